Context: an optimization exercise on an open-source flow, tuned for small area. The choices shown serve that exercise and are no tape-out recipe. Where RTL was checked, it was by simulation tests only, not by an equivalence proof against the original. Order is by start time. A run may have started before the one above it ended, and the first run may already hold edits. Not every run is shown, and edits may drop behaviour that the tests do not exercise. Function not checked in runs 2 to 6, 28, 31, 32 and 39: the RTL went through the layout flow alone.

--- flow/run.sh ---
#!/bin/bash
# synth_recipe.tcl (not shown) runs the flow's synth.tcl, then flattens the netlist and writes it again
# the make line also repeats each setting of config.mk as NAME=value (left out here)
make -C /OpenROAD-flow-scripts/flow DESIGN_CONFIG=/design/flow/config.mk WORK_HOME=/design/flow/orfs CLKGATE_MAP_FILE= SYNTH_SCRIPT=/design/flow/synth_recipe.tcl finish
--- flow/config.mk ---
export PLATFORM = sky130hd
export DESIGN_NAME = atm
export DESIGN_NICKNAME = atm
export VERILOG_FILES = /design/flow/design.v
export SDC_FILE = /design/flow/constraint.sdc
export NUM_CORES = 4
export LEC_CHECK = 0
export CAP_MARGIN = 20
export CORE_MARGIN = 2
export CORE_UTILIZATION = 40
export SLEW_MARGIN = 20
--- flow/constraint.sdc ---
create_clock -name core_clock -period 6.0 [get_ports {CLK}]
set_input_delay 1.2000 -clock core_clock [delete_from_list [all_inputs] [get_ports {CLK}]]
set_output_delay 1.2000 -clock core_clock [all_outputs]
set_load 0.01 [all_outputs]
--- flow/design.v ---
module atm
	    (
	    CLK,
	    RESET,
	    TARJETA_RECIBIDA,
	    TIPO_DE_TARJETA,
	    PIN,
	    DIGITO,
	    DIGITO_STB,
	    TIPO_TRANS,
	    MONTO,
	    MONTO_STB,
	    BALANCE_ACTUALIZADO,
	    ENTREGAR_DINERO,
	    FONDOS_INSUFICIENTES,
	    PIN_INCORRECTO,
	    ADVERTENCIA,
	    BLOQUEO
	    );
input
	CLK,
	RESET,			 
	TARJETA_RECIBIDA,
	TIPO_DE_TARJETA,	 
	DIGITO_STB,		 
	TIPO_TRANS,		 
	MONTO_STB;		 
input [15:0] PIN;		 
input [3:0] DIGITO;
input [31:0] MONTO;
output reg
	BALANCE_ACTUALIZADO,
	ENTREGAR_DINERO,
	FONDOS_INSUFICIENTES,
	PIN_INCORRECTO,
	ADVERTENCIA,
	BLOQUEO;
reg [63:0] BALANCE;
reg [1:0] Intentos_PIN;
reg [2:0] Contador_PIN;
reg [15:0] PIN_usuario;
reg [5:0] estado_actual;
reg [63:0] BALANCE_n;
reg [1:0] Intentos_PIN_n;
reg [2:0] Contador_PIN_n;
reg [15:0] PIN_usuario_n;
reg [5:0] prox_estado;
reg BA_n, ED_n, FI_n, PI_n, ADV_n, BLQ_n;
always @(posedge CLK) begin
	if (~RESET) begin
		estado_actual		<= 6'b000001;
		BALANCE			<= 64'd0;
		Intentos_PIN		<= 2'd0;
		Contador_PIN		<= 3'd0;
		PIN_usuario		<= 16'd0;
		BALANCE_ACTUALIZADO	<= 1'b0;
		ENTREGAR_DINERO		<= 1'b0;
		FONDOS_INSUFICIENTES	<= 1'b0;
		PIN_INCORRECTO		<= 1'b0;
		ADVERTENCIA		<= 1'b0;
		BLOQUEO			<= 1'b0;
	end else begin
		estado_actual		<= prox_estado;
		BALANCE			<= BALANCE_n;
		Intentos_PIN		<= Intentos_PIN_n;
		Contador_PIN		<= Contador_PIN_n;
		PIN_usuario		<= PIN_usuario_n;
		BALANCE_ACTUALIZADO	<= BA_n;
		ENTREGAR_DINERO		<= ED_n;
		FONDOS_INSUFICIENTES	<= FI_n;
		PIN_INCORRECTO		<= PI_n;
		ADVERTENCIA		<= ADV_n;
		BLOQUEO			<= BLQ_n;
	end
end
always @(*) begin
	prox_estado	= estado_actual;
	BALANCE_n	= BALANCE;
	Intentos_PIN_n	= Intentos_PIN;
	Contador_PIN_n	= Contador_PIN;
	PIN_usuario_n	= PIN_usuario;
	BA_n		= BALANCE_ACTUALIZADO;
	ED_n		= ENTREGAR_DINERO;
	FI_n		= FONDOS_INSUFICIENTES;
	PI_n		= PIN_INCORRECTO;
	ADV_n		= ADVERTENCIA;
	BLQ_n		= BLOQUEO;
	case (estado_actual)
		6'b000001:
		begin
			if (TARJETA_RECIBIDA == 1 && TIPO_DE_TARJETA == 0) begin
				BA_n		= 0;
				ED_n		= 0;
				FI_n		= 0;
				PI_n		= 0;
				ADV_n		= 0;
				BLQ_n		= 0;
				PIN_usuario_n	= 0;
				Contador_PIN_n	= 3'b0;
				Intentos_PIN_n	= 2'b00;
				prox_estado	= 6'b000010;
			end else if (TARJETA_RECIBIDA == 1 && TIPO_DE_TARJETA == 1) begin
				ED_n		= 0;
				FI_n		= 0;
				PI_n		= 0;
				ADV_n		= 0;
				BLQ_n		= 0;
				PIN_usuario_n	= 0;
				Contador_PIN_n	= 3'b0;
				Intentos_PIN_n	= 2'b00;
				BALANCE_n	= BALANCE_n - 2;
				BA_n		= 1;
				prox_estado	= 6'b000010;
			end else begin
				prox_estado	= 6'b000001;
				BALANCE_n	= 0;
				BA_n		= 0;
			end
		end
		6'b000010:
		begin
			PI_n	= 0;
			ADV_n	= 0;
			BA_n	= 0;
			if (DIGITO_STB) begin
				PIN_usuario_n	= {PIN_usuario_n, DIGITO};
				Contador_PIN_n	= Contador_PIN_n + 1;
				prox_estado	= 6'b000010;
			end else begin
				if (Intentos_PIN_n == 3) begin
					prox_estado = 6'b000100;
				end else prox_estado = 6'b000010;
			end
			if (Contador_PIN_n == 4) begin
				if (PIN_usuario_n == PIN) begin
					PIN_usuario_n	= 0;
					Contador_PIN_n	= 0;
					prox_estado	= 6'b001000;
				end else begin
					Contador_PIN_n	= 0;
					Intentos_PIN_n	= Intentos_PIN_n + 1;
					PI_n		= 1;
					if (Intentos_PIN_n < 2) begin
						prox_estado = 6'b000010;
					end
					if (Intentos_PIN_n == 2) begin
						ADV_n		= 1;
						prox_estado	= 6'b000010;
					end else if (Intentos_PIN_n == 3) begin
						prox_estado	= 6'b000100;
					end
				end
			end
		end
		6'b000100:
		begin
			BLQ_n		= 1;
			prox_estado	= 6'b000100;
		end
		6'b001000:
		begin
			BA_n = 0;
			if (TIPO_TRANS) begin
				prox_estado = 6'b010000;
			end else begin
				prox_estado = 6'b100000;
			end
		end
		6'b010000:
		begin
			BA_n = 0;
			if (MONTO_STB) begin
				if (BALANCE_n > MONTO) begin
					BALANCE_n	= BALANCE_n + -MONTO;
					BA_n		= 1;
					ED_n		= 1;
					prox_estado	= 6'b000001;
				end else begin
					FI_n		= 1;
					prox_estado	= 6'b000001;
				end
			end
		end
		6'b100000:
		begin
			BA_n = 0;
			if (MONTO_STB) begin
				BALANCE_n	= BALANCE_n + MONTO;
				BA_n		= 1;
				prox_estado	= 6'b000001;
			end
		end
		default:
		begin
			prox_estado = 6'b000001;
		end
	endcase
end
endmodule
==> results of run 1 <==
[placed cells by master, fill, tap and decap left out, types with 18 or more instances in the layout]
| master | netlist | layout |
|---|---|---|
| nand2b_1 | 18 | 18 |
| and3_1 | 23 | 21 |
| nand2_1 | 138 | 138 |
| a22oi_1 | 23 | 23 |
| ha_1 | 70 | 70 |
| a21o_1 | 18 | 18 |
| o211ai_1 | 22 | 22 |
| nor3_1 | 68 | 67 |
| o22ai_1 | 19 | 19 |
| inv_1 | 81 | 80 |
| a21oi_1 | 158 | 158 |
| nor4_1 | 44 | 44 |
| dfxtp_1 | 97 | 97 |
| nand3_1 | 52 | 50 |
| a31oi_1 | 44 | 44 |
| clkdlybuf4s50_1 | 0 | 64 |
| or4_1 | 23 | 23 |
| nor2b_1 | 21 | 21 |
| nand4_1 | 24 | 24 |
| o21ai_0 | 109 | 109 |
| a211oi_1 | 30 | 30 |
| xnor2_1 | 31 | 31 |
| nor2_1 | 171 | 171 |
| buf_4 | 1 | 26 |
[registers in the layout, summed over array words and instances (netlist names)]
name / count
BLOQUEO: 1
BALANCE_ACTUALIZADO: 1
BALANCE: 64
ENTREGAR_DINERO: 1
ADVERTENCIA: 1
Contador_PIN: 3
PIN_INCORRECTO: 1
FONDOS_INSUFICIENTES: 1
estado_actual: 6
Intentos_PIN: 2
PIN_usuario: 16
[cell families (layout without fill, tap and decap cells)]
| kind of cell | count (synthesis) | in the layout |
|---|---|---|
| DFF | 97 | 97 |
| and+or+nand+nor | 650 | 650 |
| muxes | 19 | 19 |
| xor gates and xnor gates | 44 | 44 |
| AOI/OAI and AO/OA | 628 | 628 |
| buffers and inverters | 217 | 191 |
| adders and majority gates | 72 | 72 |
[synthesized netlist by cell type, drive strengths merged (18+ instances only)]
master,n,area [µm²]
a211oi,31,238
a21o,18,135
a21oi,158,791
a22oi,23,173
a31oi,44,275
and3,23,144
buf,23,138
clkbuf,111,417
dfxtp,97,1940
ha,70,876
inv,81,304
nand2,138,518
nand2b,19,126
nand3,53,270
nand4,24,150
nor2,172,648
nor2b,21,131
nor3,68,340
nor4,48,334
o211ai,22,165
o21ai,111,556
o22ai,19,119
or4,24,184
xnor2,31,272
[routing by layer]
layer / up-vias / part of all wire (%)
met5: - / 0
met4: 0 / 3.4
met3: 128 / 9.3
met2: 750 / 43
met1: 6684 / 44
li1: 6452 / -
[path summary, 6_finish.rpt]
path                            cells after the start  slack, ns              to           start
worst max register to register                      9       1.93     BALANCE[43]      BALANCE[4]
worst max-delay path                               13       1.09     BALANCE[36]        MONTO[1]
worst min register to register                      2       0.47  PIN_INCORRECTO  PIN_INCORRECTO
worst min-delay path                                2       0.47  PIN_INCORRECTO  PIN_INCORRECTO
[worst register-to-register path, cell delays in order, from the launching register on]
cell	delay, ns
dfxtp_1	0.56
ha_1	0.43
nor2_1	0.18
o211ai_1	0.17
a2111oi_2	0.68
o211ai_1	0.28
a211oi_2	0.64
o21ai_1	0.22
or4_1	0.57
a221oi_2	0.25
[area by class of cell]
cell class	instances	area, µm²	share of cell area [%]
clock buffer	9	225	1.73
inverter	83	312	2.39
tap	390	488	3.75
sequential	97	1940	14.9
timing repair buffer	92	876	6.73
clock inverter	7	96.3	0.740
multi-input combinational	1413	9070	69.7
[per-stage QoR]
| stage | setup WS [ns] | utilization [%] | hold slack [ns] | instances | instance area (µm²) |
|---|---|---|---|---|---|
| finish | 1.09 | 44.3 | 0.473 | 2091 | 13000 |
| floorplan | 1.90 | - | 0.465 | 1727 | 11900 |
| global placement | 0.852 | 43.1 | 0.461 | 2075 | 12700 |
| detailed placement | 0.767 | 43.2 | 0.466 | 2075 | 12700 |
| global route | 0.829 | 44.3 | 0.517 | 2091 | 13000 |
| CTS | 1.14 | 44.2 | 0.483 | 2091 | 13000 |
==> results_tabular.tex, run 1 <==
\begin{tabular}{lr}
\hline
Metric & Value \\
\hline
\multicolumn{2}{l}{\textbf{Final layout}} \\
\quad Fraction of final layout cells with drive strength greater than 1 & approximately 5.5\% \\
\quad Number of nets in the finished design & 1827 \\
\quad Filler cells & between 3000 and 4000 \\
\quad Area delta synth->final & 9.80\% \\
\quad Antenna Diode Count & 0 \\
\multicolumn{2}{l}{\textbf{Clocking}} \\
\quad TritonCTS Buffers & 9 \\
\quad Bufs on Longest Clock Path & 2 \\
\quad Source-to-sink clock delay at the later pin of the worst-skew pair & approximately 0.38 ns \\
\quad Number of clock sinks & 97 \\
\quad Number of H-tree levels & 3 \\
\quad Post-CTS setup-driven buffer insertion count & 0 \\
\quad Clock-pin slew of the registers on the worst-case setup and hold paths & roughly 0.090 ns \\
\quad Number of buffers inserted for hold repair after clock tree synthesis & 0 \\
\quad CTS tree & built \\
\quad Clk Tree Root Cell & clkbuf\_16 \\
\quad Resized cells post-CTS & 0 \\
\multicolumn{2}{l}{\textbf{Synthesis}} \\
\quad Post-synthesis share of cell area spent on full adders, half adders and majority gates & 7.73\% \\
\quad Post-Syn Instances & 1727 \\
\quad Synth Cell Area & about 12000 µm² \\
\quad Portion of netlist area occupied by mux cells & around 1.7\% \\
\quad Syn\_nets & about 1900 \\
\quad Synth Area in Simple Gates & between 20\% and 30\% \\
\quad Number of synthesis warnings & 1 \\
\quad Xor and xnor area share after synthesis & 3.25\% \\
\quad Most instantiated flip-flop cell in the synthesis netlist & dfxtp\_1 \\
\quad Complex-gate fraction of the synthesized area & 36.2\% \\
\quad Netlist cell types & 94 \\
\quad Sequential share of the synthesized area & around 16\% \\
\quad Number of synthesized register bits & 97 \\
\quad Synthesized area per cell & 6.86 µm² \\
\quad Largest family of logic cells by synthesized area & compound AO/OA/AOI/OAI gates \\
\quad Post-synth EDFFs & 0 \\
\quad Share of flip-flops with an asynchronous set or reset & 0\% \\
\multicolumn{2}{l}{\textbf{Floorplanning}} \\
\quad Floorplan die width & roughly 180 µm \\
\quad \# rows & 63 \\
\quad Number of I/O pins & between 60 and 70 \\
\quad Starting Density & 40.3\% \\
\quad Core area & $\sim$29000 µm² \\
\quad Vertical die dimension & 176 µm \\
\quad Die Area & slightly above 30000 µm² \\
\multicolumn{2}{l}{\textbf{GRT}} \\
\quad Via count of the first global-routing pass & 12914 \\
\quad Remaining Overflow, GRT & 0 \\
\quad GR Util met2 & between 40 and 50\% \\
\quad Met1 usage in global routing & between 40\% and 50\% \\
\quad Antenna violations before repair & 0 \\
\quad Most Crowded Layer GR & met2 \\
\quad Global Route met3 Usage & 4.95\% \\
\quad GRT Util Overall & 29.5\% \\
\quad Global-route wire length before repair & about 73000 µm \\
\quad Maximum number of pins on one net before global-route repair & between 50 and 60 \\
\multicolumn{2}{l}{\textbf{Placed design}} \\
\quad Number of port buffers & 64 \\
\quad Routability-driven placement congestion ratio & between 0.9 and 1 \\
\quad HPWL after detailed placement & 33900 µm \\
\multicolumn{2}{l}{\textbf{Worst setup path}} \\
\quad Kind of end point of the critical path & flop \\
\quad Buffer and inverter count on the worst path & 3 \\
\quad Delay of the slowest critical-path stage & 0.55 ns \\
\quad Crit path max fanout & 8 \\
\quad CP Data Arrival Time & between 5 and 6 ns \\
\quad Endpoint required time on the critical path & 6.30 ns \\
\quad Crit-path cells & clkdlybuf4s50\_1 -> inv\_1 -> fa\_1 -> o21ba\_2 -> or4\_1 -> a21o\_1 -> a211o\_1 -> a21oi\_1 -> o22ai\_1 -> buf\_4 -> or4\_1 -> a211o\_1 -> a31oi\_1 \\
\quad Critical path's slowest cell & clkdlybuf4s50\_1 \\
\quad Delay-heaviest family, CP & compound AO/OA/AOI/OAI gates \\
\quad Crit Path Class & in2reg \\
\quad Critical path launch point type & primary input \\
\multicolumn{2}{l}{\textbf{STA}} \\
\quad Setup repair after global routing missed its margin & false \\
\quad Max Clock Freq & approximately 200 MHz \\
\quad Max-slew headroom at the worst pin & 31.2\% \\
\quad Min cycle time layout & between 4 and 5 ns \\
\quad Total setup violations reported at the end of the flow & 0 \\
\quad Crit share post-route & between 80\% and 90\% \\
\quad Setup tns final & 0 ns \\
\quad Hold Vio Cnt, Final & 0 \\
\quad Slew @ Worst Pin & between 1 and 1.5 ns \\
\quad Max-slew violation count & 0 \\
\quad Skew final & about 0.012 ns \\
\multicolumn{2}{l}{\textbf{Routing}} \\
\quad DRT Pass-1 Iters & 7 \\
\quad Routed via count & about 14000 \\
\quad Detailed-route vias per instance & about 6.7 \\
\quad Post-route antenna net violation count & 0 \\
\quad Total routed wirelength & 47000 µm \\
\quad Post-detailed-route wirelength per cell & 22.5 µm \\
\quad Total DRC errors in the routed layout & 0 \\
\quad Initial DRC count & about 1600 \\
\multicolumn{2}{l}{\textbf{Min path}} \\
\quad Path type of the worst min-delay path & reg2reg \\
\multicolumn{2}{l}{\textbf{Status}} \\
\quad Run status & finished clean \\
\multicolumn{2}{l}{\textbf{Flow run}} \\
\quad Number of maximum-capacitance violations & 0 \\
\hline
\end{tabular}
Power of run 1 is not shown: the default activity estimate is doubtful for this run.
==> run 2, diff against run 1 <==
==> flow/design.v (replaced) <==
module atm
	    (
	    CLK,
	    RESET,
	    TARJETA_RECIBIDA,
	    TIPO_DE_TARJETA,
	    PIN,
	    DIGITO,
	    DIGITO_STB,
	    TIPO_TRANS,
	    MONTO,
	    MONTO_STB,
	    BALANCE_ACTUALIZADO,
	    ENTREGAR_DINERO,
	    FONDOS_INSUFICIENTES,
	    PIN_INCORRECTO,
	    ADVERTENCIA,
	    BLOQUEO
	    );
input
	CLK,
	RESET,			 
	TARJETA_RECIBIDA,
	TIPO_DE_TARJETA,	 
	DIGITO_STB,		 
	TIPO_TRANS,		 
	MONTO_STB;		 
input [15:0] PIN;		 
input [3:0] DIGITO;
input [31:0] MONTO;
output reg
	BALANCE_ACTUALIZADO,
	ENTREGAR_DINERO,
	FONDOS_INSUFICIENTES,
	PIN_INCORRECTO,
	ADVERTENCIA,
	BLOQUEO;
localparam [2:0]
	S_IDLE	= 3'd0,
	S_PIN0	= 3'd1,
	S_PIN1	= 3'd2,
	S_PIN2	= 3'd3,
	S_ID	= 3'd4,
	S_WD	= 3'd5,
	S_DEP	= 3'd6,
	S_BLK	= 3'd7;
reg [2:0] estado;
reg [31:0] BAL_lo;		 
reg [31:0] BAL_hi;		 
reg pendiente;			 
reg [1:0] Contador_PIN;		 
reg [11:0] PIN_usuario;		 
wire in_idle	= (estado == S_IDLE);
wire in_pin	= (estado == S_PIN0) | (estado == S_PIN1) | (estado == S_PIN2);
wire in_blk	= (estado == S_BLK);
wire in_wd	= (estado == S_WD);
wire in_dep	= (estado == S_DEP);
wire cuarto	= in_pin & DIGITO_STB & (Contador_PIN == 2'd3);
wire igual	= ({PIN_usuario, DIGITO} == PIN);
wire correcto	= cuarto & igual;
wire erroneo	= cuarto & ~igual;
wire [31:0] op	= in_wd ? ~MONTO : in_dep ? MONTO : {{31{in_idle}}, 1'b0};
wire [31:0] suma;
wire acarreo;
add32 u_suma (.a(BAL_lo), .b(op), .ci(pendiente), .s(suma), .co(acarreo));
wire resta	= in_wd | in_idle;	 
wire hi_m	= |BAL_hi[30:1];
wire hi_nz	= hi_m | BAL_hi[0] | BAL_hi[31];
wire fb_up	= BAL_hi[0] ^ BAL_hi[1] ^ BAL_hi[2] ^ BAL_hi[22] ^ ~(hi_m | BAL_hi[31]);
wire fb_dn	= BAL_hi[31] ^ BAL_hi[0] ^ BAL_hi[1] ^ BAL_hi[21] ^ ~(hi_m | BAL_hi[0]);
wire mayor	= hi_nz | acarreo;	 
wire cobra	= in_idle & TARJETA_RECIBIDA & TIPO_DE_TARJETA;
wire retira	= in_wd & MONTO_STB & mayor;
wire deposita	= in_dep & MONTO_STB;
wire limpia	= in_idle & ~TARJETA_RECIBIDA;
wire actualiza	= cobra | retira | deposita | in_pin;
wire sube	= actualiza & ~resta & acarreo;
wire baja	= actualiza & resta & ~acarreo;
reg [2:0] prox;
always @(*) begin
	prox = estado;
	case (estado)
		S_IDLE:	if (TARJETA_RECIBIDA) prox = S_PIN0;
		S_PIN0:	if (correcto) prox = S_ID; else if (erroneo) prox = S_PIN1;
		S_PIN1:	if (correcto) prox = S_ID; else if (erroneo) prox = S_PIN2;
		S_PIN2:	if (correcto) prox = S_ID; else if (erroneo) prox = S_BLK;
		S_ID:	prox = TIPO_TRANS ? S_WD : S_DEP;
		S_WD:	if (MONTO_STB) prox = S_IDLE;
		S_DEP:	if (MONTO_STB) prox = S_IDLE;
		default: prox = S_BLK;
	endcase
end
always @(posedge CLK) begin
	if (DIGITO_STB)
		PIN_usuario <= {PIN_usuario[7:0], DIGITO};
	if (~RESET | limpia) begin
		BAL_lo		<= 32'd0;
		BAL_hi		<= 32'd0;
		pendiente	<= 1'b0;
	end else begin
		if (actualiza) begin
			BAL_lo		<= suma[31:0];
			pendiente	<= retira;
		end
		if (sube)
			BAL_hi <= {fb_up, BAL_hi[31:1]};
		else if (baja)
			BAL_hi <= {BAL_hi[30:0], fb_dn};
	end
	if (~RESET) begin
		estado			<= S_IDLE;
		Contador_PIN		<= 2'd0;
		BALANCE_ACTUALIZADO	<= 1'b0;
		ENTREGAR_DINERO		<= 1'b0;
		FONDOS_INSUFICIENTES	<= 1'b0;
		PIN_INCORRECTO		<= 1'b0;
		ADVERTENCIA		<= 1'b0;
		BLOQUEO			<= 1'b0;
	end else begin
		estado <= prox;
		if (in_pin & DIGITO_STB)
			Contador_PIN <= Contador_PIN + 2'd1;
		BALANCE_ACTUALIZADO	<= cobra | retira | deposita;
		if (in_idle & TARJETA_RECIBIDA) begin
			ENTREGAR_DINERO		<= 1'b0;
			FONDOS_INSUFICIENTES	<= 1'b0;
		end
		if (retira)
			ENTREGAR_DINERO <= 1'b1;
		if (in_wd & MONTO_STB & ~mayor)
			FONDOS_INSUFICIENTES <= 1'b1;
		PIN_INCORRECTO	<= erroneo | in_blk;
		ADVERTENCIA	<= erroneo & (estado == S_PIN1);
		BLOQUEO		<= in_blk;
	end
end
endmodule
module add32(input [31:0] a, input [31:0] b, input ci, output [31:0] s, output co);
wire [31:0] p0 = a ^ b;
wire [31:0] g0 = a & b;
wire gz = g0[0] | (p0[0] & ci);
wire G1 = g0[1] | (p0[1] & gz);
wire P1 = p0[1] & p0[0];
wire G2 = g0[3] | (p0[3] & g0[2]);
wire P2 = p0[3] & p0[2];
wire G3 = g0[5] | (p0[5] & g0[4]);
wire P3 = p0[5] & p0[4];
wire G4 = g0[7] | (p0[7] & g0[6]);
wire P4 = p0[7] & p0[6];
wire G5 = g0[9] | (p0[9] & g0[8]);
wire P5 = p0[9] & p0[8];
wire G6 = g0[11] | (p0[11] & g0[10]);
wire P6 = p0[11] & p0[10];
wire G7 = g0[13] | (p0[13] & g0[12]);
wire P7 = p0[13] & p0[12];
wire G8 = g0[15] | (p0[15] & g0[14]);
wire P8 = p0[15] & p0[14];
wire G9 = g0[17] | (p0[17] & g0[16]);
wire P9 = p0[17] & p0[16];
wire G10 = g0[19] | (p0[19] & g0[18]);
wire P10 = p0[19] & p0[18];
wire G11 = g0[21] | (p0[21] & g0[20]);
wire P11 = p0[21] & p0[20];
wire G12 = g0[23] | (p0[23] & g0[22]);
wire P12 = p0[23] & p0[22];
wire G13 = g0[25] | (p0[25] & g0[24]);
wire P13 = p0[25] & p0[24];
wire G14 = g0[27] | (p0[27] & g0[26]);
wire P14 = p0[27] & p0[26];
wire G15 = g0[29] | (p0[29] & g0[28]);
wire P15 = p0[29] & p0[28];
wire G16 = g0[31] | (p0[31] & g0[30]);
wire P16 = p0[31] & p0[30];
wire G17 = g0[2] | (p0[2] & G1);
wire P17 = p0[2] & P1;
wire G18 = G2 | (P2 & G1);
wire P18 = P2 & P1;
wire G19 = g0[6] | (p0[6] & G3);
wire P19 = p0[6] & P3;
wire G20 = G4 | (P4 & G3);
wire P20 = P4 & P3;
wire G21 = g0[10] | (p0[10] & G5);
wire P21 = p0[10] & P5;
wire G22 = G6 | (P6 & G5);
wire P22 = P6 & P5;
wire G23 = g0[14] | (p0[14] & G7);
wire P23 = p0[14] & P7;
wire G24 = G8 | (P8 & G7);
wire P24 = P8 & P7;
wire G25 = g0[18] | (p0[18] & G9);
wire P25 = p0[18] & P9;
wire G26 = G10 | (P10 & G9);
wire P26 = P10 & P9;
wire G27 = g0[22] | (p0[22] & G11);
wire P27 = p0[22] & P11;
wire G28 = G12 | (P12 & G11);
wire P28 = P12 & P11;
wire G29 = g0[26] | (p0[26] & G13);
wire P29 = p0[26] & P13;
wire G30 = G14 | (P14 & G13);
wire P30 = P14 & P13;
wire G31 = g0[30] | (p0[30] & G15);
wire P31 = p0[30] & P15;
wire G32 = G16 | (P16 & G15);
wire P32 = P16 & P15;
wire G33 = g0[4] | (p0[4] & G18);
wire P33 = p0[4] & P18;
wire G34 = G3 | (P3 & G18);
wire P34 = P3 & P18;
wire G35 = G19 | (P19 & G18);
wire P35 = P19 & P18;
wire G36 = G20 | (P20 & G18);
wire P36 = P20 & P18;
wire G37 = g0[12] | (p0[12] & G22);
wire P37 = p0[12] & P22;
wire G38 = G7 | (P7 & G22);
wire P38 = P7 & P22;
wire G39 = G23 | (P23 & G22);
wire P39 = P23 & P22;
wire G40 = G24 | (P24 & G22);
wire P40 = P24 & P22;
wire G41 = g0[20] | (p0[20] & G26);
wire P41 = p0[20] & P26;
wire G42 = G11 | (P11 & G26);
wire P42 = P11 & P26;
wire G43 = G27 | (P27 & G26);
wire P43 = P27 & P26;
wire G44 = G28 | (P28 & G26);
wire P44 = P28 & P26;
wire G45 = g0[28] | (p0[28] & G30);
wire P45 = p0[28] & P30;
wire G46 = G15 | (P15 & G30);
wire P46 = P15 & P30;
wire G47 = G31 | (P31 & G30);
wire P47 = P31 & P30;
wire G48 = G32 | (P32 & G30);
wire P48 = P32 & P30;
wire G49 = g0[8] | (p0[8] & G36);
wire P49 = p0[8] & P36;
wire G50 = G5 | (P5 & G36);
wire P50 = P5 & P36;
wire G51 = G21 | (P21 & G36);
wire P51 = P21 & P36;
wire G52 = G22 | (P22 & G36);
wire P52 = P22 & P36;
wire G53 = G37 | (P37 & G36);
wire P53 = P37 & P36;
wire G54 = G38 | (P38 & G36);
wire P54 = P38 & P36;
wire G55 = G39 | (P39 & G36);
wire P55 = P39 & P36;
wire G56 = G40 | (P40 & G36);
wire P56 = P40 & P36;
wire G57 = g0[24] | (p0[24] & G44);
wire P57 = p0[24] & P44;
wire G58 = G13 | (P13 & G44);
wire P58 = P13 & P44;
wire G59 = G29 | (P29 & G44);
wire P59 = P29 & P44;
wire G60 = G30 | (P30 & G44);
wire P60 = P30 & P44;
wire G61 = G45 | (P45 & G44);
wire P61 = P45 & P44;
wire G62 = G46 | (P46 & G44);
wire P62 = P46 & P44;
wire G63 = G47 | (P47 & G44);
wire P63 = P47 & P44;
wire G64 = G48 | (P48 & G44);
wire P64 = P48 & P44;
wire G65 = g0[16] | (p0[16] & G56);
wire P65 = p0[16] & P56;
wire G66 = G9 | (P9 & G56);
wire P66 = P9 & P56;
wire G67 = G25 | (P25 & G56);
wire P67 = P25 & P56;
wire G68 = G26 | (P26 & G56);
wire P68 = P26 & P56;
wire G69 = G41 | (P41 & G56);
wire P69 = P41 & P56;
wire G70 = G42 | (P42 & G56);
wire P70 = P42 & P56;
wire G71 = G43 | (P43 & G56);
wire P71 = P43 & P56;
wire G72 = G44 | (P44 & G56);
wire P72 = P44 & P56;
wire G73 = G57 | (P57 & G56);
wire P73 = P57 & P56;
wire G74 = G58 | (P58 & G56);
wire P74 = P58 & P56;
wire G75 = G59 | (P59 & G56);
wire P75 = P59 & P56;
wire G76 = G60 | (P60 & G56);
wire P76 = P60 & P56;
wire G77 = G61 | (P61 & G56);
wire P77 = P61 & P56;
wire G78 = G62 | (P62 & G56);
wire P78 = P62 & P56;
wire G79 = G63 | (P63 & G56);
wire P79 = P63 & P56;
wire G80 = G64 | (P64 & G56);
wire P80 = P64 & P56;
wire [32:0] c;
assign c[0] = ci;
assign c[1] = gz;
assign c[2] = G1;
assign c[3] = G17;
assign c[4] = G18;
assign c[5] = G33;
assign c[6] = G34;
assign c[7] = G35;
assign c[8] = G36;
assign c[9] = G49;
assign c[10] = G50;
assign c[11] = G51;
assign c[12] = G52;
assign c[13] = G53;
assign c[14] = G54;
assign c[15] = G55;
assign c[16] = G56;
assign c[17] = G65;
assign c[18] = G66;
assign c[19] = G67;
assign c[20] = G68;
assign c[21] = G69;
assign c[22] = G70;
assign c[23] = G71;
assign c[24] = G72;
assign c[25] = G73;
assign c[26] = G74;
assign c[27] = G75;
assign c[28] = G76;
assign c[29] = G77;
assign c[30] = G78;
assign c[31] = G79;
assign c[32] = G80;
assign s = p0 ^ c[31:0];
assign co = c[32];
endmodule
==> run 2 against run 1 <==
Worst setup slack got worse by 0.10 ns; clock skew fell by 0.0057 ns; first-iteration DRC count fell by 76%; register-to-register slack got worse by 0.74 ns; via count fell by 62%; core utilization rose by 4.2 points; synthesized cell count fell by 57%; sequential share of layout area rose by 13 points; die area fell by 51%; critical path type unchanged; count of clock-buffer cells in the layout did not move.
==> results_tabular.tex, run 2 <==
\begin{tabular}{lr}
\hline
Metric & Value \\
\hline
\multicolumn{2}{l}{\textbf{Status}} \\
\quad Run status & finished clean \\
\multicolumn{2}{l}{\textbf{Worst setup path}} \\
\quad Endpoint required time on the critical path & 6.22 ns (-0.08 ns) \\
\quad CP Capture Point & BAL\_hi[28] \\
\quad Worst Setup SP & MONTO[0] \\
\quad Crit Path Class & in2reg \\
\quad Worst reg2reg endpoint & BAL\_hi[28] \\
\quad Kind of end point of the critical path & flop \\
\quad Critical path launch point type & primary input \\
\quad Worst reg-to-reg path cell count & 13 (+4) \\
\quad R2R Path Start & estado[0] \\
\quad Crit path max fanout & 34 (+26) \\
\quad CP Data Arrival Time & 5.22 ns (about the same) \\
\quad Worst reg2reg setup slack & 1.19 ns (-0.74 ns) \\
\multicolumn{2}{l}{\textbf{Synthesis}} \\
\quad Number of synthesized register bits & 88 (-9.3\%) \\
\quad Syn\_nets & 845 (-55\%) \\
\quad Sequential share of the synthesized area & 33.0\% (+17 points) \\
\quad Post-Syn Instances & 749 (-57\%) \\
\quad Netlist cell types & 51 (-46\%) \\
\quad Post-synth EDFFs & 12 (+12) \\
\quad Area share of the largest cell type after synthesis & 26.6\% (+10 points) \\
\quad Most instantiated flip-flop cell in the synthesis netlist & dfxtp\_1 \\
\quad Number of synthesis warnings & 1 (unchanged) \\
\quad Biggest area contributors in the synthesized netlist & dfxtp\_1, nand2\_1, ha\_1, edfxtp\_1, a21oi\_1 \\
\quad Leading cell type by number of instances after synthesis & nand2\_1 \\
\quad Share of flip-flops with an asynchronous set or reset & 0\% (unchanged) \\
\quad Synth Cell Area & 5710 µm² (-52\%) \\
\quad List of most frequent post-synthesis cells & nand2\_1, dfxtp\_1, a21oi\_1, o21ai\_0, ha\_1 \\
\quad Largest area contributor in the synthesized netlist & dfxtp\_1 \\
\quad Synthesized area per cell & 7.62 µm² (+11\%) \\
\multicolumn{2}{l}{\textbf{Final layout}} \\
\quad Filler cells & 1330 (-56\%) \\
\quad Area delta synth->final & 18.1\% \\
\quad Number of nets in the finished design & 887 (-51\%) \\
\quad Top library cells by usage in the layout, fill and taps aside & nand2\_1, dfxtp\_1, clkdlybuf4s50\_1 \\
\quad Area of all placed cells without fillers & 6750 µm² (-48\%) \\
\quad Most frequent standard cell in the layout excluding fill and tap cells & nand2\_1 \\
\quad Fraction of final layout cells with drive strength greater than 1 & 4.27\% (-1.3 points) \\
\quad Antenna Diode Count & 0 (unchanged) \\
\quad FF/Latch Area & 1880 µm² (-3.1\%) \\
\quad Multi-input combinational cell area & 3580 µm² (-60\%) \\
\quad Largest regs & BAL\_hi (32), BAL\_lo (32), PIN\_usuario (12) \\
\multicolumn{2}{l}{\textbf{Routing}} \\
\quad Post-route antenna net violation count & 0 (unchanged) \\
\quad Post-detailed-route wirelength per cell & 14.7 µm (-35\%) \\
\quad Initial DRC count & 380 (-76\%) \\
\quad Total DRC errors in the routed layout & 0 (unchanged) \\
\quad Total routed wirelength & 14300 µm (-70\%) \\
\quad Detailed-route vias per instance & 5.50 (-18\%) \\
\quad Routed via count & 5364 (-62\%) \\
\quad DRT Pass-1 Iters & 6 (-1) \\
\multicolumn{2}{l}{\textbf{STA}} \\
\quad Hold Vio Cnt, Final & 0 (unchanged) \\
\quad Total setup violations reported at the end of the flow & 0 (unchanged) \\
\quad Setup repair after global routing missed its margin & false \\
\quad Skew final & 0.00592 ns (-0.00568 ns) \\
\quad Setup tns final & 0 ns (unchanged) \\
\quad Max-slew violation count & 0 (unchanged) \\
\quad Worst hold slack after final layout & 0.459 ns (-0.0148 ns) \\
\quad Max Clock Freq & 200 MHz (-2.0\%) \\
\quad Min cycle time layout & 5.01 ns (+0.101 ns) \\
\quad Max-slew headroom at the worst pin & 41.8\% (+11 points) \\
\quad Slew @ Worst Pin & 0.873 ns (-0.150 ns) \\
\quad Crit share post-route & 83.5\% (+1.7 points) \\
\multicolumn{2}{l}{\textbf{Floorplanning}} \\
\quad Floorplan die width & 123 µm (-30\%) \\
\quad Number of I/O pins & 65 (unchanged) \\
\quad Core area & 13900 µm² (-53\%) \\
\quad \# rows & 43 (-32\%) \\
\quad Die Area & 15200 µm² (-51\%) \\
\quad Vertical die dimension & 123 µm (-30\%) \\
\quad Starting Density & 41.0\% (+0.68 points) \\
\multicolumn{2}{l}{\textbf{Clocking}} \\
\quad Number of H-tree levels & 3 (unchanged) \\
\quad Post-CTS setup-driven buffer insertion count & 0 (unchanged) \\
\quad Number of buffers inserted for hold repair after clock tree synthesis & 0 (unchanged) \\
\quad Resized cells post-CTS & 0 (unchanged) \\
\quad TritonCTS Buffers & 9 (unchanged) \\
\quad Clock-pin slew of the registers on the worst-case setup and hold paths & 0.06 ns (-0.03 ns) \\
\quad Clk Tree Root Cell & clkbuf\_16 \\
\quad Number of clock sinks & 88 (-9.3\%) \\
\quad Source-to-sink clock delay at the later pin of the worst-skew pair & 0.35 ns (-0.03 ns) \\
\quad Bufs on Longest Clock Path & 2 (unchanged) \\
\quad CTS tree & built \\
\multicolumn{2}{l}{\textbf{GRT}} \\
\quad Remaining Overflow, GRT & 0 (unchanged) \\
\quad Maximum number of pins on one net before global-route repair & 50 (-14\%) \\
\quad Antenna violations before repair & 0 (unchanged) \\
\quad Met1 usage in global routing & 25.9\% (-15 points) \\
\quad Most Crowded Layer GR & met2 \\
\quad Via count of the first global-routing pass & 4963 (-62\%) \\
\quad Global Route met3 Usage & 3.87\% (-1.1 points) \\
\quad GRT Util Overall & 19.4\% (-10 points) \\
\quad GR Util met2 & 31.4\% (-14 points) \\
\quad Global-route wire length before repair & 23600 µm (-68\%) \\
\multicolumn{2}{l}{\textbf{Placed design}} \\
\quad Number of port buffers & 64 (unchanged) \\
\quad HPWL after detailed placement & 10100 µm (-70\%) \\
\quad Routability-driven placement congestion ratio & 0.864 (-13\%) \\
\quad Placed cell area & 6480 µm² (-49\%) \\
\multicolumn{2}{l}{\textbf{Min path}} \\
\quad Path type of the worst min-delay path & reg2reg \\
\multicolumn{2}{l}{\textbf{Flow run}} \\
\quad Number of maximum-capacitance violations & 0 (unchanged) \\
\hline
\end{tabular}
==> run 2: routing by layer <==
| metal | vias to the layer above | part of all wire, % | wire (µm) |
|---|---|---|---|
| li1 | 2734 | - | - |
| met1 | 2493 | 47 | 6790 |
| met2 | 122 | 47 | 6650 |
| met3 | 15 | 4.7 | 668 |
| met4 | 0 | 1.3 | 191 |
| met5 | - | 0 | 0 |
==> run 2: kinds of logic after synthesis <==
group	count (synthesis)	share of synthesized area, %
buf+inv	62	4.40
flops	88	33.0
mux	1	0.175
xor+xnor	42	6.44
fa+ha+maj	37	8.90
compound gates	217	24.0
simple gates	302	23.1
==> run 2: metrics by stage <==
| step | cells | worst slack (ns) | util, % |
|---|---|---|---|
| 2_1_floorplan | 749 | 1.84 | - |
| 4_1_cts | 976 | 0.989 | 48.4 |
| 3_3_place_gp | 960 | 0.782 | 46.5 |
| 6_report | 976 | 0.993 | 48.4 |
| 5_1_grt | 976 | 0.650 | 48.4 |
| 3_5_place_dp | 960 | 0.643 | 46.5 |
==> run 2: worst min path at each step <==
stage                          start    endpoint  cells past startpoint
after CTS                 BAL_lo[12]  BAL_lo[12]                      2
after floorplan           BAL_lo[13]  BAL_lo[13]                      2
after detailed placement  BAL_lo[12]  BAL_lo[12]                      2
after global routing      BAL_lo[12]  BAL_lo[12]                      2
final                     BAL_lo[12]  BAL_lo[12]                      2
after global placement    BAL_lo[12]  BAL_lo[12]                      2
==> run 2: critical path, stage by stage <==
cell and delay, ns:
clkdlybuf4s50_1 0.47, nand2_1 0.04, o21ai_0 0.06, and2_1 0.16, fa_1 0.16, inv_1 0.05, fa_1 0.39, nand2b_1 0.21
a211oi_2 0.28, o2111ai_1 0.23, a2111oi_4 0.63, o211ai_4 0.17, a221o_1 0.59, buf_4 0.35, o21ai_1 0.17, a31oi_1 0.05
==> run 2: cell type report <==
type | instances | area share, %
multi-input combinational | 599 | 53.1
sequential | 88 | 27.9
timing repair buffer | 75 | 10.7
clock buffer | 9 | 3.34
tap | 180 | 3.34
inverter | 18 | 1.00
clock inverter | 7 | 0.575
Power of run 2 is not shown: the default activity estimate is doubtful for this run.
==> run 3, diff against run 2 <==
==> flow/design.v (replaced) <==
module atm
	    (
	    CLK,
	    RESET,
	    TARJETA_RECIBIDA,
	    TIPO_DE_TARJETA,
	    PIN,
	    DIGITO,
	    DIGITO_STB,
	    TIPO_TRANS,
	    MONTO,
	    MONTO_STB,
	    BALANCE_ACTUALIZADO,
	    ENTREGAR_DINERO,
	    FONDOS_INSUFICIENTES,
	    PIN_INCORRECTO,
	    ADVERTENCIA,
	    BLOQUEO
	    );
input
	CLK,
	RESET,			 
	TARJETA_RECIBIDA,
	TIPO_DE_TARJETA,	 
	DIGITO_STB,		 
	TIPO_TRANS,		 
	MONTO_STB;		 
input [15:0] PIN;		 
input [3:0] DIGITO;
input [31:0] MONTO;
output reg
	BALANCE_ACTUALIZADO,
	ENTREGAR_DINERO,
	FONDOS_INSUFICIENTES,
	PIN_INCORRECTO,
	ADVERTENCIA,
	BLOQUEO;
localparam [2:0]
	S_IDLE	= 3'b000,
	S_PIN0	= 3'b001,
	S_PIN1	= 3'b011,
	S_PIN2	= 3'b010,
	S_ID	= 3'b100,
	S_WD	= 3'b101,
	S_DEP	= 3'b110,
	S_BLK	= 3'b111;
reg [2:0] estado;
reg [31:0] BAL_lo;		 
reg [31:0] BAL_hi;		 
reg pendiente;			 
reg [1:0] Contador_PIN;		 
reg [11:0] PIN_usuario;		 
wire in_idle	= (estado == S_IDLE);
wire in_pin	= ~estado[2] & (estado[1] | estado[0]);
wire in_blk	= (estado == S_BLK);
wire in_wd	= (estado == S_WD);
wire in_dep	= (estado == S_DEP);
wire cuarto	= in_pin & DIGITO_STB & (Contador_PIN == 2'd3);
wire igual	= ({PIN_usuario, DIGITO} == PIN);
wire correcto	= cuarto & igual;
wire erroneo	= cuarto & ~igual;
wire usa_monto	= (in_wd | in_dep) & MONTO_STB;
wire resta	= (in_wd & MONTO_STB) | in_idle;	 
wire [31:0] op	= ({32{usa_monto}} & MONTO) ^ {{31{resta}}, in_wd & MONTO_STB};
wire [31:0] suma;
wire acarreo;
add32 u_suma (.a(BAL_lo), .b(op), .ci(pendiente), .s(suma), .co(acarreo));
wire hi_m	= |BAL_hi[30:1];
wire hi_nz	= hi_m | BAL_hi[0] | BAL_hi[31];
wire fb_up	= BAL_hi[0] ^ BAL_hi[1] ^ BAL_hi[2] ^ BAL_hi[22] ^ ~(hi_m | BAL_hi[31]);
wire fb_dn	= BAL_hi[31] ^ BAL_hi[0] ^ BAL_hi[1] ^ BAL_hi[21] ^ ~(hi_m | BAL_hi[0]);
wire mayor	= hi_nz | acarreo;	 
wire cobra	= in_idle & TARJETA_RECIBIDA & TIPO_DE_TARJETA;
wire retira	= in_wd & MONTO_STB & mayor;
wire rechaza	= in_wd & MONTO_STB & ~mayor;
wire deposita	= in_dep & MONTO_STB;
wire limpia	= ~RESET | (in_idle & ~TARJETA_RECIBIDA);
wire guarda	= rechaza | (in_idle & ~TIPO_DE_TARJETA);
wire sube	= ~guarda & ~resta & acarreo;
wire baja	= ~guarda & resta & ~acarreo;
reg [2:0] prox;
always @(*) begin
	prox = estado;
	case (estado)
		S_IDLE:	if (TARJETA_RECIBIDA) prox = S_PIN0;
		S_PIN0:	if (correcto) prox = S_ID; else if (erroneo) prox = S_PIN1;
		S_PIN1:	if (correcto) prox = S_ID; else if (erroneo) prox = S_PIN2;
		S_PIN2:	if (correcto) prox = S_ID; else if (erroneo) prox = S_BLK;
		S_ID:	prox = TIPO_TRANS ? S_WD : S_DEP;
		S_WD:	if (MONTO_STB) prox = S_IDLE;
		S_DEP:	if (MONTO_STB) prox = S_IDLE;
		default: prox = S_BLK;
	endcase
end
always @(posedge CLK) begin
	if (DIGITO_STB)
		PIN_usuario <= {PIN_usuario[7:0], DIGITO};
	if (limpia) begin
		BAL_lo		<= 32'd0;
		BAL_hi		<= 32'd0;
		pendiente	<= 1'b0;
	end else begin
		if (~guarda) begin
			BAL_lo		<= suma;
			pendiente	<= retira;
		end
		if (sube)
			BAL_hi <= {fb_up, BAL_hi[31:1]};
		else if (baja)
			BAL_hi <= {BAL_hi[30:0], fb_dn};
	end
	if (~RESET) begin
		estado			<= S_IDLE;
		Contador_PIN		<= 2'd0;
		BALANCE_ACTUALIZADO	<= 1'b0;
		ENTREGAR_DINERO		<= 1'b0;
		FONDOS_INSUFICIENTES	<= 1'b0;
		PIN_INCORRECTO		<= 1'b0;
		ADVERTENCIA		<= 1'b0;
		BLOQUEO			<= 1'b0;
	end else begin
		estado <= prox;
		if (in_pin & DIGITO_STB)
			Contador_PIN <= Contador_PIN + 2'd1;
		BALANCE_ACTUALIZADO	<= cobra | retira | deposita;
		if (in_idle & TARJETA_RECIBIDA) begin
			ENTREGAR_DINERO		<= 1'b0;
			FONDOS_INSUFICIENTES	<= 1'b0;
		end
		if (retira)
			ENTREGAR_DINERO <= 1'b1;
		if (rechaza)
			FONDOS_INSUFICIENTES <= 1'b1;
		PIN_INCORRECTO	<= erroneo | in_blk;
		ADVERTENCIA	<= erroneo & (estado == S_PIN1);
		BLOQUEO		<= in_blk;
	end
end
endmodule
module add32(input [31:0] a, input [31:0] b, input ci, output [31:0] s, output co);
wire [31:0] p0 = a ^ b;
wire [31:0] g0 = a & b;
wire gz = g0[0] | (p0[0] & ci);
wire G1 = g0[1] | (p0[1] & gz);
wire P1 = p0[1] & p0[0];
wire G2 = g0[3] | (p0[3] & g0[2]);
wire P2 = p0[3] & p0[2];
wire G3 = g0[5] | (p0[5] & g0[4]);
wire P3 = p0[5] & p0[4];
wire G4 = g0[7] | (p0[7] & g0[6]);
wire P4 = p0[7] & p0[6];
wire G5 = g0[9] | (p0[9] & g0[8]);
wire P5 = p0[9] & p0[8];
wire G6 = g0[11] | (p0[11] & g0[10]);
wire P6 = p0[11] & p0[10];
wire G7 = g0[13] | (p0[13] & g0[12]);
wire P7 = p0[13] & p0[12];
wire G8 = g0[15] | (p0[15] & g0[14]);
wire P8 = p0[15] & p0[14];
wire G9 = g0[17] | (p0[17] & g0[16]);
wire P9 = p0[17] & p0[16];
wire G10 = g0[19] | (p0[19] & g0[18]);
wire P10 = p0[19] & p0[18];
wire G11 = g0[21] | (p0[21] & g0[20]);
wire P11 = p0[21] & p0[20];
wire G12 = g0[23] | (p0[23] & g0[22]);
wire P12 = p0[23] & p0[22];
wire G13 = g0[25] | (p0[25] & g0[24]);
wire P13 = p0[25] & p0[24];
wire G14 = g0[27] | (p0[27] & g0[26]);
wire P14 = p0[27] & p0[26];
wire G15 = g0[29] | (p0[29] & g0[28]);
wire P15 = p0[29] & p0[28];
wire G16 = g0[31] | (p0[31] & g0[30]);
wire P16 = p0[31] & p0[30];
wire G17 = G2 | (P2 & G1);
wire P17 = P2 & P1;
wire G18 = G4 | (P4 & G3);
wire P18 = P4 & P3;
wire G19 = G6 | (P6 & G5);
wire P19 = P6 & P5;
wire G20 = G8 | (P8 & G7);
wire P20 = P8 & P7;
wire G21 = G10 | (P10 & G9);
wire P21 = P10 & P9;
wire G22 = G12 | (P12 & G11);
wire P22 = P12 & P11;
wire G23 = G14 | (P14 & G13);
wire P23 = P14 & P13;
wire G24 = G16 | (P16 & G15);
wire P24 = P16 & P15;
wire G25 = G18 | (P18 & G17);
wire P25 = P18 & P17;
wire G26 = G20 | (P20 & G19);
wire P26 = P20 & P19;
wire G27 = G22 | (P22 & G21);
wire P27 = P22 & P21;
wire G28 = G24 | (P24 & G23);
wire P28 = P24 & P23;
wire G29 = G26 | (P26 & G25);
wire P29 = P26 & P25;
wire G30 = G28 | (P28 & G27);
wire P30 = P28 & P27;
wire G31 = G30 | (P30 & G29);
wire P31 = P30 & P29;
wire G32 = G27 | (P27 & G29);
wire P32 = P27 & P29;
wire G33 = G19 | (P19 & G25);
wire P33 = P19 & P25;
wire G34 = G21 | (P21 & G29);
wire P34 = P21 & P29;
wire G35 = G23 | (P23 & G32);
wire P35 = P23 & P32;
wire G36 = G3 | (P3 & G17);
wire P36 = P3 & P17;
wire G37 = G5 | (P5 & G25);
wire P37 = P5 & P25;
wire G38 = G7 | (P7 & G33);
wire P38 = P7 & P33;
wire G39 = G9 | (P9 & G29);
wire P39 = P9 & P29;
wire G40 = G11 | (P11 & G34);
wire P40 = P11 & P34;
wire G41 = G13 | (P13 & G32);
wire P41 = P13 & P32;
wire G42 = G15 | (P15 & G35);
wire P42 = P15 & P35;
wire G43 = g0[2] | (p0[2] & G1);
wire P43 = p0[2] & P1;
wire G44 = g0[4] | (p0[4] & G17);
wire P44 = p0[4] & P17;
wire G45 = g0[6] | (p0[6] & G36);
wire P45 = p0[6] & P36;
wire G46 = g0[8] | (p0[8] & G25);
wire P46 = p0[8] & P25;
wire G47 = g0[10] | (p0[10] & G37);
wire P47 = p0[10] & P37;
wire G48 = g0[12] | (p0[12] & G33);
wire P48 = p0[12] & P33;
wire G49 = g0[14] | (p0[14] & G38);
wire P49 = p0[14] & P38;
wire G50 = g0[16] | (p0[16] & G29);
wire P50 = p0[16] & P29;
wire G51 = g0[18] | (p0[18] & G39);
wire P51 = p0[18] & P39;
wire G52 = g0[20] | (p0[20] & G34);
wire P52 = p0[20] & P34;
wire G53 = g0[22] | (p0[22] & G40);
wire P53 = p0[22] & P40;
wire G54 = g0[24] | (p0[24] & G32);
wire P54 = p0[24] & P32;
wire G55 = g0[26] | (p0[26] & G41);
wire P55 = p0[26] & P41;
wire G56 = g0[28] | (p0[28] & G35);
wire P56 = p0[28] & P35;
wire G57 = g0[30] | (p0[30] & G42);
wire P57 = p0[30] & P42;
wire [32:0] c;
assign c[0] = ci;
assign c[1] = gz;
assign c[2] = G1;
assign c[3] = G43;
assign c[4] = G17;
assign c[5] = G44;
assign c[6] = G36;
assign c[7] = G45;
assign c[8] = G25;
assign c[9] = G46;
assign c[10] = G37;
assign c[11] = G47;
assign c[12] = G33;
assign c[13] = G48;
assign c[14] = G38;
assign c[15] = G49;
assign c[16] = G29;
assign c[17] = G50;
assign c[18] = G39;
assign c[19] = G51;
assign c[20] = G34;
assign c[21] = G52;
assign c[22] = G40;
assign c[23] = G53;
assign c[24] = G32;
assign c[25] = G54;
assign c[26] = G41;
assign c[27] = G55;
assign c[28] = G35;
assign c[29] = G56;
assign c[30] = G42;
assign c[31] = G57;
assign c[32] = G31;
assign s = p0 ^ c[31:0];
assign co = c[32];
endmodule
==> flow/flow/run.sh (new file) <==
#!/bin/bash
# Standard layout, with smaller port buffers, no dummy clock loads and
# the standard CTS arguments otherwise.
set -euo pipefail
export BUFFER_PORTS_ARGS="-buffer_cell sky130_fd_sc_hd__buf_1"
export CTS_ARGS="-sink_clustering_enable -repair_clock_nets -dont_use_dummy_load"
bash standard.sh finish > standard_flow.log 2>&1
==> flow/standard.sh (new file) <==
#!/bin/bash
# synth_recipe.tcl (not shown) runs the flow's synth.tcl, then flattens the netlist and writes it again
# the make line also repeats each setting of config.mk as NAME=value (left out here)
make -C /OpenROAD-flow-scripts/flow DESIGN_CONFIG=/design/flow/config.mk WORK_HOME=/design/flow/orfs CLKGATE_MAP_FILE= SYNTH_SCRIPT=/design/flow/synth_recipe.tcl "${@:-finish}"
removed: flow/run.sh
==> run 3 against run 2 <==
Critical path type unchanged; routed wire length shrank 15%; non-clock buffer count increased by 1; final cell count is 10% lower.
==> results_tabular.tex, run 3 <==
\begin{tabular}{lr}
\hline
Metric & Value \\
\hline
\multicolumn{2}{l}{\textbf{STA}} \\
\quad Total setup violations reported at the end of the flow & 0 (unchanged) \\
\quad Setup repair after global routing missed its margin & false \\
\quad Max-slew headroom at the worst pin & 47.4\% (+5.6 points) \\
\quad Hold Vio Cnt, Final & 0 (unchanged) \\
\quad Max-slew violation count & 0 (unchanged) \\
\quad Min cycle time layout & 4.91 ns (-0.101 ns) \\
\quad Max Clock Freq & 204 MHz (+2.1\%) \\
\quad Setup tns final & 0 ns (unchanged) \\
\quad Crit share post-route & 81.8\% (-1.7 points) \\
\quad Skew final & 0.0154 ns (+0.00950 ns) \\
\quad Slew @ Worst Pin & 0.789 ns (-0.0839 ns) \\
\multicolumn{2}{l}{\textbf{Clocking}} \\
\quad Number of buffers inserted for hold repair after clock tree synthesis & 0 (unchanged) \\
\quad Clock-pin slew of the registers on the worst-case setup and hold paths & 0.07 ns (about the same) \\
\quad CTS tree & built \\
\quad Number of clock sinks & 88 (unchanged) \\
\quad Resized cells post-CTS & 0 (unchanged) \\
\quad Number of H-tree levels & 3 (unchanged) \\
\quad Bufs on Longest Clock Path & 2 (unchanged) \\
\quad Source-to-sink clock delay at the later pin of the worst-skew pair & 0.34 ns (about the same) \\
\quad Post-CTS setup-driven buffer insertion count & 0 (unchanged) \\
\quad TritonCTS Buffers & 9 (unchanged) \\
\quad Clk Tree Root Cell & clkbuf\_16 \\
\multicolumn{2}{l}{\textbf{Worst setup path}} \\
\quad Delay of the slowest critical-path stage & 0.57 ns (-0.06 ns) \\
\quad Critical path launch point type & primary input \\
\quad Kind of end point of the critical path & flop \\
\quad Worst Setup SP & MONTO\_STB \\
\quad Most prevalent standard cell on the critical path & buf\_4 \\
\quad Worst reg2reg endpoint & BAL\_lo[23] \\
\quad Crit Path Class & in2reg \\
\quad Endpoint required time on the critical path & 6.27 ns (+0.05 ns) \\
\quad Critical path's slowest cell & nor2\_4 \\
\quad CP Data Arrival Time & 5.17 ns (-0.05 ns) \\
\quad Worst reg-to-reg path cell count & 18 (+5) \\
\quad Delay-heaviest family, CP & compound AO/OA/AOI/OAI gates \\
\quad R2R Path Start & estado[0] \\
\quad Crit-path cells & buf\_1 -> nand2\_1 -> nor2\_1 -> buf\_4 -> nor2\_4 -> buf\_4 -> xor2\_1 -> ha\_1 -> nand2\_1 -> o21ai\_0 -> a221oi\_1 -> o22ai\_1 -> o21ai\_1 -> a211o\_1 -> buf\_4 -> o22ai\_1 -> nor3\_1 \\
\quad Crit path max fanout & 32 (-5.9\%) \\
\quad Worst reg2reg setup slack & 1.38 ns (+0.19 ns) \\
\quad Buffer and inverter count on the worst path & 4 (+1) \\
\multicolumn{2}{l}{\textbf{Min path}} \\
\quad Hold depth & 0 (-2) \\
\quad Worst Min Path Start & PIN\_usuario[4] \\
\quad Path type of the worst min-delay path & reg2reg \\
\quad Destination of the worst hold path & PIN\_usuario[8] \\
\multicolumn{2}{l}{\textbf{Routing}} \\
\quad Initial DRC count & 322 (-15\%) \\
\quad Post-detailed-route wirelength per cell & 13.8 µm (-5.6\%) \\
\quad DRT Pass-1 Iters & 4 (-2) \\
\quad Post-route antenna net violation count & 0 (unchanged) \\
\quad Total DRC errors in the routed layout & 0 (unchanged) \\
\quad Detailed-routed wire length on met3 & 429 µm (-36\%) \\
\quad Met2 routed WL & 5480 µm (-18\%) \\
\quad Total routed wirelength & 12100 µm (-15\%) \\
\quad Sum of routed wire segments on met1 & 5980 µm (-12\%) \\
\quad Uppermost routed layer & met4 \\
\quad Detailed-route vias per instance & 5.26 (-4.4\%) \\
\quad Routed via count & 4593 (-14\%) \\
\multicolumn{2}{l}{\textbf{Final layout}} \\
\quad Fraction of final layout cells with drive strength greater than 1 & 5.33\% (+1.1 points) \\
\quad Number of nets in the finished design & 803 (-9.5\%) \\
\quad Largest regs & BAL\_hi (32), BAL\_lo (32), PIN\_usuario (12) \\
\quad Antenna Diode Count & 0 (unchanged) \\
\quad Area delta synth->final & 11.9\% \\
\quad Most frequent standard cell in the layout excluding fill and tap cells & dfxtp\_1 \\
\quad Filler cells & 1349 (+1.4\%) \\
\quad Top library cells by usage in the layout, fill and taps aside & dfxtp\_1, nand2\_1, a21oi\_1 \\
\multicolumn{2}{l}{\textbf{Synthesis}} \\
\quad Number of synthesized register bits & 88 (unchanged) \\
\quad Leading cell type by number of instances after synthesis & dfxtp\_1 \\
\quad Post-synth EDFFs & 12 (unchanged) \\
\quad Most instantiated flip-flop cell in the synthesis netlist & dfxtp\_1 \\
\quad Largest area contributor in the synthesized netlist & dfxtp\_1 \\
\quad Number of synthesis warnings & 1 (unchanged) \\
\quad Syn\_nets & 751 (-11\%) \\
\quad Sequential share of the synthesized area & 33.8\% (+0.81 points) \\
\quad Share of flip-flops with an asynchronous set or reset & 0\% (unchanged) \\
\quad Synth Cell Area & 5570 µm² (-2.4\%) \\
\quad List of most frequent post-synthesis cells & dfxtp\_1, nand2\_1, a21oi\_1, nor2\_1, xor2\_1 \\
\quad Biggest area contributors in the synthesized netlist & dfxtp\_1, xor2\_1, ha\_1, edfxtp\_1, a21oi\_1 \\
\quad Synthesized area per cell & 8.65 µm² (+14\%) \\
\quad Area share of the largest cell type after synthesis & 27.3\% (+0.66 points) \\
\quad Netlist cell types & 52 (+2.0\%) \\
\quad Post-Syn Instances & 644 (-14\%) \\
\multicolumn{2}{l}{\textbf{Flow run}} \\
\quad Number of maximum-capacitance violations & 0 (unchanged) \\
\multicolumn{2}{l}{\textbf{GRT}} \\
\quad Remaining Overflow, GRT & 0 (unchanged) \\
\quad Antenna violations before repair & 0 (unchanged) \\
\quad Global-route wire length before repair & 20900 µm (-11\%) \\
\quad GRT Util Overall & 17.3\% (-2.1 points) \\
\quad Maximum number of pins on one net before global-route repair & 50 (unchanged) \\
\quad Via count of the first global-routing pass & 4560 (-8.1\%) \\
\multicolumn{2}{l}{\textbf{Placed design}} \\
\quad Number of port buffers & 64 (unchanged) \\
\quad HPWL after detailed placement & 8650 µm (-14\%) \\
\quad Routability-driven placement congestion ratio & 0.798 (-7.6\%) \\
\multicolumn{2}{l}{\textbf{Status}} \\
\quad Run status & finished clean \\
\multicolumn{2}{l}{\textbf{Floorplanning}} \\
\quad Floorplan die width & 122 µm (-1.2\%) \\
\quad Starting Density & 40.6\% (-0.36 points) \\
\quad Die Area & 14900 µm² (-2.3\%) \\
\quad \# rows & 43 (unchanged) \\
\quad Core area & 13700 µm² (-1.5\%) \\
\quad Number of I/O pins & 65 (unchanged) \\
\quad Vertical die dimension & 122 µm (-1.2\%) \\
\hline
\end{tabular}
run 3: changes by cell type in the layout (fill, tap and decap cells not counted), sizes merged, moves of 11 or more:
cell           before  now
fa                  6   17
nor2               22   51
xor2               23   48
buf                11   76
o21ai              71   32
a21oi              54   68
clkdlybuf4s50      64    0
a31oi              23    2
mux2i               1   16
nand2             192   73
run 3: logic make-up (layout without fill, tap and decap cells):
group | Yosys count | after routing | share of synthesized area (%)
xor gates and xnor gates | 69 | 69 | 10.8
buffers and inverters | 61 | 111 | 4.83
muxes | 16 | 16 | 2.87
AOI/OAI and AO/OA | 165 | 165 | 18.4
adders and majority gates | 48 | 48 | 13.1
and+or+nand+nor | 197 | 197 | 16.3
DFF | 88 | 88 | 33.8
run 3: how the worst max path moves through the flow:
| stage | endpoint | cells past startpoint |
|---|---|---|
| floorplan | BAL_lo[23] | 18 |
| global placement | BAL_hi[23] | 17 |
| detailed placement | BAL_hi[3] | 17 |
| CTS | BAL_lo[23] | 18 |
| global route | BAL_lo[23] | 18 |
| finish | BAL_hi[3] | 17 |
run 3: stage by stage:
step	instances	setup slack [ns]	cell area (µm²)	utilization, %	hold slack, ns
after floorplan	644	1.30	5570	-	0.447
after global placement	865	0.868	6010	43.8	0.448
final	874	1.09	6230	45.4	0.474
after detailed placement	865	0.743	6010	43.8	0.457
after CTS	874	1.11	6230	45.4	0.473
after global routing	874	0.588	6230	45.4	0.488
run 3: per-layer routing:
layer	up-vias	global-route usage [%]
li1	2339	-
met1	2155	23.5
met2	83	27.7
met3	16	2.43
met4	0	6.75
met5	-	0
run 3: area by class of cell:
class | instances | area, µm² | share of cell area (%)
multi-input cells | 495 | 3460 | 55.5
flip-flops and latches | 88 | 1880 | 30.2
repair buffers | 76 | 343 | 5.50
clock buffers | 9 | 225 | 3.61
well taps | 180 | 225 | 3.61
inverters | 26 | 97.6 | 1.57
Power of run 3 is not shown: the default activity estimate is doubtful for this run.
==> run 4, diff against run 3 <==
==> flow/flow/run.sh (replaced) <==
#!/bin/bash
# Standard layout, with smaller port buffers, no dummy clock loads and
# the standard CTS arguments otherwise.
set -euo pipefail
export BUFFER_PORTS_ARGS="-buffer_cell sky130_fd_sc_hd__buf_1"
export CTS_ARGS="-sink_clustering_enable -repair_clock_nets -dont_use_dummy_load -buf_list sky130_fd_sc_hd__clkbuf_8 -root_buf sky130_fd_sc_hd__clkbuf_8"
bash standard.sh finish > standard_flow.log 2>&1
==> run 4 against run 3 <==
Via count decreased by 0.30%; core utilization decreased by 0.74 points; maximum frequency increased by 0.52%; critical endpoint is now BAL_lo[23]; synthesized cell count unchanged; critical path type unchanged; cell area decreased by 1.6%.
==> results_tabular.tex, run 4 <==
\begin{tabular}{lr}
\hline
Metric & Value \\
\hline
\multicolumn{2}{l}{\textbf{Synthesis}} \\
\quad Post-Syn Instances & 644 (unchanged) \\
\quad Number of synthesized register bits & 88 (unchanged) \\
\quad Xor and xnor area share after synthesis & 10.8\% (unchanged) \\
\quad Netlist cell types & 52 (unchanged) \\
\quad Synthesized area per cell & 8.65 µm² (unchanged) \\
\quad Sequential share of the synthesized area & 33.8\% (unchanged) \\
\quad Portion of netlist area occupied by mux cells & 2.87\% (unchanged) \\
\quad Synth Area in Simple Gates & 16.3\% (unchanged) \\
\quad Share of flip-flops with an asynchronous set or reset & 0\% (unchanged) \\
\quad Synth Cell Area & 5570 µm² (unchanged) \\
\quad Biggest area contributors in the synthesized netlist & dfxtp\_1, xor2\_1, ha\_1, edfxtp\_1, a21oi\_1 \\
\quad Post-synthesis share of cell area spent on full adders, half adders and majority gates & 13.1\% (unchanged) \\
\quad Area share of the largest cell type after synthesis & 27.3\% (unchanged) \\
\quad Largest area contributor in the synthesized netlist & dfxtp\_1 \\
\quad Largest family of logic cells by synthesized area & compound AO/OA/AOI/OAI gates \\
\quad Most instantiated flip-flop cell in the synthesis netlist & dfxtp\_1 \\
\quad Syn\_nets & 751 (unchanged) \\
\quad Number of synthesis warnings & 1 (unchanged) \\
\quad Complex-gate fraction of the synthesized area & 18.4\% (unchanged) \\
\quad List of most frequent post-synthesis cells & dfxtp\_1, nand2\_1, a21oi\_1, nor2\_1, xor2\_1 \\
\quad Leading cell type by number of instances after synthesis & dfxtp\_1 \\
\quad Post-synth EDFFs & 12 (unchanged) \\
\multicolumn{2}{l}{\textbf{STA}} \\
\quad Total setup violations reported at the end of the flow & 0 (unchanged) \\
\quad Max-slew headroom at the worst pin & 46.4\% (-1.0 points) \\
\quad Hold Vio Cnt, Final & 0 (unchanged) \\
\quad Setup tns final & 0 ns (unchanged) \\
\quad Max-slew violation count & 0 (unchanged) \\
\quad Max Clock Freq & 205 MHz (+0.52\%) \\
\quad Crit share post-route & 81.4\% (-0.43 points) \\
\quad Setup repair after global routing missed its margin & false \\
\quad Skew final & 0.0203 ns (+0.00487 ns) \\
\quad Min cycle time layout & 4.88 ns (-0.0256 ns) \\
\quad Slew @ Worst Pin & 0.804 ns (+0.0152 ns) \\
\quad Post-route setup slack & 1.12 ns (+0.0256 ns) \\
\multicolumn{2}{l}{\textbf{Floorplanning}} \\
\quad \# rows & 43 (unchanged) \\
\quad Starting Density & 40.6\% (unchanged) \\
\quad Vertical die dimension & 122 µm (unchanged) \\
\quad Die Area & 14900 µm² (unchanged) \\
\quad Core area & 13700 µm² (unchanged) \\
\quad Number of I/O pins & 65 (unchanged) \\
\quad Floorplan die width & 122 µm (unchanged) \\
\multicolumn{2}{l}{\textbf{Worst setup path}} \\
\quad Crit path max fanout & 17 (-47\%) \\
\quad CP Data Arrival Time & 5.11 ns (-0.06 ns) \\
\quad Kind of end point of the critical path & flop \\
\quad Crit Path Class & in2reg \\
\quad Endpoint required time on the critical path & 6.23 ns (-0.04 ns) \\
\quad Critical path launch point type & primary input \\
\multicolumn{2}{l}{\textbf{Status}} \\
\quad Run status & finished clean \\
\multicolumn{2}{l}{\textbf{Clocking}} \\
\quad Source-to-sink clock delay at the later pin of the worst-skew pair & 0.37 ns (+0.03 ns) \\
\quad Clk Tree Root Cell & clkbuf\_8 \\
\quad Post-CTS setup-driven buffer insertion count & 0 (unchanged) \\
\quad Resized cells post-CTS & 0 (unchanged) \\
\quad Bufs on Longest Clock Path & 2 (unchanged) \\
\quad Number of clock sinks & 88 (unchanged) \\
\quad TritonCTS Buffers & 9 (unchanged) \\
\quad Clock-pin slew of the registers on the worst-case setup and hold paths & 0.09 ns (+0.02 ns) \\
\quad Number of buffers inserted for hold repair after clock tree synthesis & 0 (unchanged) \\
\quad Number of H-tree levels & 3 (unchanged) \\
\quad CTS tree & built \\
\multicolumn{2}{l}{\textbf{Routing}} \\
\quad Initial DRC count & 350 (+8.7\%) \\
\quad Post-route antenna net violation count & 0 (unchanged) \\
\quad Total DRC errors in the routed layout & 0 (unchanged) \\
\quad Total routed wirelength & 12100 µm (about the same) \\
\quad Detailed-route vias per instance & 5.24 (-0.30\%) \\
\quad Post-detailed-route wirelength per cell & 13.8 µm (about the same) \\
\quad DRT Pass-1 Iters & 5 (+1) \\
\quad Routed via count & 4579 (-0.30\%) \\
\multicolumn{2}{l}{\textbf{Final layout}} \\
\quad Most frequent standard cell in the layout excluding fill and tap cells & dfxtp\_1 \\
\quad Filler cells & 1365 (+1.2\%) \\
\quad Fraction of final layout cells with drive strength greater than 1 & 5.33\% (unchanged) \\
\quad Multi-input combinational cell area & 3460 µm² (unchanged) \\
\quad Top library cells by usage in the layout, fill and taps aside & dfxtp\_1, nand2\_1, a21oi\_1 \\
\quad Area delta synth->final & 10.1\% \\
\quad Largest regs & BAL\_hi (32), BAL\_lo (32), PIN\_usuario (12) \\
\quad Number of nets in the finished design & 803 (unchanged) \\
\quad Antenna Diode Count & 0 (unchanged) \\
\quad FF/Latch Area & 1880 µm² (unchanged) \\
\multicolumn{2}{l}{\textbf{Placed design}} \\
\quad Routability-driven placement congestion ratio & 0.798 (unchanged) \\
\quad Number of port buffers & 64 (unchanged) \\
\quad HPWL after detailed placement & 8650 µm (unchanged) \\
\quad Worst slack after detailed placement & 0.743 ns (unchanged) \\
\multicolumn{2}{l}{\textbf{Flow run}} \\
\quad Number of maximum-capacitance violations & 0 (unchanged) \\
\multicolumn{2}{l}{\textbf{GRT}} \\
\quad GRT Util Overall & 17.3\% (+0.043 points) \\
\quad Via count of the first global-routing pass & 4567 (+0.15\%) \\
\quad Remaining Overflow, GRT & 0 (unchanged) \\
\quad Antenna violations before repair & 0 (unchanged) \\
\quad Global-route wire length before repair & 21000 µm (+0.17\%) \\
\quad Maximum number of pins on one net before global-route repair & 50 (unchanged) \\
\multicolumn{2}{l}{\textbf{Min path}} \\
\quad Path type of the worst min-delay path & reg2reg \\
\hline
\end{tabular}
## run 4: critical path, stage by stage
cell       delay, ns
buf_1           0.16
nand2_1         0.12
nor2_2          0.62
nand2_1         0.17
xor2_1          0.19
ha_1            0.38
o21ai_1         0.10
a2111oi_0       0.41
o21ai_1         0.17
nand2_1         0.15
a21o_1          0.13
nand2_1         0.06
a211o_1         0.30
o21a_1          0.20
fa_1            0.41
xnor2_1         0.13
mux2i_1         0.13
nor2_1          0.05
## run 4: metal layers
| metal | global-route usage, % | vias to the layer above | wire [µm] |
|---|---|---|---|
| met5 | 0 | - | 0 |
| met4 | 6.75 | 0 | 170 |
| met3 | 2.57 | 13 | 393 |
| met2 | 27.6 | 78 | 5480 |
| met1 | 23.7 | 2152 | 6030 |
| li1 | - | 2336 | - |
## run 4: cell type report
type | count | area share [%]
Clock buffer | 9 | 2.02
Inverter | 26 | 1.59
Multi-Input combinational cell | 495 | 56.4
Tap cell | 180 | 3.67
Sequential cell | 88 | 30.7
Timing Repair Buffer | 76 | 5.59
## run 4: kinds of logic after synthesis
kind of cell | Yosys count
flip-flops | 88
XOR/XNOR | 69
AO/OA/AOI/OAI | 165
adder cells (fa/ha/maj) | 48
multiplexers | 16
AND/OR/NAND/NOR | 197
buffers and inverters | 61
## run 4: metrics by stage
| step | cell area, µm² | util [%] | cells | hold WS (ns) |
|---|---|---|---|---|
| CTS | 6130 | 44.7 | 874 | 0.480 |
| finish | 6130 | 44.7 | 874 | 0.479 |
| detailed placement | 6010 | 43.8 | 865 | 0.457 |
| floorplan | 5570 | - | 644 | 0.447 |
| global route | 6130 | 44.7 | 874 | 0.495 |
| global placement | 6010 | 43.8 | 865 | 0.448 |
## run 4: worst paths after layout
| check | slack (ns) | cells past startpoint | to | start |
|---|---|---|---|---|
| worst min-delay path | 0.48 | 2 | Contador_PIN[1] | Contador_PIN[1] |
| worst max register to register | 1.34 | 18 | BAL_lo[23] | estado[0] |
| worst max-delay path | 1.12 | 18 | BAL_lo[23] | MONTO_STB |
| worst min register to register | 0.48 | 2 | Contador_PIN[1] | Contador_PIN[1] |
Power of run 4 is not shown: the default activity estimate is doubtful for this run.
==> run 5, diff against run 4 <==
==> flow/flow/run.sh (replaced) <==
#!/bin/bash
# Standard layout, with smaller port buffers, no dummy clock loads and
# the standard CTS arguments otherwise.
set -euo pipefail
export BUFFER_PORTS_ARGS="-buffer_cell sky130_fd_sc_hd__buf_1"
export CTS_ARGS="-sink_clustering_enable -repair_clock_nets -dont_use_dummy_load -buf_list sky130_fd_sc_hd__clkbuf_4 -root_buf sky130_fd_sc_hd__clkbuf_8"
bash standard.sh finish > standard_flow.log 2>&1
--- a/flow/config.mk
+++ b/flow/config.mk
@@ -9,3 +9,3 @@
 export CORE_MARGIN = 2
-export CORE_UTILIZATION = 40
+export CORE_UTILIZATION = 65
 export SLEW_MARGIN = 20
==> run 5 against run 4 <==
Highest routed layer unchanged; largest cell class unchanged; final cell count is 8.9% lower; die area shrank 37%; area after synthesis unchanged; critical path depth is 1 higher; still clean; count of clock-buffer cells in the layout did not move.
==> results_tabular.tex, run 5 <==
\begin{tabular}{lr}
\hline
Metric & Value \\
\hline
\multicolumn{2}{l}{\textbf{Synthesis}} \\
\quad Most instantiated flip-flop cell in the synthesis netlist & dfxtp\_1 \\
\quad Share of flip-flops with an asynchronous set or reset & 0\% (unchanged) \\
\quad Synthesized area per cell & 8.65 µm² (unchanged) \\
\quad Area share of the largest cell type after synthesis & 27.3\% (unchanged) \\
\quad Number of synthesis warnings & 1 (unchanged) \\
\quad Synth Cell Area & 5570 µm² (unchanged) \\
\quad Leading cell type by number of instances after synthesis & dfxtp\_1 \\
\quad Post-synth EDFFs & 12 (unchanged) \\
\quad Post-Syn Instances & 644 (unchanged) \\
\quad Netlist cell types & 52 (unchanged) \\
\quad Largest area contributor in the synthesized netlist & dfxtp\_1 \\
\quad Syn\_nets & 751 (unchanged) \\
\quad Biggest area contributors in the synthesized netlist & dfxtp\_1, xor2\_1, ha\_1, edfxtp\_1, a21oi\_1 \\
\quad List of most frequent post-synthesis cells & dfxtp\_1, nand2\_1, a21oi\_1, nor2\_1, xor2\_1 \\
\quad Number of synthesized register bits & 88 (unchanged) \\
\quad Sequential share of the synthesized area & 33.8\% (unchanged) \\
\multicolumn{2}{l}{\textbf{STA}} \\
\quad Hold Vio Cnt, Final & 0 (unchanged) \\
\quad Skew final & 0.0279 ns (+0.00757 ns) \\
\quad Max-slew headroom at the worst pin & 49.0\% (+2.6 points) \\
\quad Setup tns final & 0 ns (unchanged) \\
\quad Min cycle time layout & 4.86 ns (-0.0173 ns) \\
\quad Crit share post-route & 81.1\% (-0.29 points) \\
\quad Max-slew violation count & 0 (unchanged) \\
\quad Total setup violations reported at the end of the flow & 0 (unchanged) \\
\quad Max Clock Freq & 206 MHz (+0.36\%) \\
\quad Setup repair after global routing missed its margin & false \\
\quad Slew @ Worst Pin & 0.765 ns (-0.0387 ns) \\
\multicolumn{2}{l}{\textbf{Placed design}} \\
\quad Count of placed standard cells including taps & 787 (-9.0\%) \\
\quad HPWL after detailed placement & 8190 µm (-5.3\%) \\
\quad Routability-driven placement congestion ratio & 0.870 (+9.0\%) \\
\quad Number of port buffers & 64 (unchanged) \\
\multicolumn{2}{l}{\textbf{Routing}} \\
\quad Sum of routed wire segments on met1 & 5230 µm (-13\%) \\
\quad Post-route antenna net violation count & 0 (unchanged) \\
\quad DRT Pass-1 Iters & 5 (unchanged) \\
\quad Uppermost routed layer & met4 \\
\quad Initial DRC count & 143 (-59\%) \\
\quad Met2 routed WL & 5460 µm (-0.33\%) \\
\quad Detailed-routed wire length on met3 & 527 µm (+34\%) \\
\quad Post-detailed-route wirelength per cell & 14.3 µm (+3.6\%) \\
\quad Detailed-route vias per instance & 5.76 (+9.9\%) \\
\quad Total routed wirelength & 11400 µm (-5.7\%) \\
\quad Routed via count & 4583 (+0.087\%) \\
\quad Total DRC errors in the routed layout & 0 (unchanged) \\
\multicolumn{2}{l}{\textbf{Clocking}} \\
\quad Resized cells post-CTS & 0 (unchanged) \\
\quad Number of clock sinks & 88 (unchanged) \\
\quad Post-CTS setup-driven buffer insertion count & 0 (unchanged) \\
\quad Number of buffers inserted for hold repair after clock tree synthesis & 0 (unchanged) \\
\quad Number of H-tree levels & 3 (unchanged) \\
\quad Clock-pin slew of the registers on the worst-case setup and hold paths & 0.09 ns (about the same) \\
\quad TritonCTS Buffers & 9 (unchanged) \\
\quad Bufs on Longest Clock Path & 2 (unchanged) \\
\quad Clk Tree Root Cell & clkbuf\_8 \\
\quad Source-to-sink clock delay at the later pin of the worst-skew pair & 0.36 ns (about the same) \\
\quad CTS tree & built \\
\multicolumn{2}{l}{\textbf{Worst setup path}} \\
\quad Crit path max fanout & 13 (-4) \\
\quad R2R Path Start & estado[2] \\
\quad Kind of end point of the critical path & flop \\
\quad Worst Setup SP & MONTO\_STB \\
\quad CP Data Arrival Time & 5.09 ns (-0.02 ns) \\
\quad Critical path launch point type & primary input \\
\quad Endpoint required time on the critical path & 6.22 ns (about the same) \\
\quad Crit Path Class & in2reg \\
\multicolumn{2}{l}{\textbf{Min path}} \\
\quad Worst Min Path Start & PIN\_usuario[1] \\
\quad Path type of the worst min-delay path & reg2reg \\
\multicolumn{2}{l}{\textbf{Floorplanning}} \\
\quad Die Area & 9330 µm² (-37\%) \\
\quad Number of I/O pins & 65 (unchanged) \\
\quad \# rows & 33 (-23\%) \\
\quad Vertical die dimension & 96.6 µm (-21\%) \\
\quad Floorplan die width & 96.6 µm (-21\%) \\
\quad Core area & 8260 µm² (-40\%) \\
\quad Starting Density & 67.5\% (+27 points) \\
\multicolumn{2}{l}{\textbf{Final layout}} \\
\quad Final standard cell count with taps included and fillers excluded & 796 (-8.9\%) \\
\quad Largest regs & BAL\_hi (32), BAL\_lo (32), PIN\_usuario (12) \\
\quad Area delta synth->final & 7.97\% \\
\quad Filler cells & 652 (-52\%) \\
\quad Fraction of final layout cells with drive strength greater than 1 & 4.92\% (-0.41 points) \\
\quad Number of nets in the finished design & 800 (-0.37\%) \\
\quad Antenna Diode Count & 0 (unchanged) \\
\quad Top library cells by usage in the layout, fill and taps aside & dfxtp\_1, nand2\_1, a21oi\_1 \\
\quad Most frequent standard cell in the layout excluding fill and tap cells & dfxtp\_1 \\
\multicolumn{2}{l}{\textbf{GRT}} \\
\quad Remaining Overflow, GRT & 0 (unchanged) \\
\quad Antenna violations before repair & 0 (unchanged) \\
\quad GRT Util Overall & 26.1\% (+8.8 points) \\
\quad Maximum number of pins on one net before global-route repair & 50 (unchanged) \\
\quad Via count of the first global-routing pass & 4411 (-3.4\%) \\
\quad Global-route wire length before repair & 19200 µm (-8.5\%) \\
\multicolumn{2}{l}{\textbf{Flow run}} \\
\quad Number of maximum-capacitance violations & 0 (unchanged) \\
\multicolumn{2}{l}{\textbf{Status}} \\
\quad Run status & finished clean \\
\hline
\end{tabular}
-- run 5: changes by cell type in the layout (fill, tap and decap cells not counted), sizes merged --
cell / before / now
buf: 76 / 73
-- run 5: path summary, 6_finish.rpt --
check,end,slack [ns],depth (start not counted)
worst max-delay path,BAL_lo[23],1.14,19
worst min-delay path,PIN_usuario[5],0.46,0
worst max register to register,BAL_lo[23],1.49,18
worst min register to register,PIN_usuario[5],0.46,0
-- run 5: worst max-delay path: stages --
cell and delay (ns):
buf_1 0.17, nand2_1 0.13, nor2_1 0.47, nor2_4 0.21, buf_4 0.24, xor2_1 0.18
ha_1 0.35, nand4_1 0.14, a2111oi_0 0.28, o21ai_1 0.18, nand2_1 0.15, a21o_1 0.13
nand2_1 0.06, a211o_1 0.29, o21a_1 0.20, fa_1 0.40, xnor2_1 0.13, mux2i_1 0.13
nor2_1 0.05
-- run 5: layout make-up --
| cell class | instances | area [µm²] | share of cell area, % |
|---|---|---|---|
| multi-input combinational | 495 | 3460 | 57.5 |
| sequential | 88 | 1880 | 31.3 |
| timing repair buffer | 73 | 320 | 5.32 |
| tap | 105 | 131 | 2.18 |
| clock buffer | 9 | 124 | 2.06 |
| inverter | 26 | 97.6 | 1.62 |
-- run 5: kinds of logic (layout without fill, tap and decap cells) --
kind of cell    after synthesis  count (layout)  synth area share, %
simple gates                197             197                 16.3
fa+ha+maj                    48              48                 13.1
compound gates              165             165                 18.4
flops                        88              88                 33.8
buf+inv                      61             108                 4.83
mux                          16              16                 2.87
xor+xnor                     69              69                 10.8
-- run 5: per-layer routing --
metal  GRT usage [%]  up-vias
met3            5.82       15
met2            43.7      100
met1            33.2     2141
met5               0        -
met4            9.15        0
li1                -     2327
-- run 5: stage by stage --
stage                     cell area [µm²]  util [%]  setup WS [ns]  hold WS [ns]
final                                6020      72.9           1.14         0.465
after global routing                 6020      72.9          0.802         0.483
after CTS                            6020      72.9           1.13         0.472
after detailed placement             5890      71.4          0.742         0.461
after global placement               5890      71.4          0.850         0.450
after floorplan                      5570         -           1.30         0.447
Power of run 5 is not shown: the default activity estimate is doubtful for this run.
==> run 6, diff against run 5 <==
--- a/flow/design.v
+++ b/flow/design.v
@@ -80,2 +80,8 @@
 wire baja	= ~guarda & resta & ~acarreo;
+wire h_up	= ~limpia & sube;
+wire h_dn	= ~limpia & baja;
+wire h_keep	= ~limpia & ~sube & ~baja;
+wire [31:0] hi_prox = ({32{h_up}} & {fb_up, BAL_hi[31:1]}) |
+		      ({32{h_dn}} & {BAL_hi[30:0], fb_dn}) |
+		      ({32{h_keep}} & BAL_hi);
 reg [2:0] prox;
@@ -97,5 +103,5 @@
 		PIN_usuario <= {PIN_usuario[7:0], DIGITO};
+	BAL_hi <= hi_prox;
 	if (limpia) begin
 		BAL_lo		<= 32'd0;
-		BAL_hi		<= 32'd0;
 		pendiente	<= 1'b0;
@@ -106,6 +112,2 @@
 		end
-		if (sube)
-			BAL_hi <= {fb_up, BAL_hi[31:1]};
-		else if (baja)
-			BAL_hi <= {BAL_hi[30:0], fb_dn};
 	end
==> run 6 against run 5 <==
Die area fell by 0.93%; final cell count fell by 6.5%; core utilization shrank 0.091 points; first-iteration DRC count rose by 9.8%; register-to-register slack worse by 0.10 ns; worst hold slack lost 0.0088 ns; cell area fell by 0.62%; clock skew up 0.00072 ns; critical path depth down 3; routed wire length down 1.9%; highest routed layer unchanged.
==> results_tabular.tex, run 6 <==
\begin{tabular}{lr}
\hline
Metric & Value \\
\hline
\multicolumn{2}{l}{\textbf{Status}} \\
\quad Run status & finished clean \\
\multicolumn{2}{l}{\textbf{Final layout}} \\
\quad Largest regs & BAL\_hi (32), BAL\_lo (32), PIN\_usuario (12) \\
\quad Area delta synth->final & 8.34\% \\
\quad Most frequent standard cell in the layout excluding fill and tap cells & dfxtp\_1 \\
\quad Antenna Diode Count & 0 (unchanged) \\
\quad Fraction of final layout cells with drive strength greater than 1 & 5.79\% (+0.87 points) \\
\quad Number of nets in the finished design & 748 (-6.5\%) \\
\quad Top library cells by usage in the layout, fill and taps aside & dfxtp\_1, xnor2\_1, buf\_1 \\
\multicolumn{2}{l}{\textbf{Routing}} \\
\quad Total routed wirelength & 11200 µm (-1.9\%) \\
\quad Detailed-route vias per instance & 5.79 (+0.55\%) \\
\quad Post-route antenna net violation count & 0 (unchanged) \\
\quad Total DRC errors in the routed layout & 0 (unchanged) \\
\quad Initial DRC count & 157 (+9.8\%) \\
\quad Routed via count & 4307 (-6.0\%) \\
\quad DRT Pass-1 Iters & 4 (-1) \\
\quad Post-detailed-route wirelength per cell & 15.0 µm (+5.0\%) \\
\multicolumn{2}{l}{\textbf{STA}} \\
\quad Max-slew violation count & 0 (unchanged) \\
\quad Max-slew headroom at the worst pin & 29.9\% (-19 points) \\
\quad Skew final & 0.0286 ns (+0.000718 ns) \\
\quad Setup tns final & 0 ns (unchanged) \\
\quad Min cycle time layout & 4.70 ns (-0.164 ns) \\
\quad Total setup violations reported at the end of the flow & 0 (unchanged) \\
\quad Slew @ Worst Pin & 1.05 ns (+0.287 ns) \\
\quad Setup repair after global routing missed its margin & false \\
\quad Crit share post-route & 78.3\% (-2.7 points) \\
\quad Max Clock Freq & 213 MHz (+3.5\%) \\
\quad Hold Vio Cnt, Final & 0 (unchanged) \\
\multicolumn{2}{l}{\textbf{Floorplanning}} \\
\quad Core area & 8220 µm² (-0.50\%) \\
\quad Vertical die dimension & 96.1 µm (-0.47\%) \\
\quad Die Area & 9240 µm² (-0.93\%) \\
\quad Starting Density & 67.2\% (-0.32 points) \\
\quad Number of I/O pins & 65 (unchanged) \\
\quad Floorplan die width & 96.1 µm (-0.47\%) \\
\quad \# rows & 33 (unchanged) \\
\multicolumn{2}{l}{\textbf{Worst setup path}} \\
\quad Worst reg-to-reg path cell count & 19 (+1) \\
\quad Delay of the slowest critical-path stage & 0.47 ns (about the same) \\
\quad Number of cells on the critical path & 16 (-3) \\
\quad Crit-path cells & buf\_1 -> nand3\_1 -> o21a\_1 -> nor2\_4 -> buf\_4 -> xnor2\_1 -> ha\_1 -> nand4\_1 -> nor3\_1 -> o211ai\_1 -> a21oi\_2 -> o211ai\_4 -> a31oi\_4 -> buf\_12 -> mux2i\_1 -> nor2\_1 \\
\quad Endpoint required time on the critical path & 6.19 ns (-0.03 ns) \\
\quad Critical path launch point type & primary input \\
\quad Buffer and inverter count on the worst path & 3 (+1) \\
\quad Crit path max fanout & 37 (+24) \\
\quad Crit Path Class & in2reg \\
\quad CP Data Arrival Time & 4.89 ns (-0.20 ns) \\
\quad Critical path's slowest cell & a31oi\_4 \\
\quad Delay-heaviest family, CP & compound AO/OA/AOI/OAI gates \\
\quad Kind of end point of the critical path & flop \\
\multicolumn{2}{l}{\textbf{Clocking}} \\
\quad CTS tree & built \\
\quad Number of clock sinks & 88 (unchanged) \\
\quad Number of buffers inserted for hold repair after clock tree synthesis & 0 (unchanged) \\
\quad Clk Tree Root Cell & clkbuf\_8 \\
\quad Resized cells post-CTS & 0 (unchanged) \\
\quad Source-to-sink clock delay at the later pin of the worst-skew pair & 0.36 ns (about the same) \\
\quad TritonCTS Buffers & 9 (unchanged) \\
\quad Clock-pin slew of the registers on the worst-case setup and hold paths & 0.07 ns (-0.02 ns) \\
\quad Post-CTS setup-driven buffer insertion count & 0 (unchanged) \\
\quad Number of H-tree levels & 3 (unchanged) \\
\quad Bufs on Longest Clock Path & 2 (unchanged) \\
\multicolumn{2}{l}{\textbf{Synthesis}} \\
\quad Syn\_nets & 694 (-7.6\%) \\
\quad Biggest area contributors in the synthesized netlist & dfxtp\_1, xnor2\_1, ha\_1, edfxtp\_1, fa\_1 \\
\quad List of most frequent post-synthesis cells & dfxtp\_1, xnor2\_1, nand2\_1, nor2\_1, and2\_1 \\
\quad Netlist cell types & 54 (+3.8\%) \\
\quad Synth Cell Area & 5520 µm² (-0.97\%) \\
\quad Post-synth EDFFs & 12 (unchanged) \\
\quad Number of synthesis warnings & 1 (unchanged) \\
\quad Most instantiated flip-flop cell in the synthesis netlist & dfxtp\_1 \\
\quad Largest area contributor in the synthesized netlist & dfxtp\_1 \\
\quad Sequential share of the synthesized area & 34.1\% (+0.33 points) \\
\quad Area share of the largest cell type after synthesis & 27.6\% (+0.27 points) \\
\quad Post-Syn Instances & 587 (-8.9\%) \\
\quad Synthesized area per cell & 9.40 µm² (+8.7\%) \\
\quad Number of synthesized register bits & 88 (unchanged) \\
\quad Leading cell type by number of instances after synthesis & dfxtp\_1 \\
\quad Share of flip-flops with an asynchronous set or reset & 0\% (unchanged) \\
\multicolumn{2}{l}{\textbf{Placed design}} \\
\quad Number of port buffers & 64 (unchanged) \\
\quad HPWL after detailed placement & 8180 µm (-0.19\%) \\
\quad Routability-driven placement congestion ratio & 0.847 (-2.6\%) \\
\multicolumn{2}{l}{\textbf{GRT}} \\
\quad Maximum number of pins on one net before global-route repair & 38 (-24\%) \\
\quad Via count of the first global-routing pass & 4039 (-8.4\%) \\
\quad Global-route wire length before repair & 18300 µm (-4.6\%) \\
\quad GRT Util Overall & 24.9\% (-1.1 points) \\
\quad Antenna violations before repair & 0 (unchanged) \\
\quad Remaining Overflow, GRT & 0 (unchanged) \\
\multicolumn{2}{l}{\textbf{Flow run}} \\
\quad Number of maximum-capacitance violations & 0 (unchanged) \\
\multicolumn{2}{l}{\textbf{Min path}} \\
\quad Hold depth & 2 (+2) \\
\quad Path type of the worst min-delay path & reg2reg \\
\hline
\end{tabular}
## run 6: cell types whose count changed in the layout (fill, tap and decap cells not counted), sizes merged, moves of 17 or more
| cell | delta |
|---|---|
| a221o | +31 |
| xnor2 | +46 |
| xor2 | -46 |
| nand2 | -17 |
| o21ai | -19 |
| a21oi | -43 |
| and2 | +28 |
## run 6: worst reg2reg max path, cell delays in order, from the launching register on
cell	delay (ns)
dfxtp_1	0.66
nand2b_1	0.19
and2_1	0.22
nor2_2	0.12
buf_4	0.33
nand2_1	0.13
xor2_1	0.17
fa_1	0.39
nand2b_1	0.17
a21oi_1	0.27
nor2_1	0.09
o31ai_1	0.41
a21o_1	0.18
a21o_1	0.15
nand3_1	0.08
and2_1	0.18
fa_1	0.41
xnor2_1	0.14
mux2i_1	0.15
nor2_1	0.06
## run 6: worst paths after layout
path / start / slack [ns] / endpoint
max reg2reg: estado[1] / 1.39 / BAL_lo[15]
min reg2reg: ENTREGAR_DINERO / 0.46 / ENTREGAR_DINERO
max: MONTO_STB / 1.30 / BAL_lo[12]
min: ENTREGAR_DINERO / 0.46 / ENTREGAR_DINERO
## run 6: area by class of cell
class | count | area [µm²]
sequential | 88 | 1880
tap | 105 | 131
fill | 652 | 2240
multi-input combinational | 450 | 3450
inverter | 19 | 71.3
timing repair buffer | 73 | 320
clock buffer | 9 | 124
## run 6: kinds of logic (layout without fill, tap and decap cells)
kind of cell / count (synthesis) / count (layout) / share of synthesized area (%)
simple gates: 195 / 195 / 17.6
flops: 88 / 88 / 34.1
xor+xnor: 69 / 69 / 10.9
compound gates: 119 / 119 / 16.7
buf+inv: 49 / 101 / 4.06
mux: 19 / 19 / 3.45
fa+ha+maj: 48 / 48 / 13.2
## run 6: layer usage
layer,global-route usage (%),routed length (µm),vias to the layer above
li1,-,-,2184
met1,34.5,5350,2033
met2,39.5,5200,75
met3,3.37,442,15
met4,9.52,182,0
met5,0,0,-
## run 6: stage by stage
stage / cells / setup slack [ns] / hold slack [ns] / area (µm²) / utilization (%)
CTS: 744 / 1.30 / 0.460 / 5980 / 72.8
global placement: 735 / 1.08 / 0.447 / 5860 / 71.3
detailed placement: 735 / 0.963 / 0.450 / 5860 / 71.3
finish: 744 / 1.30 / 0.456 / 5980 / 72.8
floorplan: 587 / 1.24 / 0.440 / 5520 / -
global route: 744 / 0.960 / 0.479 / 5980 / 72.8
Power of run 6 is not shown: the default activity estimate is doubtful for this run.
==> run 7, diff against run 6 <==
--- a/flow/design.v
+++ b/flow/design.v
@@ -177,84 +177,130 @@
 wire P16 = p0[31] & p0[30];
-wire G17 = G2 | (P2 & G1);
-wire P17 = P2 & P1;
-wire G18 = G4 | (P4 & G3);
-wire P18 = P4 & P3;
-wire G19 = G6 | (P6 & G5);
-wire P19 = P6 & P5;
-wire G20 = G8 | (P8 & G7);
-wire P20 = P8 & P7;
-wire G21 = G10 | (P10 & G9);
-wire P21 = P10 & P9;
-wire G22 = G12 | (P12 & G11);
-wire P22 = P12 & P11;
-wire G23 = G14 | (P14 & G13);
-wire P23 = P14 & P13;
-wire G24 = G16 | (P16 & G15);
-wire P24 = P16 & P15;
-wire G25 = G18 | (P18 & G17);
-wire P25 = P18 & P17;
-wire G26 = G20 | (P20 & G19);
-wire P26 = P20 & P19;
-wire G27 = G22 | (P22 & G21);
-wire P27 = P22 & P21;
-wire G28 = G24 | (P24 & G23);
-wire P28 = P24 & P23;
-wire G29 = G26 | (P26 & G25);
-wire P29 = P26 & P25;
-wire G30 = G28 | (P28 & G27);
-wire P30 = P28 & P27;
-wire G31 = G30 | (P30 & G29);
-wire P31 = P30 & P29;
-wire G32 = G27 | (P27 & G29);
-wire P32 = P27 & P29;
-wire G33 = G19 | (P19 & G25);
-wire P33 = P19 & P25;
-wire G34 = G21 | (P21 & G29);
-wire P34 = P21 & P29;
-wire G35 = G23 | (P23 & G32);
-wire P35 = P23 & P32;
-wire G36 = G3 | (P3 & G17);
-wire P36 = P3 & P17;
-wire G37 = G5 | (P5 & G25);
-wire P37 = P5 & P25;
-wire G38 = G7 | (P7 & G33);
-wire P38 = P7 & P33;
-wire G39 = G9 | (P9 & G29);
-wire P39 = P9 & P29;
-wire G40 = G11 | (P11 & G34);
-wire P40 = P11 & P34;
-wire G41 = G13 | (P13 & G32);
-wire P41 = P13 & P32;
-wire G42 = G15 | (P15 & G35);
-wire P42 = P15 & P35;
-wire G43 = g0[2] | (p0[2] & G1);
-wire P43 = p0[2] & P1;
-wire G44 = g0[4] | (p0[4] & G17);
-wire P44 = p0[4] & P17;
-wire G45 = g0[6] | (p0[6] & G36);
-wire P45 = p0[6] & P36;
-wire G46 = g0[8] | (p0[8] & G25);
-wire P46 = p0[8] & P25;
-wire G47 = g0[10] | (p0[10] & G37);
-wire P47 = p0[10] & P37;
-wire G48 = g0[12] | (p0[12] & G33);
-wire P48 = p0[12] & P33;
-wire G49 = g0[14] | (p0[14] & G38);
-wire P49 = p0[14] & P38;
-wire G50 = g0[16] | (p0[16] & G29);
-wire P50 = p0[16] & P29;
-wire G51 = g0[18] | (p0[18] & G39);
-wire P51 = p0[18] & P39;
-wire G52 = g0[20] | (p0[20] & G34);
-wire P52 = p0[20] & P34;
-wire G53 = g0[22] | (p0[22] & G40);
-wire P53 = p0[22] & P40;
-wire G54 = g0[24] | (p0[24] & G32);
-wire P54 = p0[24] & P32;
-wire G55 = g0[26] | (p0[26] & G41);
-wire P55 = p0[26] & P41;
-wire G56 = g0[28] | (p0[28] & G35);
-wire P56 = p0[28] & P35;
-wire G57 = g0[30] | (p0[30] & G42);
-wire P57 = p0[30] & P42;
+wire G17 = g0[2] | (p0[2] & G1);
+wire P17 = p0[2] & P1;
+wire G18 = G2 | (P2 & G1);
+wire P18 = P2 & P1;
+wire G19 = g0[6] | (p0[6] & G3);
+wire P19 = p0[6] & P3;
+wire G20 = G4 | (P4 & G3);
+wire P20 = P4 & P3;
+wire G21 = g0[10] | (p0[10] & G5);
+wire P21 = p0[10] & P5;
+wire G22 = G6 | (P6 & G5);
+wire P22 = P6 & P5;
+wire G23 = g0[14] | (p0[14] & G7);
+wire P23 = p0[14] & P7;
+wire G24 = G8 | (P8 & G7);
+wire P24 = P8 & P7;
+wire G25 = g0[18] | (p0[18] & G9);
+wire P25 = p0[18] & P9;
+wire G26 = G10 | (P10 & G9);
+wire P26 = P10 & P9;
+wire G27 = g0[22] | (p0[22] & G11);
+wire P27 = p0[22] & P11;
+wire G28 = G12 | (P12 & G11);
+wire P28 = P12 & P11;
+wire G29 = g0[26] | (p0[26] & G13);
+wire P29 = p0[26] & P13;
+wire G30 = G14 | (P14 & G13);
+wire P30 = P14 & P13;
+wire G31 = g0[30] | (p0[30] & G15);
+wire P31 = p0[30] & P15;
+wire G32 = G16 | (P16 & G15);
+wire P32 = P16 & P15;
+wire G33 = g0[4] | (p0[4] & G18);
+wire P33 = p0[4] & P18;
+wire G34 = G3 | (P3 & G18);
+wire P34 = P3 & P18;
+wire G35 = G19 | (P19 & G18);
+wire P35 = P19 & P18;
+wire G36 = G20 | (P20 & G18);
+wire P36 = P20 & P18;
+wire G37 = g0[12] | (p0[12] & G22);
+wire P37 = p0[12] & P22;
+wire G38 = G7 | (P7 & G22);
+wire P38 = P7 & P22;
+wire G39 = G23 | (P23 & G22);
+wire P39 = P23 & P22;
+wire G40 = G24 | (P24 & G22);
+wire P40 = P24 & P22;
+wire G41 = g0[20] | (p0[20] & G26);
+wire P41 = p0[20] & P26;
+wire G42 = G11 | (P11 & G26);
+wire P42 = P11 & P26;
+wire G43 = G27 | (P27 & G26);
+wire P43 = P27 & P26;
+wire G44 = G28 | (P28 & G26);
+wire P44 = P28 & P26;
+wire G45 = g0[28] | (p0[28] & G30);
+wire P45 = p0[28] & P30;
+wire G46 = G15 | (P15 & G30);
+wire P46 = P15 & P30;
+wire G47 = G31 | (P31 & G30);
+wire P47 = P31 & P30;
+wire G48 = G32 | (P32 & G30);
+wire P48 = P32 & P30;
+wire G49 = g0[8] | (p0[8] & G36);
+wire P49 = p0[8] & P36;
+wire G50 = G5 | (P5 & G36);
+wire P50 = P5 & P36;
+wire G51 = G21 | (P21 & G36);
+wire P51 = P21 & P36;
+wire G52 = G22 | (P22 & G36);
+wire P52 = P22 & P36;
+wire G53 = G37 | (P37 & G36);
+wire P53 = P37 & P36;
+wire G54 = G38 | (P38 & G36);
+wire P54 = P38 & P36;
+wire G55 = G39 | (P39 & G36);
+wire P55 = P39 & P36;
+wire G56 = G40 | (P40 & G36);
+wire P56 = P40 & P36;
+wire G57 = g0[24] | (p0[24] & G44);
+wire P57 = p0[24] & P44;
+wire G58 = G13 | (P13 & G44);
+wire P58 = P13 & P44;
+wire G59 = G29 | (P29 & G44);
+wire P59 = P29 & P44;
+wire G60 = G30 | (P30 & G44);
+wire P60 = P30 & P44;
+wire G61 = G45 | (P45 & G44);
+wire P61 = P45 & P44;
+wire G62 = G46 | (P46 & G44);
+wire P62 = P46 & P44;
+wire G63 = G47 | (P47 & G44);
+wire P63 = P47 & P44;
+wire G64 = G48 | (P48 & G44);
+wire P64 = P48 & P44;
+wire G65 = g0[16] | (p0[16] & G56);
+wire P65 = p0[16] & P56;
+wire G66 = G9 | (P9 & G56);
+wire P66 = P9 & P56;
+wire G67 = G25 | (P25 & G56);
+wire P67 = P25 & P56;
+wire G68 = G26 | (P26 & G56);
+wire P68 = P26 & P56;
+wire G69 = G41 | (P41 & G56);
+wire P69 = P41 & P56;
+wire G70 = G42 | (P42 & G56);
+wire P70 = P42 & P56;
+wire G71 = G43 | (P43 & G56);
+wire P71 = P43 & P56;
+wire G72 = G44 | (P44 & G56);
+wire P72 = P44 & P56;
+wire G73 = G57 | (P57 & G56);
+wire P73 = P57 & P56;
+wire G74 = G58 | (P58 & G56);
+wire P74 = P58 & P56;
+wire G75 = G59 | (P59 & G56);
+wire P75 = P59 & P56;
+wire G76 = G60 | (P60 & G56);
+wire P76 = P60 & P56;
+wire G77 = G61 | (P61 & G56);
+wire P77 = P61 & P56;
+wire G78 = G62 | (P62 & G56);
+wire P78 = P62 & P56;
+wire G79 = G63 | (P63 & G56);
+wire P79 = P63 & P56;
+wire G80 = G64 | (P64 & G56);
+wire P80 = P64 & P56;
 wire [32:0] c;
@@ -263,32 +309,32 @@
 assign c[2] = G1;
-assign c[3] = G43;
-assign c[4] = G17;
-assign c[5] = G44;
-assign c[6] = G36;
-assign c[7] = G45;
-assign c[8] = G25;
-assign c[9] = G46;
-assign c[10] = G37;
-assign c[11] = G47;
-assign c[12] = G33;
-assign c[13] = G48;
-assign c[14] = G38;
-assign c[15] = G49;
-assign c[16] = G29;
-assign c[17] = G50;
-assign c[18] = G39;
-assign c[19] = G51;
-assign c[20] = G34;
-assign c[21] = G52;
-assign c[22] = G40;
-assign c[23] = G53;
-assign c[24] = G32;
-assign c[25] = G54;
-assign c[26] = G41;
-assign c[27] = G55;
-assign c[28] = G35;
-assign c[29] = G56;
-assign c[30] = G42;
-assign c[31] = G57;
-assign c[32] = G31;
+assign c[3] = G17;
+assign c[4] = G18;
+assign c[5] = G33;
+assign c[6] = G34;
+assign c[7] = G35;
+assign c[8] = G36;
+assign c[9] = G49;
+assign c[10] = G50;
+assign c[11] = G51;
+assign c[12] = G52;
+assign c[13] = G53;
+assign c[14] = G54;
+assign c[15] = G55;
+assign c[16] = G56;
+assign c[17] = G65;
+assign c[18] = G66;
+assign c[19] = G67;
+assign c[20] = G68;
+assign c[21] = G69;
+assign c[22] = G70;
+assign c[23] = G71;
+assign c[24] = G72;
+assign c[25] = G73;
+assign c[26] = G74;
+assign c[27] = G75;
+assign c[28] = G76;
+assign c[29] = G77;
+assign c[30] = G78;
+assign c[31] = G79;
+assign c[32] = G80;
 assign s = p0 ^ c[31:0];
==> run 7 against run 6 <==
Worst hold slack gained 0.010 ns; core utilization is 0.38 points lower; synthesized cell count increased by 3.7%; critical path depth up 1; cell area shrank 1.0%; routed wire length grew 3.2%; maximum frequency shrank 6.8%; register-to-register slack lost 0.14 ns; die area shrank 0.67%; first-iteration DRC count fell by 5.7%; area after synthesis shrank 0.70%.
==> results_tabular.tex, run 7 <==
\begin{tabular}{lr}
\hline
Metric & Value \\
\hline
\multicolumn{2}{l}{\textbf{GRT}} \\
\quad Most Crowded Layer GR & met2 \\
\quad GRT Util Overall & 26.6\% (+1.7 points) \\
\quad Via count of the first global-routing pass & 4415 (+9.3\%) \\
\quad Met1 usage in global routing & 34.6\% (+0.15 points) \\
\quad Global-route wire length before repair & 19500 µm (+6.3\%) \\
\quad Maximum number of pins on one net before global-route repair & 33 (-13\%) \\
\quad Antenna violations before repair & 0 (unchanged) \\
\quad GR Util met2 & 43.9\% (+4.4 points) \\
\quad Global Route met3 Usage & 5.17\% (+1.8 points) \\
\quad Remaining Overflow, GRT & 0 (unchanged) \\
\multicolumn{2}{l}{\textbf{Clocking}} \\
\quad Number of buffers inserted for hold repair after clock tree synthesis & 0 (unchanged) \\
\quad Source-to-sink clock delay at the later pin of the worst-skew pair & 0.36 ns (about the same) \\
\quad Post-CTS setup-driven buffer insertion count & 0 (unchanged) \\
\quad Clock-pin slew of the registers on the worst-case setup and hold paths & 0.10 ns (+0.03 ns) \\
\quad TritonCTS Buffers & 9 (unchanged) \\
\quad Number of H-tree levels & 3 (unchanged) \\
\quad Clk Tree Root Cell & clkbuf\_8 \\
\quad Resized cells post-CTS & 0 (unchanged) \\
\quad Bufs on Longest Clock Path & 2 (unchanged) \\
\quad CTS tree & built \\
\quad Number of clock sinks & 88 (unchanged) \\
\multicolumn{2}{l}{\textbf{Routing}} \\
\quad Total routed wirelength & 11500 µm (+3.2\%) \\
\quad DRT Pass-1 Iters & 4 (unchanged) \\
\quad Initial DRC count & 148 (-5.7\%) \\
\quad Routed via count & 4511 (+4.7\%) \\
\quad Detailed-route vias per instance & 5.88 (+1.6\%) \\
\quad Total DRC errors in the routed layout & 0 (unchanged) \\
\quad Post-detailed-route wirelength per cell & 15.0 µm (about the same) \\
\quad Post-route antenna net violation count & 0 (unchanged) \\
\multicolumn{2}{l}{\textbf{Min path}} \\
\quad Hold depth & 0 (-2) \\
\quad Worst Min Path Start & PIN\_usuario[4] \\
\quad Path type of the worst min-delay path & reg2reg \\
\quad Destination of the worst hold path & PIN\_usuario[8] \\
\multicolumn{2}{l}{\textbf{Synthesis}} \\
\quad Largest area contributor in the synthesized netlist & dfxtp\_1 \\
\quad Area share of the largest cell type after synthesis & 27.8\% (+0.20 points) \\
\quad Post-Syn Instances & 609 (+3.7\%) \\
\quad Share of flip-flops with an asynchronous set or reset & 0\% (unchanged) \\
\quad Most instantiated flip-flop cell in the synthesis netlist & dfxtp\_1 \\
\quad Leading cell type by number of instances after synthesis & dfxtp\_1 \\
\quad Synth Cell Area & 5480 µm² (-0.70\%) \\
\quad Synthesized area per cell & 9.00 µm² (-4.3\%) \\
\quad Netlist cell types & 52 (-3.7\%) \\
\quad Biggest area contributors in the synthesized netlist & dfxtp\_1, xnor2\_1, ha\_1, edfxtp\_1, a221o\_1 \\
\quad Number of synthesis warnings & 1 (unchanged) \\
\quad Syn\_nets & 705 (+1.6\%) \\
\quad Number of synthesized register bits & 88 (unchanged) \\
\quad List of most frequent post-synthesis cells & dfxtp\_1, nand2\_1, nor2\_1, xnor2\_1, and2\_1 \\
\quad Post-synth EDFFs & 12 (unchanged) \\
\quad Sequential share of the synthesized area & 34.3\% (+0.24 points) \\
\multicolumn{2}{l}{\textbf{Floorplanning}} \\
\quad Vertical die dimension & 95.8 µm (-0.34\%) \\
\quad Number of I/O pins & 65 (unchanged) \\
\quad Core area & 8180 µm² (-0.50\%) \\
\quad \# rows & 33 (unchanged) \\
\quad Floorplan die width & 95.8 µm (-0.34\%) \\
\quad Starting Density & 67.0\% (-0.14 points) \\
\quad Die Area & 9180 µm² (-0.67\%) \\
\multicolumn{2}{l}{\textbf{Placed design}} \\
\quad Placed cell area & 5790 µm² (-1.0\%) \\
\quad HPWL after detailed placement & 8350 µm (+2.1\%) \\
\quad Routability-driven placement congestion ratio & 0.900 (+6.3\%) \\
\quad Number of port buffers & 64 (unchanged) \\
\multicolumn{2}{l}{\textbf{STA}} \\
\quad Setup repair after global routing missed its margin & false \\
\quad Min cycle time layout & 5.04 ns (+0.344 ns) \\
\quad Max Clock Freq & 198 MHz (-6.8\%) \\
\quad Skew final & 0.0241 ns (-0.00451 ns) \\
\quad Max-slew violation count & 0 (unchanged) \\
\quad Max-slew headroom at the worst pin & 47.9\% (+18 points) \\
\quad Crit share post-route & 84.1\% (+5.7 points) \\
\quad Setup tns final & 0 ns (unchanged) \\
\quad Hold Vio Cnt, Final & 0 (unchanged) \\
\quad Total setup violations reported at the end of the flow & 0 (unchanged) \\
\quad Slew @ Worst Pin & 0.781 ns (-0.271 ns) \\
\multicolumn{2}{l}{\textbf{Worst setup path}} \\
\quad Critical path launch point type & primary input \\
\quad Worst reg-to-reg path cell count & 16 (-3) \\
\quad Worst reg2reg setup slack & 1.25 ns (-0.14 ns) \\
\quad CP Data Arrival Time & 5.28 ns (+0.39 ns) \\
\quad Crit Path Class & in2reg \\
\quad Worst reg2reg endpoint & BAL\_hi[27] \\
\quad Kind of end point of the critical path & flop \\
\quad Endpoint required time on the critical path & 6.24 ns (+0.05 ns) \\
\quad Critical path's slowest cell & nor2\_2 \\
\quad R2R Path Start & estado[1] \\
\quad Crit path max fanout & 32 (-14\%) \\
\quad Crit-path cells & buf\_1 -> nand2\_1 -> nor2\_2 -> buf\_4 -> nand2\_1 -> xnor2\_1 -> ha\_1 -> a21oi\_1 -> nand2\_1 -> a221oi\_1 -> a21oi\_1 -> or2\_2 -> a21oi\_1 -> and2\_1 -> a211oi\_2 -> buf\_4 -> a221o\_1 \\
\quad Delay of the slowest critical-path stage & 0.53 ns (+0.06 ns) \\
\multicolumn{2}{l}{\textbf{Final layout}} \\
\quad Filler cells & 705 (+8.1\%) \\
\quad Fraction of final layout cells with drive strength greater than 1 & 5.14\% (-0.65 points) \\
\quad Number of nets in the finished design & 760 (+1.6\%) \\
\quad Area delta synth->final & 7.99\% \\
\quad FF/Latch Area & 1880 µm² (unchanged) \\
\quad Top library cells by usage in the layout, fill and taps aside & dfxtp\_1, nand2\_1, buf\_1 \\
\quad Multi-input combinational cell area & 3420 µm² (-0.76\%) \\
\quad Area of all placed cells without fillers & 5920 µm² (-1.0\%) \\
\quad Antenna Diode Count & 0 (unchanged) \\
\quad Largest regs & BAL\_hi (32), BAL\_lo (32), PIN\_usuario (12) \\
\quad Most frequent standard cell in the layout excluding fill and tap cells & dfxtp\_1 \\
\multicolumn{2}{l}{\textbf{Flow run}} \\
\quad Number of maximum-capacitance violations & 0 (unchanged) \\
\multicolumn{2}{l}{\textbf{Status}} \\
\quad Run status & finished clean \\
\hline
\end{tabular}
run 7: cell types whose count changed in the layout (fill, tap and decap cells not counted), moves of 5 or more:
cell,before,now
a211oi_1,19,2
a21boi_0,1,6
a21oi_1,22,32
fa_1,17,6
inv_1,19,11
nand2_1,56,65
o21a_1,1,6
o21ai_0,12,23
xnor2_1,67,46
xor2_1,2,29
run 7: metrics by stage:
stage | worst slack (ns) | hold WS (ns) | util [%] | instances
2_1_floorplan | 1.12 | 0.447 | - | 609
3_3_place_gp | 0.795 | 0.454 | 70.9 | 758
3_5_place_dp | 0.583 | 0.466 | 70.9 | 758
4_1_cts | 0.939 | 0.476 | 72.4 | 767
5_1_grt | 0.591 | 0.486 | 72.4 | 767
6_report | 0.955 | 0.466 | 72.4 | 767
run 7: worst max-delay path, delay by kind of cell:
kind / cells / cell delay [ns]
fa+ha+maj: 1 / 0.36
xor+xnor: 1 / 0.13
compound gates: 6 / 1.50
simple gates: 6 / 1.40
buf+inv: 3 / 0.67
run 7: how the worst max path moves through the flow:
stage | end | slack, ns | startpoint | depth (start not counted)
global route | BAL_hi[1] | 0.59 | MONTO_STB | 16
CTS | BAL_hi[3] | 0.94 | MONTO_STB | 17
detailed placement | BAL_hi[6] | 0.58 | MONTO_STB | 17
floorplan | BAL_hi[10] | 1.12 | MONTO_STB | 17
global placement | BAL_hi[8] | 0.79 | MONTO_STB | 17
finish | BAL_hi[27] | 0.96 | MONTO_STB | 17
run 7: cell type report:
type | instances | share of cell area [%]
inverter | 11 | 0.698
sequential | 88 | 31.8
multi-input combinational | 480 | 57.9
clock buffer | 9 | 2.09
tap | 105 | 2.22
timing repair buffer | 74 | 5.33
run 7: routing by layer:
layer / up-vias / routed length (µm)
met1: 2071 / 5130
li1: 2276 / -
met3: 19 / 791
met4: 0 / 188
met2: 145 / 5420
met5: - / 0
run 7: logic make-up (layout without fill, tap and decap cells):
group | Yosys count | in the layout | synth area share, %
simple gates | 217 | 217 | 19.9
compound gates | 135 | 135 | 18.1
flops | 88 | 88 | 34.3
xor+xnor | 75 | 75 | 12.0
buf+inv | 41 | 94 | 3.52
fa+ha+maj | 37 | 37 | 9.27
mux | 16 | 16 | 2.92
Power of run 7 is not shown: the default activity estimate is doubtful for this run.
==> run 8, diff against run 7 <==
==> flow/flow/run.sh (replaced) <==
#!/bin/bash
# Standard layout with three changes:
#  * synthesis is the standard flow's own script, but ABC maps with an area-oriented
#    script (flow/abc_map.script: no delay-optimal mapping, no buffering or
#    sizing inside ABC; the layout's repair steps size for timing instead);
#  * the port buffers are the smallest buffer;
#  * the clock tree uses small clock buffers and no dummy loads.
set -euo pipefail
W=$(pwd)
cat > "$W/flow_synth.tcl" <<EOT
proc abc {args} {
  set i [lsearch -exact \$args -script]
  if {\$i >= 0} { lset args [expr {\$i + 1}] $W/flow/abc_map.script }
  yosys abc {*}\$args
}
source $W/synth_recipe.tcl
EOT
sed "s#SYNTH_SCRIPT=[^ ]*#SYNTH_SCRIPT=$W/flow_synth.tcl#" standard.sh > flow_standard.sh
grep -q "SYNTH_SCRIPT=$W/flow_synth.tcl" flow_standard.sh
export BUFFER_PORTS_ARGS="-buffer_cell sky130_fd_sc_hd__buf_1"
export CTS_ARGS="-sink_clustering_enable -repair_clock_nets -dont_use_dummy_load -buf_list sky130_fd_sc_hd__clkbuf_4 -root_buf sky130_fd_sc_hd__clkbuf_8"
bash flow_standard.sh finish > standard_flow.log 2>&1
==> flow/flow/abc_map.script (new file) <==
&get -n
&st
&dch
&nf -R 1000
&st
&syn2
&if -g -K 6
&synch2
&nf -R 1000
&st
&syn2
&if -g -K 6
&synch2
&nf -R 1000
&st
&syn2
&if -g -K 6
&synch2
&nf -R 1000
&st
&syn2
&if -g -K 6
&synch2
&nf -R 1000
&st
&syn2
&if -g -K 6
&synch2
&nf -R 1000
&put
topo
stime -c
==> run 8 against run 7 <==
Still clean; via count shrank 4.4%; area after synthesis fell by 9.2%; global-route usage shrank 0.11 points; clock skew grew 0.0043 ns; critical path depth grew 11; sequential cell count is the same; die area shrank 8.8%; synthesized cell count shrank 7.2%; first-iteration DRC count rose by 98%; largest cell class unchanged.
==> results_tabular.tex, run 8 <==
\begin{tabular}{lr}
\hline
Metric & Value \\
\hline
\multicolumn{2}{l}{\textbf{Synthesis}} \\
\quad Area share of the largest cell type after synthesis & 30.6\% (+2.8 points) \\
\quad Share of flip-flops with an asynchronous set or reset & 0\% (unchanged) \\
\quad Largest area contributor in the synthesized netlist & dfxtp\_1 \\
\quad Sequential share of the synthesized area & 37.8\% (+3.5 points) \\
\quad Biggest area contributors in the synthesized netlist & dfxtp\_1, xnor2\_1, ha\_1, nand2\_1, edfxtp\_1 \\
\quad Most instantiated flip-flop cell in the synthesis netlist & dfxtp\_1 \\
\quad Synth Cell Area & 4980 µm² (-9.2\%) \\
\quad Number of synthesis warnings & 1 (unchanged) \\
\quad Number of synthesized register bits & 88 (unchanged) \\
\quad Syn\_nets & 661 (-6.2\%) \\
\quad List of most frequent post-synthesis cells & nand2\_1, dfxtp\_1, xnor2\_1, a21oi\_1, clkinv\_1 \\
\quad Netlist cell types & 35 (-33\%) \\
\quad Post-synth EDFFs & 12 (unchanged) \\
\quad Post-Syn Instances & 565 (-7.2\%) \\
\quad Leading cell type by number of instances after synthesis & nand2\_1 \\
\quad Synthesized area per cell & 8.81 µm² (-2.1\%) \\
\multicolumn{2}{l}{\textbf{Worst setup path}} \\
\quad Endpoint required time on the critical path & 6.23 ns (about the same) \\
\quad Crit path max fanout & 32 (unchanged) \\
\quad Crit Path Class & in2reg \\
\quad CP Data Arrival Time & 5.75 ns (+0.47 ns) \\
\quad Critical path launch point type & primary input \\
\quad Kind of end point of the critical path & flop \\
\multicolumn{2}{l}{\textbf{GRT}} \\
\quad Most Crowded Layer GR & met2 \\
\quad Global Route met3 Usage & 5.31\% (+0.14 points) \\
\quad Global-route wire length before repair & 18300 µm (-5.7\%) \\
\quad Maximum number of pins on one net before global-route repair & 33 (unchanged) \\
\quad Via count of the first global-routing pass & 4167 (-5.6\%) \\
\quad Antenna violations before repair & 0 (unchanged) \\
\quad GR Util met2 & 43.8\% (-0.19 points) \\
\quad Met1 usage in global routing & 35.3\% (+0.62 points) \\
\quad GRT Util Overall & 26.5\% (-0.11 points) \\
\quad Remaining Overflow, GRT & 0 (unchanged) \\
\multicolumn{2}{l}{\textbf{Placed design}} \\
\quad Worst slack after detailed placement & -0.0114 ns (-0.595 ns) \\
\quad HPWL after detailed placement & 7560 µm (-9.4\%) \\
\quad Number of port buffers & 64 (unchanged) \\
\quad Routability-driven placement congestion ratio & 0.853 (-5.3\%) \\
\multicolumn{2}{l}{\textbf{Floorplanning}} \\
\quad Core area & 7330 µm² (-10\%) \\
\quad Vertical die dimension & 91.5 µm (-4.5\%) \\
\quad Die Area & 8370 µm² (-8.8\%) \\
\quad Floorplan die width & 91.5 µm (-4.5\%) \\
\quad Number of I/O pins & 65 (unchanged) \\
\quad Starting Density & 67.9\% (+0.86 points) \\
\quad \# rows & 31 (-6.1\%) \\
\multicolumn{2}{l}{\textbf{STA}} \\
\quad Max-slew headroom at the worst pin & 44.9\% (-3.0 points) \\
\quad Slew @ Worst Pin & 0.826 ns (+0.0450 ns) \\
\quad Hold Vio Cnt, Final & 0 (unchanged) \\
\quad Post-route setup slack & 0.478 ns (-0.477 ns) \\
\quad Skew final & 0.0284 ns (+0.00429 ns) \\
\quad Max Clock Freq & 181 MHz (-8.6\%) \\
\quad Crit share post-route & 92.0\% (+8.0 points) \\
\quad Setup repair after global routing missed its margin & false \\
\quad Total setup violations reported at the end of the flow & 0 (unchanged) \\
\quad Min cycle time layout & 5.52 ns (+0.477 ns) \\
\quad Max-slew violation count & 0 (unchanged) \\
\multicolumn{2}{l}{\textbf{Routing}} \\
\quad Detailed-route vias per instance & 5.77 (-1.9\%) \\
\quad Total DRC errors in the routed layout & 0 (unchanged) \\
\quad Initial DRC count & 293 (+98\%) \\
\quad Total routed wirelength & 10500 µm (-8.5\%) \\
\quad DRT Pass-1 Iters & 10 (+6) \\
\quad Routed via count & 4311 (-4.4\%) \\
\quad Post-detailed-route wirelength per cell & 14.1 µm (-6.1\%) \\
\quad Post-route antenna net violation count & 0 (unchanged) \\
\multicolumn{2}{l}{\textbf{Final layout}} \\
\quad Number of nets in the finished design & 746 (-1.8\%) \\
\quad Antenna Diode Count & 0 (unchanged) \\
\quad Multi-input combinational cell area & 3040 µm² (-11\%) \\
\quad Area delta synth->final & 13.4\% \\
\quad Filler cells & 563 (-20\%) \\
\quad FF/Latch Area & 1880 µm² (unchanged) \\
\quad Top library cells by usage in the layout, fill and taps aside & nand2\_1, dfxtp\_1, buf\_1 \\
\quad Largest regs & BAL\_hi (32), BAL\_lo (32), PIN\_usuario (12) \\
\quad Fraction of final layout cells with drive strength greater than 1 & 5.71\% (+0.57 points) \\
\quad Most frequent standard cell in the layout excluding fill and tap cells & nand2\_1 \\
\multicolumn{2}{l}{\textbf{Clocking}} \\
\quad Clock-pin slew of the registers on the worst-case setup and hold paths & 0.09 ns (about the same) \\
\quad Number of clock sinks & 88 (unchanged) \\
\quad Number of buffers inserted for hold repair after clock tree synthesis & 0 (unchanged) \\
\quad Clk Tree Root Cell & clkbuf\_8 \\
\quad TritonCTS Buffers & 9 (unchanged) \\
\quad Post-CTS setup-driven buffer insertion count & 0 (unchanged) \\
\quad Resized cells post-CTS & 0 (unchanged) \\
\quad Bufs on Longest Clock Path & 2 (unchanged) \\
\quad Number of H-tree levels & 3 (unchanged) \\
\quad Source-to-sink clock delay at the later pin of the worst-skew pair & 0.36 ns (about the same) \\
\quad CTS tree & built \\
\multicolumn{2}{l}{\textbf{Flow run}} \\
\quad Number of maximum-capacitance violations & 0 (unchanged) \\
\multicolumn{2}{l}{\textbf{Min path}} \\
\quad Path type of the worst min-delay path & reg2reg \\
\multicolumn{2}{l}{\textbf{Status}} \\
\quad Run status & finished clean \\
\hline
\end{tabular}
## run 8: cell types whose count changed in the layout (fill, tap and decap cells not counted), moves of 11 or more
cell      delta
clkinv_1    +43
and2_1      -36
nand2_1     +33
a221o_1     -32
a222oi_1    +32
nor2_1      -20
mux2i_1     -16
inv_1       -11
## run 8: path summary, 6_finish.rpt
path	endpoint	cells after the start	from	slack (ns)
worst max register to register	BAL_hi[27]	28	estado[1]	0.72
worst max-delay path	BAL_hi[27]	28	MONTO_STB	0.48
worst min-delay path	PIN_usuario[10]	0	PIN_usuario[6]	0.45
worst min register to register	PIN_usuario[10]	0	PIN_usuario[6]	0.45
## run 8: cell type report
cell class	count	area share (%)
clock buffers	9	2.19
inverters	43	2.86
multi-input cells	434	53.8
flip-flops and latches	88	33.3
well taps	99	2.19
repair buffers	74	5.59
## run 8: metrics by stage
| stage | hold WS [ns] | TNS [ns] | std cells | util (%) | cell area (µm²) |
|---|---|---|---|---|---|
| after global routing | 0.470 | 0 | 747 | 77.0 | 5640 |
| after detailed placement | 0.450 | -0.0167 | 738 | 75.3 | 5520 |
| final | 0.452 | 0 | 747 | 77.0 | 5640 |
| after floorplan | 0.436 | -28.94 | 565 | - | 5070 |
| after global placement | 0.441 | 0 | 738 | 75.3 | 5520 |
| after CTS | 0.454 | 0 | 747 | 77.0 | 5640 |
## run 8: logic make-up after synthesis
group / count (synthesis) / share of synthesized area [%]
flip-flops: 88 / 37.8
XOR/XNOR: 77 / 13.5
AO/OA/AOI/OAI: 131 / 18.4
buffers and inverters: 43 / 3.24
adder cells (fa/ha/maj): 37 / 10.2
AND/OR/NAND/NOR: 189 / 16.8
## run 8: metal layers
| layer | up-vias | wire [µm] | part of all wire (%) |
|---|---|---|---|
| li1 | 2187 | - | - |
| met1 | 1996 | 4910 | 47 |
| met2 | 112 | 4900 | 46 |
| met3 | 16 | 561 | 5.3 |
| met4 | 0 | 177 | 1.7 |
| met5 | - | 0 | 0 |
## run 8: critical path: stages
cell       delay, ns
buf_1           0.21
nand2_1         0.18
nor2_4          0.14
buf_4           0.18
nand2_1         0.08
xor2_1          0.15
fa_1            0.44
nor2b_4         0.14
nor3_2          0.05
o21ai_1         0.25
nor3_1          0.08
nor2_1          0.23
a2111oi_2       0.14
nor2b_1         0.16
nand4_1         0.09
nand2_1         0.08
and2_4          0.15
nand3_2         0.08
nand2_2         0.08
a21o_1          0.14
nand2_2         0.08
nor2_4          0.15
a41oi_2         0.20
nor2_1          0.18
a211oi_2        0.05
buf_4           0.27
a222oi_1        0.41
clkinv_1        0.13
Power of run 8 is not shown: the default activity estimate is doubtful for this run.
==> run 9, diff against run 8 <==
==> flow/flow/abc_map.script (replaced) <==
&get -n
&st
&deepsyn -T 60
&dch -f
&nf -R 1000
&st
&syn3
&dch -f
&nf -R 1000
&put
==> run 9 against run 8 <==
The run now fails in clock tree synthesis (4_1_cts); area after synthesis down 11%; synthesized cell count down 16%.
==> results_tabular.tex, run 9 <==
\begin{tabular}{lr}
\hline
Metric & Value \\
\hline
\multicolumn{2}{l}{\textbf{Status}} \\
\quad Run status & did not finish \\
\quad Stage at which the flow ended & clock tree synthesis (4\_1\_cts) \\
\quad Error that halted the flow & [ERROR DPL-0038] Utilization greater than 100\%, impossible to legalize \\
\multicolumn{2}{l}{\textbf{Floorplanning}} \\
\quad Number of I/O pins & 65 (unchanged) \\
\quad Vertical die dimension & 86.7 µm (-5.2\%) \\
\quad \# rows & 30 (-3.2\%) \\
\quad Starting Density & 66.2\% (-1.7 points) \\
\quad Floorplan die width & 86.7 µm (-5.2\%) \\
\multicolumn{2}{l}{\textbf{Synthesis}} \\
\quad Number of synthesized register bits & 88 (unchanged) \\
\quad Synthesized area per cell & 9.35 µm² (+6.1\%) \\
\quad Most instantiated flip-flop cell in the synthesis netlist & dfxtp\_1 \\
\quad Largest area contributor in the synthesized netlist & dfxtp\_1 \\
\quad Post-Syn Instances & 476 (-16\%) \\
\quad Sequential share of the synthesized area & 42.3\% (+4.5 points) \\
\quad Share of flip-flops with an asynchronous set or reset & 0\% (unchanged) \\
\quad Syn\_nets & 572 (-13\%) \\
\quad Netlist cell types & 35 (unchanged) \\
\quad Leading cell type by number of instances after synthesis & dfxtp\_1 \\
\quad Biggest area contributors in the synthesized netlist & dfxtp\_1, ha\_1, edfxtp\_1, a222oi\_1, o21ai\_0 \\
\quad Synth Cell Area & 4450 µm² (-11\%) \\
\quad Area share of the largest cell type after synthesis & 34.2\% (+3.6 points) \\
\quad Number of synthesis warnings & 1 (unchanged) \\
\quad List of most frequent post-synthesis cells & dfxtp\_1, nand2\_1, o21ai\_0, clkinv\_1, a222oi\_1 \\
\quad Post-synth EDFFs & 12 (unchanged) \\
\multicolumn{2}{l}{\textbf{Clocking}} \\
\quad Number of H-tree levels & 3 (unchanged) \\
\quad Number of clock sinks & 88 (unchanged) \\
\quad Resized cells post-CTS & 36 (+36) \\
\quad Bufs on Longest Clock Path & 2 (unchanged) \\
\quad TritonCTS Buffers & 9 (unchanged) \\
\quad Clk Tree Root Cell & clkbuf\_8 \\
\quad Post-CTS setup-driven buffer insertion count & 175 (+175) \\
\quad Number of buffers inserted for hold repair after clock tree synthesis & 0 (unchanged) \\
\multicolumn{2}{l}{\textbf{Placed design}} \\
\quad Number of port buffers & 64 (unchanged) \\
\quad Routability-driven placement congestion ratio & 0.825 (-3.3\%) \\
\quad Placed cell area & 5320 µm² (-3.6\%) \\
\quad HPWL after detailed placement & 7240 µm (-4.2\%) \\
\hline
\end{tabular}
run 9: cell count changes after synthesis, sizes merged, moves of 6 or more:
cell,before,now
nand3,17,2
nor2,27,15
a21o,14,2
o31ai,0,17
o21a,4,16
xnor2,47,14
a211oi,7,0
o21ai,18,50
a21boi,6,0
xor2,30,9
nor3,7,22
a21oi,43,8
nand2,100,63
run 9: worst max path at each step:
| stage | startpoint | to |
|---|---|---|
| global placement | MONTO_STB | BAL_hi[14] |
| detailed placement | MONTO_STB | BAL_hi[5] |
| floorplan | MONTO_STB | BAL_hi[30] |
run 9: kinds of logic after synthesis:
logic type	share of synthesized area [%]
xor gates and xnor gates	4.53
AOI/OAI and AO/OA	23.0
buffers and inverters	3.88
and+or+nand+nor	14.5
adders and majority gates	11.4
DFF	42.3
muxes	0.450
run 9: stage by stage:
stage,instances,setup slack [ns]
floorplan,476,-3.50
global placement,672,-2.85
detailed placement,672,-3.22
==> run 10, diff against run 9 <==
==> flow/flow/abc_map.script (replaced) <==
&get -n
&st
&syn3
&dch -f
&nf -R 1000
&st
&syn3
&dch -f
&nf -R 1000
&st
&syn2
&dch -f
&nf -R 1000
&put
==> run 10 against run 9 <==
The flow stops in global routing (5_1_grt); area after synthesis rose by 5.2%; synthesized cell count rose by 8.2%.
==> results_tabular.tex, run 10 <==
\begin{tabular}{lr}
\hline
Metric & Value \\
\hline
\multicolumn{2}{l}{\textbf{Status}} \\
\quad Run status & did not finish \\
\quad Stage at which the flow ended & global routing (5\_1\_grt) \\
\quad Error that halted the flow & [ERROR DPL-0038] Utilization greater than 100\%, impossible to legalize \\
\multicolumn{2}{l}{\textbf{Synthesis}} \\
\quad Number of synthesis warnings & 1 (unchanged) \\
\quad Share of flip-flops with an asynchronous set or reset & 0\% (unchanged) \\
\quad Sequential share of the synthesized area & 40.2\% (-2.1 points) \\
\quad Complex-gate fraction of the synthesized area & 24.7\% (+1.7 points) \\
\quad Leading cell type by number of instances after synthesis & a21oi\_1 \\
\quad Synth Cell Area & 4680 µm² (+5.2\%) \\
\quad Post-synthesis share of cell area spent on full adders, half adders and majority gates & 10.9\% (-0.56 points) \\
\quad Xor and xnor area share after synthesis & 7.11\% (+2.6 points) \\
\quad Portion of netlist area occupied by mux cells & 0.856\% (+0.41 points) \\
\quad Synth Area in Simple Gates & 12.6\% (-1.8 points) \\
\quad Biggest area contributors in the synthesized netlist & dfxtp\_1, a21oi\_1, ha\_1, edfxtp\_1, a222oi\_1 \\
\quad Syn\_nets & 611 (+6.8\%) \\
\quad Post-synth EDFFs & 12 (unchanged) \\
\quad Number of synthesized register bits & 88 (unchanged) \\
\quad Largest family of logic cells by synthesized area & compound AO/OA/AOI/OAI gates \\
\quad Most instantiated flip-flop cell in the synthesis netlist & dfxtp\_1 \\
\quad Largest area contributor in the synthesized netlist & dfxtp\_1 \\
\quad List of most frequent post-synthesis cells & a21oi\_1, dfxtp\_1, clkinv\_1, nor2\_1 \\
\quad Area share of the largest cell type after synthesis & 32.5\% (-1.7 points) \\
\quad Netlist cell types & 34 (-2.9\%) \\
\quad Synthesized area per cell & 9.09 µm² (-2.8\%) \\
\quad Post-Syn Instances & 515 (+8.2\%) \\
\multicolumn{2}{l}{\textbf{Clocking}} \\
\quad Number of H-tree levels & 3 (unchanged) \\
\quad TritonCTS Buffers & 9 (unchanged) \\
\quad Clk Tree Root Cell & clkbuf\_8 \\
\quad Number of buffers inserted for hold repair after clock tree synthesis & 0 (unchanged) \\
\quad Number of clock sinks & 88 (unchanged) \\
\quad Bufs on Longest Clock Path & 2 (unchanged) \\
\multicolumn{2}{l}{\textbf{STA}} \\
\quad Endpoint with the least setup slack after the last repair & BAL\_hi[28]\$\_DFF\_P\_/D \\
\quad Worst ep type & sequential cell input \\
\multicolumn{2}{l}{\textbf{Floorplanning}} \\
\quad Number of I/O pins & 65 (unchanged) \\
\quad \# rows & 30 (unchanged) \\
\quad Starting Density & 68.1\% (+1.9 points) \\
\quad Floorplan die width & 88.9 µm (+2.4\%) \\
\quad Vertical die dimension & 88.9 µm (+2.4\%) \\
\multicolumn{2}{l}{\textbf{Placed design}} \\
\quad HPWL after detailed placement & 7690 µm (+6.2\%) \\
\quad Placed cell area & 5590 µm² (+5.1\%) \\
\quad Routability-driven placement congestion ratio & 0.843 (+2.2\%) \\
\quad Number of port buffers & 64 (unchanged) \\
\quad Worst slack after detailed placement & -2.49 ns (+0.727 ns) \\
\multicolumn{2}{l}{\textbf{GRT}} \\
\quad Maximum number of pins on one net before global-route repair & 33 \\
\hline
\end{tabular}
## run 10: logic make-up after synthesis
logic type,count (synthesis)
xor+xnor,38
compound gates,182
buf+inv,45
fa+ha+maj,37
simple gates,121
mux,4
flops,88
## run 10: repair_timing
action	CTS
endpoints found under the setup margin	68
cloned	3
pin swaps	36
gates resized for setup	50
setup buffers	49
## run 10: worst max-delay path by stage
stage | startpoint | to | cells past startpoint
4_1_cts | MONTO[0] | BAL_hi[31] | 44
3_5_place_dp | MONTO_STB | BAL_hi[31] | 43
3_3_place_gp | MONTO_STB | BAL_hi[26] | 44
2_1_floorplan | MONTO_STB | BAL_hi[30] | 40
## run 10: through the flow
stage / cells / hold slack [ns] / setup TNS, ns / util, %
after global placement: 726 / 0.440 / -138.83 / 81.4
after floorplan: 515 / 0.435 / -162.73 / -
after CTS: 786 / 0.457 / -103.69 / 92.6
after detailed placement: 726 / 0.446 / -155.74 / 81.4
==> run 11, diff against run 10 <==
==> flow/flow/abc_map.script (replaced) <==
&get -n
&st
&deepsyn -T 60
&dch -f
&nf
&put
--- a/flow/config.mk
+++ b/flow/config.mk
@@ -9,3 +9,3 @@
 export CORE_MARGIN = 2
-export CORE_UTILIZATION = 65
+export CORE_UTILIZATION = 55
 export SLEW_MARGIN = 20
==> run 11 against run 10 <==
Now fails the layout checks on negative setup slack; area after synthesis is 2.4% lower; synthesized cell count fell by 6.4%.
==> results_tabular.tex, run 11 <==
\begin{tabular}{lr}
\hline
Metric & Value \\
\hline
\multicolumn{2}{l}{\textbf{Clocking}} \\
\quad TritonCTS Buffers & 9 (unchanged) \\
\quad Clock-pin slew of the registers on the worst-case setup and hold paths & around 0.06 ns \\
\quad Clk Tree Root Cell & clkbuf\_8 \\
\quad CTS tree & built \\
\quad Bufs on Longest Clock Path & 2 (unchanged) \\
\quad Number of H-tree levels & 3 (unchanged) \\
\quad Number of clock sinks & 88 (unchanged) \\
\quad Number of buffers inserted for hold repair after clock tree synthesis & 0 (unchanged) \\
\quad Source-to-sink clock delay at the later pin of the worst-skew pair & about 0.36 ns \\
\multicolumn{2}{l}{\textbf{Worst setup path}} \\
\quad Critical path's slowest cell & nor4b\_4 \\
\quad Worst reg2reg endpoint & BAL\_hi[31] \\
\quad Most prevalent standard cell on the critical path & o21a\_1 \\
\quad Worst reg2reg setup slack & -1.69 ns \\
\quad Endpoint required time on the critical path & slightly above 6 ns \\
\quad Worst reg-to-reg path cell count & 42 \\
\quad Crit Path Class & in2reg \\
\quad Crit path max fanout & 16 \\
\quad Kind of end point of the critical path & flop \\
\quad Delay of the slowest critical-path stage & around 0.37 ns \\
\quad R2R Path Start & estado[2] \\
\quad Critical path launch point type & primary input \\
\quad CP Data Arrival Time & about 8.4 ns \\
\multicolumn{2}{l}{\textbf{Final layout}} \\
\quad Antenna Diode Count & 0 \\
\quad Number of nets in the finished design & a little over 700 \\
\quad Most frequent standard cell in the layout excluding fill and tap cells & dfxtp\_1 \\
\quad Area delta synth->final & 27.3\% \\
\quad Largest regs & BAL\_hi (32), BAL\_lo (32), PIN\_usuario (12) \\
\quad Top library cells by usage in the layout, fill and taps aside & dfxtp\_1, nand2\_1, buf\_1 \\
\quad Fraction of final layout cells with drive strength greater than 1 & roughly 16\% \\
\quad Filler cells & approximately 660 \\
\quad Area of all placed cells without fillers & about 5800 µm² \\
\multicolumn{2}{l}{\textbf{Routing}} \\
\quad Post-route antenna net violation count & 0 \\
\quad Total DRC errors in the routed layout & 0 \\
\quad Routed via count & $\sim$4100 \\
\quad Total routed wirelength & around 10000 µm \\
\quad Detailed-route vias per instance & about 5.7 \\
\quad Initial DRC count & between 100 and 150 \\
\quad Post-detailed-route wirelength per cell & roughly 14 µm \\
\quad DRT Pass-1 Iters & 4 \\
\multicolumn{2}{l}{\textbf{GRT}} \\
\quad Global-route wire length before repair & around 17000 µm \\
\quad Antenna violations before repair & 0 \\
\quad Maximum number of pins on one net before global-route repair & 33 \\
\quad GRT Util Overall & a little under a quarter \\
\quad Remaining Overflow, GRT & 0 \\
\quad Via count of the first global-routing pass & 3764 \\
\multicolumn{2}{l}{\textbf{Synthesis}} \\
\quad Share of flip-flops with an asynchronous set or reset & 0\% (unchanged) \\
\quad Number of synthesized register bits & 88 (unchanged) \\
\quad Biggest area contributors in the synthesized netlist & dfxtp\_1, ha\_1, edfxtp\_1, a22o\_1, a21o\_1 \\
\quad Leading cell type by number of instances after synthesis & dfxtp\_1 \\
\quad Most instantiated flip-flop cell in the synthesis netlist & dfxtp\_1 \\
\quad Netlist cell types & 41 (+21\%) \\
\quad Number of synthesis warnings & 1 (unchanged) \\
\quad Synthesized area per cell & 9.47 µm² (+4.3\%) \\
\quad Post-synth EDFFs & 12 (unchanged) \\
\quad Synth Cell Area & 4570 µm² (-2.4\%) \\
\quad List of most frequent post-synthesis cells & dfxtp\_1, nand2\_1, o21ai\_0, a22o\_1, a21o\_1 \\
\quad Area share of the largest cell type after synthesis & 33.3\% (+0.80 points) \\
\quad Sequential share of the synthesized area & 41.2\% (+0.99 points) \\
\quad Syn\_nets & 578 (-5.4\%) \\
\quad Post-Syn Instances & 482 (-6.4\%) \\
\quad Largest area contributor in the synthesized netlist & dfxtp\_1 \\
\multicolumn{2}{l}{\textbf{Floorplanning}} \\
\quad Starting Density & 56.1\% (-12 points) \\
\quad Core area & 8130 µm² \\
\quad \# rows & 33 (+10\%) \\
\quad Floorplan die width & 95.1 µm (+7.1\%) \\
\quad Vertical die dimension & 95.1 µm (+7.1\%) \\
\quad Die Area & $\sim$9000 µm² \\
\quad Number of I/O pins & 65 (unchanged) \\
\multicolumn{2}{l}{\textbf{Min path}} \\
\quad Destination of the worst hold path & BAL\_lo[27] \\
\quad Worst Min Path Start & BAL\_lo[27] \\
\quad Hold depth & 2 \\
\quad Path type of the worst min-delay path & reg2reg \\
\multicolumn{2}{l}{\textbf{STA}} \\
\quad Setup tns final & -141.08 ns \\
\quad Slew @ Worst Pin & slightly above 1 ns \\
\quad Crit share post-route & 136\% \\
\quad Skew final & about 0.026 ns \\
\quad Max Clock Freq & $\sim$120 MHz \\
\quad Max-slew violation count & 0 \\
\quad Max-slew headroom at the worst pin & between 30\% and 40\% \\
\quad Worst hold slack after final layout & 0.460 ns \\
\quad Min cycle time layout & 8.14 ns \\
\quad Hold Vio Cnt, Final & 0 \\
\quad Post-route setup slack & -2.14 ns \\
\quad Total setup violations reported at the end of the flow & a little under 70 \\
\quad Setup repair after global routing missed its margin & true \\
\multicolumn{2}{l}{\textbf{Placed design}} \\
\quad Placed cell area & 5370 µm² (-4.0\%) \\
\quad Number of port buffers & 64 (unchanged) \\
\quad HPWL after detailed placement & 6970 µm (-9.4\%) \\
\quad Routability-driven placement congestion ratio & 0.856 (+1.5\%) \\
\quad Worst slack after detailed placement & -2.81 ns (-0.325 ns) \\
\multicolumn{2}{l}{\textbf{Flow run}} \\
\quad Number of maximum-capacitance violations & 0 \\
\multicolumn{2}{l}{\textbf{Status}} \\
\quad Run status & complete, but fails checks \\
\quad Layout violations & negative setup slack \\
\hline
\end{tabular}
-- run 11: changes by cell type after synthesis, moves of 28 or more --
cell,delta
nand2_1,+46
a22o_1,+36
a21o_1,+32
a21oi_1,-79
nor2_1,-28
a222oi_1,-28
-- run 11: logic make-up after synthesis --
family | Yosys count | share of synthesized area (%)
AO/OA/AOI/OAI | 190 | 30.0
XOR/XNOR | 14 | 2.68
adder cells (fa/ha/maj) | 37 | 11.1
buffers and inverters | 24 | 1.97
flip-flops | 88 | 41.2
AND/OR/NAND/NOR | 129 | 13.0
-- run 11: what timing repair did --
item	CTS	global route
resized for setup	9	25
pin swaps	3	31
endpoints found under the setup margin	68	68
setup buffers	6	12
cloned	3	3
-- run 11: layer usage --
layer / up-vias / GRT usage, % / share of wire (%)
met5: - / 0 / 0
li1: 2113 / - / -
met2: 71 / 37.3 / 47
met1: 1919 / 31.0 / 48
met4: 0 / 8.94 / 1.5
met3: 12 / 3.72 / 3.7
-- run 11: area by class of cell --
type	instances	area [µm²]	share of cell area (%)
multi-input cells	371	2720	46.8
flip-flops and latches	88	1880	32.4
repair buffers	129	865	14.9
well taps	105	131	2.26
clock buffers	9	124	2.13
inverters	24	90.1	1.55
-- run 11: worst max-delay path by stage --
stage,endpoint,startpoint
final,BAL_hi[31],MONTO_STB
after global routing,BAL_hi[1],MONTO_STB
after detailed placement,BAL_hi[11],MONTO_STB
after floorplan,BAL_hi[0],MONTO_STB
after global placement,BAL_hi[17],MONTO_STB
after CTS,BAL_hi[10],MONTO_STB
-- run 11: critical path: cells and delay by family --
family | cells | cell delay [ns]
compound gates | 30 | 5.35
buf+inv | 4 | 0.57
simple gates | 6 | 0.98
fa+ha+maj | 1 | 0.27
-- run 11: metrics by stage --
step | instances | util, %
finish | 726 | 71.5
global route | 726 | 71.5
CTS | 713 | 69.3
detailed placement | 696 | 66.1
global placement | 696 | 66.1
floorplan | 482 | -
Power of run 11 is not shown: the default activity estimate is doubtful for this run.
==> run 12, diff against run 11 <==
==> flow/flow/abc_map.script (replaced) <==
&get -n
&st
&syn3
&dch -f
&nf -R 1000
&st
&syn3
&dch -f
&nf -R 1000
&st
&syn2
&dch -f
&nf -R 1000
&put
==> run 12 against run 11 <==
Still fails the layout checks on negative setup slack; worst setup slack lost 0.32 ns; sequential cell count is the same; highest routed layer unchanged; non-clock buffer count grew 97; final cell count grew 18%; maximum frequency shrank 3.8%; critical path depth grew 2; worst hold slack lost 0.020 ns; die area grew 2.4%; synthesized cell count grew 6.8%.
==> results_tabular.tex, run 12 <==
\begin{tabular}{lr}
\hline
Metric & Value \\
\hline
\multicolumn{2}{l}{\textbf{Worst setup path}} \\
\quad CP Data Arrival Time & 8.69 ns (+0.31 ns) \\
\quad Critical path launch point type & primary input \\
\quad Most prevalent standard cell on the critical path & o21a\_1 \\
\quad Critical path's slowest cell & a222oi\_1 \\
\quad Worst reg-to-reg path cell count & 43 (+2.4\%) \\
\quad Crit Path Class & in2reg \\
\quad Endpoint required time on the critical path & 6.23 ns (about the same) \\
\quad Crit path max fanout & 8 (-8) \\
\quad Delay of the slowest critical-path stage & 0.43 ns (+0.06 ns) \\
\quad Kind of end point of the critical path & flop \\
\multicolumn{2}{l}{\textbf{Clocking}} \\
\quad Clock-pin slew of the registers on the worst-case setup and hold paths & 0.10 ns (+0.04 ns) \\
\quad Number of clock sinks & 88 (unchanged) \\
\quad Clk Tree Root Cell & clkbuf\_8 \\
\quad Bufs on Longest Clock Path & 2 (unchanged) \\
\quad Source-to-sink clock delay at the later pin of the worst-skew pair & 0.37 ns (about the same) \\
\quad Number of H-tree levels & 3 (unchanged) \\
\quad CTS tree & built \\
\quad TritonCTS Buffers & 9 (unchanged) \\
\quad Number of buffers inserted for hold repair after clock tree synthesis & 0 (unchanged) \\
\multicolumn{2}{l}{\textbf{Placed design}} \\
\quad Number of port buffers & 64 (unchanged) \\
\quad Routability-driven placement congestion ratio & 0.773 (-9.7\%) \\
\quad HPWL after detailed placement & 7500 µm (+7.6\%) \\
\multicolumn{2}{l}{\textbf{Routing}} \\
\quad Total DRC errors in the routed layout & 0 (unchanged) \\
\quad DRT Pass-1 Iters & 10 (+6) \\
\quad Initial DRC count & 481 (+230\%) \\
\quad Routed via count & 5433 (+32\%) \\
\quad Detailed-route vias per instance & 6.35 (+12\%) \\
\quad Post-route antenna net violation count & 0 (unchanged) \\
\quad Post-detailed-route wirelength per cell & 21.0 µm (+46\%) \\
\quad Total routed wirelength & 18000 µm (+72\%) \\
\multicolumn{2}{l}{\textbf{STA}} \\
\quad Max-slew violation count & 0 (unchanged) \\
\quad Setup repair after global routing missed its margin & true \\
\quad Hold Vio Cnt, Final & 0 (unchanged) \\
\quad Min cycle time layout & 8.46 ns (+0.318 ns) \\
\quad Post-route setup slack & -2.46 ns (-0.318 ns) \\
\quad Setup tns final & -150.91 ns (-9.83 ns) \\
\quad Skew final & 0.0242 ns (-0.00179 ns) \\
\quad Max-slew headroom at the worst pin & 28.9\% (-1.3 points) \\
\quad Crit share post-route & 141\% (+5.3 points) \\
\quad Max Clock Freq & 118 MHz (-3.8\%) \\
\quad Slew @ Worst Pin & 1.07 ns (+0.0273 ns) \\
\quad Total setup violations reported at the end of the flow & 68 (unchanged) \\
\multicolumn{2}{l}{\textbf{GRT}} \\
\quad GRT Util Overall & 32.8\% (+9.7 points) \\
\quad Maximum number of pins on one net before global-route repair & 36 (+9.1\%) \\
\quad Antenna violations before repair & 0 (unchanged) \\
\quad Global-route wire length before repair & 23100 µm (+40\%) \\
\quad Via count of the first global-routing pass & 4821 (+28\%) \\
\quad Remaining Overflow, GRT & 0 (unchanged) \\
\multicolumn{2}{l}{\textbf{Status}} \\
\quad Layout violations & negative setup slack \\
\quad Run status & complete, but fails checks \\
\multicolumn{2}{l}{\textbf{Synthesis}} \\
\quad Sequential share of the synthesized area & 40.2\% (-0.99 points) \\
\quad Number of synthesized register bits & 88 (unchanged) \\
\quad Largest area contributor in the synthesized netlist & dfxtp\_1 \\
\quad Largest family of logic cells by synthesized area & compound AO/OA/AOI/OAI gates \\
\quad Synth Area in Simple Gates & 12.6\% (-0.34 points) \\
\quad Post-synthesis share of cell area spent on full adders, half adders and majority gates & 10.9\% (-0.27 points) \\
\quad List of most frequent post-synthesis cells & a21oi\_1, dfxtp\_1, clkinv\_1, nor2\_1 \\
\quad Syn\_nets & 611 (+5.7\%) \\
\quad Xor and xnor area share after synthesis & 7.11\% (+4.4 points) \\
\quad Post-synth EDFFs & 12 (unchanged) \\
\quad Number of synthesis warnings & 1 (unchanged) \\
\quad Leading cell type by number of instances after synthesis & a21oi\_1 \\
\quad Post-Syn Instances & 515 (+6.8\%) \\
\quad Share of flip-flops with an asynchronous set or reset & 0\% (unchanged) \\
\quad Netlist cell types & 34 (-17\%) \\
\quad Synth Cell Area & 4680 µm² (+2.5\%) \\
\quad Complex-gate fraction of the synthesized area & 24.7\% (-5.3 points) \\
\quad Portion of netlist area occupied by mux cells & 0.856\% (+0.86 points) \\
\quad Synthesized area per cell & 9.09 µm² (-4.1\%) \\
\quad Biggest area contributors in the synthesized netlist & dfxtp\_1, a21oi\_1, ha\_1, edfxtp\_1, a222oi\_1 \\
\quad Area share of the largest cell type after synthesis & 32.5\% (-0.80 points) \\
\quad Most instantiated flip-flop cell in the synthesis netlist & dfxtp\_1 \\
\multicolumn{2}{l}{\textbf{Final layout}} \\
\quad Fraction of final layout cells with drive strength greater than 1 & 31.9\% (+16 points) \\
\quad Antenna Diode Count & 0 (unchanged) \\
\quad Largest regs & BAL\_hi (32), BAL\_lo (32), PIN\_usuario (12) \\
\quad Most frequent standard cell in the layout excluding fill and tap cells & buf\_4 \\
\quad Number of nets in the finished design & 848 (+18\%) \\
\quad Area delta synth->final & 49.7\% \\
\quad Top library cells by usage in the layout, fill and taps aside & buf\_4, dfxtp\_1, a21oi\_1 \\
\multicolumn{2}{l}{\textbf{Floorplanning}} \\
\quad Starting Density & 57.0\% (+0.81 points) \\
\quad Core area & 8220 µm² (+1.0\%) \\
\quad \# rows & 33 (unchanged) \\
\quad Number of I/O pins & 65 (unchanged) \\
\quad Floorplan die width & 96.2 µm (+1.2\%) \\
\quad Die Area & 9260 µm² (+2.4\%) \\
\quad Vertical die dimension & 96.2 µm (+1.2\%) \\
\multicolumn{2}{l}{\textbf{Min path}} \\
\quad Path type of the worst min-delay path & reg2reg \\
\quad Hold depth & 0 (-2) \\
\multicolumn{2}{l}{\textbf{Flow run}} \\
\quad Number of maximum-capacitance violations & 0 (unchanged) \\
\hline
\end{tabular}
run 12: cell count changes after synthesis, sizes merged, moves of 11 or more:
| cell | change |
|---|---|
| a21oi | +79 |
| nand2 | -46 |
| a22o | -36 |
| a21o | -32 |
| a222oi | +28 |
| nor2 | +28 |
| clkinv | +21 |
| o31ai | -21 |
| xnor2 | +18 |
| o21ai | -17 |
| a211oi | +14 |
| o21a | -13 |
| nor3 | -11 |
| or2 | +11 |
run 12: metal layers:
metal / up-vias / GRT usage [%] / part of all wire [%]
li1: 2397 / - / -
met1: 2519 / 37.1 / 36
met2: 384 / 57.3 / 48
met3: 133 / 6.66 / 7.9
met4: 0 / 18.2 / 8.2
met5: - / 0 / 0
run 12: final cells by class:
class	instances	area, µm²
fill	456	1210
sequential	88	1880
tap	105	131
clock buffer	9	124
multi-input combinational	382	3020
inverter	45	171
timing repair buffer	226	1670
run 12: worst paths after layout:
| path | slack (ns) | endpoint | startpoint |
|---|---|---|---|
| worst max-delay path | -2.46 | BAL_hi[7] | MONTO_STB |
| worst min-delay path | 0.44 | PIN_usuario[11] | PIN_usuario[7] |
| worst max register to register | -2.17 | BAL_hi[7] | estado[1] |
| worst min register to register | 0.44 | PIN_usuario[11] | PIN_usuario[7] |
run 12: through the flow:
stage / setup WS [ns] / std cells / hold WS (ns) / cell area, µm² / util, %
floorplan: -2.96 / 515 / 0.435 / 4790 / -
global placement: -2.24 / 738 / 0.441 / 5620 / 68.3
detailed placement: -2.39 / 738 / 0.443 / 5620 / 68.4
CTS: -1.70 / 840 / 0.442 / 6670 / 81.2
global route: -2.70 / 855 / 0.446 / 7000 / 85.2
finish: -2.46 / 855 / 0.440 / 7000 / 85.2
run 12: critical path: cells and delay by family:
family | cells | cell delay, ns
AOI/OAI and AO/OA | 25 | 4.72
adders and majority gates | 1 | 0.30
buffers and inverters | 5 | 0.76
and+or+nand+nor | 11 | 1.55
xor gates and xnor gates | 1 | 0.13
run 12: kinds of logic (layout without fill, tap and decap cells):
family,Yosys count,in the layout
AOI/OAI and AO/OA,182,182
xor gates and xnor gates,38,38
adders and majority gates,37,37
buffers and inverters,45,280
DFF,88,88
muxes,4,4
and+or+nand+nor,121,121
run 12: repair_timing:
action                     in CTS  in global routing
setup endpoints to repair      68                 68
pin swaps                      31                 46
resized for setup              48                 41
setup buffers                  90                 20
gates cloned                    3                  4
Power of run 12 is not shown: the default activity estimate is doubtful for this run.
==> run 13, diff against run 12 <==
--- a/flow/design.v
+++ b/flow/design.v
@@ -61,5 +61,5 @@
 wire erroneo	= cuarto & ~igual;
-wire usa_monto	= (in_wd | in_dep) & MONTO_STB;
-wire resta	= (in_wd & MONTO_STB) | in_idle;	 
-wire [31:0] op	= ({32{usa_monto}} & MONTO) ^ {{31{resta}}, in_wd & MONTO_STB};
+wire usa_monto	= in_wd | in_dep;
+wire resta	= in_wd | in_idle;	 
+wire [31:0] op	= ({32{usa_monto}} & MONTO) ^ {{31{resta}}, in_wd};
 wire [31:0] suma;
@@ -77,8 +77,7 @@
 wire limpia	= ~RESET | (in_idle & ~TARJETA_RECIBIDA);
-wire guarda	= rechaza | (in_idle & ~TIPO_DE_TARJETA);
-wire sube	= ~guarda & ~resta & acarreo;
-wire baja	= ~guarda & resta & ~acarreo;
-wire h_up	= ~limpia & sube;
-wire h_dn	= ~limpia & baja;
-wire h_keep	= ~limpia & ~sube & ~baja;
+wire guarda	= (in_wd & ~retira) | (in_dep & ~MONTO_STB) | (in_idle & ~TIPO_DE_TARJETA);
+reg paso_sube, paso_baja;
+wire h_up	= ~limpia & paso_sube;
+wire h_dn	= ~limpia & paso_baja;
+wire h_keep	= ~limpia & ~paso_sube & ~paso_baja;
 wire [31:0] hi_prox = ({32{h_up}} & {fb_up, BAL_hi[31:1]}) |
@@ -107,2 +106,4 @@
 		pendiente	<= 1'b0;
+		paso_sube	<= 1'b0;
+		paso_baja	<= 1'b0;
 	end else begin
@@ -112,2 +113,4 @@
 		end
+		paso_sube	<= ~guarda & ~resta & acarreo;
+		paso_baja	<= ~guarda & resta & ~acarreo;
 	end
==> flow/flow/abc_map.script (replaced) <==
&get -n
&st
&syn2
&dch -f
&nf -R 1000
&st
&syn2
&dch -f
&nf -R 1000
&st
&syn2
&dch -f
&nf -R 1000
&put
==> run 13 against run 12 <==
The run now finishes clean; via count fell by 17%; cell area fell by 18%; sequential share of layout area rose by 6.5 points; worst hold slack improved by 0.024 ns; area after synthesis rose by 6.6%; first-iteration DRC count fell by 75%; critical path depth fell by 13; synthesized cell count rose by 14%; clock skew rose by 0.0052 ns; global-route usage fell by 9.9 points; critical path type unchanged; maximum frequency rose by 51%.
==> results_tabular.tex, run 13 <==
\begin{tabular}{lr}
\hline
Metric & Value \\
\hline
\multicolumn{2}{l}{\textbf{Routing}} \\
\quad DRT Pass-1 Iters & 4 (-6) \\
\quad Sum of routed wire segments on met1 & 5070 µm (-22\%) \\
\quad Detailed-routed wire length on met3 & 367 µm (-74\%) \\
\quad Met2 routed WL & 5370 µm (-37\%) \\
\quad Uppermost routed layer & met4 \\
\quad Post-route antenna net violation count & 0 (unchanged) \\
\quad Total routed wirelength & 11000 µm (-39\%) \\
\quad Routed via count & 4483 (-17\%) \\
\quad Total DRC errors in the routed layout & 0 (unchanged) \\
\quad Post-detailed-route wirelength per cell & 13.8 µm (-34\%) \\
\quad Initial DRC count & 120 (-75\%) \\
\quad Detailed-route vias per instance & 5.63 (-11\%) \\
\multicolumn{2}{l}{\textbf{Worst setup path}} \\
\quad Crit path max fanout & 15 (+7) \\
\quad CP Data Arrival Time & 5.82 ns (-2.87 ns) \\
\quad Delay of the slowest critical-path stage & 0.36 ns (-0.07 ns) \\
\quad R2R Path Start & estado[0] \\
\quad Critical path launch point type & primary input \\
\quad Worst reg-to-reg path cell count & 30 (-30\%) \\
\quad Crit Path Class & in2reg \\
\quad Endpoint required time on the critical path & 6.23 ns (about the same) \\
\quad Number of cells on the critical path & 30 (-30\%) \\
\quad Delay-heaviest family, CP & simple AND/OR/NAND/NOR gates \\
\quad Critical path's slowest cell & nor4\_1 \\
\quad Worst reg2reg setup slack & 0.64 ns (+2.81 ns) \\
\quad Worst Setup SP & MONTO[0] \\
\quad Worst reg2reg endpoint & BAL\_lo[29] \\
\quad CP Capture Point & BAL\_lo[11] \\
\quad Kind of end point of the critical path & flop \\
\quad Buffer and inverter count on the worst path & 4 (-1) \\
\multicolumn{2}{l}{\textbf{Synthesis}} \\
\quad Synth Area in Simple Gates & 19.1\% (+6.5 points) \\
\quad Number of synthesized register bits & 90 (+2.3\%) \\
\quad List of most frequent post-synthesis cells & nand2\_1, dfxtp\_1, a21oi\_1, o21ai\_0, a22oi\_1 \\
\quad Syn\_nets & 683 (+12\%) \\
\quad Largest family of logic cells by synthesized area & compound AO/OA/AOI/OAI gates \\
\quad Area share of the largest cell type after synthesis & 31.3\% (-1.2 points) \\
\quad Xor and xnor area share after synthesis & 7.20\% (+0.088 points) \\
\quad Number of synthesis warnings & 1 (unchanged) \\
\quad Post-synth EDFFs & 12 (unchanged) \\
\quad Sequential share of the synthesized area & 38.5\% (-1.7 points) \\
\quad Synthesized area per cell & 8.50 µm² (-6.5\%) \\
\quad Share of flip-flops with an asynchronous set or reset & 0\% (unchanged) \\
\quad Biggest area contributors in the synthesized netlist & dfxtp\_1, nand2\_1, ha\_1, edfxtp\_1, a21oi\_1 \\
\quad Portion of netlist area occupied by mux cells & 0.401\% (-0.45 points) \\
\quad Post-Syn Instances & 587 (+14\%) \\
\quad Largest area contributor in the synthesized netlist & dfxtp\_1 \\
\quad Most instantiated flip-flop cell in the synthesis netlist & dfxtp\_1 \\
\quad Post-synthesis share of cell area spent on full adders, half adders and majority gates & 10.2\% (-0.67 points) \\
\quad Complex-gate fraction of the synthesized area & 23.3\% (-1.4 points) \\
\quad Netlist cell types & 40 (+18\%) \\
\quad Synth Cell Area & 4990 µm² (+6.6\%) \\
\quad Leading cell type by number of instances after synthesis & nand2\_1 \\
\multicolumn{2}{l}{\textbf{STA}} \\
\quad Post-route setup slack & 0.413 ns (+2.88 ns) \\
\quad Max Clock Freq & 179 MHz (+51\%) \\
\quad Max-slew violation count & 0 (unchanged) \\
\quad Total setup violations reported at the end of the flow & 0 (-100\%) \\
\quad Skew final & 0.0295 ns (+0.00523 ns) \\
\quad Max-slew headroom at the worst pin & 51.7\% (+23 points) \\
\quad Slew @ Worst Pin & 0.722 ns (-0.344 ns) \\
\quad Min cycle time layout & 5.59 ns (-2.88 ns) \\
\quad Hold Vio Cnt, Final & 0 (unchanged) \\
\quad Crit share post-route & 93.1\% (-48 points) \\
\multicolumn{2}{l}{\textbf{Clocking}} \\
\quad Source-to-sink clock delay at the later pin of the worst-skew pair & 0.36 ns (about the same) \\
\quad Clock-pin slew of the registers on the worst-case setup and hold paths & 0.08 ns (-0.02 ns) \\
\quad Clk Tree Root Cell & clkbuf\_8 \\
\quad Number of clock sinks & 90 (+2.3\%) \\
\quad TritonCTS Buffers & 9 (unchanged) \\
\quad CTS tree & built \\
\quad Bufs on Longest Clock Path & 2 (unchanged) \\
\quad Post-CTS setup-driven buffer insertion count & 0 (-100\%) \\
\quad Number of H-tree levels & 3 (unchanged) \\
\quad Number of buffers inserted for hold repair after clock tree synthesis & 0 (unchanged) \\
\multicolumn{2}{l}{\textbf{GRT}} \\
\quad Antenna violations before repair & 0 (unchanged) \\
\quad Via count of the first global-routing pass & 4218 (-13\%) \\
\quad GRT Util Overall & 22.9\% (-9.9 points) \\
\quad Global-route wire length before repair & 18700 µm (-19\%) \\
\quad Maximum number of pins on one net before global-route repair & 38 (+5.6\%) \\
\quad Remaining Overflow, GRT & 0 (unchanged) \\
\multicolumn{2}{l}{\textbf{Final layout}} \\
\quad Most frequent standard cell in the layout excluding fill and tap cells & nand2\_1 \\
\quad Multi-input combinational cell area & 3070 µm² (+1.7\%) \\
\quad Filler cells & 814 (+79\%) \\
\quad Number of nets in the finished design & 786 (-7.3\%) \\
\quad Antenna Diode Count & 0 (unchanged) \\
\quad Area delta synth->final & 15.6\% \\
\quad Top library cells by usage in the layout, fill and taps aside & nand2\_1, dfxtp\_1, buf\_1 \\
\quad FF/Latch Area & 1920 µm² (+2.2\%) \\
\quad Fraction of final layout cells with drive strength greater than 1 & 7.85\% (-24 points) \\
\quad Largest regs & BAL\_hi (32), BAL\_lo (32), PIN\_usuario (12) \\
\multicolumn{2}{l}{\textbf{Floorplanning}} \\
\quad Core area & 8760 µm² (+6.7\%) \\
\quad Floorplan die width & 99.2 µm (+3.1\%) \\
\quad \# rows & 34 (+3.0\%) \\
\quad Vertical die dimension & 99.2 µm (+3.1\%) \\
\quad Starting Density & 56.9\% (about the same) \\
\quad Number of I/O pins & 65 (unchanged) \\
\quad Die Area & 9850 µm² (+6.3\%) \\
\multicolumn{2}{l}{\textbf{Flow run}} \\
\quad Number of maximum-capacitance violations & 0 (unchanged) \\
\multicolumn{2}{l}{\textbf{Placed design}} \\
\quad HPWL after detailed placement & 8060 µm (+7.5\%) \\
\quad Number of port buffers & 64 (unchanged) \\
\quad Worst slack after detailed placement & -0.0868 ns (+2.30 ns) \\
\quad Routability-driven placement congestion ratio & 0.802 (+3.7\%) \\
\multicolumn{2}{l}{\textbf{Min path}} \\
\quad Hold depth & 2 (+2) \\
\quad Path type of the worst min-delay path & reg2reg \\
\multicolumn{2}{l}{\textbf{Status}} \\
\quad Run status & finished clean \\
\hline
\end{tabular}
-- run 13: repair_timing --
action                     in CTS  in global routing
setup endpoints to repair       0                 35
hold endpoints to repair        0                  0
resized for setup               0                  3
-- run 13: worst min-delay path by stage --
stage,startpoint,endpoint,slack [ns]
3_3_place_gp,BAL_lo[19],BAL_lo[19],0.45
6_report,BAL_lo[24],BAL_lo[24],0.46
3_5_place_dp,BAL_lo[28],BAL_lo[28],0.45
4_1_cts,BAL_hi[19],BAL_hi[20],0.47
5_1_grt,BAL_hi[19],BAL_hi[20],0.48
2_1_floorplan,BAL_lo[21],BAL_lo[21],0.43
-- run 13: per-layer routing --
metal	global-route usage [%]	vias up
met5	0	-
met4	8.11	0
met3	3.16	17
met2	39.4	83
met1	29.6	2038
li1	-	2345
-- run 13: kinds of logic after synthesis --
group / Yosys count
simple gates: 219
compound gates: 182
flops: 90
xor+xnor: 41
fa+ha+maj: 37
buf+inv: 16
mux: 2
-- run 13: cell type report --
cell class | instances | area share [%]
Clock buffer | 9 | 2.15
Inverter | 16 | 1.08
Multi-Input combinational cell | 481 | 53.3
Sequential cell | 90 | 33.3
Tap cell | 108 | 2.34
Timing Repair Buffer | 92 | 7.81
-- run 13: worst reg2reg max path: cells and delay by family, from the launching register on --
| kind | cells | cell delay, ns |
|---|---|---|
| buffers and inverters | 3 | 0.31 |
| flip-flops | 1 | 0.35 |
| adder cells (fa/ha/maj) | 2 | 0.55 |
| AND/OR/NAND/NOR | 15 | 2.17 |
| AO/OA/AOI/OAI | 10 | 1.89 |
-- run 13: stage by stage --
stage	instance area (µm²)	utilization, %	hold WS, ns	instances	TNS (ns)
floorplan	5040	-	0.435	587	-13.60
global route	5770	65.8	0.476	796	-0.262
CTS	5750	65.6	0.465	796	0
global placement	5630	64.2	0.446	787	0
detailed placement	5630	64.2	0.453	787	-1.64
finish	5770	65.8	0.465	796	0
Power of run 13 is not shown: the default activity estimate is doubtful for this run.
==> run 14, diff against run 13 <==
--- a/flow/design.v
+++ b/flow/design.v
@@ -61,5 +61,5 @@
 wire erroneo	= cuarto & ~igual;
-wire usa_monto	= in_wd | in_dep;
-wire resta	= in_wd | in_idle;	 
-wire [31:0] op	= ({32{usa_monto}} & MONTO) ^ {{31{resta}}, in_wd};
+wire usa_monto	= (in_wd | in_dep) & MONTO_STB;
+wire resta	= (in_wd & MONTO_STB) | in_idle;	 
+wire [31:0] op	= ({32{usa_monto}} & MONTO) ^ {{31{resta}}, in_wd & MONTO_STB};
 wire [31:0] suma;
@@ -77,7 +77,8 @@
 wire limpia	= ~RESET | (in_idle & ~TARJETA_RECIBIDA);
-wire guarda	= (in_wd & ~retira) | (in_dep & ~MONTO_STB) | (in_idle & ~TIPO_DE_TARJETA);
-reg paso_sube, paso_baja;
-wire h_up	= ~limpia & paso_sube;
-wire h_dn	= ~limpia & paso_baja;
-wire h_keep	= ~limpia & ~paso_sube & ~paso_baja;
+wire guarda	= rechaza | (in_idle & ~TIPO_DE_TARJETA);
+wire sube	= ~guarda & ~resta & acarreo;
+wire baja	= ~guarda & resta & ~acarreo;
+wire h_up	= ~limpia & sube;
+wire h_dn	= ~limpia & baja;
+wire h_keep	= ~limpia & ~sube & ~baja;
 wire [31:0] hi_prox = ({32{h_up}} & {fb_up, BAL_hi[31:1]}) |
@@ -106,4 +107,2 @@
 		pendiente	<= 1'b0;
-		paso_sube	<= 1'b0;
-		paso_baja	<= 1'b0;
 	end else begin
@@ -113,4 +112,2 @@
 		end
-		paso_sube	<= ~guarda & ~resta & acarreo;
-		paso_baja	<= ~guarda & resta & ~acarreo;
 	end
--- a/flow/config.mk
+++ b/flow/config.mk
@@ -9,3 +9,3 @@
 export CORE_MARGIN = 2
-export CORE_UTILIZATION = 55
+export CORE_UTILIZATION = 65
 export SLEW_MARGIN = 20
==> run 14 against run 13 <==
Clock skew decreased by 0.0040 ns; non-clock buffer count is 17 lower; global-route usage grew 2.1 points; die area shrank 17%; maximum frequency decreased by 0.53%; worst setup slack lost 0.030 ns; still clean; register-to-register slack improved by 0.02 ns; worst hold slack improved by 0.0035 ns; synthesized cell count decreased by 9.5%; core utilization up 12 points.
==> results_tabular.tex, run 14 <==
\begin{tabular}{lr}
\hline
Metric & Value \\
\hline
\multicolumn{2}{l}{\textbf{STA}} \\
\quad Setup repair after global routing missed its margin & false \\
\quad Skew final & 0.0255 ns (-0.00398 ns) \\
\quad Max-slew violation count & 0 (unchanged) \\
\quad Min cycle time layout & 5.62 ns (+0.0297 ns) \\
\quad Total setup violations reported at the end of the flow & 0 (unchanged) \\
\quad Slew @ Worst Pin & 0.697 ns (-0.0255 ns) \\
\quad Hold Vio Cnt, Final & 0 (unchanged) \\
\quad Crit share post-route & 93.6\% (+0.50 points) \\
\quad Max-slew headroom at the worst pin & 53.6\% (+1.9 points) \\
\quad Max Clock Freq & 178 MHz (-0.53\%) \\
\multicolumn{2}{l}{\textbf{Floorplanning}} \\
\quad Core area & 7250 µm² (-17\%) \\
\quad Starting Density & 66.9\% (+10 points) \\
\quad Die Area & 8170 µm² (-17\%) \\
\quad Vertical die dimension & 90.4 µm (-8.9\%) \\
\quad Floorplan die width & 90.4 µm (-8.9\%) \\
\quad Number of I/O pins & 65 (unchanged) \\
\quad \# rows & 31 (-8.8\%) \\
\multicolumn{2}{l}{\textbf{Clocking}} \\
\quad TritonCTS Buffers & 9 (unchanged) \\
\quad CTS tree & built \\
\quad Bufs on Longest Clock Path & 2 (unchanged) \\
\quad Number of clock sinks & 88 (-2.2\%) \\
\quad Number of H-tree levels & 3 (unchanged) \\
\quad Clk Tree Root Cell & clkbuf\_8 \\
\quad Source-to-sink clock delay at the later pin of the worst-skew pair & 0.36 ns (about the same) \\
\quad Clock-pin slew of the registers on the worst-case setup and hold paths & 0.09 ns (about the same) \\
\quad Post-CTS setup-driven buffer insertion count & 0 (unchanged) \\
\multicolumn{2}{l}{\textbf{Final layout}} \\
\quad Filler cells & 541 (-34\%) \\
\quad Fraction of final layout cells with drive strength greater than 1 & 6.49\% (-1.4 points) \\
\quad Area delta synth->final & 15.7\% (about the same) \\
\quad Multi-input combinational cell area & 2970 µm² (-3.4\%) \\
\quad End-of-flow core utilization & 77.4\% (+12 points) \\
\quad Number of nets in the finished design & 714 (-9.2\%) \\
\quad Largest regs & BAL\_hi (32), BAL\_lo (32), PIN\_usuario (12) \\
\quad Most frequent standard cell in the layout excluding fill and tap cells & dfxtp\_1 \\
\quad FF/Latch Area & 1880 µm² (-2.1\%) \\
\quad Top library cells by usage in the layout, fill and taps aside & dfxtp\_1, buf\_1, xnor2\_1 \\
\quad Antenna Diode Count & 0 (unchanged) \\
\multicolumn{2}{l}{\textbf{Worst setup path}} \\
\quad Worst Setup SP & MONTO\_STB \\
\quad Critical path launch point type & primary input \\
\quad Worst reg2reg setup slack & 0.66 ns (+0.02 ns) \\
\quad Kind of end point of the critical path & flop \\
\quad Critical path's slowest cell & a222oi\_1 \\
\quad Endpoint required time on the critical path & 6.22 ns (about the same) \\
\quad Crit Path Class & in2reg \\
\quad Crit path max fanout & 32 (+17) \\
\quad Worst reg2reg endpoint & BAL\_hi[10] \\
\quad Buffer and inverter count on the worst path & 6 (+2) \\
\quad Delay of the slowest critical-path stage & 0.38 ns (+0.02 ns) \\
\quad R2R Path Start & estado[0] \\
\quad CP Data Arrival Time & 5.84 ns (+0.02 ns) \\
\quad Delay-heaviest family, CP & simple AND/OR/NAND/NOR gates \\
\quad Worst reg-to-reg path cell count & 29 (-3.3\%) \\
\multicolumn{2}{l}{\textbf{Routing}} \\
\quad DRT Pass-1 Iters & 7 (+3) \\
\quad Detailed-route vias per instance & 5.74 (+1.9\%) \\
\quad Routed via count & 4105 (-8.4\%) \\
\quad Post-detailed-route wirelength per cell & 14.2 µm (+2.5\%) \\
\quad Total routed wirelength & 10100 µm (-7.9\%) \\
\quad Initial DRC count & 299 (+150\%) \\
\quad Total DRC errors in the routed layout & 0 (unchanged) \\
\quad Post-route antenna net violation count & 0 (unchanged) \\
\multicolumn{2}{l}{\textbf{Synthesis}} \\
\quad Number of synthesized register bits & 88 (-2.2\%) \\
\quad Post-synth EDFFs & 12 (unchanged) \\
\quad Share of flip-flops with an asynchronous set or reset & 0\% (unchanged) \\
\quad Synth Cell Area & 4850 µm² (-2.7\%) \\
\quad Most instantiated flip-flop cell in the synthesis netlist & dfxtp\_1 \\
\quad Leading cell type by number of instances after synthesis & dfxtp\_1 \\
\quad Largest area contributor in the synthesized netlist & dfxtp\_1 \\
\quad Synthesized area per cell & 9.14 µm² (+7.5\%) \\
\quad Area share of the largest cell type after synthesis & 31.4\% (+0.055 points) \\
\quad Biggest area contributors in the synthesized netlist & dfxtp\_1, xnor2\_1, ha\_1, edfxtp\_1, a222oi\_1 \\
\quad Syn\_nets & 627 (-8.2\%) \\
\quad List of most frequent post-synthesis cells & dfxtp\_1, nand2\_1, xnor2\_1, clkinv\_1, a21oi\_1 \\
\quad Number of synthesis warnings & 1 (unchanged) \\
\quad Sequential share of the synthesized area & 38.8\% (+0.26 points) \\
\quad Netlist cell types & 34 (-15\%) \\
\quad Post-Syn Instances & 531 (-9.5\%) \\
\multicolumn{2}{l}{\textbf{Placed design}} \\
\quad Number of port buffers & 64 (unchanged) \\
\quad Routability-driven placement congestion ratio & 0.826 (+3.0\%) \\
\quad HPWL after detailed placement & 7140 µm (-11\%) \\
\multicolumn{2}{l}{\textbf{GRT}} \\
\quad Met1 usage in global routing & 33.4\% (+3.8 points) \\
\quad Remaining Overflow, GRT & 0 (unchanged) \\
\quad Global Route met3 Usage & 4.26\% (+1.1 points) \\
\quad Most Crowded Layer GR & met2 \\
\quad GR Util met2 & 41.8\% (+2.4 points) \\
\quad Antenna violations before repair & 0 (unchanged) \\
\quad Global-route wire length before repair & 17000 µm (-9.1\%) \\
\quad Maximum number of pins on one net before global-route repair & 61 (+61\%) \\
\quad Via count of the first global-routing pass & 3859 (-8.5\%) \\
\quad GRT Util Overall & 25.0\% (+2.1 points) \\
\multicolumn{2}{l}{\textbf{Status}} \\
\quad Run status & finished clean \\
\multicolumn{2}{l}{\textbf{Flow run}} \\
\quad Number of maximum-capacitance violations & 0 (unchanged) \\
\multicolumn{2}{l}{\textbf{Min path}} \\
\quad Path type of the worst min-delay path & reg2reg \\
\quad Hold depth & 2 (unchanged) \\
\quad Worst Min Path Start & ENTREGAR\_DINERO \\
\quad Destination of the worst hold path & ENTREGAR\_DINERO \\
\hline
\end{tabular}
-- run 14: cell count changes after synthesis, moves of 22 or more --
cell      change
xnor2_1      +39
clkinv_1     +28
o211ai_1     -31
nand2_1      -84
a22oi_1      -32
nor2_1       +22
a222oi_1     +31
-- run 14: stage by stage --
step / TNS [ns] / instance area, µm² / instances / setup WS (ns) / hold slack (ns)
2_1_floorplan: -8.48 / 4990 / 531 / -0.306 / 0.435
3_3_place_gp: 0 / 5460 / 705 / 0.119 / 0.446
3_5_place_dp: -2.74 / 5460 / 705 / -0.133 / 0.459
4_1_cts: 0 / 5590 / 714 / 0.223 / 0.476
5_1_grt: 0 / 5610 / 715 / 0.0170 / 0.494
6_report: 0 / 5610 / 715 / 0.383 / 0.468
-- run 14: logic make-up (layout without fill, tap and decap cells) --
| family | Yosys count | in the layout | share of synthesized area (%) |
|---|---|---|---|
| compound gates | 128 | 128 | 18.1 |
| xor+xnor | 77 | 77 | 13.9 |
| fa+ha+maj | 37 | 37 | 10.5 |
| buf+inv | 44 | 128 | 3.40 |
| flops | 88 | 88 | 38.8 |
| mux | 6 | 6 | 1.24 |
| simple gates | 151 | 152 | 14.1 |
-- run 14: layout make-up --
cell class | count | share of cell area [%]
multi-input cells | 400 | 52.8
flip-flops and latches | 88 | 33.5
repair buffers | 75 | 6.26
inverters | 44 | 2.96
clock buffers | 9 | 2.21
well taps | 99 | 2.21
-- run 14: metal layers --
metal	vias to the layer above	part of all wire, %
li1	2090	-
met1	1907	47
met2	98	48
met3	10	4.5
met4	0	1.2
met5	-	0
-- run 14: how the worst max path moves through the flow --
stage	depth (start not counted)	slack [ns]	end
3_3_place_gp	29	0.12	BAL_hi[30]
2_1_floorplan	28	-0.31	BAL_hi[30]
4_1_cts	29	0.22	BAL_hi[10]
6_report	30	0.38	BAL_hi[10]
3_5_place_dp	29	-0.13	BAL_hi[27]
5_1_grt	30	0.02	BAL_hi[27]
-- run 14: worst register-to-register path, delay by kind of cell, from the launching register on --
| kind | cells | cell delay, ns |
|---|---|---|
| simple gates | 17 | 2.32 |
| xor+xnor | 1 | 0.22 |
| buf+inv | 2 | 0.26 |
| fa+ha+maj | 1 | 0.28 |
| compound gates | 8 | 1.58 |
| flops | 1 | 0.52 |
-- run 14: timing repair --
| action | CTS | global route |
|---|---|---|
| gates resized for setup | 0 | 4 |
| setup endpoints to repair | 0 | 64 |
| hold buffers | 0 | 0 |
Power of run 14 is not shown: the default activity estimate is doubtful for this run.
==> run 15, diff against run 14 <==
==> flow/flow/run.sh (replaced) <==
#!/bin/bash
set -euo pipefail
W=$(pwd)
cat > "$W/flow_synth.tcl" <<EOT
proc abc {args} {
  set i [lsearch -exact \$args -script]
  set a1 \$args
  set a2 \$args
  lset a1 [expr {\$i + 1}] $W/flow/abc_adder.script
  lset a2 [expr {\$i + 1}] $W/flow/abc_map.script
  yosys abc {*}\$a1 add32
  yosys abc {*}\$a2 atm
}
source $W/synth_recipe.tcl
EOT
sed "s#SYNTH_SCRIPT=[^ ]*#SYNTH_SCRIPT=$W/flow_synth.tcl#" standard.sh > flow_standard.sh
grep -q "SYNTH_SCRIPT=$W/flow_synth.tcl" flow_standard.sh
export BUFFER_PORTS_ARGS="-buffer_cell sky130_fd_sc_hd__buf_1"
export CTS_ARGS="-sink_clustering_enable -repair_clock_nets -dont_use_dummy_load -buf_list sky130_fd_sc_hd__clkbuf_4 -root_buf sky130_fd_sc_hd__clkbuf_8"
bash flow_standard.sh finish > standard_flow.log 2>&1
==> flow/flow/abc_adder.script (new file) <==
&get -n
&st
&dch
&nf
&st
&syn2
&if -g -K 6
&synch2
&nf
&st
&syn2
&if -g -K 6
&synch2
&nf
&st
&syn2
&if -g -K 6
&synch2
&nf
&st
&syn2
&if -g -K 6
&synch2
&nf
&st
&syn2
&if -g -K 6
&synch2
&nf
&put
==> flow/flow/abc_map.script (replaced) <==
&get -n
&st
&deepsyn -T 60
&dch -f
&nf -R 1000
&st
&syn3
&dch -f
&nf -R 1000
&put
--- a/flow/config.mk
+++ b/flow/config.mk
@@ -9,3 +9,4 @@
 export CORE_MARGIN = 2
-export CORE_UTILIZATION = 65
+export CORE_UTILIZATION = 55
 export SLEW_MARGIN = 20
+export SYNTH_HIERARCHICAL = 1
==> run 15 against run 14 <==
Final cell count grew 9.0%; routed wire length grew 11%; die area grew 19%; maximum frequency grew 1.0%; clock skew is essentially flat; area after synthesis grew 1.6%; via count grew 11%; count of clock-buffer cells in the layout is the same; critical endpoint is now BAL_hi[0]; highest routed layer unchanged.
==> results_tabular.tex, run 15 <==
\begin{tabular}{lr}
\hline
Metric & Value \\
\hline
\multicolumn{2}{l}{\textbf{STA}} \\
\quad Hold Vio Cnt, Final & 0 (unchanged) \\
\quad Skew final & 0.0257 ns (+0.000170 ns) \\
\quad Max Clock Freq & 180 MHz (+1.0\%) \\
\quad Min cycle time layout & 5.56 ns (-0.0576 ns) \\
\quad Total setup violations reported at the end of the flow & 0 (unchanged) \\
\quad Max-slew violation count & 0 (unchanged) \\
\quad Crit share post-route & 92.7\% (-0.96 points) \\
\quad Setup repair after global routing missed its margin & false \\
\quad Slew @ Worst Pin & 0.751 ns (+0.0543 ns) \\
\quad Max-slew headroom at the worst pin & 49.9\% (-3.6 points) \\
\quad Post-route setup slack & 0.441 ns (+0.0576 ns) \\
\quad Worst hold slack after final layout & 0.457 ns (-0.0107 ns) \\
\multicolumn{2}{l}{\textbf{GRT}} \\
\quad Maximum number of pins on one net before global-route repair & 36 (-41\%) \\
\quad Global-route wire length before repair & 19700 µm (+15\%) \\
\quad Antenna violations before repair & 0 (unchanged) \\
\quad GRT Util Overall & 24.2\% (-0.88 points) \\
\quad Via count of the first global-routing pass & 4389 (+14\%) \\
\quad Remaining Overflow, GRT & 0 (unchanged) \\
\multicolumn{2}{l}{\textbf{Synthesis}} \\
\quad Area share of the largest cell type after synthesis & 30.9\% (-0.49 points) \\
\quad Share of flip-flops with an asynchronous set or reset & 0\% (unchanged) \\
\quad Post-Syn Instances & 587 (+11\%) \\
\quad Biggest area contributors in the synthesized netlist & dfxtp\_1, ha\_1, a21oi\_1, edfxtp\_1, a222oi\_1 \\
\quad Synth Cell Area & 4930 µm² (+1.6\%) \\
\quad Number of synthesis warnings & 7 (+6) \\
\quad Portion of netlist area occupied by mux cells & 0.203\% (-1.0 points) \\
\quad Post-synth EDFFs & 12 (unchanged) \\
\quad Netlist cell types & 45 (+32\%) \\
\quad Synth Area in Simple Gates & 17.9\% (+3.8 points) \\
\quad Number of synthesized register bits & 88 (unchanged) \\
\quad Synthesized area per cell & 8.39 µm² (-8.1\%) \\
\quad Complex-gate fraction of the synthesized area & 23.0\% (+5.0 points) \\
\quad Sequential share of the synthesized area & 38.2\% (-0.60 points) \\
\quad Syn\_nets & 683 (+8.9\%) \\
\quad Largest family of logic cells by synthesized area & compound AO/OA/AOI/OAI gates \\
\quad Xor and xnor area share after synthesis & 5.87\% (-8.0 points) \\
\quad Largest area contributor in the synthesized netlist & dfxtp\_1 \\
\quad Post-synthesis share of cell area spent on full adders, half adders and majority gates & 10.3\% (-0.16 points) \\
\quad Most instantiated flip-flop cell in the synthesis netlist & dfxtp\_1 \\
\quad Leading cell type by number of instances after synthesis & nand2\_1 \\
\quad List of most frequent post-synthesis cells & nand2\_1, a21oi\_1, dfxtp\_1, clkinv\_1, nor2\_1 \\
\multicolumn{2}{l}{\textbf{Placed design}} \\
\quad HPWL after detailed placement & 7980 µm (+12\%) \\
\quad Number of port buffers & 64 (unchanged) \\
\quad Worst slack after detailed placement & 0.0990 ns (+0.232 ns) \\
\quad Routability-driven placement congestion ratio & 0.920 (+11\%) \\
\multicolumn{2}{l}{\textbf{Clocking}} \\
\quad Number of H-tree levels & 3 (unchanged) \\
\quad Number of buffers inserted for hold repair after clock tree synthesis & 0 (unchanged) \\
\quad Bufs on Longest Clock Path & 2 (unchanged) \\
\quad TritonCTS Buffers & 9 (unchanged) \\
\quad Post-CTS setup-driven buffer insertion count & 0 (unchanged) \\
\quad Number of clock sinks & 88 (unchanged) \\
\quad Clock-pin slew of the registers on the worst-case setup and hold paths & 0.09 ns (about the same) \\
\quad Source-to-sink clock delay at the later pin of the worst-skew pair & 0.36 ns (about the same) \\
\quad CTS tree & built \\
\quad Resized cells post-CTS & 0 (unchanged) \\
\quad Clk Tree Root Cell & clkbuf\_8 \\
\multicolumn{2}{l}{\textbf{Final layout}} \\
\quad Area delta synth->final & 14.0\% \\
\quad Most frequent standard cell in the layout excluding fill and tap cells & nand2\_1 \\
\quad Top library cells by usage in the layout, fill and taps aside & nand2\_1, a21oi\_1, dfxtp\_1 \\
\quad Number of nets in the finished design & 769 (+7.7\%) \\
\quad Antenna Diode Count & 0 (unchanged) \\
\quad Fraction of final layout cells with drive strength greater than 1 & 5.37\% (-1.1 points) \\
\quad Largest regs & BAL\_hi (32), BAL\_lo (32), PIN\_usuario (12) \\
\multicolumn{2}{l}{\textbf{Routing}} \\
\quad Detailed-route vias per instance & 5.83 (+1.6\%) \\
\quad Total DRC errors in the routed layout & 0 (unchanged) \\
\quad Initial DRC count & 297 (-0.67\%) \\
\quad Post-route antenna net violation count & 0 (unchanged) \\
\quad Routed via count & 4542 (+11\%) \\
\quad DRT Pass-1 Iters & 7 (unchanged) \\
\quad Total routed wirelength & 11200 µm (+11\%) \\
\quad Post-detailed-route wirelength per cell & 14.4 µm (+1.7\%) \\
\multicolumn{2}{l}{\textbf{Floorplanning}} \\
\quad Core area & 8720 µm² (+20\%) \\
\quad \# rows & 34 (+9.7\%) \\
\quad Number of I/O pins & 65 (unchanged) \\
\quad Starting Density & 56.5\% (-10 points) \\
\quad Floorplan die width & 98.7 µm (+9.1\%) \\
\quad Vertical die dimension & 98.7 µm (+9.1\%) \\
\quad Die Area & 9730 µm² (+19\%) \\
\multicolumn{2}{l}{\textbf{Worst setup path}} \\
\quad Crit path max fanout & 16 (-50\%) \\
\quad Kind of end point of the critical path & flop \\
\quad Crit Path Class & in2reg \\
\quad Critical path launch point type & primary input \\
\quad Endpoint required time on the critical path & 6.22 ns (about the same) \\
\quad CP Data Arrival Time & 5.78 ns (-0.06 ns) \\
\multicolumn{2}{l}{\textbf{Flow run}} \\
\quad Number of maximum-capacitance violations & 0 (unchanged) \\
\multicolumn{2}{l}{\textbf{Min path}} \\
\quad Path type of the worst min-delay path & reg2reg \\
\multicolumn{2}{l}{\textbf{Status}} \\
\quad Run status & finished clean \\
\hline
\end{tabular}
run 15: logic make-up (layout without fill, tap and decap cells):
| logic type | Yosys count | in the layout |
|---|---|---|
| AOI/OAI and AO/OA | 169 | 169 |
| xor gates and xnor gates | 33 | 33 |
| adders and majority gates | 37 | 37 |
| buffers and inverters | 59 | 143 |
| DFF | 88 | 88 |
| muxes | 1 | 1 |
| and+or+nand+nor | 200 | 200 |
run 15: path summary, 6_finish.rpt:
kind	from	to	slack (ns)	cells after the start
worst min-delay path	PIN_usuario[0]	PIN_usuario[4]	0.46	0
worst max-delay path	MONTO_STB	BAL_hi[0]	0.44	24
worst max register to register	estado[2]	BAL_hi[0]	0.74	21
worst min register to register	PIN_usuario[0]	PIN_usuario[4]	0.46	0
run 15: critical path, cell delays in order:
cell and delay (ns):
buf_1 0.22, nand2_8 0.08, nor3b_4 0.30, nand2_1 0.09, o21ai_1 0.09, clkinv_1 0.10
fa_2 0.34, clkinv_2 0.06, fa_2 0.21, nand2_2 0.07, a211oi_2 0.30, o2111ai_2 0.21
a211oi_2 0.39, nor3_1 0.11, o31ai_1 0.37, a21o_1 0.23, nor3b_2 0.07, nand2_1 0.15
o21ai_4 0.08, nor4_2 0.38, nor3_2 0.09, buf_4 0.21, a222oi_1 0.32, clkinv_1 0.10
run 15: cell type report:
type	instances	area [µm²]
fill	812	3110
multi-input combinational	440	2920
sequential	88	1880
timing repair buffer	75	335
inverter	59	223
tap	108	135
clock buffer	9	124
run 15: per-stage QoR:
stage,util [%],cells,area (µm²),setup TNS (ns)
floorplan,-,587,5010,-76.92
global placement,63.0,770,5490,0
detailed placement,63.0,770,5490,0
CTS,64.4,779,5620,0
global route,64.4,779,5620,0
finish,64.4,779,5620,0
run 15: per-module statistics from Yosys, one instance, submodules excluded:
module | flops+latches | copies in the design | cells | area (µm²)
atm | 88 | 1 | 421 | 3650
add32 | 0 | 1 | 166 | 1270
run 15: routing by layer:
| metal | wire length [µm] | vias to the layer above | global-route usage [%] |
|---|---|---|---|
| li1 | - | 2303 | - |
| met1 | 5420 | 2121 | 32.4 |
| met2 | 5240 | 111 | 40.5 |
| met3 | 492 | 7 | 4.04 |
| met4 | 74 | 0 | 6.85 |
| met5 | 0 | - | 0 |
Power of run 15 is not shown: the default activity estimate is doubtful for this run.
==> run 16, diff against run 15 <==
==> flow/flow/abc_adder.script (replaced) <==
&get -n
&st
&syn2
&dch -f
&nf -R 1000
&st
&syn2
&dch -f
&nf -R 1000
&st
&syn2
&dch -f
&nf -R 1000
&st
&syn2
&dch -f
&nf -R 1000
&st
&syn2
&dch -f
&nf -R 1000
&put
==> run 16 against run 15 <==
The layout now fails its checks (negative setup slack); register-to-register slack got worse by 0.75 ns; area after synthesis is 3.7% lower; global-route usage increased by 0.17 points; cell area rose by 8.8%; routed wire length increased by 8.2%; non-clock buffer count up 60; worst setup slack got worse by 0.82 ns; die area fell by 3.6%; first-iteration DRC count shrank 22%; clock skew is 0.0027 ns higher.
==> results_tabular.tex, run 16 <==
\begin{tabular}{lr}
\hline
Metric & Value \\
\hline
\multicolumn{2}{l}{\textbf{Routing}} \\
\quad Routed via count & 4620 (+1.7\%) \\
\quad Post-detailed-route wirelength per cell & 14.9 µm (+3.6\%) \\
\quad Detailed-route vias per instance & 5.68 (-2.7\%) \\
\quad DRT Pass-1 Iters & 8 (+1) \\
\quad Initial DRC count & 231 (-22\%) \\
\quad Total routed wirelength & 12100 µm (+8.2\%) \\
\quad Total DRC errors in the routed layout & 0 (unchanged) \\
\quad Post-route antenna net violation count & 0 (unchanged) \\
\multicolumn{2}{l}{\textbf{GRT}} \\
\quad Remaining Overflow, GRT & 0 (unchanged) \\
\quad Global-route wire length before repair & 19300 µm (-1.8\%) \\
\quad Via count of the first global-routing pass & 4396 (+0.16\%) \\
\quad Maximum number of pins on one net before global-route repair & 36 (unchanged) \\
\quad GRT Util Overall & 24.3\% (+0.17 points) \\
\quad Antenna violations before repair & 0 (unchanged) \\
\multicolumn{2}{l}{\textbf{Worst setup path}} \\
\quad Most prevalent standard cell on the critical path & buf\_4 \\
\quad Critical path launch point type & primary input \\
\quad Number of cells on the critical path & 39 (+63\%) \\
\quad Crit Path Class & in2reg \\
\quad Worst reg-to-reg path cell count & 38 (+81\%) \\
\quad CP Data Arrival Time & 6.61 ns (+0.83 ns) \\
\quad Buffer and inverter count on the worst path & 11 (+6) \\
\quad Delay-heaviest family, CP & compound AO/OA/AOI/OAI gates \\
\quad Endpoint required time on the critical path & 6.23 ns (about the same) \\
\quad Delay of the slowest critical-path stage & 0.31 ns (-0.08 ns) \\
\quad Crit path max fanout & 5 (-11) \\
\quad Kind of end point of the critical path & flop \\
\quad Critical path's slowest cell & o31a\_1 \\
\multicolumn{2}{l}{\textbf{Final layout}} \\
\quad FF/Latch Area & 1880 µm² (unchanged) \\
\quad Area delta synth->final & 28.7\% \\
\quad Area of all placed cells without fillers & 6110 µm² (+8.8\%) \\
\quad Number of nets in the finished design & 807 (+4.9\%) \\
\quad Top library cells by usage in the layout, fill and taps aside & dfxtp\_1, a21oi\_1, buf\_1 \\
\quad Multi-input combinational cell area & 2890 µm² (-0.94\%) \\
\quad Antenna Diode Count & 0 (unchanged) \\
\quad Filler cells & 675 (-17\%) \\
\quad Final standard cell count with taps included and fillers excluded & 814 (+4.5\%) \\
\quad Most frequent standard cell in the layout excluding fill and tap cells & dfxtp\_1 \\
\quad Fraction of final layout cells with drive strength greater than 1 & 18.3\% (+13 points) \\
\quad Largest regs & BAL\_hi (32), BAL\_lo (32), PIN\_usuario (12) \\
\multicolumn{2}{l}{\textbf{Synthesis}} \\
\quad Synth Cell Area & 4740 µm² (-3.7\%) \\
\quad Area share of the largest cell type after synthesis & 32.1\% (+1.2 points) \\
\quad Number of synthesis warnings & 7 (unchanged) \\
\quad Sequential share of the synthesized area & 39.7\% (+1.5 points) \\
\quad Leading cell type by number of instances after synthesis & nand2\_1 \\
\quad Most instantiated flip-flop cell in the synthesis netlist & dfxtp\_1 \\
\quad Share of flip-flops with an asynchronous set or reset & 0\% (unchanged) \\
\quad Biggest area contributors in the synthesized netlist & dfxtp\_1, ha\_1, a21oi\_1, edfxtp\_1, a222oi\_1 \\
\quad Number of synthesized register bits & 88 (unchanged) \\
\quad Largest family of logic cells by synthesized area & compound AO/OA/AOI/OAI gates \\
\quad Post-Syn Instances & 562 (-4.3\%) \\
\quad Portion of netlist area occupied by mux cells & 0.211\% (+0.0078 points) \\
\quad List of most frequent post-synthesis cells & nand2\_1, dfxtp\_1, a21oi\_1, nor2\_1, clkinv\_1 \\
\quad Synth Area in Simple Gates & 18.5\% (+0.58 points) \\
\quad Post-synth EDFFs & 12 (unchanged) \\
\quad Syn\_nets & 658 (-3.7\%) \\
\quad Post-synthesis share of cell area spent on full adders, half adders and majority gates & 10.7\% (+0.40 points) \\
\quad Synthesized area per cell & 8.44 µm² (+0.58\%) \\
\quad Complex-gate fraction of the synthesized area & 21.3\% (-1.8 points) \\
\quad Largest area contributor in the synthesized netlist & dfxtp\_1 \\
\quad Xor and xnor area share after synthesis & 5.17\% (-0.70 points) \\
\quad Netlist cell types & 39 (-13\%) \\
\multicolumn{2}{l}{\textbf{STA}} \\
\quad Post-route setup slack & -0.379 ns (-0.819 ns) \\
\quad Hold Vio Cnt, Final & 0 (unchanged) \\
\quad Max-slew violation count & 0 (unchanged) \\
\quad Setup repair after global routing missed its margin & true \\
\quad Skew final & 0.0284 ns (+0.00273 ns) \\
\quad Slew @ Worst Pin & 0.751 ns (+0.00000727 ns) \\
\quad Max-slew headroom at the worst pin & 49.9\% (about the same) \\
\quad Crit share post-route & 106\% (+14 points) \\
\quad Total setup violations reported at the end of the flow & 48 (+48) \\
\quad Max Clock Freq & 157 MHz (-13\%) \\
\quad Setup tns final & -9.66 ns (-9.66 ns) \\
\quad Min cycle time layout & 6.38 ns (+0.819 ns) \\
\multicolumn{2}{l}{\textbf{Floorplanning}} \\
\quad Number of I/O pins & 65 (unchanged) \\
\quad Starting Density & 57.2\% (+0.67 points) \\
\quad Core area & 8300 µm² (-4.8\%) \\
\quad Vertical die dimension & 96.9 µm (-1.8\%) \\
\quad \# rows & 33 (-2.9\%) \\
\quad Die Area & 9390 µm² (-3.6\%) \\
\quad Floorplan die width & 96.9 µm (-1.8\%) \\
\multicolumn{2}{l}{\textbf{Clocking}} \\
\quad CTS tree & built \\
\quad Clock-pin slew of the registers on the worst-case setup and hold paths & 0.07 ns (-0.02 ns) \\
\quad Number of clock sinks & 88 (unchanged) \\
\quad Bufs on Longest Clock Path & 2 (unchanged) \\
\quad Source-to-sink clock delay at the later pin of the worst-skew pair & 0.37 ns (about the same) \\
\quad TritonCTS Buffers & 9 (unchanged) \\
\quad Number of H-tree levels & 3 (unchanged) \\
\quad Clk Tree Root Cell & clkbuf\_8 \\
\multicolumn{2}{l}{\textbf{Min path}} \\
\quad Path type of the worst min-delay path & reg2reg \\
\quad Hold depth & 1 (+1) \\
\multicolumn{2}{l}{\textbf{Placed design}} \\
\quad Placed cell area & 5540 µm² (+0.80\%) \\
\quad Number of port buffers & 64 (unchanged) \\
\quad Routability-driven placement congestion ratio & 0.828 (-9.9\%) \\
\quad Count of placed standard cells including taps & 773 (+0.39\%) \\
\quad HPWL after detailed placement & 7520 µm (-5.7\%) \\
\multicolumn{2}{l}{\textbf{Flow run}} \\
\quad Number of maximum-capacitance violations & 0 (unchanged) \\
\multicolumn{2}{l}{\textbf{Status}} \\
\quad Layout violations & negative setup slack \\
\quad Run status & complete, but fails checks \\
\hline
\end{tabular}
run 16: path summary, 6_finish.rpt:
path / end / from / slack, ns
worst min register to register: Contador_PIN[0] / Contador_PIN[0] / 0.46
worst min-delay path: Contador_PIN[0] / Contador_PIN[0] / 0.46
worst max-delay path: BALANCE_ACTUALIZADO / MONTO_STB / -0.38
worst max register to register: BALANCE_ACTUALIZADO / estado[0] / -0.01
run 16: modules after synthesis (local to each module, per instance):
module  copies in the design  area, µm²  flops+latches  cells
atm                        1       3650             88    421
add32                      1       1090              0    141
run 16: cell families (layout without fill, tap and decap cells):
family	after synthesis	in the layout
fa+ha+maj	37	37
flops	88	88
buf+inv	57	201
mux	1	1
xor+xnor	28	28
simple gates	200	200
compound gates	151	154
run 16: layout make-up:
cell class / instances / area share [%]
clock buffer: 9 / 2.03
multi-input combinational: 420 / 47.3
sequential: 88 / 30.8
inverter: 57 / 3.52
timing repair buffer: 135 / 14.2
tap: 105 / 2.15
run 16: metal layers:
layer  up-vias  wire length (µm)  part of all wire, %  track usage, %
met5         -                 0                    0               0
met4         0               293                  2.4            8.56
met3        24               451                  3.7            4.34
met2       103              6290                   52            43.3
met1      2175              5110                   42            29.5
li1       2318                 -                    -               -
run 16: what timing repair did:
| action | CTS | global route |
|---|---|---|
| gates cloned | 3 | 6 |
| resized for setup | 13 | 38 |
| pin swaps | 47 | 62 |
| hold buffers | 0 | 0 |
| setup endpoints to repair | 65 | 68 |
| buffers inserted | 11 | 12 |
run 16: through the flow:
| step | util [%] | hold WS (ns) | worst slack, ns |
|---|---|---|---|
| 5_1_grt | 73.6 | 0.471 | -0.711 |
| 2_1_floorplan | - | 0.428 | -3.70 |
| 3_3_place_gp | 66.7 | 0.442 | -0.717 |
| 3_5_place_dp | 66.7 | 0.449 | -0.898 |
| 6_report | 73.6 | 0.460 | -0.379 |
| 4_1_cts | 70.0 | 0.459 | -0.277 |
Power of run 16 is not shown: the default activity estimate is doubtful for this run.
==> run 17, diff against run 16 <==
--- a/flow/design.v
+++ b/flow/design.v
@@ -61,5 +61,5 @@
 wire erroneo	= cuarto & ~igual;
-wire usa_monto	= (in_wd | in_dep) & MONTO_STB;
-wire resta	= (in_wd & MONTO_STB) | in_idle;	 
-wire [31:0] op	= ({32{usa_monto}} & MONTO) ^ {{31{resta}}, in_wd & MONTO_STB};
+wire usa_monto	= in_wd | in_dep;
+wire resta	= in_wd | in_idle;	 
+wire [31:0] op	= ({32{usa_monto}} & MONTO) ^ {{31{resta}}, in_wd};
 wire [31:0] suma;
@@ -77,8 +77,7 @@
 wire limpia	= ~RESET | (in_idle & ~TARJETA_RECIBIDA);
-wire guarda	= rechaza | (in_idle & ~TIPO_DE_TARJETA);
-wire sube	= ~guarda & ~resta & acarreo;
-wire baja	= ~guarda & resta & ~acarreo;
-wire h_up	= ~limpia & sube;
-wire h_dn	= ~limpia & baja;
-wire h_keep	= ~limpia & ~sube & ~baja;
+wire guarda	= (in_wd & ~retira) | (in_dep & ~MONTO_STB) | (in_idle & ~TIPO_DE_TARJETA);
+reg paso_sube, paso_baja;
+wire h_up	= ~limpia & paso_sube;
+wire h_dn	= ~limpia & paso_baja;
+wire h_keep	= ~limpia & ~paso_sube & ~paso_baja;
 wire [31:0] hi_prox = ({32{h_up}} & {fb_up, BAL_hi[31:1]}) |
@@ -107,2 +106,4 @@
 		pendiente	<= 1'b0;
+		paso_sube	<= 1'b0;
+		paso_baja	<= 1'b0;
 	end else begin
@@ -112,2 +113,4 @@
 		end
+		paso_sube	<= ~guarda & ~resta & acarreo;
+		paso_baja	<= ~guarda & resta & ~acarreo;
 	end
--- a/flow/flow/run.sh
+++ b/flow/flow/run.sh
@@ -15,3 +15,3 @@
 EOT
-sed "s#SYNTH_SCRIPT=[^ ]*#SYNTH_SCRIPT=$W/flow_synth.tcl#" standard.sh > flow_standard.sh
+sed -e "s#SYNTH_SCRIPT=[^ ]*#SYNTH_SCRIPT=$W/flow_synth.tcl ADDER_MAP_FILE=#" standard.sh > flow_standard.sh
 grep -q "SYNTH_SCRIPT=$W/flow_synth.tcl" flow_standard.sh
==> flow/flow/abc_adder.script (replaced) <==
&get -n
&st
&dch
&nf
&st
&syn2
&if -g -K 6
&synch2
&nf
&st
&syn2
&if -g -K 6
&synch2
&nf
&st
&syn2
&if -g -K 6
&synch2
&nf
&st
&syn2
&if -g -K 6
&synch2
&nf
&st
&syn2
&if -g -K 6
&synch2
&nf
&put
==> run 17 against run 16 <==
Via count shrank 3.3%; highest routed layer unchanged; critical path type is now reg2reg; now clean on timing, DRC and antenna; maximum frequency increased by 17%; count of clock-buffer cells in the layout stayed put; critical endpoint is now pendiente.
==> results_tabular.tex, run 17 <==
\begin{tabular}{lr}
\hline
Metric & Value \\
\hline
\multicolumn{2}{l}{\textbf{Synthesis}} \\
\quad Synthesized area per cell & 9.28 µm² (+9.9\%) \\
\quad Largest area contributor in the synthesized netlist & dfxtp\_1 \\
\quad Syn\_nets & 586 (-11\%) \\
\quad Number of synthesis warnings & 7 (unchanged) \\
\quad Post-Syn Instances & 527 (-6.2\%) \\
\quad Biggest area contributors in the synthesized netlist & dfxtp\_1, xnor2\_1, edfxtp\_1, a222oi\_1, a22o\_1 \\
\quad Most instantiated flip-flop cell in the synthesis netlist & dfxtp\_1 \\
\quad Post-synth EDFFs & 12 (unchanged) \\
\quad Netlist cell types & 41 (+5.1\%) \\
\quad Area share of the largest cell type after synthesis & 31.9\% (-0.13 points) \\
\quad List of most frequent post-synthesis cells & dfxtp\_1, xnor2\_1, clkinv\_1, a21oi\_1, o22ai\_1 \\
\quad Leading cell type by number of instances after synthesis & dfxtp\_1 \\
\quad Sequential share of the synthesized area & 39.3\% (-0.36 points) \\
\quad Share of flip-flops with an asynchronous set or reset & 0\% (unchanged) \\
\quad Number of synthesized register bits & 90 (+2.3\%) \\
\quad Synth Cell Area & 4890 µm² (+3.1\%) \\
\multicolumn{2}{l}{\textbf{Final layout}} \\
\quad Filler cells & 793 (+17\%) \\
\quad Number of nets in the finished design & 676 (-16\%) \\
\quad Fraction of final layout cells with drive strength greater than 1 & 4.55\% (-14 points) \\
\quad Multi-input combinational cell area & 2820 µm² (-2.3\%) \\
\quad Antenna Diode Count & 0 (unchanged) \\
\quad Largest regs & BAL\_hi (32), BAL\_lo (32), PIN\_usuario (12) \\
\quad Area delta synth->final & 12.9\% \\
\quad Most frequent standard cell in the layout excluding fill and tap cells & dfxtp\_1 \\
\quad Top library cells by usage in the layout, fill and taps aside & dfxtp\_1, xnor2\_1, buf\_1 \\
\quad FF/Latch Area & 1920 µm² (+2.1\%) \\
\multicolumn{2}{l}{\textbf{Floorplanning}} \\
\quad Starting Density & 56.3\% (-0.82 points) \\
\quad Die Area & 9660 µm² (+2.9\%) \\
\quad \# rows & 34 (+3.0\%) \\
\quad Floorplan die width & 98.3 µm (+1.5\%) \\
\quad Core area & 8680 µm² (+4.6\%) \\
\quad Vertical die dimension & 98.3 µm (+1.5\%) \\
\quad Number of I/O pins & 65 (unchanged) \\
\multicolumn{2}{l}{\textbf{Clocking}} \\
\quad TritonCTS Buffers & 9 (unchanged) \\
\quad Clock-pin slew of the registers on the worst-case setup and hold paths & 0.09 ns (+0.02 ns) \\
\quad Number of clock sinks & 90 (+2.3\%) \\
\quad Bufs on Longest Clock Path & 2 (unchanged) \\
\quad Resized cells post-CTS & 0 (-13) \\
\quad Number of H-tree levels & 3 (unchanged) \\
\quad CTS tree & built \\
\quad Clk Tree Root Cell & clkbuf\_8 \\
\quad Number of buffers inserted for hold repair after clock tree synthesis & 0 (unchanged) \\
\quad Post-CTS setup-driven buffer insertion count & 0 (-11) \\
\quad Source-to-sink clock delay at the later pin of the worst-skew pair & 0.35 ns (-0.02 ns) \\
\multicolumn{2}{l}{\textbf{Worst setup path}} \\
\quad CP Data Arrival Time & 5.69 ns (-0.92 ns) \\
\quad Kind of end point of the critical path & flop \\
\quad Critical path launch point type & flop \\
\quad Crit path max fanout & 20 (+15) \\
\quad Worst reg2reg setup slack & 0.54 ns (+0.55 ns) \\
\quad Delay of the slowest critical-path stage & 0.87 ns (+0.56 ns) \\
\quad Endpoint required time on the critical path & 6.22 ns (about the same) \\
\quad Crit-path cells & and2\_0 -> a21oi\_1 -> o22ai\_1 -> xnor2\_1 -> nor3\_1 -> and3\_1 -> nand3\_1 -> a31oi\_1 -> o22ai\_1 -> a31oi\_1 -> maj3\_1 -> maj3\_1 -> maj3\_1 -> nor4b\_1 -> buf\_4 -> nor2\_1 -> nor2\_2 -> buf\_4 -> nor2\_1 -> a22o\_1 \\
\quad Worst reg-to-reg path cell count & 20 (-47\%) \\
\quad CP Capture Point & pendiente \\
\quad Crit Path Class & reg2reg \\
\quad Worst Setup SP & estado[1] \\
\quad Most prevalent standard cell on the critical path & maj3\_1 \\
\quad Critical path's slowest cell & and2\_0 \\
\quad R2R Path Start & estado[1] \\
\quad Worst reg2reg endpoint & pendiente \\
\multicolumn{2}{l}{\textbf{STA}} \\
\quad Hold Vio Cnt, Final & 0 (unchanged) \\
\quad Setup tns final & 0 ns (+9.66 ns) \\
\quad Max-slew violation count & 0 (unchanged) \\
\quad Slew @ Worst Pin & 1.05 ns (+0.303 ns) \\
\quad Max Clock Freq & 183 MHz (+17\%) \\
\quad Max-slew headroom at the worst pin & 29.7\% (-20 points) \\
\quad Crit share post-route & 91.1\% (-15 points) \\
\quad Min cycle time layout & 5.46 ns (-0.915 ns) \\
\quad Setup repair after global routing missed its margin & false \\
\quad Skew final & 0.0268 ns (-0.00160 ns) \\
\quad Total setup violations reported at the end of the flow & 0 (-100\%) \\
\multicolumn{2}{l}{\textbf{Routing}} \\
\quad Post-detailed-route wirelength per cell & 15.5 µm (+3.9\%) \\
\quad Routed via count & 4466 (-3.3\%) \\
\quad Total routed wirelength & 11200 µm (-7.7\%) \\
\quad Detailed-route vias per instance & 6.18 (+8.8\%) \\
\quad Initial DRC count & 274 (+19\%) \\
\quad DRT Pass-1 Iters & 8 (unchanged) \\
\quad Post-route antenna net violation count & 0 (unchanged) \\
\quad Total DRC errors in the routed layout & 0 (unchanged) \\
\multicolumn{2}{l}{\textbf{GRT}} \\
\quad Via count of the first global-routing pass & 4113 (-6.4\%) \\
\quad Maximum number of pins on one net before global-route repair & 38 (+5.6\%) \\
\quad Antenna violations before repair & 0 (unchanged) \\
\quad GRT Util Overall & 23.3\% (-0.98 points) \\
\quad Global-route wire length before repair & 18800 µm (-2.3\%) \\
\quad Remaining Overflow, GRT & 0 (unchanged) \\
\multicolumn{2}{l}{\textbf{Placed design}} \\
\quad HPWL after detailed placement & 7900 µm (+5.0\%) \\
\quad Number of port buffers & 64 (unchanged) \\
\quad Routability-driven placement congestion ratio & 0.916 (+11\%) \\
\multicolumn{2}{l}{\textbf{Min path}} \\
\quad Worst Min Path Start & PIN\_usuario[3] \\
\quad Path type of the worst min-delay path & reg2reg \\
\multicolumn{2}{l}{\textbf{Status}} \\
\quad Run status & finished clean \\
\multicolumn{2}{l}{\textbf{Flow run}} \\
\quad Number of maximum-capacitance violations & 0 (unchanged) \\
\hline
\end{tabular}
-- run 17: cell families (layout without fill, tap and decap cells) --
group / Yosys count / in the layout / share of synthesized area, %
AOI/OAI and AO/OA: 205 / 205 / 30.1
adders and majority gates: 21 / 21 / 4.30
and+or+nand+nor: 90 / 90 / 9.14
xor gates and xnor gates: 77 / 77 / 13.8
DFF: 90 / 90 / 39.3
buffers and inverters: 44 / 132 / 3.38
-- run 17: per-module statistics from Yosys, one instance, submodules excluded --
module	cell area [µm²]	flip-flops and latches	cells inside	times used
atm	3640	90	363	1
add32	1250	0	164	1
-- run 17: layout make-up --
| cell class | count | share of cell area (%) |
|---|---|---|
| Tap cell | 108 | 2.45 |
| Multi-Input combinational cell | 393 | 51.1 |
| Timing Repair Buffer | 79 | 6.39 |
| Sequential cell | 90 | 34.8 |
| Clock buffer | 9 | 2.24 |
| Inverter | 44 | 2.99 |
-- run 17: through the flow --
step / setup slack (ns) / instances / util [%] / instance area (µm²) / hold WS, ns
floorplan: 0.103 / 527 / - / 4900 / 0.435
global placement: 0.716 / 714 / 62.2 / 5400 / 0.441
detailed placement: 0.641 / 714 / 62.2 / 5400 / 0.459
CTS: 0.560 / 723 / 63.6 / 5520 / 0.475
global route: 0.0738 / 723 / 63.6 / 5520 / 0.486
finish: 0.536 / 723 / 63.6 / 5520 / 0.468
-- run 17: routing by layer --
layer	global-route usage, %	vias up	part of all wire, %
met5	0	-	0
met4	8.96	0	1.9
met3	3.29	20	4.1
met2	39.1	102	47
met1	30.6	2112	47
li1	-	2232	-
-- run 17: critical path, delay by kind of cell (launching register included) --
family | cells | cell delay, ns
compound gates | 6 | 1.19
simple gates | 8 | 1.83
buf+inv | 2 | 0.38
xor+xnor | 1 | 0.21
flops | 1 | 0.50
fa+ha+maj | 3 | 1.22
-- run 17: worst min path at each step --
stage / endpoint / slack [ns] / cells after the start
2_1_floorplan: PIN_usuario[4] / 0.43 / 0
3_3_place_gp: PIN_usuario[8] / 0.44 / 0
3_5_place_dp: PIN_usuario[9] / 0.46 / 0
4_1_cts: PIN_usuario[7] / 0.47 / 0
5_1_grt: PIN_usuario[7] / 0.49 / 0
6_report: PIN_usuario[7] / 0.47 / 0
Power of run 17 is not shown: the default activity estimate is doubtful for this run.
==> run 18, diff against run 17 <==
==> flow/flow/abc_adder.script (replaced) <==
&get -n
&st
&syn2
&dch -f
&nf -R 1000
&st
&syn2
&dch -f
&nf -R 1000
&st
&syn2
&dch -f
&nf -R 1000
&put
==> run 18 against run 17 <==
Register-to-register slack lost 0.05 ns; routed wire length shrank 0.86%; first-iteration DRC count grew 9.9%; via count is essentially flat; still clean on timing, DRC and antenna.
==> results_tabular.tex, run 18 <==
\begin{tabular}{lr}
\hline
Metric & Value \\
\hline
\multicolumn{2}{l}{\textbf{Status}} \\
\quad Run status & finished clean \\
\multicolumn{2}{l}{\textbf{Floorplanning}} \\
\quad Die Area & 9430 µm² (-2.4\%) \\
\quad \# rows & 33 (-2.9\%) \\
\quad Core area & 8300 µm² (-4.4\%) \\
\quad Number of I/O pins & 65 (unchanged) \\
\quad Vertical die dimension & 97.1 µm (-1.2\%) \\
\quad Floorplan die width & 97.1 µm (-1.2\%) \\
\quad Starting Density & 57.4\% (+1.1 points) \\
\multicolumn{2}{l}{\textbf{Clocking}} \\
\quad Source-to-sink clock delay at the later pin of the worst-skew pair & 0.35 ns (about the same) \\
\quad TritonCTS Buffers & 9 (unchanged) \\
\quad Clock-pin slew of the registers on the worst-case setup and hold paths & 0.07 ns (-0.02 ns) \\
\quad Number of clock sinks & 90 (unchanged) \\
\quad Number of buffers inserted for hold repair after clock tree synthesis & 0 (unchanged) \\
\quad Bufs on Longest Clock Path & 2 (unchanged) \\
\quad CTS tree & built \\
\quad Number of H-tree levels & 3 (unchanged) \\
\quad Clk Tree Root Cell & clkbuf\_8 \\
\multicolumn{2}{l}{\textbf{Routing}} \\
\quad Total DRC errors in the routed layout & 0 (unchanged) \\
\quad Detailed-route vias per instance & 6.01 (-2.7\%) \\
\quad Post-route antenna net violation count & 0 (unchanged) \\
\quad Total routed wirelength & 11100 µm (-0.86\%) \\
\quad DRT Pass-1 Iters & 6 (-2) \\
\quad Initial DRC count & 301 (+9.9\%) \\
\quad Post-detailed-route wirelength per cell & 14.9 µm (-3.7\%) \\
\quad Routed via count & 4470 (+0.090\%) \\
\multicolumn{2}{l}{\textbf{GRT}} \\
\quad GRT Util Overall & 23.9\% (+0.60 points) \\
\quad Maximum number of pins on one net before global-route repair & 33 (-13\%) \\
\quad Global-route wire length before repair & 19100 µm (+1.4\%) \\
\quad Antenna violations before repair & 0 (unchanged) \\
\quad Remaining Overflow, GRT & 0 (unchanged) \\
\quad Via count of the first global-routing pass & 4278 (+4.0\%) \\
\multicolumn{2}{l}{\textbf{Synthesis}} \\
\quad Biggest area contributors in the synthesized netlist & dfxtp\_1, edfxtp\_1, xnor2\_1, a222oi\_1, a22o\_1 \\
\quad Syn\_nets & 602 (+2.7\%) \\
\quad List of most frequent post-synthesis cells & dfxtp\_1, a21oi\_1, nor2\_1, clkinv\_1 \\
\quad Netlist cell types & 36 (-12\%) \\
\quad Sequential share of the synthesized area & 40.3\% (+1.0 points) \\
\quad Synth Cell Area & 4770 µm² (-2.5\%) \\
\quad Largest area contributor in the synthesized netlist & dfxtp\_1 \\
\quad Most instantiated flip-flop cell in the synthesis netlist & dfxtp\_1 \\
\quad Area share of the largest cell type after synthesis & 32.8\% (+0.83 points) \\
\quad Post-synth EDFFs & 12 (unchanged) \\
\quad Share of flip-flops with an asynchronous set or reset & 0\% (unchanged) \\
\quad Post-Syn Instances & 543 (+3.0\%) \\
\quad Synthesized area per cell & 8.78 µm² (-5.4\%) \\
\quad Number of synthesis warnings & 7 (unchanged) \\
\quad Number of synthesized register bits & 90 (unchanged) \\
\quad Leading cell type by number of instances after synthesis & dfxtp\_1 \\
\multicolumn{2}{l}{\textbf{Final layout}} \\
\quad Final standard cell count with taps included and fillers excluded & 744 (+2.9\%) \\
\quad Most frequent standard cell in the layout excluding fill and tap cells & dfxtp\_1 \\
\quad Largest regs & BAL\_hi (32), BAL\_lo (32), PIN\_usuario (12) \\
\quad Top library cells by usage in the layout, fill and taps aside & dfxtp\_1, buf\_1, a21oi\_1 \\
\quad Antenna Diode Count & 0 (unchanged) \\
\quad Number of nets in the finished design & 700 (+3.6\%) \\
\quad Area delta synth->final & 17.2\% \\
\quad Fraction of final layout cells with drive strength greater than 1 & 8.29\% (+3.7 points) \\
\multicolumn{2}{l}{\textbf{STA}} \\
\quad Max Clock Freq & 178 MHz (-2.8\%) \\
\quad Setup repair after global routing missed its margin & false \\
\quad Worst hold slack after final layout & 0.461 ns (-0.00643 ns) \\
\quad Max-slew violation count & 0 (unchanged) \\
\quad Total setup violations reported at the end of the flow & 0 (unchanged) \\
\quad Skew final & 0.0288 ns (+0.00201 ns) \\
\quad Crit share post-route & 93.7\% (+2.7 points) \\
\quad Min cycle time layout & 5.62 ns (+0.159 ns) \\
\quad Slew @ Worst Pin & 0.963 ns (-0.0902 ns) \\
\quad Hold Vio Cnt, Final & 0 (unchanged) \\
\quad Max-slew headroom at the worst pin & 35.1\% (+5.4 points) \\
\multicolumn{2}{l}{\textbf{Worst setup path}} \\
\quad Endpoint required time on the critical path & 6.22 ns (about the same) \\
\quad Crit path max fanout & 22 (+10\%) \\
\quad Crit Path Class & in2reg \\
\quad Delay of the slowest critical-path stage & 0.41 ns (-0.46 ns) \\
\quad CP Capture Point & BAL\_lo[29] \\
\quad Most prevalent standard cell on the critical path & maj3\_1 \\
\quad Critical path's slowest cell & maj3\_1 \\
\quad Critical path launch point type & primary input \\
\quad Worst reg-to-reg path cell count & 25 (+25\%) \\
\quad CP Data Arrival Time & 5.84 ns (+0.15 ns) \\
\quad Kind of end point of the critical path & flop \\
\quad R2R Path Start & estado[1] \\
\quad Worst Setup SP & MONTO[4] \\
\quad Worst reg2reg endpoint & BAL\_lo[29] \\
\quad Worst reg2reg setup slack & 0.49 ns (-0.05 ns) \\
\multicolumn{2}{l}{\textbf{Placed design}} \\
\quad Routability-driven placement congestion ratio & 0.825 (-9.9\%) \\
\quad Count of placed standard cells including taps & 731 (+2.4\%) \\
\quad HPWL after detailed placement & 8010 µm (+1.4\%) \\
\quad Number of port buffers & 64 (unchanged) \\
\multicolumn{2}{l}{\textbf{Min path}} \\
\quad Path type of the worst min-delay path & reg2reg \\
\multicolumn{2}{l}{\textbf{Flow run}} \\
\quad Number of maximum-capacitance violations & 0 (unchanged) \\
\hline
\end{tabular}
[run 18: cell types whose count changed after synthesis, moves of 5 or more]
cell,delta
nor2_1,+23
a31oi_1,+5
a21oi_1,+8
xor2_1,+13
nand2_1,+16
maj3_1,-11
xnor2_1,-26
[run 18: worst min path at each step]
stage                           endpoint  cells past startpoint           start
after detailed placement  PIN_usuario[8]                      0  PIN_usuario[4]
after CTS                 PIN_usuario[8]                      0  PIN_usuario[4]
after floorplan           PIN_usuario[4]                      0  PIN_usuario[0]
final                     PIN_usuario[8]                      0  PIN_usuario[4]
after global placement    PIN_usuario[8]                      0  PIN_usuario[4]
after global routing      PIN_usuario[8]                      0  PIN_usuario[4]
[run 18: through the flow]
step / area (µm²) / TNS, ns / util (%) / setup WS (ns)
global placement: 5430 / 0 / 65.4 / 0.114
detailed placement: 5430 / -0.00263 / 65.4 / -0.00174
finish: 5590 / 0 / 67.3 / 0.377
global route: 5590 / 0 / 67.3 / 0.00125
CTS: 5550 / 0 / 66.9 / 0.316
floorplan: 4880 / 0 / - / 0.00741
[run 18: per-module statistics from Yosys, one instance, submodules excluded]
module,copies in the design,cells
atm,1,363
add32,1,180
[run 18: final cells by class]
| class | instances | area [µm²] |
|---|---|---|
| Multi-Input combinational cell | 406 | 2790 |
| Fill cell | 719 | 2710 |
| Sequential cell | 90 | 1920 |
| Timing Repair Buffer | 87 | 438 |
| Inverter | 47 | 176 |
| Tap cell | 105 | 131 |
| Clock buffer | 9 | 124 |
[run 18: metal layers]
metal / up-vias / global-route usage, % / share of wire (%)
met5: - / 0 / 0
met4: 0 / 9.10 / 1.8
met3: 15 / 3.38 / 3.9
met2: 98 / 40.6 / 49
met1: 2105 / 31.0 / 45
li1: 2252 / - / -
[run 18: kinds of logic after synthesis]
family	count (synthesis)	synth area share, %
AOI/OAI and AO/OA	200	29.2
xor gates and xnor gates	64	11.8
adders and majority gates	10	2.10
buffers and inverters	47	3.70
DFF	90	40.3
and+or+nand+nor	132	12.9
[run 18: worst max-delay path: cells and delay by family]
kind                       cells  cell delay, ns
AOI/OAI and AO/OA             10            1.64
buffers and inverters          4            0.54
adders and majority gates      4            1.43
and+or+nand+nor                7            1.03
[run 18: repair_timing]
item,CTS,global route
endpoints found under the setup margin,0,36
gates resized for setup,0,1
buffers inserted,0,4
Power of run 18 is not shown: the default activity estimate is doubtful for this run.
==> run 19, diff against run 18 <==
--- a/flow/flow/run.sh
+++ b/flow/flow/run.sh
@@ -15,3 +15,3 @@
 EOT
-sed -e "s#SYNTH_SCRIPT=[^ ]*#SYNTH_SCRIPT=$W/flow_synth.tcl ADDER_MAP_FILE=#" standard.sh > flow_standard.sh
+sed "s#SYNTH_SCRIPT=[^ ]*#SYNTH_SCRIPT=$W/flow_synth.tcl#" standard.sh > flow_standard.sh
 grep -q "SYNTH_SCRIPT=$W/flow_synth.tcl" flow_standard.sh
==> flow/flow/abc_adder.script (replaced) <==
&get -n
&st
&dch
&nf
&st
&syn2
&if -g -K 6
&synch2
&nf
&st
&syn2
&if -g -K 6
&synch2
&nf
&st
&syn2
&if -g -K 6
&synch2
&nf
&st
&syn2
&if -g -K 6
&synch2
&nf
&st
&syn2
&if -g -K 6
&synch2
&nf
&put
==> run 19 against run 18 <==
Critical path depth shrank 6; via count shrank 4.9%; final cell count shrank 4.2%; largest cell class unchanged; still clean; non-clock buffer count shrank 14; area after synthesis grew 2.7%.
==> results_tabular.tex, run 19 <==
\begin{tabular}{lr}
\hline
Metric & Value \\
\hline
\multicolumn{2}{l}{\textbf{Status}} \\
\quad Run status & finished clean \\
\multicolumn{2}{l}{\textbf{Clocking}} \\
\quad Source-to-sink clock delay at the later pin of the worst-skew pair & 0.36 ns (about the same) \\
\quad Number of buffers inserted for hold repair after clock tree synthesis & 0 (unchanged) \\
\quad Bufs on Longest Clock Path & 2 (unchanged) \\
\quad CTS tree & built \\
\quad TritonCTS Buffers & 9 (unchanged) \\
\quad Number of H-tree levels & 3 (unchanged) \\
\quad Clk Tree Root Cell & clkbuf\_8 \\
\quad Post-CTS setup-driven buffer insertion count & 0 (unchanged) \\
\quad Resized cells post-CTS & 0 (unchanged) \\
\quad Number of clock sinks & 90 (unchanged) \\
\quad Clock-pin slew of the registers on the worst-case setup and hold paths & 0.08 ns (about the same) \\
\multicolumn{2}{l}{\textbf{Synthesis}} \\
\quad Synthesized area per cell & 9.36 µm² (+6.6\%) \\
\quad Most instantiated flip-flop cell in the synthesis netlist & dfxtp\_1 \\
\quad Biggest area contributors in the synthesized netlist & dfxtp\_1, ha\_1, o21ai\_0, edfxtp\_1, a222oi\_1 \\
\quad List of most frequent post-synthesis cells & dfxtp\_1, o21ai\_0, clkinv\_1, a222oi\_1, a22o\_1 \\
\quad Syn\_nets & 619 (+2.8\%) \\
\quad Sequential share of the synthesized area & 39.3\% (-1.1 points) \\
\quad Netlist cell types & 44 (+22\%) \\
\quad Post-synth EDFFs & 12 (unchanged) \\
\quad Number of synthesis warnings & 7 (unchanged) \\
\quad Share of flip-flops with an asynchronous set or reset & 0\% (unchanged) \\
\quad Post-Syn Instances & 523 (-3.7\%) \\
\quad Largest area contributor in the synthesized netlist & dfxtp\_1 \\
\quad Area share of the largest cell type after synthesis & 31.9\% (-0.85 points) \\
\quad Leading cell type by number of instances after synthesis & dfxtp\_1 \\
\quad Number of synthesized register bits & 90 (unchanged) \\
\quad Synth Cell Area & 4890 µm² (+2.7\%) \\
\multicolumn{2}{l}{\textbf{Floorplanning}} \\
\quad Starting Density & 56.4\% (-1.0 points) \\
\quad Number of I/O pins & 65 (unchanged) \\
\quad Core area & 8680 µm² (+4.6\%) \\
\quad Floorplan die width & 98.3 µm (+1.3\%) \\
\quad Die Area & 9670 µm² (+2.6\%) \\
\quad Vertical die dimension & 98.3 µm (+1.3\%) \\
\quad \# rows & 34 (+3.0\%) \\
\multicolumn{2}{l}{\textbf{Placed design}} \\
\quad Routability-driven placement congestion ratio & 0.885 (+7.2\%) \\
\quad Number of port buffers & 64 (unchanged) \\
\quad HPWL after detailed placement & 7320 µm (-8.7\%) \\
\multicolumn{2}{l}{\textbf{Worst setup path}} \\
\quad CP Data Arrival Time & 5.52 ns (-0.32 ns) \\
\quad Endpoint required time on the critical path & 6.27 ns (+0.05 ns) \\
\quad Critical path launch point type & primary input \\
\quad Kind of end point of the critical path & flop \\
\quad Crit path max fanout & 24 (+9.1\%) \\
\quad Crit Path Class & in2reg \\
\multicolumn{2}{l}{\textbf{Final layout}} \\
\quad Area delta synth->final & 11.7\% \\
\quad Fraction of final layout cells with drive strength greater than 1 & 3.31\% (-5.0 points) \\
\quad Filler cells & 790 (+9.9\%) \\
\quad Largest regs & BAL\_hi (32), BAL\_lo (32), PIN\_usuario (12) \\
\quad Antenna Diode Count & 0 (unchanged) \\
\quad Number of nets in the finished design & 703 (+0.43\%) \\
\quad Top library cells by usage in the layout, fill and taps aside & dfxtp\_1, o21ai\_0, buf\_1 \\
\quad Most frequent standard cell in the layout excluding fill and tap cells & dfxtp\_1 \\
\multicolumn{2}{l}{\textbf{Routing}} \\
\quad Total DRC errors in the routed layout & 0 (unchanged) \\
\quad DRT Pass-1 Iters & 7 (+1) \\
\quad Initial DRC count & 305 (+1.3\%) \\
\quad Routed via count & 4249 (-4.9\%) \\
\quad Total routed wirelength & 10300 µm (-7.7\%) \\
\quad Post-route antenna net violation count & 0 (unchanged) \\
\quad Detailed-route vias per instance & 5.96 (-0.81\%) \\
\quad Post-detailed-route wirelength per cell & 14.4 µm (-3.7\%) \\
\multicolumn{2}{l}{\textbf{STA}} \\
\quad Setup tns final & 0 ns (unchanged) \\
\quad Crit share post-route & 87.6\% (-6.2 points) \\
\quad Setup repair after global routing missed its margin & false \\
\quad Max Clock Freq & 190 MHz (+7.0\%) \\
\quad Skew final & 0.0388 ns (+0.00999 ns) \\
\quad Max-slew headroom at the worst pin & 53.1\% (+18 points) \\
\quad Hold Vio Cnt, Final & 0 (unchanged) \\
\quad Slew @ Worst Pin & 0.696 ns (-0.267 ns) \\
\quad Max-slew violation count & 0 (unchanged) \\
\quad Min cycle time layout & 5.25 ns (-0.370 ns) \\
\quad Total setup violations reported at the end of the flow & 0 (unchanged) \\
\multicolumn{2}{l}{\textbf{GRT}} \\
\quad Met1 usage in global routing & 28.0\% (-3.0 points) \\
\quad Remaining Overflow, GRT & 0 (unchanged) \\
\quad Global Route met3 Usage & 3.22\% (-0.16 points) \\
\quad Via count of the first global-routing pass & 3990 (-6.7\%) \\
\quad Global-route wire length before repair & 17600 µm (-7.8\%) \\
\quad GRT Util Overall & 21.7\% (-2.2 points) \\
\quad Most Crowded Layer GR & met2 \\
\quad GR Util met2 & 37.7\% (-2.9 points) \\
\quad Maximum number of pins on one net before global-route repair & 34 (+3.0\%) \\
\quad Antenna violations before repair & 0 (unchanged) \\
\multicolumn{2}{l}{\textbf{Min path}} \\
\quad Path type of the worst min-delay path & reg2reg \\
\multicolumn{2}{l}{\textbf{Flow run}} \\
\quad Number of maximum-capacitance violations & 0 (unchanged) \\
\hline
\end{tabular}
run 19: changes by cell type in the layout (fill, tap and decap cells not counted), sizes merged, moves of 11 or more:
cell	previous run	this run
a21oi	51	13
ha	0	31
xnor2	39	22
o21ai	20	75
o22ai	39	3
buf	87	73
nor2	48	29
nand2	31	19
xor2	25	14
run 19: stage by stage:
step | hold slack (ns) | setup WS, ns | std cells | cell area [µm²] | utilization [%]
floorplan | 0.427 | 0.248 | 523 | 4890 | -
global placement | 0.436 | 0.550 | 704 | 5340 | 61.6
detailed placement | 0.448 | 0.428 | 704 | 5340 | 61.6
CTS | 0.459 | 0.751 | 713 | 5470 | 63.0
global route | 0.474 | 0.308 | 713 | 5470 | 63.0
finish | 0.452 | 0.746 | 713 | 5470 | 63.0
run 19: cell type report:
class	instances	area, µm²	share of cell area, %
flip-flops and latches	90	1920	35.1
multi-input cells	376	2770	50.6
clock buffers	9	124	2.27
repair buffers	73	308	5.63
inverters	57	214	3.91
well taps	108	135	2.47
run 19: cell families after synthesis:
kind of cell	Yosys count	synth area share, %
AND/OR/NAND/NOR	101	10.1
buffers and inverters	57	4.37
flip-flops	90	39.3
adder cells (fa/ha/maj)	37	10.4
XOR/XNOR	36	6.44
multiplexers	1	0.205
AO/OA/AOI/OAI	201	29.2
run 19: worst max-delay path, cell delays in order:
cell	delay, ns
buf_1	0.09
a221oi_1	0.32
clkinv_1	0.15
fa_1	0.41
clkinv_1	0.06
fa_1	0.18
nand2_1	0.08
a211oi_1	0.39
o2111ai_1	0.31
a211oi_1	0.48
nor3_1	0.14
o31ai_1	0.37
a21o_1	0.21
nor3b_1	0.07
nand2b_1	0.15
a21oi_1	0.25
and2_1	0.19
buf_4	0.28
a22o_1	0.19
run 19: worst paths after layout:
check	from	endpoint	slack (ns)	cells past startpoint
worst max-delay path	MONTO[0]	BAL_lo[13]	0.75	19
worst min register to register	pendiente	pendiente	0.45	2
worst max register to register	estado[1]	BAL_lo[13]	0.90	19
worst min-delay path	pendiente	pendiente	0.45	2
run 19: routing by layer:
layer | wire length [µm] | part of all wire, %
met1 | 4780 | 47
met2 | 4970 | 48
met3 | 336 | 3.3
met4 | 171 | 1.7
met5 | 0 | 0
run 19: Yosys stat by module (local to each module, per instance):
module	flip-flops and latches	copies in the design
atm	90	1
add32	0	1
Power of run 19 is not shown: the default activity estimate is doubtful for this run.
==> run 20, diff against run 19 <==
--- a/flow/flow/run.sh
+++ b/flow/flow/run.sh
@@ -18,3 +18,3 @@
 export BUFFER_PORTS_ARGS="-buffer_cell sky130_fd_sc_hd__buf_1"
-export CTS_ARGS="-sink_clustering_enable -repair_clock_nets -dont_use_dummy_load -buf_list sky130_fd_sc_hd__clkbuf_4 -root_buf sky130_fd_sc_hd__clkbuf_8"
+export CTS_ARGS="-sink_clustering_enable -repair_clock_nets -dont_use_dummy_load -buf_list sky130_fd_sc_hd__clkbuf_4 -root_buf sky130_fd_sc_hd__clkbuf_8 -sink_clustering_size 10 -sink_clustering_max_diameter 60"
 bash flow_standard.sh finish > standard_flow.log 2>&1
==> run 20 against run 19 <==
Synthesized cell count stayed put; maximum frequency stayed put; non-clock buffer count stayed put; first-iteration DRC count stayed put; sequential cell count stayed put; via count stayed put; global-route usage stayed put; worst hold slack stayed put; clock skew stayed put; die area stayed put; critical path depth stayed put.
==> results_tabular.tex, run 20 <==
\begin{tabular}{lr}
\hline
Metric & Value \\
\hline
\multicolumn{2}{l}{\textbf{Status}} \\
\quad Run status & finished clean \\
\multicolumn{2}{l}{\textbf{Final layout}} \\
\quad Number of nets in the finished design & 703 (unchanged) \\
\quad Largest regs & BAL\_hi (32), BAL\_lo (32), PIN\_usuario (12) \\
\quad Most frequent standard cell in the layout excluding fill and tap cells & dfxtp\_1 \\
\quad Antenna Diode Count & 0 (unchanged) \\
\quad FF/Latch Area & 1920 µm² (unchanged) \\
\quad Filler cells & 790 (unchanged) \\
\quad Area delta synth->final & 11.7\% (unchanged) \\
\quad Top library cells by usage in the layout, fill and taps aside & dfxtp\_1, o21ai\_0, buf\_1 \\
\quad Fraction of final layout cells with drive strength greater than 1 & 3.31\% (unchanged) \\
\quad Multi-input combinational cell area & 2770 µm² (unchanged) \\
\quad Final standard cell count with taps included and fillers excluded & 713 (unchanged) \\
\multicolumn{2}{l}{\textbf{Routing}} \\
\quad Routed via count & 4249 (unchanged) \\
\quad Initial DRC count & 305 (unchanged) \\
\quad Total DRC errors in the routed layout & 0 (unchanged) \\
\quad Post-route antenna net violation count & 0 (unchanged) \\
\quad Detailed-route vias per instance & 5.96 (unchanged) \\
\quad DRT Pass-1 Iters & 7 (unchanged) \\
\quad Total routed wirelength & 10300 µm (unchanged) \\
\quad Post-detailed-route wirelength per cell & 14.4 µm (unchanged) \\
\multicolumn{2}{l}{\textbf{Clocking}} \\
\quad Resized cells post-CTS & 0 (unchanged) \\
\quad Bufs on Longest Clock Path & 2 (unchanged) \\
\quad CTS tree & built \\
\quad Number of clock sinks & 90 (unchanged) \\
\quad Clock-pin slew of the registers on the worst-case setup and hold paths & 0.08 ns (about the same) \\
\quad Source-to-sink clock delay at the later pin of the worst-skew pair & 0.36 ns (about the same) \\
\quad Clk Tree Root Cell & clkbuf\_8 \\
\quad Post-CTS setup-driven buffer insertion count & 0 (unchanged) \\
\quad Number of H-tree levels & 3 (unchanged) \\
\quad Number of buffers inserted for hold repair after clock tree synthesis & 0 (unchanged) \\
\quad TritonCTS Buffers & 9 (unchanged) \\
\multicolumn{2}{l}{\textbf{Synthesis}} \\
\quad Netlist cell types & 44 (unchanged) \\
\quad Post-synth EDFFs & 12 (unchanged) \\
\quad Sequential share of the synthesized area & 39.3\% (unchanged) \\
\quad Number of synthesis warnings & 7 (unchanged) \\
\quad Post-Syn Instances & 523 (unchanged) \\
\quad Number of synthesized register bits & 90 (unchanged) \\
\quad Syn\_nets & 619 (unchanged) \\
\quad Largest area contributor in the synthesized netlist & dfxtp\_1 \\
\quad Share of flip-flops with an asynchronous set or reset & 0\% (unchanged) \\
\quad List of most frequent post-synthesis cells & dfxtp\_1, o21ai\_0, clkinv\_1, a222oi\_1, a22o\_1 \\
\quad Most instantiated flip-flop cell in the synthesis netlist & dfxtp\_1 \\
\quad Synth Cell Area & 4890 µm² (unchanged) \\
\quad Synthesized area per cell & 9.36 µm² (unchanged) \\
\quad Leading cell type by number of instances after synthesis & dfxtp\_1 \\
\quad Biggest area contributors in the synthesized netlist & dfxtp\_1, ha\_1, o21ai\_0, edfxtp\_1, a222oi\_1 \\
\quad Area share of the largest cell type after synthesis & 31.9\% (unchanged) \\
\multicolumn{2}{l}{\textbf{GRT}} \\
\quad Via count of the first global-routing pass & 3990 (unchanged) \\
\quad Most Crowded Layer GR & met2 \\
\quad Antenna violations before repair & 0 (unchanged) \\
\quad Met1 usage in global routing & 28.0\% (unchanged) \\
\quad GRT Util Overall & 21.7\% (unchanged) \\
\quad GR Util met2 & 37.7\% (unchanged) \\
\quad Global Route met3 Usage & 3.22\% (unchanged) \\
\quad Maximum number of pins on one net before global-route repair & 34 (unchanged) \\
\quad Remaining Overflow, GRT & 0 (unchanged) \\
\quad Global-route wire length before repair & 17600 µm (unchanged) \\
\multicolumn{2}{l}{\textbf{STA}} \\
\quad Total setup violations reported at the end of the flow & 0 (unchanged) \\
\quad Skew final & 0.0388 ns (unchanged) \\
\quad Setup repair after global routing missed its margin & false \\
\quad Max Clock Freq & 190 MHz (unchanged) \\
\quad Max-slew violation count & 0 (unchanged) \\
\quad Hold Vio Cnt, Final & 0 (unchanged) \\
\quad Min cycle time layout & 5.25 ns (unchanged) \\
\quad Crit share post-route & 87.6\% (unchanged) \\
\quad Setup tns final & 0 ns (unchanged) \\
\quad Max-slew headroom at the worst pin & 53.1\% (unchanged) \\
\quad Slew @ Worst Pin & 0.696 ns (unchanged) \\
\quad Worst hold slack after final layout & 0.452 ns (unchanged) \\
\multicolumn{2}{l}{\textbf{Placed design}} \\
\quad HPWL after detailed placement & 7320 µm (unchanged) \\
\quad Routability-driven placement congestion ratio & 0.885 (unchanged) \\
\quad Number of port buffers & 64 (unchanged) \\
\quad Count of placed standard cells including taps & 704 (unchanged) \\
\multicolumn{2}{l}{\textbf{Worst setup path}} \\
\quad CP Data Arrival Time & 5.52 ns (about the same) \\
\quad R2R Path Start & estado[1] \\
\quad Buffer and inverter count on the worst path & 4 (unchanged) \\
\quad CP Capture Point & BAL\_lo[13] \\
\quad Endpoint required time on the critical path & 6.27 ns (about the same) \\
\quad Number of cells on the critical path & 19 (unchanged) \\
\quad Critical path launch point type & primary input \\
\quad Kind of end point of the critical path & flop \\
\quad Worst reg2reg endpoint & BAL\_lo[13] \\
\quad Worst Setup SP & MONTO[0] \\
\quad Crit path max fanout & 24 (unchanged) \\
\quad Delay of the slowest critical-path stage & 0.48 ns (about the same) \\
\quad Worst reg-to-reg path cell count & 19 (unchanged) \\
\quad Critical path's slowest cell & a211oi\_1 \\
\quad Delay-heaviest family, CP & compound AO/OA/AOI/OAI gates \\
\quad Worst reg2reg setup slack & 0.90 ns (about the same) \\
\quad Crit-path cells & buf\_1 -> a221oi\_1 -> clkinv\_1 -> fa\_1 -> clkinv\_1 -> fa\_1 -> nand2\_1 -> a211oi\_1 -> o2111ai\_1 -> a211oi\_1 -> nor3\_1 -> o31ai\_1 -> a21o\_1 -> nor3b\_1 -> nand2b\_1 -> a21oi\_1 -> and2\_1 -> buf\_4 -> a22o\_1 \\
\quad Crit Path Class & in2reg \\
\multicolumn{2}{l}{\textbf{Floorplanning}} \\
\quad Core area & 8680 µm² (unchanged) \\
\quad \# rows & 34 (unchanged) \\
\quad Starting Density & 56.4\% (unchanged) \\
\quad Die Area & 9670 µm² (unchanged) \\
\quad Number of I/O pins & 65 (unchanged) \\
\quad Floorplan die width & 98.3 µm (unchanged) \\
\quad Vertical die dimension & 98.3 µm (unchanged) \\
\multicolumn{2}{l}{\textbf{Min path}} \\
\quad Path type of the worst min-delay path & reg2reg \\
\multicolumn{2}{l}{\textbf{Flow run}} \\
\quad Number of maximum-capacitance violations & 0 (unchanged) \\
\hline
\end{tabular}
run 20: cell counts after synthesis:
Identical to the previous run, type by type.
run 20: routing by layer:
layer	part of all wire, %	up-vias
li1	-	2170
met5	0	-
met1	47	1982
met4	1.7	0
met2	48	85
met3	3.3	12
run 20: how the worst min path moves through the flow:
stage	from	endpoint	slack, ns	cells past startpoint
3_5_place_dp	pendiente	pendiente	0.45	2
3_3_place_gp	pendiente	pendiente	0.44	2
5_1_grt	pendiente	pendiente	0.47	2
2_1_floorplan	pendiente	pendiente	0.43	2
4_1_cts	pendiente	pendiente	0.46	2
6_report	pendiente	pendiente	0.45	2
run 20: worst min-delay path: cells and delay by family (launching register included):
| kind | cells | cell delay (ns) |
|---|---|---|
| flip-flops | 1 | 0.32 |
| AND/OR/NAND/NOR | 2 | 0.09 |
run 20: metrics by stage:
stage | cell area, µm² | setup WS (ns) | utilization (%)
floorplan | 4890 | 0.248 | -
global placement | 5340 | 0.550 | 61.6
detailed placement | 5340 | 0.428 | 61.6
CTS | 5470 | 0.751 | 63.0
global route | 5470 | 0.308 | 63.0
finish | 5470 | 0.746 | 63.0
run 20: layout make-up:
cell class                      instances  area share (%)
Multi-Input combinational cell        376            50.6
Sequential cell                        90            35.1
Timing Repair Buffer                   73            5.63
Inverter                               57            3.91
Tap cell                              108            2.47
Clock buffer                            9            2.27
run 20: logic make-up after synthesis:
logic type	synth area share [%]
mux	0.205
xor+xnor	6.44
fa+ha+maj	10.4
flops	39.3
simple gates	10.1
buf+inv	4.37
compound gates	29.2
run 20: per-module statistics from Yosys, one instance, submodules excluded:
module	copies in the design	flip-flops and latches	area (µm²)	cells
atm	1	90	3620	357
add32	1	0	1270	166
Power of run 20 is not shown: the default activity estimate is doubtful for this run.
==> run 21, diff against run 20 <==
--- a/flow/flow/run.sh
+++ b/flow/flow/run.sh
@@ -18,3 +18,3 @@
 export BUFFER_PORTS_ARGS="-buffer_cell sky130_fd_sc_hd__buf_1"
-export CTS_ARGS="-sink_clustering_enable -repair_clock_nets -dont_use_dummy_load -buf_list sky130_fd_sc_hd__clkbuf_4 -root_buf sky130_fd_sc_hd__clkbuf_8 -sink_clustering_size 10 -sink_clustering_max_diameter 60"
+export CTS_ARGS="-sink_clustering_enable -dont_use_dummy_load -buf_list sky130_fd_sc_hd__clkbuf_4 -root_buf sky130_fd_sc_hd__clkbuf_8"
 bash flow_standard.sh finish > standard_flow.log 2>&1
==> run 21 against run 20 <==
Non-clock buffer count is the same; sequential cell count stayed put; clock skew unchanged; register-to-register slack about the same; area after synthesis stayed put; first-iteration DRC count did not move; synthesized cell count unchanged; critical path type unchanged.
==> results_tabular.tex, run 21 <==
\begin{tabular}{lr}
\hline
Metric & Value \\
\hline
\multicolumn{2}{l}{\textbf{Status}} \\
\quad Run status & finished clean \\
\multicolumn{2}{l}{\textbf{Routing}} \\
\quad Initial DRC count & 305 (unchanged) \\
\quad Total DRC errors in the routed layout & 0 (unchanged) \\
\quad DRT Pass-1 Iters & 7 (unchanged) \\
\quad Routed via count & 4249 (unchanged) \\
\quad Post-route antenna net violation count & 0 (unchanged) \\
\quad Post-detailed-route wirelength per cell & 14.4 µm (unchanged) \\
\quad Detailed-route vias per instance & 5.96 (unchanged) \\
\quad Total routed wirelength & 10300 µm (unchanged) \\
\multicolumn{2}{l}{\textbf{Placed design}} \\
\quad Number of port buffers & 64 (unchanged) \\
\quad HPWL after detailed placement & 7320 µm (unchanged) \\
\quad Placed cell area & 5340 µm² (unchanged) \\
\quad Routability-driven placement congestion ratio & 0.885 (unchanged) \\
\quad Worst slack after detailed placement & 0.428 ns (unchanged) \\
\multicolumn{2}{l}{\textbf{Worst setup path}} \\
\quad Worst reg-to-reg path cell count & 19 (unchanged) \\
\quad Worst Setup SP & MONTO[0] \\
\quad Crit path max fanout & 24 (unchanged) \\
\quad CP Capture Point & BAL\_lo[13] \\
\quad Worst reg2reg endpoint & BAL\_lo[13] \\
\quad Critical path launch point type & primary input \\
\quad CP Data Arrival Time & 5.52 ns (about the same) \\
\quad R2R Path Start & estado[1] \\
\quad Critical path's slowest cell & a211oi\_1 \\
\quad Crit Path Class & in2reg \\
\quad Kind of end point of the critical path & flop \\
\quad Crit-path cells & buf\_1 -> a221oi\_1 -> clkinv\_1 -> fa\_1 -> clkinv\_1 -> fa\_1 -> nand2\_1 -> a211oi\_1 -> o2111ai\_1 -> a211oi\_1 -> nor3\_1 -> o31ai\_1 -> a21o\_1 -> nor3b\_1 -> nand2b\_1 -> a21oi\_1 -> and2\_1 -> buf\_4 -> a22o\_1 \\
\quad Worst reg2reg setup slack & 0.90 ns (about the same) \\
\quad Delay of the slowest critical-path stage & 0.48 ns (about the same) \\
\quad Endpoint required time on the critical path & 6.27 ns (about the same) \\
\multicolumn{2}{l}{\textbf{Synthesis}} \\
\quad Largest family of logic cells by synthesized area & compound AO/OA/AOI/OAI gates \\
\quad Synth Cell Area & 4890 µm² (unchanged) \\
\quad Post-synthesis share of cell area spent on full adders, half adders and majority gates & 10.4\% (unchanged) \\
\quad Netlist cell types & 44 (unchanged) \\
\quad Biggest area contributors in the synthesized netlist & dfxtp\_1, ha\_1, o21ai\_0, edfxtp\_1, a222oi\_1 \\
\quad Leading cell type by number of instances after synthesis & dfxtp\_1 \\
\quad Portion of netlist area occupied by mux cells & 0.205\% (unchanged) \\
\quad Post-Syn Instances & 523 (unchanged) \\
\quad Area share of the largest cell type after synthesis & 31.9\% (unchanged) \\
\quad List of most frequent post-synthesis cells & dfxtp\_1, o21ai\_0, clkinv\_1, a222oi\_1, a22o\_1 \\
\quad Most instantiated flip-flop cell in the synthesis netlist & dfxtp\_1 \\
\quad Post-synth EDFFs & 12 (unchanged) \\
\quad Largest area contributor in the synthesized netlist & dfxtp\_1 \\
\quad Sequential share of the synthesized area & 39.3\% (unchanged) \\
\quad Xor and xnor area share after synthesis & 6.44\% (unchanged) \\
\quad Number of synthesis warnings & 7 (unchanged) \\
\quad Synth Area in Simple Gates & 10.1\% (unchanged) \\
\quad Syn\_nets & 619 (unchanged) \\
\quad Complex-gate fraction of the synthesized area & 29.2\% (unchanged) \\
\quad Number of synthesized register bits & 90 (unchanged) \\
\quad Share of flip-flops with an asynchronous set or reset & 0\% (unchanged) \\
\quad Synthesized area per cell & 9.36 µm² (unchanged) \\
\multicolumn{2}{l}{\textbf{Final layout}} \\
\quad Top library cells by usage in the layout, fill and taps aside & dfxtp\_1, o21ai\_0, buf\_1 \\
\quad Area of all placed cells without fillers & 5470 µm² (unchanged) \\
\quad FF/Latch Area & 1920 µm² (unchanged) \\
\quad Antenna Diode Count & 0 (unchanged) \\
\quad Number of nets in the finished design & 703 (unchanged) \\
\quad Fraction of final layout cells with drive strength greater than 1 & 3.31\% (unchanged) \\
\quad Filler cells & 790 (unchanged) \\
\quad Area delta synth->final & 11.7\% (unchanged) \\
\quad Most frequent standard cell in the layout excluding fill and tap cells & dfxtp\_1 \\
\quad Largest regs & BAL\_hi (32), BAL\_lo (32), PIN\_usuario (12) \\
\quad Multi-input combinational cell area & 2770 µm² (unchanged) \\
\multicolumn{2}{l}{\textbf{Floorplanning}} \\
\quad \# rows & 34 (unchanged) \\
\quad Core area & 8680 µm² (unchanged) \\
\quad Vertical die dimension & 98.3 µm (unchanged) \\
\quad Floorplan die width & 98.3 µm (unchanged) \\
\quad Starting Density & 56.4\% (unchanged) \\
\quad Die Area & 9670 µm² (unchanged) \\
\quad Number of I/O pins & 65 (unchanged) \\
\multicolumn{2}{l}{\textbf{Clocking}} \\
\quad Clk Tree Root Cell & clkbuf\_8 \\
\quad Number of H-tree levels & 3 (unchanged) \\
\quad Post-CTS setup-driven buffer insertion count & 0 (unchanged) \\
\quad CTS tree & built \\
\quad Number of clock sinks & 90 (unchanged) \\
\quad Bufs on Longest Clock Path & 2 (unchanged) \\
\quad Clock-pin slew of the registers on the worst-case setup and hold paths & 0.08 ns (about the same) \\
\quad Number of buffers inserted for hold repair after clock tree synthesis & 0 (unchanged) \\
\quad TritonCTS Buffers & 9 (unchanged) \\
\quad Resized cells post-CTS & 0 (unchanged) \\
\quad Source-to-sink clock delay at the later pin of the worst-skew pair & 0.36 ns (about the same) \\
\multicolumn{2}{l}{\textbf{STA}} \\
\quad Worst hold slack after final layout & 0.452 ns (unchanged) \\
\quad Min cycle time layout & 5.25 ns (unchanged) \\
\quad Max Clock Freq & 190 MHz (unchanged) \\
\quad Hold Vio Cnt, Final & 0 (unchanged) \\
\quad Post-route setup slack & 0.746 ns (unchanged) \\
\quad Crit share post-route & 87.6\% (unchanged) \\
\quad Slew @ Worst Pin & 0.696 ns (unchanged) \\
\quad Max-slew headroom at the worst pin & 53.1\% (unchanged) \\
\quad Setup repair after global routing missed its margin & false \\
\quad Skew final & 0.0388 ns (unchanged) \\
\quad Total setup violations reported at the end of the flow & 0 (unchanged) \\
\quad Setup tns final & 0 ns (unchanged) \\
\quad Max-slew violation count & 0 (unchanged) \\
\multicolumn{2}{l}{\textbf{GRT}} \\
\quad Global-route wire length before repair & 17600 µm (unchanged) \\
\quad Global Route met3 Usage & 3.22\% (unchanged) \\
\quad Antenna violations before repair & 0 (unchanged) \\
\quad GRT Util Overall & 21.7\% (unchanged) \\
\quad Via count of the first global-routing pass & 3990 (unchanged) \\
\quad Remaining Overflow, GRT & 0 (unchanged) \\
\quad Most Crowded Layer GR & met2 \\
\quad Maximum number of pins on one net before global-route repair & 34 (unchanged) \\
\quad Met1 usage in global routing & 28.0\% (unchanged) \\
\quad GR Util met2 & 37.7\% (unchanged) \\
\multicolumn{2}{l}{\textbf{Min path}} \\
\quad Path type of the worst min-delay path & reg2reg \\
\multicolumn{2}{l}{\textbf{Flow run}} \\
\quad Number of maximum-capacitance violations & 0 (unchanged) \\
\hline
\end{tabular}
[run 21: layer usage]
metal  share of wire [%]  wire [µm]
met1                  47       4780
met2                  48       4970
met3                 3.3        336
met4                 1.7        171
met5                   0          0
[run 21: Yosys stat by module (local to each module, per instance)]
module | area [µm²] | cells | times used | flops+latches
atm | 3620 | 357 | 1 | 90
add32 | 1270 | 166 | 1 | 0
[run 21: final cells by class]
type	instances	share of cell area (%)
repair buffers	73	5.63
flip-flops and latches	90	35.1
inverters	57	3.91
well taps	108	2.47
clock buffers	9	2.27
multi-input cells	376	50.6
[run 21: critical path, delay by kind of cell]
kind | cells | cell delay, ns
AO/OA/AOI/OAI | 8 | 2.52
buffers and inverters | 4 | 0.58
AND/OR/NAND/NOR | 5 | 0.63
adder cells (fa/ha/maj) | 2 | 0.59
[run 21: cells by family after synthesis]
group,count (synthesis)
compound gates,201
simple gates,101
flops,90
buf+inv,57
fa+ha+maj,37
xor+xnor,36
mux,1
[run 21: through the flow]
stage	std cells	util, %
after floorplan	523	-
after global placement	704	61.6
after detailed placement	704	61.6
after CTS	713	63.0
after global routing	713	63.0
final	713	63.0
[run 21: how the worst min path moves through the flow]
stage	to	cells after the start	startpoint
global placement	pendiente	2	pendiente
global route	pendiente	2	pendiente
detailed placement	pendiente	2	pendiente
floorplan	pendiente	2	pendiente
CTS	pendiente	2	pendiente
finish	pendiente	2	pendiente
Power of run 21 is not shown: the default activity estimate is doubtful for this run.
==> run 22, diff against run 21 <==
--- a/flow/design.v
+++ b/flow/design.v
@@ -33,3 +33,4 @@
 	ENTREGAR_DINERO,
-	FONDOS_INSUFICIENTES,
+	FONDOS_INSUFICIENTES;
+output
 	PIN_INCORRECTO,
@@ -52,2 +53,3 @@
 reg [11:0] PIN_usuario;		 
+reg error_pin;			 
 wire in_idle	= (estado == S_IDLE);
@@ -85,2 +87,5 @@
 		      ({32{h_keep}} & BAL_hi);
+assign PIN_INCORRECTO	= error_pin | in_blk;
+assign ADVERTENCIA	= error_pin & (estado == S_PIN2);
+assign BLOQUEO		= in_blk & ~error_pin;
 reg [2:0] prox;
@@ -122,5 +127,3 @@
 		FONDOS_INSUFICIENTES	<= 1'b0;
-		PIN_INCORRECTO		<= 1'b0;
-		ADVERTENCIA		<= 1'b0;
-		BLOQUEO			<= 1'b0;
+		error_pin		<= 1'b0;
 	end else begin
@@ -138,5 +141,3 @@
 			FONDOS_INSUFICIENTES <= 1'b1;
-		PIN_INCORRECTO	<= erroneo | in_blk;
-		ADVERTENCIA	<= erroneo & (estado == S_PIN1);
-		BLOQUEO		<= in_blk;
+		error_pin	<= erroneo;
 	end
--- a/flow/flow/run.sh
+++ b/flow/flow/run.sh
@@ -18,3 +18,3 @@
 export BUFFER_PORTS_ARGS="-buffer_cell sky130_fd_sc_hd__buf_1"
-export CTS_ARGS="-sink_clustering_enable -dont_use_dummy_load -buf_list sky130_fd_sc_hd__clkbuf_4 -root_buf sky130_fd_sc_hd__clkbuf_8"
+export CTS_ARGS="-sink_clustering_enable -repair_clock_nets -dont_use_dummy_load -buf_list sky130_fd_sc_hd__clkbuf_4 -root_buf sky130_fd_sc_hd__clkbuf_8"
 bash flow_standard.sh finish > standard_flow.log 2>&1
==> run 22 against run 21 <==
Cell area up 0.30%; critical path depth is 2 higher; synthesized cell count grew 1.5%; maximum frequency shrank 4.1%; core utilization increased by 0.50 points; largest cell class unchanged; routed wire length is 6.9% higher; worst hold slack better by 0.026 ns; clock skew up 0.0014 ns.
==> results_tabular.tex, run 22 <==
\begin{tabular}{lr}
\hline
Metric & Value \\
\hline
\multicolumn{2}{l}{\textbf{Status}} \\
\quad Run status & finished clean \\
\multicolumn{2}{l}{\textbf{Final layout}} \\
\quad Top library cells by usage in the layout, fill and taps aside & dfxtp\_1, o21ai\_0, buf\_1 \\
\quad Largest regs & BAL\_hi (32), BAL\_lo (32), PIN\_usuario (12) \\
\quad End-of-flow core utilization & 63.5\% (+0.50 points) \\
\quad Number of nets in the finished design & 715 (+1.7\%) \\
\quad Fraction of final layout cells with drive strength greater than 1 & 4.54\% (+1.2 points) \\
\quad Area delta synth->final & 13.0\% \\
\quad Antenna Diode Count & 0 (unchanged) \\
\quad Filler cells & 770 (-2.5\%) \\
\multicolumn{2}{l}{\textbf{Routing}} \\
\quad Total DRC errors in the routed layout & 0 (unchanged) \\
\quad Detailed-route vias per instance & 5.97 (+0.15\%) \\
\quad Post-route antenna net violation count & 0 (unchanged) \\
\quad Initial DRC count & 295 (-3.3\%) \\
\quad Post-detailed-route wirelength per cell & 15.1 µm (+5.1\%) \\
\quad Routed via count & 4327 (+1.8\%) \\
\quad Total routed wirelength & 11000 µm (+6.9\%) \\
\quad DRT Pass-1 Iters & 8 (+1) \\
\multicolumn{2}{l}{\textbf{Clocking}} \\
\quad CTS tree & built \\
\quad Source-to-sink clock delay at the later pin of the worst-skew pair & 0.37 ns (about the same) \\
\quad Post-CTS setup-driven buffer insertion count & 0 (unchanged) \\
\quad Bufs on Longest Clock Path & 2 (unchanged) \\
\quad Clk Tree Root Cell & clkbuf\_8 \\
\quad Number of clock sinks & 88 (-2.2\%) \\
\quad Number of buffers inserted for hold repair after clock tree synthesis & 0 (unchanged) \\
\quad Clock-pin slew of the registers on the worst-case setup and hold paths & 0.09 ns (about the same) \\
\quad Number of H-tree levels & 3 (unchanged) \\
\quad TritonCTS Buffers & 9 (unchanged) \\
\multicolumn{2}{l}{\textbf{Synthesis}} \\
\quad Synthesized area per cell & 9.14 µm² (-2.3\%) \\
\quad Number of synthesized register bits & 88 (-2.2\%) \\
\quad Post-synth EDFFs & 12 (unchanged) \\
\quad Syn\_nets & 627 (+1.3\%) \\
\quad Post-Syn Instances & 531 (+1.5\%) \\
\quad Largest area contributor in the synthesized netlist & dfxtp\_1 \\
\quad Biggest area contributors in the synthesized netlist & dfxtp\_1, ha\_1, o21ai\_0, edfxtp\_1, a222oi\_1 \\
\quad Area share of the largest cell type after synthesis & 31.3\% (-0.56 points) \\
\quad Most instantiated flip-flop cell in the synthesis netlist & dfxtp\_1 \\
\quad Share of flip-flops with an asynchronous set or reset & 0\% (unchanged) \\
\quad Sequential share of the synthesized area & 38.8\% (-0.50 points) \\
\quad Synth Cell Area & 4850 µm² (-0.82\%) \\
\quad Netlist cell types & 46 (+4.5\%) \\
\quad Number of synthesis warnings & 7 (unchanged) \\
\quad List of most frequent post-synthesis cells & dfxtp\_1, o21ai\_0, clkinv\_1, nor2\_1, a22o\_1 \\
\multicolumn{2}{l}{\textbf{GRT}} \\
\quad Antenna violations before repair & 0 (unchanged) \\
\quad GRT Util Overall & 23.3\% (+1.5 points) \\
\quad Via count of the first global-routing pass & 4097 (+2.7\%) \\
\quad Global-route wire length before repair & 18600 µm (+5.6\%) \\
\quad Remaining Overflow, GRT & 0 (unchanged) \\
\quad Maximum number of pins on one net before global-route repair & 33 (-2.9\%) \\
\multicolumn{2}{l}{\textbf{Floorplanning}} \\
\quad Vertical die dimension & 97.9 µm (-0.39\%) \\
\quad Starting Density & 56.2\% (-0.19 points) \\
\quad \# rows & 34 (unchanged) \\
\quad Floorplan die width & 97.9 µm (-0.39\%) \\
\quad Die Area & 9590 µm² (-0.78\%) \\
\quad Number of I/O pins & 65 (unchanged) \\
\quad Core area & 8640 µm² (-0.49\%) \\
\multicolumn{2}{l}{\textbf{Worst setup path}} \\
\quad Critical path launch point type & flop \\
\quad Buffer and inverter count on the worst path & 5 (+1) \\
\quad Crit-path cells & buf\_4 -> clkinv\_1 -> nor2\_1 -> nand2\_1 -> buf\_4 -> o21ai\_0 -> ha\_1 -> nand3\_1 -> nor3\_1 -> o21ai\_0 -> a21oi\_1 -> or2\_0 -> a41oi\_2 -> o211ai\_1 -> a41o\_1 -> a21o\_1 -> nor4b\_1 -> buf\_4 -> nor3\_4 -> buf\_4 -> a22o\_1 \\
\quad CP Data Arrival Time & 5.75 ns (+0.23 ns) \\
\quad Crit path max fanout & 29 (+21\%) \\
\quad Kind of end point of the critical path & flop \\
\quad Worst reg2reg setup slack & 0.52 ns (-0.38 ns) \\
\quad Crit Path Class & reg2reg \\
\quad Delay-heaviest family, CP & compound AO/OA/AOI/OAI gates \\
\quad Endpoint required time on the critical path & 6.28 ns (about the same) \\
\quad Delay of the slowest critical-path stage & 0.61 ns (+0.13 ns) \\
\quad Critical path's slowest cell & nor3\_4 \\
\quad Most prevalent standard cell on the critical path & buf\_4 \\
\multicolumn{2}{l}{\textbf{STA}} \\
\quad Max Clock Freq & 183 MHz (-4.1\%) \\
\quad Post-route setup slack & 0.524 ns (-0.222 ns) \\
\quad Crit share post-route & 91.3\% (+3.7 points) \\
\quad Min cycle time layout & 5.48 ns (+0.222 ns) \\
\quad Skew final & 0.0402 ns (+0.00139 ns) \\
\quad Max-slew violation count & 0 (unchanged) \\
\quad Slew @ Worst Pin & 0.738 ns (+0.0418 ns) \\
\quad Total setup violations reported at the end of the flow & 0 (unchanged) \\
\quad Max-slew headroom at the worst pin & 50.7\% (-2.5 points) \\
\quad Hold Vio Cnt, Final & 0 (unchanged) \\
\multicolumn{2}{l}{\textbf{Placed design}} \\
\quad Worst slack after detailed placement & -0.0718 ns (-0.500 ns) \\
\quad Routability-driven placement congestion ratio & 0.859 (-2.9\%) \\
\quad HPWL after detailed placement & 7580 µm (+3.6\%) \\
\quad Number of port buffers & 64 (unchanged) \\
\multicolumn{2}{l}{\textbf{Min path}} \\
\quad Path type of the worst min-delay path & reg2reg \\
\multicolumn{2}{l}{\textbf{Flow run}} \\
\quad Number of maximum-capacitance violations & 0 (unchanged) \\
\hline
\end{tabular}
-- run 22: changes by cell type in the layout (fill, tap and decap cells not counted), moves of 3 or more --
cell,delta
and2_0,+5
buf_4,+3
dfxtp_1,-3
nand2_1,+4
nand2b_1,-3
nor2_1,+15
nor2b_1,-3
or3_1,-3
-- run 22: path summary, 6_finish.rpt --
check / start / cells after the start / end
worst max register to register: estado[2] / 21 / BAL_lo[0]
worst min-delay path: PIN_usuario[4] / 0 / PIN_usuario[8]
worst max-delay path: estado[2] / 21 / BAL_lo[0]
worst min register to register: PIN_usuario[4] / 0 / PIN_usuario[8]
-- run 22: worst reg2reg max path, stage by stage, from the launching register on --
cell and delay [ns]:
dfxtp_1 0.45, buf_4 0.21, clkinv_1 0.15, nor2_1 0.24, nand2_1 0.23, buf_4 0.29
o21ai_0 0.29, ha_1 0.21, nand3_1 0.11, nor3_1 0.22, o21ai_0 0.17, a21oi_1 0.27
or2_0 0.22, a41oi_2 0.21, o211ai_1 0.35, a41o_1 0.26, a21o_1 0.16, nor4b_1 0.07
buf_4 0.16, nor3_4 0.61, buf_4 0.36, a22o_1 0.18
-- run 22: stage by stage --
stage | setup TNS, ns | area (µm²) | cells | hold slack (ns)
after floorplan | 0 | 4860 | 531 | 0.447
after global routing | -0.0104 | 5480 | 725 | 0.493
after detailed placement | -0.701 | 5340 | 715 | 0.460
after global placement | 0 | 5340 | 715 | 0.455
after CTS | 0 | 5470 | 724 | 0.481
final | 0 | 5480 | 725 | 0.478
-- run 22: repair_timing --
action,4_1_cts,5_1_grt
gates cloned,0,1
pin swaps,0,1
gates resized for setup,1,2
endpoints found under the setup margin,34,34
-- run 22: logic make-up (layout without fill, tap and decap cells) --
logic type	after synthesis	in the layout	synth area share [%]
buffers and inverters	56	141	4.33
and+or+nand+nor	116	117	11.1
AOI/OAI and AO/OA	197	197	28.6
adders and majority gates	37	37	10.5
xor gates and xnor gates	37	37	6.68
DFF	88	88	38.8
-- run 22: layout make-up --
cell class / instances / area [µm²] / area share [%]
Inverter: 56 / 210 / 3.83
Tap cell: 108 / 135 / 2.46
Timing Repair Buffer: 76 / 330 / 6.02
Clock buffer: 9 / 124 / 2.26
Sequential cell: 88 / 1880 / 34.3
Multi-Input combinational cell: 388 / 2800 / 51.1
-- run 22: metal layers --
layer	track usage [%]	part of all wire, %
met2	37.6	46
met4	6.52	1.0
met1	32.1	47
met5	0	0
met3	4.44	6.3
-- run 22: Yosys stat by module, one instance, submodules excluded --
module  cell area (µm²)  cells  copies in the design
add32              1260    168                     1
atm                3600    363                     1
Power of run 22 is not shown: the default activity estimate is doubtful for this run.
==> run 23, diff against run 22 <==
==> flow/flow/abc_adder.script (replaced) <==
&get -n
&st
&dch
&nf -R 100
&st
&syn2
&if -g -K 6
&synch2
&nf -R 100
&st
&syn2
&if -g -K 6
&synch2
&nf -R 100
&st
&syn2
&if -g -K 6
&synch2
&nf -R 100
&st
&syn2
&if -g -K 6
&synch2
&nf -R 100
&st
&syn2
&if -g -K 6
&synch2
&nf -R 100
&put
==> run 23 against run 22 <==
Non-clock buffer count rose by 11; via count decreased by 1.2%; sequential share of layout area decreased by 0.23 points; worst setup slack worse by 0.20 ns; count of clock-buffer cells in the layout is the same; synthesized cell count down 3.6%; critical endpoint is now BAL_lo[21]; largest cell class unchanged.
==> results_tabular.tex, run 23 <==
\begin{tabular}{lr}
\hline
Metric & Value \\
\hline
\multicolumn{2}{l}{\textbf{GRT}} \\
\quad Remaining Overflow, GRT & 0 (unchanged) \\
\quad Antenna violations before repair & 0 (unchanged) \\
\quad GRT Util Overall & 23.5\% (+0.20 points) \\
\quad Global-route wire length before repair & 18400 µm (-0.96\%) \\
\quad Maximum number of pins on one net before global-route repair & 33 (unchanged) \\
\quad Via count of the first global-routing pass & 4112 (+0.37\%) \\
\multicolumn{2}{l}{\textbf{STA}} \\
\quad Max Clock Freq & 176 MHz (-3.6\%) \\
\quad Crit share post-route & 94.7\% (+3.4 points) \\
\quad Slew @ Worst Pin & 0.834 ns (+0.0967 ns) \\
\quad Hold Vio Cnt, Final & 0 (unchanged) \\
\quad Min cycle time layout & 5.68 ns (+0.204 ns) \\
\quad Total setup violations reported at the end of the flow & 0 (unchanged) \\
\quad Max-slew violation count & 0 (unchanged) \\
\quad Max-slew headroom at the worst pin & 43.8\% (-6.9 points) \\
\quad Skew final & 0.0308 ns (-0.00935 ns) \\
\multicolumn{2}{l}{\textbf{Routing}} \\
\quad Uppermost routed layer & met4 \\
\quad Met2 routed WL & 5350 µm (+6.0\%) \\
\quad Sum of routed wire segments on met1 & 4760 µm (-6.8\%) \\
\quad Total DRC errors in the routed layout & 0 (unchanged) \\
\quad DRT Pass-1 Iters & 7 (-1) \\
\quad Initial DRC count & 232 (-21\%) \\
\quad Total routed wirelength & 10700 µm (-2.8\%) \\
\quad Post-detailed-route wirelength per cell & 14.9 µm (-1.1\%) \\
\quad Post-route antenna net violation count & 0 (unchanged) \\
\quad Detailed-route vias per instance & 5.99 (+0.41\%) \\
\quad Routed via count & 4273 (-1.2\%) \\
\quad Detailed-routed wire length on met3 & 393 µm (-43\%) \\
\multicolumn{2}{l}{\textbf{Final layout}} \\
\quad Antenna Diode Count & 0 (unchanged) \\
\quad Top library cells by usage in the layout, fill and taps aside & dfxtp\_1, o21ai\_0, buf\_1 \\
\quad Final standard cell count with taps included and fillers excluded & 713 (-1.7\%) \\
\quad Fraction of final layout cells with drive strength greater than 1 & 6.74\% (+2.2 points) \\
\quad Most frequent standard cell in the layout excluding fill and tap cells & dfxtp\_1 \\
\quad End-of-flow core utilization & 66.5\% (+3.0 points) \\
\quad Number of nets in the finished design & 706 (-1.3\%) \\
\quad Area delta synth->final & 16.6\% \\
\quad Largest regs & BAL\_hi (32), BAL\_lo (32), PIN\_usuario (12) \\
\multicolumn{2}{l}{\textbf{Worst setup path}} \\
\quad Critical path launch point type & primary input \\
\quad Worst reg2reg setup slack & 0.55 ns (+0.03 ns) \\
\quad CP Data Arrival Time & 5.90 ns (+0.15 ns) \\
\quad Worst reg2reg endpoint & BAL\_lo[21] \\
\quad Critical path's slowest cell & fa\_1 \\
\quad Crit path max fanout & 7 (-76\%) \\
\quad Delay of the slowest critical-path stage & 0.39 ns (-0.22 ns) \\
\quad Crit Path Class & in2reg \\
\quad Worst reg-to-reg path cell count & 29 (+38\%) \\
\quad R2R Path Start & estado[1] \\
\quad Kind of end point of the critical path & flop \\
\quad Endpoint required time on the critical path & 6.22 ns (-0.06 ns) \\
\multicolumn{2}{l}{\textbf{Status}} \\
\quad Run status & finished clean \\
\multicolumn{2}{l}{\textbf{Placed design}} \\
\quad Count of placed standard cells including taps & 704 (-1.5\%) \\
\quad Routability-driven placement congestion ratio & 0.827 (-3.8\%) \\
\quad Number of port buffers & 64 (unchanged) \\
\quad HPWL after detailed placement & 7570 µm (-0.13\%) \\
\multicolumn{2}{l}{\textbf{Floorplanning}} \\
\quad Core area & 8300 µm² (-3.9\%) \\
\quad Number of I/O pins & 65 (unchanged) \\
\quad \# rows & 33 (-2.9\%) \\
\quad Floorplan die width & 96.8 µm (-1.2\%) \\
\quad Vertical die dimension & 96.8 µm (-1.2\%) \\
\quad Die Area & 9370 µm² (-2.3\%) \\
\quad Starting Density & 57.1\% (+0.86 points) \\
\multicolumn{2}{l}{\textbf{Synthesis}} \\
\quad Largest area contributor in the synthesized netlist & dfxtp\_1 \\
\quad Area share of the largest cell type after synthesis & 32.1\% (+0.78 points) \\
\quad Syn\_nets & 608 (-3.0\%) \\
\quad Post-Syn Instances & 512 (-3.6\%) \\
\quad Sequential share of the synthesized area & 39.7\% (+0.96 points) \\
\quad Synth Cell Area & 4740 µm² (-2.4\%) \\
\quad Biggest area contributors in the synthesized netlist & dfxtp\_1, ha\_1, o21ai\_0, edfxtp\_1, a222oi\_1 \\
\quad List of most frequent post-synthesis cells & dfxtp\_1, o21ai\_0, clkinv\_1, nor2\_1, a22o\_1 \\
\quad Number of synthesis warnings & 7 (unchanged) \\
\quad Most instantiated flip-flop cell in the synthesis netlist & dfxtp\_1 \\
\quad Netlist cell types & 37 (-20\%) \\
\quad Synthesized area per cell & 9.25 µm² (+1.2\%) \\
\quad Post-synth EDFFs & 12 (unchanged) \\
\quad Leading cell type by number of instances after synthesis & dfxtp\_1 \\
\quad Number of synthesized register bits & 88 (unchanged) \\
\quad Share of flip-flops with an asynchronous set or reset & 0\% (unchanged) \\
\multicolumn{2}{l}{\textbf{Clocking}} \\
\quad Number of clock sinks & 88 (unchanged) \\
\quad Clk Tree Root Cell & clkbuf\_8 \\
\quad Clock-pin slew of the registers on the worst-case setup and hold paths & 0.06 ns (-0.03 ns) \\
\quad Bufs on Longest Clock Path & 2 (unchanged) \\
\quad TritonCTS Buffers & 9 (unchanged) \\
\quad Number of H-tree levels & 3 (unchanged) \\
\quad CTS tree & built \\
\quad Source-to-sink clock delay at the later pin of the worst-skew pair & 0.36 ns (about the same) \\
\multicolumn{2}{l}{\textbf{Min path}} \\
\quad Hold depth & 1 (+1) \\
\quad Path type of the worst min-delay path & reg2reg \\
\quad Destination of the worst hold path & BAL\_lo[26] \\
\quad Worst Min Path Start & BAL\_lo[26] \\
\multicolumn{2}{l}{\textbf{Flow run}} \\
\quad Number of maximum-capacitance violations & 0 (unchanged) \\
\hline
\end{tabular}
[run 23: modules after synthesis (local to each module, per instance)]
| module | cells | copies in the design | flops+latches | area, µm² |
|---|---|---|---|---|
| add32 | 149 | 1 | 0 | 1140 |
| atm | 363 | 1 | 88 | 3600 |
[run 23: stage by stage]
step	TNS, ns	hold slack (ns)	cell area, µm²	worst slack [ns]
detailed placement	-4.30	0.464	5380	-0.154
floorplan	-2.19	0.447	4760	-0.0656
finish	0	0.482	5520	0.320
global placement	-0.318	0.450	5380	-0.0236
global route	-0.00156	0.491	5520	-0.00156
CTS	0	0.483	5500	0.151
[run 23: what timing repair did]
action,4_1_cts,5_1_grt
endpoints found under the hold margin,0,0
gates resized for setup,0,7
hold buffers,0,0
setup endpoints to repair,0,36
setup buffers,0,0
[run 23: critical path, delay by kind of cell]
| family | cells | cell delay (ns) |
|---|---|---|
| buffers and inverters | 5 | 0.63 |
| adders and majority gates | 2 | 0.57 |
| and+or+nand+nor | 9 | 1.18 |
| AOI/OAI and AO/OA | 14 | 2.32 |
[run 23: how the worst max path moves through the flow]
stage | from | end | slack, ns | depth (start not counted)
floorplan | MONTO[0] | BAL_lo[0] | -0.07 | 27
CTS | MONTO[0] | BAL_lo[21] | 0.15 | 30
detailed placement | MONTO[0] | BAL_lo[23] | -0.15 | 30
global placement | MONTO[0] | BAL_lo[23] | -0.02 | 29
global route | MONTO[0] | BAL_lo[21] | -0.002 | 30
finish | MONTO[0] | BAL_lo[21] | 0.32 | 30
[run 23: kinds of logic after synthesis]
kind of cell,share of synthesized area (%)
AO/OA/AOI/OAI,28.0
AND/OR/NAND/NOR,10.8
adder cells (fa/ha/maj),10.7
buffers and inverters,4.12
XOR/XNOR,6.66
flip-flops,39.7
[run 23: layout make-up]
| type | count | area (µm²) |
|---|---|---|
| multi-input combinational | 372 | 2710 |
| fill | 714 | 2780 |
| tap | 105 | 131 |
| clock buffer | 9 | 124 |
| sequential | 88 | 1880 |
| timing repair buffer | 87 | 475 |
| inverter | 52 | 195 |
[run 23: routing by layer]
layer | up-vias | GRT usage [%]
met1 | 2022 | 29.0
met4 | 0 | 7.69
met2 | 98 | 40.7
met3 | 11 | 5.06
li1 | 2142 | -
met5 | - | 0
Power of run 23 is not shown: the default activity estimate is doubtful for this run.
==> run 24, diff against run 23 <==
--- a/flow/design.v
+++ b/flow/design.v
@@ -33,4 +33,3 @@
 	ENTREGAR_DINERO,
-	FONDOS_INSUFICIENTES;
-output
+	FONDOS_INSUFICIENTES,
 	PIN_INCORRECTO,
@@ -53,3 +52,2 @@
 reg [11:0] PIN_usuario;		 
-reg error_pin;			 
 wire in_idle	= (estado == S_IDLE);
@@ -87,5 +85,2 @@
 		      ({32{h_keep}} & BAL_hi);
-assign PIN_INCORRECTO	= error_pin | in_blk;
-assign ADVERTENCIA	= error_pin & (estado == S_PIN2);
-assign BLOQUEO		= in_blk & ~error_pin;
 reg [2:0] prox;
@@ -127,3 +122,5 @@
 		FONDOS_INSUFICIENTES	<= 1'b0;
-		error_pin		<= 1'b0;
+		PIN_INCORRECTO		<= 1'b0;
+		ADVERTENCIA		<= 1'b0;
+		BLOQUEO			<= 1'b0;
 	end else begin
@@ -141,3 +138,5 @@
 			FONDOS_INSUFICIENTES <= 1'b1;
-		error_pin	<= erroneo;
+		PIN_INCORRECTO	<= erroneo | in_blk;
+		ADVERTENCIA	<= erroneo & (estado == S_PIN1);
+		BLOQUEO		<= in_blk;
 	end
==> flow/flow/abc_adder.script (replaced) <==
&get -n
&st
&dch
&nf
&st
&syn2
&if -g -K 6
&synch2
&nf
&st
&syn2
&if -g -K 6
&synch2
&nf
&st
&syn2
&if -g -K 6
&synch2
&nf
&st
&syn2
&if -g -K 6
&synch2
&nf
&st
&syn2
&if -g -K 6
&synch2
&nf
&put
--- a/flow/config.mk
+++ b/flow/config.mk
@@ -10,2 +10,3 @@
 export CORE_UTILIZATION = 55
+export GPL_TIMING_DRIVEN = 0
 export SLEW_MARGIN = 20
==> run 24 against run 23 <==
Cell area increased by 0.16%; sequential share of layout area increased by 0.65 points; final cell count decreased by 0.28%; first-iteration DRC count increased by 6.9%; still clean on timing, DRC and antenna; via count increased by 0.28%; area after synthesis increased by 3.3%; register-to-register slack improved by 0.02 ns; core utilization decreased by 2.8 points; maximum frequency increased by 3.6%; sequential cell count increased by 2; worst hold slack got worse by 0.019 ns.
==> results_tabular.tex, run 24 <==
\begin{tabular}{lr}
\hline
Metric & Value \\
\hline
\multicolumn{2}{l}{\textbf{Status}} \\
\quad Run status & finished clean \\
\multicolumn{2}{l}{\textbf{Clocking}} \\
\quad Number of clock sinks & 90 (+2.3\%) \\
\quad Source-to-sink clock delay at the later pin of the worst-skew pair & 0.36 ns (about the same) \\
\quad Number of buffers inserted for hold repair after clock tree synthesis & 0 (unchanged) \\
\quad Bufs on Longest Clock Path & 2 (unchanged) \\
\quad Number of H-tree levels & 3 (unchanged) \\
\quad Clock-pin slew of the registers on the worst-case setup and hold paths & 0.08 ns (+0.02 ns) \\
\quad TritonCTS Buffers & 9 (unchanged) \\
\quad Clk Tree Root Cell & clkbuf\_8 \\
\quad CTS tree & built \\
\multicolumn{2}{l}{\textbf{STA}} \\
\quad Slew @ Worst Pin & 0.811 ns (-0.0232 ns) \\
\quad Min cycle time layout & 5.48 ns (-0.199 ns) \\
\quad Max Clock Freq & 182 MHz (+3.6\%) \\
\quad Max-slew headroom at the worst pin & 45.3\% (+1.6 points) \\
\quad Max-slew violation count & 0 (unchanged) \\
\quad Hold Vio Cnt, Final & 0 (unchanged) \\
\quad Total setup violations reported at the end of the flow & 0 (unchanged) \\
\quad Skew final & 0.0332 ns (+0.00232 ns) \\
\quad Worst hold slack after final layout & 0.462 ns (-0.0192 ns) \\
\quad Setup repair after global routing missed its margin & false \\
\quad Crit share post-route & 91.3\% (-3.3 points) \\
\quad Post-route setup slack & 0.519 ns (+0.199 ns) \\
\multicolumn{2}{l}{\textbf{Worst setup path}} \\
\quad Critical path's slowest cell & a211oi\_1 \\
\quad Worst reg2reg endpoint & paso\_baja \\
\quad CP Data Arrival Time & 5.77 ns (-0.13 ns) \\
\quad Crit-path cells & buf\_1 -> a221oi\_1 -> clkinv\_1 -> fa\_1 -> clkinv\_1 -> fa\_1 -> nand2\_1 -> a211oi\_1 -> o2111ai\_1 -> a211oi\_1 -> nor3\_1 -> o31ai\_1 -> a21o\_1 -> nor3b\_1 -> nand2b\_1 -> a21oi\_1 -> and2\_4 -> o21ai\_0 -> nor2\_1 \\
\quad Kind of end point of the critical path & flop \\
\quad Endpoint required time on the critical path & 6.29 ns (+0.07 ns) \\
\quad Crit Path Class & in2reg \\
\quad Worst reg-to-reg path cell count & 18 (-38\%) \\
\quad Crit path max fanout & 34 (+27) \\
\quad Delay of the slowest critical-path stage & 0.54 ns (+0.15 ns) \\
\quad R2R Path Start & estado[0] \\
\quad Critical path launch point type & primary input \\
\quad Worst reg2reg setup slack & 0.57 ns (+0.02 ns) \\
\multicolumn{2}{l}{\textbf{Placed design}} \\
\quad Worst slack after detailed placement & -0.135 ns (+0.0187 ns) \\
\quad Routability-driven placement congestion ratio & 0.856 (+3.5\%) \\
\quad Number of port buffers & 64 (unchanged) \\
\quad HPWL after detailed placement & 7630 µm (+0.71\%) \\
\multicolumn{2}{l}{\textbf{Final layout}} \\
\quad Antenna Diode Count & 0 (unchanged) \\
\quad Largest regs & BAL\_hi (32), BAL\_lo (32), PIN\_usuario (12) \\
\quad Top library cells by usage in the layout, fill and taps aside & dfxtp\_1, o21ai\_0, buf\_1 \\
\quad Filler cells & 769 (+7.7\%) \\
\quad Multi-input combinational cell area & 2790 µm² (+2.8\%) \\
\quad Number of nets in the finished design & 701 (-0.71\%) \\
\quad Fraction of final layout cells with drive strength greater than 1 & 3.65\% (-3.1 points) \\
\quad FF/Latch Area & 1920 µm² (+2.1\%) \\
\quad Area delta synth->final & 13.0\% \\
\quad Most frequent standard cell in the layout excluding fill and tap cells & dfxtp\_1 \\
\multicolumn{2}{l}{\textbf{GRT}} \\
\quad Maximum number of pins on one net before global-route repair & 35 (+6.1\%) \\
\quad GRT Util Overall & 23.1\% (-0.38 points) \\
\quad Remaining Overflow, GRT & 0 (unchanged) \\
\quad Antenna violations before repair & 0 (unchanged) \\
\quad Via count of the first global-routing pass & 4154 (+1.0\%) \\
\quad Global-route wire length before repair & 18600 µm (+1.1\%) \\
\multicolumn{2}{l}{\textbf{Flow run}} \\
\quad Number of maximum-capacitance violations & 0 (unchanged) \\
\multicolumn{2}{l}{\textbf{Floorplanning}} \\
\quad Starting Density & 56.4\% (-0.68 points) \\
\quad Die Area & 9670 µm² (+3.2\%) \\
\quad \# rows & 34 (+3.0\%) \\
\quad Floorplan die width & 98.3 µm (+1.6\%) \\
\quad Core area & 8680 µm² (+4.6\%) \\
\quad Vertical die dimension & 98.3 µm (+1.6\%) \\
\quad Number of I/O pins & 65 (unchanged) \\
\multicolumn{2}{l}{\textbf{Synthesis}} \\
\quad Number of synthesis warnings & 7 (unchanged) \\
\quad Sequential share of the synthesized area & 39.3\% (-0.46 points) \\
\quad Number of synthesized register bits & 90 (+2.3\%) \\
\quad Post-synth EDFFs & 12 (unchanged) \\
\quad Synth Cell Area & 4890 µm² (+3.3\%) \\
\quad Share of flip-flops with an asynchronous set or reset & 0\% (unchanged) \\
\quad Largest area contributor in the synthesized netlist & dfxtp\_1 \\
\quad Netlist cell types & 44 (+19\%) \\
\quad List of most frequent post-synthesis cells & dfxtp\_1, o21ai\_0, clkinv\_1, a222oi\_1, a22o\_1 \\
\quad Syn\_nets & 619 (+1.8\%) \\
\quad Most instantiated flip-flop cell in the synthesis netlist & dfxtp\_1 \\
\quad Synthesized area per cell & 9.36 µm² (+1.2\%) \\
\quad Biggest area contributors in the synthesized netlist & dfxtp\_1, ha\_1, o21ai\_0, edfxtp\_1, a222oi\_1 \\
\quad Leading cell type by number of instances after synthesis & dfxtp\_1 \\
\quad Area share of the largest cell type after synthesis & 31.9\% (-0.22 points) \\
\quad Post-Syn Instances & 523 (+2.1\%) \\
\multicolumn{2}{l}{\textbf{Routing}} \\
\quad Total DRC errors in the routed layout & 0 (unchanged) \\
\quad Post-detailed-route wirelength per cell & 15.2 µm (+1.7\%) \\
\quad Detailed-route vias per instance & 6.03 (+0.56\%) \\
\quad Initial DRC count & 248 (+6.9\%) \\
\quad DRT Pass-1 Iters & 8 (+1) \\
\quad Routed via count & 4285 (+0.28\%) \\
\quad Post-route antenna net violation count & 0 (unchanged) \\
\quad Total routed wirelength & 10800 µm (+1.4\%) \\
\multicolumn{2}{l}{\textbf{Min path}} \\
\quad Hold depth & 2 (+1) \\
\quad Path type of the worst min-delay path & reg2reg \\
\quad Destination of the worst hold path & pendiente \\
\quad Worst Min Path Start & pendiente \\
\hline
\end{tabular}
## run 24: cell type report
cell class / count / area share (%)
Timing Repair Buffer: 71 / 6.27
Tap cell: 108 / 2.44
Clock buffer: 9 / 2.24
Sequential cell: 90 / 34.8
Inverter: 57 / 3.87
Multi-Input combinational cell: 376 / 50.4
## run 24: timing repair
item                       CTS  global route
buffers inserted             0             0
setup endpoints to repair    0            34
resized for setup            0             2
## run 24: how the worst max path moves through the flow
stage	from	endpoint	slack [ns]	cells after the start
after global routing	MONTO[0]	paso_baja	0.08	19
after floorplan	estado[1]	paso_baja	0.25	18
final	MONTO[0]	paso_baja	0.52	19
after detailed placement	MONTO[0]	paso_baja	-0.14	19
after global placement	estado[1]	paso_baja	-2.38	18
after CTS	estado[1]	paso_baja	0.17	19
## run 24: cell families after synthesis
family	Yosys count	synth area share [%]
mux	1	0.205
fa+ha+maj	37	10.4
xor+xnor	36	6.44
buf+inv	57	4.37
simple gates	101	10.1
flops	90	39.3
compound gates	201	29.2
## run 24: routing by layer
metal,wire [µm],share of wire (%),vias up,global-route usage [%]
met2,5250,49,82,40.3
met1,5010,46,2019,29.1
met3,407,3.8,14,4.37
li1,-,-,2170,-
met4,135,1.2,0,6.74
met5,0,0,-,0
## run 24: per-module statistics from Yosys (local to each module, per instance)
| module | cells | cell area (µm²) | times used | flops+latches |
|---|---|---|---|---|
| add32 | 166 | 1270 | 1 | 0 |
| atm | 357 | 3620 | 1 | 90 |
## run 24: worst max-delay path, delay by kind of cell
family                     cells  cell delay (ns)
adders and majority gates      2             0.60
buffers and inverters          3             0.28
AOI/OAI and AO/OA              8             2.64
and+or+nand+nor                6             1.02
## run 24: through the flow
step	std cells	cell area, µm²	TNS [ns]	utilization (%)
after floorplan	523	4890	0	-
after global placement	695	5270	-81.41	60.7
after detailed placement	702	5400	-1.20	62.2
after CTS	711	5520	0	63.6
after global routing	711	5530	0	63.7
final	711	5530	0	63.7
Power of run 24 is not shown: the default activity estimate is doubtful for this run.
==> run 25, diff against run 24 <==
--- a/flow/config.mk
+++ b/flow/config.mk
@@ -10,4 +10,4 @@
 export CORE_UTILIZATION = 55
-export GPL_TIMING_DRIVEN = 0
 export SLEW_MARGIN = 20
 export SYNTH_HIERARCHICAL = 1
+export TNS_END_PERCENT = 0
==> run 25 against run 24 <==
Clock skew is 0.0056 ns higher; maximum frequency increased by 4.3%; first-iteration DRC count up 23%; largest cell class unchanged; sequential share of layout area increased by 0.39 points; critical endpoint is now BAL_lo[13].
==> results_tabular.tex, run 25 <==
\begin{tabular}{lr}
\hline
Metric & Value \\
\hline
\multicolumn{2}{l}{\textbf{Status}} \\
\quad Run status & finished clean \\
\multicolumn{2}{l}{\textbf{Synthesis}} \\
\quad Number of synthesized register bits & 90 (unchanged) \\
\quad Netlist cell types & 44 (unchanged) \\
\quad List of most frequent post-synthesis cells & dfxtp\_1, o21ai\_0, clkinv\_1, a222oi\_1, a22o\_1 \\
\quad Portion of netlist area occupied by mux cells & 0.205\% (unchanged) \\
\quad Synthesized area per cell & 9.36 µm² (unchanged) \\
\quad Xor and xnor area share after synthesis & 6.44\% (unchanged) \\
\quad Share of flip-flops with an asynchronous set or reset & 0\% (unchanged) \\
\quad Post-synth EDFFs & 12 (unchanged) \\
\quad Area share of the largest cell type after synthesis & 31.9\% (unchanged) \\
\quad Leading cell type by number of instances after synthesis & dfxtp\_1 \\
\quad Synth Area in Simple Gates & 10.1\% (unchanged) \\
\quad Sequential share of the synthesized area & 39.3\% (unchanged) \\
\quad Largest area contributor in the synthesized netlist & dfxtp\_1 \\
\quad Number of synthesis warnings & 7 (unchanged) \\
\quad Post-synthesis share of cell area spent on full adders, half adders and majority gates & 10.4\% (unchanged) \\
\quad Synth Cell Area & 4890 µm² (unchanged) \\
\quad Syn\_nets & 619 (unchanged) \\
\quad Largest family of logic cells by synthesized area & compound AO/OA/AOI/OAI gates \\
\quad Biggest area contributors in the synthesized netlist & dfxtp\_1, ha\_1, o21ai\_0, edfxtp\_1, a222oi\_1 \\
\quad Most instantiated flip-flop cell in the synthesis netlist & dfxtp\_1 \\
\quad Post-Syn Instances & 523 (unchanged) \\
\quad Complex-gate fraction of the synthesized area & 29.2\% (unchanged) \\
\multicolumn{2}{l}{\textbf{Routing}} \\
\quad Total routed wirelength & 10300 µm (-5.1\%) \\
\quad Routed via count & 4249 (-0.84\%) \\
\quad DRT Pass-1 Iters & 7 (-1) \\
\quad Total DRC errors in the routed layout & 0 (unchanged) \\
\quad Detailed-route vias per instance & 5.96 (-1.1\%) \\
\quad Post-detailed-route wirelength per cell & 14.4 µm (-5.4\%) \\
\quad Post-route antenna net violation count & 0 (unchanged) \\
\quad Initial DRC count & 305 (+23\%) \\
\multicolumn{2}{l}{\textbf{Min path}} \\
\quad Destination of the worst hold path & pendiente \\
\quad Hold depth & 2 (unchanged) \\
\quad Worst Min Path Start & pendiente \\
\quad Path type of the worst min-delay path & reg2reg \\
\multicolumn{2}{l}{\textbf{STA}} \\
\quad Skew final & 0.0388 ns (+0.00563 ns) \\
\quad Total setup violations reported at the end of the flow & 0 (unchanged) \\
\quad Worst hold slack after final layout & 0.452 ns (-0.0107 ns) \\
\quad Max Clock Freq & 190 MHz (+4.3\%) \\
\quad Crit share post-route & 87.6\% (-3.8 points) \\
\quad Max-slew violation count & 0 (unchanged) \\
\quad Slew @ Worst Pin & 0.696 ns (-0.115 ns) \\
\quad Max-slew headroom at the worst pin & 53.1\% (+7.8 points) \\
\quad Hold Vio Cnt, Final & 0 (unchanged) \\
\quad Setup tns final & 0 ns (unchanged) \\
\quad Setup repair after global routing missed its margin & false \\
\quad Min cycle time layout & 5.25 ns (-0.227 ns) \\
\multicolumn{2}{l}{\textbf{Floorplanning}} \\
\quad Number of I/O pins & 65 (unchanged) \\
\quad Die Area & 9670 µm² (unchanged) \\
\quad Core area & 8680 µm² (unchanged) \\
\quad Vertical die dimension & 98.3 µm (unchanged) \\
\quad Starting Density & 56.4\% (unchanged) \\
\quad \# rows & 34 (unchanged) \\
\quad Floorplan die width & 98.3 µm (unchanged) \\
\multicolumn{2}{l}{\textbf{Clocking}} \\
\quad Clock-pin slew of the registers on the worst-case setup and hold paths & 0.08 ns (about the same) \\
\quad Source-to-sink clock delay at the later pin of the worst-skew pair & 0.36 ns (about the same) \\
\quad TritonCTS Buffers & 9 (unchanged) \\
\quad Bufs on Longest Clock Path & 2 (unchanged) \\
\quad Post-CTS setup-driven buffer insertion count & 0 (unchanged) \\
\quad Number of H-tree levels & 3 (unchanged) \\
\quad Number of buffers inserted for hold repair after clock tree synthesis & 0 (unchanged) \\
\quad Resized cells post-CTS & 0 (unchanged) \\
\quad Number of clock sinks & 90 (unchanged) \\
\quad Clk Tree Root Cell & clkbuf\_8 \\
\quad CTS tree & built \\
\multicolumn{2}{l}{\textbf{Worst setup path}} \\
\quad Worst reg2reg setup slack & 0.90 ns (+0.33 ns) \\
\quad CP Data Arrival Time & 5.52 ns (-0.25 ns) \\
\quad Crit Path Class & in2reg \\
\quad Critical path launch point type & primary input \\
\quad Kind of end point of the critical path & flop \\
\quad Crit path max fanout & 24 (-29\%) \\
\quad Worst reg-to-reg path cell count & 19 (+1) \\
\quad R2R Path Start & estado[1] \\
\quad Endpoint required time on the critical path & 6.27 ns (-0.02 ns) \\
\quad Worst reg2reg endpoint & BAL\_lo[13] \\
\multicolumn{2}{l}{\textbf{Final layout}} \\
\quad Most frequent standard cell in the layout excluding fill and tap cells & dfxtp\_1 \\
\quad Top library cells by usage in the layout, fill and taps aside & dfxtp\_1, o21ai\_0, buf\_1 \\
\quad Antenna Diode Count & 0 (unchanged) \\
\quad Filler cells & 790 (+2.7\%) \\
\quad End-of-flow core utilization & 63.0\% (-0.71 points) \\
\quad Final standard cell count with taps included and fillers excluded & 713 (+0.28\%) \\
\quad Fraction of final layout cells with drive strength greater than 1 & 3.31\% (-0.34 points) \\
\quad Largest regs & BAL\_hi (32), BAL\_lo (32), PIN\_usuario (12) \\
\quad Area delta synth->final & 11.7\% \\
\quad Number of nets in the finished design & 703 (+0.29\%) \\
\multicolumn{2}{l}{\textbf{GRT}} \\
\quad Global Route met3 Usage & 3.22\% (-1.1 points) \\
\quad Remaining Overflow, GRT & 0 (unchanged) \\
\quad GR Util met2 & 37.7\% (-2.6 points) \\
\quad Most Crowded Layer GR & met2 \\
\quad Global-route wire length before repair & 17600 µm (-5.4\%) \\
\quad Antenna violations before repair & 0 (unchanged) \\
\quad Via count of the first global-routing pass & 3990 (-3.9\%) \\
\quad GRT Util Overall & 21.7\% (-1.3 points) \\
\quad Met1 usage in global routing & 28.0\% (-1.1 points) \\
\quad Maximum number of pins on one net before global-route repair & 34 (-2.9\%) \\
\multicolumn{2}{l}{\textbf{Placed design}} \\
\quad Number of port buffers & 64 (unchanged) \\
\quad HPWL after detailed placement & 7320 µm (-4.1\%) \\
\quad Routability-driven placement congestion ratio & 0.885 (+3.4\%) \\
\quad Count of placed standard cells including taps & 704 (+0.28\%) \\
\multicolumn{2}{l}{\textbf{Flow run}} \\
\quad Number of maximum-capacitance violations & 0 (unchanged) \\
\hline
\end{tabular}
[run 25: cell counts after synthesis]
Identical to the previous run, type by type.
[run 25: worst max-delay path: stages]
cell and delay [ns]:
buf_1 0.09, a221oi_1 0.32, clkinv_1 0.15, fa_1 0.41, clkinv_1 0.06, fa_1 0.18
nand2_1 0.08, a211oi_1 0.39, o2111ai_1 0.31, a211oi_1 0.48, nor3_1 0.14, o31ai_1 0.37
a21o_1 0.21, nor3b_1 0.07, nand2b_1 0.15, a21oi_1 0.25, and2_1 0.19, buf_4 0.28
a22o_1 0.19
[run 25: layout make-up]
cell class,count,area [µm²],area share [%]
multi-input combinational,376,2770,50.6
sequential,90,1920,35.1
timing repair buffer,73,308,5.63
inverter,57,214,3.91
tap,108,135,2.47
clock buffer,9,124,2.27
[run 25: layer usage]
layer  vias up  routed length (µm)
met4         0                 171
met5         -                   0
met1      1982                4780
met2        85                4970
li1       2170                   -
met3        12                 336
[run 25: cells by family after synthesis]
family / after synthesis
multiplexers: 1
AO/OA/AOI/OAI: 201
AND/OR/NAND/NOR: 101
adder cells (fa/ha/maj): 37
XOR/XNOR: 36
buffers and inverters: 57
flip-flops: 90
[run 25: worst max path at each step]
stage                  to  cells past startpoint       from
2_1_floorplan   paso_baja                     18  estado[1]
3_3_place_gp    BAL_lo[4]                     19   MONTO[0]
3_5_place_dp    BAL_lo[9]                     19   MONTO[0]
4_1_cts        BAL_lo[13]                     19   MONTO[0]
5_1_grt        BAL_lo[13]                     19   MONTO[0]
6_report       BAL_lo[13]                     19   MONTO[0]
[run 25: metrics by stage]
step / worst slack [ns] / cell area [µm²]
after floorplan: 0.248 / 4890
after global placement: 0.550 / 5340
after detailed placement: 0.428 / 5340
after CTS: 0.751 / 5470
after global routing: 0.308 / 5470
final: 0.746 / 5470
[run 25: Yosys stat by module (local to each module, per instance)]
| module | cell area, µm² | cells | times used | flops+latches |
|---|---|---|---|---|
| atm | 3620 | 357 | 1 | 90 |
| add32 | 1270 | 166 | 1 | 0 |
Power of run 25 is not shown: the default activity estimate is doubtful for this run.
==> run 26, diff against run 25 <==
==> flow/flow/abc_adder.script (replaced) <==
&get -n
&st
&dch
&nf -R 30
&st
&syn2
&if -g -K 6
&synch2
&nf -R 30
&st
&syn2
&if -g -K 6
&synch2
&nf -R 30
&st
&syn2
&if -g -K 6
&synch2
&nf -R 30
&st
&syn2
&if -g -K 6
&synch2
&nf -R 30
&st
&syn2
&if -g -K 6
&synch2
&nf -R 30
&put
--- a/flow/config.mk
+++ b/flow/config.mk
@@ -12,2 +12 @@
 export SYNTH_HIERARCHICAL = 1
-export TNS_END_PERCENT = 0
==> run 26 against run 25 <==
Via count down 0.47%; first-iteration DRC count down 12%; still clean on timing, DRC and antenna; synthesized cell count down 2.1%; worst hold slack better by 0.0064 ns; clock skew down 0.014 ns; die area down 1.2%; maximum frequency down 5.3%; final cell count down 1.1%; worst setup slack worse by 0.29 ns; non-clock buffer count up 3; largest cell class unchanged; cell area down 0.21%.
==> results_tabular.tex, run 26 <==
\begin{tabular}{lr}
\hline
Metric & Value \\
\hline
\multicolumn{2}{l}{\textbf{Clocking}} \\
\quad Number of clock sinks & 90 (unchanged) \\
\quad TritonCTS Buffers & 9 (unchanged) \\
\quad Bufs on Longest Clock Path & 2 (unchanged) \\
\quad Clock-pin slew of the registers on the worst-case setup and hold paths & 0.07 ns (about the same) \\
\quad Number of buffers inserted for hold repair after clock tree synthesis & 0 (unchanged) \\
\quad Number of H-tree levels & 3 (unchanged) \\
\quad CTS tree & built \\
\quad Source-to-sink clock delay at the later pin of the worst-skew pair & 0.35 ns (about the same) \\
\quad Clk Tree Root Cell & clkbuf\_8 \\
\multicolumn{2}{l}{\textbf{STA}} \\
\quad Max-slew headroom at the worst pin & 48.0\% (-5.1 points) \\
\quad Slew @ Worst Pin & 0.777 ns (+0.0814 ns) \\
\quad Max Clock Freq & 180 MHz (-5.3\%) \\
\quad Setup repair after global routing missed its margin & false \\
\quad Total setup violations reported at the end of the flow & 0 (unchanged) \\
\quad Crit share post-route & 92.5\% (+4.9 points) \\
\quad Skew final & 0.0252 ns (-0.0135 ns) \\
\quad Max-slew violation count & 0 (unchanged) \\
\quad Setup tns final & 0 ns (unchanged) \\
\quad Hold Vio Cnt, Final & 0 (unchanged) \\
\quad Min cycle time layout & 5.55 ns (+0.294 ns) \\
\quad Post-route setup slack & 0.453 ns (-0.294 ns) \\
\multicolumn{2}{l}{\textbf{Worst setup path}} \\
\quad Crit path max fanout & 34 (+42\%) \\
\quad Crit Path Class & in2reg \\
\quad Worst reg2reg setup slack & 0.51 ns (-0.39 ns) \\
\quad CP Data Arrival Time & 5.77 ns (+0.25 ns) \\
\quad Worst reg2reg endpoint & BAL\_lo[5] \\
\quad Worst Setup SP & MONTO[0] \\
\quad Worst reg-to-reg path cell count & 20 (+1) \\
\quad CP Capture Point & BAL\_lo[5] \\
\quad R2R Path Start & estado[1] \\
\quad Critical path launch point type & primary input \\
\quad Kind of end point of the critical path & flop \\
\quad Endpoint required time on the critical path & 6.22 ns (-0.05 ns) \\
\multicolumn{2}{l}{\textbf{Final layout}} \\
\quad Filler cells & 786 (-0.51\%) \\
\quad Top library cells by usage in the layout, fill and taps aside & dfxtp\_1, o21ai\_0, buf\_1 \\
\quad Area of all placed cells without fillers & 5460 µm² (-0.21\%) \\
\quad Antenna Diode Count & 0 (unchanged) \\
\quad Largest regs & BAL\_hi (32), BAL\_lo (32), PIN\_usuario (12) \\
\quad Final standard cell count with taps included and fillers excluded & 705 (-1.1\%) \\
\quad Number of nets in the finished design & 695 (-1.1\%) \\
\quad Area delta synth->final & 12.9\% \\
\quad Multi-input combinational cell area & 2730 µm² (-1.3\%) \\
\quad FF/Latch Area & 1920 µm² (about the same) \\
\quad Fraction of final layout cells with drive strength greater than 1 & 4.19\% (+0.88 points) \\
\quad Most frequent standard cell in the layout excluding fill and tap cells & dfxtp\_1 \\
\multicolumn{2}{l}{\textbf{Synthesis}} \\
\quad Netlist cell types & 46 (+4.5\%) \\
\quad Number of synthesized register bits & 90 (unchanged) \\
\quad Share of flip-flops with an asynchronous set or reset & 0\% (unchanged) \\
\quad Sequential share of the synthesized area & 39.8\% (+0.48 points) \\
\quad Synth Cell Area & 4830 µm² (-1.2\%) \\
\quad Number of synthesis warnings & 7 (unchanged) \\
\quad Biggest area contributors in the synthesized netlist & dfxtp\_1, ha\_1, o21ai\_0, edfxtp\_1, a222oi\_1 \\
\quad Syn\_nets & 608 (-1.8\%) \\
\quad Post-Syn Instances & 512 (-2.1\%) \\
\quad Post-synth EDFFs & 12 (unchanged) \\
\quad Largest area contributor in the synthesized netlist & dfxtp\_1 \\
\quad Most instantiated flip-flop cell in the synthesis netlist & dfxtp\_1 \\
\quad Area share of the largest cell type after synthesis & 32.3\% (+0.39 points) \\
\quad Leading cell type by number of instances after synthesis & dfxtp\_1 \\
\quad List of most frequent post-synthesis cells & dfxtp\_1, o21ai\_0, clkinv\_1, a222oi\_1, a22o\_1 \\
\quad Synthesized area per cell & 9.44 µm² (+0.92\%) \\
\multicolumn{2}{l}{\textbf{Routing}} \\
\quad Total routed wirelength & 10500 µm (+2.3\%) \\
\quad DRT Pass-1 Iters & 7 (unchanged) \\
\quad Routed via count & 4229 (-0.47\%) \\
\quad Total DRC errors in the routed layout & 0 (unchanged) \\
\quad Detailed-route vias per instance & 6.00 (+0.66\%) \\
\quad Post-route antenna net violation count & 0 (unchanged) \\
\quad Initial DRC count & 268 (-12\%) \\
\quad Post-detailed-route wirelength per cell & 14.9 µm (+3.5\%) \\
\multicolumn{2}{l}{\textbf{Floorplanning}} \\
\quad Core area & 8640 µm² (-0.49\%) \\
\quad Floorplan die width & 97.8 µm (-0.58\%) \\
\quad Vertical die dimension & 97.8 µm (-0.58\%) \\
\quad Die Area & 9560 µm² (-1.2\%) \\
\quad Starting Density & 56.0\% (-0.40 points) \\
\quad Number of I/O pins & 65 (unchanged) \\
\quad \# rows & 34 (unchanged) \\
\multicolumn{2}{l}{\textbf{Min path}} \\
\quad Path type of the worst min-delay path & reg2reg \\
\multicolumn{2}{l}{\textbf{GRT}} \\
\quad GRT Util Overall & 22.1\% (+0.36 points) \\
\quad Global-route wire length before repair & 17600 µm (-0.19\%) \\
\quad Via count of the first global-routing pass & 3840 (-3.8\%) \\
\quad Remaining Overflow, GRT & 0 (unchanged) \\
\quad Antenna violations before repair & 0 (unchanged) \\
\quad Maximum number of pins on one net before global-route repair & 35 (+2.9\%) \\
\multicolumn{2}{l}{\textbf{Placed design}} \\
\quad Placed cell area & 5300 µm² (-0.80\%) \\
\quad Worst slack after detailed placement & 0.204 ns (-0.224 ns) \\
\quad HPWL after detailed placement & 7380 µm (+0.88\%) \\
\quad Count of placed standard cells including taps & 693 (-1.6\%) \\
\quad Routability-driven placement congestion ratio & 0.823 (-7.1\%) \\
\quad Number of port buffers & 64 (unchanged) \\
\multicolumn{2}{l}{\textbf{Status}} \\
\quad Run status & finished clean \\
\multicolumn{2}{l}{\textbf{Flow run}} \\
\quad Number of maximum-capacitance violations & 0 (unchanged) \\
\hline
\end{tabular}
==> run 26: worst min-delay path by stage <==
stage                   startpoint              end  slack, ns  cells past startpoint
floorplan                pendiente        pendiente       0.43                      2
global placement         pendiente        pendiente       0.44                      2
detailed placement  PIN_usuario[7]  PIN_usuario[11]       0.45                      0
CTS                      pendiente        pendiente       0.46                      2
global route        PIN_usuario[5]   PIN_usuario[9]       0.48                      0
finish                   pendiente        pendiente       0.46                      2
==> run 26: final cells by class <==
class                   instances  share of cell area (%)
clock buffers                   9                    2.27
inverters                      54                    3.71
multi-input cells             368                    50.0
flip-flops and latches         90                    35.2
well taps                     108                    2.48
repair buffers                 76                    6.28
==> run 26: repair_timing <==
action                     CTS  global route
resized for setup            0             3
buffers inserted             0             3
setup endpoints to repair    0            35
==> run 26: critical path, stage by stage <==
cell and delay (ns):
buf_1 0.10, nor2b_1 0.11, a221oi_1 0.06, clkinv_1 0.08, fa_1 0.16, clkinv_1 0.07
fa_1 0.41, a211oi_1 0.30, nor3_1 0.11, o31ai_1 0.45, a21oi_1 0.18, o2111a_1 0.30
o41a_1 0.35, a21o_1 0.21, a21oi_1 0.24, o21bai_1 0.15, nor3b_1 0.28, nand2b_1 0.15
a21oi_1 0.10, and2_1 0.20, buf_4 0.25, a22o_1 0.27
==> run 26: per-stage QoR <==
step / hold WS [ns] / util, %
global route: 0.478 / 63.2
global placement: 0.438 / 61.4
CTS: 0.460 / 62.8
floorplan: 0.427 / -
detailed placement: 0.448 / 61.4
finish: 0.458 / 63.2
==> run 26: Yosys stat by module, one instance, submodules excluded <==
module,cells,flops+latches,times used
add32,155,0,1
atm,357,90,1
==> run 26: kinds of logic (layout without fill, tap and decap cells) <==
| family | Yosys count | after routing | synth area share [%] |
|---|---|---|---|
| simple gates | 100 | 100 | 10.1 |
| xor+xnor | 35 | 35 | 6.34 |
| mux | 1 | 1 | 0.207 |
| flops | 90 | 90 | 39.8 |
| fa+ha+maj | 37 | 37 | 10.5 |
| compound gates | 195 | 195 | 28.9 |
| buf+inv | 54 | 139 | 4.19 |
==> run 26: per-layer routing <==
layer  part of all wire, %  track usage [%]
met3                   2.9             3.36
met5                     0                0
met1                    48             31.0
met2                    47             34.6
met4                   2.0             8.65
Power of run 26 is not shown: the default activity estimate is doubtful for this run.
==> run 27, diff against run 26 <==
--- a/flow/design.v
+++ b/flow/design.v
@@ -33,3 +33,4 @@
 	ENTREGAR_DINERO,
-	FONDOS_INSUFICIENTES,
+	FONDOS_INSUFICIENTES;
+output
 	PIN_INCORRECTO,
@@ -52,2 +53,3 @@
 reg [11:0] PIN_usuario;		 
+reg error_pin;			 
 wire in_idle	= (estado == S_IDLE);
@@ -85,2 +87,5 @@
 		      ({32{h_keep}} & BAL_hi);
+assign PIN_INCORRECTO	= error_pin | in_blk;
+assign ADVERTENCIA	= error_pin & (estado == S_PIN2);
+assign BLOQUEO		= in_blk & ~error_pin;
 reg [2:0] prox;
@@ -122,5 +127,3 @@
 		FONDOS_INSUFICIENTES	<= 1'b0;
-		PIN_INCORRECTO		<= 1'b0;
-		ADVERTENCIA		<= 1'b0;
-		BLOQUEO			<= 1'b0;
+		error_pin		<= 1'b0;
 	end else begin
@@ -138,5 +141,3 @@
 			FONDOS_INSUFICIENTES <= 1'b1;
-		PIN_INCORRECTO	<= erroneo | in_blk;
-		ADVERTENCIA	<= erroneo & (estado == S_PIN1);
-		BLOQUEO		<= in_blk;
+		error_pin	<= erroneo;
 	end
==> run 27 against run 26 <==
Count of clock-buffer cells in the layout unchanged; sequential cell count is 2 lower; worst hold slack gained 0.022 ns; maximum frequency up 2.0%; critical path type unchanged; global-route usage is 0.78 points higher; highest routed layer unchanged; final cell count rose by 1.6%; routed wire length fell by 3.1%; via count shrank 0.66%; die area is 1.1% lower; still clean.
==> results_tabular.tex, run 27 <==
\begin{tabular}{lr}
\hline
Metric & Value \\
\hline
\multicolumn{2}{l}{\textbf{Final layout}} \\
\quad Top library cells by usage in the layout, fill and taps aside & dfxtp\_1, o21ai\_0, buf\_1 \\
\quad Area delta synth->final & 13.5\% \\
\quad Number of nets in the finished design & 706 (+1.6\%) \\
\quad Final standard cell count with taps included and fillers excluded & 716 (+1.6\%) \\
\quad Fraction of final layout cells with drive strength greater than 1 & 5.10\% (+0.91 points) \\
\quad Area of all placed cells without fillers & 5420 µm² (-0.60\%) \\
\quad Antenna Diode Count & 0 (unchanged) \\
\quad Largest regs & BAL\_hi (32), BAL\_lo (32), PIN\_usuario (12) \\
\quad Most frequent standard cell in the layout excluding fill and tap cells & dfxtp\_1 \\
\multicolumn{2}{l}{\textbf{Worst setup path}} \\
\quad Most prevalent standard cell on the critical path & o21ai\_0 \\
\quad Critical path launch point type & primary input \\
\quad CP Data Arrival Time & 5.71 ns (-0.06 ns) \\
\quad Crit Path Class & in2reg \\
\quad Delay of the slowest critical-path stage & 0.64 ns (+0.19 ns) \\
\quad Worst reg-to-reg path cell count & 23 (+15\%) \\
\quad Crit-path cells & buf\_1 -> o21ai\_0 -> o211a\_1 -> clkinv\_1 -> fa\_1 -> clkinv\_1 -> fa\_1 -> a211oi\_1 -> nor3\_1 -> o21ai\_0 -> a21oi\_1 -> a21oi\_1 -> o21ai\_0 -> a211oi\_2 -> nor2b\_1 -> nand3\_1 -> nand2\_1 -> a21o\_1 -> nor4b\_1 -> buf\_4 -> nor3\_4 -> buf\_4 -> a22o\_1 \\
\quad Kind of end point of the critical path & flop \\
\quad Endpoint required time on the critical path & 6.27 ns (+0.05 ns) \\
\quad Crit path max fanout & 19 (-44\%) \\
\quad Critical path's slowest cell & nor3\_4 \\
\multicolumn{2}{l}{\textbf{STA}} \\
\quad Skew final & 0.0300 ns (+0.00477 ns) \\
\quad Setup repair after global routing missed its margin & false \\
\quad Hold Vio Cnt, Final & 0 (unchanged) \\
\quad Min cycle time layout & 5.44 ns (-0.109 ns) \\
\quad Crit share post-route & 90.6\% (-1.8 points) \\
\quad Slew @ Worst Pin & 0.771 ns (-0.00606 ns) \\
\quad Max-slew headroom at the worst pin & 48.4\% (+0.43 points) \\
\quad Post-route setup slack & 0.562 ns (+0.109 ns) \\
\quad Max-slew violation count & 0 (unchanged) \\
\quad Max Clock Freq & 184 MHz (+2.0\%) \\
\quad Setup tns final & 0 ns (unchanged) \\
\quad Total setup violations reported at the end of the flow & 0 (unchanged) \\
\multicolumn{2}{l}{\textbf{Synthesis}} \\
\quad Share of flip-flops with an asynchronous set or reset & 0\% (unchanged) \\
\quad Largest family of logic cells by synthesized area & compound AO/OA/AOI/OAI gates \\
\quad Complex-gate fraction of the synthesized area & 28.0\% (-0.88 points) \\
\quad Largest area contributor in the synthesized netlist & dfxtp\_1 \\
\quad Post-synthesis share of cell area spent on full adders, half adders and majority gates & 10.6\% (+0.12 points) \\
\quad Post-synth EDFFs & 12 (unchanged) \\
\quad Portion of netlist area occupied by mux cells & 0\% (-0.21 points) \\
\quad Syn\_nets & 616 (+1.3\%) \\
\quad Sequential share of the synthesized area & 39.4\% (-0.39 points) \\
\quad Number of synthesis warnings & 7 (unchanged) \\
\quad Post-Syn Instances & 520 (+1.6\%) \\
\quad Synth Area in Simple Gates & 11.1\% (+0.95 points) \\
\quad Netlist cell types & 39 (-15\%) \\
\quad Number of synthesized register bits & 88 (-2.2\%) \\
\quad Most instantiated flip-flop cell in the synthesis netlist & dfxtp\_1 \\
\quad Xor and xnor area share after synthesis & 6.78\% (+0.44 points) \\
\quad List of most frequent post-synthesis cells & dfxtp\_1, o21ai\_0, clkinv\_1, nor2\_1, a22o\_1 \\
\quad Synthesized area per cell & 9.19 µm² (-2.6\%) \\
\quad Leading cell type by number of instances after synthesis & dfxtp\_1 \\
\quad Synth Cell Area & 4780 µm² (-1.1\%) \\
\quad Area share of the largest cell type after synthesis & 31.8\% (-0.47 points) \\
\quad Biggest area contributors in the synthesized netlist & dfxtp\_1, ha\_1, o21ai\_0, edfxtp\_1, a222oi\_1 \\
\multicolumn{2}{l}{\textbf{GRT}} \\
\quad Remaining Overflow, GRT & 0 (unchanged) \\
\quad Via count of the first global-routing pass & 4010 (+4.4\%) \\
\quad Maximum number of pins on one net before global-route repair & 33 (-5.7\%) \\
\quad Global-route wire length before repair & 18200 µm (+3.5\%) \\
\quad Antenna violations before repair & 0 (unchanged) \\
\quad GRT Util Overall & 22.9\% (+0.78 points) \\
\multicolumn{2}{l}{\textbf{Placed design}} \\
\quad Count of placed standard cells including taps & 707 (+2.0\%) \\
\quad Placed cell area & 5290 µm² (-0.21\%) \\
\quad HPWL after detailed placement & 7640 µm (+3.5\%) \\
\quad Number of port buffers & 64 (unchanged) \\
\quad Routability-driven placement congestion ratio & 0.813 (-1.2\%) \\
\quad Worst slack after detailed placement & 0.208 ns (+0.00368 ns) \\
\multicolumn{2}{l}{\textbf{Clocking}} \\
\quad Number of H-tree levels & 3 (unchanged) \\
\quad Bufs on Longest Clock Path & 2 (unchanged) \\
\quad TritonCTS Buffers & 9 (unchanged) \\
\quad Number of clock sinks & 88 (-2.2\%) \\
\quad Clock-pin slew of the registers on the worst-case setup and hold paths & 0.07 ns (about the same) \\
\quad Clk Tree Root Cell & clkbuf\_8 \\
\quad Source-to-sink clock delay at the later pin of the worst-skew pair & 0.35 ns (about the same) \\
\quad CTS tree & built \\
\multicolumn{2}{l}{\textbf{Routing}} \\
\quad Total DRC errors in the routed layout & 0 (unchanged) \\
\quad Detailed-route vias per instance & 5.87 (-2.2\%) \\
\quad Post-route antenna net violation count & 0 (unchanged) \\
\quad Routed via count & 4201 (-0.66\%) \\
\quad Total routed wirelength & 10200 µm (-3.1\%) \\
\quad Post-detailed-route wirelength per cell & 14.2 µm (-4.6\%) \\
\quad DRT Pass-1 Iters & 8 (+1) \\
\quad Initial DRC count & 229 (-15\%) \\
\multicolumn{2}{l}{\textbf{Floorplanning}} \\
\quad Die Area & 9450 µm² (-1.1\%) \\
\quad Starting Density & 55.6\% (-0.35 points) \\
\quad \# rows & 34 (unchanged) \\
\quad Number of I/O pins & 65 (unchanged) \\
\quad Vertical die dimension & 97.2 µm (-0.53\%) \\
\quad Core area & 8590 µm² (-0.49\%) \\
\quad Floorplan die width & 97.2 µm (-0.53\%) \\
\multicolumn{2}{l}{\textbf{Min path}} \\
\quad Path type of the worst min-delay path & reg2reg \\
\quad Hold depth & 0 (-2) \\
\multicolumn{2}{l}{\textbf{Status}} \\
\quad Run status & finished clean \\
\multicolumn{2}{l}{\textbf{Flow run}} \\
\quad Number of maximum-capacitance violations & 0 (unchanged) \\
\hline
\end{tabular}
==> run 27: cell count changes after synthesis, sizes merged, moves of 3 or more <==
cell | previous run | this run
and3 | 0 | 3
nand2 | 15 | 23
nand2b | 6 | 2
a21o | 9 | 6
a21oi | 13 | 17
nor2 | 31 | 42
==> run 27: through the flow <==
step | utilization [%] | hold WS (ns)
after global placement | 61.6 | 0.452
after global routing | 63.1 | 0.496
final | 63.1 | 0.480
after CTS | 63.0 | 0.481
after detailed placement | 61.6 | 0.465
after floorplan | - | 0.447
==> run 27: worst max-delay path, delay by kind of cell <==
kind	cells	cell delay (ns)
and+or+nand+nor	6	1.38
buffers and inverters	5	0.74
adders and majority gates	2	0.60
AOI/OAI and AO/OA	10	1.80
==> run 27: path summary, 6_finish.rpt <==
check / startpoint / endpoint / slack [ns]
max: MONTO[0] / BAL_lo[25] / 0.56
min: PIN_usuario[2] / PIN_usuario[6] / 0.48
max reg2reg: estado[0] / BAL_lo[25] / 0.73
min reg2reg: PIN_usuario[2] / PIN_usuario[6] / 0.48
==> run 27: kinds of logic after synthesis <==
family / after synthesis
buf+inv: 53
simple gates: 114
xor+xnor: 37
compound gates: 191
flops: 88
fa+ha+maj: 37
==> run 27: metal layers <==
metal  global-route usage (%)  share of wire [%]
met1                     31.0                 45
met2                     37.9                 49
met3                     3.45                3.8
met4                     7.26                1.7
met5                        0                  0
==> run 27: area by class of cell <==
cell class	instances	area (µm²)
fill	769	3170
multi-input combinational	379	2730
sequential	88	1880
timing repair buffer	79	353
inverter	53	199
tap	108	135
clock buffer	9	124
==> run 27: what timing repair did <==
action / CTS / global route
setup buffers: 0 / 0
setup endpoints to repair: 0 / 30
resized for setup: 0 / 3
hold buffers: 0 / 0
==> run 27: per-module statistics from Yosys (local to each module, per instance) <==
module,copies in the design,flops+latches
atm,1,88
add32,1,0
Power of run 27 is not shown: the default activity estimate is doubtful for this run.
==> run 28, diff against run 27 <==
--- a/flow/design.v
+++ b/flow/design.v
@@ -33,4 +33,3 @@
 	ENTREGAR_DINERO,
-	FONDOS_INSUFICIENTES;
-output
+	FONDOS_INSUFICIENTES,
 	PIN_INCORRECTO,
@@ -53,3 +52,2 @@
 reg [11:0] PIN_usuario;		 
-reg error_pin;			 
 wire in_idle	= (estado == S_IDLE);
@@ -80,6 +78,7 @@
 wire guarda	= (in_wd & ~retira) | (in_dep & ~MONTO_STB) | (in_idle & ~TIPO_DE_TARJETA);
-reg paso_sube, paso_baja;
-wire h_up	= ~limpia & paso_sube;
-wire h_dn	= ~limpia & paso_baja;
-wire h_keep	= ~limpia & ~paso_sube & ~paso_baja;
+wire sube	= ~guarda & ~resta & acarreo;
+wire baja	= ~guarda & resta & ~acarreo;
+wire h_up	= ~limpia & sube;
+wire h_dn	= ~limpia & baja;
+wire h_keep	= ~limpia & ~sube & ~baja;
 wire [31:0] hi_prox = ({32{h_up}} & {fb_up, BAL_hi[31:1]}) |
@@ -87,5 +86,2 @@
 		      ({32{h_keep}} & BAL_hi);
-assign PIN_INCORRECTO	= error_pin | in_blk;
-assign ADVERTENCIA	= error_pin & (estado == S_PIN2);
-assign BLOQUEO		= in_blk & ~error_pin;
 reg [2:0] prox;
@@ -111,4 +107,2 @@
 		pendiente	<= 1'b0;
-		paso_sube	<= 1'b0;
-		paso_baja	<= 1'b0;
 	end else begin
@@ -118,4 +112,2 @@
 		end
-		paso_sube	<= ~guarda & ~resta & acarreo;
-		paso_baja	<= ~guarda & resta & ~acarreo;
 	end
@@ -127,3 +119,5 @@
 		FONDOS_INSUFICIENTES	<= 1'b0;
-		error_pin		<= 1'b0;
+		PIN_INCORRECTO		<= 1'b0;
+		ADVERTENCIA		<= 1'b0;
+		BLOQUEO			<= 1'b0;
 	end else begin
@@ -141,3 +135,5 @@
 			FONDOS_INSUFICIENTES <= 1'b1;
-		error_pin	<= erroneo;
+		PIN_INCORRECTO	<= erroneo | in_blk;
+		ADVERTENCIA	<= erroneo & (estado == S_PIN1);
+		BLOQUEO		<= in_blk;
 	end
==> run 28 against run 27 <==
Worst hold slack worse by 0.020 ns; die area up 0.53%; non-clock buffer count unchanged; global-route usage up 0.64 points; sequential cell count unchanged; routed wire length up 5.8%; final cell count down 1.1%; critical path type unchanged; critical endpoint is now BAL_hi[27].
==> results_tabular.tex, run 28 <==
\begin{tabular}{lr}
\hline
Metric & Value \\
\hline
\multicolumn{2}{l}{\textbf{Status}} \\
\quad Run status & finished clean \\
\multicolumn{2}{l}{\textbf{Clocking}} \\
\quad Number of clock sinks & 88 (unchanged) \\
\quad Source-to-sink clock delay at the later pin of the worst-skew pair & 0.36 ns (about the same) \\
\quad Clk Tree Root Cell & clkbuf\_8 \\
\quad TritonCTS Buffers & 9 (unchanged) \\
\quad Number of buffers inserted for hold repair after clock tree synthesis & 0 (unchanged) \\
\quad CTS tree & built \\
\quad Clock-pin slew of the registers on the worst-case setup and hold paths & 0.08 ns (about the same) \\
\quad Number of H-tree levels & 3 (unchanged) \\
\quad Post-CTS setup-driven buffer insertion count & 0 (unchanged) \\
\quad Bufs on Longest Clock Path & 2 (unchanged) \\
\multicolumn{2}{l}{\textbf{Final layout}} \\
\quad Top library cells by usage in the layout, fill and taps aside & dfxtp\_1, buf\_1, clkinv\_1 \\
\quad Antenna Diode Count & 0 (unchanged) \\
\quad Number of nets in the finished design & 698 (-1.1\%) \\
\quad Largest regs & BAL\_hi (32), BAL\_lo (32), PIN\_usuario (12) \\
\quad Fraction of final layout cells with drive strength greater than 1 & 5.83\% (+0.73 points) \\
\quad Most frequent standard cell in the layout excluding fill and tap cells & dfxtp\_1 \\
\quad Area delta synth->final & 14.1\% \\
\multicolumn{2}{l}{\textbf{Routing}} \\
\quad Total DRC errors in the routed layout & 0 (unchanged) \\
\quad DRT Pass-1 Iters & 8 (unchanged) \\
\quad Detailed-route vias per instance & 6.09 (+3.9\%) \\
\quad Post-detailed-route wirelength per cell & 15.2 µm (+7.0\%) \\
\quad Routed via count & 4315 (+2.7\%) \\
\quad Post-route antenna net violation count & 0 (unchanged) \\
\quad Total routed wirelength & 10800 µm (+5.8\%) \\
\quad Initial DRC count & 279 (+22\%) \\
\multicolumn{2}{l}{\textbf{Worst setup path}} \\
\quad Worst reg-to-reg path cell count & 21 (-8.7\%) \\
\quad Crit Path Class & in2reg \\
\quad Number of cells on the critical path & 23 (unchanged) \\
\quad Crit-path cells & buf\_1 -> mux2i\_1 -> nor2\_1 -> clkinv\_1 -> fa\_1 -> clkinv\_1 -> fa\_1 -> a211oi\_1 -> nor3\_1 -> o31ai\_2 -> a21oi\_1 -> o2111a\_1 -> o41a\_1 -> a21o\_1 -> a21oi\_1 -> o21bai\_1 -> nor4b\_2 -> a311oi\_1 -> clkinv\_1 -> nor2\_4 -> and3\_4 -> a222oi\_1 -> clkinv\_1 \\
\quad CP Data Arrival Time & 5.81 ns (+0.10 ns) \\
\quad Kind of end point of the critical path & flop \\
\quad Endpoint required time on the critical path & 6.20 ns (-0.07 ns) \\
\quad Delay of the slowest critical-path stage & 0.41 ns (-0.23 ns) \\
\quad Delay-heaviest family, CP & compound AO/OA/AOI/OAI gates \\
\quad Critical path's slowest cell & fa\_1 \\
\quad Most prevalent standard cell on the critical path & clkinv\_1 \\
\quad Buffer and inverter count on the worst path & 5 (unchanged) \\
\quad Crit path max fanout & 32 (+13) \\
\quad Critical path launch point type & primary input \\
\multicolumn{2}{l}{\textbf{Synthesis}} \\
\quad Number of synthesis warnings & 7 (unchanged) \\
\quad Synth Cell Area & 4810 µm² (+0.55\%) \\
\quad Post-Syn Instances & 512 (-1.5\%) \\
\quad Biggest area contributors in the synthesized netlist & dfxtp\_1, ha\_1, edfxtp\_1, a222oi\_1, a22o\_1 \\
\quad Synthesized area per cell & 9.39 µm² (+2.1\%) \\
\quad Post-synth EDFFs & 12 (unchanged) \\
\quad Leading cell type by number of instances after synthesis & dfxtp\_1 \\
\quad Netlist cell types & 45 (+15\%) \\
\quad Area share of the largest cell type after synthesis & 31.7\% (-0.17 points) \\
\quad Sequential share of the synthesized area & 39.1\% (-0.22 points) \\
\quad Share of flip-flops with an asynchronous set or reset & 0\% (unchanged) \\
\quad Most instantiated flip-flop cell in the synthesis netlist & dfxtp\_1 \\
\quad Syn\_nets & 608 (-1.3\%) \\
\quad Number of synthesized register bits & 88 (unchanged) \\
\quad Largest area contributor in the synthesized netlist & dfxtp\_1 \\
\quad List of most frequent post-synthesis cells & dfxtp\_1, clkinv\_1, o21ai\_0, nor2\_1 \\
\multicolumn{2}{l}{\textbf{STA}} \\
\quad Skew final & 0.0328 ns (+0.00278 ns) \\
\quad Max-slew violation count & 0 (unchanged) \\
\quad Min cycle time layout & 5.60 ns (+0.167 ns) \\
\quad Setup repair after global routing missed its margin & false \\
\quad Worst hold slack after final layout & 0.460 ns (-0.0203 ns) \\
\quad Slew @ Worst Pin & 1.02 ns (+0.248 ns) \\
\quad Max-slew headroom at the worst pin & 31.3\% (-17 points) \\
\quad Total setup violations reported at the end of the flow & 0 (unchanged) \\
\quad Max Clock Freq & 178 MHz (-3.0\%) \\
\quad Hold Vio Cnt, Final & 0 (unchanged) \\
\quad Crit share post-route & 93.4\% (+2.8 points) \\
\multicolumn{2}{l}{\textbf{GRT}} \\
\quad Remaining Overflow, GRT & 0 (unchanged) \\
\quad Maximum number of pins on one net before global-route repair & 34 (+3.0\%) \\
\quad Antenna violations before repair & 0 (unchanged) \\
\quad GRT Util Overall & 23.5\% (+0.64 points) \\
\quad Global-route wire length before repair & 18600 µm (+2.4\%) \\
\quad Via count of the first global-routing pass & 4123 (+2.8\%) \\
\multicolumn{2}{l}{\textbf{Placed design}} \\
\quad Routability-driven placement congestion ratio & 0.842 (+3.6\%) \\
\quad Number of port buffers & 64 (unchanged) \\
\quad HPWL after detailed placement & 7720 µm (+1.1\%) \\
\multicolumn{2}{l}{\textbf{Flow run}} \\
\quad Number of maximum-capacitance violations & 0 (unchanged) \\
\multicolumn{2}{l}{\textbf{Min path}} \\
\quad Path type of the worst min-delay path & reg2reg \\
\quad Hold depth & 1 (+1) \\
\multicolumn{2}{l}{\textbf{Floorplanning}} \\
\quad Vertical die dimension & 97.5 µm (+0.26\%) \\
\quad \# rows & 34 (unchanged) \\
\quad Core area & 8590 µm² (unchanged) \\
\quad Starting Density & 55.9\% (+0.31 points) \\
\quad Die Area & 9500 µm² (+0.53\%) \\
\quad Floorplan die width & 97.5 µm (+0.26\%) \\
\quad Number of I/O pins & 65 (unchanged) \\
\hline
\end{tabular}
run 28: cell types whose count changed after synthesis, sizes merged, moves of 3 or more:
cell	previous run	this run
a21o	6	10
a22oi	1	4
a31oi	1	31
clkinv	53	60
nand2	23	12
nor2	42	34
nor3	14	11
o21a	9	6
o21ai	74	40
o22ai	2	7
xnor2	22	13
run 28: worst reg2reg max path, stage by stage (launching register included):
cell and delay [ns]:
dfxtp_1 0.38, nor3_4 0.74, buf_4 0.30, a31oi_1 0.06, o21ai_0 0.10, ha_1 0.34
a21oi_1 0.15, o21ai_0 0.11, a22oi_1 0.34, a21oi_1 0.17, o2111a_1 0.30, o41a_1 0.37
a21o_1 0.22, a21oi_1 0.22, o21bai_1 0.12, nor4b_2 0.34, a311oi_1 0.14, clkinv_1 0.16
nor2_4 0.05, and3_4 0.32, a222oi_1 0.34, clkinv_1 0.13
run 28: metal layers:
layer	GRT usage, %	vias up	part of all wire [%]	routed length, µm
met4	8.76	0	1.5	163
li1	-	2169	-	-
met2	40.4	98	49	5250
met5	0	-	0	0
met3	3.38	9	3.7	400
met1	30.0	2039	46	4940
run 28: per-module statistics from Yosys (local to each module, per instance):
module,cells inside,times used,flip-flops and latches
add32,155,1,0
atm,357,1,88
run 28: metrics by stage:
step                utilization (%)  setup TNS [ns]  setup WS (ns)  area (µm²)  std cells
global placement               62.2           -1.82        -0.0779        5350        699
finish                         63.8               0          0.395        5490        708
detailed placement             62.2           -5.93         -0.261        5350        699
CTS                            63.7               0         0.0676        5470        708
global route                   63.8               0         0.0271        5490        708
floorplan                         -               0          0.163        4860        512
run 28: final timing paths:
path | from | end | slack, ns
worst min register to register | Contador_PIN[0] | Contador_PIN[0] | 0.46
worst min-delay path | Contador_PIN[0] | Contador_PIN[0] | 0.46
worst max-delay path | MONTO[0] | BAL_hi[27] | 0.40
worst max register to register | estado[0] | BAL_hi[27] | 0.46
run 28: layout make-up:
class / count / area (µm²)
clock buffer: 9 / 124
fill: 808 / 3110
inverter: 60 / 225
multi-input combinational: 364 / 2770
sequential: 88 / 1880
tap: 108 / 135
timing repair buffer: 79 / 353
run 28: repair_timing:
item / in CTS / in global routing
setup endpoints to repair: 30 / 32
pin swaps: 0 / 1
gates resized for setup: 1 / 3
run 28: logic make-up (layout without fill, tap and decap cells):
kind of cell,Yosys count,count (layout),share of synthesized area (%)
muxes,2,2,0.416
and+or+nand+nor,96,96,9.73
AOI/OAI and AO/OA,199,199,30.0
adders and majority gates,37,37,10.6
xor gates and xnor gates,30,30,5.47
DFF,88,88,39.1
buffers and inverters,60,148,4.69
Power of run 28 is not shown: the default activity estimate is doubtful for this run.
==> run 29, diff against run 28 <==
--- a/flow/design.v
+++ b/flow/design.v
@@ -33,3 +33,4 @@
 	ENTREGAR_DINERO,
-	FONDOS_INSUFICIENTES,
+	FONDOS_INSUFICIENTES;
+output
 	PIN_INCORRECTO,
@@ -52,2 +53,3 @@
 reg [11:0] PIN_usuario;		 
+reg error_pin;			 
 wire in_idle	= (estado == S_IDLE);
@@ -78,7 +80,6 @@
 wire guarda	= (in_wd & ~retira) | (in_dep & ~MONTO_STB) | (in_idle & ~TIPO_DE_TARJETA);
-wire sube	= ~guarda & ~resta & acarreo;
-wire baja	= ~guarda & resta & ~acarreo;
-wire h_up	= ~limpia & sube;
-wire h_dn	= ~limpia & baja;
-wire h_keep	= ~limpia & ~sube & ~baja;
+reg paso_sube, paso_baja;
+wire h_up	= ~limpia & paso_sube;
+wire h_dn	= ~limpia & paso_baja;
+wire h_keep	= ~limpia & ~paso_sube & ~paso_baja;
 wire [31:0] hi_prox = ({32{h_up}} & {fb_up, BAL_hi[31:1]}) |
@@ -86,2 +87,5 @@
 		      ({32{h_keep}} & BAL_hi);
+assign PIN_INCORRECTO	= error_pin | in_blk;
+assign ADVERTENCIA	= error_pin & (estado == S_PIN2);
+assign BLOQUEO		= in_blk & ~error_pin;
 reg [2:0] prox;
@@ -107,2 +111,4 @@
 		pendiente	<= 1'b0;
+		paso_sube	<= 1'b0;
+		paso_baja	<= 1'b0;
 	end else begin
@@ -112,2 +118,4 @@
 		end
+		paso_sube	<= ~guarda & ~resta & acarreo;
+		paso_baja	<= ~guarda & resta & ~acarreo;
 	end
@@ -119,5 +127,3 @@
 		FONDOS_INSUFICIENTES	<= 1'b0;
-		PIN_INCORRECTO		<= 1'b0;
-		ADVERTENCIA		<= 1'b0;
-		BLOQUEO			<= 1'b0;
+		error_pin		<= 1'b0;
 	end else begin
@@ -135,5 +141,3 @@
 			FONDOS_INSUFICIENTES <= 1'b1;
-		PIN_INCORRECTO	<= erroneo | in_blk;
-		ADVERTENCIA	<= erroneo & (estado == S_PIN1);
-		BLOQUEO		<= in_blk;
+		error_pin	<= erroneo;
 	end
--- a/flow/flow/run.sh
+++ b/flow/flow/run.sh
@@ -15,3 +15,3 @@
 EOT
-sed "s#SYNTH_SCRIPT=[^ ]*#SYNTH_SCRIPT=$W/flow_synth.tcl#" standard.sh > flow_standard.sh
+sed -e "s#SYNTH_SCRIPT=[^ ]*#SYNTH_SCRIPT=$W/flow_synth.tcl ADDER_MAP_FILE=#" standard.sh > flow_standard.sh
 grep -q "SYNTH_SCRIPT=$W/flow_synth.tcl" flow_standard.sh
==> run 29 against run 28 <==
Cell area rose by 2.9%; critical path depth fell by 1; register-to-register slack got worse by 0.22 ns; area after synthesis barely moved; largest cell class unchanged.
==> results_tabular.tex, run 29 <==
\begin{tabular}{lr}
\hline
Metric & Value \\
\hline
\multicolumn{2}{l}{\textbf{Clocking}} \\
\quad Number of clock sinks & 88 (unchanged) \\
\quad Clock-pin slew of the registers on the worst-case setup and hold paths & 0.08 ns (about the same) \\
\quad Number of H-tree levels & 3 (unchanged) \\
\quad Number of buffers inserted for hold repair after clock tree synthesis & 0 (unchanged) \\
\quad Source-to-sink clock delay at the later pin of the worst-skew pair & 0.36 ns (about the same) \\
\quad Bufs on Longest Clock Path & 2 (unchanged) \\
\quad CTS tree & built \\
\quad Clk Tree Root Cell & clkbuf\_8 \\
\quad TritonCTS Buffers & 9 (unchanged) \\
\multicolumn{2}{l}{\textbf{STA}} \\
\quad Crit share post-route & 97.3\% (+3.9 points) \\
\quad Total setup violations reported at the end of the flow & 0 (unchanged) \\
\quad Max Clock Freq & 171 MHz (-4.0\%) \\
\quad Setup tns final & 0 ns (unchanged) \\
\quad Skew final & 0.0305 ns (-0.00232 ns) \\
\quad Hold Vio Cnt, Final & 0 (unchanged) \\
\quad Post-route setup slack & 0.160 ns (-0.235 ns) \\
\quad Max-slew violation count & 0 (unchanged) \\
\quad Slew @ Worst Pin & 0.842 ns (-0.177 ns) \\
\quad Min cycle time layout & 5.84 ns (+0.235 ns) \\
\quad Max-slew headroom at the worst pin & 42.4\% (+11 points) \\
\multicolumn{2}{l}{\textbf{Worst setup path}} \\
\quad CP Data Arrival Time & 6.07 ns (+0.26 ns) \\
\quad Crit path max fanout & 8 (-75\%) \\
\quad Endpoint required time on the critical path & 6.23 ns (+0.03 ns) \\
\quad Worst reg-to-reg path cell count & 23 (+9.5\%) \\
\quad Crit Path Class & in2reg \\
\quad Critical path launch point type & primary input \\
\quad Worst reg2reg endpoint & BAL\_lo[3] \\
\quad Worst reg2reg setup slack & 0.24 ns (-0.22 ns) \\
\quad R2R Path Start & estado[2] \\
\quad CP Capture Point & BAL\_lo[3] \\
\quad Worst Setup SP & MONTO[16] \\
\quad Kind of end point of the critical path & flop \\
\multicolumn{2}{l}{\textbf{Final layout}} \\
\quad Area delta synth->final & 17.6\% \\
\quad Filler cells & 767 (-5.1\%) \\
\quad Fraction of final layout cells with drive strength greater than 1 & 10.4\% (+4.5 points) \\
\quad Largest regs & BAL\_hi (32), BAL\_lo (32), PIN\_usuario (12) \\
\quad Area of all placed cells without fillers & 5650 µm² (+2.9\%) \\
\quad Number of nets in the finished design & 679 (-2.7\%) \\
\quad Antenna Diode Count & 0 (unchanged) \\
\quad Final standard cell count with taps included and fillers excluded & 726 (+2.5\%) \\
\quad Most frequent standard cell in the layout excluding fill and tap cells & dfxtp\_1 \\
\quad Top library cells by usage in the layout, fill and taps aside & dfxtp\_1, buf\_1, xnor2\_1 \\
\multicolumn{2}{l}{\textbf{Floorplanning}} \\
\quad Die Area & 9500 µm² (about the same) \\
\quad Core area & 8590 µm² (unchanged) \\
\quad Starting Density & 55.9\% (about the same) \\
\quad \# rows & 34 (unchanged) \\
\quad Number of I/O pins & 65 (unchanged) \\
\quad Vertical die dimension & 97.5 µm (about the same) \\
\quad Floorplan die width & 97.5 µm (about the same) \\
\multicolumn{2}{l}{\textbf{GRT}} \\
\quad GR Util met2 & 36.7\% (-3.8 points) \\
\quad Most Crowded Layer GR & met2 \\
\quad GRT Util Overall & 23.1\% (-0.41 points) \\
\quad Global Route met3 Usage & 5.18\% (+1.8 points) \\
\quad Via count of the first global-routing pass & 4070 (-1.3\%) \\
\quad Remaining Overflow, GRT & 0 (unchanged) \\
\quad Met1 usage in global routing & 32.0\% (+2.0 points) \\
\quad Global-route wire length before repair & 18400 µm (-1.1\%) \\
\quad Antenna violations before repair & 0 (unchanged) \\
\quad Maximum number of pins on one net before global-route repair & 35 (+2.9\%) \\
\multicolumn{2}{l}{\textbf{Synthesis}} \\
\quad Sequential share of the synthesized area & 39.2\% (about the same) \\
\quad Synthesized area per cell & 9.36 µm² (-0.27\%) \\
\quad Netlist cell types & 42 (-6.7\%) \\
\quad Biggest area contributors in the synthesized netlist & dfxtp\_1, xnor2\_1, edfxtp\_1, a222oi\_1, a22o\_1 \\
\quad Number of synthesized register bits & 88 (unchanged) \\
\quad Post-synth EDFFs & 12 (unchanged) \\
\quad Leading cell type by number of instances after synthesis & dfxtp\_1 \\
\quad Number of synthesis warnings & 7 (unchanged) \\
\quad Synth Cell Area & 4800 µm² (about the same) \\
\quad List of most frequent post-synthesis cells & dfxtp\_1, xnor2\_1, clkinv\_1, nand2\_1 \\
\quad Syn\_nets & 572 (-5.9\%) \\
\quad Area share of the largest cell type after synthesis & 31.7\% (about the same) \\
\quad Largest area contributor in the synthesized netlist & dfxtp\_1 \\
\quad Post-Syn Instances & 513 (+0.20\%) \\
\quad Most instantiated flip-flop cell in the synthesis netlist & dfxtp\_1 \\
\quad Share of flip-flops with an asynchronous set or reset & 0\% (unchanged) \\
\multicolumn{2}{l}{\textbf{Status}} \\
\quad Run status & finished clean \\
\multicolumn{2}{l}{\textbf{Placed design}} \\
\quad Count of placed standard cells including taps & 712 (+1.9\%) \\
\quad Number of port buffers & 64 (unchanged) \\
\quad Worst slack after detailed placement & -0.134 ns (+0.127 ns) \\
\quad HPWL after detailed placement & 7800 µm (+1.0\%) \\
\quad Placed cell area & 5460 µm² (+2.1\%) \\
\quad Routability-driven placement congestion ratio & 0.849 (+0.78\%) \\
\multicolumn{2}{l}{\textbf{Routing}} \\
\quad DRT Pass-1 Iters & 8 (unchanged) \\
\quad Post-detailed-route wirelength per cell & 15.6 µm (+2.6\%) \\
\quad Routed via count & 4338 (+0.53\%) \\
\quad Detailed-route vias per instance & 5.98 (-2.0\%) \\
\quad Total routed wirelength & 11300 µm (+5.2\%) \\
\quad Post-route antenna net violation count & 0 (unchanged) \\
\quad Initial DRC count & 303 (+8.6\%) \\
\quad Total DRC errors in the routed layout & 0 (unchanged) \\
\multicolumn{2}{l}{\textbf{Min path}} \\
\quad Path type of the worst min-delay path & reg2reg \\
\multicolumn{2}{l}{\textbf{Flow run}} \\
\quad Number of maximum-capacitance violations & 0 (unchanged) \\
\hline
\end{tabular}
-- run 29: cell type report --
type	instances	area [µm²]	share of cell area [%]
multi-input combinational	379	2840	50.3
sequential	88	1880	33.4
timing repair buffer	92	475	8.42
inverter	50	188	3.32
tap	108	135	2.39
clock buffer	9	124	2.19
-- run 29: cells by family (layout without fill, tap and decap cells) --
kind of cell    after synthesis  after routing  synth area share [%]
buf+inv                      50            151                  3.91
xor+xnor                     76             76                  13.9
fa+ha+maj                    27             27                  5.63
simple gates                109            113                  10.7
flops                        88             88                  39.2
compound gates              163            163                  26.8
-- run 29: how the worst min path moves through the flow --
| stage | startpoint | to | slack (ns) | cells past startpoint |
|---|---|---|---|---|
| 4_1_cts | Contador_PIN[1] | Contador_PIN[1] | 0.46 | 1 |
| 3_3_place_gp | Contador_PIN[1] | Contador_PIN[1] | 0.44 | 1 |
| 2_1_floorplan | Contador_PIN[1] | Contador_PIN[1] | 0.42 | 1 |
| 3_5_place_dp | Contador_PIN[1] | Contador_PIN[1] | 0.45 | 1 |
| 5_1_grt | Contador_PIN[1] | Contador_PIN[1] | 0.48 | 1 |
| 6_report | Contador_PIN[1] | Contador_PIN[1] | 0.46 | 1 |
-- run 29: modules after synthesis, one instance, submodules excluded --
module  times used  flops+latches  cells inside
add32            1              0           149
atm              1             88           364
-- run 29: metal layers --
layer | up-vias | share of wire (%)
li1 | 2176 | -
met1 | 2053 | 48
met2 | 102 | 46
met3 | 7 | 5.2
met4 | 0 | 0.83
met5 | - | 0
-- run 29: repair_timing --
action                     CTS  global route
buffers inserted             0             1
gates resized for setup      0            10
setup endpoints to repair    0            35
-- run 29: worst max-delay path, cell delays in order --
cell and delay, ns:
buf_1 0.09, nand2_1 0.06, o211ai_1 0.19, a31oi_1 0.23, nor2_1 0.08, maj3_1 0.37
maj3_1 0.36, a21o_1 0.19, maj3_1 0.34, o21bai_2 0.21, a21oi_2 0.18, o21ai_1 0.11
maj3_2 0.33, maj3_2 0.34, maj3_2 0.34, maj3_2 0.34, nor3b_4 0.21, a21oi_1 0.10
nor3_2 0.14, a21oi_2 0.10, and2_2 0.31, a22o_1 0.25
-- run 29: through the flow --
stage,utilization [%],hold slack [ns]
global placement,63.5,0.437
global route,65.7,0.484
floorplan,-,0.422
detailed placement,63.5,0.445
finish,65.7,0.457
CTS,65.0,0.460
Power of run 29 is not shown: the default activity estimate is doubtful for this run.
==> run 30, diff against run 29 <==
--- a/flow/design.v
+++ b/flow/design.v
@@ -33,4 +33,3 @@
 	ENTREGAR_DINERO,
-	FONDOS_INSUFICIENTES;
-output
+	FONDOS_INSUFICIENTES,
 	PIN_INCORRECTO,
@@ -53,3 +52,2 @@
 reg [11:0] PIN_usuario;		 
-reg error_pin;			 
 wire in_idle	= (estado == S_IDLE);
@@ -87,5 +85,2 @@
 		      ({32{h_keep}} & BAL_hi);
-assign PIN_INCORRECTO	= error_pin | in_blk;
-assign ADVERTENCIA	= error_pin & (estado == S_PIN2);
-assign BLOQUEO		= in_blk & ~error_pin;
 reg [2:0] prox;
@@ -127,3 +122,5 @@
 		FONDOS_INSUFICIENTES	<= 1'b0;
-		error_pin		<= 1'b0;
+		PIN_INCORRECTO		<= 1'b0;
+		ADVERTENCIA		<= 1'b0;
+		BLOQUEO			<= 1'b0;
 	end else begin
@@ -141,3 +138,5 @@
 			FONDOS_INSUFICIENTES <= 1'b1;
-		error_pin	<= erroneo;
+		PIN_INCORRECTO	<= erroneo | in_blk;
+		ADVERTENCIA	<= erroneo & (estado == S_PIN1);
+		BLOQUEO		<= in_blk;
 	end
==> run 30 against run 29 <==
Maximum frequency is 5.0% higher; global-route usage decreased by 0.84 points; cell area fell by 2.1%; critical path depth increased by 1; count of clock-buffer cells in the layout did not move.
==> results_tabular.tex, run 30 <==
\begin{tabular}{lr}
\hline
Metric & Value \\
\hline
\multicolumn{2}{l}{\textbf{Status}} \\
\quad Run status & finished clean \\
\multicolumn{2}{l}{\textbf{Worst setup path}} \\
\quad Delay of the slowest critical-path stage & 0.50 ns (+0.13 ns) \\
\quad Delay-heaviest family, CP & adder cells \\
\quad Crit-path cells & nor2\_2 -> nand2\_2 -> o21ai\_2 -> buf\_4 -> o21ai\_0 -> o21ai\_1 -> a31oi\_1 -> nor2\_1 -> maj3\_1 -> maj3\_1 -> a21o\_1 -> maj3\_1 -> o21bai\_4 -> a21oi\_2 -> o21ai\_2 -> maj3\_2 -> maj3\_2 -> maj3\_2 -> maj3\_2 -> nor4b\_4 -> nor4\_4 -> buf\_12 -> a22o\_1 \\
\quad Kind of end point of the critical path & flop \\
\quad Endpoint required time on the critical path & 6.24 ns (about the same) \\
\quad Critical path launch point type & flop \\
\quad Critical path's slowest cell & dfxtp\_1 \\
\quad Buffer and inverter count on the worst path & 2 (+1) \\
\quad CP Data Arrival Time & 5.80 ns (-0.27 ns) \\
\quad Most prevalent standard cell on the critical path & maj3\_2 \\
\quad Crit Path Class & reg2reg \\
\quad Crit path max fanout & 27 (+19) \\
\multicolumn{2}{l}{\textbf{GRT}} \\
\quad Global-route wire length before repair & 17500 µm (-4.8\%) \\
\quad Maximum number of pins on one net before global-route repair & 33 (-5.7\%) \\
\quad Antenna violations before repair & 0 (unchanged) \\
\quad Via count of the first global-routing pass & 3902 (-4.1\%) \\
\quad GRT Util Overall & 22.3\% (-0.84 points) \\
\quad Remaining Overflow, GRT & 0 (unchanged) \\
\multicolumn{2}{l}{\textbf{Synthesis}} \\
\quad Most instantiated flip-flop cell in the synthesis netlist & dfxtp\_1 \\
\quad Number of synthesized register bits & 90 (+2.3\%) \\
\quad Synthesized area per cell & 9.39 µm² (+0.30\%) \\
\quad Portion of netlist area occupied by mux cells & 0\% (unchanged) \\
\quad Biggest area contributors in the synthesized netlist & dfxtp\_1, xnor2\_1, o21ai\_0, edfxtp\_1, a222oi\_1 \\
\quad Synth Cell Area & 4750 µm² (-1.1\%) \\
\quad Xor and xnor area share after synthesis & 14.6\% (+0.70 points) \\
\quad Post-synth EDFFs & 12 (unchanged) \\
\quad Largest family of logic cells by synthesized area & compound AO/OA/AOI/OAI gates \\
\quad Synth Area in Simple Gates & 8.11\% (-2.6 points) \\
\quad Leading cell type by number of instances after synthesis & o21ai\_0 \\
\quad Area share of the largest cell type after synthesis & 32.9\% (+1.2 points) \\
\quad Sequential share of the synthesized area & 40.4\% (+1.3 points) \\
\quad Syn\_nets & 565 (-1.2\%) \\
\quad Netlist cell types & 38 (-9.5\%) \\
\quad Share of flip-flops with an asynchronous set or reset & 0\% (unchanged) \\
\quad Complex-gate fraction of the synthesized area & 27.7\% (+0.97 points) \\
\quad Post-synthesis share of cell area spent on full adders, half adders and majority gates & 5.69\% (+0.061 points) \\
\quad Post-Syn Instances & 506 (-1.4\%) \\
\quad List of most frequent post-synthesis cells & o21ai\_0, dfxtp\_1, xnor2\_1, clkinv\_1 \\
\quad Number of synthesis warnings & 7 (unchanged) \\
\quad Largest area contributor in the synthesized netlist & dfxtp\_1 \\
\multicolumn{2}{l}{\textbf{Routing}} \\
\quad Total routed wirelength & 10200 µm (-9.5\%) \\
\quad Total DRC errors in the routed layout & 0 (unchanged) \\
\quad DRT Pass-1 Iters & 7 (-1) \\
\quad Routed via count & 4126 (-4.9\%) \\
\quad Initial DRC count & 267 (-12\%) \\
\quad Post-detailed-route wirelength per cell & 14.6 µm (-6.4\%) \\
\quad Post-route antenna net violation count & 0 (unchanged) \\
\quad Detailed-route vias per instance & 5.88 (-1.6\%) \\
\multicolumn{2}{l}{\textbf{Clocking}} \\
\quad Source-to-sink clock delay at the later pin of the worst-skew pair & 0.35 ns (about the same) \\
\quad Post-CTS setup-driven buffer insertion count & 0 (unchanged) \\
\quad Number of clock sinks & 90 (+2.3\%) \\
\quad CTS tree & built \\
\quad TritonCTS Buffers & 9 (unchanged) \\
\quad Bufs on Longest Clock Path & 2 (unchanged) \\
\quad Number of buffers inserted for hold repair after clock tree synthesis & 0 (unchanged) \\
\quad Clk Tree Root Cell & clkbuf\_8 \\
\quad Number of H-tree levels & 3 (unchanged) \\
\quad Clock-pin slew of the registers on the worst-case setup and hold paths & 0.08 ns (about the same) \\
\multicolumn{2}{l}{\textbf{Floorplanning}} \\
\quad Die Area & 9400 µm² (-1.0\%) \\
\quad Starting Density & 57.3\% (+1.4 points) \\
\quad Number of I/O pins & 65 (unchanged) \\
\quad Floorplan die width & 97.0 µm (-0.51\%) \\
\quad \# rows & 33 (-2.9\%) \\
\quad Core area & 8300 µm² (-3.4\%) \\
\quad Vertical die dimension & 97.0 µm (-0.51\%) \\
\multicolumn{2}{l}{\textbf{Final layout}} \\
\quad Area delta synth->final & 16.4\% \\
\quad Filler cells & 708 (-7.7\%) \\
\quad Multi-input combinational cell area & 2760 µm² (-2.9\%) \\
\quad Most frequent standard cell in the layout excluding fill and tap cells & dfxtp\_1 \\
\quad Top library cells by usage in the layout, fill and taps aside & dfxtp\_1, o21ai\_0, buf\_1 \\
\quad Antenna Diode Count & 0 (unchanged) \\
\quad FF/Latch Area & 1920 µm² (+2.1\%) \\
\quad Largest regs & BAL\_hi (32), BAL\_lo (32), PIN\_usuario (12) \\
\quad Number of nets in the finished design & 658 (-3.1\%) \\
\quad Fraction of final layout cells with drive strength greater than 1 & 8.38\% (-2.0 points) \\
\multicolumn{2}{l}{\textbf{STA}} \\
\quad Slew @ Worst Pin & 0.919 ns (+0.0761 ns) \\
\quad Hold Vio Cnt, Final & 0 (unchanged) \\
\quad Setup tns final & 0 ns (unchanged) \\
\quad Skew final & 0.0154 ns (-0.0151 ns) \\
\quad Max Clock Freq & 180 MHz (+5.0\%) \\
\quad Max-slew violation count & 0 (unchanged) \\
\quad Post-route setup slack & 0.438 ns (+0.278 ns) \\
\quad Crit share post-route & 92.7\% (-4.6 points) \\
\quad Total setup violations reported at the end of the flow & 0 (unchanged) \\
\quad Max-slew headroom at the worst pin & 38.1\% (-4.3 points) \\
\quad Setup repair after global routing missed its margin & false \\
\quad Min cycle time layout & 5.56 ns (-0.278 ns) \\
\multicolumn{2}{l}{\textbf{Placed design}} \\
\quad Routability-driven placement congestion ratio & 0.795 (-6.4\%) \\
\quad HPWL after detailed placement & 7450 µm (-4.5\%) \\
\quad Worst slack after detailed placement & 0.0169 ns (+0.151 ns) \\
\quad Number of port buffers & 64 (unchanged) \\
\multicolumn{2}{l}{\textbf{Flow run}} \\
\quad Number of maximum-capacitance violations & 0 (unchanged) \\
\multicolumn{2}{l}{\textbf{Min path}} \\
\quad Path type of the worst min-delay path & reg2reg \\
\hline
\end{tabular}
run 30: cell count changes in the layout (fill, tap and decap cells not counted), moves of 3 or more:
cell,previous run,this run
dfxtp_1,74,77
xnor2_1,58,55
clkinv_1,50,43
buf_4,26,14
xor2_1,18,24
o21ai_0,13,76
o211ai_1,33,2
nand2_1,42,13
and2_4,3,0
run 30: worst paths after layout:
kind / endpoint / slack (ns) / cells past startpoint / start
worst max register to register: BAL_lo[12] / 0.44 / 23 / estado[2]
worst min register to register: PIN_usuario[10] / 0.47 / 0 / PIN_usuario[6]
worst min-delay path: PIN_usuario[10] / 0.47 / 0 / PIN_usuario[6]
worst max-delay path: BAL_lo[12] / 0.44 / 23 / estado[2]
run 30: logic make-up (layout without fill, tap and decap cells):
kind of cell / Yosys count / in the layout
buf+inv: 44 / 135
simple gates: 76 / 76
fa+ha+maj: 27 / 27
compound gates: 190 / 190
flops: 90 / 90
xor+xnor: 79 / 79
run 30: per-layer routing:
metal	vias to the layer above	part of all wire, %	GRT usage (%)
met5	-	0	0
li1	2115	-	-
met2	99	48	37.9
met3	12	4.9	3.76
met1	1900	46	28.7
met4	0	1.4	7.48
run 30: Yosys stat by module (local to each module, per instance):
module | flip-flops and latches | times used
atm | 90 | 1
add32 | 0 | 1
run 30: layout make-up:
cell class              instances  share of cell area, %
clock buffers                   9                   2.24
inverters                      44                   2.99
multi-input cells             372                   49.9
flip-flops and latches         90                   34.8
well taps                     105                   2.38
repair buffers                 82                   7.69
run 30: repair_timing:
item	in CTS	in global routing
resized for setup	0	3
endpoints found under the hold margin	0	0
endpoints found under the setup margin	0	35
run 30: stage by stage:
stage | std cells | hold slack, ns | utilization, % | instance area [µm²]
floorplan | 506 | 0.435 | - | 4840
global placement | 693 | 0.444 | 65.1 | 5400
detailed placement | 693 | 0.454 | 65.1 | 5400
CTS | 702 | 0.471 | 66.6 | 5530
global route | 702 | 0.485 | 66.6 | 5530
finish | 702 | 0.467 | 66.6 | 5530
Power of run 30 is not shown: the default activity estimate is doubtful for this run.
==> run 31, diff against run 30 <==
--- a/flow/design.v
+++ b/flow/design.v
@@ -78,2 +78,6 @@
 wire guarda	= (in_wd & ~retira) | (in_dep & ~MONTO_STB) | (in_idle & ~TIPO_DE_TARJETA);
+wire guarda_pre	= ((in_wd | in_dep) & ~MONTO_STB) | (in_idle & ~TIPO_DE_TARJETA);
+wire espera_c	= in_wd & ~hi_nz;	 
+wire [31:0] lo_c = acarreo ? suma : BAL_lo;
+wire [31:0] lo_n = guarda_pre ? BAL_lo : (espera_c ? lo_c : suma);
 reg paso_sube, paso_baja;
@@ -109,6 +113,5 @@
 	end else begin
-		if (~guarda) begin
-			BAL_lo		<= suma;
-			pendiente	<= retira;
-		end
+		BAL_lo <= lo_n;
+		if (~guarda)
+			pendiente <= retira;
 		paso_sube	<= ~guarda & ~resta & acarreo;
--- a/flow/flow/run.sh
+++ b/flow/flow/run.sh
@@ -15,3 +15,3 @@
 EOT
-sed -e "s#SYNTH_SCRIPT=[^ ]*#SYNTH_SCRIPT=$W/flow_synth.tcl ADDER_MAP_FILE=#" standard.sh > flow_standard.sh
+sed "s#SYNTH_SCRIPT=[^ ]*#SYNTH_SCRIPT=$W/flow_synth.tcl#" standard.sh > flow_standard.sh
 grep -q "SYNTH_SCRIPT=$W/flow_synth.tcl" flow_standard.sh
==> run 31 against run 30 <==
Sequential cell count stayed put; still clean on timing, DRC and antenna; maximum frequency is 3.9% higher; area after synthesis is 2.0% higher; critical endpoint is now BAL_lo[19]; synthesized cell count is 1.4% higher; routed wire length hardly changed.
==> results_tabular.tex, run 31 <==
\begin{tabular}{lr}
\hline
Metric & Value \\
\hline
\multicolumn{2}{l}{\textbf{Worst setup path}} \\
\quad Crit-path cells & or2\_0 -> a21oi\_4 -> o21ai\_0 -> o21ai\_0 -> ha\_1 -> a211oi\_1 -> nor3\_1 -> o31ai\_1 -> a21oi\_1 -> o2111a\_1 -> o41a\_1 -> a21o\_1 -> a21oi\_1 -> o21bai\_1 -> nor4b\_1 -> a21oi\_1 -> and2\_1 -> buf\_4 -> a22o\_1 \\
\quad Delay-heaviest family, CP & compound AO/OA/AOI/OAI gates \\
\quad Critical path launch point type & flop \\
\quad Buffer and inverter count on the worst path & 1 (-1) \\
\quad CP Data Arrival Time & 5.56 ns (-0.24 ns) \\
\quad Critical path's slowest cell & dfxtp\_1 \\
\quad Crit path max fanout & 35 (+30\%) \\
\quad Crit Path Class & reg2reg \\
\quad Kind of end point of the critical path & flop \\
\quad R2R Path Start & estado[2] \\
\quad Delay of the slowest critical-path stage & 0.44 ns (-0.06 ns) \\
\quad Endpoint required time on the critical path & 6.21 ns (-0.03 ns) \\
\quad Worst Setup SP & estado[2] \\
\quad Most prevalent standard cell on the critical path & a21oi\_1 \\
\multicolumn{2}{l}{\textbf{Routing}} \\
\quad Post-detailed-route wirelength per cell & 14.6 µm (-0.16\%) \\
\quad Total DRC errors in the routed layout & 0 (unchanged) \\
\quad Detailed-route vias per instance & 5.94 (+1.1\%) \\
\quad Total routed wirelength & 10200 µm (about the same) \\
\quad Initial DRC count & 281 (+5.2\%) \\
\quad Routed via count & 4179 (+1.3\%) \\
\quad Post-route antenna net violation count & 0 (unchanged) \\
\quad DRT Pass-1 Iters & 8 (+1) \\
\multicolumn{2}{l}{\textbf{Placed design}} \\
\quad Routability-driven placement congestion ratio & 0.843 (+6.0\%) \\
\quad Number of port buffers & 64 (unchanged) \\
\quad HPWL after detailed placement & 7460 µm (+0.11\%) \\
\multicolumn{2}{l}{\textbf{Clocking}} \\
\quad TritonCTS Buffers & 9 (unchanged) \\
\quad Number of H-tree levels & 3 (unchanged) \\
\quad Clk Tree Root Cell & clkbuf\_8 \\
\quad CTS tree & built \\
\quad Clock-pin slew of the registers on the worst-case setup and hold paths & 0.09 ns (about the same) \\
\quad Source-to-sink clock delay at the later pin of the worst-skew pair & 0.35 ns (about the same) \\
\quad Number of buffers inserted for hold repair after clock tree synthesis & 0 (unchanged) \\
\quad Bufs on Longest Clock Path & 2 (unchanged) \\
\quad Number of clock sinks & 90 (unchanged) \\
\quad Post-CTS setup-driven buffer insertion count & 0 (unchanged) \\
\quad Resized cells post-CTS & 0 (unchanged) \\
\multicolumn{2}{l}{\textbf{Floorplanning}} \\
\quad Core area & 8640 µm² (+4.1\%) \\
\quad Floorplan die width & 97.9 µm (+0.95\%) \\
\quad Vertical die dimension & 97.9 µm (+0.95\%) \\
\quad Die Area & 9580 µm² (+1.9\%) \\
\quad Number of I/O pins & 65 (unchanged) \\
\quad Starting Density & 56.1\% (-1.1 points) \\
\quad \# rows & 34 (+3.0\%) \\
\multicolumn{2}{l}{\textbf{Final layout}} \\
\quad Multi-input combinational cell area & 2760 µm² (about the same) \\
\quad Top library cells by usage in the layout, fill and taps aside & dfxtp\_1, o21ai\_0, buf\_1 \\
\quad Largest regs & BAL\_hi (32), BAL\_lo (32), PIN\_usuario (12) \\
\quad Fraction of final layout cells with drive strength greater than 1 & 3.87\% (-4.5 points) \\
\quad Number of nets in the finished design & 693 (+5.3\%) \\
\quad Filler cells & 790 (+12\%) \\
\quad Area delta synth->final & 12.2\% \\
\quad Antenna Diode Count & 0 (unchanged) \\
\quad Most frequent standard cell in the layout excluding fill and tap cells & dfxtp\_1 \\
\quad FF/Latch Area & 1920 µm² (about the same) \\
\multicolumn{2}{l}{\textbf{Synthesis}} \\
\quad List of most frequent post-synthesis cells & dfxtp\_1, o21ai\_0, clkinv\_1, a22o\_1, nor2\_1 \\
\quad Post-Syn Instances & 513 (+1.4\%) \\
\quad Post-synth EDFFs & 12 (unchanged) \\
\quad Largest area contributor in the synthesized netlist & dfxtp\_1 \\
\quad Syn\_nets & 609 (+7.8\%) \\
\quad Biggest area contributors in the synthesized netlist & dfxtp\_1, ha\_1, o21ai\_0, edfxtp\_1, a222oi\_1 \\
\quad Synth Cell Area & 4850 µm² (+2.0\%) \\
\quad Leading cell type by number of instances after synthesis & dfxtp\_1 \\
\quad Number of synthesized register bits & 90 (unchanged) \\
\quad Sequential share of the synthesized area & 39.6\% (-0.79 points) \\
\quad Netlist cell types & 46 (+21\%) \\
\quad Share of flip-flops with an asynchronous set or reset & 0\% (unchanged) \\
\quad Synthesized area per cell & 9.45 µm² (+0.61\%) \\
\quad Area share of the largest cell type after synthesis & 32.2\% (-0.64 points) \\
\quad Number of synthesis warnings & 7 (unchanged) \\
\quad Most instantiated flip-flop cell in the synthesis netlist & dfxtp\_1 \\
\multicolumn{2}{l}{\textbf{GRT}} \\
\quad Via count of the first global-routing pass & 4044 (+3.6\%) \\
\quad Global-route wire length before repair & 18000 µm (+2.6\%) \\
\quad Antenna violations before repair & 0 (unchanged) \\
\quad Maximum number of pins on one net before global-route repair & 36 (+9.1\%) \\
\quad Remaining Overflow, GRT & 0 (unchanged) \\
\quad GRT Util Overall & 22.3\% (+0.078 points) \\
\multicolumn{2}{l}{\textbf{STA}} \\
\quad Max-slew violation count & 0 (unchanged) \\
\quad Hold Vio Cnt, Final & 0 (unchanged) \\
\quad Max-slew headroom at the worst pin & 53.1\% (+15 points) \\
\quad Setup repair after global routing missed its margin & false \\
\quad Crit share post-route & 89.2\% (-3.5 points) \\
\quad Skew final & 0.0347 ns (+0.0193 ns) \\
\quad Setup tns final & 0 ns (unchanged) \\
\quad Total setup violations reported at the end of the flow & 0 (unchanged) \\
\quad Slew @ Worst Pin & 0.703 ns (-0.216 ns) \\
\quad Min cycle time layout & 5.35 ns (-0.211 ns) \\
\quad Max Clock Freq & 187 MHz (+3.9\%) \\
\multicolumn{2}{l}{\textbf{Status}} \\
\quad Run status & finished clean \\
\multicolumn{2}{l}{\textbf{Min path}} \\
\quad Path type of the worst min-delay path & reg2reg \\
\quad Worst Min Path Start & PIN\_usuario[5] \\
\multicolumn{2}{l}{\textbf{Flow run}} \\
\quad Number of maximum-capacitance violations & 0 (unchanged) \\
\hline
\end{tabular}
-- run 31: per-module statistics from Yosys (local to each module, per instance) --
module | cell area [µm²] | flip-flops and latches | copies in the design | cells inside
add32 | 1220 | 0 | 1 | 155
atm | 3630 | 90 | 1 | 358
-- run 31: cell families (layout without fill, tap and decap cells) --
logic type | count (synthesis) | in the layout | share of synthesized area, %
compound gates | 192 | 192 | 28.1
mux | 1 | 1 | 0.207
fa+ha+maj | 37 | 37 | 10.5
simple gates | 106 | 106 | 11.1
buf+inv | 51 | 133 | 3.95
xor+xnor | 36 | 36 | 6.50
flops | 90 | 90 | 39.6
-- run 31: final cells by class --
cell class	instances	area share (%)
Inverter	51	3.52
Tap cell	108	2.49
Clock buffer	9	2.28
Multi-Input combinational cell	372	50.7
Sequential cell	90	35.3
Timing Repair Buffer	73	5.66
-- run 31: worst paths after layout --
kind	end	slack (ns)	cells past startpoint
hold / removal	PIN_usuario[9]	0.45	0
setup / recovery	BAL_lo[19]	0.65	19
hold reg to reg	PIN_usuario[9]	0.45	0
setup reg to reg	BAL_lo[19]	0.65	19
-- run 31: per-layer routing --
layer / routed length [µm] / share of wire, % / vias to the layer above / GRT usage, %
li1: - / - / 2116 / -
met1: 4530 / 44 / 1965 / 27.8
met2: 5110 / 50 / 81 / 39.6
met3: 398 / 3.9 / 17 / 3.01
met4: 203 / 2.0 / 0 / 8.12
met5: 0 / 0 / - / 0
-- run 31: per-stage QoR --
stage                     hold WS (ns)  std cells  instance area (µm²)  utilization [%]  setup slack, ns
final                            0.454        703                 5440             63.0            0.649
after detailed placement         0.452        694                 5300             61.4            0.332
after global routing             0.482        703                 5440             63.0           0.0861
after CTS                        0.467        703                 5430             62.8            0.485
after floorplan                  0.428        513                 4850                -            0.392
after global placement           0.440        694                 5300             61.4            0.450
Power of run 31 is not shown: the default activity estimate is doubtful for this run.
==> run 32, diff against run 31 <==
==> flow/flow/abc_adder.script (replaced) <==
&get -n
&st
&dch
&nf -R 100
&st
&syn2
&if -g -K 6
&synch2
&nf -R 100
&st
&syn2
&if -g -K 6
&synch2
&nf -R 100
&st
&syn2
&if -g -K 6
&synch2
&nf -R 100
&st
&syn2
&if -g -K 6
&synch2
&nf -R 100
&st
&syn2
&if -g -K 6
&synch2
&nf -R 100
&put
==> run 32 against run 31 <==
Register-to-register slack got worse by 0.13 ns; global-route usage decreased by 0.86 points; clock skew decreased by 0.0065 ns; critical endpoint is now BAL_lo[28]; synthesized cell count decreased by 0.19%; via count decreased by 1.2%; largest cell class unchanged; routed wire length decreased by 1.4%; sequential cell count unchanged; still clean.
==> results_tabular.tex, run 32 <==
\begin{tabular}{lr}
\hline
Metric & Value \\
\hline
\multicolumn{2}{l}{\textbf{Floorplanning}} \\
\quad Die Area & 9520 µm² (-0.64\%) \\
\quad Starting Density & 56.0\% (-0.10 points) \\
\quad Vertical die dimension & 97.6 µm (-0.32\%) \\
\quad \# rows & 34 (unchanged) \\
\quad Number of I/O pins & 65 (unchanged) \\
\quad Floorplan die width & 97.6 µm (-0.32\%) \\
\quad Core area & 8590 µm² (-0.49\%) \\
\multicolumn{2}{l}{\textbf{Clocking}} \\
\quad Number of H-tree levels & 3 (unchanged) \\
\quad Clock-pin slew of the registers on the worst-case setup and hold paths & 0.09 ns (about the same) \\
\quad Bufs on Longest Clock Path & 2 (unchanged) \\
\quad CTS tree & built \\
\quad Source-to-sink clock delay at the later pin of the worst-skew pair & 0.36 ns (about the same) \\
\quad Number of clock sinks & 90 (unchanged) \\
\quad Post-CTS setup-driven buffer insertion count & 0 (unchanged) \\
\quad TritonCTS Buffers & 9 (unchanged) \\
\quad Clk Tree Root Cell & clkbuf\_8 \\
\multicolumn{2}{l}{\textbf{Routing}} \\
\quad Total DRC errors in the routed layout & 0 (unchanged) \\
\quad DRT Pass-1 Iters & 6 (-2) \\
\quad Post-detailed-route wirelength per cell & 14.4 µm (-1.4\%) \\
\quad Initial DRC count & 222 (-21\%) \\
\quad Total routed wirelength & 10100 µm (-1.4\%) \\
\quad Routed via count & 4128 (-1.2\%) \\
\quad Detailed-route vias per instance & 5.87 (-1.2\%) \\
\quad Post-route antenna net violation count & 0 (unchanged) \\
\multicolumn{2}{l}{\textbf{STA}} \\
\quad Max-slew headroom at the worst pin & 51.4\% (-1.8 points) \\
\quad Hold Vio Cnt, Final & 0 (unchanged) \\
\quad Crit share post-route & 92.4\% (+3.2 points) \\
\quad Setup repair after global routing missed its margin & false \\
\quad Max-slew violation count & 0 (unchanged) \\
\quad Post-route setup slack & 0.456 ns (-0.192 ns) \\
\quad Min cycle time layout & 5.54 ns (+0.192 ns) \\
\quad Total setup violations reported at the end of the flow & 0 (unchanged) \\
\quad Max Clock Freq & 180 MHz (-3.5\%) \\
\quad Skew final & 0.0283 ns (-0.00645 ns) \\
\quad Slew @ Worst Pin & 0.730 ns (+0.0268 ns) \\
\multicolumn{2}{l}{\textbf{Final layout}} \\
\quad Area delta synth->final & 13.0\% \\
\quad Antenna Diode Count & 0 (unchanged) \\
\quad Most frequent standard cell in the layout excluding fill and tap cells & dfxtp\_1 \\
\quad Final standard cell count with taps included and fillers excluded & 703 (unchanged) \\
\quad Filler cells & 774 (-2.0\%) \\
\quad Largest regs & BAL\_hi (32), BAL\_lo (32), PIN\_usuario (12) \\
\quad FF/Latch Area & 1920 µm² (unchanged) \\
\quad Top library cells by usage in the layout, fill and taps aside & dfxtp\_1, o21ai\_0, buf\_1 \\
\quad Multi-input combinational cell area & 2740 µm² (-0.77\%) \\
\quad Number of nets in the finished design & 693 (unchanged) \\
\quad Area of all placed cells without fillers & 5440 µm² (about the same) \\
\quad Fraction of final layout cells with drive strength greater than 1 & 4.54\% (+0.67 points) \\
\multicolumn{2}{l}{\textbf{Worst setup path}} \\
\quad Kind of end point of the critical path & flop \\
\quad Worst reg2reg setup slack & 0.52 ns (-0.13 ns) \\
\quad Worst reg-to-reg path cell count & 25 (+6) \\
\quad Crit Path Class & in2reg \\
\quad Crit path max fanout & 35 (unchanged) \\
\quad CP Data Arrival Time & 5.77 ns (+0.21 ns) \\
\quad R2R Path Start & estado[2] \\
\quad Critical path launch point type & primary input \\
\quad Worst reg2reg endpoint & BAL\_lo[28] \\
\quad Endpoint required time on the critical path & 6.22 ns (about the same) \\
\multicolumn{2}{l}{\textbf{Synthesis}} \\
\quad Xor and xnor area share after synthesis & 6.19\% (-0.32 points) \\
\quad Syn\_nets & 608 (-0.16\%) \\
\quad Sequential share of the synthesized area & 39.9\% (+0.27 points) \\
\quad Complex-gate fraction of the synthesized area & 27.3\% (-0.80 points) \\
\quad Number of synthesized register bits & 90 (unchanged) \\
\quad Area share of the largest cell type after synthesis & 32.4\% (+0.22 points) \\
\quad Leading cell type by number of instances after synthesis & dfxtp\_1 \\
\quad Netlist cell types & 41 (-11\%) \\
\quad Number of synthesis warnings & 7 (unchanged) \\
\quad Portion of netlist area occupied by mux cells & 0.208\% (+0.0014 points) \\
\quad Synth Area in Simple Gates & 11.8\% (+0.75 points) \\
\quad Largest area contributor in the synthesized netlist & dfxtp\_1 \\
\quad Largest family of logic cells by synthesized area & compound AO/OA/AOI/OAI gates \\
\quad Most instantiated flip-flop cell in the synthesis netlist & dfxtp\_1 \\
\quad List of most frequent post-synthesis cells & dfxtp\_1, o21ai\_0, clkinv\_1, nor2\_1, a22o\_1 \\
\quad Synthesized area per cell & 9.40 µm² (-0.48\%) \\
\quad Synth Cell Area & 4810 µm² (-0.67\%) \\
\quad Post-synth EDFFs & 12 (unchanged) \\
\quad Post-Syn Instances & 512 (-0.19\%) \\
\quad Post-synthesis share of cell area spent on full adders, half adders and majority gates & 10.6\% (+0.071 points) \\
\quad Share of flip-flops with an asynchronous set or reset & 0\% (unchanged) \\
\quad Biggest area contributors in the synthesized netlist & dfxtp\_1, ha\_1, o21ai\_0, edfxtp\_1, a222oi\_1 \\
\multicolumn{2}{l}{\textbf{Min path}} \\
\quad Worst Min Path Start & PIN\_usuario[5] \\
\quad Path type of the worst min-delay path & reg2reg \\
\quad Destination of the worst hold path & PIN\_usuario[9] \\
\quad Hold depth & 0 (unchanged) \\
\multicolumn{2}{l}{\textbf{GRT}} \\
\quad Global-route wire length before repair & 17200 µm (-4.6\%) \\
\quad Maximum number of pins on one net before global-route repair & 36 (unchanged) \\
\quad Antenna violations before repair & 0 (unchanged) \\
\quad Via count of the first global-routing pass & 3828 (-5.3\%) \\
\quad Remaining Overflow, GRT & 0 (unchanged) \\
\quad GRT Util Overall & 21.5\% (-0.86 points) \\
\multicolumn{2}{l}{\textbf{Placed design}} \\
\quad Worst slack after detailed placement & -0.0946 ns (-0.427 ns) \\
\quad HPWL after detailed placement & 7190 µm (-3.6\%) \\
\quad Count of placed standard cells including taps & 694 (unchanged) \\
\quad Placed cell area & 5290 µm² (-0.24\%) \\
\quad Routability-driven placement congestion ratio & 0.859 (+2.0\%) \\
\quad Number of port buffers & 64 (unchanged) \\
\multicolumn{2}{l}{\textbf{Flow run}} \\
\quad Number of maximum-capacitance violations & 0 (unchanged) \\
\multicolumn{2}{l}{\textbf{Status}} \\
\quad Run status & finished clean \\
\hline
\end{tabular}
-- run 32: cell count changes after synthesis, moves of 4 or more --
cell,before,now
xor2_1,14,10
nor3_1,11,7
nor2b_1,7,12
nor2_1,33,38
-- run 32: logic make-up after synthesis --
family                     count (synthesis)
AOI/OAI and AO/OA                        187
xor gates and xnor gates                  34
adders and majority gates                 37
buffers and inverters                     51
DFF                                       90
muxes                                      1
and+or+nand+nor                          112
-- run 32: metrics by stage --
stage / utilization (%) / setup TNS, ns / hold WS (ns)
global route: 63.3 / 0 / 0.477
detailed placement: 61.5 / -2.87 / 0.452
finish: 63.3 / 0 / 0.467
global placement: 61.5 / 0 / 0.441
CTS: 63.0 / 0 / 0.466
floorplan: - / 0 / 0.428
-- run 32: what timing repair did --
item,in CTS,in global routing
hold buffers,0,0
gates resized for setup,0,7
setup endpoints to repair,0,37
-- run 32: final cells by class --
cell class	instances	area share (%)
Timing Repair Buffer	74	6.09
Sequential cell	90	35.3
Clock buffer	9	2.28
Inverter	51	3.52
Tap cell	108	2.48
Multi-Input combinational cell	371	50.3
-- run 32: how the worst max path moves through the flow --
stage / start / end / slack (ns)
after floorplan: estado[2] / paso_sube / 0.08
after global placement: MONTO[0] / BAL_lo[4] / 0.1
after detailed placement: MONTO[0] / BAL_lo[28] / -0.09
after CTS: estado[0] / BAL_lo[28] / 0.09
after global routing: MONTO[0] / BAL_lo[28] / 0.02
final: MONTO[0] / BAL_lo[28] / 0.46
-- run 32: routing by layer --
metal / part of all wire [%] / GRT usage, % / vias to the layer above
met1: 47 / 27.9 / 1925
met2: 48 / 36.6 / 85
li1: - / - / 2108
met3: 3.9 / 3.38 / 10
met5: 0 / 0 / -
met4: 1.3 / 7.16 / 0
-- run 32: critical path, stage by stage --
cell       delay, ns
buf_1           0.08
o211a_1         0.22
clkinv_1        0.06
fa_1            0.16
clkinv_1        0.07
fa_1            0.42
a211oi_1        0.23
o21ai_0         0.16
a41oi_1         0.29
o21ai_0         0.16
and2_0          0.22
o2bb2ai_1       0.17
a21oi_1         0.22
nor2b_1         0.11
and3_1          0.22
nor4_2          0.19
nor4b_2         0.11
o21a_1          0.20
o21ai_1         0.15
nand2b_1        0.12
nor4b_2         0.33
a21oi_1         0.11
and2_1          0.21
buf_12          0.17
a22o_1          0.19
-- run 32: modules after synthesis, one instance, submodules excluded --
module	flip-flops and latches	times used	cells inside
add32	0	1	154
atm	90	1	358
Power of run 32 is not shown: the default activity estimate is doubtful for this run.
==> run 33, diff against run 32 <==
--- a/flow/design.v
+++ b/flow/design.v
@@ -33,3 +33,4 @@
 	ENTREGAR_DINERO,
-	FONDOS_INSUFICIENTES,
+	FONDOS_INSUFICIENTES;
+output
 	PIN_INCORRECTO,
@@ -52,2 +53,3 @@
 reg [11:0] PIN_usuario;		 
+reg error_pin;			 
 wire in_idle	= (estado == S_IDLE);
@@ -78,6 +80,2 @@
 wire guarda	= (in_wd & ~retira) | (in_dep & ~MONTO_STB) | (in_idle & ~TIPO_DE_TARJETA);
-wire guarda_pre	= ((in_wd | in_dep) & ~MONTO_STB) | (in_idle & ~TIPO_DE_TARJETA);
-wire espera_c	= in_wd & ~hi_nz;	 
-wire [31:0] lo_c = acarreo ? suma : BAL_lo;
-wire [31:0] lo_n = guarda_pre ? BAL_lo : (espera_c ? lo_c : suma);
 reg paso_sube, paso_baja;
@@ -89,2 +87,5 @@
 		      ({32{h_keep}} & BAL_hi);
+assign PIN_INCORRECTO	= error_pin | in_blk;
+assign ADVERTENCIA	= error_pin & (estado == S_PIN2);
+assign BLOQUEO		= in_blk & ~error_pin;
 reg [2:0] prox;
@@ -113,5 +114,6 @@
 	end else begin
-		BAL_lo <= lo_n;
-		if (~guarda)
-			pendiente <= retira;
+		if (~guarda) begin
+			BAL_lo		<= suma;
+			pendiente	<= retira;
+		end
 		paso_sube	<= ~guarda & ~resta & acarreo;
@@ -125,5 +127,3 @@
 		FONDOS_INSUFICIENTES	<= 1'b0;
-		PIN_INCORRECTO		<= 1'b0;
-		ADVERTENCIA		<= 1'b0;
-		BLOQUEO			<= 1'b0;
+		error_pin		<= 1'b0;
 	end else begin
@@ -141,5 +141,3 @@
 			FONDOS_INSUFICIENTES <= 1'b1;
-		PIN_INCORRECTO	<= erroneo | in_blk;
-		ADVERTENCIA	<= erroneo & (estado == S_PIN1);
-		BLOQUEO		<= in_blk;
+		error_pin	<= erroneo;
 	end
==> flow/flow/abc_adder.script (replaced) <==
&get -n
&st
&dch
&nf -R 30
&st
&syn2
&if -g -K 6
&synch2
&nf -R 30
&st
&syn2
&if -g -K 6
&synch2
&nf -R 30
&st
&syn2
&if -g -K 6
&synch2
&nf -R 30
&st
&syn2
&if -g -K 6
&synch2
&nf -R 30
&st
&syn2
&if -g -K 6
&synch2
&nf -R 30
&put
--- a/flow/config.mk
+++ b/flow/config.mk
@@ -9,3 +9,3 @@
 export CORE_MARGIN = 2
-export CORE_UTILIZATION = 55
+export CORE_UTILIZATION = 45
 export SLEW_MARGIN = 20
==> run 33 against run 32 <==
Maximum frequency is 4.0% higher; critical path depth down 2; via count up 2.2%; routed wire length grew 6.5%; count of clock-buffer cells in the layout unchanged; area after synthesis fell by 0.70%; synthesized cell count grew 1.6%; global-route usage decreased by 1.7 points; die area is 20% higher; first-iteration DRC count up 37%; sequential cell count decreased by 2; register-to-register slack better by 0.15 ns; critical endpoint is now BAL_lo[25].
==> results_tabular.tex, run 33 <==
\begin{tabular}{lr}
\hline
Metric & Value \\
\hline
\multicolumn{2}{l}{\textbf{Worst setup path}} \\
\quad Most prevalent standard cell on the critical path & o21ai\_0 \\
\quad CP Data Arrival Time & 5.62 ns (-0.15 ns) \\
\quad Worst reg2reg setup slack & 0.67 ns (+0.15 ns) \\
\quad Critical path's slowest cell & dfxtp\_1 \\
\quad Kind of end point of the critical path & flop \\
\quad Crit path max fanout & 25 (-29\%) \\
\quad Crit-path cells & clkinv\_1 -> nor2\_1 -> nand2\_1 -> buf\_4 -> o21ai\_0 -> ha\_1 -> nand3\_1 -> o22ai\_1 -> o21ai\_0 -> a21oi\_1 -> a21oi\_1 -> o21ai\_0 -> a211oi\_1 -> nor2b\_1 -> nand3\_1 -> nand2\_1 -> a21o\_1 -> nor4b\_1 -> buf\_4 -> nor2\_1 -> nor2\_4 -> buf\_12 -> a22o\_1 \\
\quad Delay of the slowest critical-path stage & 0.54 ns (+0.12 ns) \\
\quad Buffer and inverter count on the worst path & 4 (unchanged) \\
\quad Endpoint required time on the critical path & 6.28 ns (+0.06 ns) \\
\quad Delay-heaviest family, CP & compound AO/OA/AOI/OAI gates \\
\quad Critical path launch point type & flop \\
\quad Crit Path Class & reg2reg \\
\multicolumn{2}{l}{\textbf{GRT}} \\
\quad Antenna violations before repair & 0 (unchanged) \\
\quad GRT Util Overall & 19.8\% (-1.7 points) \\
\quad Via count of the first global-routing pass & 4058 (+6.0\%) \\
\quad Remaining Overflow, GRT & 0 (unchanged) \\
\quad Maximum number of pins on one net before global-route repair & 33 (-8.3\%) \\
\quad Global-route wire length before repair & 18300 µm (+6.5\%) \\
\multicolumn{2}{l}{\textbf{Synthesis}} \\
\quad Biggest area contributors in the synthesized netlist & dfxtp\_1, ha\_1, o21ai\_0, edfxtp\_1, a222oi\_1 \\
\quad Synthesized area per cell & 9.19 µm² (-2.2\%) \\
\quad Synth Area in Simple Gates & 11.1\% (-0.73 points) \\
\quad Number of synthesis warnings & 7 (unchanged) \\
\quad Number of synthesized register bits & 88 (-2.2\%) \\
\quad Complex-gate fraction of the synthesized area & 28.0\% (+0.64 points) \\
\quad Leading cell type by number of instances after synthesis & dfxtp\_1 \\
\quad Post-Syn Instances & 520 (+1.6\%) \\
\quad Syn\_nets & 616 (+1.3\%) \\
\quad Sequential share of the synthesized area & 39.4\% (-0.56 points) \\
\quad Most instantiated flip-flop cell in the synthesis netlist & dfxtp\_1 \\
\quad List of most frequent post-synthesis cells & dfxtp\_1, o21ai\_0, clkinv\_1, nor2\_1, a22o\_1 \\
\quad Xor and xnor area share after synthesis & 6.78\% (+0.59 points) \\
\quad Share of flip-flops with an asynchronous set or reset & 0\% (unchanged) \\
\quad Synth Cell Area & 4780 µm² (-0.70\%) \\
\quad Largest family of logic cells by synthesized area & compound AO/OA/AOI/OAI gates \\
\quad Netlist cell types & 39 (-4.9\%) \\
\quad Post-synthesis share of cell area spent on full adders, half adders and majority gates & 10.6\% (+0.075 points) \\
\quad Largest area contributor in the synthesized netlist & dfxtp\_1 \\
\quad Post-synth EDFFs & 12 (unchanged) \\
\quad Area share of the largest cell type after synthesis & 31.8\% (-0.61 points) \\
\quad Portion of netlist area occupied by mux cells & 0\% (-0.21 points) \\
\multicolumn{2}{l}{\textbf{STA}} \\
\quad Hold Vio Cnt, Final & 0 (unchanged) \\
\quad Setup tns final & 0 ns (unchanged) \\
\quad Total setup violations reported at the end of the flow & 0 (unchanged) \\
\quad Slew @ Worst Pin & 0.895 ns (+0.166 ns) \\
\quad Max-slew headroom at the worst pin & 39.7\% (-12 points) \\
\quad Max-slew violation count & 0 (unchanged) \\
\quad Min cycle time layout & 5.33 ns (-0.212 ns) \\
\quad Crit share post-route & 88.9\% (-3.5 points) \\
\quad Setup repair after global routing missed its margin & false \\
\quad Skew final & 0.0301 ns (+0.00183 ns) \\
\quad Max Clock Freq & 188 MHz (+4.0\%) \\
\multicolumn{2}{l}{\textbf{Floorplanning}} \\
\quad Die Area & 11500 µm² (+20\%) \\
\quad Floorplan die width & 107 µm (+9.8\%) \\
\quad Number of I/O pins & 65 (unchanged) \\
\quad Starting Density & 46.3\% (-9.7 points) \\
\quad \# rows & 37 (+8.8\%) \\
\quad Vertical die dimension & 107 µm (+9.8\%) \\
\quad Core area & 10300 µm² (+20\%) \\
\multicolumn{2}{l}{\textbf{Final layout}} \\
\quad Top library cells by usage in the layout, fill and taps aside & dfxtp\_1, o21ai\_0, buf\_1 \\
\quad Largest regs & BAL\_hi (32), BAL\_lo (32), PIN\_usuario (12) \\
\quad Number of nets in the finished design & 707 (+2.0\%) \\
\quad Fraction of final layout cells with drive strength greater than 1 & 4.76\% (+0.22 points) \\
\quad Most frequent standard cell in the layout excluding fill and tap cells & dfxtp\_1 \\
\quad Antenna Diode Count & 0 (unchanged) \\
\quad Area delta synth->final & 14.7\% \\
\multicolumn{2}{l}{\textbf{Routing}} \\
\quad Total DRC errors in the routed layout & 0 (unchanged) \\
\quad Total routed wirelength & 10800 µm (+6.5\%) \\
\quad Detailed-routed wire length on met3 & 381 µm (-2.8\%) \\
\quad DRT Pass-1 Iters & 9 (+3) \\
\quad Routed via count & 4218 (+2.2\%) \\
\quad Sum of routed wire segments on met1 & 4900 µm (+3.1\%) \\
\quad Detailed-route vias per instance & 5.66 (-3.6\%) \\
\quad Uppermost routed layer & met4 \\
\quad Post-route antenna net violation count & 0 (unchanged) \\
\quad Initial DRC count & 305 (+37\%) \\
\quad Post-detailed-route wirelength per cell & 14.4 µm (+0.54\%) \\
\quad Met2 routed WL & 5230 µm (+8.5\%) \\
\multicolumn{2}{l}{\textbf{Placed design}} \\
\quad Number of port buffers & 64 (unchanged) \\
\quad HPWL after detailed placement & 7800 µm (+8.4\%) \\
\quad Routability-driven placement congestion ratio & 0.814 (-5.2\%) \\
\multicolumn{2}{l}{\textbf{Clocking}} \\
\quad Source-to-sink clock delay at the later pin of the worst-skew pair & 0.37 ns (about the same) \\
\quad Number of clock sinks & 88 (-2.2\%) \\
\quad Clock-pin slew of the registers on the worst-case setup and hold paths & 0.08 ns (about the same) \\
\quad Number of H-tree levels & 3 (unchanged) \\
\quad TritonCTS Buffers & 9 (unchanged) \\
\quad Bufs on Longest Clock Path & 2 (unchanged) \\
\quad Clk Tree Root Cell & clkbuf\_8 \\
\quad CTS tree & built \\
\multicolumn{2}{l}{\textbf{Min path}} \\
\quad Path type of the worst min-delay path & reg2reg \\
\multicolumn{2}{l}{\textbf{Flow run}} \\
\quad Number of maximum-capacitance violations & 0 (unchanged) \\
\multicolumn{2}{l}{\textbf{Status}} \\
\quad Run status & finished clean \\
\hline
\end{tabular}
-- run 33: worst register-to-register path, delay by kind of cell, from the launching register on --
| family | cells | cell delay [ns] |
|---|---|---|
| AO/OA/AOI/OAI | 9 | 1.91 |
| adder cells (fa/ha/maj) | 1 | 0.32 |
| buffers and inverters | 4 | 0.95 |
| flip-flops | 1 | 0.54 |
| AND/OR/NAND/NOR | 9 | 1.54 |
-- run 33: through the flow --
step / worst slack, ns / instances / instance area [µm²] / util (%) / hold slack [ns]
after floorplan: 0.104 / 520 / 4790 / - / 0.447
after global placement: 0.425 / 731 / 5310 / 51.4 / 0.453
after detailed placement: 0.309 / 731 / 5310 / 51.4 / 0.463
after CTS: 0.495 / 740 / 5430 / 52.6 / 0.468
after global routing: 0.0572 / 745 / 5480 / 53.1 / 0.490
final: 0.669 / 745 / 5480 / 53.1 / 0.462
-- run 33: worst paths after layout --
check	start	endpoint	cells past startpoint
setup / recovery	estado[2]	BAL_lo[25]	23
hold / removal	PIN_usuario[6]	PIN_usuario[10]	0
setup reg to reg	estado[2]	BAL_lo[25]	23
hold reg to reg	PIN_usuario[6]	PIN_usuario[10]	0
-- run 33: Yosys stat by module (local to each module, per instance) --
module / flops+latches / copies in the design
add32: 0 / 1
atm: 88 / 1
-- run 33: kinds of logic (layout without fill, tap and decap cells) --
group | after synthesis | in the layout
buf+inv | 53 | 142
xor+xnor | 37 | 37
compound gates | 191 | 191
simple gates | 114 | 114
fa+ha+maj | 37 | 37
flops | 88 | 88
-- run 33: area by class of cell --
cell class / count / area (µm²)
repair buffers: 80 / 380
flip-flops and latches: 88 / 1880
multi-input cells: 379 / 2730
inverters: 53 / 199
fillers: 993 / 4840
clock buffers: 9 / 124
well taps: 136 / 170
-- run 33: what timing repair did --
item,4_1_cts,5_1_grt
hold buffers,0,0
resized for setup,0,1
setup buffers,0,4
setup endpoints to repair,0,27
hold endpoints to repair,0,0
-- run 33: layer usage --
metal | GRT usage, % | vias to the layer above
met4 | 7.42 | 0
met2 | 33.8 | 72
met3 | 3.83 | 17
met5 | 0 | -
li1 | - | 2152
met1 | 24.6 | 1977
Power of run 33 is not shown: the default activity estimate is doubtful for this run.
==> run 34, diff against run 33 <==
--- a/flow/flow/run.sh
+++ b/flow/flow/run.sh
@@ -18,3 +18,3 @@
 export BUFFER_PORTS_ARGS="-buffer_cell sky130_fd_sc_hd__buf_1"
-export CTS_ARGS="-sink_clustering_enable -repair_clock_nets -dont_use_dummy_load -buf_list sky130_fd_sc_hd__clkbuf_4 -root_buf sky130_fd_sc_hd__clkbuf_8"
+export CTS_ARGS="-sink_clustering_enable -repair_clock_nets -dont_use_dummy_load -buf_list sky130_fd_sc_hd__clkbuf_4 -root_buf sky130_fd_sc_hd__clkbuf_8 -sink_clustering_size 40"
 bash flow_standard.sh finish > standard_flow.log 2>&1
--- a/flow/config.mk
+++ b/flow/config.mk
@@ -9,3 +9,3 @@
 export CORE_MARGIN = 2
-export CORE_UTILIZATION = 45
+export CORE_UTILIZATION = 55
 export SLEW_MARGIN = 20
==> run 34 against run 33 <==
Sequential share of layout area grew 0.39 points; first-iteration DRC count down 25%; non-clock buffer count shrank 1; via count fell by 0.40%; critical path depth stayed put; critical path type is now in2reg; clock skew about the same.
==> results_tabular.tex, run 34 <==
\begin{tabular}{lr}
\hline
Metric & Value \\
\hline
\multicolumn{2}{l}{\textbf{Synthesis}} \\
\quad Share of flip-flops with an asynchronous set or reset & 0\% (unchanged) \\
\quad Sequential share of the synthesized area & 39.4\% (unchanged) \\
\quad Leading cell type by number of instances after synthesis & dfxtp\_1 \\
\quad Post-synth EDFFs & 12 (unchanged) \\
\quad Largest area contributor in the synthesized netlist & dfxtp\_1 \\
\quad Area share of the largest cell type after synthesis & 31.8\% (unchanged) \\
\quad Netlist cell types & 39 (unchanged) \\
\quad Synth Cell Area & 4780 µm² (unchanged) \\
\quad Most instantiated flip-flop cell in the synthesis netlist & dfxtp\_1 \\
\quad Number of synthesis warnings & 7 (unchanged) \\
\quad Biggest area contributors in the synthesized netlist & dfxtp\_1, ha\_1, o21ai\_0, edfxtp\_1, a222oi\_1 \\
\quad Syn\_nets & 616 (unchanged) \\
\quad List of most frequent post-synthesis cells & dfxtp\_1, o21ai\_0, clkinv\_1, nor2\_1, a22o\_1 \\
\quad Post-Syn Instances & 520 (unchanged) \\
\quad Number of synthesized register bits & 88 (unchanged) \\
\quad Synthesized area per cell & 9.19 µm² (unchanged) \\
\multicolumn{2}{l}{\textbf{Flow run}} \\
\quad Number of maximum-capacitance violations & 0 (unchanged) \\
\multicolumn{2}{l}{\textbf{STA}} \\
\quad Total setup violations reported at the end of the flow & 0 (unchanged) \\
\quad Hold Vio Cnt, Final & 0 (unchanged) \\
\quad Max Clock Freq & 184 MHz (-2.0\%) \\
\quad Crit share post-route & 90.6\% (+1.8 points) \\
\quad Max-slew violation count & 0 (unchanged) \\
\quad Setup tns final & 0 ns (unchanged) \\
\quad Setup repair after global routing missed its margin & false \\
\quad Slew @ Worst Pin & 0.771 ns (-0.124 ns) \\
\quad Min cycle time layout & 5.44 ns (+0.107 ns) \\
\quad Max-slew headroom at the worst pin & 48.4\% (+8.7 points) \\
\quad Skew final & 0.0300 ns (-0.0000800 ns) \\
\multicolumn{2}{l}{\textbf{Final layout}} \\
\quad Area delta synth->final & 13.5\% \\
\quad Number of nets in the finished design & 706 (-0.14\%) \\
\quad Top library cells by usage in the layout, fill and taps aside & dfxtp\_1, o21ai\_0, buf\_1 \\
\quad Area of all placed cells without fillers & 5420 µm² (-1.1\%) \\
\quad Largest regs & BAL\_hi (32), BAL\_lo (32), PIN\_usuario (12) \\
\quad Antenna Diode Count & 0 (unchanged) \\
\quad Most frequent standard cell in the layout excluding fill and tap cells & dfxtp\_1 \\
\quad Fraction of final layout cells with drive strength greater than 1 & 5.10\% (+0.34 points) \\
\multicolumn{2}{l}{\textbf{Routing}} \\
\quad DRT Pass-1 Iters & 8 (-1) \\
\quad Initial DRC count & 229 (-25\%) \\
\quad Routed via count & 4201 (-0.40\%) \\
\quad Post-route antenna net violation count & 0 (unchanged) \\
\quad Total DRC errors in the routed layout & 0 (unchanged) \\
\quad Total routed wirelength & 10200 µm (-5.4\%) \\
\quad Post-detailed-route wirelength per cell & 14.2 µm (-1.6\%) \\
\quad Detailed-route vias per instance & 5.87 (+3.6\%) \\
\multicolumn{2}{l}{\textbf{Worst setup path}} \\
\quad Kind of end point of the critical path & flop \\
\quad Worst reg2reg endpoint & BAL\_lo[25] \\
\quad Endpoint required time on the critical path & 6.27 ns (about the same) \\
\quad Worst reg2reg setup slack & 0.73 ns (+0.06 ns) \\
\quad Critical path launch point type & primary input \\
\quad CP Data Arrival Time & 5.71 ns (+0.09 ns) \\
\quad Worst reg-to-reg path cell count & 23 (unchanged) \\
\quad R2R Path Start & estado[0] \\
\quad Crit Path Class & in2reg \\
\quad Crit path max fanout & 19 (-24\%) \\
\multicolumn{2}{l}{\textbf{GRT}} \\
\quad Remaining Overflow, GRT & 0 (unchanged) \\
\quad Antenna violations before repair & 0 (unchanged) \\
\quad Maximum number of pins on one net before global-route repair & 33 (unchanged) \\
\quad GRT Util Overall & 22.9\% (+3.1 points) \\
\quad Global-route wire length before repair & 18200 µm (-0.56\%) \\
\quad Via count of the first global-routing pass & 4010 (-1.2\%) \\
\multicolumn{2}{l}{\textbf{Floorplanning}} \\
\quad Number of I/O pins & 65 (unchanged) \\
\quad Die Area & 9450 µm² (-18\%) \\
\quad Floorplan die width & 97.2 µm (-9.2\%) \\
\quad \# rows & 34 (-8.1\%) \\
\quad Core area & 8590 µm² (-17\%) \\
\quad Starting Density & 55.6\% (+9.3 points) \\
\quad Vertical die dimension & 97.2 µm (-9.2\%) \\
\multicolumn{2}{l}{\textbf{Clocking}} \\
\quad Number of H-tree levels & 3 (unchanged) \\
\quad Resized cells post-CTS & 0 (unchanged) \\
\quad Number of clock sinks & 88 (unchanged) \\
\quad Clk Tree Root Cell & clkbuf\_8 \\
\quad Source-to-sink clock delay at the later pin of the worst-skew pair & 0.35 ns (-0.02 ns) \\
\quad Post-CTS setup-driven buffer insertion count & 0 (unchanged) \\
\quad TritonCTS Buffers & 9 (unchanged) \\
\quad CTS tree & built \\
\quad Clock-pin slew of the registers on the worst-case setup and hold paths & 0.07 ns (about the same) \\
\quad Number of buffers inserted for hold repair after clock tree synthesis & 0 (unchanged) \\
\quad Bufs on Longest Clock Path & 2 (unchanged) \\
\multicolumn{2}{l}{\textbf{Min path}} \\
\quad Hold depth & 0 (unchanged) \\
\quad Worst Min Path Start & PIN\_usuario[2] \\
\quad Path type of the worst min-delay path & reg2reg \\
\quad Destination of the worst hold path & PIN\_usuario[6] \\
\multicolumn{2}{l}{\textbf{Placed design}} \\
\quad Number of port buffers & 64 (unchanged) \\
\quad HPWL after detailed placement & 7640 µm (-2.0\%) \\
\quad Routability-driven placement congestion ratio & 0.813 (-0.14\%) \\
\quad Placed cell area & 5290 µm² (-0.33\%) \\
\multicolumn{2}{l}{\textbf{Status}} \\
\quad Run status & finished clean \\
\hline
\end{tabular}
[run 34: cell counts after synthesis]
Identical to the previous run, type by type.
[run 34: metrics by stage]
| step | util, % | instances | worst slack, ns | hold WS (ns) |
|---|---|---|---|---|
| 5_1_grt | 63.1 | 716 | 0.0748 | 0.496 |
| 4_1_cts | 63.0 | 716 | 0.270 | 0.481 |
| 3_3_place_gp | 61.6 | 707 | 0.413 | 0.452 |
| 3_5_place_dp | 61.6 | 707 | 0.208 | 0.465 |
| 6_report | 63.1 | 716 | 0.562 | 0.480 |
| 2_1_floorplan | - | 520 | 0.104 | 0.447 |
[run 34: Yosys stat by module, one instance, submodules excluded]
| module | cells | area, µm² | copies in the design | flip-flops and latches |
|---|---|---|---|---|
| add32 | 157 | 1180 | 1 | 0 |
| atm | 363 | 3600 | 1 | 88 |
[run 34: critical path, cell delays in order]
cell,delay (ns)
buf_1,0.10
o21ai_0,0.08
o211a_1,0.20
clkinv_1,0.09
fa_1,0.39
clkinv_1,0.06
fa_1,0.21
a211oi_1,0.10
nor3_1,0.23
o21ai_0,0.17
a21oi_1,0.23
a21oi_1,0.13
o21ai_0,0.40
a211oi_2,0.16
nor2b_1,0.22
nand3_1,0.10
nand2_1,0.11
a21o_1,0.17
nor4b_1,0.08
buf_4,0.15
nor3_4,0.64
buf_4,0.34
a22o_1,0.16
[run 34: kinds of logic (layout without fill, tap and decap cells)]
family                     after synthesis  count (layout)  synth area share, %
and+or+nand+nor                        114             114                 11.1
DFF                                     88              88                 39.4
adders and majority gates               37              37                 10.6
buffers and inverters                   53             141                 4.16
AOI/OAI and AO/OA                      191             191                 28.0
xor gates and xnor gates                37              37                 6.78
[run 34: per-layer routing]
layer / track usage [%] / vias to the layer above / part of all wire, %
met1: 31.0 / 1953 / 45
li1: - / 2147 / -
met5: 0 / - / 0
met3: 3.45 / 15 / 3.8
met4: 7.26 / 0 / 1.7
met2: 37.9 / 86 / 49
[run 34: area by class of cell]
cell class                      count  area (µm²)
Clock buffer                        9         124
Fill cell                         769        3170
Inverter                           53         199
Multi-Input combinational cell    379        2730
Sequential cell                    88        1880
Tap cell                          108         135
Timing Repair Buffer               79         353
[run 34: how the worst max path moves through the flow]
stage                          from         end  slack [ns]  cells past startpoint
after floorplan           estado[1]   pendiente        0.10                     22
after global placement     MONTO[0]  BAL_lo[10]        0.41                     23
after detailed placement   MONTO[0]  BAL_lo[30]        0.21                     24
after CTS                 estado[0]  BAL_lo[25]        0.27                     23
after global routing       MONTO[0]  BAL_lo[25]        0.07                     23
final                      MONTO[0]  BAL_lo[25]        0.56                     23
Power of run 34 is not shown: the default activity estimate is doubtful for this run.
==> run 35, diff against run 34 <==
--- a/flow/flow/run.sh
+++ b/flow/flow/run.sh
@@ -18,3 +18,3 @@
 export BUFFER_PORTS_ARGS="-buffer_cell sky130_fd_sc_hd__buf_1"
-export CTS_ARGS="-sink_clustering_enable -repair_clock_nets -dont_use_dummy_load -buf_list sky130_fd_sc_hd__clkbuf_4 -root_buf sky130_fd_sc_hd__clkbuf_8 -sink_clustering_size 40"
+export CTS_ARGS="-sink_clustering_enable -repair_clock_nets -dont_use_dummy_load -buf_list sky130_fd_sc_hd__clkbuf_4 -root_buf sky130_fd_sc_hd__clkbuf_8"
 bash flow_standard.sh finish > standard_flow.log 2>&1
--- a/flow/config.mk
+++ b/flow/config.mk
@@ -9,3 +9,3 @@
 export CORE_MARGIN = 2
-export CORE_UTILIZATION = 55
+export CORE_UTILIZATION = 80
 export SLEW_MARGIN = 20
==> run 35 against run 34 <==
Via count rose by 13%; count of clock-buffer cells in the layout stayed put; synthesized cell count is the same; critical path type unchanged.
==> results_tabular.tex, run 35 <==
\begin{tabular}{lr}
\hline
Metric & Value \\
\hline
\multicolumn{2}{l}{\textbf{Status}} \\
\quad Run status & finished clean \\
\multicolumn{2}{l}{\textbf{Final layout}} \\
\quad Number of nets in the finished design & 701 (-0.71\%) \\
\quad Antenna Diode Count & 0 (unchanged) \\
\quad Fraction of final layout cells with drive strength greater than 1 & 4.31\% (-0.79 points) \\
\quad Largest regs & BAL\_hi (32), BAL\_lo (32), PIN\_usuario (12) \\
\quad Area delta synth->final & 11.9\% \\
\quad Top library cells by usage in the layout, fill and taps aside & dfxtp\_1, o21ai\_0, buf\_1 \\
\quad Final standard cell count with taps included and fillers excluded & 678 (-5.3\%) \\
\quad End-of-flow core utilization & 91.4\% (+28 points) \\
\quad Most frequent standard cell in the layout excluding fill and tap cells & dfxtp\_1 \\
\quad Area of all placed cells without fillers & 5350 µm² (-1.4\%) \\
\multicolumn{2}{l}{\textbf{Synthesis}} \\
\quad Largest family of logic cells by synthesized area & compound AO/OA/AOI/OAI gates \\
\quad Biggest area contributors in the synthesized netlist & dfxtp\_1, ha\_1, o21ai\_0, edfxtp\_1, a222oi\_1 \\
\quad Largest area contributor in the synthesized netlist & dfxtp\_1 \\
\quad Syn\_nets & 616 (unchanged) \\
\quad Post-Syn Instances & 520 (unchanged) \\
\quad Share of flip-flops with an asynchronous set or reset & 0\% (unchanged) \\
\quad Post-synthesis share of cell area spent on full adders, half adders and majority gates & 10.6\% (unchanged) \\
\quad Complex-gate fraction of the synthesized area & 28.0\% (unchanged) \\
\quad Synth Area in Simple Gates & 11.1\% (unchanged) \\
\quad Number of synthesized register bits & 88 (unchanged) \\
\quad Synth Cell Area & 4780 µm² (unchanged) \\
\quad Netlist cell types & 39 (unchanged) \\
\quad Number of synthesis warnings & 7 (unchanged) \\
\quad List of most frequent post-synthesis cells & dfxtp\_1, o21ai\_0, clkinv\_1, nor2\_1, a22o\_1 \\
\quad Leading cell type by number of instances after synthesis & dfxtp\_1 \\
\quad Post-synth EDFFs & 12 (unchanged) \\
\quad Synthesized area per cell & 9.19 µm² (unchanged) \\
\quad Portion of netlist area occupied by mux cells & 0\% (unchanged) \\
\quad Xor and xnor area share after synthesis & 6.78\% (unchanged) \\
\quad Sequential share of the synthesized area & 39.4\% (unchanged) \\
\quad Area share of the largest cell type after synthesis & 31.8\% (unchanged) \\
\quad Most instantiated flip-flop cell in the synthesis netlist & dfxtp\_1 \\
\multicolumn{2}{l}{\textbf{Placed design}} \\
\quad Routability-driven placement congestion ratio & 0.902 (+11\%) \\
\quad Placed cell area & 5210 µm² (-1.5\%) \\
\quad Count of placed standard cells including taps & 669 (-5.4\%) \\
\quad Number of port buffers & 64 (unchanged) \\
\quad HPWL after detailed placement & 8540 µm (+12\%) \\
\multicolumn{2}{l}{\textbf{Clocking}} \\
\quad Clock-pin slew of the registers on the worst-case setup and hold paths & 0.08 ns (about the same) \\
\quad CTS tree & built \\
\quad Bufs on Longest Clock Path & 2 (unchanged) \\
\quad Source-to-sink clock delay at the later pin of the worst-skew pair & 0.36 ns (about the same) \\
\quad TritonCTS Buffers & 9 (unchanged) \\
\quad Number of clock sinks & 88 (unchanged) \\
\quad Clk Tree Root Cell & clkbuf\_8 \\
\quad Number of H-tree levels & 3 (unchanged) \\
\multicolumn{2}{l}{\textbf{STA}} \\
\quad Hold Vio Cnt, Final & 0 (unchanged) \\
\quad Total setup violations reported at the end of the flow & 0 (unchanged) \\
\quad Crit share post-route & 93.0\% (+2.3 points) \\
\quad Max Clock Freq & 179 MHz (-2.5\%) \\
\quad Skew final & 0.0316 ns (+0.00158 ns) \\
\quad Min cycle time layout & 5.58 ns (+0.139 ns) \\
\quad Max-slew violation count & 0 (unchanged) \\
\quad Max-slew headroom at the worst pin & 51.2\% (+2.8 points) \\
\quad Worst hold slack after final layout & 0.485 ns (+0.00493 ns) \\
\quad Slew @ Worst Pin & 0.725 ns (-0.0465 ns) \\
\multicolumn{2}{l}{\textbf{Floorplanning}} \\
\quad Floorplan die width & 81.3 µm (-16\%) \\
\quad Number of I/O pins & 65 (unchanged) \\
\quad Starting Density & 81.7\% (+26 points) \\
\quad \# rows & 28 (-18\%) \\
\quad Core area & 5850 µm² (-32\%) \\
\quad Vertical die dimension & 81.3 µm (-16\%) \\
\quad Die Area & 6610 µm² (-30\%) \\
\multicolumn{2}{l}{\textbf{Flow run}} \\
\quad Number of maximum-capacitance violations & 0 (unchanged) \\
\multicolumn{2}{l}{\textbf{Routing}} \\
\quad Routed via count & 4745 (+13\%) \\
\quad DRT Pass-1 Iters & 9 (+1) \\
\quad Total routed wirelength & 13200 µm (+30\%) \\
\quad Post-detailed-route wirelength per cell & 19.5 µm (+37\%) \\
\quad Total DRC errors in the routed layout & 0 (unchanged) \\
\quad Initial DRC count & 640 (+180\%) \\
\quad Post-route antenna net violation count & 0 (unchanged) \\
\quad Detailed-route vias per instance & 7.00 (+19\%) \\
\multicolumn{2}{l}{\textbf{Worst setup path}} \\
\quad Delay-heaviest family, CP & compound AO/OA/AOI/OAI gates \\
\quad Endpoint required time on the critical path & 6.27 ns (about the same) \\
\quad Crit Path Class & in2reg \\
\quad Worst reg-to-reg path cell count & 23 (unchanged) \\
\quad Crit-path cells & buf\_1 -> o21ai\_0 -> o211a\_1 -> clkinv\_1 -> fa\_1 -> clkinv\_1 -> fa\_1 -> a211oi\_1 -> nor3\_1 -> o21ai\_1 -> a21oi\_1 -> a21oi\_1 -> o21ai\_1 -> a211oi\_2 -> nor2b\_1 -> nand3\_1 -> nand2\_1 -> a21o\_1 -> nor4b\_1 -> buf\_4 -> nor2\_1 -> nor2\_2 -> buf\_6 -> a22o\_1 \\
\quad Kind of end point of the critical path & flop \\
\quad Critical path's slowest cell & fa\_1 \\
\quad Crit path max fanout & 32 (+13) \\
\quad CP Data Arrival Time & 5.84 ns (+0.13 ns) \\
\quad Critical path launch point type & primary input \\
\quad Buffer and inverter count on the worst path & 5 (unchanged) \\
\quad Number of cells on the critical path & 24 (+4.3\%) \\
\quad Delay of the slowest critical-path stage & 0.42 ns (-0.22 ns) \\
\multicolumn{2}{l}{\textbf{Min path}} \\
\quad Path type of the worst min-delay path & reg2reg \\
\quad Hold depth & 0 (unchanged) \\
\multicolumn{2}{l}{\textbf{GRT}} \\
\quad Maximum number of pins on one net before global-route repair & 33 (unchanged) \\
\quad Via count of the first global-routing pass & 4545 (+13\%) \\
\quad Global-route wire length before repair & 21300 µm (+17\%) \\
\quad GRT Util Overall & 41.7\% (+19 points) \\
\quad Antenna violations before repair & 0 (unchanged) \\
\quad Remaining Overflow, GRT & 0 (unchanged) \\
\hline
\end{tabular}
==> run 35: changes by cell type in the layout (fill, tap and decap cells not counted), sizes merged <==
cell  previous run  this run
buf             79        74
==> run 35: layout make-up <==
cell class / instances / area (µm²)
multi-input cells: 379 / 2730
flip-flops and latches: 88 / 1880
repair buffers: 74 / 319
well taps: 75 / 93.8
clock buffers: 9 / 124
inverters: 53 / 199
fillers: 244 / 502
==> run 35: path summary, 6_finish.rpt <==
| path | startpoint | slack, ns | end |
|---|---|---|---|
| hold reg to reg | PIN_usuario[5] | 0.49 | PIN_usuario[9] |
| hold / removal | PIN_usuario[5] | 0.49 | PIN_usuario[9] |
| setup / recovery | MONTO[0] | 0.42 | BAL_lo[25] |
| setup reg to reg | estado[2] | 0.44 | BAL_lo[25] |
==> run 35: cells by family (layout without fill, tap and decap cells) <==
family,count (synthesis),count (layout)
simple gates,114,114
xor+xnor,37,37
buf+inv,53,136
fa+ha+maj,37,37
compound gates,191,191
flops,88,88
==> run 35: modules after synthesis (local to each module, per instance) <==
module | cells | copies in the design | cell area [µm²] | flip-flops and latches
add32 | 157 | 1 | 1180 | 0
atm | 363 | 1 | 3600 | 88
==> run 35: metrics by stage <==
step | setup WS (ns) | TNS, ns
floorplan | 0.104 | 0
global placement | 0.511 | 0
global route | -0.0255 | -0.0255
CTS | 0.00494 | 0
detailed placement | 0.0709 | 0
finish | 0.423 | 0
==> run 35: repair_timing <==
item | in CTS | in global routing
endpoints found under the setup margin | 0 | 37
buffers inserted | 0 | 0
resized for setup | 0 | 8
hold buffers | 0 | 0
==> run 35: per-layer routing <==
layer  vias to the layer above  global-route usage [%]  part of all wire, %
li1                       2138                       -                    -
met1                      2159                    47.9                   36
met2                       342                    69.3                   48
met3                       106                    9.78                  9.4
met4                         0                    26.9                  6.7
met5                         -                       0                    0
Power of run 35 is not shown: the default activity estimate is doubtful for this run.
==> run 36, diff against run 35 <==
--- a/flow/design.v
+++ b/flow/design.v
@@ -33,4 +33,3 @@
 	ENTREGAR_DINERO,
-	FONDOS_INSUFICIENTES;
-output
+	FONDOS_INSUFICIENTES,
 	PIN_INCORRECTO,
@@ -53,3 +52,2 @@
 reg [11:0] PIN_usuario;		 
-reg error_pin;			 
 wire in_idle	= (estado == S_IDLE);
@@ -87,5 +85,2 @@
 		      ({32{h_keep}} & BAL_hi);
-assign PIN_INCORRECTO	= error_pin | in_blk;
-assign ADVERTENCIA	= error_pin & (estado == S_PIN2);
-assign BLOQUEO		= in_blk & ~error_pin;
 reg [2:0] prox;
@@ -127,3 +122,5 @@
 		FONDOS_INSUFICIENTES	<= 1'b0;
-		error_pin		<= 1'b0;
+		PIN_INCORRECTO		<= 1'b0;
+		ADVERTENCIA		<= 1'b0;
+		BLOQUEO			<= 1'b0;
 	end else begin
@@ -141,3 +138,5 @@
 			FONDOS_INSUFICIENTES <= 1'b1;
-		error_pin	<= erroneo;
+		PIN_INCORRECTO	<= erroneo | in_blk;
+		ADVERTENCIA	<= erroneo & (estado == S_PIN1);
+		BLOQUEO		<= in_blk;
 	end
--- a/flow/config.mk
+++ b/flow/config.mk
@@ -9,3 +9,3 @@
 export CORE_MARGIN = 2
-export CORE_UTILIZATION = 80
+export CORE_UTILIZATION = 70
 export SLEW_MARGIN = 20
==> run 36 against run 35 <==
Still clean on timing, DRC and antenna; maximum frequency rose by 0.76%; synthesized cell count down 1.5%; critical path depth down 2; clock skew increased by 0.0020 ns; sequential share of layout area up 0.33 points; routed wire length down 19%; critical path type unchanged; largest cell class unchanged.
==> results_tabular.tex, run 36 <==
\begin{tabular}{lr}
\hline
Metric & Value \\
\hline
\multicolumn{2}{l}{\textbf{STA}} \\
\quad Max Clock Freq & 181 MHz (+0.76\%) \\
\quad Max-slew headroom at the worst pin & 55.9\% (+4.7 points) \\
\quad Total setup violations reported at the end of the flow & 0 (unchanged) \\
\quad Max-slew violation count & 0 (unchanged) \\
\quad Setup tns final & 0 ns (unchanged) \\
\quad Hold Vio Cnt, Final & 0 (unchanged) \\
\quad Skew final & 0.0336 ns (+0.00199 ns) \\
\quad Setup repair after global routing missed its margin & false \\
\quad Post-route setup slack & 0.465 ns (+0.0421 ns) \\
\quad Crit share post-route & 92.2\% (-0.70 points) \\
\quad Min cycle time layout & 5.53 ns (-0.0421 ns) \\
\quad Slew @ Worst Pin & 0.655 ns (-0.0701 ns) \\
\multicolumn{2}{l}{\textbf{GRT}} \\
\quad Remaining Overflow, GRT & 0 (unchanged) \\
\quad Maximum number of pins on one net before global-route repair & 35 (+6.1\%) \\
\quad Antenna violations before repair & 0 (unchanged) \\
\quad Global-route wire length before repair & 17800 µm (-16\%) \\
\quad Via count of the first global-routing pass & 4065 (-11\%) \\
\quad GRT Util Overall & 29.4\% (-12 points) \\
\multicolumn{2}{l}{\textbf{Synthesis}} \\
\quad Synth Cell Area & 4830 µm² (+1.1\%) \\
\quad Number of synthesized register bits & 90 (+2.3\%) \\
\quad Sequential share of the synthesized area & 39.8\% (+0.39 points) \\
\quad Share of flip-flops with an asynchronous set or reset & 0\% (unchanged) \\
\quad Largest area contributor in the synthesized netlist & dfxtp\_1 \\
\quad Netlist cell types & 46 (+18\%) \\
\quad Biggest area contributors in the synthesized netlist & dfxtp\_1, ha\_1, o21ai\_0, edfxtp\_1, a222oi\_1 \\
\quad Post-synth EDFFs & 12 (unchanged) \\
\quad Syn\_nets & 608 (-1.3\%) \\
\quad Most instantiated flip-flop cell in the synthesis netlist & dfxtp\_1 \\
\quad List of most frequent post-synthesis cells & dfxtp\_1, o21ai\_0, clkinv\_1, a222oi\_1, a22o\_1 \\
\quad Area share of the largest cell type after synthesis & 32.3\% (+0.47 points) \\
\quad Number of synthesis warnings & 7 (unchanged) \\
\quad Synthesized area per cell & 9.44 µm² (+2.7\%) \\
\quad Leading cell type by number of instances after synthesis & dfxtp\_1 \\
\quad Post-Syn Instances & 512 (-1.5\%) \\
\multicolumn{2}{l}{\textbf{Routing}} \\
\quad Total routed wirelength & 10800 µm (-19\%) \\
\quad Total DRC errors in the routed layout & 0 (unchanged) \\
\quad Post-detailed-route wirelength per cell & 16.0 µm (-18\%) \\
\quad DRT Pass-1 Iters & 8 (-1) \\
\quad Initial DRC count & 413 (-35\%) \\
\quad Detailed-route vias per instance & 6.48 (-7.4\%) \\
\quad Routed via count & 4374 (-7.8\%) \\
\quad Post-route antenna net violation count & 0 (unchanged) \\
\multicolumn{2}{l}{\textbf{Clocking}} \\
\quad Clk Tree Root Cell & clkbuf\_8 \\
\quad Number of H-tree levels & 3 (unchanged) \\
\quad Bufs on Longest Clock Path & 2 (unchanged) \\
\quad TritonCTS Buffers & 9 (unchanged) \\
\quad Clock-pin slew of the registers on the worst-case setup and hold paths & 0.08 ns (about the same) \\
\quad Source-to-sink clock delay at the later pin of the worst-skew pair & 0.36 ns (about the same) \\
\quad Number of buffers inserted for hold repair after clock tree synthesis & 0 (unchanged) \\
\quad Resized cells post-CTS & 0 (unchanged) \\
\quad CTS tree & built \\
\quad Number of clock sinks & 90 (+2.3\%) \\
\quad Post-CTS setup-driven buffer insertion count & 0 (unchanged) \\
\multicolumn{2}{l}{\textbf{Final layout}} \\
\quad Largest regs & BAL\_hi (32), BAL\_lo (32), PIN\_usuario (12) \\
\quad Area delta synth->final & 11.9\% (about the same) \\
\quad Antenna Diode Count & 0 (unchanged) \\
\quad Fraction of final layout cells with drive strength greater than 1 & 3.87\% (-0.45 points) \\
\quad Top library cells by usage in the layout, fill and taps aside & dfxtp\_1, o21ai\_0, buf\_1 \\
\quad Number of nets in the finished design & 693 (-1.1\%) \\
\quad Most frequent standard cell in the layout excluding fill and tap cells & dfxtp\_1 \\
\quad Filler cells & 504 (+110\%) \\
\multicolumn{2}{l}{\textbf{Placed design}} \\
\quad Worst slack after detailed placement & 0.202 ns (+0.131 ns) \\
\quad Number of port buffers & 64 (unchanged) \\
\quad Routability-driven placement congestion ratio & 0.852 (-5.6\%) \\
\quad HPWL after detailed placement & 7600 µm (-11\%) \\
\multicolumn{2}{l}{\textbf{Worst setup path}} \\
\quad Critical path launch point type & primary input \\
\quad CP Data Arrival Time & 5.75 ns (-0.09 ns) \\
\quad Endpoint required time on the critical path & 6.22 ns (-0.05 ns) \\
\quad Kind of end point of the critical path & flop \\
\quad Crit path max fanout & 34 (+6.3\%) \\
\quad Crit Path Class & in2reg \\
\multicolumn{2}{l}{\textbf{Floorplanning}} \\
\quad Vertical die dimension & 87.1 µm (+7.1\%) \\
\quad \# rows & 30 (+7.1\%) \\
\quad Starting Density & 71.6\% (-10 points) \\
\quad Die Area & 7590 µm² (+15\%) \\
\quad Floorplan die width & 87.1 µm (+7.1\%) \\
\quad Number of I/O pins & 65 (unchanged) \\
\quad Core area & 6760 µm² (+15\%) \\
\multicolumn{2}{l}{\textbf{Min path}} \\
\quad Path type of the worst min-delay path & reg2reg \\
\multicolumn{2}{l}{\textbf{Flow run}} \\
\quad Number of maximum-capacitance violations & 0 (unchanged) \\
\multicolumn{2}{l}{\textbf{Status}} \\
\quad Run status & finished clean \\
\hline
\end{tabular}
run 36: cell count changes after synthesis, moves of 2 or more:
cell,previous run,this run
a211oi_1,4,2
nand2_1,23,15
or3_1,0,2
xnor2_1,22,20
or2_0,0,2
nand2b_1,2,6
dfxtp_1,76,78
a21o_1,6,9
a221oi_1,1,3
nor2_1,42,31
nor2b_1,2,4
a21oi_1,17,13
and3_1,3,0
nand3_1,8,6
run 36: kinds of logic (layout without fill, tap and decap cells):
logic type | Yosys count | in the layout | share of synthesized area [%]
AOI/OAI and AO/OA | 195 | 195 | 28.9
xor gates and xnor gates | 35 | 35 | 6.34
adders and majority gates | 37 | 37 | 10.5
buffers and inverters | 54 | 137 | 4.19
DFF | 90 | 90 | 39.8
muxes | 1 | 1 | 0.207
and+or+nand+nor | 100 | 100 | 10.1
run 36: critical path: stages:
cell	delay, ns
buf_1	0.10
nor2b_1	0.11
a221oi_1	0.06
clkinv_1	0.08
fa_1	0.17
clkinv_1	0.07
fa_1	0.41
a211oi_1	0.28
nor3_1	0.10
o31ai_1	0.45
a21oi_1	0.18
o2111a_1	0.31
o41a_1	0.36
a21o_1	0.22
a21oi_1	0.24
o21bai_1	0.15
nor3b_1	0.27
nand2b_1	0.14
a21oi_1	0.10
and2_1	0.20
buf_4	0.24
a22o_1	0.28
run 36: per-layer routing:
layer,track usage [%],wire [µm],vias up
met3,5.59,506,20
met4,10.8,187,0
met2,51.8,5410,124
met1,35.6,4680,2101
met5,0,0,-
li1,-,-,2129
run 36: modules after synthesis, one instance, submodules excluded:
module	cells inside	times used	flops+latches
atm	357	1	90
add32	155	1	0
run 36: stage by stage:
| stage | instance area [µm²] | instances | hold WS (ns) | utilization (%) |
|---|---|---|---|---|
| floorplan | 4830 | 512 | 0.427 | - |
| global placement | 5270 | 666 | 0.437 | 78.0 |
| detailed placement | 5270 | 666 | 0.446 | 78.0 |
| CTS | 5390 | 675 | 0.464 | 79.8 |
| global route | 5410 | 675 | 0.480 | 80.0 |
| finish | 5410 | 675 | 0.456 | 80.0 |
run 36: path summary, 6_finish.rpt:
path | from | to | slack, ns | depth (start not counted)
worst max-delay path | MONTO[0] | BAL_lo[31] | 0.47 | 22
worst min-delay path | PIN_usuario[3] | PIN_usuario[7] | 0.46 | 0
worst max register to register | estado[1] | BAL_lo[31] | 0.47 | 21
worst min register to register | PIN_usuario[3] | PIN_usuario[7] | 0.46 | 0
run 36: layout make-up:
type / instances / area [µm²] / share of cell area [%]
sequential: 90 / 1920 / 35.5
multi-input combinational: 368 / 2730 / 50.5
timing repair buffer: 74 / 328 / 6.06
clock buffer: 9 / 124 / 2.29
tap: 80 / 100 / 1.85
inverter: 54 / 203 / 3.75
Power of run 36 is not shown: the default activity estimate is doubtful for this run.
==> run 37, diff against run 36 <==
--- a/flow/design.v
+++ b/flow/design.v
@@ -33,3 +33,4 @@
 	ENTREGAR_DINERO,
-	FONDOS_INSUFICIENTES,
+	FONDOS_INSUFICIENTES;
+output
 	PIN_INCORRECTO,
@@ -52,2 +53,3 @@
 reg [11:0] PIN_usuario;		 
+reg error_pin;			 
 wire in_idle	= (estado == S_IDLE);
@@ -85,2 +87,5 @@
 		      ({32{h_keep}} & BAL_hi);
+assign PIN_INCORRECTO	= error_pin | in_blk;
+assign ADVERTENCIA	= error_pin & (estado == S_PIN2);
+assign BLOQUEO		= in_blk & ~error_pin;
 reg [2:0] prox;
@@ -122,5 +127,3 @@
 		FONDOS_INSUFICIENTES	<= 1'b0;
-		PIN_INCORRECTO		<= 1'b0;
-		ADVERTENCIA		<= 1'b0;
-		BLOQUEO			<= 1'b0;
+		error_pin		<= 1'b0;
 	end else begin
@@ -138,5 +141,3 @@
 			FONDOS_INSUFICIENTES <= 1'b1;
-		PIN_INCORRECTO	<= erroneo | in_blk;
-		ADVERTENCIA	<= erroneo & (estado == S_PIN1);
-		BLOQUEO		<= in_blk;
+		error_pin	<= erroneo;
 	end
==> run 37 against run 36 <==
First-iteration DRC count shrank 12%; cell area shrank 1.1%; core utilization shrank 0.47 points; die area shrank 1.1%; worst hold slack gained 0.021 ns; maximum frequency grew 0.97%; via count shrank 3.0%; count of clock-buffer cells in the layout is the same; critical path depth is the same; sequential cell count shrank 2; register-to-register slack gained 0.05 ns; critical path type is now reg2reg.
==> results_tabular.tex, run 37 <==
\begin{tabular}{lr}
\hline
Metric & Value \\
\hline
\multicolumn{2}{l}{\textbf{STA}} \\
\quad Post-route setup slack & 0.518 ns (+0.0533 ns) \\
\quad Crit share post-route & 91.4\% (-0.89 points) \\
\quad Max Clock Freq & 182 MHz (+0.97\%) \\
\quad Max-slew headroom at the worst pin & 48.8\% (-7.1 points) \\
\quad Max-slew violation count & 0 (unchanged) \\
\quad Worst hold slack after final layout & 0.477 ns (+0.0215 ns) \\
\quad Skew final & 0.0268 ns (-0.00679 ns) \\
\quad Setup tns final & 0 ns (unchanged) \\
\quad Total setup violations reported at the end of the flow & 0 (unchanged) \\
\quad Min cycle time layout & 5.48 ns (-0.0533 ns) \\
\quad Slew @ Worst Pin & 0.764 ns (+0.109 ns) \\
\quad Hold Vio Cnt, Final & 0 (unchanged) \\
\quad Setup repair after global routing missed its margin & false \\
\multicolumn{2}{l}{\textbf{Synthesis}} \\
\quad Largest family of logic cells by synthesized area & compound AO/OA/AOI/OAI gates \\
\quad Number of synthesized register bits & 88 (-2.2\%) \\
\quad Area share of the largest cell type after synthesis & 31.8\% (-0.47 points) \\
\quad Portion of netlist area occupied by mux cells & 0\% (-0.21 points) \\
\quad Netlist cell types & 39 (-15\%) \\
\quad Leading cell type by number of instances after synthesis & dfxtp\_1 \\
\quad Sequential share of the synthesized area & 39.4\% (-0.39 points) \\
\quad Syn\_nets & 616 (+1.3\%) \\
\quad Number of synthesis warnings & 7 (unchanged) \\
\quad Most instantiated flip-flop cell in the synthesis netlist & dfxtp\_1 \\
\quad Post-Syn Instances & 520 (+1.6\%) \\
\quad Synthesized area per cell & 9.19 µm² (-2.6\%) \\
\quad Post-synth EDFFs & 12 (unchanged) \\
\quad Complex-gate fraction of the synthesized area & 28.0\% (-0.88 points) \\
\quad Share of flip-flops with an asynchronous set or reset & 0\% (unchanged) \\
\quad Biggest area contributors in the synthesized netlist & dfxtp\_1, ha\_1, o21ai\_0, edfxtp\_1, a222oi\_1 \\
\quad Synth Cell Area & 4780 µm² (-1.1\%) \\
\quad Xor and xnor area share after synthesis & 6.78\% (+0.44 points) \\
\quad List of most frequent post-synthesis cells & dfxtp\_1, o21ai\_0, clkinv\_1, nor2\_1, a22o\_1 \\
\quad Post-synthesis share of cell area spent on full adders, half adders and majority gates & 10.6\% (+0.12 points) \\
\quad Largest area contributor in the synthesized netlist & dfxtp\_1 \\
\quad Synth Area in Simple Gates & 11.1\% (+0.95 points) \\
\multicolumn{2}{l}{\textbf{Final layout}} \\
\quad Top library cells by usage in the layout, fill and taps aside & dfxtp\_1, o21ai\_0, buf\_1 \\
\quad Most frequent standard cell in the layout excluding fill and tap cells & dfxtp\_1 \\
\quad End-of-flow core utilization & 79.6\% (-0.47 points) \\
\quad Largest regs & BAL\_hi (32), BAL\_lo (32), PIN\_usuario (12) \\
\quad Number of nets in the finished design & 701 (+1.2\%) \\
\quad Fraction of final layout cells with drive strength greater than 1 & 3.98\% (+0.11 points) \\
\quad Antenna Diode Count & 0 (unchanged) \\
\quad Area delta synth->final & 11.8\% (about the same) \\
\multicolumn{2}{l}{\textbf{Routing}} \\
\quad Total routed wirelength & 10500 µm (-2.1\%) \\
\quad Post-detailed-route wirelength per cell & 15.4 µm (-3.3\%) \\
\quad Post-route antenna net violation count & 0 (unchanged) \\
\quad Detailed-route vias per instance & 6.21 (-4.1\%) \\
\quad Initial DRC count & 362 (-12\%) \\
\quad Routed via count & 4243 (-3.0\%) \\
\quad DRT Pass-1 Iters & 9 (+1) \\
\quad Total DRC errors in the routed layout & 0 (unchanged) \\
\multicolumn{2}{l}{\textbf{Min path}} \\
\quad Path type of the worst min-delay path & reg2reg \\
\multicolumn{2}{l}{\textbf{Clocking}} \\
\quad Clk Tree Root Cell & clkbuf\_8 \\
\quad Post-CTS setup-driven buffer insertion count & 0 (unchanged) \\
\quad Source-to-sink clock delay at the later pin of the worst-skew pair & 0.36 ns (about the same) \\
\quad Number of clock sinks & 88 (-2.2\%) \\
\quad CTS tree & built \\
\quad Number of H-tree levels & 3 (unchanged) \\
\quad Clock-pin slew of the registers on the worst-case setup and hold paths & 0.08 ns (about the same) \\
\quad Bufs on Longest Clock Path & 2 (unchanged) \\
\quad TritonCTS Buffers & 9 (unchanged) \\
\multicolumn{2}{l}{\textbf{Worst setup path}} \\
\quad Endpoint required time on the critical path & 6.22 ns (about the same) \\
\quad Crit path max fanout & 23 (-32\%) \\
\quad Kind of end point of the critical path & flop \\
\quad Most prevalent standard cell on the critical path & o21ai\_0 \\
\quad CP Data Arrival Time & 5.70 ns (-0.05 ns) \\
\quad Delay of the slowest critical-path stage & 0.52 ns (+0.07 ns) \\
\quad Critical path launch point type & flop \\
\quad Critical path's slowest cell & dfxtp\_1 \\
\quad Crit Path Class & reg2reg \\
\quad Crit-path cells & clkinv\_1 -> nand2\_1 -> o21ai\_1 -> o21ai\_0 -> o21ai\_0 -> fa\_1 -> a211oi\_1 -> nor3\_1 -> o21ai\_0 -> a21oi\_1 -> a21oi\_1 -> o21ai\_1 -> a211oi\_2 -> nor2b\_1 -> nand3\_1 -> nand2\_1 -> a21o\_1 -> nor4b\_1 -> buf\_4 -> nor3\_4 -> buf\_4 -> a22o\_1 \\
\multicolumn{2}{l}{\textbf{Floorplanning}} \\
\quad Core area & 6720 µm² (-0.56\%) \\
\quad Floorplan die width & 86.6 µm (-0.53\%) \\
\quad \# rows & 30 (unchanged) \\
\quad Number of I/O pins & 65 (unchanged) \\
\quad Vertical die dimension & 86.6 µm (-0.53\%) \\
\quad Die Area & 7510 µm² (-1.1\%) \\
\quad Starting Density & 71.2\% (-0.40 points) \\
\multicolumn{2}{l}{\textbf{Placed design}} \\
\quad HPWL after detailed placement & 7360 µm (-3.2\%) \\
\quad Worst slack after detailed placement & 0.263 ns (+0.0605 ns) \\
\quad Number of port buffers & 64 (unchanged) \\
\quad Routability-driven placement congestion ratio & 0.864 (+1.4\%) \\
\multicolumn{2}{l}{\textbf{GRT}} \\
\quad Maximum number of pins on one net before global-route repair & 33 (-5.7\%) \\
\quad Global-route wire length before repair & 17400 µm (-2.3\%) \\
\quad Global Route met3 Usage & 4.10\% (-1.5 points) \\
\quad Via count of the first global-routing pass & 3969 (-2.4\%) \\
\quad Met1 usage in global routing & 36.3\% (+0.70 points) \\
\quad GRT Util Overall & 28.9\% (-0.49 points) \\
\quad Antenna violations before repair & 0 (unchanged) \\
\quad Remaining Overflow, GRT & 0 (unchanged) \\
\quad GR Util met2 & 50.4\% (-1.4 points) \\
\quad Most Crowded Layer GR & met2 \\
\multicolumn{2}{l}{\textbf{Flow run}} \\
\quad Number of maximum-capacitance violations & 0 (unchanged) \\
\multicolumn{2}{l}{\textbf{Status}} \\
\quad Run status & finished clean \\
\hline
\end{tabular}
-- run 37: layout make-up --
type,count,area (µm²)
tap,80,100
multi-input combinational,379,2730
timing repair buffer,74,315
clock buffer,9,124
sequential,88,1880
fill,467,1370
inverter,53,199
-- run 37: cells by family (layout without fill, tap and decap cells) --
| kind of cell | after synthesis | count (layout) |
|---|---|---|
| AND/OR/NAND/NOR | 114 | 114 |
| adder cells (fa/ha/maj) | 37 | 37 |
| flip-flops | 88 | 88 |
| AO/OA/AOI/OAI | 191 | 191 |
| buffers and inverters | 53 | 136 |
| XOR/XNOR | 37 | 37 |
-- run 37: what timing repair did --
| action | 4_1_cts | 5_1_grt |
|---|---|---|
| hold buffers | 0 | 0 |
| endpoints found under the setup margin | 0 | 25 |
| gates resized for setup | 0 | 2 |
-- run 37: routing by layer --
metal	part of all wire [%]	up-vias
li1	-	2137
met1	44	1964
met2	50	124
met3	5.1	18
met4	1.8	0
met5	0	-
-- run 37: final timing paths --
kind         depth (start not counted)            from        endpoint  slack [ns]
min reg2reg                          0  PIN_usuario[4]  PIN_usuario[8]        0.48
max reg2reg                         22       estado[0]      BAL_lo[16]        0.52
max                                 22       estado[0]      BAL_lo[16]        0.52
min                                  0  PIN_usuario[4]  PIN_usuario[8]        0.48
-- run 37: per-module statistics from Yosys, one instance, submodules excluded --
module  cells  flip-flops and latches  copies in the design  cell area, µm²
add32     157                       0                     1            1180
atm       363                      88                     1            3600
-- run 37: worst max-delay path: cells and delay by family (launching register included) --
family | cells | cell delay (ns)
AOI/OAI and AO/OA | 11 | 2.56
DFF | 1 | 0.52
buffers and inverters | 3 | 0.78
adders and majority gates | 1 | 0.46
and+or+nand+nor | 7 | 1.02
-- run 37: stage by stage --
step	instance area [µm²]	std cells
after floorplan	4790	520
after global placement	5220	674
after detailed placement	5220	674
after CTS	5340	683
after global routing	5350	683
final	5350	683
Power of run 37 is not shown: the default activity estimate is doubtful for this run.
==> run 38, diff against run 37 <==
==> flow/flow/abc_map.script (replaced) <==
&get -n
&st
&deepsyn -T 60
&dch -f
&nf -R 20
&st
&syn3
&dch -f
&nf -R 20
&put
==> run 38 against run 37 <==
Via count increased by 1.5%; critical path depth decreased by 2; worst hold slack gained 0.0018 ns; core utilization increased by 0.71 points; sequential share of layout area is 0.31 points lower; area after synthesis rose by 0.31%; count of clock-buffer cells in the layout is the same; critical path type unchanged.
==> results_tabular.tex, run 38 <==
\begin{tabular}{lr}
\hline
Metric & Value \\
\hline
\multicolumn{2}{l}{\textbf{Final layout}} \\
\quad Top library cells by usage in the layout, fill and taps aside & o21ai\_0, dfxtp\_1, buf\_1 \\
\quad Antenna Diode Count & 0 (unchanged) \\
\quad Most frequent standard cell in the layout excluding fill and tap cells & o21ai\_0 \\
\quad Largest regs & BAL\_hi (32), BAL\_lo (32), PIN\_usuario (12) \\
\quad Number of nets in the finished design & 705 (+0.57\%) \\
\quad End-of-flow core utilization & 80.3\% (+0.71 points) \\
\quad Fraction of final layout cells with drive strength greater than 1 & 4.28\% (+0.30 points) \\
\quad Area delta synth->final & 12.5\% \\
\multicolumn{2}{l}{\textbf{Synthesis}} \\
\quad Post-synth EDFFs & 12 (unchanged) \\
\quad Area share of the largest cell type after synthesis & 31.7\% (-0.10 points) \\
\quad Number of synthesized register bits & 88 (unchanged) \\
\quad Most instantiated flip-flop cell in the synthesis netlist & dfxtp\_1 \\
\quad Sequential share of the synthesized area & 39.2\% (-0.12 points) \\
\quad Share of flip-flops with an asynchronous set or reset & 0\% (unchanged) \\
\quad Leading cell type by number of instances after synthesis & o21ai\_0 \\
\quad Largest area contributor in the synthesized netlist & dfxtp\_1 \\
\quad Post-Syn Instances & 521 (+0.19\%) \\
\quad Number of synthesis warnings & 7 (unchanged) \\
\quad Netlist cell types & 39 (unchanged) \\
\quad Synthesized area per cell & 9.21 µm² (+0.12\%) \\
\quad Synth Cell Area & 4800 µm² (+0.31\%) \\
\quad Biggest area contributors in the synthesized netlist & dfxtp\_1, o21ai\_0, ha\_1, edfxtp\_1, a222oi\_1 \\
\quad List of most frequent post-synthesis cells & o21ai\_0, dfxtp\_1, clkinv\_1, nor2\_1, a22o\_1 \\
\quad Syn\_nets & 617 (+0.16\%) \\
\multicolumn{2}{l}{\textbf{Clocking}} \\
\quad Source-to-sink clock delay at the later pin of the worst-skew pair & 0.36 ns (about the same) \\
\quad Bufs on Longest Clock Path & 2 (unchanged) \\
\quad Resized cells post-CTS & 0 (unchanged) \\
\quad Clock-pin slew of the registers on the worst-case setup and hold paths & 0.07 ns (about the same) \\
\quad Number of buffers inserted for hold repair after clock tree synthesis & 0 (unchanged) \\
\quad TritonCTS Buffers & 9 (unchanged) \\
\quad CTS tree & built \\
\quad Clk Tree Root Cell & clkbuf\_8 \\
\quad Post-CTS setup-driven buffer insertion count & 0 (unchanged) \\
\quad Number of H-tree levels & 3 (unchanged) \\
\quad Number of clock sinks & 88 (unchanged) \\
\multicolumn{2}{l}{\textbf{GRT}} \\
\quad Via count of the first global-routing pass & 4000 (+0.78\%) \\
\quad GRT Util Overall & 29.6\% (+0.73 points) \\
\quad Antenna violations before repair & 0 (unchanged) \\
\quad Global-route wire length before repair & 17800 µm (+2.4\%) \\
\quad Remaining Overflow, GRT & 0 (unchanged) \\
\quad Maximum number of pins on one net before global-route repair & 34 (+3.0\%) \\
\multicolumn{2}{l}{\textbf{Routing}} \\
\quad Routed via count & 4307 (+1.5\%) \\
\quad Post-route antenna net violation count & 0 (unchanged) \\
\quad DRT Pass-1 Iters & 8 (-1) \\
\quad Total routed wirelength & 10600 µm (+0.64\%) \\
\quad Total DRC errors in the routed layout & 0 (unchanged) \\
\quad Initial DRC count & 316 (-13\%) \\
\quad Detailed-route vias per instance & 6.27 (+0.92\%) \\
\quad Post-detailed-route wirelength per cell & 15.4 µm (about the same) \\
\multicolumn{2}{l}{\textbf{Placed design}} \\
\quad Routability-driven placement congestion ratio & 0.821 (-4.9\%) \\
\quad HPWL after detailed placement & 7360 µm (about the same) \\
\quad Number of port buffers & 64 (unchanged) \\
\multicolumn{2}{l}{\textbf{STA}} \\
\quad Max-slew headroom at the worst pin & 35.0\% (-14 points) \\
\quad Max Clock Freq & 180 MHz (-1.5\%) \\
\quad Skew final & 0.0283 ns (+0.00152 ns) \\
\quad Setup tns final & 0 ns (unchanged) \\
\quad Crit share post-route & 92.8\% (+1.4 points) \\
\quad Slew @ Worst Pin & 0.971 ns (+0.208 ns) \\
\quad Min cycle time layout & 5.57 ns (+0.0841 ns) \\
\quad Hold Vio Cnt, Final & 0 (unchanged) \\
\quad Max-slew violation count & 0 (unchanged) \\
\quad Total setup violations reported at the end of the flow & 0 (unchanged) \\
\multicolumn{2}{l}{\textbf{Worst setup path}} \\
\quad Crit Path Class & reg2reg \\
\quad Critical path launch point type & flop \\
\quad Endpoint required time on the critical path & 6.23 ns (about the same) \\
\quad Kind of end point of the critical path & flop \\
\quad Crit path max fanout & 33 (+43\%) \\
\quad CP Data Arrival Time & 5.79 ns (+0.09 ns) \\
\multicolumn{2}{l}{\textbf{Status}} \\
\quad Run status & finished clean \\
\multicolumn{2}{l}{\textbf{Floorplanning}} \\
\quad Vertical die dimension & 86.8 µm (+0.15\%) \\
\quad Floorplan die width & 86.8 µm (+0.15\%) \\
\quad Starting Density & 71.4\% (+0.22 points) \\
\quad Core area & 6720 µm² (unchanged) \\
\quad Die Area & 7530 µm² (+0.30\%) \\
\quad \# rows & 30 (unchanged) \\
\quad Number of I/O pins & 65 (unchanged) \\
\multicolumn{2}{l}{\textbf{Min path}} \\
\quad Path type of the worst min-delay path & reg2reg \\
\multicolumn{2}{l}{\textbf{Flow run}} \\
\quad Number of maximum-capacitance violations & 0 (unchanged) \\
\hline
\end{tabular}
==> run 38: through the flow <==
step	hold slack, ns	setup slack (ns)	std cells	cell area (µm²)
global placement	0.453	0.307	678	5270
global route	0.492	-0.0966	687	5390
finish	0.479	0.434	687	5390
floorplan	0.447	0.0755	521	4800
detailed placement	0.463	0.133	678	5270
CTS	0.481	0.479	687	5390
==> run 38: cell type report <==
cell class,count,area [µm²]
clock buffer,9,124
fill,500,1330
inverter,51,191
multi-input combinational,382,2750
sequential,88,1880
tap,80,100
timing repair buffer,77,350
==> run 38: cells by family (layout without fill, tap and decap cells) <==
kind of cell	after synthesis	in the layout	share of synthesized area, %
adder cells (fa/ha/maj)	37	37	10.6
AO/OA/AOI/OAI	193	193	27.8
AND/OR/NAND/NOR	116	116	11.8
flip-flops	88	88	39.2
XOR/XNOR	36	36	6.57
buffers and inverters	51	137	3.99
==> run 38: per-module statistics from Yosys, one instance, submodules excluded <==
| module | cell area (µm²) | copies in the design | flops+latches | cells |
|---|---|---|---|---|
| add32 | 1180 | 1 | 0 | 157 |
| atm | 3610 | 1 | 88 | 364 |
==> run 38: layer usage <==
metal | vias to the layer above | track usage (%) | part of all wire [%]
met3 | 16 | 6.10 | 5.3
met2 | 133 | 50.1 | 50
met4 | 0 | 9.38 | 1.6
li1 | 2152 | - | -
met1 | 2006 | 38.0 | 43
met5 | - | 0 | 0
==> run 38: final timing paths <==
check	from	end	slack, ns	cells past startpoint
worst min-delay path	PIN_usuario[1]	PIN_usuario[5]	0.48	0
worst min register to register	PIN_usuario[1]	PIN_usuario[5]	0.48	0
worst max-delay path	estado[2]	BAL_lo[13]	0.43	20
worst max register to register	estado[2]	BAL_lo[13]	0.43	20
==> run 38: worst max-delay path, cell delays in order (launching register included) <==
cell      delay [ns]
dfxtp_1         0.64
nand3b_1        0.50
buf_4           0.36
o21ai_0         0.17
ha_1            0.29
a21oi_1         0.22
o21ai_0         0.20
a221o_1         0.40
a21oi_1         0.23
o21ai_0         0.25
a211oi_2        0.36
nor2b_1         0.12
nand3_1         0.09
nand2_1         0.08
a21o_1          0.21
or3_1           0.34
nor4_1          0.19
buf_4           0.19
nor3_4          0.04
buf_4           0.28
a22o_1          0.27
Power of run 38 is not shown: the default activity estimate is doubtful for this run.
==> run 39, diff against run 38 <==
--- a/flow/design.v
+++ b/flow/design.v
@@ -80,2 +80,6 @@
 wire guarda	= (in_wd & ~retira) | (in_dep & ~MONTO_STB) | (in_idle & ~TIPO_DE_TARJETA);
+wire guarda_pre	= ((in_wd | in_dep) & ~MONTO_STB) | (in_idle & ~TIPO_DE_TARJETA);
+wire espera_c	= in_wd & ~hi_nz;	 
+wire [31:0] lo_c = acarreo ? suma : BAL_lo;
+wire [31:0] lo_n = guarda_pre ? BAL_lo : (espera_c ? lo_c : suma);
 reg paso_sube, paso_baja;
@@ -114,6 +118,5 @@
 	end else begin
-		if (~guarda) begin
-			BAL_lo		<= suma;
-			pendiente	<= retira;
-		end
+		BAL_lo <= lo_n;
+		if (~guarda)
+			pendiente <= retira;
 		paso_sube	<= ~guarda & ~resta & acarreo;
==> flow/flow/abc_map.script (replaced) <==
&get -n
&st
&deepsyn -T 60
&dch -f
&nf -R 1000
&st
&syn3
&dch -f
&nf -R 1000
&put
==> run 39 against run 38 <==
Via count decreased by 0.51%; critical endpoint is now BAL_lo[13]; routed wire length decreased by 5.0%; highest routed layer unchanged; worst hold slack got worse by 0.0031 ns; worst setup slack improved by 0.23 ns; critical path depth increased by 2; cell area decreased by 0.72%; synthesized cell count decreased by 0.58%; sequential cell count unchanged; maximum frequency increased by 4.4%.
==> results_tabular.tex, run 39 <==
\begin{tabular}{lr}
\hline
Metric & Value \\
\hline
\multicolumn{2}{l}{\textbf{Floorplanning}} \\
\quad Starting Density & 71.5\% (+0.10 points) \\
\quad Floorplan die width & 86.6 µm (-0.20\%) \\
\quad Die Area & 7500 µm² (-0.39\%) \\
\quad \# rows & 30 (unchanged) \\
\quad Vertical die dimension & 86.6 µm (-0.20\%) \\
\quad Core area & 6680 µm² (-0.56\%) \\
\quad Number of I/O pins & 65 (unchanged) \\
\multicolumn{2}{l}{\textbf{Synthesis}} \\
\quad Synthesized area per cell & 9.22 µm² (+0.16\%) \\
\quad Synth Cell Area & 4780 µm² (-0.42\%) \\
\quad Area share of the largest cell type after synthesis & 31.9\% (+0.13 points) \\
\quad Largest area contributor in the synthesized netlist & dfxtp\_1 \\
\quad Share of flip-flops with an asynchronous set or reset & 0\% (unchanged) \\
\quad Biggest area contributors in the synthesized netlist & dfxtp\_1, ha\_1, o21ai\_0, edfxtp\_1, a222oi\_1 \\
\quad Most instantiated flip-flop cell in the synthesis netlist & dfxtp\_1 \\
\quad List of most frequent post-synthesis cells & dfxtp\_1, o21ai\_0, clkinv\_1, nor2\_1, a22o\_1 \\
\quad Post-Syn Instances & 518 (-0.58\%) \\
\quad Number of synthesis warnings & 7 (unchanged) \\
\quad Syn\_nets & 614 (-0.49\%) \\
\quad Post-synth EDFFs & 12 (unchanged) \\
\quad Number of synthesized register bits & 88 (unchanged) \\
\quad Sequential share of the synthesized area & 39.4\% (+0.16 points) \\
\quad Leading cell type by number of instances after synthesis & dfxtp\_1 \\
\quad Netlist cell types & 37 (-5.1\%) \\
\multicolumn{2}{l}{\textbf{Worst setup path}} \\
\quad Delay of the slowest critical-path stage & 0.48 ns (-0.16 ns) \\
\quad Number of cells on the critical path & 22 (+10\%) \\
\quad Kind of end point of the critical path & flop \\
\quad Critical path's slowest cell & or3\_1 \\
\quad Delay-heaviest family, CP & compound AO/OA/AOI/OAI gates \\
\quad Crit Path Class & reg2reg \\
\quad Most prevalent standard cell on the critical path & o21ai\_0 \\
\quad Crit-path cells & or3\_1 -> o21ai\_1 -> buf\_4 -> o21ai\_0 -> o21ai\_0 -> ha\_1 -> a211oi\_1 -> nor3\_1 -> o21ai\_0 -> a21oi\_1 -> a21oi\_1 -> o21ai\_0 -> a211oi\_2 -> nor2b\_1 -> nand3\_1 -> nand2\_1 -> a21o\_1 -> nor4b\_1 -> buf\_4 -> nor4\_4 -> buf\_4 -> a22o\_1 \\
\quad CP Data Arrival Time & 5.54 ns (-0.25 ns) \\
\quad Worst reg-to-reg path cell count & 22 (+10\%) \\
\quad Critical path launch point type & flop \\
\quad Crit path max fanout & 35 (+6.1\%) \\
\quad Endpoint required time on the critical path & 6.21 ns (-0.02 ns) \\
\quad Buffer and inverter count on the worst path & 3 (unchanged) \\
\multicolumn{2}{l}{\textbf{Clocking}} \\
\quad Number of clock sinks & 88 (unchanged) \\
\quad Number of buffers inserted for hold repair after clock tree synthesis & 0 (unchanged) \\
\quad Post-CTS setup-driven buffer insertion count & 0 (unchanged) \\
\quad Bufs on Longest Clock Path & 2 (unchanged) \\
\quad Number of H-tree levels & 3 (unchanged) \\
\quad TritonCTS Buffers & 9 (unchanged) \\
\quad Clk Tree Root Cell & clkbuf\_8 \\
\quad Source-to-sink clock delay at the later pin of the worst-skew pair & 0.36 ns (about the same) \\
\quad Clock-pin slew of the registers on the worst-case setup and hold paths & 0.07 ns (about the same) \\
\quad Resized cells post-CTS & 0 (unchanged) \\
\quad CTS tree & built \\
\multicolumn{2}{l}{\textbf{Routing}} \\
\quad Total DRC errors in the routed layout & 0 (unchanged) \\
\quad Detailed-route vias per instance & 6.29 (+0.37\%) \\
\quad Initial DRC count & 312 (-1.3\%) \\
\quad Routed via count & 4285 (-0.51\%) \\
\quad Detailed-routed wire length on met3 & 446 µm (-20\%) \\
\quad Met2 routed WL & 4840 µm (-8.1\%) \\
\quad DRT Pass-1 Iters & 9 (+1) \\
\quad Post-route antenna net violation count & 0 (unchanged) \\
\quad Post-detailed-route wirelength per cell & 14.8 µm (-4.2\%) \\
\quad Total routed wirelength & 10100 µm (-5.0\%) \\
\quad Uppermost routed layer & met4 \\
\quad Sum of routed wire segments on met1 & 4550 µm (-1.3\%) \\
\multicolumn{2}{l}{\textbf{Placed design}} \\
\quad HPWL after detailed placement & 7110 µm (-3.3\%) \\
\quad Routability-driven placement congestion ratio & 0.787 (-4.2\%) \\
\quad Number of port buffers & 64 (unchanged) \\
\multicolumn{2}{l}{\textbf{Flow run}} \\
\quad Number of maximum-capacitance violations & 0 (unchanged) \\
\multicolumn{2}{l}{\textbf{STA}} \\
\quad Hold Vio Cnt, Final & 0 (unchanged) \\
\quad Total setup violations reported at the end of the flow & 0 (unchanged) \\
\quad Setup repair after global routing missed its margin & false \\
\quad Worst hold slack after final layout & 0.476 ns (-0.00310 ns) \\
\quad Crit share post-route & 88.9\% (-3.9 points) \\
\quad Slew @ Worst Pin & 0.974 ns (+0.00286 ns) \\
\quad Setup tns final & 0 ns (unchanged) \\
\quad Max Clock Freq & 188 MHz (+4.4\%) \\
\quad Max-slew violation count & 0 (unchanged) \\
\quad Skew final & 0.0370 ns (+0.00868 ns) \\
\quad Max-slew headroom at the worst pin & 34.8\% (-0.19 points) \\
\quad Min cycle time layout & 5.33 ns (-0.233 ns) \\
\multicolumn{2}{l}{\textbf{Final layout}} \\
\quad Largest regs & BAL\_hi (32), BAL\_lo (32), PIN\_usuario (12) \\
\quad Multi-input combinational cell area & 2720 µm² (-1.0\%) \\
\quad Antenna Diode Count & 0 (unchanged) \\
\quad Filler cells & 493 (-1.4\%) \\
\quad Top library cells by usage in the layout, fill and taps aside & dfxtp\_1, o21ai\_0, buf\_1 \\
\quad Most frequent standard cell in the layout excluding fill and tap cells & dfxtp\_1 \\
\quad Area delta synth->final & 12.1\% \\
\quad End-of-flow core utilization & 80.1\% (-0.13 points) \\
\quad Fraction of final layout cells with drive strength greater than 1 & 3.83\% (-0.46 points) \\
\quad Number of nets in the finished design & 699 (-0.85\%) \\
\quad FF/Latch Area & 1880 µm² (unchanged) \\
\multicolumn{2}{l}{\textbf{Min path}} \\
\quad Hold depth & 0 (unchanged) \\
\quad Path type of the worst min-delay path & reg2reg \\
\multicolumn{2}{l}{\textbf{GRT}} \\
\quad Global-route wire length before repair & 16800 µm (-5.5\%) \\
\quad Via count of the first global-routing pass & 3940 (-1.5\%) \\
\quad Remaining Overflow, GRT & 0 (unchanged) \\
\quad Antenna violations before repair & 0 (unchanged) \\
\quad GRT Util Overall & 27.4\% (-2.2 points) \\
\quad Maximum number of pins on one net before global-route repair & 36 (+5.9\%) \\
\multicolumn{2}{l}{\textbf{Status}} \\
\quad Run status & finished clean \\
\hline
\end{tabular}
[run 39: cell types whose count changed in the layout (fill, tap and decap cells not counted), moves of 3 or more]
cell	change
nor3b_1	+3
buf_4	-3
and2_0	+3
xor2_1	-3
o22ai_1	+3
o21ai_0	-5
clkinv_1	+3
nor4_1	-3
[run 39: area by class of cell]
type                       count  area share, %
multi-input combinational    376           50.8
sequential                    88           35.1
timing repair buffer          74           6.12
inverter                      54           3.79
clock buffer                   9           2.31
tap                           80           1.87
[run 39: final timing paths]
kind / startpoint / to / slack [ns]
setup reg to reg: estado[0] / BAL_lo[13] / 0.67
hold / removal: PIN_usuario[7] / PIN_usuario[11] / 0.48
hold reg to reg: PIN_usuario[7] / PIN_usuario[11] / 0.48
setup / recovery: estado[0] / BAL_lo[13] / 0.67
[run 39: logic make-up after synthesis]
group	after synthesis	share of synthesized area, %
AOI/OAI and AO/OA	188	27.4
xor gates and xnor gates	33	6.05
adders and majority gates	37	10.6
buffers and inverters	54	4.24
DFF	88	39.4
muxes	1	0.210
and+or+nand+nor	117	12.1
[run 39: through the flow]
stage | setup WS, ns | cell area [µm²] | cells
global route | 0.0365 | 5360 | 681
CTS | 0.567 | 5350 | 681
detailed placement | 0.306 | 5230 | 672
global placement | 0.451 | 5230 | 672
finish | 0.668 | 5360 | 681
floorplan | 0.159 | 4780 | 518
[run 39: per-layer routing]
layer | vias up | track usage (%)
li1 | 2130 | -
met4 | 0 | 9.38
met5 | - | 0
met2 | 121 | 47.7
met3 | 24 | 4.29
met1 | 2010 | 34.6
[run 39: per-module statistics from Yosys (local to each module, per instance)]
module | area, µm² | cells | copies in the design | flops+latches
atm | 3590 | 361 | 1 | 88
add32 | 1180 | 157 | 1 | 0
Power of run 39 is not shown: the default activity estimate is doubtful for this run.

==> what the ideal ports hide <==
The flow's constraints put no driver on any port. The routed layouts listed below were extracted and timed again, unchanged, in two steps. Step 1 (the two cells are an assumption about what drives the block):
set clk [get_ports {CLK}]
set_driving_cell -lib_cell sky130_fd_sc_hd__clkbuf_16 $clk
set_driving_cell -lib_cell sky130_fd_sc_hd__buf_2 [delete_from_list [all_inputs] $clk]
Step 2 also shifts input and output timing later by t, the mid clock arrival at the registers, as if the neighbouring blocks saw the same clock. Three values: ideal ports, drivers, drivers and shift; two values: the first two.
| run | shift t [ns] | slack for setup (ns) | worst setup path at the end |
|---|---|---|---|
| run 1 | 0.426 | 1.094 / 1.123 / 0.696 | input to register |
| run 2 | 0.382 | 0.993 / 1.003 / 0.621 | input to register |
| run 3 | 0.374 | 1.093 / 1.106 / 0.732 | input to register |
| run 4 | 0.391 | 1.119 / 1.124 / 0.733 | input to register |
| run 5 | 0.385 | 1.136 / 1.148 / 0.763 | input to register |
| run 6 | 0.384 | 1.300 / 1.288 / 0.904 | input to register |
| run 7 | 0.385 | 0.955 / 0.948 / 0.564 | input to register |
| run 8 | 0.374 | 0.478 / 0.489 / 0.115 | input to register |
| run 11 | 0.380 | -2.145 / -2.147 / -2.527 | input to register |
| run 12 | 0.394 | -2.463 / -2.481 / -2.875 | input to register |
| run 13 | 0.375 | 0.413 / 0.422 / 0.047 | input to register |
| run 14 | 0.381 | 0.383 / 0.391 / 0.010 | input to register |
| run 15 | 0.377 | 0.441 / 0.442 / 0.066 | input to register |
| run 16 | 0.385 | -0.379 / -0.399 / -0.784 | input to register |
| run 17 | 0.374 | 0.536 / 0.536 / 0.536 | register to register |
| run 18 | 0.371 | 0.377 / 0.387 / 0.016 | input to register |
| run 19 | 0.374 | 0.746 / 0.757 / 0.383 | input to register |
| run 20 | 0.374 | 0.746 / 0.757 / 0.383 | input to register |
| run 21 | 0.374 | 0.746 / 0.757 / 0.383 | input to register |
| run 22 | 0.379 | 0.524 / 0.524 / 0.220 | input to register |
| run 23 | 0.379 | 0.320 / 0.333 / -0.046 | input to register |
| run 24 | 0.384 | 0.519 / 0.530 / 0.146 | input to register |
| run 25 | 0.374 | 0.746 / 0.757 / 0.383 | input to register |
| run 26 | 0.375 | 0.453 / 0.470 / 0.095 | input to register |
| run 27 | 0.374 | 0.562 / 0.578 / 0.204 | input to register |
| run 28 | 0.384 | 0.395 / 0.405 / 0.021 | input to register |
| run 29 | 0.374 | 0.160 / 0.169 / -0.206 | input to register |
| run 30 | 0.378 | 0.438 / 0.438 / 0.096 | input to register |
| run 31 | 0.365 | 0.649 / 0.649 / 0.304 | input to register |
| run 32 | 0.377 | 0.456 / 0.469 / 0.092 | input to register |
| run 33 | 0.384 | 0.669 / 0.669 / 0.393 | input to register |
| run 34 | 0.374 | 0.562 / 0.578 / 0.204 | input to register |
| run 35 | 0.377 | 0.423 / 0.433 / 0.056 | input to register |
| run 36 | 0.373 | 0.465 / 0.465 / 0.102 | input to register |
| run 37 | 0.377 | 0.518 / 0.518 / 0.293 | input to register |
| run 38 | 0.378 | 0.434 / 0.434 / 0.087 | input to register |
| run 39 | 0.369 | 0.668 / 0.668 / 0.405 | input to register |
Met with ideal ports but missed after step 2: setup timing in run 23 and run 29. The setup slack of run 12, which loses most, moves by -0.018 ns with the drivers and by -0.412 ns with both steps.
